Source: an optimization exercise on an open RTL-to-GDS flow (aim: small area, a short achievable clock period and few clock cycles per item). Production flows keep margins and buffers that such runs may drop. Where RTL was checked, it was by simulation tests only, not by an equivalence proof against the original. Runs are listed by start time; runs that overlapped did not see each other's results, and the first one shown may already differ from the original design. The series may have gaps, and a smaller design here may also do less where the tests do not look. Function not checked in runs 2, 3, 8 to 11 and 13: the RTL went through the layout flow alone.

--- design/flow/design.v ---
module biriscv_divider
(
     input           clk_i
    ,input           rst_i
    ,input           opcode_valid_i
    ,input  [ 31:0]  opcode_opcode_i
    ,input  [ 31:0]  opcode_pc_i
    ,input           opcode_invalid_i
    ,input  [  4:0]  opcode_rd_idx_i
    ,input  [  4:0]  opcode_ra_idx_i
    ,input  [  4:0]  opcode_rb_idx_i
    ,input  [ 31:0]  opcode_ra_operand_i
    ,input  [ 31:0]  opcode_rb_operand_i
    ,output          writeback_valid_o
    ,output [ 31:0]  writeback_value_o
);
reg          valid_q;
reg  [31:0]  wb_result_q;
wire inst_div_w         = (opcode_opcode_i & 32'hfe00707f) == 32'h2004033;
wire inst_divu_w        = (opcode_opcode_i & 32'hfe00707f) == 32'h2005033;
wire inst_rem_w         = (opcode_opcode_i & 32'hfe00707f) == 32'h2006033;
wire inst_remu_w        = (opcode_opcode_i & 32'hfe00707f) == 32'h2007033;
wire div_rem_inst_w     = ((opcode_opcode_i & 32'hfe00707f) == 32'h2004033)  || 
                          ((opcode_opcode_i & 32'hfe00707f) == 32'h2005033) ||
                          ((opcode_opcode_i & 32'hfe00707f) == 32'h2006033)  ||
                          ((opcode_opcode_i & 32'hfe00707f) == 32'h2007033);
wire signed_operation_w = ((opcode_opcode_i & 32'hfe00707f) == 32'h2004033) || ((opcode_opcode_i & 32'hfe00707f) == 32'h2006033);
wire div_operation_w    = ((opcode_opcode_i & 32'hfe00707f) == 32'h2004033) || ((opcode_opcode_i & 32'hfe00707f) == 32'h2005033);
reg [31:0] dividend_q;
reg [62:0] divisor_q;
reg [31:0] quotient_q;
reg [31:0] q_mask_q;
reg        div_inst_q;
reg        div_busy_q;
reg        invert_res_q;
reg [31:0] last_a_q;
reg [31:0] last_b_q;
reg        last_div_q;
reg        last_divu_q;
reg        last_rem_q;
reg        last_remu_q;
wire div_start_w    = opcode_valid_i & div_rem_inst_w;
wire div_complete_w = !(|q_mask_q) & div_busy_q;
always @(posedge clk_i or posedge rst_i)
if (rst_i)
begin
    div_busy_q     <= 1'b0;
    dividend_q     <= 32'b0;
    divisor_q      <= 63'b0;
    invert_res_q   <= 1'b0;
    quotient_q     <= 32'b0;
    q_mask_q       <= 32'b0;
    div_inst_q     <= 1'b0;
    last_a_q       <= 32'b0;
    last_b_q       <= 32'b0;
    last_div_q     <= 1'b0;
    last_divu_q    <= 1'b0;
    last_rem_q     <= 1'b0;
    last_remu_q    <= 1'b0;
end
else if (div_start_w)
begin
    if (last_a_q    == opcode_ra_operand_i && 
        last_b_q    == opcode_rb_operand_i &&
        last_div_q  == inst_div_w &&
        last_divu_q == inst_divu_w &&
        last_rem_q  == inst_rem_w &&
        last_remu_q == inst_remu_w)
    begin
        div_busy_q     <= 1'b1;
    end
    else
    begin
        last_a_q       <= opcode_ra_operand_i;
        last_b_q       <= opcode_rb_operand_i;
        last_div_q     <= inst_div_w;
        last_divu_q    <= inst_divu_w;
        last_rem_q     <= inst_rem_w;
        last_remu_q    <= inst_remu_w;
        div_busy_q     <= 1'b1;
        div_inst_q     <= div_operation_w;
        if (signed_operation_w && opcode_ra_operand_i[31])
            dividend_q <= -opcode_ra_operand_i;
        else
            dividend_q <= opcode_ra_operand_i;
        if (signed_operation_w && opcode_rb_operand_i[31])
            divisor_q <= {-opcode_rb_operand_i, 31'b0};
        else
            divisor_q <= {opcode_rb_operand_i, 31'b0};
        invert_res_q  <= (((opcode_opcode_i & 32'hfe00707f) == 32'h2004033) && (opcode_ra_operand_i[31] != opcode_rb_operand_i[31]) && |opcode_rb_operand_i) || 
                         (((opcode_opcode_i & 32'hfe00707f) == 32'h2006033) && opcode_ra_operand_i[31]);
        quotient_q     <= 32'b0;
        q_mask_q       <= 32'h80000000;
    end
end
else if (div_complete_w)
begin
    div_busy_q <= 1'b0;
end
else if (div_busy_q)
begin
    if (divisor_q <= {31'b0, dividend_q})
    begin
        dividend_q <= dividend_q - divisor_q[31:0];
        quotient_q <= quotient_q | q_mask_q;
    end
    divisor_q <= {1'b0, divisor_q[62:1]};
    q_mask_q  <= {1'b0, q_mask_q[31:1]};
end
reg [31:0] div_result_r;
always @ *
begin
    div_result_r = 32'b0;
    if (div_inst_q)
        div_result_r = invert_res_q ? -quotient_q : quotient_q;
    else
        div_result_r = invert_res_q ? -dividend_q : dividend_q;
end
always @(posedge clk_i or posedge rst_i)
if (rst_i)
    valid_q <= 1'b0;
else
    valid_q <= div_complete_w;
always @(posedge clk_i or posedge rst_i)
if (rst_i)
    wb_result_q <= 32'b0;
else if (div_complete_w)
    wb_result_q <= div_result_r;
assign writeback_valid_o = valid_q;
assign writeback_value_o  = wb_result_q;
endmodule
--- design/flow/run.sh ---
#!/bin/bash
# synth_recipe.tcl (not shown) runs the flow's synth.tcl, then flattens the netlist and writes it again
# the make line also repeats each setting of config.mk as NAME=value (left out here)
make -C /OpenROAD-flow-scripts/flow DESIGN_CONFIG=/design/flow/config.mk WORK_HOME=/design/flow/orfs CLKGATE_MAP_FILE= SYNTH_SCRIPT=/design/flow/synth_recipe.tcl finish
--- design/flow/config.mk ---
export PLATFORM = sky130hd
export DESIGN_NAME = biriscv_divider
export DESIGN_NICKNAME = biriscv_divider
export VERILOG_FILES = /design/flow/design.v
export SDC_FILE = /design/flow/constraint.sdc
export NUM_CORES = 8
export LEC_CHECK = 0
export CAP_MARGIN = 20
export CORE_MARGIN = 2
export CORE_UTILIZATION = 40
export SLEW_MARGIN = 20
--- design/flow/constraint.sdc ---
create_clock -name core_clock -period 7.0 [get_ports {clk_i}]
set_input_delay 1.4000 -clock core_clock [delete_from_list [all_inputs] [get_ports {clk_i}]]
set_output_delay 1.4000 -clock core_clock [all_outputs]
set_load 0.01 [all_outputs]
==> impl_results.md, run 1 <==
* Outcome: timing/DRC/antenna clean
* Mapped cell area at roughly 17,000 um2
* CP required at between 7000 and 8000 ps
* Hold buffer count at CTS at 0
* Largest net degree at the start of global routing at ~190
* Worst-path clk slew at approximately 60 ps
* Crit path launch type: input pin
* Fin crit period at between 4000 and 5000 ps
* GPL Wtd Cong at a little under 0.9
* Yosys reg bits at ~260
* Slew headroom at about a third
* Ys async rst share at 100.0%
* Leading cell types in the layout, fill and taps excluded: 261 x dfrtp_1, 248 x nand2_1, 187 x o21ai_0, 155 x a21oi_1, 144 x nor2_1
* Final Cycle Share at approximately two thirds
* Worst Tran Pin Value at 1025 ps
* H-tree levels at 2
* Max cap viols at 0
* # IOs at between 150 and 200
* Drt via density at around 5.5
* Max stage delay cell, worst path: nor4_1
* Mux cell area share after synthesis at ~5.3%
* Setup_tns at 0 ps
* Post-synthesis compound-gate area fraction at a little under a fifth
* Max-slew violations at 0
* Initial antenna violation count at 3
* Worst hold-check path type: reg -> reg
* CP endpoint kind: register
* Fmax at approximately 210 MHz
* Synth Area in Adders at between 5 and 6%
* Nets at between 2,000 and 2,500
* Slowest cell delay on critical path at 650 ps
* CTS Buffer Depth at 3
* Netlist cell types at 70
* First-pass GRT wire length at roughly 75 mm
* Post-Synth XOR/XNOR Area at 10.42%
* Clock skew at ~26 ps
* Die H at approximately 210 um
* Die W at between 200 and 250 um
* # DRC at 0
* Worst EP arrival at 5130 ps
* Max FO, Critical Path at a little over 60
* Clock root cell: clkbuf_16
* Post-cts sizing count at 0
* Ys Warns at 1
* DR iter-0 viols at just over 1,000
* Port bufs at roughly 120
* EDFF count, synth at 0
* Final WL at 46.64 mm
* RSZ-0062 raised after global routing: no
* Initial Utilization at about two fifths
* Post-synthesis simple-gate area fraction at 16.37%
* CP Cell Sequence: clkdlybuf4s50_1 > xor2_1 > nor4_1 > nand4_1 > nor4_1 > a31oi_4 > o21bai_4 > buf_4 > o211ai_1 > o21ai_0
* Crit Path Category: in -> reg
* HPWL after DPL at about 33 mm
* WL/cell at between 15 and 20 um
* Via count at between 10,000 and 15,000
* Num CTS Buffers at 34
* Post-Syn Instances at between 1,500 and 2,000
* Detailed-router iteration count before antenna repair at 7
* Avg Synthesized Cell Area at about 8.7 um2
* Overflow after GRT at 0
* Syn nets at 2,140
* Final ANT Viol Nets at 0
* Largest family of logic cells by synthesized area: compound AO/OA/AOI/OAI gates
* CTS tree: done
* FP Rows at between 70 and 80
* Post-CTS setup buffer count at 0
* Seq/Total Area, Yosys at 39.16%
* Vias in the first global route at 13,630
* Most used flip-flop cell after synthesis: dfrtp_1
* CP dominant cell by count: nor4_1
* Area Growth Syn to Fin at 16.55%
* Die area at around 44,000 um2
* Clock Latency Late Sink at ~550 ps
* Final setup viols at 0
* Num Clock Sinks at 263
* Commonest non-fill, non-tap cell in the layout: dfrtp_1
* Core area at about 42,000 um2
* Final hold vios at 0
* Total GRT Usage at a little over a fifth
* Share of cells above drive strength 1 at just over 6%
[metal layers]
layer / global-route usage [%] / wire length (um)
met3: 3.727 / 2263
met1: 30.39 / 21760
met2: 33.83 / 21320
met4: 6.675 / 1264
met5: 0 / 30
[cell families after synthesis]
kind of cell / count (synthesis)
xor+xnor: 200
flops: 263
buf+inv: 205
compound gates: 521
fa+ha+maj: 68
simple gates: 588
mux: 80
[registers in the layout, summed over array words and instances, names as in the netlist, 32 cells and up]
signal / flops
last_b_q: 32
dividend_q: 32
divisor_q: 63
last_a_q: 32
wb_result_q: 32
quotient_q: 32
q_mask_q: 32
[cells in the mapped netlist, types with 17 or more instances]
cell type | n | area share, %
o21ai_0 | 187 | 5.6
o22ai_1 | 30 | 1.1
nand2_1 | 249 | 5.6
ha_1 | 67 | 5.0
a21oi_1 | 155 | 4.6
nor3_1 | 21 | 0.63
dfrtp_1 | 263 | 39
inv_1 | 89 | 2.0
xor2_1 | 125 | 6.5
nor4_1 | 44 | 1.6
xnor2_1 | 75 | 3.9
nand4_1 | 21 | 0.78
clkbuf_1 | 85 | 1.9
nand3_1 | 20 | 0.60
o31ai_1 | 29 | 1.3
a21o_1 | 28 | 1.3
or3_1 | 17 | 0.63
mux2_1 | 64 | 4.3
nor2_1 | 146 | 3.3
[area by class of cell]
| type | count | area (um2) |
|---|---|---|
| clock buffer | 47 | 991.0 |
| sequential | 263 | 6584 |
| inverter | 89 | 337.8 |
| clock inverter | 15 | 236.5 |
| tap | 539 | 674.4 |
| multi-input combinational | 1457 | 9389 |
| fill | 4023 | 22080 |
| antenna | 1 | 2.502 |
| timing repair buffer | 134 | 1374 |
[final timing paths]
kind                                        start         endpoint  slack, ps  cells after the start
setup / recovery           opcode_ra_operand_i[3]    dividend_q[7]       2240                     10
hold / removal                    wb_result_q[21]  wb_result_q[21]        470                      2
setup reg to reg                   dividend_q[11]    dividend_q[7]       2810                     11
hold reg to reg                   wb_result_q[21]  wb_result_q[21]        470                      2
max in group asynchronous                   rst_i    divisor_q[28]       4680                      4
min in group asynchronous                   rst_i      q_mask_q[4]       1310                      3
[worst max-delay path, delay by kind of cell]
family          cells  cell delay [ps]
compound gates      4              930
buf+inv             2              870
xor+xnor            1              260
simple gates        3             1630
[through the flow]
step                hold slack, ps  instances  setup slack (ps)  cell area, um2  utilization, %
global route                 517.0       2545              2181           19590           47.02
floorplan                    460.5       1925              2130           16810               -
CTS                          482.2       2541              1923           19510           46.83
detailed placement           469.6       2479              1367           18280           43.88
global placement             459.1       2479              1374           18280           43.88
finish                       474.3       2545              2243           19590           47.02
Testbench counts, summed over its fixed seeds: cycles 148,140, ops 4,800.
Power of run 1 is not shown: the default activity estimate is doubtful for this run.
==> run 2: changes to the inputs <==
==> design/flow/design.v (replaced) <==
module biriscv_divider
(
     input           clk_i
    ,input           rst_i
    ,input           opcode_valid_i
    ,input  [ 31:0]  opcode_opcode_i
    ,input  [ 31:0]  opcode_pc_i
    ,input           opcode_invalid_i
    ,input  [  4:0]  opcode_rd_idx_i
    ,input  [  4:0]  opcode_ra_idx_i
    ,input  [  4:0]  opcode_rb_idx_i
    ,input  [ 31:0]  opcode_ra_operand_i
    ,input  [ 31:0]  opcode_rb_operand_i
    ,output          writeback_valid_o
    ,output [ 31:0]  writeback_value_o
);
wire div_rem_inst_w = ((opcode_opcode_i & 32'hfe00707f)  == 32'h2004033)  ||
                      ((opcode_opcode_i & 32'hfe00707f) == 32'h2005033) ||
                      ((opcode_opcode_i & 32'hfe00707f)  == 32'h2006033)  ||
                      ((opcode_opcode_i & 32'hfe00707f) == 32'h2007033);
wire start_w  = opcode_valid_i & div_rem_inst_w;
wire signed_w = ~opcode_opcode_i[12];    
wire div_w    = ~opcode_opcode_i[13];    
wire a_neg_w  = signed_w & opcode_ra_operand_i[31];
wire b_neg_w  = signed_w & opcode_rb_operand_i[31];
wire [31:0] a_abs_w = a_neg_w ? -opcode_ra_operand_i : opcode_ra_operand_i;
wire [31:0] b_abs_w = b_neg_w ? -opcode_rb_operand_i : opcode_rb_operand_i;
function [5:0] clz32;
    input [31:0] x;
    integer i;
    reg found;
    begin
        clz32 = 6'd32;
        found = 1'b0;
        for (i = 31; i >= 0; i = i - 1)
            if (!found && x[i])
            begin
                clz32 = 31 - i;
                found = 1'b1;
            end
    end
endfunction
localparam STATE_IDLE  = 2'd0;
localparam STATE_ALIGN = 2'd1;
localparam STATE_ITER  = 2'd2;
reg [1:0]  state_q;
reg        valid_q;
reg [4:0]  cnt_q;
reg        div_q;       
reg        neg_q;       
reg [31:0] r_q;         
reg [31:0] d_q;         
reg [31:0] q_q;         
wire       idle_w   = (state_q == STATE_IDLE);
wire [5:0] za_w     = clz32(r_q);
wire [5:0] zb_w     = clz32(d_q);
wire       d_zero_w = zb_w[5];
wire [6:0] shift_w  = {1'b0, zb_w} - {1'b0, za_w};
wire       no_q_w   = shift_w[6];        
wire [32:0] sub_w   = {1'b0, r_q} - {1'b0, d_q};
wire        qbit_w  = ~sub_w[32];
always @(posedge clk_i or posedge rst_i)
if (rst_i)
begin
    state_q <= STATE_IDLE;
    valid_q <= 1'b0;
    cnt_q   <= 5'b0;
end
else
begin
    valid_q <= 1'b0;
    case (state_q)
    STATE_ALIGN:
    begin
        cnt_q <= shift_w[4:0];
        if (d_zero_w || no_q_w)
        begin
            valid_q <= 1'b1;
            state_q <= STATE_IDLE;
        end
        else
            state_q <= STATE_ITER;
    end
    STATE_ITER:
    begin
        cnt_q <= cnt_q - 5'd1;
        if (cnt_q == 5'd0)
        begin
            valid_q <= 1'b1;
            state_q <= STATE_IDLE;
        end
    end
    default:
    begin
        if (start_w)
            state_q <= STATE_ALIGN;
    end
    endcase
end
always @(posedge clk_i)
begin
    case (state_q)
    STATE_ALIGN:
    begin
        d_q <= d_q << shift_w[4:0];
        q_q <= {32{d_zero_w}};
        if (d_zero_w & div_q)
            neg_q <= 1'b0;
    end
    STATE_ITER:
    begin
        if (qbit_w)
            r_q <= sub_w[31:0];
        d_q <= {1'b0, d_q[31:1]};
        q_q <= {q_q[30:0], qbit_w};
    end
    default:
    begin
        r_q   <= a_abs_w;
        d_q   <= b_abs_w;
        div_q <= div_w;
        neg_q <= div_w ? (a_neg_w ^ b_neg_w) : a_neg_w;
    end
    endcase
end
wire [31:0] res_w = div_q ? q_q : r_q;
assign writeback_valid_o = valid_q;
assign writeback_value_o = neg_q ? -res_w : res_w;
endmodule
==> run 2 against run 1 <==
Critical path depth increased by 5. Clock skew shrank 16 ps. Core utilization down 0.20 points. Cell count shrank 28%. Maximum frequency decreased by 14%. Synthesized cell count decreased by 28%. Register-to-register slack lost 1300 ps. Highest routed layer is now met4. Via count down 24%. Wire length down 27%. Critical endpoint is now d_q[24]. Largest cell class unchanged. Critical path type is now reg -> reg. Worst setup slack lost 780 ps.
==> impl_results.md, run 2 <==
* Outcome: timing/DRC/antenna clean (unchanged)
* Max-slew violations at 0 (unchanged)
* Leading cell types in the layout, fill and taps excluded: 147 x a21oi_1, 133 x nor2_1, 116 x clkdlybuf4s50_1, 109 x nand2_1, 79 x o21ai_0 (was 261 x dfrtp_1, 248 x nand2_1, 187 x o21ai_0, 155 x a21oi_1, 144 x nor2_1)
* # IOs at 180 (unchanged)
* Seq/Total Area, Yosys at 25.31% (was 39.16%)
* Syn nets at 1,572 (was 2,140)
* Fin crit period at 5539 ps (was 4757 ps)
* Nets at 1,637 (was 2,194)
* Initial antenna violation count at 0 (was 3)
* Post-synthesis compound-gate area fraction at 23.56% (was 18.46%)
* Num CTS Buffers at 9 (was 34)
* Port bufs at 116 (unchanged)
* Clock Latency Late Sink at 370 ps (was 550 ps)
* Mapped cell area at 11,150 um2 (was 16,810 um2)
* Clock root cell: clkbuf_16 (unchanged)
* Vias in the first global route at 10,200 (was 13,630)
* RSZ-0062 raised after global routing: no (unchanged)
* H-tree levels at 3 (was 2)
* Final WL at 34.15 mm (was 46.64 mm)
* Total GRT Usage at 23.41% (was 21.55%)
* Crit path launch type: register (was input pin)
* Fmax at 180.5 MHz (was 210.2 MHz)
* Final core utilization at 46.82% (was 47.02%)
* Antenna diodes at 0 (was 1)
* Largest net degree at the start of global routing at 82 (was 189)
* Mux cell area share after synthesis at 11.21% (was 5.345%)
* # DRC at 0 (unchanged)
* Biggest regs: d_q x32, q_q x32, r_q x32
* Yosys reg bits at 106 (was 263)
* Final Cycle Share at 79.13% (was 67.96%)
* Final hold vios at 0 (unchanged)
* Max stage delay cell, worst path: fa_2 (was nor4_1)
* Overflow after GRT at 0 (unchanged)
* Worst Tran Pin Value at 1066 ps (was 1025 ps)
* Initial Utilization at 40.37% (was 40.34%)
* Commonest non-fill, non-tap cell in the layout: a21oi_1 (was dfrtp_1)
* CTS tree: done (unchanged)
* Yosys top cell area share at 17.77% (was 39.16%)
* Top post-synthesis cells by area: edfxtp_1 18%, a21oi_1 6.6%, dfxtp_1 5.7% (was dfrtp_1 39%, xor2_1 6.5%, o21ai_0 5.6%)
* Worst hold-check path type: reg -> reg (unchanged)
* Avg Synthesized Cell Area at 8.094 um2 (was 8.731 um2)
* Synth Area in Adders at 5.407% (was 5.107%)
* FP Rows at 61 (was 75)
* Clock skew at 10.38 ps (was 26.09 ps)
* Post-CTS setup buffer count at 0 (unchanged)
* Ys Warns at 1 (unchanged)
* Area Growth Syn to Fin at 15.97% (was 16.55%)
* Max FO, Critical Path at 27 (was 61)
* CP endpoint kind: register (unchanged)
* Crit Path Category: reg -> reg (was in -> reg)
* Via count at 10,720 (was 14,100)
* Pre-CTS setup slack at 1501 ps (was 1367 ps)
* Num Clock Sinks at 106 (was 263)
* Post-Synth XOR/XNOR Area at 9.502% (was 10.42%)
* Hold buffer count at CTS at 0 (unchanged)
* Max cap viols at 0 (unchanged)
* HPWL after DPL at 26.33 mm (was 33.43 mm)
* Detailed-router iteration count before antenna repair at 5 (was 7)
* GPL Wtd Cong at 0.9153 (was 0.8807)
* Final worst setup slack at 1461 ps (was 2243 ps)
* Drt via density at 5.869 (was 5.542)
* Synth top cells by count: 147 x a21oi_1, 134 x nor2_1, 109 x nand2_1 (was 263 x dfrtp_1, 249 x nand2_1, 187 x o21ai_0)
* DR iter-0 viols at 886 (was 1,024)
* EDFF count, synth at 66 (was 0)
* Worst-path clk slew at 80 ps (was 60 ps)
* Core area at 27,630 um2 (was 41,670 um2)
* Most used flip-flop cell after synthesis: edfxtp_1 (was dfrtp_1)
* First-pass GRT wire length at 54.20 mm (was 75.26 mm)
* CP Buf/Inv Count at 1 (was 2)
* CP dominant cell by count: nand2_1 (was nor4_1)
* Final setup viols at 0 (unchanged)
* Share of cells above drive strength 1 at 6.699% (was 6.185%)
* Post-cts sizing count at 0 (unchanged)
* Worst hold slack at 516.2 ps (was 474.3 ps)
* Ys async rst share at 7.547% (was 100.0%)
* Final ANT Viol Nets at 0 (unchanged)
* Netlist cell types at 74 (was 70)
* Largest family of logic cells by synthesized area: compound AO/OA/AOI/OAI gates (unchanged)
* Post-Syn Instances at 1,378 (was 1,925)
* Worst EP arrival at 5770 ps (was 5130 ps)
* Slew headroom at 28.80% (was 31.64%)
* CP Cell Sequence: nor2_1 > nand2_1 > nor3_1 > nand3_1 > or3_1 > nor4_1 > a31oi_1 > fa_2 > buf_4 > mux4_2 > nand2_1 > nand2_1 > mux4_2 > a221oi_1 > a21oi_1 (was clkdlybuf4s50_1 > xor2_1 > nor4_1 > nand4_1 > nor4_1 > a31oi_4 > o21bai_4 > buf_4 > o211ai_1 > o21ai_0)
* Die area at 29,230 um2 (was 43,670 um2)
* Cell with the most instances after synthesis: a21oi_1 (was dfrtp_1)
* Top cell type by total area after synthesis: edfxtp_1 (was dfrtp_1)
* WL/cell at 18.70 um (was 18.32 um)
* Die H at 171.0 um (was 209.0 um)
* CP required at 7230 ps (was 7370 ps)
* Die W at 171.0 um (was 209.0 um)
* Post-synthesis simple-gate area fraction at 19.78% (was 16.37%)
* CTS Buffer Depth at 2 (was 3)
* Setup_tns at 0 ps (unchanged)
* Slowest cell delay on critical path at 1170 ps (was 650 ps)
* Delay-heaviest family, CP: simple AND/OR/NAND/NOR gates (unchanged)
==> run 2: cell count changes after synthesis, moves of 29 or more <==
cell / before / now
nand2_1: 249 / 109
edfxtp_1: 0 / 66
xor2_1: 125 / 66
dfxtp_1: 0 / 32
nor3_1: 21 / 52
mux2i_1: 11 / 63
dfrtp_1: 263 / 8
clkbuf_1: 85 / 56
o21ai_0: 187 / 79
mux2_1: 64 / 0
==> run 2: final timing paths <==
check	to	depth (start not counted)	slack [ps]	startpoint
min in group asynchronous	cnt_q[1]	2	1270	rst_i
max in group asynchronous	state_q[0]	2	5490	rst_i
worst min-delay path	cnt_q[4]	2	520	cnt_q[4]
worst max register to register	d_q[24]	15	1460	r_q[28]
worst min register to register	cnt_q[4]	2	520	cnt_q[4]
worst max-delay path	d_q[24]	15	1460	r_q[28]
==> run 2: metrics by stage <==
step                      cells  instance area (um2)
final                      1826                12930
after global routing       1826                12930
after CTS                  1825                12910
after detailed placement   1809                12610
after global placement     1809                12610
after floorplan            1378                11150
==> run 2: per-layer routing <==
metal | GRT usage [%] | share of wire (%) | up-vias | wire [um]
met5 | 0 | 0 | - | 0
met4 | 6.485 | 1.9 | 0 | 647
met2 | 37.94 | 46 | 335 | 15850
met3 | 3.747 | 6.5 | 46 | 2231
li1 | - | - | 5208 | -
met1 | 32.30 | 45 | 5128 | 15430
==> run 2: cell type report <==
type | count | area (um2)
inverters | 70 | 262.8
well taps | 378 | 473.0
flip-flops and latches | 106 | 2823
fillers | 2778 | 14690
multi-input cells | 1125 | 7784
repair buffers | 131 | 1294
clock buffers | 11 | 252.7
clock inverters | 5 | 46.29
==> run 2: cells by family (layout without fill, tap and decap cells) <==
group / Yosys count / after routing
compound gates: 418 / 418
fa+ha+maj: 47 / 47
mux: 93 / 93
xor+xnor: 121 / 121
flops: 106 / 106
buf+inv: 147 / 217
simple gates: 446 / 446
==> run 2: worst reg2reg max path: cells and delay by family (launching register included) <==
kind | cells | cell delay [ps]
muxes | 2 | 1040
AOI/OAI and AO/OA | 3 | 580
adders and majority gates | 1 | 1170
and+or+nand+nor | 8 | 1680
buffers and inverters | 1 | 370
DFF | 1 | 550
Power of run 2 is left out: the tool's default activity adds up to more than one toggle a clock period on the data nets, which glitch-free logic cannot reach.
==> run 3: changes to the inputs <==
==> design/flow/design.v (replaced) <==
module biriscv_divider
(
     input           clk_i
    ,input           rst_i
    ,input           opcode_valid_i
    ,input  [ 31:0]  opcode_opcode_i
    ,input  [ 31:0]  opcode_pc_i
    ,input           opcode_invalid_i
    ,input  [  4:0]  opcode_rd_idx_i
    ,input  [  4:0]  opcode_ra_idx_i
    ,input  [  4:0]  opcode_rb_idx_i
    ,input  [ 31:0]  opcode_ra_operand_i
    ,input  [ 31:0]  opcode_rb_operand_i
    ,output          writeback_valid_o
    ,output [ 31:0]  writeback_value_o
);
function [5:0] clz32;
    input [31:0] x;
    integer i;
    reg found;
    begin
        clz32 = 6'd32;
        found = 1'b0;
        for (i = 31; i >= 0; i = i - 1)
            if (!found && x[i])
            begin
                clz32 = 31 - i;
                found = 1'b1;
            end
    end
endfunction
function low_mask32;
    input [31:0] x;
    begin
        low_mask32 = ~|(x[31:1] & ~x[30:0]);
    end
endfunction
wire div_rem_inst_w = ((opcode_opcode_i & 32'hfe00707f)  == 32'h2004033)  ||
                      ((opcode_opcode_i & 32'hfe00707f) == 32'h2005033) ||
                      ((opcode_opcode_i & 32'hfe00707f)  == 32'h2006033)  ||
                      ((opcode_opcode_i & 32'hfe00707f) == 32'h2007033);
wire start_w  = opcode_valid_i & div_rem_inst_w;
wire signed_w = ~opcode_opcode_i[12];    
wire div_w    = ~opcode_opcode_i[13];    
wire [31:0] a_w = opcode_ra_operand_i;
wire [31:0] b_w = opcode_rb_operand_i;
wire a_neg_w  = signed_w & a_w[31];
wire b_neg_w  = signed_w & b_w[31];
wire [31:0] a_abs_w = a_neg_w ? -a_w : a_w;
wire [31:0] b_abs_w = b_neg_w ? -b_w : b_w;
wire [31:0] a_inv_w = a_w ^ {32{a_neg_w}};
wire [31:0] b_inv_w = b_w ^ {32{b_neg_w}};
wire [5:0]  za_w    = clz32(a_inv_w);
wire [5:0]  zb_w    = clz32(b_inv_w);
wire        pa_w    = a_neg_w & low_mask32(a_inv_w);
wire        pb_w    = b_neg_w & low_mask32(b_inv_w);
wire        b_zero_w = zb_w[5] & ~b_neg_w;
wire [6:0]  shift_w  = {1'b0, zb_w} - {1'b0, za_w} + {6'b0, pa_w} - {6'b0, pb_w};
wire        no_q_w   = shift_w[6] | b_zero_w;
wire [4:0]  sh_w     = {shift_w[4:1], 1'b1};
wire [32:0] d_init_w = {1'b0, b_abs_w} << sh_w;
reg        busy_q;
reg        valid_q;
reg [3:0]  cnt_q;
reg        div_q;       
reg        neg_q;       
reg [31:0] r_q;         
reg [32:0] d_q;         
reg [31:0] q_q;         
wire [33:0] sub1_w  = {2'b0, r_q} - {1'b0, d_q};
wire        q1_w    = ~sub1_w[33];
wire [31:0] r1_w    = q1_w ? sub1_w[31:0] : r_q;
wire [32:0] d1_w    = {1'b0, d_q[32:1]};
wire [33:0] sub2_w  = {2'b0, r1_w} - {1'b0, d1_w};
wire        q2_w    = ~sub2_w[33];
wire [31:0] r2_w    = q2_w ? sub2_w[31:0] : r1_w;
always @(posedge clk_i or posedge rst_i)
if (rst_i)
begin
    busy_q  <= 1'b0;
    valid_q <= 1'b0;
    cnt_q   <= 4'b0;
end
else if (busy_q)
begin
    cnt_q   <= cnt_q - 4'd1;
    if (cnt_q == 4'd0)
    begin
        valid_q <= 1'b1;
        busy_q  <= 1'b0;
    end
    else
        valid_q <= 1'b0;
end
else
begin
    cnt_q   <= sh_w[4:1];
    valid_q <= start_w & no_q_w;
    busy_q  <= start_w & ~no_q_w;
end
always @(posedge clk_i)
if (busy_q)
begin
    r_q <= r2_w;
    d_q <= {2'b0, d_q[32:2]};
    q_q <= {q_q[29:0], q1_w, q2_w};
end
else
begin
    r_q   <= a_abs_w;
    d_q   <= d_init_w;
    q_q   <= {32{b_zero_w}};
    div_q <= div_w;
    neg_q <= div_w ? (a_neg_w ^ b_neg_w) & ~b_zero_w : a_neg_w;
end
wire [31:0] res_w = div_q ? q_q : r_q;
assign writeback_valid_o = valid_q;
assign writeback_value_o = neg_q ? -res_w : res_w;
endmodule
==> run 3 against run 2 <==
Still clean. Die area increased by 27%. Clock-buffer cell count decreased by 1. Synthesized area is 28% higher. Non-clock buffer count rose by 257. Core utilization rose by 4.6 points. Largest cell class unchanged. Highest routed layer is now met5.
==> impl_results.md, run 3 <==
* Yosys reg bits at 105 (was 106)
* Largest net degree at the start of global routing at 58 (was 82)
* Biggest register: d_q
* Max cap viols at 0 (unchanged)
* CTS Buffer Depth at 2 (unchanged)
* Fin crit period at 6862 ps (was 5539 ps)
* Most used flip-flop cell after synthesis: dfxtp_1 (was edfxtp_1)
* Initial Utilization at 40.38% (was 40.37%)
* Outcome: timing/DRC/antenna clean (unchanged)
* Vias in the first global route at 15,120 (was 10,200)
* Placed cell areas at 17,480 um2 (was 12,610 um2)
* Largest register FFs at 33
* Biggest regs: d_q x33, q_q x32, r_q x32 (was d_q x32, q_q x32, r_q x32)
* Mux cell area share after synthesis at 5.874% (was 11.21%)
* Setup_tns at 0 ps (unchanged)
* Final ANT Viol Nets at 0 (unchanged)
* Area Growth Syn to Fin at 27.38% (was 15.97%)
* CP required at 7290 ps (was 7230 ps)
* Post-synthesis compound-gate area fraction at 31.65% (was 23.56%)
* RSZ-0062 raised after global routing: yes (was no)
* Slew headroom at 24.38% (was 28.80%)
* Nets at 2,538 (was 1,637)
* Leading cell types in the layout, fill and taps excluded: 256 x buf_4, 186 x nor2_1, 184 x nand2_1, 169 x a21oi_1, 148 x o21ai_0 (was 147 x a21oi_1, 133 x nor2_1, 116 x clkdlybuf4s50_1, 109 x nand2_1, 79 x o21ai_0)
* Fmax at 145.7 MHz (was 180.5 MHz)
* Crit path launch type: input pin (was register)
* CTS tree: done (unchanged)
* Clock root cell: clkbuf_16 (unchanged)
* Design area at 18,210 um2 (was 12,930 um2)
* Syn nets at 2,291 (was 1,572)
* Final setup viols at 0 (unchanged)
* Top post-synthesis cells by area: dfxtp_1 14%, ha_1 7.0%, a21oi_1 6.0% (was edfxtp_1 18%, a21oi_1 6.6%, dfxtp_1 5.7%)
* Num Clock Sinks at 105 (was 106)
* Die H at 193.0 um (was 171.0 um)
* First-pass GRT wire length at 79.78 mm (was 54.20 mm)
* Die W at 193.0 um (was 171.0 um)
* HPWL after DPL at 41.14 mm (was 26.33 mm)
* H-tree levels at 3 (unchanged)
* # IOs at 180 (unchanged)
* Netlist cell types at 92 (was 74)
* Final worst setup slack at 138.4 ps (was 1461 ps)
* Commonest non-fill, non-tap cell in the layout: buf_4 (was a21oi_1)
* Core area at 35,400 um2 (was 27,630 um2)
* Worst Tran Pin Value at 1127 ps (was 1066 ps)
* Ys Warns at 1 (unchanged)
* # DRC at 0 (unchanged)
* Max-slew violations at 0 (unchanged)
* Port bufs at 116 (unchanged)
* Overflow after GRT at 0 (unchanged)
* Synth Area in Adders at 7.703% (was 5.407%)
* Num CTS Buffers at 9 (unchanged)
* Cell with the most instances after synthesis: nor2_1 (was a21oi_1)
* Mapped cell area at 14,290 um2 (was 11,150 um2)
* Final hold vios at 0 (unchanged)
* GPL Wtd Cong at 0.9558 (was 0.9153)
* Total GRT Usage at 26.81% (was 23.41%)
* Die area at 37,260 um2 (was 29,230 um2)
* Worst EP arrival at 7150 ps (was 5770 ps)
* Top cell type by total area after synthesis: dfxtp_1 (was edfxtp_1)
* Drt via density at 5.906 (was 5.869)
* Final core utilization at 51.44% (was 46.82%)
* Post-Synth XOR/XNOR Area at 8.640% (was 9.502%)
* Ys async rst share at 5.714% (was 7.547%)
* Share of cells above drive strength 1 at 17.14% (was 6.699%)
* Max FO, Critical Path at 4 (was 27)
* DR iter-0 viols at 1,462 (was 886)
* Final WL at 50.67 mm (was 34.15 mm)
* Via count at 16,390 (was 10,720)
* Clock skew at 8.471 ps (was 10.38 ps)
* WL/cell at 18.26 um (was 18.70 um)
* Clock Latency Late Sink at 360 ps (was 370 ps)
* EDFF count, synth at 2 (was 66)
* Synth top cells by count: 188 x nor2_1, 184 x nand2_1, 172 x a21oi_1 (was 147 x a21oi_1, 134 x nor2_1, 109 x nand2_1)
* Worst reg2reg setup slack at 610 ps (was 1460 ps)
* Post-Syn Instances at 2,059 (was 1,378)
* CP endpoint kind: register (unchanged)
* Avg Synthesized Cell Area at 6.942 um2 (was 8.094 um2)
* FP Rows at 69 (was 61)
* Detailed-router iteration count before antenna repair at 6 (was 5)
* Pre-CTS setup slack at -1093 ps (was 1501 ps)
* Initial antenna violation count at 4 (was 0)
* Seq/Total Area, Yosys at 15.06% (was 25.31%)
* Yosys top cell area share at 13.59% (was 17.77%)
* Crit Path Category: in -> reg (was reg -> reg)
* Final Cycle Share at 98.02% (was 79.13%)
* Hold buffer count at CTS at 0 (unchanged)
* Worst-path clk slew at 70 ps (was 80 ps)
* Post-synthesis simple-gate area fraction at 24.10% (was 19.78%)
* Largest family of logic cells by synthesized area: compound AO/OA/AOI/OAI gates (unchanged)
* Worst hold-check path type: reg -> reg (unchanged)
[run 3: through the flow]
stage          instances  hold slack, ps
5_1_grt             2772           480.5
3_3_place_gp        2744           439.4
2_1_floorplan       2059           428.3
4_1_cts             2763           460.3
3_5_place_dp        2744           444.9
6_report            2775           454.0
[run 3: area by class of cell]
class | instances | area, um2
clock buffer | 10 | 229.0
fill | 3525 | 17190
sequential | 105 | 2156
clock inverter | 6 | 66.31
inverter | 101 | 381.6
timing repair buffer | 388 | 3323
antenna | 3 | 7.507
multi-input combinational | 1701 | 11470
tap | 461 | 576.8
[run 3: kinds of logic after synthesis]
group	after synthesis
adders and majority gates	85
DFF	105
AOI/OAI and AO/OA	691
buffers and inverters	253
and+or+nand+nor	704
muxes	80
xor gates and xnor gates	141
[run 3: final timing paths]
check	endpoint	start	cells after the start
max in group asynchronous	busy_q	rst_i	2
min in group asynchronous	valid_q	rst_i	2
max reg2reg	q_q[0]	d_q[1]	20
max	d_q[29]	opcode_rb_operand_i[31]	26
min reg2reg	q_q[29]	q_q[27]	1
min	q_q[29]	q_q[27]	1
[run 3: layer usage]
layer  global-route usage [%]  wire (um)  vias up
met3                    3.910       3309       95
met4                    10.84       1825        2
met2                    42.71      22250      603
li1                         -          -     8073
met5                        0          9        -
met1                    36.35      23270     7616
[run 3: worst max-delay path, cell delays in order]
cell and delay (ps):
buf_8 100, or4_4 550, o22ai_4 210, nand4_4 140, nor4b_4 390, nand3_2 130, buf_6 150, or3_4 370
a31oi_4 240, a2111oi_4 70, fa_1 490, a2111oi_2 330, and4_1 240, o2111ai_2 140, nor4_2 160, buf_4 160
ha_4 120, inv_2 30, fa_2 600, inv_4 70, mux4_2 330, mux2i_2 210, nor2_1 60, a311oi_1 240
a21oi_1 80, a21oi_1 160
[run 3: repair_timing]
action	in CTS	in global routing
setup endpoints to repair	35	32
pin swaps	20	21
resized for setup	38	52
hold endpoints to repair	0	0
buffers inserted	4	9
Power of run 3 is not shown: the default activity estimate is doubtful for this run.
==> run 4: changes to the inputs <==
--- a/design/flow/design.v
+++ b/design/flow/design.v
@@ -16,17 +16,2 @@
 );
-function [5:0] clz32;
-    input [31:0] x;
-    integer i;
-    reg found;
-    begin
-        clz32 = 6'd32;
-        found = 1'b0;
-        for (i = 31; i >= 0; i = i - 1)
-            if (!found && x[i])
-            begin
-                clz32 = 31 - i;
-                found = 1'b1;
-            end
-    end
-endfunction
 function low_mask32;
@@ -49,7 +34,8 @@
 wire [31:0] a_abs_w = a_neg_w ? -a_w : a_w;
-wire [31:0] b_abs_w = b_neg_w ? -b_w : b_w;
 wire [31:0] a_inv_w = a_w ^ {32{a_neg_w}};
 wire [31:0] b_inv_w = b_w ^ {32{b_neg_w}};
-wire [5:0]  za_w    = clz32(a_inv_w);
-wire [5:0]  zb_w    = clz32(b_inv_w);
+wire [5:0]  za_w;
+wire [5:0]  zb_w;
+biriscv_divider_clz u_clz_a (.x_i(a_inv_w), .z_o(za_w));
+biriscv_divider_clz u_clz_b (.x_i(b_inv_w), .z_o(zb_w));
 wire        pa_w    = a_neg_w & low_mask32(a_inv_w);
@@ -60,3 +46,4 @@
 wire [4:0]  sh_w     = {shift_w[4:1], 1'b1};
-wire [32:0] d_init_w = {1'b0, b_abs_w} << sh_w;
+wire [64:0] e_sh_w   = {1'b1, ~b_inv_w, {32{~b_neg_w}}} << sh_w;
+wire [32:0] e_init_w = e_sh_w[64:32];
 reg        busy_q;
@@ -67,9 +54,10 @@
 reg [31:0] r_q;         
-reg [32:0] d_q;         
+reg [32:0] e_q;         
+reg        c_q;         
 reg [31:0] q_q;         
-wire [33:0] sub1_w  = {2'b0, r_q} - {1'b0, d_q};
+wire [33:0] sub1_w  = {2'b0, r_q} + {1'b1, e_q} + {33'b0, c_q};
 wire        q1_w    = ~sub1_w[33];
 wire [31:0] r1_w    = q1_w ? sub1_w[31:0] : r_q;
-wire [32:0] d1_w    = {1'b0, d_q[32:1]};
-wire [33:0] sub2_w  = {2'b0, r1_w} - {1'b0, d1_w};
+wire [32:0] e1_w    = {1'b1, e_q[32:1]};
+wire [33:0] sub2_w  = {2'b0, r1_w} + {1'b1, e1_w} + {33'b0, c_q};
 wire        q2_w    = ~sub2_w[33];
@@ -104,3 +92,3 @@
     r_q <= r2_w;
-    d_q <= {2'b0, d_q[32:2]};
+    e_q <= {2'b11, e_q[32:2]};
     q_q <= {q_q[29:0], q1_w, q2_w};
@@ -110,3 +98,4 @@
     r_q   <= a_abs_w;
-    d_q   <= d_init_w;
+    e_q   <= e_init_w;
+    c_q   <= ~b_neg_w;
     q_q   <= {32{b_zero_w}};
@@ -119 +108,37 @@
 endmodule
+module biriscv_divider_clz
+(
+     input  [31:0] x_i
+    ,output [5:0]  z_o
+);
+wire [15:0] v1; wire [15:0] c1;
+wire [7:0]  v2; wire [15:0] c2;
+wire [3:0]  v3; wire [11:0] c3;
+wire [1:0]  v4; wire [7:0]  c4;
+genvar i;
+generate
+for (i = 0; i < 16; i = i + 1)
+begin : l1
+    assign v1[i] = x_i[2*i+1] | x_i[2*i];
+    assign c1[i] = ~x_i[2*i+1];
+end
+for (i = 0; i < 8; i = i + 1)
+begin : l2
+    assign v2[i]         = v1[2*i+1] | v1[2*i];
+    assign c2[2*i+1:2*i] = v1[2*i+1] ? {1'b0, c1[2*i+1]} : {1'b1, c1[2*i]};
+end
+for (i = 0; i < 4; i = i + 1)
+begin : l3
+    assign v3[i]         = v2[2*i+1] | v2[2*i];
+    assign c3[3*i+2:3*i] = v2[2*i+1] ? {1'b0, c2[4*i+3:4*i+2]} : {1'b1, c2[4*i+1:4*i]};
+end
+for (i = 0; i < 2; i = i + 1)
+begin : l4
+    assign v4[i]         = v3[2*i+1] | v3[2*i];
+    assign c4[4*i+3:4*i] = v3[2*i+1] ? {1'b0, c3[6*i+5:6*i+3]} : {1'b1, c3[6*i+2:6*i]};
+end
+endgenerate
+wire       v5 = v4[1] | v4[0];
+wire [4:0] c5 = v4[1] ? {1'b0, c4[7:4]} : {1'b1, c4[3:0]};
+assign z_o = v5 ? {1'b0, c5} : 6'd32;
+endmodule
==> run 4 against run 3 <==
Core utilization is 4.0 points lower. Largest cell class unchanged. Critical path type unchanged. Sequential share of layout area is 2.3 points higher. Hold slack better by 14 ps. Sequential cell count is 1 higher. Wire length is 16% lower. First-iteration DRC count is 41% lower. Final area is 15% lower.
==> impl_results.md, run 4 <==
* Outcome: timing/DRC/antenna clean (unchanged)
* Antenna diodes at 0 (was 3)
* GPL Wtd Cong at 0.9321 (was 0.9558)
* Final WL at 42.65 mm (was 50.67 mm)
* Worst EP arrival at 6750 ps (was 7150 ps)
* Delay-heaviest family, CP: compound AO/OA/AOI/OAI gates (was simple AND/OR/NAND/NOR gates)
* Slew headroom at 51.14% (was 24.38%)
* Die area at 34,560 um2 (was 37,260 um2)
* Die W at 185.9 um (was 193.0 um)
* Setup_tns at 0 ps (unchanged)
* Die H at 185.9 um (was 193.0 um)
* Commonest non-fill, non-tap cell in the layout: nand2_1 (was buf_4)
* Worst-path clk slew at 80 ps (was 70 ps)
* Max-slew violations at 0 (unchanged)
* Top cell type by total area after synthesis: dfxtp_1 (unchanged)
* Initial antenna violation count at 0 (was 4)
* Total GRT Usage at 24.85% (was 26.81%)
* Port bufs at 116 (unchanged)
* Ys async rst share at 5.660% (was 5.714%)
* Post-Syn Instances at 1,927 (was 2,059)
* Worst hold-check path type: reg -> reg (unchanged)
* Final setup viols at 0 (unchanged)
* Crit Path Category: in -> reg (unchanged)
* Final hold vios at 0 (unchanged)
* RSZ-0062 raised after global routing: no (was yes)
* Avg Synthesized Cell Area at 6.869 um2 (was 6.942 um2)
* Yosys top cell area share at 14.67% (was 13.59%)
* CP Depth at 24 (was 26)
* DR iter-0 viols at 867 (was 1,462)
* Clock Latency Late Sink at 370 ps (was 360 ps)
* FF-to-FF path depth at 22 (was 20)
* # IOs at 180 (unchanged)
* Num CTS Buffers at 9 (unchanged)
* Worst reg2reg setup slack at 1020 ps (was 610 ps)
* Num Clock Sinks at 106 (was 105)
* Synth top cells by count: 298 x nand2_1, 185 x o21ai_0, 149 x a21oi_1 (was 188 x nor2_1, 184 x nand2_1, 172 x a21oi_1)
* Worst hold slack at 468.5 ps (was 454.0 ps)
* Final Cycle Share at 93.08% (was 98.02%)
* Fin crit period at 6516 ps (was 6862 ps)
* Initial Utilization at 40.68% (was 40.38%)
* Biggest register: e_q (was d_q)
* Hold buffer count at CTS at 0 (unchanged)
* Hold depth at 2 (was 1)
* EDFF count, synth at 3 (was 2)
* Yosys reg bits at 106 (was 105)
* Netlist cell types at 78 (was 92)
* Hold EP: q_q[20] (was q_q[29])
* Biggest regs: e_q x33, q_q x32, r_q x32 (was d_q x33, q_q x32, r_q x32)
* Area Growth Syn to Fin at 16.49% (was 27.38%)
* Top post-synthesis cells by area: dfxtp_1 15%, nand2_1 8.5%, xnor2_1 7.6% (was dfxtp_1 14%, ha_1 7.0%, a21oi_1 6.0%)
* CP Cell Sequence: clkdlybuf4s50_1 > nor2b_2 > nand2_1 > a2bb2oi_1 > o21ai_0 > a21boi_0 > o22ai_1 > o21ai_0 > a32oi_1 > o21ai_0 > fa_1 > inv_1 > fa_1 > ha_1 > inv_1 > fa_2 > buf_12 > nor2_1 > a22oi_1 > xnor2_1 > nand2_1 > o21ai_0 > o21ai_0 > o21ai_0
* Ys Warns at 1 (unchanged)
* Largest net degree at the start of global routing at 86 (was 58)
* Worst Tran Pin Value at 732.9 ps (was 1127 ps)
* Crit path launch type: input pin (unchanged)
* CTS tree: done (unchanged)
* Area used by multi-input combinational logic at 10,270 um2 (was 11,470 um2)
* Via count at 14,030 (was 16,390)
* CP Buf/Inv Count at 4 (was 5)
* Slowest cell delay on critical path at 640 ps (was 600 ps)
* Mapped cell area at 13,240 um2 (was 14,290 um2)
* Overflow after GRT at 0 (unchanged)
* Max stage delay cell, worst path: clkdlybuf4s50_1 (was fa_2)
* Seq/Total Area, Yosys at 16.49% (was 15.06%)
* CP endpoint kind: register (unchanged)
* Share of cells above drive strength 1 at 6.567% (was 17.14%)
* CTS Buffer Depth at 2 (unchanged)
* Post-cts sizing count at 0 (was 38)
* Min-delay src: q_q[18] (was q_q[27])
* Largest register FFs at 33 (unchanged)
* CP required at 7230 ps (was 7290 ps)
* First-pass GRT wire length at 68.38 mm (was 79.78 mm)
* Reg2reg end: r_q[23] (was q_q[0])
* Crit path launch: opcode_ra_operand_i[31] (was opcode_rb_operand_i[31])
* Final ANT Viol Nets at 0 (unchanged)
* CP dominant cell by count: o21ai_0 (was a21oi_1)
* # DRC at 0 (unchanged)
* FP Rows at 66 (was 69)
* Leading cell types in the layout, fill and taps excluded: 298 x nand2_1, 185 x o21ai_0, 149 x a21oi_1, 148 x nor2_1, 116 x clkdlybuf4s50_1 (was 256 x buf_4, 186 x nor2_1, 184 x nand2_1, 169 x a21oi_1, 148 x o21ai_0)
* Clock skew at 11.52 ps (was 8.471 ps)
* WL/cell at 17.40 um (was 18.26 um)
* Core area at 32,540 um2 (was 35,400 um2)
* H-tree levels at 3 (unchanged)
* Nets at 2,236 (was 2,538)
* HPWL after DPL at 34.86 mm (was 41.14 mm)
* Drt via density at 5.723 (was 5.906)
* Fill count at 3,414 (was 3,525)
* Clock root cell: clkbuf_16 (unchanged)
* Detailed-router iteration count before antenna repair at 5 (was 6)
* Reg2reg start: r_q[1] (was d_q[1])
* Max FO, Critical Path at 28 (was 4)
* Syn nets at 2,158 (was 2,291)
* Max cap viols at 0 (unchanged)
* Vias in the first global route at 12,910 (was 15,120)
* Post-CTS setup buffer count at 0 (was 4)
* Reg area at 2186 um2 (was 2156 um2)
* Cell with the most instances after synthesis: nand2_1 (was nor2_1)
* Fmax at 153.5 MHz (was 145.7 MHz)
* Most used flip-flop cell after synthesis: dfxtp_1 (unchanged)
[run 4: cell types whose count changed in the layout (fill, tap and decap cells not counted), sizes merged, moves of 14 or more]
cell    previous run  this run
nand3             51        37
a21oi            172       149
nand2b            28        13
xnor2             89       115
o21ai            157       186
nand2            184       298
nor2             188       148
a21o              54        30
buf              273        77
nor3              96        47
[run 4: cell families (layout without fill, tap and decap cells)]
logic type | count (synthesis) | count (layout) | synth area share (%)
XOR/XNOR | 161 | 161 | 10.65
adder cells (fa/ha/maj) | 84 | 84 | 8.337
AO/OA/AOI/OAI | 613 | 613 | 28.83
buffers and inverters | 208 | 291 | 6.258
multiplexers | 84 | 84 | 6.456
flip-flops | 106 | 106 | 16.49
AND/OR/NAND/NOR | 671 | 671 | 22.98
[run 4: per-layer routing]
layer  share of wire [%]  wire length, um  up-vias  GRT usage, %
li1                    -                -     7071             -
met1                  50            21220     6512         35.73
met2                  43            18310      399         38.91
met3                 4.5             1934       51         2.035
met4                 2.8             1191        0         8.346
met5                   0                0        -             0
[run 4: how the worst max path moves through the flow]
stage,endpoint,slack (ps)
6_report,e_q[30],480
5_1_grt,e_q[30],20
4_1_cts,e_q[30],500
3_5_place_dp,e_q[30],100
3_3_place_gp,e_q[26],140
2_1_floorplan,e_q[29],510
[run 4: stage by stage]
step	instances	instance area [um2]	setup WS [ps]	utilization (%)
after floorplan	1927	13240	507.0	-
after global placement	2436	15130	140.5	46.49
after detailed placement	2436	15130	99.38	46.49
after CTS	2452	15420	496.7	47.39
after global routing	2452	15420	23.28	47.39
final	2452	15420	484.3	47.39
[run 4: cell type report]
cell class | count | area share [%]
Inverter | 82 | 1.996
Multi-Input combinational cell | 1613 | 66.58
Tap cell | 442 | 3.587
Sequential cell | 106 | 14.18
Clock buffer | 9 | 1.461
Timing Repair Buffer | 193 | 11.77
Clock inverter | 7 | 0.4301
[run 4: tightest hold or removal path, delay by kind of cell, from the launching register on]
kind	cells	cell delay (ps)
flops	1	320
simple gates	2	100
Testbench counts for the RTL of run 4, summed over its fixed seeds: cycles 19,588, ops 4,800.
Power of run 4 is not shown: the default activity estimate is doubtful for this run.
==> run 5: changes to the inputs <==
--- a/design/flow/config.mk
+++ b/design/flow/config.mk
@@ -10,2 +10,3 @@
 export CORE_UTILIZATION = 40
+export GPL_TIMING_DRIVEN = 0
 export SLEW_MARGIN = 20
==> run 5 against run 4 <==
Clock-buffer cell count unchanged. Hold slack better by 1.6 ps. Via count up 3.8%. Maximum frequency down 3.7%. Worst setup slack worse by 250 ps. Cell count up 0.45%. Sequential share of layout area up 0.30 points. Critical path type unchanged. Critical endpoint is now e_q[29]. Highest routed layer unchanged.
==> impl_results.md, run 5 <==
* Outcome: timing/DRC/antenna clean (unchanged)
* Ys Warns at 1 (unchanged)
* Cell with the most instances after synthesis: nand2_1 (unchanged)
* Delay-heaviest family, CP: compound AO/OA/AOI/OAI gates (unchanged)
* Hold EP: q_q[30] (was q_q[20])
* Post-synthesis compound-gate area fraction at 28.83% (unchanged)
* Max stage delay cell, worst path: clkdlybuf4s50_1 (unchanged)
* Via count at 14,560 (was 14,030)
* Avg Synthesized Cell Area at 6.869 um2 (unchanged)
* Yosys reg bits at 106 (unchanged)
* Vias in the first global route at 13,740 (was 12,910)
* Ys async rst share at 5.660% (unchanged)
* DR iter-0 viols at 1,238 (was 867)
* Top post-synthesis cells by area: dfxtp_1 15%, nand2_1 8.5%, xnor2_1 7.6% (unchanged)
* H-tree levels at 3 (unchanged)
* Post-synthesis simple-gate area fraction at 22.98% (unchanged)
* Largest register FFs at 33 (unchanged)
* Share of cells above drive strength 1 at 4.899% (was 6.567%)
* Detailed-router iteration count before antenna repair at 5 (unchanged)
* Biggest regs: e_q x33, q_q x32, r_q x32 (unchanged)
* Post-route met1 wirelength at 22.58 mm (was 21.22 mm)
* Commonest non-fill, non-tap cell in the layout: nand2_1 (unchanged)
* Hold buffer count at CTS at 0 (unchanged)
* Yosys top cell area share at 14.67% (unchanged)
* Largest net degree at the start of global routing at 20 (was 86)
* Worst hold-check path type: reg -> reg (unchanged)
* Overflow after GRT at 0 (unchanged)
* Mapped cell area at 13,240 um2 (unchanged)
* CP Cell Sequence: clkdlybuf4s50_1 > nor2b_1 > buf_2 > nand2_1 > o21ai_0 > nand2_1 > nor3_2 > a211oi_1 > a211oi_1 > o21ai_1 > fa_1 > inv_1 > fa_1 > ha_2 > inv_1 > fa_1 > clkbuf_4 > nor2_1 > a22oi_1 > xnor2_2 > o21ai_0 > o21ai_0 > o21ai_0 (was clkdlybuf4s50_1 > nor2b_2 > nand2_1 > a2bb2oi_1 > o21ai_0 > a21boi_0 > o22ai_1 > o21ai_0 > a32oi_1 > o21ai_0 > fa_1 > inv_1 > fa_1 > ha_1 > inv_1 > fa_2 > buf_12 > nor2_1 > a22oi_1 > xnor2_1 > nand2_1 > o21ai_0 > o21ai_0 > o21ai_0)
* CP dominant cell by count: o21ai_0 (unchanged)
* Core area at 32,540 um2 (unchanged)
* GPL Wtd Cong at 0.9500 (was 0.9321)
* Synth Area in Adders at 8.337% (unchanged)
* Port bufs at 82 (was 116)
* Nets at 2,247 (was 2,236)
* Clock skew at 12.02 ps (was 11.52 ps)
* Drt via density at 5.912 (was 5.723)
* Final Cycle Share at 96.65% (was 93.08%)
* Num CTS Buffers at 9 (unchanged)
* Initial Utilization at 40.68% (unchanged)
* Min-delay src: q_q[28] (was q_q[18])
* Worst reg2reg setup slack at 440 ps (was 1020 ps)
* Netlist cell types at 78 (unchanged)
* Slew headroom at 28.50% (was 51.14%)
* Max cap viols at 0 (unchanged)
* Worst hold slack at 470.1 ps (was 468.5 ps)
* CTS Buffer Depth at 2 (unchanged)
* Initial antenna violation count at 0 (unchanged)
* Num Clock Sinks at 106 (unchanged)
* Clock Latency Late Sink at 370 ps (about the same)
* Fin crit period at 6765 ps (was 6516 ps)
* CTS tree: done (unchanged)
* Hold depth at 2 (unchanged)
* HPWL after DPL at 41.73 mm (was 34.86 mm)
* # DRC at 0 (unchanged)
* # IOs at 180 (unchanged)
* Placed cell areas at 14,620 um2 (was 15,130 um2)
* Clock root cell: clkbuf_16 (unchanged)
* Metal3 WL at 2.934 mm (was 1.934 mm)
* Die area at 34,560 um2 (unchanged)
* Mux cell area share after synthesis at 6.456% (unchanged)
* Synth top cells by count: 298 x nand2_1, 185 x o21ai_0, 149 x a21oi_1 (unchanged)
* Syn nets at 2,158 (unchanged)
* FF-to-FF path depth at 23 (was 22)
* Slowest cell delay on critical path at 620 ps (was 640 ps)
* Final setup viols at 0 (unchanged)
* Leading cell types in the layout, fill and taps excluded: 298 x nand2_1, 183 x o21ai_0, 148 x nor2_1, 146 x a21oi_1, 113 x xnor2_1 (was 298 x nand2_1, 185 x o21ai_0, 149 x a21oi_1, 148 x nor2_1, 116 x clkdlybuf4s50_1)
* Total GRT Usage at 29.03% (was 24.85%)
* CP required at 7290 ps (was 7230 ps)
* EDFF count, synth at 3 (unchanged)
* CP endpoint kind: register (unchanged)
* Crit Path Category: in -> reg (unchanged)
* Worst EP arrival at 7060 ps (was 6750 ps)
* Worst-path clk slew at 70 ps (was 80 ps)
* Post-Synth XOR/XNOR Area at 10.65% (unchanged)
* Crit path launch type: input pin (unchanged)
* Reg2reg end: r_q[1] (was r_q[23])
* Largest family of logic cells by synthesized area: compound AO/OA/AOI/OAI gates (unchanged)
* Top Metal Used: met4 (unchanged)
* WL/cell at 20.27 um (was 17.40 um)
* Max-slew violations at 0 (unchanged)
* CP Buf/Inv Count at 5 (was 4)
* First-pass GRT wire length at 77.98 mm (was 68.38 mm)
* Max FO, Critical Path at 10 (was 28)
* Most used flip-flop cell after synthesis: dfxtp_1 (unchanged)
* Final hold vios at 0 (unchanged)
* Reg2reg start: r_q[1] (unchanged)
* Final WL at 49.93 mm (was 42.65 mm)
* Design area at 15,070 um2 (was 15,420 um2)
* FP Rows at 66 (unchanged)
* Top cell type by total area after synthesis: dfxtp_1 (unchanged)
* Final ANT Viol Nets at 0 (unchanged)
* Final core utilization at 46.31% (was 47.39%)
* Biggest register: e_q (unchanged)
* Die W at 185.9 um (unchanged)
* Post-Syn Instances at 1,927 (unchanged)
* Die H at 185.9 um (unchanged)
* Met2 Routed Length at 22.72 mm (was 18.31 mm)
* Fmax at 147.8 MHz (was 153.5 MHz)
* Antenna diodes at 0 (unchanged)
* Area Growth Syn to Fin at 13.84% (was 16.49%)
* Worst Tran Pin Value at 1045 ps (was 732.9 ps)
* Seq/Total Area, Yosys at 16.49% (unchanged)
[run 5: cell counts after synthesis]
Identical to the previous run, type by type.
[run 5: timing repair]
item | CTS | global route
buffers inserted | 0 | 0
resized for setup | 32 | 49
setup endpoints to repair | 71 | 67
[run 5: cells by family after synthesis]
group | count (synthesis)
AO/OA/AOI/OAI | 613
buffers and inverters | 208
XOR/XNOR | 161
multiplexers | 84
AND/OR/NAND/NOR | 671
flip-flops | 106
adder cells (fa/ha/maj) | 84
[run 5: how the worst max path moves through the flow]
stage                                  from       to  slack [ps]  cells past startpoint
floorplan           opcode_rb_operand_i[31]  e_q[29]         510                     21
global placement        opcode_opcode_i[12]  e_q[17]       -1940                     22
detailed placement      opcode_opcode_i[12]  e_q[26]       -1950                     22
CTS                     opcode_opcode_i[12]  e_q[27]          10                     20
global route        opcode_ra_operand_i[31]  e_q[17]         -20                     23
finish              opcode_ra_operand_i[31]  e_q[29]         230                     23
[run 5: area by class of cell]
cell class,count,area (um2)
fill,3454,17470
inverter,82,310.3
timing repair buffer,83,833.3
sequential,106,2182
tap,442,553.0
clock buffer,9,225.2
clock inverter,7,52.55
buffer,121,565.5
multi-input combinational,1613,10350
[run 5: tightest hold or removal path, stage by stage (launching register included)]
cell     delay, ps
dfxtp_1        320
nand2_1         60
nand2_1         50
[run 5: metrics by stage]
step	setup WS [ps]	cells	TNS, ps
floorplan	507.0	1927	0
global placement	-1944	2451	-80300
detailed placement	-1955	2452	-62830
CTS	9.980	2465	0
global route	-24.85	2463	-33.81
finish	234.8	2463	0
[run 5: metal layers]
layer	track usage, %	vias up
met2	48.82	574
met5	0	-
li1	-	7096
met1	39.30	6809
met3	1.820	82
met4	10.05	0
Power of run 5 is not shown: the default activity estimate is doubtful for this run.
==> run 6: changes to the inputs <==
--- a/design/flow/design.v
+++ b/design/flow/design.v
@@ -43,3 +43,5 @@
 wire        b_zero_w = zb_w[5] & ~b_neg_w;
-wire [6:0]  shift_w  = {1'b0, zb_w} - {1'b0, za_w} + {6'b0, pa_w} - {6'b0, pb_w};
+wire [5:0]  za_x_w   = za_w - {5'b0, pa_w};
+wire [5:0]  zb_x_w   = zb_w - {5'b0, pb_w};
+wire [6:0]  shift_w  = {1'b0, zb_x_w} - {1'b0, za_x_w};
 wire        no_q_w   = shift_w[6] | b_zero_w;
--- a/design/flow/config.mk
+++ b/design/flow/config.mk
@@ -10,3 +10,3 @@
 export CORE_UTILIZATION = 40
-export GPL_TIMING_DRIVEN = 0
+export SETUP_SLACK_MARGIN = 1.75
 export SLEW_MARGIN = 20
==> run 6 against run 5 <==
Still clean. First-iteration DRC count down 4.9%. Critical path type unchanged. Hold slack worse by 13 ps. Cell count up 0.12%. Via count down 0.32%. Global-route usage down 4.1 points.
==> impl_results.md, run 6 <==
* Worst Tran Pin Value at 750.4 ps (was 1045 ps)
* Total GRT Usage at 24.90% (was 29.03%)
* CTS tree: done (unchanged)
* Area Growth Syn to Fin at 30.17% (was 13.84%)
* Vias in the first global route at 13,140 (was 13,740)
* Via count at 14,510 (was 14,560)
* Largest net degree at the start of global routing at 82 (was 20)
* Reg2reg end: r_q[29] (was r_q[1])
* Final ANT Viol Nets at 0 (unchanged)
* Max cap viols at 0 (unchanged)
* Initial antenna violation count at 2 (was 0)
* Post-Syn Instances at 1,881 (was 1,927)
* CTS Buffer Depth at 2 (unchanged)
* Hold buffer count at CTS at 0 (unchanged)
* CP endpoint kind: register (unchanged)
* Outcome: timing/DRC/antenna clean (unchanged)
* Min-delay src: q_q[23] (was q_q[28])
* Worst-path clk slew at 80 ps (was 70 ps)
* Final hold vios at 0 (unchanged)
* Nets at 2,237 (was 2,247)
* Worst hold-check path type: reg -> reg (unchanged)
* EDFF count, synth at 3 (unchanged)
* Overflow after GRT at 0 (unchanged)
* Detailed-router iteration count before antenna repair at 7 (was 5)
* Leading cell types in the layout, fill and taps excluded: 198 x nand2_1, 140 x a21oi_1, 136 x nor2_1, 111 x buf_4, 106 x o21ai_0 (was 298 x nand2_1, 183 x o21ai_0, 148 x nor2_1, 146 x a21oi_1, 113 x xnor2_1)
* Worst reg2reg setup slack at 1890 ps (was 440 ps)
* Die H at 187.4 um (was 185.9 um)
* Hold EP: q_q[25] (was q_q[30])
* Initial Utilization at 40.32% (was 40.68%)
* Avg Synthesized Cell Area at 7.152 um2 (was 6.869 um2)
* WL/cell at 18.88 um (was 20.27 um)
* FP Rows at 67 (was 66)
* Core area at 33,360 um2 (was 32,540 um2)
* Cell with the most instances after synthesis: nand2_1 (unchanged)
* Drt via density at 5.886 (was 5.912)
* RSZ-0062 raised after global routing: yes
* Final setup viols at 0 (unchanged)
* Crit path launch type: input pin (unchanged)
* Num Clock Sinks at 106 (unchanged)
* Die area at 35,120 um2 (was 34,560 um2)
* Top cell type by total area after synthesis: dfxtp_1 (unchanged)
* DR iter-0 viols at 1,177 (was 1,238)
* HPWL after DPL at 34.56 mm (was 41.73 mm)
* # IOs at 180 (unchanged)
* Clock skew at 10.05 ps (was 12.02 ps)
* Fmax at 183.7 MHz (was 147.8 MHz)
* Die W at 187.4 um (was 185.9 um)
* Final core utilization at 52.49% (was 46.31%)
* Biggest register: e_q (unchanged)
* Hold depth at 1 (was 2)
* Ys Warns at 1 (unchanged)
* Top post-synthesis cells by area: dfxtp_1 14%, xnor2_1 7.7%, ha_1 6.9% (was dfxtp_1 15%, nand2_1 8.5%, xnor2_1 7.6%)
* Most used flip-flop cell after synthesis: dfxtp_1 (unchanged)
* Final Cycle Share at 77.77% (was 96.65%)
* Synth top cells by count: 203 x nand2_1, 170 x a21oi_1, 155 x o21ai_0 (was 298 x nand2_1, 185 x o21ai_0, 149 x a21oi_1)
* Port bufs at 116 (was 82)
* GPL Wtd Cong at 0.9289 (was 0.9500)
* Crit Path Category: in -> reg (unchanged)
* Netlist cell types at 89 (was 78)
* Share of cells above drive strength 1 at 22.27% (was 4.899%)
* Biggest regs: e_q x33, q_q x32, r_q x32 (unchanged)
* Worst EP arrival at 5670 ps (was 7060 ps)
* Mapped cell area at 13,450 um2 (was 13,240 um2)
* Final worst setup slack at 1556 ps (was 234.8 ps)
* CP required at 7220 ps (was 7290 ps)
* Num CTS Buffers at 9 (unchanged)
* Slew headroom at 49.97% (was 28.50%)
* Max-slew violations at 0 (unchanged)
* Clock root cell: clkbuf_16 (unchanged)
* Final WL at 46.55 mm (was 49.93 mm)
* Clock Latency Late Sink at 360 ps (was 370 ps)
* Commonest non-fill, non-tap cell in the layout: nand2_1 (unchanged)
* Yosys reg bits at 106 (unchanged)
* Syn nets at 2,107 (was 2,158)
* Post-placement cell count at 2,342 (was 2,452)
* Largest register FFs at 33 (unchanged)
* Ys async rst share at 5.660% (unchanged)
* Fin cells at 2,466 (was 2,463)
* Reg2reg start: c_q (was r_q[1])
* Setup_tns at 0 ps (unchanged)
* H-tree levels at 3 (unchanged)
* # DRC at 0 (unchanged)
* Fin crit period at 5444 ps (was 6765 ps)
* First-pass GRT wire length at 71.05 mm (was 77.98 mm)
* Yosys top cell area share at 14.43% (was 14.67%)
* Seq/Total Area, Yosys at 16.22% (was 16.49%)
* Pre-CTS setup slack at 287.7 ps (was -1955 ps)
* FF-to-FF path depth at 23 (unchanged)
* Max FO, Critical Path at 9 (was 10)
run 6: cell types whose count changed in the layout (fill, tap and decap cells not counted), moves of 31 or more:
| cell | before | now |
|---|---|---|
| clkdlybuf4s50_1 | 80 | 49 |
| dlygate4sd2_1 | 0 | 40 |
| o21ai_1 | 2 | 34 |
| clkbuf_1 | 82 | 0 |
| o21ai_0 | 183 | 106 |
| buf_4 | 4 | 111 |
| nand2_1 | 298 | 198 |
run 6: layout make-up:
| cell class | count | area (um2) |
|---|---|---|
| fill | 3258 | 15850 |
| multi-input combinational | 1565 | 11670 |
| timing repair buffer | 263 | 2532 |
| sequential | 106 | 2190 |
| tap | 448 | 560.5 |
| inverter | 66 | 259.0 |
| clock buffer | 9 | 225.2 |
| clock inverter | 7 | 66.31 |
| antenna | 2 | 5.005 |
run 6: metal layers:
layer | wire length, um | GRT usage, % | up-vias
li1 | - | - | 7068
met1 | 21220 | 34.81 | 6790
met2 | 21110 | 40.28 | 540
met3 | 2614 | 2.364 | 116
met4 | 1616 | 8.116 | 0
met5 | 0 | 0 | -
run 6: what timing repair did:
item / 4_1_cts / 5_1_grt
cloned: 6 / 1
gates resized for setup: 252 / 172
pin swaps: 83 / 74
setup buffers: 52 / 47
endpoints found under the setup margin: 82 / 71
run 6: worst max-delay path by stage:
stage | from | to | slack, ps | cells past startpoint
after global routing | opcode_opcode_i[12] | e_q[17] | 1460 | 21
after floorplan | opcode_ra_operand_i[6] | e_q[29] | 1700 | 22
final | opcode_rb_operand_i[6] | e_q[17] | 1560 | 19
after global placement | opcode_opcode_i[12] | e_q[16] | 310 | 18
after CTS | opcode_ra_operand_i[7] | e_q[9] | 1660 | 20
after detailed placement | opcode_ra_operand_i[31] | e_q[16] | 290 | 18
run 6: worst max-delay path, cell delays in order:
cell	delay [ps]
clkdlybuf4s15_1	400
inv_1	160
a2111oi_1	390
nand2_1	90
nor3_1	170
o2111ai_1	150
a311oi_2	370
ha_2	270
ha_4	210
inv_4	50
fa_2	520
buf_6	180
buf_16	140
mux4_2	420
nand2_2	90
a221oi_2	280
a31oi_1	70
a21oi_1	220
o21ai_1	80
run 6: metrics by stage:
step	hold slack, ps	area (um2)
finish	456.9	17510
global route	477.3	17510
CTS	461.6	16530
detailed placement	441.4	15150
global placement	442.9	15150
floorplan	421.8	13740
run 6: cell families after synthesis:
| kind of cell | synth area share (%) |
|---|---|
| AND/OR/NAND/NOR | 21.18 |
| multiplexers | 8.845 |
| adder cells (fa/ha/maj) | 7.627 |
| AO/OA/AOI/OAI | 29.12 |
| flip-flops | 16.22 |
| XOR/XNOR | 10.81 |
| buffers and inverters | 6.203 |
Testbench counts for the RTL of run 6, summed over its fixed seeds: cycles 19,588, ops 4,800.
Power of run 6 is not shown: the default activity estimate is doubtful for this run.
==> run 7: changes to the inputs <==
--- a/design/flow/config.mk
+++ b/design/flow/config.mk
@@ -10,3 +10,3 @@
 export CORE_UTILIZATION = 40
-export SETUP_SLACK_MARGIN = 1.75
+export SETUP_SLACK_MARGIN = 1.5
 export SLEW_MARGIN = 20
==> run 7 against run 6 <==
Still clean on timing, DRC and antenna. Worst setup slack better by 110 ps. Synthesized cell count stayed put. Sequential cell count stayed put. Cell count is 1.7% lower. Synthesized area stayed put. Hold slack worse by 10 ps. First-iteration DRC count is 7.8% lower. Clock-buffer cell count is 1 higher. Clock skew is 0.71 ps higher. Via count is 2.6% lower. Sequential share of layout area is 0.50 points higher. Maximum frequency is 2.0% higher. Critical endpoint is now e_q[9].
==> impl_results.md, run 7 <==
* Final setup viols at 0 (unchanged)
* # IOs at 180 (unchanged)
* Clock Latency Late Sink at 360 ps (about the same)
* Avg Synthesized Cell Area at 7.152 um2 (unchanged)
* CP endpoint kind: register (unchanged)
* Seq/Total Area, Yosys at 16.22% (unchanged)
* Max FO, Critical Path at 9 (unchanged)
* First-pass GRT wire length at 70.81 mm (was 71.05 mm)
* Worst reg2reg setup slack at 1740 ps (was 1890 ps)
* Num Clock Sinks at 106 (unchanged)
* Slew headroom at 48.74% (was 49.97%)
* CP Cell Sequence: dlygate4sd2_1 > nand4_1 > o21ai_1 > nand2_2 > nor2_4 > and2_4 > a31oi_1 > o22ai_1 > nor2_2 > ha_2 > ha_4 > inv_4 > fa_2 > buf_12 > buf_16 > mux4_2 > a21oi_2 > xnor2_1 > o21ai_1 > o21ai_0 (was clkdlybuf4s15_1 > inv_1 > a2111oi_1 > nand2_1 > nor3_1 > o2111ai_1 > a311oi_2 > ha_2 > ha_4 > inv_4 > fa_2 > buf_6 > buf_16 > mux4_2 > nand2_2 > a221oi_2 > a31oi_1 > a21oi_1 > o21ai_1)
* Worst EP arrival at 5550 ps (was 5670 ps)
* Most used flip-flop cell after synthesis: dfxtp_1 (unchanged)
* Worst-path clk slew at 70 ps (was 80 ps)
* EDFF count, synth at 3 (unchanged)
* Netlist cell types at 89 (unchanged)
* Fill count at 3,351 (was 3,258)
* Final Cycle Share at 76.24% (was 77.77%)
* Synth top cells by count: 203 x nand2_1, 170 x a21oi_1, 155 x o21ai_0 (unchanged)
* DR iter-0 viols at 1,085 (was 1,177)
* Port bufs at 116 (unchanged)
* WL/cell at 18.55 um (was 18.88 um)
* Largest net degree at the start of global routing at 89 (was 82)
* Outcome: timing/DRC/antenna clean (unchanged)
* Reg2reg end: r_q[23] (was r_q[29])
* RSZ-0062 raised after global routing: yes (unchanged)
* FF-to-FF path depth at 21 (was 23)
* Drt via density at 5.837 (was 5.886)
* Num CTS Buffers at 9 (unchanged)
* Hold EP: q_q[9] (was q_q[25])
* Pre-CTS setup slack at 148.2 ps (was 287.7 ps)
* Ys async rst share at 5.660% (unchanged)
* CP dominant cell by count: o21ai_1
* GPL Wtd Cong at 0.9619 (was 0.9289)
* Crit Path Category: in -> reg (unchanged)
* Worst Tran Pin Value at 768.9 ps (was 750.4 ps)
* Mapped cell area at 13,450 um2 (unchanged)
* CP required at 7210 ps (was 7220 ps)
* Min-delay src: q_q[7] (was q_q[23])
* Crit path launch type: input pin (unchanged)
* Area Growth Syn to Fin at 24.99% (was 30.17%)
* Fmax at 187.4 MHz (was 183.7 MHz)
* HPWL after DPL at 34.61 mm (was 34.56 mm)
* Max cap viols at 0 (unchanged)
* Max-slew violations at 0 (unchanged)
* Leading cell types in the layout, fill and taps excluded: 199 x nand2_1, 146 x a21oi_1, 142 x nor2_1, 120 x o21ai_0, 108 x xnor2_1 (was 198 x nand2_1, 140 x a21oi_1, 136 x nor2_1, 111 x buf_4, 106 x o21ai_0)
* Die area at 35,120 um2 (unchanged)
* # DRC at 0 (unchanged)
* Vias in the first global route at 13,090 (was 13,140)
* Max stage delay cell, worst path: fa_2 (unchanged)
* Ys Warns at 1 (unchanged)
* Die W at 187.4 um (unchanged)
* Core area at 33,360 um2 (unchanged)
* Final hold vios at 0 (unchanged)
* Commonest non-fill, non-tap cell in the layout: nand2_1 (unchanged)
* Share of cells above drive strength 1 at 17.52% (was 22.27%)
* Clock root cell: clkbuf_16 (unchanged)
* H-tree levels at 3 (unchanged)
* Slowest cell delay on critical path at 670 ps (was 520 ps)
* Fin cells at 2,423 (was 2,466)
* Initial Utilization at 40.32% (unchanged)
* Hold depth at 1 (unchanged)
* Post-placement cell count at 2,352 (was 2,342)
* Detailed-router iteration count before antenna repair at 6 (was 7)
* Final WL at 44.94 mm (was 46.55 mm)
* Setup_tns at 0 ps (unchanged)
* FP Rows at 67 (unchanged)
* Post-Syn Instances at 1,881 (unchanged)
* Worst hold-check path type: reg -> reg (unchanged)
* Via count at 14,140 (was 14,510)
* Worst hold slack at 446.5 ps (was 456.9 ps)
* Top post-synthesis cells by area: dfxtp_1 14%, xnor2_1 7.7%, ha_1 6.9% (unchanged)
* Final ANT Viol Nets at 0 (unchanged)
* Largest register FFs at 33 (unchanged)
* CP Buf/Inv Count at 4 (was 5)
* CTS Buffer Depth at 2 (unchanged)
* Yosys reg bits at 106 (unchanged)
* Top cell type by total area after synthesis: dfxtp_1 (unchanged)
* Yosys top cell area share at 14.43% (unchanged)
* Biggest register: e_q (unchanged)
* Antenna diodes at 0 (was 2)
* Clock skew at 10.76 ps (was 10.05 ps)
* Nets at 2,196 (was 2,237)
* Fin crit period at 5337 ps (was 5444 ps)
* Syn nets at 2,107 (unchanged)
* Die H at 187.4 um (unchanged)
* Final worst setup slack at 1663 ps (was 1556 ps)
* Delay-heaviest family, CP: adder cells (was compound AO/OA/AOI/OAI gates)
* Reg2reg start: r_q[0] (was c_q)
* CTS tree: done (unchanged)
* Cell with the most instances after synthesis: nand2_1 (unchanged)
* Overflow after GRT at 0 (unchanged)
* Initial antenna violation count at 0 (was 2)
* Total GRT Usage at 24.71% (was 24.90%)
* Biggest regs: e_q x33, q_q x32, r_q x32 (unchanged)
## run 7: kinds of logic (layout without fill, tap and decap cells)
family / Yosys count / in the layout / share of synthesized area [%]
muxes: 107 / 107 / 8.845
adders and majority gates: 79 / 79 / 7.627
AOI/OAI and AO/OA: 612 / 612 / 29.12
and+or+nand+nor: 601 / 601 / 21.18
xor gates and xnor gates: 166 / 166 / 10.81
DFF: 106 / 106 / 16.22
buffers and inverters: 210 / 304 / 6.203
## run 7: through the flow
| step | utilization (%) | instance area (um2) |
|---|---|---|
| 2_1_floorplan | - | 13590 |
| 6_report | 50.40 | 16810 |
| 4_1_cts | 48.28 | 16110 |
| 5_1_grt | 50.40 | 16810 |
| 3_3_place_gp | 45.34 | 15130 |
| 3_5_place_dp | 45.34 | 15130 |
## run 7: cell type report
type	instances	area, um2	share of cell area (%)
multi-input cells	1565	11270	67.05
repair buffers	221	2258	13.43
flip-flops and latches	106	2186	13.00
well taps	448	560.5	3.334
inverters	66	256.5	1.525
clock buffers	10	229.0	1.362
clock inverters	6	42.54	0.2530
repair inverters	1	7.507	0.04465
## run 7: how the worst max path moves through the flow
stage                       endpoint                     from  cells after the start
6_report                      e_q[9]  opcode_rb_operand_i[24]                     20
5_1_grt                      e_q[20]  opcode_rb_operand_i[24]                     21
4_1_cts        writeback_value_o[30]                    div_q                     11
3_5_place_dp                 e_q[28]      opcode_opcode_i[12]                     23
3_3_place_gp                 e_q[28]      opcode_opcode_i[12]                     23
2_1_floorplan                e_q[23]  opcode_rb_operand_i[31]                     22
## run 7: repair_timing
action | in CTS | in global routing
gates resized for setup | 166 | 177
pin swaps | 51 | 63
setup endpoints to repair | 76 | 73
gates cloned | 5 | 1
setup buffers | 27 | 22
hold buffers | 0 | 0
## run 7: routing by layer
layer / vias up / share of wire [%] / GRT usage (%)
met4: 0 / 2.7 / 7.480
met3: 71 / 5.5 / 1.295
met5: - / 0 / 0
li1: 6997 / - / -
met1: 6574 / 47 / 35.24
met2: 500 / 45 / 40.18
## run 7: worst register-to-register path, cell delays in order (launching register included)
cell,delay [ps]
dfxtp_1,410
inv_1,90
fa_2,410
nor2b_2,160
o2111ai_2,190
a21oi_2,240
o21ai_2,140
o31ai_4,280
o21a_2,210
buf_12,160
mux2_2,380
ha_1,360
and3_1,230
and3_1,190
a211o_4,360
a211o_1,390
nand2_2,150
o21a_1,170
nor2_1,90
buf_4,210
a22oi_1,210
o31a_1,180
Power of run 7 is not shown: the default activity estimate is doubtful for this run.
==> run 8: changes to the inputs <==
--- a/design/flow/design.v
+++ b/design/flow/design.v
@@ -59,3 +59,4 @@
 reg [31:0] q_q;         
-wire [33:0] sub1_w  = {2'b0, r_q} + {1'b1, e_q} + {33'b0, c_q};
+wire [34:0] sum1_w  = {2'b0, r_q, 1'b1} + {1'b1, e_q, c_q};
+wire [33:0] sub1_w  = sum1_w[34:1];
 wire        q1_w    = ~sub1_w[33];
@@ -63,3 +64,4 @@
 wire [32:0] e1_w    = {1'b1, e_q[32:1]};
-wire [33:0] sub2_w  = {2'b0, r1_w} + {1'b1, e1_w} + {33'b0, c_q};
+wire [34:0] sum2_w  = {2'b0, r1_w, 1'b1} + {1'b1, e1_w, c_q};
+wire [33:0] sub2_w  = sum2_w[34:1];
 wire        q2_w    = ~sub2_w[33];
@@ -93,3 +95,6 @@
 begin
-    r_q <= r2_w;
+    if (div_q && cnt_q == 4'd0)
+        r_q <= {q_q[29:0], q1_w, q2_w};
+    else
+        r_q <= r2_w;
     e_q <= {2'b11, e_q[32:2]};
@@ -99,6 +104,6 @@
 begin
-    r_q   <= a_abs_w;
+    r_q   <= (div_w & no_q_w) ? {32{b_zero_w}} : a_abs_w;
     e_q   <= e_init_w;
     c_q   <= ~b_neg_w;
-    q_q   <= {32{b_zero_w}};
+    q_q   <= 32'b0;
     div_q <= div_w;
@@ -106,5 +111,4 @@
 end
-wire [31:0] res_w = div_q ? q_q : r_q;
 assign writeback_valid_o = valid_q;
-assign writeback_value_o = neg_q ? -res_w : res_w;
+assign writeback_value_o = neg_q ? -r_q : r_q;
 endmodule
--- a/design/flow/config.mk
+++ b/design/flow/config.mk
@@ -9,3 +9,3 @@
 export CORE_MARGIN = 2
-export CORE_UTILIZATION = 40
+export CORE_UTILIZATION = 60
 export SETUP_SLACK_MARGIN = 1.5
==> run 8 against run 7 <==
Via count increased by 6.5%. Critical path depth up 3. Clock-buffer cell count shrank 1. Global-route usage is 12 points higher. Hold slack got worse by 15 ps. Die area down 36%. Non-clock buffer count grew 26. Core utilization rose by 29 points. Register-to-register slack worse by 340 ps. First-iteration DRC count grew 32%. Synthesized area fell by 4.8%. Clock skew grew 5.6 ps.
==> impl_results.md, run 8 <==
* Worst hold slack at 431.8 ps (was 446.5 ps)
* FP Rows at 53 (was 67)
* Hold buffer count at CTS at 0 (unchanged)
* Outcome: timing/DRC/antenna clean (unchanged)
* Largest net degree at the start of global routing at 96 (was 89)
* Fmax at 178.5 MHz (was 187.4 MHz)
* Nets at 2,189 (was 2,196)
* Mapped cell area at 12,810 um2 (was 13,450 um2)
* Syn nets at 2,053 (was 2,107)
* Cell with the most instances after synthesis: o21ai_0 (was nand2_1)
* RSZ-0062 raised after global routing: yes (unchanged)
* Met3 GRT Util at 3.455% (was 1.295%)
* Num Clock Sinks at 104 (was 106)
* Top post-synthesis cells by area: dfxtp_1 15%, xnor2_1 9.5%, o21ai_0 7.7% (was dfxtp_1 14%, xnor2_1 7.7%, ha_1 6.9%)
* Slowest cell delay on critical path at 500 ps (was 670 ps)
* Crit path launch type: register (was input pin)
* Most used flip-flop cell after synthesis: dfxtp_1 (unchanged)
* Drt via density at 6.715 (was 5.837)
* Initial antenna violation count at 0 (unchanged)
* Worst Tran Pin Value at 1073 ps (was 768.9 ps)
* CTS tree: done (unchanged)
* Clock root cell: clkbuf_16 (unchanged)
* Detailed-router iteration count before antenna repair at 9 (was 6)
* Die W at 150.1 um (was 187.4 um)
* Biggest register: e_q (unchanged)
* Leading cell types in the layout, fill and taps excluded: 185 x nand2_1, 133 x nor2_1, 133 x xnor2_1, 131 x a21oi_1, 118 x o21ai_0 (was 199 x nand2_1, 146 x a21oi_1, 142 x nor2_1, 120 x o21ai_0, 108 x xnor2_1)
* Crit Path Category: reg -> reg (was in -> reg)
* Initial Utilization at 61.12% (was 40.32%)
* Largest register FFs at 33 (unchanged)
* Max-slew violations at 0 (unchanged)
* Seq/Total Area, Yosys at 16.72% (was 16.22%)
* Top cell type by total area after synthesis: dfxtp_1 (unchanged)
* Worst hold-check path type: reg -> reg (unchanged)
* Core area at 20,960 um2 (was 33,360 um2)
* Fin crit period at 5601 ps (was 5337 ps)
* Die H at 150.1 um (was 187.4 um)
* Final WL at 46.13 mm (was 44.94 mm)
* Avg Synthesized Cell Area at 7.011 um2 (was 7.152 um2)
* Met2 Resource Use GR at 61.71% (was 40.18%)
* Post-Syn Instances at 1,827 (was 1,881)
* Worst-path clk slew at 90 ps (was 70 ps)
* Overflow after GRT at 0 (unchanged)
* DR iter-0 viols at 1,432 (was 1,085)
* Share of cells above drive strength 1 at 20.73% (was 17.52%)
* Vias in the first global route at 13,100 (was 13,090)
* Delay-heaviest family, CP: compound AO/OA/AOI/OAI gates (was adder cells)
* Via count at 15,060 (was 14,140)
* Worst EP arrival at 5870 ps (was 5550 ps)
* Synth top cells by count: 196 x o21ai_0, 188 x nand2_1, 172 x a21oi_1 (was 203 x nand2_1, 170 x a21oi_1, 155 x o21ai_0)
* Final setup viols at 0 (unchanged)
* Gr busiest metal: met2 (unchanged)
* Yosys top cell area share at 14.85% (was 14.43%)
* Netlist cell types at 88 (was 89)
* Antenna diodes at 0 (unchanged)
* EDFF count, synth at 3 (unchanged)
* Clock Latency Late Sink at 370 ps (was 360 ps)
* Ys Warns at 1 (unchanged)
* # DRC at 0 (unchanged)
* CP endpoint kind: register (unchanged)
* Clock skew at 16.39 ps (was 10.76 ps)
* # IOs at 180 (unchanged)
* CTS Buffer Depth at 2 (unchanged)
* WL/cell at 20.57 um (was 18.55 um)
* Biggest regs: e_q x33, r_q x32, q_q x30 (was e_q x33, q_q x32, r_q x32)
* CP Buf/Inv Count at 4 (unchanged)
* CP Cell Sequence: inv_2 > fa_2 > nor2b_2 > o211ai_1 > a21boi_2 > a21oi_2 > o41a_1 > o21ai_4 > buf_12 > mux2_4 > ha_4 > a21o_4 > a22o_4 > o31ai_4 > o21ai_4 > buf_6 > a211o_1 > a21o_1 > buf_4 > xor2_1 > a31oi_1 > a21boi_2 > a41o_1 (was dlygate4sd2_1 > nand4_1 > o21ai_1 > nand2_2 > nor2_4 > and2_4 > a31oi_1 > o22ai_1 > nor2_2 > ha_2 > ha_4 > inv_4 > fa_2 > buf_12 > buf_16 > mux4_2 > a21oi_2 > xnor2_1 > o21ai_1 > o21ai_0)
* Ys async rst share at 5.769% (was 5.660%)
* Max stage delay cell, worst path: o41a_1 (was fa_2)
* Max FO, Critical Path at 5 (was 9)
* Num CTS Buffers at 9 (unchanged)
* First-pass GRT wire length at 67.57 mm (was 70.81 mm)
* Commonest non-fill, non-tap cell in the layout: nand2_1 (unchanged)
* Setup_tns at 0 ps (unchanged)
* Max cap viols at 0 (unchanged)
* Total GRT Usage at 37.14% (was 24.71%)
* Die area at 22,530 um2 (was 35,120 um2)
* Area Growth Syn to Fin at 29.15% (was 24.99%)
* Met1 Use GR at 49.90% (was 35.24%)
* Port bufs at 116 (unchanged)
* Final ANT Viol Nets at 0 (unchanged)
* GPL Wtd Cong at 1.006 (was 0.9619)
* CP required at 7270 ps (was 7210 ps)
* Final hold vios at 0 (unchanged)
* HPWL after DPL at 32.23 mm (was 34.61 mm)
* Yosys reg bits at 104 (was 106)
* Final Cycle Share at 80.02% (was 76.24%)
* Slew headroom at 28.41% (was 48.74%)
* H-tree levels at 3 (unchanged)
==> run 8: cell families (layout without fill, tap and decap cells) <==
| logic type | count (synthesis) | count (layout) | synth area share (%) |
|---|---|---|---|
| AO/OA/AOI/OAI | 646 | 646 | 31.52 |
| adder cells (fa/ha/maj) | 79 | 79 | 7.893 |
| multiplexers | 54 | 54 | 4.474 |
| AND/OR/NAND/NOR | 574 | 574 | 21.66 |
| flip-flops | 104 | 104 | 16.72 |
| XOR/XNOR | 170 | 170 | 11.62 |
| buffers and inverters | 200 | 341 | 6.105 |
==> run 8: worst paths after layout <==
check                       start  endpoint  slack (ps)  cells after the start
max reg2reg                   c_q   r_q[31]        1400                     23
max in group asynchronous   rst_i    busy_q        5510                      2
min                        q_q[1]    q_q[3]         430                      2
min in group asynchronous   rst_i   valid_q        1260                      2
min reg2reg                q_q[1]    q_q[3]         430                      2
max                           c_q   r_q[31]        1400                     23
==> run 8: final cells by class <==
type | instances | area [um2]
Sequential cell | 104 | 2151
Timing Repair Buffer | 247 | 2431
Clock buffer | 9 | 225.2
Clock inverter | 7 | 86.33
Tap cell | 275 | 344.1
Inverter | 78 | 300.3
Multi-Input combinational cell | 1523 | 11000
Fill cell | 1519 | 4413
==> run 8: per-stage QoR <==
stage                     utilization, %  setup slack, ps  std cells  area [um2]
after floorplan                        -             1510       1827       12850
after global placement             68.25            305.7       2147       14300
after detailed placement           68.25            218.8       2147       14300
after CTS                          73.63             1501       2202       15430
after global routing               78.94             1161       2243       16540
final                              78.94             1399       2243       16540
==> run 8: tightest hold or removal path, stage by stage, from the launching register on <==
cell and delay, ps:
dfxtp_1 300, inv_1 60, nor2_1 40
==> run 8: routing by layer <==
layer	share of wire [%]	up-vias	wire length [um]
li1	-	6936	-
met1	40	6986	18540
met2	46	955	21360
met3	8.7	185	3994
met4	4.8	0	2237
met5	0	-	0
==> run 8: what timing repair did <==
action | 4_1_cts | 5_1_grt
resized for setup | 202 | 251
gates cloned | 4 | 4
pin swaps | 41 | 86
setup endpoints to repair | 69 | 65
endpoints found under the hold margin | 0 | 0
setup buffers | 35 | 36
Power of run 8 is not shown: the default activity estimate is doubtful for this run.
==> run 9: changes to the inputs <==
--- a/design/flow/design.v
+++ b/design/flow/design.v
@@ -41,6 +41,5 @@
 wire        pa_w    = a_neg_w & low_mask32(a_inv_w);
-wire        pb_w    = b_neg_w & low_mask32(b_inv_w);
 wire        b_zero_w = zb_w[5] & ~b_neg_w;
 wire [5:0]  za_x_w   = za_w - {5'b0, pa_w};
-wire [5:0]  zb_x_w   = zb_w - {5'b0, pb_w};
+wire [5:0]  zb_x_w   = {zb_w[5] & ~b_neg_w, zb_w[4:0] | {5{zb_w[5]}}};
 wire [6:0]  shift_w  = {1'b0, zb_x_w} - {1'b0, za_x_w};
@@ -48,4 +47,4 @@
 wire [4:0]  sh_w     = {shift_w[4:1], 1'b1};
-wire [64:0] e_sh_w   = {1'b1, ~b_inv_w, {32{~b_neg_w}}} << sh_w;
-wire [32:0] e_init_w = e_sh_w[64:32];
+wire [65:0] e_sh_w   = {2'b11, ~b_inv_w, {32{~b_neg_w}}} << sh_w;
+wire [33:0] e_init_w = e_sh_w[65:32];
 reg        busy_q;
@@ -56,13 +55,13 @@
 reg [31:0] r_q;         
-reg [32:0] e_q;         
+reg [33:0] e_q;         
 reg        c_q;         
 reg [31:0] q_q;         
-wire [34:0] sum1_w  = {2'b0, r_q, 1'b1} + {1'b1, e_q, c_q};
-wire [33:0] sub1_w  = sum1_w[34:1];
-wire        q1_w    = ~sub1_w[33];
+wire [35:0] sum1_w  = {3'b0, r_q, 1'b1} + {1'b1, e_q, c_q};
+wire [34:0] sub1_w  = sum1_w[35:1];
+wire        q1_w    = ~sub1_w[34];
 wire [31:0] r1_w    = q1_w ? sub1_w[31:0] : r_q;
-wire [32:0] e1_w    = {1'b1, e_q[32:1]};
-wire [34:0] sum2_w  = {2'b0, r1_w, 1'b1} + {1'b1, e1_w, c_q};
-wire [33:0] sub2_w  = sum2_w[34:1];
-wire        q2_w    = ~sub2_w[33];
+wire [33:0] e1_w    = {1'b1, e_q[33:1]};
+wire [35:0] sum2_w  = {3'b0, r1_w, 1'b1} + {1'b1, e1_w, c_q};
+wire [34:0] sub2_w  = sum2_w[35:1];
+wire        q2_w    = ~sub2_w[34];
 wire [31:0] r2_w    = q2_w ? sub2_w[31:0] : r1_w;
@@ -99,3 +98,3 @@
         r_q <= r2_w;
-    e_q <= {2'b11, e_q[32:2]};
+    e_q <= {2'b11, e_q[33:2]};
     q_q <= {q_q[29:0], q1_w, q2_w};
==> run 9 against run 8 <==
Still clean. Sequential cell count grew 1. Via count shrank 2.1%. Synthesized area shrank 1.8%. Final area grew 0.54%. Maximum frequency shrank 5.9%. Clock-buffer cell count is the same. Die area shrank 1.8%. Global-route usage grew 0.57 points. Hold slack gained 38 ps. Critical path type is now in -> reg.
==> impl_results.md, run 9 <==
* Post-Syn Instances at 1,715 (was 1,827)
* Final hold vios at 0 (unchanged)
* WL/cell at 22.11 um (was 20.57 um)
* Total GRT Usage at 37.71% (was 37.14%)
* Gr busiest metal: met2 (unchanged)
* Commonest non-fill, non-tap cell in the layout: nand2_1 (unchanged)
* Most used flip-flop cell after synthesis: dfxtp_1 (unchanged)
* Overflow after GRT at 0 (unchanged)
* Clock skew at 13.34 ps (was 16.39 ps)
* Yosys reg bits at 105 (was 104)
* Worst-path clk slew at 80 ps (was 90 ps)
* Num Clock Sinks at 105 (was 104)
* Num CTS Buffers at 9 (unchanged)
* Share of cells above drive strength 1 at 22.74% (was 20.73%)
* Delay-heaviest family, CP: compound AO/OA/AOI/OAI gates (unchanged)
* Crit Path Category: in -> reg (was reg -> reg)
* Final Cycle Share at 85.07% (was 80.02%)
* Max-slew violations at 0 (unchanged)
* GPL Wtd Cong at 0.9788 (was 1.006)
* CP Cell Sequence: clkdlybuf4s50_1 > nor2b_4 > inv_2 > nand3b_1 > and2_1 > nor2_1 > o41ai_1 > o21ai_0 > a32oi_2 > fa_2 > buf_6 > buf_16 > buf_8 > mux2i_4 > xnor2_2 > nor2_2 > a211oi_2 > a21oi_1 > nor2_1 > o21ai_1 > o211ai_1 (was inv_2 > fa_2 > nor2b_2 > o211ai_1 > a21boi_2 > a21oi_2 > o41a_1 > o21ai_4 > buf_12 > mux2_4 > ha_4 > a21o_4 > a22o_4 > o31ai_4 > o21ai_4 > buf_6 > a211o_1 > a21o_1 > buf_4 > xor2_1 > a31oi_1 > a21boi_2 > a41o_1)
* Top post-synthesis cells by area: dfxtp_1 15%, xnor2_1 9.4%, ha_1 7.4% (was dfxtp_1 15%, xnor2_1 9.5%, o21ai_0 7.7%)
* Ys async rst share at 5.714% (was 5.769%)
* Cell with the most instances after synthesis: o21ai_0 (unchanged)
* Worst EP arrival at 6240 ps (was 5870 ps)
* Final ANT Viol Nets at 0 (unchanged)
* Via count at 14,750 (was 15,060)
* Port bufs at 116 (unchanged)
* Top cell type by total area after synthesis: dfxtp_1 (unchanged)
* Vias in the first global route at 12,850 (was 13,100)
* Largest net degree at the start of global routing at 94 (was 96)
* Clock root cell: clkbuf_16 (unchanged)
* Fmax at 167.9 MHz (was 178.5 MHz)
* # DRC at 0 (unchanged)
* Mapped cell area at 12,580 um2 (was 12,810 um2)
* CP endpoint kind: register (unchanged)
* FP Rows at 52 (was 53)
* CTS Buffer Depth at 2 (unchanged)
* Biggest register: e_q (unchanged)
* Max stage delay cell, worst path: clkdlybuf4s50_1 (was o41a_1)
* Yosys top cell area share at 15.28% (was 14.85%)
* RSZ-0062 raised after global routing: yes (unchanged)
* Leading cell types in the layout, fill and taps excluded: 150 x nand2_1, 122 x a21oi_1, 117 x xnor2_1, 106 x nor2_1, 101 x buf_4 (was 185 x nand2_1, 133 x nor2_1, 133 x xnor2_1, 131 x a21oi_1, 118 x o21ai_0)
* Final core utilization at 81.41% (was 78.94%)
* Pre-CTS setup slack at 120.3 ps (was 218.8 ps)
* Biggest regs: e_q x34, r_q x32, q_q x30 (was e_q x33, r_q x32, q_q x30)
* Detailed-router iteration count before antenna repair at 6 (was 9)
* Synth top cells by count: 180 x o21ai_0, 153 x nand2_1, 139 x a21oi_1 (was 196 x o21ai_0, 188 x nand2_1, 172 x a21oi_1)
* Syn nets at 1,939 (was 2,053)
* Final WL at 47.38 mm (was 46.13 mm)
* Largest register FFs at 34 (was 33)
* # IOs at 180 (unchanged)
* Die W at 148.8 um (was 150.1 um)
* Max cap viols at 0 (unchanged)
* H-tree levels at 3 (unchanged)
* Final worst setup slack at 1045 ps (was 1399 ps)
* Area Growth Syn to Fin at 32.23% (was 29.15%)
* Met1 Use GR at 50.89% (was 49.90%)
* Nets at 2,092 (was 2,189)
* Outcome: timing/DRC/antenna clean (unchanged)
* Worst Tran Pin Value at 1435 ps (was 1073 ps)
* Initial antenna violation count at 0 (unchanged)
* Ys Warns at 1 (unchanged)
* Crit path launch type: input pin (was register)
* Initial Utilization at 61.56% (was 61.12%)
* Met2 Resource Use GR at 63.47% (was 61.71%)
* Max FO, Critical Path at 10 (was 5)
* Setup_tns at 0 ps (unchanged)
* Seq/Total Area, Yosys at 17.19% (was 16.72%)
* Worst hold-check path type: reg -> reg (unchanged)
* CP required at 7280 ps (was 7270 ps)
* Met3 GRT Util at 3.700% (was 3.455%)
* Final setup viols at 0 (unchanged)
* First-pass GRT wire length at 67.30 mm (was 67.57 mm)
* Slowest cell delay on critical path at 630 ps (was 500 ps)
* Fin crit period at 5955 ps (was 5601 ps)
* Die area at 22,140 um2 (was 22,530 um2)
* CP Buf/Inv Count at 5 (was 4)
* Slew headroom at 4.121% (was 28.41%)
* Die H at 148.8 um (was 150.1 um)
* Avg Synthesized Cell Area at 7.334 um2 (was 7.011 um2)
* Drt via density at 6.883 (was 6.715)
* Antenna diodes at 0 (unchanged)
* HPWL after DPL at 32.23 mm (about the same)
* Clock Latency Late Sink at 360 ps (was 370 ps)
* CTS tree: done (unchanged)
* Fill count at 1,294 (was 1,519)
* DR iter-0 viols at 1,717 (was 1,432)
* CP dominant cell by count: nor2_1
* Netlist cell types at 90 (was 88)
* EDFF count, synth at 3 (unchanged)
* Core area at 20,430 um2 (was 20,960 um2)
-- run 9: changes by cell type in the layout (fill, tap and decap cells not counted), moves of 16 or more --
| cell | before | now |
|---|---|---|
| o21ai_1 | 53 | 36 |
| clkdlybuf4s50_1 | 63 | 84 |
| o21ai_0 | 118 | 99 |
| nor2_1 | 133 | 106 |
| nand2_1 | 185 | 150 |
| xnor2_1 | 133 | 117 |
| o211ai_1 | 36 | 9 |
| a21oi_2 | 37 | 15 |
-- run 9: area by class of cell --
cell class	count	area (um2)	share of cell area [%]
Clock inverter	7	93.84	0.5642
Tap cell	270	337.8	2.031
Inverter	64	240.2	1.444
Timing Repair Buffer	253	2546	15.31
Clock buffer	9	225.2	1.354
Sequential cell	105	2165	13.02
Multi-Input combinational cell	1435	11020	66.28
-- run 9: metal layers --
metal | share of wire (%) | vias up
met2 | 46 | 983
met4 | 5.7 | 0
li1 | - | 6652
met5 | 0 | -
met1 | 39 | 6877
met3 | 9.5 | 238
-- run 9: what timing repair did --
item,4_1_cts,5_1_grt
setup buffers,34,38
pin swaps,48,56
setup endpoints to repair,71,71
gates cloned,4,5
hold buffers,0,0
resized for setup,165,193
-- run 9: worst reg2reg max path, cell delays in order, from the launching register on --
cell      delay, ps
dfxtp_1         360
ha_1            390
and4_2          290
nand2_1         110
or4b_4          610
o22ai_4         210
nor3_4           90
nor2_4          200
buf_12          130
buf_12          140
mux2_2          360
ha_1            350
a21o_1          220
a21o_1          200
a211oi_1        270
o21ai_2         130
a31oi_4         250
o21ai_4         110
and2_2          270
buf_4           190
a211o_1         270
a31oi_1         150
-- run 9: stage by stage --
step	instances	hold slack, ps	area (um2)
floorplan	1715	435.3	12790
global route	2143	482.9	16630
finish	2143	469.5	16630
detailed placement	2046	447.3	14240
CTS	2100	466.1	15340
global placement	2046	441.0	14240
-- run 9: kinds of logic after synthesis --
| family | Yosys count | synth area share, % |
|---|---|---|
| AND/OR/NAND/NOR | 530 | 20.96 |
| flip-flops | 105 | 17.19 |
| adder cells (fa/ha/maj) | 77 | 7.839 |
| AO/OA/AOI/OAI | 592 | 30.13 |
| multiplexers | 77 | 7.581 |
| buffers and inverters | 178 | 5.432 |
| XOR/XNOR | 156 | 10.86 |
-- run 9: final timing paths --
path                                    startpoint       end  slack (ps)  depth (start not counted)
min in group asynchronous                    rst_i  cnt_q[2]        1260                          2
min                                        q_q[26]   q_q[28]         470                          1
min reg2reg                                q_q[26]   q_q[28]         470                          1
max reg2reg                                e_q[13]   r_q[29]        1640                         21
max                        opcode_rb_operand_i[31]   e_q[30]        1050                         21
max in group asynchronous                    rst_i    busy_q        5530                          2
Power of run 9 is not shown: the default activity estimate is doubtful for this run.
==> run 10: changes to the inputs <==
--- a/design/flow/design.v
+++ b/design/flow/design.v
@@ -41,5 +41,6 @@
 wire        pa_w    = a_neg_w & low_mask32(a_inv_w);
+wire        pb_w    = b_neg_w & low_mask32(b_inv_w);
 wire        b_zero_w = zb_w[5] & ~b_neg_w;
 wire [5:0]  za_x_w   = za_w - {5'b0, pa_w};
-wire [5:0]  zb_x_w   = {zb_w[5] & ~b_neg_w, zb_w[4:0] | {5{zb_w[5]}}};
+wire [5:0]  zb_x_w   = zb_w - {5'b0, pb_w};
 wire [6:0]  shift_w  = {1'b0, zb_x_w} - {1'b0, za_x_w};
@@ -47,4 +48,4 @@
 wire [4:0]  sh_w     = {shift_w[4:1], 1'b1};
-wire [65:0] e_sh_w   = {2'b11, ~b_inv_w, {32{~b_neg_w}}} << sh_w;
-wire [33:0] e_init_w = e_sh_w[65:32];
+wire [64:0] e_sh_w   = {1'b1, ~b_inv_w, {32{~b_neg_w}}} << sh_w;
+wire [32:0] e_init_w = e_sh_w[64:32];
 reg        busy_q;
@@ -55,13 +56,13 @@
 reg [31:0] r_q;         
-reg [33:0] e_q;         
+reg [32:0] e_q;         
 reg        c_q;         
 reg [31:0] q_q;         
-wire [35:0] sum1_w  = {3'b0, r_q, 1'b1} + {1'b1, e_q, c_q};
-wire [34:0] sub1_w  = sum1_w[35:1];
-wire        q1_w    = ~sub1_w[34];
+wire [34:0] sum1_w  = {2'b0, r_q, 1'b1} + {1'b1, e_q, c_q};
+wire [33:0] sub1_w  = sum1_w[34:1];
+wire        q1_w    = ~sub1_w[33];
 wire [31:0] r1_w    = q1_w ? sub1_w[31:0] : r_q;
-wire [33:0] e1_w    = {1'b1, e_q[33:1]};
-wire [35:0] sum2_w  = {3'b0, r1_w, 1'b1} + {1'b1, e1_w, c_q};
-wire [34:0] sub2_w  = sum2_w[35:1];
-wire        q2_w    = ~sub2_w[34];
+wire [32:0] e1_w    = {1'b1, e_q[32:1]};
+wire [34:0] sum2_w  = {2'b0, r1_w, 1'b1} + {1'b1, e1_w, c_q};
+wire [33:0] sub2_w  = sum2_w[34:1];
+wire        q2_w    = ~sub2_w[33];
 wire [31:0] r2_w    = q2_w ? sub2_w[31:0] : r1_w;
@@ -98,3 +99,3 @@
         r_q <= r2_w;
-    e_q <= {2'b11, e_q[33:2]};
+    e_q <= {2'b11, e_q[32:2]};
     q_q <= {q_q[29:0], q1_w, q2_w};
==> design/flow/flow/run.sh (new file) <==
#!/bin/bash
# Standard layout, with plain buffers (buf_1) on the ports instead of the
# default delay cells; repair resizes them where timing needs it.
set -euo pipefail
export BUFFER_PORTS_ARGS="-buffer_cell sky130_fd_sc_hd__buf_1"
bash standard.sh > standard.log 2>&1
==> design/flow/standard.sh (new file) <==
#!/bin/bash
# synth_recipe.tcl (not shown) runs the flow's synth.tcl, then flattens the netlist and writes it again
# the make line also repeats each setting of config.mk as NAME=value (left out here)
make -C /OpenROAD-flow-scripts/flow DESIGN_CONFIG=/design/flow/config.mk WORK_HOME=/design/flow/orfs CLKGATE_MAP_FILE= SYNTH_SCRIPT=/design/flow/synth_recipe.tcl "${@:-finish}"
--- a/design/flow/config.mk
+++ b/design/flow/config.mk
@@ -9,3 +9,3 @@
 export CORE_MARGIN = 2
-export CORE_UTILIZATION = 60
+export CORE_UTILIZATION = 50
 export SETUP_SLACK_MARGIN = 1.5
removed: design/flow/run.sh
==> run 10 against run 9 <==
Core utilization is 18 points lower. Worst setup slack better by 320 ps. Final area is 4.0% lower. Non-clock buffer count down 30.
==> impl_results.md, run 10 <==
* Slew headroom at 17.82% (was 4.121%)
* Post-Syn Instances at 1,827 (was 1,715)
* Area Growth Syn to Fin at 24.65% (was 32.23%)
* Max FO, Critical Path at 8 (was 10)
* Yosys reg bits at 104 (was 105)
* Synth top cells by count: 196 x o21ai_0, 188 x nand2_1, 172 x a21oi_1 (was 180 x o21ai_0, 153 x nand2_1, 139 x a21oi_1)
* Antenna diodes at 0 (unchanged)
* Total GRT Usage at 32.64% (was 37.71%)
* Reg area at 2150 um2 (was 2165 um2)
* Fin crit period at 5638 ps (was 5955 ps)
* Max cap viols at 0 (unchanged)
* # IOs at 180 (unchanged)
* Cell with the most instances after synthesis: o21ai_0 (unchanged)
* Biggest register: e_q (unchanged)
* Crit path launch: opcode_ra_operand_i[1] (was opcode_rb_operand_i[31])
* Crit Path Category: in -> reg (unchanged)
* Drt via density at 6.209 (was 6.883)
* Biggest regs: e_q x33, r_q x32, q_q x30 (was e_q x34, r_q x32, q_q x30)
* Leading cell types in the layout, fill and taps excluded: 184 x nand2_1, 132 x nor2_1, 130 x a21oi_1, 129 x xnor2_1, 114 x o21ai_0 (was 150 x nand2_1, 122 x a21oi_1, 117 x xnor2_1, 106 x nor2_1, 101 x buf_4)
* Reg2reg start: r_q[0] (was e_q[13])
* Ys async rst share at 5.769% (was 5.714%)
* Port bufs at 116 (unchanged)
* Core area at 25,180 um2 (was 20,430 um2)
* # DRC at 0 (unchanged)
* Final WL at 45.79 mm (was 47.38 mm)
* Final setup viols at 0 (unchanged)
* Worst hold-check path type: reg -> reg (unchanged)
* Top post-synthesis cells by area: dfxtp_1 15%, xnor2_1 9.5%, o21ai_0 7.7% (was dfxtp_1 15%, xnor2_1 9.4%, ha_1 7.4%)
* Die W at 164.1 um (was 148.8 um)
* Initial Utilization at 50.86% (was 61.56%)
* Crit path launch type: input pin (unchanged)
* CP endpoint kind: register (unchanged)
* H-tree levels at 3 (unchanged)
* Num CTS Buffers at 9 (unchanged)
* HPWL after DPL at 33.78 mm (was 32.23 mm)
* Worst Tran Pin Value at 1229 ps (was 1435 ps)
* Met3 GRT Util at 3.510% (was 3.700%)
* Share of cells above drive strength 1 at 20.01% (was 22.74%)
* EDFF count, synth at 3 (unchanged)
* Hold EP: q_q[3] (was q_q[28])
* Met2 Resource Use GR at 52.90% (was 63.47%)
* Outcome: timing/DRC/antenna clean (unchanged)
* Vias in the first global route at 12,890 (was 12,850)
* FP Rows at 58 (was 52)
* Final hold vios at 0 (unchanged)
* Yosys top cell area share at 14.85% (was 15.28%)
* Top cell type by total area after synthesis: dfxtp_1 (unchanged)
* Most used flip-flop cell after synthesis: dfxtp_1 (unchanged)
* Fill count at 2,295 (was 1,294)
* CTS Buffer Depth at 2 (unchanged)
* First-pass GRT wire length at 69.37 mm (was 67.30 mm)
* Clock skew at 13.68 ps (was 13.34 ps)
* Commonest non-fill, non-tap cell in the layout: nand2_1 (unchanged)
* Netlist cell types at 88 (was 90)
* Mapped cell area at 12,810 um2 (was 12,580 um2)
* Detailed-router iteration count before antenna repair at 8 (was 6)
* Largest net degree at the start of global routing at 94 (unchanged)
* Worst reg2reg setup slack at 1580 ps (was 1640 ps)
* DR iter-0 viols at 1,118 (was 1,717)
* GPL Wtd Cong at 0.9587 (was 0.9788)
* Final ANT Viol Nets at 0 (unchanged)
* Die H at 164.1 um (was 148.8 um)
* Reg2reg end: r_q[22] (was r_q[29])
* Initial antenna violation count at 0 (unchanged)
* Hold depth at 2 (was 1)
* WL/cell at 20.14 um (was 22.11 um)
* Min-delay src: q_q[1] (was q_q[26])
* Overflow after GRT at 0 (unchanged)
* Setup_tns at 0 ps (unchanged)
* Fmax at 177.4 MHz (was 167.9 MHz)
* CP required at 7240 ps (was 7280 ps)
* CTS tree: done (unchanged)
* Met1 Use GR at 44.03% (was 50.89%)
* Max-slew violations at 0 (unchanged)
* Die area at 26,910 um2 (was 22,140 um2)
* Num Clock Sinks at 104 (was 105)
* Largest register FFs at 33 (was 34)
* Worst-path clk slew at 70 ps (was 80 ps)
* Clock Latency Late Sink at 360 ps (about the same)
* Ys Warns at 1 (unchanged)
* Area used by multi-input combinational logic at 11,110 um2 (was 11,020 um2)
* Seq/Total Area, Yosys at 16.72% (was 17.19%)
* Via count at 14,120 (was 14,750)
* FF-to-FF path depth at 24 (was 21)
* Nets at 2,165 (was 2,092)
* Syn nets at 2,053 (was 1,939)
* Final Cycle Share at 80.54% (was 85.07%)
* Clock root cell: clkbuf_16 (unchanged)
* Gr busiest metal: met2 (unchanged)
* Avg Synthesized Cell Area at 7.011 um2 (was 7.334 um2)
* Hold buffer count at CTS at 0 (unchanged)
* Worst hold slack at 447.3 ps (was 469.5 ps)
* RSZ-0062 raised after global routing: yes (unchanged)
* Worst EP arrival at 5880 ps (was 6240 ps)
==> run 10: per-layer routing <==
metal / wire length [um] / vias up
met5: 0 / -
met4: 1891 / 0
met3: 2760 / 86
met2: 20880 / 562
met1: 20260 / 6597
li1: - / 6874
==> run 10: cell families after synthesis <==
family,synth area share [%]
multiplexers,4.474
adder cells (fa/ha/maj),7.893
flip-flops,16.72
XOR/XNOR,11.62
AO/OA/AOI/OAI,31.52
AND/OR/NAND/NOR,21.66
buffers and inverters,6.105
==> run 10: what timing repair did <==
item	CTS	global route
pin swaps	42	80
gates cloned	9	2
setup buffers	28	23
setup endpoints to repair	68	66
resized for setup	157	228
==> run 10: through the flow <==
stage | area, um2 | utilization (%) | setup WS [ps] | instances
after floorplan | 12850 | - | 1510 | 1827
after global placement | 13630 | 54.14 | 518.0 | 2196
after detailed placement | 13630 | 54.14 | 468.2 | 2196
after CTS | 14880 | 59.10 | 1393 | 2249
after global routing | 15970 | 63.40 | 1238 | 2274
final | 15970 | 63.40 | 1362 | 2274
==> run 10: worst max-delay path, cell delays in order <==
cell	delay, ps
buf_12	110
nand2b_4	140
a21oi_4	160
o221ai_2	100
a21oi_1	220
nor2_1	90
a221oi_2	350
nor3_2	90
o211ai_1	230
a21boi_1	120
o41ai_2	260
ha_2	270
ha_4	230
fa_2	400
buf_6	150
xor2_4	180
buf_6	140
buf_16	140
a21oi_4	160
mux2i_1	100
xnor2_1	200
nor2_1	90
a21oi_2	180
a21oi_2	100
mux2_2	270
==> run 10: area by class of cell <==
cell class | instances | share of cell area (%)
Clock buffer | 9 | 1.411
Clock inverter | 7 | 0.4859
Inverter | 78 | 1.881
Multi-Input combinational cell | 1523 | 69.58
Sequential cell | 104 | 13.46
Tap cell | 330 | 2.586
Timing Repair Buffer | 223 | 10.59
==> run 10: worst max-delay path by stage <==
stage | endpoint | slack, ps | cells past startpoint
after floorplan | r_q[31] | 1510 | 24
after global placement | r_q[5] | 520 | 24
after detailed placement | r_q[5] | 470 | 24
after CTS | e_q[18] | 1390 | 26
after global routing | e_q[17] | 1240 | 26
final | e_q[30] | 1360 | 25
Power of run 10 is not shown: the default activity estimate is doubtful for this run.
==> run 11: changes to the inputs <==
--- a/design/flow/config.mk
+++ b/design/flow/config.mk
@@ -9,3 +9,3 @@
 export CORE_MARGIN = 2
-export CORE_UTILIZATION = 50
+export CORE_UTILIZATION = 40
 export SETUP_SLACK_MARGIN = 1.5
==> run 11 against run 10 <==
Synthesized cell count is the same. Maximum frequency rose by 2.4%. Still clean. Sequential share of layout area is 0.34 points lower. Core utilization decreased by 11 points. Sequential cell count unchanged. Final area up 2.6%. Global-route usage decreased by 5.7 points. Cell count rose by 4.9%. Via count up 0.76%. Die area increased by 24%. Critical path type is now reg -> reg.
==> impl_results.md, run 11 <==
* Outcome: timing/DRC/antenna clean (unchanged)
* Clock Latency Late Sink at 360 ps (about the same)
* Syn nets at 2,053 (unchanged)
* CP required at 7230 ps (was 7240 ps)
* Vias in the first global route at 12,970 (was 12,890)
* WL/cell at 19.73 um (was 20.14 um)
* H-tree levels at 3 (unchanged)
* Post-Syn Instances at 1,827 (unchanged)
* Reg2reg end: r_q[22] (unchanged)
* Area Growth Syn to Fin at 27.95% (was 24.65%)
* Netlist cell types at 88 (unchanged)
* Num Clock Sinks at 104 (unchanged)
* Final setup viols at 0 (unchanged)
* EDFF count, synth at 3 (unchanged)
* CP Capture Point: r_q[22] (was e_q[30])
* Setup_tns at 0 ps (unchanged)
* Clock root cell: clkbuf_16 (unchanged)
* Crit path launch: r_q[0] (was opcode_ra_operand_i[1])
* Top post-synthesis cells by area: dfxtp_1 15%, xnor2_1 9.5%, o21ai_0 7.7% (unchanged)
* Num CTS Buffers at 9 (unchanged)
* Reg2reg start: r_q[0] (unchanged)
* Detailed-router iteration count before antenna repair at 7 (was 8)
* First-pass GRT wire length at 72.16 mm (was 69.37 mm)
* # DRC at 0 (unchanged)
* Crit path launch type: register (was input pin)
* Worst reg2reg setup slack at 1500 ps (was 1580 ps)
* Slew headroom at 36.22% (was 17.82%)
* Final WL at 47.08 mm (was 45.79 mm)
* Top cell type by total area after synthesis: dfxtp_1 (unchanged)
* # IOs at 180 (unchanged)
* Clock skew at 10.20 ps (was 13.68 ps)
* Avg Synthesized Cell Area at 7.011 um2 (unchanged)
* Die W at 182.9 um (was 164.1 um)
* DR iter-0 viols at 1,041 (was 1,118)
* Share of cells above drive strength 1 at 22.23% (was 20.01%)
* Crit Path Category: reg -> reg (was in -> reg)
* Max FO, Critical Path at 8 (unchanged)
* Largest register FFs at 33 (unchanged)
* Port bufs at 116 (unchanged)
* Most used flip-flop cell after synthesis: dfxtp_1 (unchanged)
* Yosys top cell area share at 14.85% (unchanged)
* Worst hold-check path type: reg -> reg (unchanged)
* Max-slew violations at 0 (unchanged)
* Seq/Total Area, Yosys at 16.72% (unchanged)
* Max cap viols at 0 (unchanged)
* GPL Wtd Cong at 0.9220 (was 0.9587)
* Initial antenna violation count at 0 (unchanged)
* HPWL after DPL at 35.51 mm (was 33.78 mm)
* Yosys reg bits at 104 (unchanged)
* Synth top cells by count: 196 x o21ai_0, 188 x nand2_1, 172 x a21oi_1 (unchanged)
* Drt via density at 5.962 (was 6.209)
* Worst EP arrival at 5730 ps (was 5880 ps)
* Final ANT Viol Nets at 0 (unchanged)
* Final hold vios at 0 (unchanged)
* Biggest register: e_q (unchanged)
* Ys Warns at 1 (unchanged)
* Commonest non-fill, non-tap cell in the layout: nand2_1 (unchanged)
* Initial Utilization at 40.59% (was 50.86%)
* Biggest regs: e_q x33, r_q x32, q_q x30 (unchanged)
* Die H at 182.9 um (was 164.1 um)
* FF-to-FF path depth at 23 (was 24)
* CTS tree: done (unchanged)
* Cell with the most instances after synthesis: o21ai_0 (unchanged)
* Via count at 14,230 (was 14,120)
* Fin crit period at 5504 ps (was 5638 ps)
* Fmax at 181.7 MHz (was 177.4 MHz)
* Antenna diodes at 0 (unchanged)
* Leading cell types in the layout, fill and taps excluded: 182 x nand2_1, 133 x nor2_1, 133 x o21ai_0, 131 x xnor2_1, 121 x a21oi_1 (was 184 x nand2_1, 132 x nor2_1, 130 x a21oi_1, 129 x xnor2_1, 114 x o21ai_0)
* RSZ-0062 raised after global routing: yes (unchanged)
* Worst Tran Pin Value at 955.6 ps (was 1229 ps)
* Ys async rst share at 5.769% (unchanged)
* FP Rows at 65 (was 58)
* Final Cycle Share at 78.63% (was 80.54%)
* Worst-path clk slew at 80 ps (was 70 ps)
* Total GRT Usage at 26.99% (was 32.64%)
* CTS Buffer Depth at 2 (unchanged)
* Overflow after GRT at 0 (unchanged)
* Core area at 31,560 um2 (was 25,180 um2)
* Die area at 33,470 um2 (was 26,910 um2)
* Largest net degree at the start of global routing at 97 (was 94)
* Mapped cell area at 12,810 um2 (unchanged)
* CP endpoint kind: register (unchanged)
* Nets at 2,205 (was 2,165)
## run 11: cell counts after synthesis
No cell type changed its count.
## run 11: area by class of cell
class / count / area [um2]
fill: 3143 / 15170
sequential: 104 / 2151
inverter: 78 / 297.8
timing repair buffer: 263 / 2068
clock inverter: 7 / 60.06
multi-input combinational: 1523 / 11080
tap: 402 / 503.0
clock buffer: 9 / 225.2
## run 11: layer usage
| metal | part of all wire, % | track usage [%] |
|---|---|---|
| met3 | 6.0 | 2.303 |
| met5 | 0 | 0 |
| met4 | 2.3 | 6.272 |
| met2 | 45 | 43.09 |
| met1 | 47 | 39.35 |
## run 11: how the worst min path moves through the flow
stage / start / endpoint / slack, ps / depth (start not counted)
after floorplan: q_q[1] / q_q[3] / 410 / 2
after global placement: q_q[1] / q_q[3] / 430 / 2
after detailed placement: q_q[1] / q_q[3] / 430 / 2
after CTS: q_q[1] / q_q[3] / 440 / 2
after global routing: q_q[1] / q_q[3] / 460 / 2
final: q_q[1] / q_q[3] / 450 / 2
## run 11: cells by family after synthesis
logic type / synth area share, %
AOI/OAI and AO/OA: 31.52
xor gates and xnor gates: 11.62
adders and majority gates: 7.893
buffers and inverters: 6.105
DFF: 16.72
muxes: 4.474
and+or+nand+nor: 21.66
## run 11: critical path: stages, from the launching register on
cell and delay [ps]:
dfxtp_4 390, inv_4 50, fa_2 420, nor2b_4 130, o211ai_1 160, a21boi_2 210
a21oi_1 80, buf_4 160, o41a_1 470, o21ai_4 260, buf_12 190, mux2_4 320
ha_4 230, a21o_1 230, a22o_4 270, o31ai_4 300, o21ai_4 110, a211o_1 260
a21o_1 210, a21oi_4 220, buf_12 160, nor3_1 50, a211o_1 270, o211a_1 190
## run 11: repair_timing
item / in CTS / in global routing
setup endpoints to repair: 66 / 65
setup buffers: 42 / 31
pin swaps: 53 / 97
endpoints found under the hold margin: 0 / 0
gates cloned: 8 / 2
hold buffers: 0 / 0
resized for setup: 151 / 224
## run 11: through the flow
stage | std cells | instance area [um2] | util [%] | setup slack [ps] | hold slack, ps
5_1_grt | 2386 | 16390 | 51.93 | 1340 | 462.6
4_1_cts | 2352 | 15290 | 48.45 | 1505 | 444.4
2_1_floorplan | 1827 | 12850 | - | 1510 | 408.7
3_5_place_dp | 2286 | 13860 | 43.92 | 556.0 | 433.8
3_3_place_gp | 2286 | 13860 | 43.92 | 630.6 | 427.2
6_report | 2386 | 16390 | 51.93 | 1496 | 447.9
Power of run 11 is not shown: the default activity estimate is doubtful for this run.
==> run 12: changes to the inputs <==
--- a/design/flow/design.v
+++ b/design/flow/design.v
@@ -59,4 +59,3 @@
 reg [31:0] q_q;         
-wire [34:0] sum1_w  = {2'b0, r_q, 1'b1} + {1'b1, e_q, c_q};
-wire [33:0] sub1_w  = sum1_w[34:1];
+wire [33:0] sub1_w  = {2'b0, r_q} + {1'b1, e_q} + {33'b0, c_q};
 wire        q1_w    = ~sub1_w[33];
@@ -64,4 +63,3 @@
 wire [32:0] e1_w    = {1'b1, e_q[32:1]};
-wire [34:0] sum2_w  = {2'b0, r1_w, 1'b1} + {1'b1, e1_w, c_q};
-wire [33:0] sub2_w  = sum2_w[34:1];
+wire [33:0] sub2_w  = {2'b0, r1_w} + {1'b1, e1_w} + {33'b0, c_q};
 wire        q2_w    = ~sub2_w[33];
@@ -95,6 +93,3 @@
 begin
-    if (div_q && cnt_q == 4'd0)
-        r_q <= {q_q[29:0], q1_w, q2_w};
-    else
-        r_q <= r2_w;
+    r_q <= r2_w;
     e_q <= {2'b11, e_q[32:2]};
@@ -104,6 +99,6 @@
 begin
-    r_q   <= (div_w & no_q_w) ? {32{b_zero_w}} : a_abs_w;
+    r_q   <= a_abs_w;
     e_q   <= e_init_w;
     c_q   <= ~b_neg_w;
-    q_q   <= 32'b0;
+    q_q   <= {32{b_zero_w}};
     div_q <= div_w;
@@ -111,4 +106,5 @@
 end
+wire [31:0] res_w = div_q ? q_q : r_q;
 assign writeback_valid_o = valid_q;
-assign writeback_value_o = neg_q ? -r_q : r_q;
+assign writeback_value_o = neg_q ? -res_w : res_w;
 endmodule
==> run 12 against run 11 <==
Maximum frequency barely moved. Via count fell by 1.9%. Synthesized cell count rose by 3.0%. First-iteration DRC count rose by 29%. Core utilization fell by 4.3 points. Largest cell class unchanged. Die area rose by 4.9%. Register-to-register slack improved by 180 ps. Global-route usage fell by 3.0 points. Clock-buffer cell count rose by 1. Sequential share of layout area rose by 0.64 points. Wire length fell by 5.8%.
==> impl_results.md, run 12 <==
* HPWL after DPL at 34.06 mm (was 35.51 mm)
* Vias in the first global route at 12,760 (was 12,970)
* Fin crit period at 5509 ps (was 5504 ps)
* Initial Utilization at 40.32% (was 40.59%)
* Min-delay src: q_q[29] (was q_q[1])
* Outcome: timing/DRC/antenna clean (unchanged)
* Most used flip-flop cell after synthesis: dfxtp_1 (unchanged)
* Share of cells above drive strength 1 at 15.15% (was 22.23%)
* Max cap viols at 0 (unchanged)
* Detailed-router iteration count before antenna repair at 7 (unchanged)
* WL/cell at 18.41 um (was 19.73 um)
* CTS Buffer Depth at 2 (unchanged)
* Worst-path clk slew at 70 ps (was 80 ps)
* Worst reg2reg setup slack at 1680 ps (was 1500 ps)
* Setup_tns at 0 ps (unchanged)
* Ys async rst share at 5.660% (was 5.769%)
* H-tree levels at 3 (unchanged)
* Yosys reg bits at 106 (was 104)
* Die area at 35,120 um2 (was 33,470 um2)
* Top cell type by total area after synthesis: dfxtp_1 (unchanged)
* Seq/Total Area, Yosys at 16.22% (was 16.72%)
* CP required at 7220 ps (was 7230 ps)
* Slowest cell delay on critical path at 500 ps (was 470 ps)
* Fill count at 3,403 (was 3,143)
* Biggest register: e_q (unchanged)
* Num CTS Buffers at 9 (unchanged)
* Total GRT Usage at 23.99% (was 26.99%)
* Pre-CTS setup slack at 420.9 ps (was 556.0 ps)
* Reg2reg end: r_q[29] (was r_q[22])
* FP Rows at 67 (was 65)
* Final setup viols at 0 (unchanged)
* Yosys top cell area share at 14.43% (was 14.85%)
* CP Buf/Inv Count at 6 (was 4)
* Fmax at 181.5 MHz (was 181.7 MHz)
* Via count at 13,950 (was 14,230)
* Num Clock Sinks at 106 (was 104)
* # DRC at 0 (unchanged)
* Worst EP arrival at 5730 ps (about the same)
* Final ANT Viol Nets at 0 (unchanged)
* Netlist cell types at 89 (was 88)
* Clock Latency Late Sink at 360 ps (about the same)
* Nets at 2,181 (was 2,205)
* Overflow after GRT at 0 (unchanged)
* Max FO, Critical Path at 14 (was 8)
* Crit path launch type: input pin (was register)
* Avg Synthesized Cell Area at 7.152 um2 (was 7.011 um2)
* Worst Tran Pin Value at 720.9 ps (was 955.6 ps)
* Worst hold slack at 455.6 ps (was 447.9 ps)
* GPL Wtd Cong at 0.9280 (was 0.9220)
* Leading cell types in the layout, fill and taps excluded: 201 x nand2_1, 151 x a21oi_1, 148 x nor2_1, 127 x o21ai_0, 108 x xnor2_1 (was 182 x nand2_1, 133 x nor2_1, 133 x o21ai_0, 131 x xnor2_1, 121 x a21oi_1)
* EDFF count, synth at 3 (unchanged)
* Final hold vios at 0 (unchanged)
* DR iter-0 viols at 1,340 (was 1,041)
* Post-Syn Instances at 1,881 (was 1,827)
* Core area at 33,360 um2 (was 31,560 um2)
* Max stage delay cell, worst path: fa_2 (was o41a_1)
* Final worst setup slack at 1491 ps (was 1496 ps)
* Synth top cells by count: 203 x nand2_1, 170 x a21oi_1, 155 x o21ai_0 (was 196 x o21ai_0, 188 x nand2_1, 172 x a21oi_1)
* Final WL at 44.37 mm (was 47.08 mm)
* Delay-heaviest family, CP: compound AO/OA/AOI/OAI gates (unchanged)
* First-pass GRT wire length at 68.53 mm (was 72.16 mm)
* Area Growth Syn to Fin at 18.18% (was 27.95%)
* Crit Path Category: in -> reg (was reg -> reg)
* Clock root cell: clkbuf_16 (unchanged)
* RSZ-0062 raised after global routing: yes (unchanged)
* Die H at 187.4 um (was 182.9 um)
* Initial antenna violation count at 4 (was 0)
* Clock skew at 7.262 ps (was 10.20 ps)
* # IOs at 180 (unchanged)
* Ys Warns at 1 (unchanged)
* Final Cycle Share at 78.71% (was 78.63%)
* Cell with the most instances after synthesis: nand2_1 (was o21ai_0)
* Drt via density at 5.789 (was 5.962)
* Commonest non-fill, non-tap cell in the layout: nand2_1 (unchanged)
* FF-to-FF path depth at 21 (was 23)
* Port bufs at 116 (unchanged)
* Hold EP: q_q[31] (was q_q[3])
* Largest net degree at the start of global routing at 77 (was 97)
* Worst hold-check path type: reg -> reg (unchanged)
* Biggest regs: e_q x33, q_q x32, r_q x32 (was e_q x33, r_q x32, q_q x30)
* Max-slew violations at 0 (unchanged)
* CP Cell Sequence: buf_4 > nor2b_4 > buf_4 > bufbuf_16 > nand3_2 > a2111oi_4 > o2111ai_2 > a311oi_2 > ha_2 > ha_1 > inv_2 > fa_2 > buf_6 > buf_16 > o211a_1 > a21oi_2 > xnor2_2 > nor2_1 > or3_1 > o21ai_0 > o21ai_0 (was inv_4 > fa_2 > nor2b_4 > o211ai_1 > a21boi_2 > a21oi_1 > buf_4 > o41a_1 > o21ai_4 > buf_12 > mux2_4 > ha_4 > a21o_1 > a22o_4 > o31ai_4 > o21ai_4 > a211o_1 > a21o_1 > a21oi_4 > buf_12 > nor3_1 > a211o_1 > o211a_1)
* Syn nets at 2,107 (was 2,053)
* Mapped cell area at 13,450 um2 (was 12,810 um2)
* Largest register FFs at 33 (unchanged)
* Slew headroom at 51.94% (was 36.22%)
* CP endpoint kind: register (unchanged)
* CTS tree: done (unchanged)
* Reg2reg start: r_q[0] (unchanged)
* Die W at 187.4 um (was 182.9 um)
* Hold depth at 1 (was 2)
* Top post-synthesis cells by area: dfxtp_1 14%, xnor2_1 7.7%, ha_1 6.9% (was dfxtp_1 15%, xnor2_1 9.5%, o21ai_0 7.7%)
## run 12: kinds of logic (layout without fill, tap and decap cells)
group	Yosys count	after routing	share of synthesized area, %
and+or+nand+nor	601	601	21.18
other	0	2	0
xor gates and xnor gates	166	166	10.81
DFF	106	106	16.22
muxes	107	107	8.845
buffers and inverters	210	289	6.203
AOI/OAI and AO/OA	612	612	29.12
adders and majority gates	79	79	7.627
## run 12: per-layer routing
layer	up-vias	global-route usage (%)	part of all wire, %	wire length (um)
met5	-	0	0.072	32
met2	443	36.89	43	19060
met3	77	2.927	5.7	2522
met4	4	8.631	3.2	1409
met1	6484	34.37	48	21350
li1	6943	-	-	-
## run 12: layout make-up
| cell class | count | area (um2) | area share (%) |
|---|---|---|---|
| Multi-Input combinational cell | 1565 | 11130 | 69.99 |
| Sequential cell | 106 | 2188 | 13.76 |
| Timing Repair Buffer | 207 | 1414 | 8.893 |
| Tap cell | 448 | 560.5 | 3.526 |
| Inverter | 66 | 252.7 | 1.590 |
| Clock buffer | 10 | 239.0 | 1.503 |
| Clock inverter | 6 | 111.4 | 0.7004 |
| Antenna cell | 2 | 5.005 | 0.03148 |
## run 12: worst max-delay path by stage
| stage | startpoint | to | slack [ps] | cells after the start |
|---|---|---|---|---|
| after global placement | opcode_rb_operand_i[31] | e_q[23] | 490 | 22 |
| after detailed placement | opcode_rb_operand_i[31] | e_q[23] | 420 | 22 |
| after floorplan | opcode_rb_operand_i[31] | e_q[23] | 1500 | 22 |
| final | opcode_rb_operand_i[31] | e_q[23] | 1490 | 21 |
| after CTS | c_q | r_q[20] | 1460 | 23 |
| after global routing | opcode_rb_operand_i[31] | e_q[23] | 1360 | 22 |
## run 12: through the flow
stage	util [%]	instance area, um2	instances
3_5_place_dp	42.81	14280	2337
2_1_floorplan	-	13590	1881
4_1_cts	44.95	15000	2365
5_1_grt	47.64	15890	2408
3_3_place_gp	42.81	14280	2337
6_report	47.65	15900	2410
## run 12: repair_timing
| item | in CTS | in global routing |
|---|---|---|
| buffers inserted | 7 | 39 |
| gates resized for setup | 48 | 151 |
| endpoints found under the setup margin | 68 | 72 |
| cloned | 5 | 4 |
| hold buffers | 0 | 0 |
| pin swaps | 11 | 50 |
## run 12: worst register-to-register path, cell delays in order, from the launching register on
cell and delay (ps):
dfxtp_2 370, inv_1 80, fa_2 420, nor2b_2 170
o2111ai_2 200, a21oi_2 230, o21ai_2 120, o31ai_4 300
o21a_2 200, buf_12 160, mux2_2 400, ha_2 320
and3_1 200, and3_1 180, a211o_1 350, a211o_1 380
a21oi_1 140, buf_4 150, o21ai_1 130, a21oi_1 210
mux2_2 350, o311a_1 130
Testbench counts for the RTL of run 12, summed over its fixed seeds: cycles 19,588, ops 4,800.
Power of run 12 is not shown: the default activity estimate is doubtful for this run.
==> run 13: changes to the inputs <==
--- a/design/flow/design.v
+++ b/design/flow/design.v
@@ -59,3 +59,4 @@
 reg [31:0] q_q;         
-wire [33:0] sub1_w  = {2'b0, r_q} + {1'b1, e_q} + {33'b0, c_q};
+wire [34:0] sum1_w  = {2'b0, r_q, 1'b1} + {1'b1, e_q, c_q};
+wire [33:0] sub1_w  = sum1_w[34:1];
 wire        q1_w    = ~sub1_w[33];
@@ -63,3 +64,4 @@
 wire [32:0] e1_w    = {1'b1, e_q[32:1]};
-wire [33:0] sub2_w  = {2'b0, r1_w} + {1'b1, e1_w} + {33'b0, c_q};
+wire [34:0] sum2_w  = {2'b0, r1_w, 1'b1} + {1'b1, e1_w, c_q};
+wire [33:0] sub2_w  = sum2_w[34:1];
 wire        q2_w    = ~sub2_w[33];
@@ -93,3 +95,6 @@
 begin
-    r_q <= r2_w;
+    if (div_q && cnt_q == 4'd0)
+        r_q <= {q_q[29:0], q1_w, q2_w};
+    else
+        r_q <= r2_w;
     e_q <= {2'b11, e_q[32:2]};
@@ -99,6 +104,6 @@
 begin
-    r_q   <= a_abs_w;
+    r_q   <= (div_w & no_q_w) ? {32{b_zero_w}} : a_abs_w;
     e_q   <= e_init_w;
     c_q   <= ~b_neg_w;
-    q_q   <= {32{b_zero_w}};
+    q_q   <= 32'b0;
     div_q <= div_w;
@@ -106,5 +111,4 @@
 end
-wire [31:0] res_w = div_q ? q_q : r_q;
 assign writeback_valid_o = valid_q;
-assign writeback_value_o = neg_q ? -res_w : res_w;
+assign writeback_value_o = neg_q ? -r_q : r_q;
 endmodule
==> design/flow/run.sh (new file) <==
#!/bin/bash
# synth_recipe.tcl (not shown) runs the flow's synth.tcl, then flattens the netlist and writes it again
# the make line also repeats each setting of config.mk as NAME=value (left out here)
make -C /OpenROAD-flow-scripts/flow DESIGN_CONFIG=/design/flow/config.mk WORK_HOME=/design/flow/orfs CLKGATE_MAP_FILE= SYNTH_SCRIPT=/design/flow/synth_recipe.tcl finish
removed: design/flow/flow/run.sh
removed: design/flow/standard.sh
==> run 13 against run 12 <==
Hold slack got worse by 12 ps. Cell count down 0.17%. Highest routed layer is now met4. Still clean. Sequential cell count is 2 lower. Non-clock buffer count rose by 75. Synthesized cell count decreased by 2.9%.
==> impl_results.md, run 13 <==
* Outcome: timing/DRC/antenna clean (unchanged)
* Final hold vios at 0 (unchanged)
* Leading cell types in the layout, fill and taps excluded: 184 x nand2_1, 135 x a21oi_1, 133 x o21ai_0, 131 x nor2_1, 130 x xnor2_1 (was 201 x nand2_1, 151 x a21oi_1, 148 x nor2_1, 127 x o21ai_0, 108 x xnor2_1)
* Biggest register: e_q (unchanged)
* Met2 Routed Length at 21.31 mm (was 19.06 mm)
* Nets at 2,225 (was 2,181)
* Hold buffer count at CTS at 0 (unchanged)
* Netlist cell types at 88 (was 89)
* Post-Synth XOR/XNOR Area at 11.62% (was 10.81%)
* # DRC at 0 (unchanged)
* Synth top cells by count: 196 x o21ai_0, 188 x nand2_1, 172 x a21oi_1 (was 203 x nand2_1, 170 x a21oi_1, 155 x o21ai_0)
* Commonest non-fill, non-tap cell in the layout: nand2_1 (unchanged)
* Top post-synthesis cells by area: dfxtp_1 15%, xnor2_1 9.5%, o21ai_0 7.7% (was dfxtp_1 14%, xnor2_1 7.7%, ha_1 6.9%)
* Slew headroom at 44.04% (was 51.94%)
* Port bufs at 116 (unchanged)
* Worst hold-check path type: reg -> reg (unchanged)
* Area used by multi-input combinational logic at 11,120 um2 (was 11,130 um2)
* Ys Warns at 1 (unchanged)
* Avg Synthesized Cell Area at 7.011 um2 (was 7.152 um2)
* Area Growth Syn to Fin at 34.32% (was 18.18%)
* Fin crit period at 5515 ps (was 5509 ps)
* Mapped cell area at 12,810 um2 (was 13,450 um2)
* Max cap viols at 0 (unchanged)
* Crit Path Category: in -> reg (unchanged)
* Antenna diodes at 0 (was 2)
* Fill count at 3,078 (was 3,403)
* Largest net degree at the start of global routing at 98 (was 77)
* Reg area at 2158 um2 (was 2188 um2)
* WL/cell at 20.29 um (was 18.41 um)
* Vias in the first global route at 13,360 (was 12,760)
* Final WL at 48.82 mm (was 44.37 mm)
* Ys async rst share at 5.769% (was 5.660%)
* Worst-path clk slew at 80 ps (was 70 ps)
* Top cell type by total area after synthesis: dfxtp_1 (unchanged)
* Top Metal Used: met4 (was met5)
* FP Rows at 65 (was 67)
* GPL Wtd Cong at 0.9522 (was 0.9280)
* Crit path launch type: input pin (unchanged)
* DR iter-0 viols at 1,121 (was 1,340)
* Die W at 182.9 um (was 187.4 um)
* Initial Utilization at 40.59% (was 40.32%)
* CTS tree: done (unchanged)
* CP required at 7220 ps (about the same)
* Post-route met1 wirelength at 22.50 mm (was 21.35 mm)
* Most used flip-flop cell after synthesis: dfxtp_1 (unchanged)
* Biggest regs: e_q x33, r_q x32, q_q x30 (was e_q x33, q_q x32, r_q x32)
* Die area at 33,470 um2 (was 35,120 um2)
* Yosys top cell area share at 14.85% (was 14.43%)
* Worst EP arrival at 5740 ps (was 5730 ps)
* Overflow after GRT at 0 (unchanged)
* Post-synthesis compound-gate area fraction at 31.52% (was 29.12%)
* # IOs at 180 (unchanged)
* First-pass GRT wire length at 73.86 mm (was 68.53 mm)
* Num CTS Buffers at 9 (unchanged)
* Post-Syn Instances at 1,827 (was 1,881)
* EDFF count, synth at 3 (unchanged)
* Max-slew violations at 0 (unchanged)
* RSZ-0062 raised after global routing: yes (unchanged)
* CP endpoint kind: register (unchanged)
* Largest family of logic cells by synthesized area: compound AO/OA/AOI/OAI gates (unchanged)
* Clock Latency Late Sink at 360 ps (about the same)
* Setup_tns at 0 ps (unchanged)
* Mux cell area share after synthesis at 4.474% (was 8.845%)
* HPWL after DPL at 36.28 mm (was 34.06 mm)
* Final ANT Viol Nets at 0 (unchanged)
* Detailed-router iteration count before antenna repair at 6 (was 7)
* Largest register FFs at 33 (unchanged)
* Num Clock Sinks at 104 (was 106)
* Fmax at 181.3 MHz (was 181.5 MHz)
* Clock skew at 13.38 ps (was 7.262 ps)
* Initial antenna violation count at 1 (was 4)
* Syn nets at 2,053 (was 2,107)
* Final setup viols at 0 (unchanged)
* H-tree levels at 3 (unchanged)
* Yosys reg bits at 104 (was 106)
* Total GRT Usage at 27.59% (was 23.99%)
* Via count at 14,620 (was 13,950)
* Worst Tran Pin Value at 839.3 ps (was 720.9 ps)
* Synth Area in Adders at 7.893% (was 7.626%)
* CTS Buffer Depth at 2 (unchanged)
* Drt via density at 6.076 (was 5.789)
* Core area at 31,560 um2 (was 33,360 um2)
* Max FO, Critical Path at 8 (was 14)
* Seq/Total Area, Yosys at 16.72% (was 16.22%)
* Die H at 182.9 um (was 187.4 um)
* Metal3 WL at 3.227 mm (was 2.522 mm)
* Clock root cell: clkbuf_16 (unchanged)
* Post-synthesis simple-gate area fraction at 21.66% (was 21.18%)
* Share of cells above drive strength 1 at 23.00% (was 15.15%)
* Cell with the most instances after synthesis: o21ai_0 (was nand2_1)
* Final Cycle Share at 78.78% (was 78.71%)
[run 13: cell count changes after synthesis, sizes merged, moves of 12 or more]
cell    change
nor2b      -15
inv        +12
and2       +30
a21o       -20
clkbuf     -20
mux2i      -32
xnor2      +21
o21ai      +38
nand2      -14
xor2       -17
mux2       -16
[run 13: logic make-up after synthesis]
family / after synthesis
flops: 104
compound gates: 646
xor+xnor: 170
simple gates: 574
fa+ha+maj: 79
buf+inv: 200
mux: 54
[run 13: routing by layer]
metal | vias to the layer above | GRT usage (%)
met5 | - | 0
met1 | 6895 | 39.61
met4 | 0 | 10.11
met3 | 90 | 2.145
li1 | 6994 | -
met2 | 641 | 43.20
[run 13: per-stage QoR]
step	instances	instance area [um2]	hold slack (ps)	utilization, %	worst slack (ps)
floorplan	1827	12850	408.7	-	1510
global placement	2296	14680	430.3	46.53	288.4
detailed placement	2296	14680	433.0	46.53	253.0
CTS	2358	16020	442.4	50.76	1474
global route	2406	17200	482.8	54.52	1330
finish	2406	17200	443.6	54.52	1485
[run 13: final timing paths]
path / start / cells past startpoint / slack [ps] / endpoint
min: q_q[1] / 2 / 440 / q_q[3]
min in group asynchronous: rst_i / 2 / 1280 / valid_q
max in group asynchronous: rst_i / 2 / 5470 / busy_q
max: opcode_ra_operand_i[24] / 20 / 1490 / e_q[19]
max reg2reg: e_q[26] / 23 / 1520 / r_q[22]
min reg2reg: q_q[1] / 2 / 440 / q_q[3]
[run 13: timing repair]
item | CTS | global route
pin swaps | 54 | 81
setup buffers | 40 | 42
endpoints found under the setup margin | 69 | 65
cloned | 6 | 5
gates resized for setup | 251 | 227
[run 13: worst max-delay path: stages]
cell and delay, ps:
clkdlybuf4s15_1 360, inv_1 190, a21oi_1 200, o211ai_1 130, or3_1 350, o311ai_1 130
nor4bb_1 300, buf_4 180, ha_2 200, ha_4 220, fa_2 590, buf_12 140
buf_8 140, mux2i_4 270, mux2i_2 110, xnor2_1 230, nor2_1 70, or3_1 380
o21ai_2 80, o21ai_1 70
[run 13: final cells by class]
class / count / share of cell area, %
Inverter: 78 / 1.767
Sequential cell: 104 / 12.55
Multi-Input combinational cell: 1524 / 64.62
Timing Repair Buffer: 282 / 16.41
Clock inverter: 7 / 0.4218
Clock buffer: 9 / 1.309
Tap cell: 402 / 2.924
Power of run 13 is not shown: the default activity estimate is doubtful for this run.
==> run 14: changes to the inputs <==
--- a/design/flow/design.v
+++ b/design/flow/design.v
@@ -59,4 +59,3 @@
 reg [31:0] q_q;         
-wire [34:0] sum1_w  = {2'b0, r_q, 1'b1} + {1'b1, e_q, c_q};
-wire [33:0] sub1_w  = sum1_w[34:1];
+wire [33:0] sub1_w  = {2'b0, r_q} + {1'b1, e_q} + {33'b0, c_q};
 wire        q1_w    = ~sub1_w[33];
@@ -64,4 +63,3 @@
 wire [32:0] e1_w    = {1'b1, e_q[32:1]};
-wire [34:0] sum2_w  = {2'b0, r1_w, 1'b1} + {1'b1, e1_w, c_q};
-wire [33:0] sub2_w  = sum2_w[34:1];
+wire [33:0] sub2_w  = {2'b0, r1_w} + {1'b1, e1_w} + {33'b0, c_q};
 wire        q2_w    = ~sub2_w[33];
@@ -95,6 +93,3 @@
 begin
-    if (div_q && cnt_q == 4'd0)
-        r_q <= {q_q[29:0], q1_w, q2_w};
-    else
-        r_q <= r2_w;
+    r_q <= r2_w;
     e_q <= {2'b11, e_q[32:2]};
@@ -104,6 +99,6 @@
 begin
-    r_q   <= (div_w & no_q_w) ? {32{b_zero_w}} : a_abs_w;
+    r_q   <= a_abs_w;
     e_q   <= e_init_w;
     c_q   <= ~b_neg_w;
-    q_q   <= 32'b0;
+    q_q   <= {32{b_zero_w}};
     div_q <= div_w;
@@ -111,4 +106,5 @@
 end
+wire [31:0] res_w = div_q ? q_q : r_q;
 assign writeback_valid_o = valid_q;
-assign writeback_value_o = neg_q ? -r_q : r_q;
+assign writeback_value_o = neg_q ? -res_w : res_w;
 endmodule
==> design/flow/flow/run.sh (new file) <==
#!/bin/bash
# Standard layout, with plain buffers (buf_1) on the ports instead of the
# default delay cells; repair resizes them where timing needs it.
set -euo pipefail
export BUFFER_PORTS_ARGS="-buffer_cell sky130_fd_sc_hd__buf_1"
bash standard.sh > standard.log 2>&1
==> design/flow/standard.sh (new file) <==
#!/bin/bash
# synth_recipe.tcl (not shown) runs the flow's synth.tcl, then flattens the netlist and writes it again
# the make line also repeats each setting of config.mk as NAME=value (left out here)
make -C /OpenROAD-flow-scripts/flow DESIGN_CONFIG=/design/flow/config.mk WORK_HOME=/design/flow/orfs CLKGATE_MAP_FILE= SYNTH_SCRIPT=/design/flow/synth_recipe.tcl "${@:-finish}"
--- a/design/flow/config.mk
+++ b/design/flow/config.mk
@@ -10,3 +10,3 @@
 export CORE_UTILIZATION = 40
-export SETUP_SLACK_MARGIN = 1.5
+export SETUP_SLACK_MARGIN = 1.25
 export SLEW_MARGIN = 20
removed: design/flow/run.sh
==> run 14 against run 13 <==
Worst setup slack improved by 33 ps. Clock skew decreased by 3.1 ps. Still clean. Sequential share of layout area increased by 1.9 points. Non-clock buffer count decreased by 101. Largest cell class unchanged. Highest routed layer is now met5. Hold slack improved by 12 ps. Core utilization decreased by 9.0 points. Via count decreased by 5.8%. Synthesized cell count increased by 3.0%. Die area increased by 4.9%. Clock-buffer cell count increased by 1. Critical path type unchanged.
==> impl_results.md, run 14 <==
* Final Cycle Share at 78.31% (was 78.78%)
* Detailed-router iteration count before antenna repair at 5 (was 6)
* Cell with the most instances after synthesis: nand2_1 (was o21ai_0)
* Yosys reg bits at 106 (was 104)
* CTS Buffer Depth at 2 (unchanged)
* Ys Warns at 1 (unchanged)
* Max FO, Critical Path at 8 (unchanged)
* Mux cell area share after synthesis at 8.845% (was 4.474%)
* Seq/Total Area, Yosys at 16.22% (was 16.72%)
* Final hold vios at 0 (unchanged)
* Max stage delay cell, worst path: or3_4 (was fa_2)
* Most used flip-flop cell after synthesis: dfxtp_1 (unchanged)
* Gr busiest metal: met2 (unchanged)
* Outcome: timing/DRC/antenna clean (unchanged)
* Core area at 33,360 um2 (was 31,560 um2)
* Ys async rst share at 5.660% (was 5.769%)
* Min-delay src: q_q[29] (was q_q[1])
* Final WL at 43.00 mm (was 48.82 mm)
* Fin cells at 2,384 (was 2,406)
* Die H at 187.4 um (was 182.9 um)
* Vias in the first global route at 12,620 (was 13,360)
* Mapped cell area at 13,450 um2 (was 12,810 um2)
* Delay-heaviest family, CP: simple AND/OR/NAND/NOR gates (unchanged)
* Drt via density at 5.779 (was 6.076)
* Num Clock Sinks at 106 (was 104)
* Top cell type by total area after synthesis: dfxtp_1 (unchanged)
* Overflow after GRT at 0 (unchanged)
* Worst hold slack at 455.3 ps (was 443.6 ps)
* Port bufs at 116 (unchanged)
* Crit Path Category: in -> reg (unchanged)
* Synth Area in Adders at 7.626% (was 7.893%)
* Post-synthesis compound-gate area fraction at 29.12% (was 31.52%)
* Fmax at 182.4 MHz (was 181.3 MHz)
* FF-to-FF path depth at 20 (was 23)
* Fin crit period at 5482 ps (was 5515 ps)
* Nets at 2,155 (was 2,225)
* Leading cell types in the layout, fill and taps excluded: 203 x nand2_1, 159 x a21oi_1, 148 x nor2_1, 139 x o21ai_0, 112 x xnor2_1 (was 184 x nand2_1, 135 x a21oi_1, 133 x o21ai_0, 131 x nor2_1, 130 x xnor2_1)
* H-tree levels at 3 (unchanged)
* Commonest non-fill, non-tap cell in the layout: nand2_1 (unchanged)
* Hold depth at 1 (was 2)
* Worst Tran Pin Value at 730.6 ps (was 839.3 ps)
* Total GRT Usage at 23.76% (was 27.59%)
* Slew headroom at 51.29% (was 44.04%)
* Clock root cell: clkbuf_16 (unchanged)
* Area used by multi-input combinational logic at 10,860 um2 (was 11,120 um2)
* CP Buf/Inv Count at 4 (was 5)
* Yosys top cell area share at 14.43% (was 14.85%)
* Worst hold-check path type: reg -> reg (unchanged)
* Final setup viols at 0 (unchanged)
* Worst EP arrival at 5760 ps (was 5740 ps)
* Post-Synth XOR/XNOR Area at 10.81% (was 11.62%)
* WL/cell at 18.04 um (was 20.29 um)
* DR iter-0 viols at 916 (was 1,121)
* Largest register FFs at 33 (unchanged)
* Hold EP: q_q[31] (was q_q[3])
* Setup_tns at 0 ps (unchanged)
* RSZ-0062 raised after global routing: no (was yes)
* GPL Wtd Cong at 0.9609 (was 0.9522)
* EDFF count, synth at 3 (unchanged)
* Max cap viols at 0 (unchanged)
* Synth top cells by count: 203 x nand2_1, 170 x a21oi_1, 155 x o21ai_0 (was 196 x o21ai_0, 188 x nand2_1, 172 x a21oi_1)
* Fill count at 3,485 (was 3,078)
* Reg area at 2187 um2 (was 2158 um2)
* Worst reg2reg setup slack at 1550 ps (was 1520 ps)
* Largest family of logic cells by synthesized area: compound AO/OA/AOI/OAI gates (unchanged)
* # IOs at 180 (unchanged)
* Post-Syn Instances at 1,881 (was 1,827)
* Final ANT Viol Nets at 0 (unchanged)
* Clock Latency Late Sink at 370 ps (was 360 ps)
* Syn nets at 2,107 (was 2,053)
* Clock skew at 10.29 ps (was 13.38 ps)
* Netlist cell types at 89 (was 88)
* Initial Utilization at 40.32% (was 40.59%)
* Biggest register: e_q (unchanged)
* Die area at 35,120 um2 (was 33,470 um2)
* Top post-synthesis cells by area: dfxtp_1 14%, xnor2_1 7.7%, ha_1 6.9% (was dfxtp_1 15%, xnor2_1 9.5%, o21ai_0 7.7%)
* Met3 GRT Util at 3.640% (was 2.145%)
* First-pass GRT wire length at 67.79 mm (was 73.86 mm)
* Avg Synthesized Cell Area at 7.152 um2 (was 7.011 um2)
* Met1 Use GR at 32.82% (was 39.61%)
* Max-slew violations at 0 (unchanged)
* Design area at 15,190 um2 (was 17,200 um2)
* Reg2reg end: r_q[29] (was r_q[22])
* Post-placement cell count at 2,337 (was 2,296)
* Placed cell areas at 14,180 um2 (was 14,680 um2)
* Reg2reg start: r_q[0] (was e_q[26])
* Area Growth Syn to Fin at 12.88% (was 34.32%)
* FP Rows at 67 (was 65)
* Via count at 13,780 (was 14,620)
* Slowest cell delay on critical path at 410 ps (was 590 ps)
* CP endpoint kind: register (unchanged)
* Worst-path clk slew at 70 ps (was 80 ps)
* Num CTS Buffers at 9 (unchanged)
* Initial antenna violation count at 4 (was 1)
* # DRC at 0 (unchanged)
* CP required at 7280 ps (was 7220 ps)
* Crit path launch type: input pin (unchanged)
* Post-synthesis simple-gate area fraction at 21.18% (was 21.66%)
* Met2 Resource Use GR at 36.87% (was 43.20%)
* Largest net degree at the start of global routing at 79 (was 98)
* CTS tree: done (unchanged)
* Die W at 187.4 um (was 182.9 um)
* HPWL after DPL at 33.98 mm (was 36.28 mm)
* Biggest regs: e_q x33, q_q x32, r_q x32 (was e_q x33, r_q x32, q_q x30)
* Share of cells above drive strength 1 at 11.27% (was 23.00%)
run 14: cell count changes after synthesis, sizes merged, moves of 17 or more:
cell    change
o21ai      -38
mux2i      +32
and2       -30
xnor2      -21
a21o       +20
clkbuf     +20
xor2       +17
run 14: per-layer routing:
layer | part of all wire [%] | up-vias
met3 | 6.1 | 87
met2 | 43 | 417
met1 | 47 | 6365
met4 | 3.6 | 4
met5 | 0.053 | -
li1 | - | 6904
run 14: cell families (layout without fill, tap and decap cells):
group | count (synthesis) | in the layout
other | 0 | 2
AOI/OAI and AO/OA | 612 | 612
and+or+nand+nor | 601 | 601
adders and majority gates | 79 | 79
buffers and inverters | 210 | 263
xor gates and xnor gates | 166 | 166
muxes | 107 | 107
DFF | 106 | 106
run 14: what timing repair did:
action                                  in CTS  in global routing
cloned                                       0                  3
setup buffers                                6                 20
gates resized for setup                     23                 97
pin swaps                                    4                 24
endpoints found under the setup margin      66                 67
hold buffers                                 0                  0
run 14: worst max-delay path by stage:
stage / startpoint / endpoint / slack (ps) / depth (start not counted)
floorplan: opcode_ra_operand_i[31] / e_q[29] / 1300 / 23
detailed placement: opcode_opcode_i[12] / e_q[23] / 300 / 22
CTS: e_q[6] / r_q[27] / 1210 / 18
global placement: opcode_opcode_i[12] / e_q[23] / 390 / 22
finish: opcode_opcode_i[12] / e_q[29] / 1520 / 25
global route: opcode_opcode_i[12] / e_q[15] / 1240 / 19
run 14: layout make-up:
class	instances	share of cell area, %
multi-input combinational	1565	71.53
timing repair buffer	181	6.699
antenna	2	0.03296
inverter	66	1.664
clock inverter	6	0.4779
tap	448	3.691
sequential	106	14.40
clock buffer	10	1.508
run 14: stage by stage:
step	worst slack [ps]	util, %
after floorplan	1295	-
after global placement	390.7	42.50
after detailed placement	302.5	42.50
after CTS	1208	43.91
after global routing	1237	45.50
final	1518	45.51
Testbench counts for the RTL of run 14, summed over its fixed seeds: cycles 19,588, ops 4,800.
Power of run 14 is not shown: the default activity estimate is doubtful for this run.
==> run 15: changes to the inputs <==
--- a/design/flow/config.mk
+++ b/design/flow/config.mk
@@ -10,3 +10,3 @@
 export CORE_UTILIZATION = 40
-export SETUP_SLACK_MARGIN = 1.25
+export SETUP_SLACK_MARGIN = 1.75
 export SLEW_MARGIN = 20
==> run 15 against run 14 <==
Via count is 6.6% higher. Clock skew is 1.7 ps higher. Critical path depth is 2 lower. Maximum frequency is 2.1% higher. Synthesized area stayed put. Final area is 13% higher. Non-clock buffer count is 77 higher. Hold slack worse by 3.4 ps. Register-to-register slack better by 280 ps. First-iteration DRC count is 31% higher. Cell count is 3.3% higher. Critical endpoint is now e_q[20].
==> impl_results.md, run 15 <==
* Share of cells above drive strength 1 at 23.04% (was 11.27%)
* Leading cell types in the layout, fill and taps excluded: 191 x nand2_1, 139 x nor2_1, 134 x a21oi_1, 99 x buf_1, 98 x buf_4 (was 203 x nand2_1, 159 x a21oi_1, 148 x nor2_1, 139 x o21ai_0, 112 x xnor2_1)
* Initial antenna violation count at 0 (was 4)
* Max FO, Critical Path at 8 (unchanged)
* Mapped cell area at 13,450 um2 (unchanged)
* Outcome: timing/DRC/antenna clean (unchanged)
* Worst Tran Pin Value at 850.4 ps (was 730.6 ps)
* Hold buffer count at CTS at 0 (unchanged)
* Die W at 187.4 um (unchanged)
* # DRC at 0 (unchanged)
* DR iter-0 viols at 1,199 (was 916)
* Setup_tns at 0 ps (unchanged)
* Netlist cell types at 89 (unchanged)
* Most used flip-flop cell after synthesis: dfxtp_1 (unchanged)
* Vias in the first global route at 13,090 (was 12,620)
* Detailed-router iteration count before antenna repair at 5 (unchanged)
* Placed cell areas at 14,360 um2 (was 14,180 um2)
* Commonest non-fill, non-tap cell in the layout: nand2_1 (unchanged)
* Gr busiest metal: met2 (unchanged)
* Slew headroom at 43.30% (was 51.29%)
* RSZ-0062 raised after global routing: yes (was no)
* Design area at 17,160 um2 (was 15,190 um2)
* Area Growth Syn to Fin at 27.57% (was 12.88%)
* Yosys top cell area share at 14.43% (unchanged)
* Final ANT Viol Nets at 0 (unchanged)
* Clock Latency Late Sink at 370 ps (about the same)
* Num CTS Buffers at 9 (unchanged)
* Nets at 2,235 (was 2,155)
* Fmax at 186.3 MHz (was 182.4 MHz)
* Max-slew violations at 0 (unchanged)
* Total GRT Usage at 24.78% (was 23.76%)
* H-tree levels at 3 (unchanged)
* Final WL at 46.92 mm (was 43.00 mm)
* Worst hold slack at 451.9 ps (was 455.3 ps)
* Final hold vios at 0 (unchanged)
* EDFF count, synth at 3 (unchanged)
* Antenna diodes at 0 (was 2)
* FP Rows at 67 (unchanged)
* Port bufs at 116 (unchanged)
* Max cap viols at 0 (unchanged)
* GPL Wtd Cong at 0.9424 (was 0.9609)
* Met2 Resource Use GR at 39.23% (was 36.87%)
* Die H at 187.4 um (unchanged)
* Via count at 14,690 (was 13,780)
* CP dominant cell by count: buf_12
* Yosys reg bits at 106 (unchanged)
* Clock root cell: clkbuf_16 (unchanged)
* CP endpoint kind: register (unchanged)
* CTS Buffer Depth at 2 (unchanged)
* Biggest register: e_q (unchanged)
* Fin crit period at 5367 ps (was 5482 ps)
* Worst EP arrival at 5600 ps (was 5760 ps)
* CTS tree: done (unchanged)
* Worst-path clk slew at 70 ps (about the same)
* First-pass GRT wire length at 70.59 mm (was 67.79 mm)
* Core area at 33,360 um2 (unchanged)
* Post-Syn Instances at 1,881 (unchanged)
* Synth top cells by count: 203 x nand2_1, 170 x a21oi_1, 155 x o21ai_0 (unchanged)
* Overflow after GRT at 0 (unchanged)
* Drt via density at 5.965 (was 5.779)
* CP Cell Sequence: buf_12 > nor2b_4 > buf_12 > inv_4 > o21ai_1 > nand2b_4 > nor2_4 > and2_4 > a31oi_1 > o22ai_1 > nor2_1 > ha_2 > ha_4 > inv_4 > fa_2 > buf_12 > buf_8 > mux2i_1 > a21oi_2 > xnor2_1 > mux2i_1 > a21oi_1 > o21ai_0
* Met3 GRT Util at 2.326% (was 3.640%)
* Cell with the most instances after synthesis: nand2_1 (unchanged)
* Final core utilization at 51.44% (was 45.51%)
* Die area at 35,120 um2 (unchanged)
* Top cell type by total area after synthesis: dfxtp_1 (unchanged)
* Slowest cell delay on critical path at 540 ps (was 410 ps)
* Top post-synthesis cells by area: dfxtp_1 14%, xnor2_1 7.7%, ha_1 6.9% (unchanged)
* Ys Warns at 1 (unchanged)
* Syn nets at 2,107 (unchanged)
* Crit Path Category: in -> reg (unchanged)
* Clock skew at 12.01 ps (was 10.29 ps)
* Ys async rst share at 5.660% (unchanged)
* Final setup viols at 0 (unchanged)
* Num Clock Sinks at 106 (unchanged)
* Delay-heaviest family, CP: adder cells (was simple AND/OR/NAND/NOR gates)
* Avg Synthesized Cell Area at 7.152 um2 (unchanged)
* Largest net degree at the start of global routing at 80 (was 79)
* # IOs at 180 (unchanged)
* Biggest regs: e_q x33, q_q x32, r_q x32 (unchanged)
* Seq/Total Area, Yosys at 16.22% (unchanged)
* Initial Utilization at 40.32% (unchanged)
* Met1 Use GR at 34.65% (was 32.82%)
* CP required at 7230 ps (was 7280 ps)
* WL/cell at 19.06 um (was 18.04 um)
* Worst hold-check path type: reg -> reg (unchanged)
* Crit path launch type: input pin (unchanged)
* Final Cycle Share at 76.67% (was 78.31%)
* Max stage delay cell, worst path: fa_2 (was or3_4)
* CP Buf/Inv Count at 6 (was 4)
* HPWL after DPL at 34.35 mm (was 33.98 mm)
* Largest register FFs at 33 (unchanged)
## run 15: cell counts after synthesis
No cell type changed its count.
## run 15: timing repair
item,CTS,global route
pin swaps,59,73
gates cloned,8,2
resized for setup,132,250
endpoints found under the setup margin,76,71
buffers inserted,56,42
## run 15: logic make-up after synthesis
group                      synth area share [%]
AOI/OAI and AO/OA                         29.12
and+or+nand+nor                           21.18
buffers and inverters                     6.203
xor gates and xnor gates                  10.81
muxes                                     8.845
DFF                                       16.22
adders and majority gates                 7.627
## run 15: final timing paths
path | startpoint | end | slack (ps) | cells past startpoint
max in group asynchronous | rst_i | busy_q | 5860 | 2
min in group asynchronous | rst_i | cnt_q[2] | 920 | 2
max reg2reg | e_q[6] | r_q[28] | 1830 | 22
max | opcode_opcode_i[12] | e_q[20] | 1630 | 23
min reg2reg | q_q[23] | q_q[25] | 450 | 1
min | q_q[23] | q_q[25] | 450 | 1
## run 15: cell type report
type,count,area [um2]
Fill cell,3275,16200
Multi-Input combinational cell,1566,11830
Sequential cell,106,2200
Timing Repair Buffer,258,2006
Tap cell,448,560.5
Inverter,66,257.7
Clock buffer,9,225.2
Clock inverter,7,67.56
Timing Repair inverter,2,12.51
## run 15: through the flow
stage | std cells | setup WS (ps)
after CTS | 2418 | 1728
after global placement | 2338 | 472.4
final | 2462 | 1633
after detailed placement | 2338 | 374.0
after global routing | 2462 | 1500
after floorplan | 1881 | 1696
## run 15: per-layer routing
| metal | wire (um) | share of wire (%) | vias to the layer above |
|---|---|---|---|
| li1 | - | - | 7071 |
| met1 | 21500 | 46 | 6940 |
| met5 | 0 | 0 | - |
| met3 | 2803 | 6.0 | 90 |
| met4 | 1754 | 3.7 | 0 |
| met2 | 20870 | 44 | 585 |
Power of run 15 is not shown: the default activity estimate is doubtful for this run.
==> run 16: changes to the inputs <==
--- a/design/flow/config.mk
+++ b/design/flow/config.mk
@@ -10,3 +10,3 @@
 export CORE_UTILIZATION = 40
-export SETUP_SLACK_MARGIN = 1.75
+export SETUP_SLACK_MARGIN = 1.0
 export SLEW_MARGIN = 20
==> run 16 against run 15 <==
Still clean. Die area unchanged. Synthesized cell count unchanged. Via count shrank 6.6%. Register-to-register slack lost 600 ps. Hold slack improved by 6.9 ps. Clock skew is 4.6 ps lower. Sequential share of layout area is 1.8 points higher. Clock-buffer cell count stayed put. Critical endpoint is now r_q[29]. Largest cell class unchanged. Highest routed layer unchanged.
==> impl_results.md, run 16 <==
* # IOs at 180 (unchanged)
* Leading cell types in the layout, fill and taps excluded: 203 x nand2_1, 162 x a21oi_1, 151 x nor2_1, 149 x o21ai_0, 112 x xnor2_1 (was 191 x nand2_1, 139 x nor2_1, 134 x a21oi_1, 99 x buf_1, 98 x buf_4)
* Final setup viols at 0 (unchanged)
* WL/cell at 18.14 um (was 19.06 um)
* Worst-path clk slew at 80 ps (was 70 ps)
* Final hold vios at 0 (unchanged)
* Commonest non-fill, non-tap cell in the layout: nand2_1 (unchanged)
* Yosys top cell area share at 14.43% (unchanged)
* DR iter-0 viols at 972 (was 1,199)
* Vias in the first global route at 12,620 (was 13,090)
* Avg Synthesized Cell Area at 7.152 um2 (unchanged)
* Total GRT Usage at 23.65% (was 24.78%)
* Worst Tran Pin Value at 735.5 ps (was 850.4 ps)
* Synth top cells by count: 203 x nand2_1, 170 x a21oi_1, 155 x o21ai_0 (unchanged)
* CTS tree: done (unchanged)
* Top post-synthesis cells by area: dfxtp_1 14%, xnor2_1 7.7%, ha_1 6.9% (unchanged)
* Area Growth Syn to Fin at 10.93% (was 27.57%)
* Worst hold slack at 458.8 ps (was 451.9 ps)
* Mapped cell area at 13,450 um2 (unchanged)
* Final Cycle Share at 82.50% (was 76.67%)
* Ys Warns at 1 (unchanged)
* Die H at 187.4 um (unchanged)
* Biggest register: e_q (unchanged)
* Core area at 33,360 um2 (unchanged)
* Syn nets at 2,107 (unchanged)
* Top cell type by total area after synthesis: dfxtp_1 (unchanged)
* Crit Path Category: reg -> reg (was in -> reg)
* EDFF count, synth at 3 (unchanged)
* Share of cells above drive strength 1 at 8.820% (was 23.04%)
* Largest net degree at the start of global routing at 80 (unchanged)
* HPWL after DPL at 34.15 mm (was 34.35 mm)
* Max-slew violations at 0 (unchanged)
* Fin crit period at 5775 ps (was 5367 ps)
* Initial Utilization at 40.32% (unchanged)
* Seq/Total Area, Yosys at 16.22% (unchanged)
* Port bufs at 116 (unchanged)
* Antenna diodes at 0 (unchanged)
* Post-synthesis compound-gate area fraction at 29.12% (unchanged)
* Max cap viols at 0 (unchanged)
* Drt via density at 5.803 (was 5.965)
* Initial antenna violation count at 0 (unchanged)
* Max stage delay cell, worst path: ha_1 (was fa_2)
* Max FO, Critical Path at 14 (was 8)
* CP required at 7250 ps (was 7230 ps)
* Cell with the most instances after synthesis: nand2_1 (unchanged)
* Placed cell areas at 14,200 um2 (was 14,360 um2)
* Worst EP arrival at 6030 ps (was 5600 ps)
* Largest register FFs at 33 (unchanged)
* H-tree levels at 3 (unchanged)
* Slowest cell delay on critical path at 490 ps (was 540 ps)
* Fin cells at 2,364 (was 2,462)
* Num Clock Sinks at 106 (unchanged)
* Post-Syn Instances at 1,881 (unchanged)
* Die W at 187.4 um (unchanged)
* Final ANT Viol Nets at 0 (unchanged)
* First-pass GRT wire length at 67.96 mm (was 70.59 mm)
* RSZ-0062 raised after global routing: no (was yes)
* Outcome: timing/DRC/antenna clean (unchanged)
* # DRC at 0 (unchanged)
* Design area at 14,920 um2 (was 17,160 um2)
* Hold buffer count at CTS at 0 (unchanged)
* Slew headroom at 50.51% (was 43.30%)
* Fmax at 173.2 MHz (was 186.3 MHz)
* Synth Area in Adders at 7.626% (unchanged)
* GPL Wtd Cong at 0.9644 (was 0.9424)
* Nets at 2,137 (was 2,235)
* Final WL at 42.87 mm (was 46.92 mm)
* CP Buf/Inv Count at 3 (was 6)
* Overflow after GRT at 0 (unchanged)
* Post-placement cell count at 2,336 (was 2,338)
* CP Cell Sequence: inv_1 > fa_1 > nor2b_1 > o2111ai_1 > a21oi_2 > o21ai_1 > o31ai_4 > o21a_4 > buf_4 > mux2_2 > ha_1 > a21o_1 > a31oi_1 > o32ai_1 > a211o_1 > nand2_1 > o21a_1 > buf_4 > or3_1 > mux2_2 > o311a_1 (was buf_12 > nor2b_4 > buf_12 > inv_4 > o21ai_1 > nand2b_4 > nor2_4 > and2_4 > a31oi_1 > o22ai_1 > nor2_1 > ha_2 > ha_4 > inv_4 > fa_2 > buf_12 > buf_8 > mux2i_1 > a21oi_2 > xnor2_1 > mux2i_1 > a21oi_1 > o21ai_0)
* Largest family of logic cells by synthesized area: compound AO/OA/AOI/OAI gates (unchanged)
* Clock skew at 7.361 ps (was 12.01 ps)
* Most used flip-flop cell after synthesis: dfxtp_1 (unchanged)
* FP Rows at 67 (unchanged)
* Setup_tns at 0 ps (unchanged)
* Post-synthesis simple-gate area fraction at 21.18% (unchanged)
* Delay-heaviest family, CP: compound AO/OA/AOI/OAI gates (was adder cells)
* Num CTS Buffers at 9 (unchanged)
* Worst hold-check path type: reg -> reg (unchanged)
* Clock root cell: clkbuf_16 (unchanged)
* Netlist cell types at 89 (unchanged)
* Crit path launch type: register (was input pin)
* Clock Latency Late Sink at 360 ps (was 370 ps)
* Yosys reg bits at 106 (unchanged)
* Ys async rst share at 5.660% (unchanged)
* Mux cell area share after synthesis at 8.845% (unchanged)
* Detailed-router iteration count before antenna repair at 8 (was 5)
* CTS Buffer Depth at 2 (unchanged)
* Post-Synth XOR/XNOR Area at 10.81% (unchanged)
* Biggest regs: e_q x33, q_q x32, r_q x32 (unchanged)
* Die area at 35,120 um2 (unchanged)
* Via count at 13,720 (was 14,690)
* CP endpoint kind: register (unchanged)
==> run 16: area by class of cell <==
cell class                      count  area, um2
Clock buffer                        9      225.2
Sequential cell                   106       2186
Timing Repair Buffer              163      922.1
Inverter                           66      250.2
Tap cell                          448      560.5
Multi-Input combinational cell   1565      10690
Fill cell                        3489      18440
Clock inverter                      7      86.33
==> run 16: metrics by stage <==
step | util [%] | setup slack, ps
after floorplan | - | 1012
after global placement | 42.57 | 605.2
after detailed placement | 42.57 | 515.6
after CTS | 43.56 | 991.9
after global routing | 44.73 | 953.2
final | 44.73 | 1225
==> run 16: metal layers <==
layer  track usage (%)  share of wire [%]
met5                 0                  0
met4             6.360                2.3
met3             2.026                4.8
met2             38.25                 45
met1             33.72                 48
==> run 16: logic make-up after synthesis <==
family | count (synthesis)
buffers and inverters | 210
AOI/OAI and AO/OA | 612
xor gates and xnor gates | 166
and+or+nand+nor | 601
adders and majority gates | 79
muxes | 107
DFF | 106
==> run 16: final timing paths <==
kind / startpoint / endpoint / slack [ps] / depth (start not counted)
worst max-delay path: r_q[0] / r_q[29] / 1230 / 21
worst min-delay path: q_q[23] / q_q[25] / 460 / 1
worst max register to register: r_q[0] / r_q[29] / 1230 / 21
worst min register to register: q_q[23] / q_q[25] / 460 / 1
max in group asynchronous: rst_i / busy_q / 5870 / 2
min in group asynchronous: rst_i / valid_q / 920 / 2
==> run 16: what timing repair did <==
action                     4_1_cts  5_1_grt
cloned                           0        4
setup endpoints to repair       45       68
pin swaps                        0        6
setup buffers                    0        8
resized for setup                6       53
Power of run 16 is not shown: the default activity estimate is doubtful for this run.
==> run 17: changes to the inputs <==
--- a/design/flow/config.mk
+++ b/design/flow/config.mk
@@ -10,3 +10,3 @@
 export CORE_UTILIZATION = 40
-export SETUP_SLACK_MARGIN = 1.0
+export SETUP_SLACK_MARGIN = 0.75
 export SLEW_MARGIN = 20
==> run 17 against run 16 <==
Global-route usage down 0.19 points. Register-to-register slack got worse by 50 ps. Sequential cell count unchanged. Sequential share of layout area up 0.21 points. Clock skew hardly changed. Critical path type is now in -> reg. Largest cell class unchanged.
==> impl_results.md, run 17 <==
* Fin crit period at 5901 ps (was 5775 ps)
* Final Cycle Share at 84.30% (was 82.50%)
* WL/cell at 17.73 um (was 18.14 um)
* Leading cell types in the layout, fill and taps excluded: 203 x nand2_1, 167 x a21oi_1, 154 x o21ai_0, 151 x nor2_1, 114 x xnor2_1 (was 203 x nand2_1, 162 x a21oi_1, 151 x nor2_1, 149 x o21ai_0, 112 x xnor2_1)
* Netlist cell types at 89 (unchanged)
* CP endpoint kind: register (unchanged)
* Largest net degree at the start of global routing at 76 (was 80)
* Fmax at 169.5 MHz (was 173.2 MHz)
* CP required at 7200 ps (was 7250 ps)
* Yosys reg bits at 106 (unchanged)
* EDFF count, synth at 3 (unchanged)
* Clock root cell: clkbuf_16 (unchanged)
* Post-Syn Instances at 1,881 (unchanged)
* Avg Synthesized Cell Area at 7.152 um2 (unchanged)
* Total GRT Usage at 23.46% (was 23.65%)
* Worst Tran Pin Value at 980.5 ps (was 735.5 ps)
* Final hold vios at 0 (unchanged)
* Top post-synthesis cells by area: dfxtp_1 14%, xnor2_1 7.7%, ha_1 6.9% (unchanged)
* Fin cells at 2,368 (was 2,364)
* Worst-path clk slew at 70 ps (was 80 ps)
* Syn nets at 2,107 (unchanged)
* Die H at 187.4 um (unchanged)
* Final setup viols at 0 (unchanged)
* Max-slew violations at 0 (unchanged)
* Worst hold-check path type: reg -> reg (unchanged)
* RSZ-0062 raised after global routing: no (unchanged)
* Antenna diodes at 0 (unchanged)
* First-pass GRT wire length at 67.61 mm (was 67.96 mm)
* Crit path launch type: input pin (was register)
* Synth top cells by count: 203 x nand2_1, 170 x a21oi_1, 155 x o21ai_0 (unchanged)
* H-tree levels at 3 (unchanged)
* Initial Utilization at 40.32% (unchanged)
* Slew headroom at 34.19% (was 50.51%)
* Biggest regs: e_q x33, q_q x32, r_q x32 (unchanged)
* Num CTS Buffers at 9 (unchanged)
* CTS tree: done (unchanged)
* Pre-CTS setup slack at 267.2 ps (was 515.6 ps)
* DR iter-0 viols at 778 (was 972)
* Core area at 33,360 um2 (unchanged)
* Worst EP arrival at 6100 ps (was 6030 ps)
* Commonest non-fill, non-tap cell in the layout: nand2_1 (unchanged)
* Most used flip-flop cell after synthesis: dfxtp_1 (unchanged)
* Crit Path Category: in -> reg (was reg -> reg)
* CTS Buffer Depth at 2 (unchanged)
* Largest register FFs at 33 (unchanged)
* Outcome: timing/DRC/antenna clean (unchanged)
* # DRC at 0 (unchanged)
* Max cap viols at 0 (unchanged)
* # IOs at 180 (unchanged)
* Share of cells above drive strength 1 at 8.073% (was 8.820%)
* Cell with the most instances after synthesis: nand2_1 (unchanged)
* Ys async rst share at 5.660% (unchanged)
* Drt via density at 5.746 (was 5.803)
* Die area at 35,120 um2 (unchanged)
* Clock Latency Late Sink at 350 ps (was 360 ps)
* FP Rows at 67 (unchanged)
* HPWL after DPL at 33.88 mm (was 34.15 mm)
* Via count at 13,610 (was 13,720)
* Area Growth Syn to Fin at 9.393% (was 10.93%)
* Nets at 2,141 (was 2,137)
* Final ANT Viol Nets at 0 (unchanged)
* Mapped cell area at 13,450 um2 (unchanged)
* Max FO, Critical Path at 21 (was 14)
* Top cell type by total area after synthesis: dfxtp_1 (unchanged)
* Final worst setup slack at 1099 ps (was 1225 ps)
* Port bufs at 116 (unchanged)
* Setup_tns at 0 ps (unchanged)
* Num Clock Sinks at 106 (unchanged)
* Yosys top cell area share at 14.43% (unchanged)
* Post-placement cell count at 2,347 (was 2,336)
* Vias in the first global route at 12,570 (was 12,620)
* Ys Warns at 1 (unchanged)
* Clock skew at 7.121 ps (was 7.361 ps)
* Final WL at 41.97 mm (was 42.87 mm)
* Detailed-router iteration count before antenna repair at 6 (was 8)
* Biggest register: e_q (unchanged)
* Overflow after GRT at 0 (unchanged)
* Initial antenna violation count at 0 (unchanged)
* Die W at 187.4 um (unchanged)
* Seq/Total Area, Yosys at 16.22% (unchanged)
* GPL Wtd Cong at 0.9419 (was 0.9644)
-- run 17: metrics by stage --
stage / util [%] / area, um2 / hold WS [ps]
6_report: 44.11 / 14720 / 449.9
5_1_grt: 44.11 / 14720 / 466.6
4_1_cts: 43.68 / 14580 / 454.3
3_5_place_dp: 42.78 / 14270 / 437.6
3_3_place_gp: 42.78 / 14270 / 439.8
2_1_floorplan: - / 13460 / 421.8
-- run 17: critical path, cell delays in order --
cell and delay (ps):
clkbuf_2 170, nor2b_4 280, inv_2 200, or3_1 430
a21oi_2 230, nand3_1 110, and2_1 260, a31oi_1 200
o22ai_1 100, nor2_1 150, ha_1 200, ha_1 150
inv_1 50, xnor2_1 200, ha_2 360, xor2_4 240
buf_4 220, mux2i_1 230, o21ai_0 150, xnor2_1 200
buf_4 170, o21ai_0 220, o311ai_0 170
-- run 17: layout make-up --
type	count	area, um2
flip-flops and latches	106	2186
repair buffers	167	863.3
fillers	3539	18650
clock buffers	9	225.2
inverters	66	247.7
well taps	448	560.5
multi-input cells	1565	10560
clock inverters	7	77.57
-- run 17: layer usage --
metal / share of wire (%) / track usage [%] / wire [um]
met2: 43 / 37.68 / 18230
met1: 50 / 33.56 / 20890
met5: 0 / 0 / 0
met4: 2.6 / 7.208 / 1088
met3: 4.2 / 1.595 / 1770
-- run 17: path summary, 6_finish.rpt --
check,from,to,slack [ps],depth (start not counted)
min in group asynchronous,rst_i,valid_q,930,2
worst max register to register,r_q[1],r_q[29],1180,19
max in group asynchronous,rst_i,busy_q,5860,2
worst min register to register,q_q[7],q_q[9],450,1
worst min-delay path,q_q[7],q_q[9],450,1
worst max-delay path,opcode_rb_operand_i[31],e_q[22],1100,23
-- run 17: cell families after synthesis --
family | after synthesis | synth area share, %
buf+inv | 210 | 6.203
fa+ha+maj | 79 | 7.627
simple gates | 601 | 21.18
mux | 107 | 8.845
flops | 106 | 16.22
xor+xnor | 166 | 10.81
compound gates | 612 | 29.12
-- run 17: what timing repair did --
item / CTS / global route
buffers inserted: 0 / 5
gates resized for setup: 1 / 18
hold buffers: 0 / 0
gates cloned: 0 / 0
pin swaps: 0 / 3
endpoints found under the setup margin: 8 / 61
Power of run 17 is not shown: the default activity estimate is doubtful for this run.
==> run 18: changes to the inputs <==
--- a/design/flow/design.v
+++ b/design/flow/design.v
@@ -16,8 +16,2 @@
 );
-function low_mask32;
-    input [31:0] x;
-    begin
-        low_mask32 = ~|(x[31:1] & ~x[30:0]);
-    end
-endfunction
 wire div_rem_inst_w = ((opcode_opcode_i & 32'hfe00707f)  == 32'h2004033)  ||
@@ -40,7 +34,5 @@
 biriscv_divider_clz u_clz_b (.x_i(b_inv_w), .z_o(zb_w));
-wire        pa_w    = a_neg_w & low_mask32(a_inv_w);
-wire        pb_w    = b_neg_w & low_mask32(b_inv_w);
 wire        b_zero_w = zb_w[5] & ~b_neg_w;
-wire [5:0]  za_x_w   = za_w - {5'b0, pa_w};
-wire [5:0]  zb_x_w   = zb_w - {5'b0, pb_w};
+wire [5:0]  za_x_w   = za_w - {5'b0, a_neg_w};
+wire [5:0]  zb_x_w   = {zb_w[5] & ~b_neg_w, zb_w[4:0] | {5{zb_w[5]}}};
 wire [6:0]  shift_w  = {1'b0, zb_x_w} - {1'b0, za_x_w};
@@ -48,4 +40,4 @@
 wire [4:0]  sh_w     = {shift_w[4:1], 1'b1};
-wire [64:0] e_sh_w   = {1'b1, ~b_inv_w, {32{~b_neg_w}}} << sh_w;
-wire [32:0] e_init_w = e_sh_w[64:32];
+wire [65:0] e_sh_w   = {2'b11, ~b_inv_w, {32{~b_neg_w}}} << sh_w;
+wire [33:0] e_init_w = e_sh_w[65:32];
 reg        busy_q;
@@ -56,11 +48,13 @@
 reg [31:0] r_q;         
-reg [32:0] e_q;         
+reg [33:0] e_q;         
 reg        c_q;         
 reg [31:0] q_q;         
-wire [33:0] sub1_w  = {2'b0, r_q} + {1'b1, e_q} + {33'b0, c_q};
-wire        q1_w    = ~sub1_w[33];
+wire [35:0] sum1_w  = {3'b0, r_q, 1'b1} + {1'b1, e_q, c_q};
+wire [34:0] sub1_w  = sum1_w[35:1];
+wire        q1_w    = ~sub1_w[34];
 wire [31:0] r1_w    = q1_w ? sub1_w[31:0] : r_q;
-wire [32:0] e1_w    = {1'b1, e_q[32:1]};
-wire [33:0] sub2_w  = {2'b0, r1_w} + {1'b1, e1_w} + {33'b0, c_q};
-wire        q2_w    = ~sub2_w[33];
+wire [33:0] e1_w    = {1'b1, e_q[33:1]};
+wire [35:0] sum2_w  = {3'b0, r1_w, 1'b1} + {1'b1, e1_w, c_q};
+wire [34:0] sub2_w  = sum2_w[35:1];
+wire        q2_w    = ~sub2_w[34];
 wire [31:0] r2_w    = q2_w ? sub2_w[31:0] : r1_w;
@@ -93,4 +87,7 @@
 begin
-    r_q <= r2_w;
-    e_q <= {2'b11, e_q[32:2]};
+    if (div_q && cnt_q == 4'd0)
+        r_q <= {q_q[29:0], q1_w, q2_w};
+    else
+        r_q <= r2_w;
+    e_q <= {2'b11, e_q[33:2]};
     q_q <= {q_q[29:0], q1_w, q2_w};
@@ -99,6 +96,6 @@
 begin
-    r_q   <= a_abs_w;
+    r_q   <= (div_w & no_q_w) ? {32{b_zero_w}} : a_abs_w;
     e_q   <= e_init_w;
     c_q   <= ~b_neg_w;
-    q_q   <= {32{b_zero_w}};
+    q_q   <= 32'b0;
     div_q <= div_w;
@@ -106,5 +103,4 @@
 end
-wire [31:0] res_w = div_q ? q_q : r_q;
 assign writeback_valid_o = valid_q;
-assign writeback_value_o = neg_q ? -res_w : res_w;
+assign writeback_value_o = neg_q ? -r_q : r_q;
 endmodule
--- a/design/flow/config.mk
+++ b/design/flow/config.mk
@@ -10,3 +10,3 @@
 export CORE_UTILIZATION = 40
-export SETUP_SLACK_MARGIN = 0.75
+export SETUP_SLACK_MARGIN = 1.5
 export SLEW_MARGIN = 20
==> run 18 against run 17 <==
Still clean on timing, DRC and antenna. Critical path depth down 1. Cell count fell by 8.7%. Non-clock buffer count grew 32. Sequential cell count down 1. Sequential share of layout area is 0.14 points higher. Maximum frequency grew 6.7%. Die area shrank 9.7%. Final area is 1.6% lower. Worst setup slack better by 370 ps. Critical path type unchanged. Highest routed layer unchanged.
==> impl_results.md, run 18 <==
* GPL Wtd Cong at 0.9569 (was 0.9419)
* CP required at 7280 ps (was 7200 ps)
* Ys async rst share at 5.714% (was 5.660%)
* WL/cell at 18.39 um (was 17.73 um)
* Max FO, Critical Path at 7 (was 21)
* Clock root cell: clkbuf_16 (unchanged)
* Worst Tran Pin Value at 897.9 ps (was 980.5 ps)
* Top post-synthesis cells by area: dfxtp_1 16%, xnor2_1 8.9%, o21ai_0 7.8% (was dfxtp_1 14%, xnor2_1 7.7%, ha_1 6.9%)
* CP endpoint kind: register (unchanged)
* Final worst setup slack at 1471 ps (was 1099 ps)
* Die H at 178.1 um (was 187.4 um)
* Synth top cells by count: 188 x o21ai_0, 168 x nand2_1, 143 x a21oi_1 (was 203 x nand2_1, 170 x a21oi_1, 155 x o21ai_0)
* Biggest regs: e_q x34, r_q x32, q_q x30 (was e_q x33, q_q x32, r_q x32)
* Post-placement cell count at 2,092 (was 2,347)
* Final Cycle Share at 78.98% (was 84.30%)
* Clock skew at 11.12 ps (was 7.121 ps)
* Met3 GRT Util at 2.110% (was 1.595%)
* Post-Syn Instances at 1,647 (was 1,881)
* RSZ-0062 raised after global routing: yes (was no)
* Nets at 1,989 (was 2,141)
* Cell with the most instances after synthesis: o21ai_0 (was nand2_1)
* Clock Latency Late Sink at 350 ps (about the same)
* Final hold vios at 0 (unchanged)
* Yosys reg bits at 105 (was 106)
* Die area at 31,710 um2 (was 35,120 um2)
* Max-slew violations at 0 (unchanged)
* Worst hold-check path type: reg -> reg (unchanged)
* FP Rows at 63 (was 67)
* Slew headroom at 40.14% (was 34.19%)
* CP Cell Sequence: buf_6 > nand2b_4 > buf_6 > clkinvlp_4 > buf_6 > nand2_4 > o22ai_4 > a32oi_2 > nor2_1 > o21ai_1 > o21ai_1 > a41oi_1 > ha_1 > a31oi_4 > nand2_2 > fa_2 > buf_6 > mux4_2 > xnor2_2 > inv_2 > mux4_2 > o21ai_1 (was clkbuf_2 > nor2b_4 > inv_2 > or3_1 > a21oi_2 > nand3_1 > and2_1 > a31oi_1 > o22ai_1 > nor2_1 > ha_1 > ha_1 > inv_1 > xnor2_1 > ha_2 > xor2_4 > buf_4 > mux2i_1 > o21ai_0 > xnor2_1 > buf_4 > o21ai_0 > o311ai_0)
* Area Growth Syn to Fin at 19.52% (was 9.393%)
* Via count at 12,530 (was 13,610)
* Commonest non-fill, non-tap cell in the layout: nand2_1 (unchanged)
* Fmax at 180.9 MHz (was 169.5 MHz)
* Mapped cell area at 12,120 um2 (was 13,450 um2)
* # IOs at 180 (unchanged)
* Pre-CTS setup slack at 348.8 ps (was 267.2 ps)
* Fin crit period at 5529 ps (was 5901 ps)
* Avg Synthesized Cell Area at 7.359 um2 (was 7.152 um2)
* Met2 Resource Use GR at 38.50% (was 37.68%)
* Seq/Total Area, Yosys at 17.84% (was 16.22%)
* Core area at 29,720 um2 (was 33,360 um2)
* Setup_tns at 0 ps (unchanged)
* CP dominant cell by count: buf_6
* Port bufs at 116 (unchanged)
* CTS tree: done (unchanged)
* Delay-heaviest family, CP: multiplexers (was simple AND/OR/NAND/NOR gates)
* Initial antenna violation count at 1 (was 0)
* # DRC at 0 (unchanged)
* Gr busiest metal: met2 (unchanged)
* Worst EP arrival at 5810 ps (was 6100 ps)
* Drt via density at 5.798 (was 5.746)
* Vias in the first global route at 11,450 (was 12,570)
* Netlist cell types at 79 (was 89)
* Crit Path Category: in -> reg (unchanged)
* Total GRT Usage at 24.52% (was 23.46%)
* Most used flip-flop cell after synthesis: dfxtp_1 (unchanged)
* Max stage delay cell, worst path: fa_2 (was or3_1)
* CTS Buffer Depth at 2 (unchanged)
* Fill count at 2,981 (was 3,539)
* Initial Utilization at 40.79% (was 40.32%)
* Worst hold slack at 459.6 ps (was 449.9 ps)
* Die W at 178.1 um (was 187.4 um)
* HPWL after DPL at 30.51 mm (was 33.88 mm)
* Largest register FFs at 34 (was 33)
* Overflow after GRT at 0 (unchanged)
* Num CTS Buffers at 9 (unchanged)
* Met1 Use GR at 36.16% (was 33.56%)
* Final ANT Viol Nets at 0 (unchanged)
* First-pass GRT wire length at 62.21 mm (was 67.61 mm)
* H-tree levels at 3 (unchanged)
* Final WL at 39.74 mm (was 41.97 mm)
* Biggest register: e_q (unchanged)
* Slowest cell delay on critical path at 650 ps (was 430 ps)
* Largest net degree at the start of global routing at 101 (was 76)
* Outcome: timing/DRC/antenna clean (unchanged)
* Max cap viols at 0 (unchanged)
* DR iter-0 viols at 716 (was 778)
* Syn nets at 1,871 (was 2,107)
* Num Clock Sinks at 105 (was 106)
* Share of cells above drive strength 1 at 17.29% (was 8.073%)
* Final setup viols at 0 (unchanged)
* CP Buf/Inv Count at 6 (was 5)
* Top cell type by total area after synthesis: dfxtp_1 (unchanged)
* Hold buffer count at CTS at 0 (unchanged)
* Ys Warns at 1 (unchanged)
* Fin cells at 2,161 (was 2,368)
* EDFF count, synth at 3 (unchanged)
* Detailed-router iteration count before antenna repair at 5 (was 6)
* Leading cell types in the layout, fill and taps excluded: 163 x nand2_1, 134 x o21ai_0, 133 x a21oi_1, 118 x nor2_1, 113 x xnor2_1 (was 203 x nand2_1, 167 x a21oi_1, 154 x o21ai_0, 151 x nor2_1, 114 x xnor2_1)
* Crit path launch type: input pin (unchanged)
* Yosys top cell area share at 15.86% (was 14.43%)
* Worst-path clk slew at 80 ps (was 70 ps)
==> run 18: timing repair <==
| action | CTS | global route |
|---|---|---|
| cloned | 1 | 4 |
| setup buffers | 27 | 19 |
| setup endpoints to repair | 67 | 64 |
| pin swaps | 16 | 44 |
| gates resized for setup | 62 | 161 |
==> run 18: kinds of logic (layout without fill, tap and decap cells) <==
| group | after synthesis | count (layout) | share of synthesized area [%] |
|---|---|---|---|
| XOR/XNOR | 156 | 157 | 11.33 |
| adder cells (fa/ha/maj) | 77 | 77 | 8.135 |
| flip-flops | 105 | 105 | 17.84 |
| AO/OA/AOI/OAI | 564 | 564 | 28.73 |
| other | 0 | 1 | 0 |
| multiplexers | 72 | 72 | 7.907 |
| AND/OR/NAND/NOR | 533 | 534 | 21.40 |
| buffers and inverters | 140 | 261 | 4.656 |
==> run 18: worst paths after layout <==
check / startpoint / to / slack, ps / cells after the start
max: opcode_opcode_i[12] / e_q[25] / 1470 / 22
min: q_q[18] / q_q[20] / 460 / 1
max reg2reg: e_q[5] / r_q[19] / 1680 / 23
min reg2reg: q_q[18] / q_q[20] / 460 / 1
max in group asynchronous: rst_i / busy_q / 5880 / 2
min in group asynchronous: rst_i / valid_q / 920 / 2
==> run 18: layout make-up <==
cell class / count / area (um2) / share of cell area, %
clock buffers: 10 / 239.0 / 1.650
inverters: 46 / 176.4 / 1.218
multi-input cells: 1404 / 10050 / 69.40
flip-flops and latches: 105 / 2172 / 14.99
repair buffers: 199 / 1299 / 8.965
diodes: 1 / 2.502 / 0.01727
clock inverters: 6 / 56.30 / 0.3887
well taps: 390 / 488.0 / 3.368
==> run 18: routing by layer <==
metal  part of all wire (%)  vias to the layer above
li1                       -                     6276
met1                     48                     5845
met2                     45                      356
met3                    5.0                       52
met4                    2.0                        0
met5                      0                        -
==> run 18: metrics by stage <==
step                      util [%]  area (um2)
after detailed placement     43.66       12970
after CTS                    46.15       13710
after global routing         48.74       14480
after floorplan                  -       12150
after global placement       43.66       12970
final                        48.75       14490
==> run 18: worst register-to-register path, cell delays in order (launching register included) <==
cell and delay [ps]:
dfxtp_4 390, ha_2 320, a2111oi_2 320, o21ai_1 170, a41o_1 310, a21oi_2 180, o21a_2 210, o21ai_2 120
a31oi_4 220, buf_12 160, buf_4 150, buf_4 120, mux2_2 360, ha_4 180, or3_1 410, o31ai_4 310
o22ai_2 190, buf_4 190, a211oi_2 260, o21ai_0 110, a21oi_1 190, xnor2_1 140, a21oi_1 80, a21oi_1 160
Testbench counts for the RTL of run 18, summed over its fixed seeds: cycles 19,868, ops 4,800.
Power of run 18 is not shown: the default activity estimate is doubtful for this run.
==> run 19: changes to the inputs <==
--- a/design/flow/config.mk
+++ b/design/flow/config.mk
@@ -10,3 +10,3 @@
 export CORE_UTILIZATION = 40
-export SETUP_SLACK_MARGIN = 1.5
+export SETUP_SLACK_MARGIN = 1.25
 export SLEW_MARGIN = 20
==> run 19 against run 18 <==
Still clean. Hold slack got worse by 0.92 ps. Cell count fell by 1.5%. Clock skew fell by 1.5 ps. Maximum frequency fell by 0.47%. Clock-buffer cell count did not move. Core utilization fell by 2.3 points. Non-clock buffer count fell by 29. Critical path type unchanged. Highest routed layer unchanged.
==> impl_results.md, run 19 <==
* Mux cell area share after synthesis at 7.908% (unchanged)
* Clock root cell: clkbuf_16 (unchanged)
* Share of cells above drive strength 1 at 12.77% (was 17.29%)
* Setup_tns at 0 ps (unchanged)
* Final Cycle Share at 79.36% (was 78.98%)
* Area Growth Syn to Fin at 13.94% (was 19.52%)
* Netlist cell types at 79 (unchanged)
* # DRC at 0 (unchanged)
* Fin crit period at 5555 ps (was 5529 ps)
* Post-Syn Instances at 1,647 (unchanged)
* Crit path launch type: input pin (unchanged)
* First-pass GRT wire length at 61.00 mm (was 62.21 mm)
* Final worst setup slack at 1445 ps (was 1471 ps)
* Biggest register: e_q (unchanged)
* H-tree levels at 3 (unchanged)
* Total GRT Usage at 23.81% (was 24.52%)
* Crit Path Category: in -> reg (unchanged)
* Seq/Total Area, Yosys at 17.84% (unchanged)
* Syn nets at 1,871 (unchanged)
* Post-Synth XOR/XNOR Area at 11.33% (unchanged)
* Max stage delay cell, worst path: fa_2 (unchanged)
* Clock skew at 9.641 ps (was 11.12 ps)
* Synth top cells by count: 188 x o21ai_0, 168 x nand2_1, 143 x a21oi_1 (unchanged)
* Mapped cell area at 12,120 um2 (unchanged)
* Yosys reg bits at 105 (unchanged)
* Initial Utilization at 40.79% (unchanged)
* Max-slew violations at 0 (unchanged)
* Post-placement cell count at 2,092 (unchanged)
* Reg2reg start: e_q[5] (unchanged)
* Final ANT Viol Nets at 0 (unchanged)
* Die W at 178.1 um (unchanged)
* Fmax at 180.0 MHz (was 180.9 MHz)
* Area used by multi-input combinational logic at 9753 um2 (was 10,050 um2)
* Hold buffer count at CTS at 0 (unchanged)
* Max cap viols at 0 (unchanged)
* CP Buf/Inv Count at 6 (unchanged)
* Pre-CTS setup slack at 397.2 ps (was 348.8 ps)
* Placed cell areas at 12,960 um2 (was 12,970 um2)
* # IOs at 180 (unchanged)
* Final WL at 38.29 mm (was 39.74 mm)
* Max FO, Critical Path at 19 (was 7)
* Most used flip-flop cell after synthesis: dfxtp_1 (unchanged)
* Antenna diodes at 0 (was 1)
* Ys Warns at 1 (unchanged)
* Fin cells at 2,129 (was 2,161)
* Post-synthesis compound-gate area fraction at 28.73% (unchanged)
* Top cell type by total area after synthesis: dfxtp_1 (unchanged)
* Final hold vios at 0 (unchanged)
* Num Clock Sinks at 105 (unchanged)
* Slowest cell delay on critical path at 690 ps (was 650 ps)
* Avg Synthesized Cell Area at 7.359 um2 (unchanged)
* CTS tree: done (unchanged)
* Core area at 29,720 um2 (unchanged)
* Top post-synthesis cells by area: dfxtp_1 16%, xnor2_1 8.9%, o21ai_0 7.8% (unchanged)
* Reg area at 2165 um2 (was 2172 um2)
* EDFF count, synth at 3 (unchanged)
* Worst-path clk slew at 80 ps (about the same)
* Nets at 1,958 (was 1,989)
* Drt via density at 5.821 (was 5.798)
* CP required at 7290 ps (was 7280 ps)
* Biggest regs: e_q x34, r_q x32, q_q x30 (unchanged)
* Num CTS Buffers at 9 (unchanged)
* Crit path launch: opcode_opcode_i[12] (unchanged)
* Design area at 13,810 um2 (was 14,490 um2)
* Min-delay src: q_q[12] (was q_q[18])
* Largest register FFs at 34 (unchanged)
* Initial antenna violation count at 0 (was 1)
* FP Rows at 63 (unchanged)
* Via count at 12,390 (was 12,530)
* Leading cell types in the layout, fill and taps excluded: 167 x nand2_1, 164 x o21ai_0, 137 x a21oi_1, 118 x nor2_1, 117 x xnor2_1 (was 163 x nand2_1, 134 x o21ai_0, 133 x a21oi_1, 118 x nor2_1, 113 x xnor2_1)
* Fill count at 3,002 (was 2,981)
* HPWL after DPL at 30.28 mm (was 30.51 mm)
* Worst hold-check path type: reg -> reg (unchanged)
* Die area at 31,710 um2 (unchanged)
* Commonest non-fill, non-tap cell in the layout: nand2_1 (unchanged)
* DR iter-0 viols at 895 (was 716)
* Vias in the first global route at 11,310 (was 11,450)
* Delay-heaviest family, CP: compound AO/OA/AOI/OAI gates (was multiplexers)
* Worst EP arrival at 5850 ps (was 5810 ps)
* WL/cell at 17.98 um (was 18.39 um)
* Clock Latency Late Sink at 350 ps (about the same)
* CP Cell Sequence: buf_1 > nand2b_4 > buf_6 > inv_1 > buf_6 > o41ai_1 > nor3_1 > a21oi_1 > o31ai_2 > a221oi_2 > ha_2 > fa_2 > buf_6 > mux4_2 > xnor2_2 > inv_1 > mux2_2 > o31ai_1 > a31o_2 (was buf_6 > nand2b_4 > buf_6 > clkinvlp_4 > buf_6 > nand2_4 > o22ai_4 > a32oi_2 > nor2_1 > o21ai_1 > o21ai_1 > a41oi_1 > ha_1 > a31oi_4 > nand2_2 > fa_2 > buf_6 > mux4_2 > xnor2_2 > inv_2 > mux4_2 > o21ai_1)
* Detailed-router iteration count before antenna repair at 5 (unchanged)
* Largest net degree at the start of global routing at 100 (was 101)
* CTS Buffer Depth at 2 (unchanged)
* Largest family of logic cells by synthesized area: compound AO/OA/AOI/OAI gates (unchanged)
* CP endpoint kind: register (unchanged)
* Final setup viols at 0 (unchanged)
* GPL Wtd Cong at 0.9457 (was 0.9569)
* Worst Tran Pin Value at 858.1 ps (was 897.9 ps)
* Outcome: timing/DRC/antenna clean (unchanged)
* RSZ-0062 raised after global routing: yes (unchanged)
* Synth Area in Adders at 8.135% (unchanged)
* Overflow after GRT at 0 (unchanged)
* Die H at 178.1 um (unchanged)
* Slew headroom at 42.79% (was 40.14%)
* Post-synthesis simple-gate area fraction at 21.40% (unchanged)
* Cell with the most instances after synthesis: o21ai_0 (unchanged)
* CP dominant cell by count: buf_6 (unchanged)
* Ys async rst share at 5.714% (unchanged)
* Yosys top cell area share at 15.86% (unchanged)
* Port bufs at 116 (unchanged)
run 19: cells by family (layout without fill, tap and decap cells):
| logic type | Yosys count | after routing |
|---|---|---|
| AND/OR/NAND/NOR | 533 | 533 |
| buffers and inverters | 140 | 232 |
| flip-flops | 105 | 105 |
| multiplexers | 72 | 72 |
| AO/OA/AOI/OAI | 564 | 564 |
| XOR/XNOR | 156 | 156 |
| adder cells (fa/ha/maj) | 77 | 77 |
run 19: final cells by class:
cell class                 count  share of cell area (%)
clock buffer                  10                   1.731
timing repair buffer         170                   6.786
clock inverter                 6                  0.3987
tap                          390                   3.534
sequential                   105                   15.67
multi-input combinational   1402                   70.63
inverter                      46                   1.250
run 19: worst reg2reg max path, cell delays in order (launching register included):
cell,delay [ps]
dfxtp_1,400
ha_1,330
a2111oi_2,300
o21ai_1,150
a41o_1,270
a21oi_2,190
o21a_2,210
o21ai_2,120
a31oi_4,210
buf_12,150
buf_4,200
mux2_2,380
ha_1,400
nand3_1,150
nor2_1,80
a2111oi_2,420
o22ai_2,230
a21boi_2,220
or3_1,140
nand2_1,80
a221oi_1,360
xnor2_1,110
o221a_2,250
run 19: layer usage:
metal	up-vias	routed length (um)	global-route usage, %
met5	-	0	0
li1	6206	-	-
met1	5754	18580	34.61
met3	46	2066	1.897
met2	387	16910	38.36
met4	0	728	4.986
run 19: per-stage QoR:
| stage | hold WS, ps | utilization, % |
|---|---|---|
| finish | 458.7 | 46.47 |
| detailed placement | 438.6 | 43.61 |
| floorplan | 429.6 | - |
| CTS | 459.6 | 45.28 |
| global route | 483.1 | 46.47 |
| global placement | 436.4 | 43.61 |
run 19: what timing repair did:
| action | CTS | global route |
|---|---|---|
| setup buffers | 10 | 10 |
| setup endpoints to repair | 61 | 66 |
| resized for setup | 39 | 71 |
| pin swaps | 6 | 17 |
run 19: final timing paths:
path                       cells after the start  slack [ps]  endpoint
min                                            1         460   q_q[14]
min reg2reg                                    1         460   q_q[14]
min in group asynchronous                      2         920   valid_q
max reg2reg                                   22        1560   r_q[29]
max in group asynchronous                      2        5880    busy_q
max                                           19        1450   e_q[17]
Power of run 19 is not shown: the default activity estimate is doubtful for this run.
==> run 20: changes to the inputs <==
--- a/design/flow/config.mk
+++ b/design/flow/config.mk
@@ -10,2 +10,3 @@
 export CORE_UTILIZATION = 40
+export GPL_TIMING_DRIVEN = 0
 export SETUP_SLACK_MARGIN = 1.25
==> run 20 against run 19 <==
First-iteration DRC count is 9.1% higher. Synthesized area stayed put. Hold slack hardly changed. Via count is 5.2% higher. Clock skew is 0.79 ps higher. Sequential share of layout area is 0.59 points lower. Critical path depth is 4 higher. Critical endpoint is now e_q[25]. Largest cell class unchanged.
==> impl_results.md, run 20 <==
* RSZ-0062 raised after global routing: no (was yes)
* Final Cycle Share at 79.61% (was 79.36%)
* Most used flip-flop cell after synthesis: dfxtp_1 (unchanged)
* Synth top cells by count: 188 x o21ai_0, 168 x nand2_1, 143 x a21oi_1 (unchanged)
* Detailed-router iteration count before antenna repair at 5 (unchanged)
* Slowest cell delay on critical path at 660 ps (was 690 ps)
* Num Clock Sinks at 105 (unchanged)
* Post-Syn Instances at 1,647 (unchanged)
* Yosys top cell area share at 15.86% (unchanged)
* Yosys reg bits at 105 (unchanged)
* Top post-synthesis cells by area: dfxtp_1 16%, xnor2_1 8.9%, o21ai_0 7.8% (unchanged)
* Worst-path clk slew at 80 ps (about the same)
* # DRC at 0 (unchanged)
* Post-placement cell count at 2,139 (was 2,092)
* Die area at 31,710 um2 (unchanged)
* Initial antenna violation count at 2 (was 0)
* Fin cells at 2,193 (was 2,129)
* Share of cells above drive strength 1 at 16.26% (was 12.77%)
* CP dominant cell by count: o21ai_1 (was buf_6)
* HPWL after DPL at 34.58 mm (was 30.28 mm)
* Final hold vios at 0 (unchanged)
* Delay-heaviest family, CP: compound AO/OA/AOI/OAI gates (unchanged)
* Largest net degree at the start of global routing at 20 (was 100)
* CP required at 7290 ps (about the same)
* Die W at 178.1 um (unchanged)
* Max FO, Critical Path at 10 (was 19)
* Outcome: timing/DRC/antenna clean (unchanged)
* Syn nets at 1,871 (unchanged)
* H-tree levels at 3 (unchanged)
* Total GRT Usage at 26.92% (was 23.81%)
* Hold buffer count at CTS at 0 (unchanged)
* Max-slew violations at 0 (unchanged)
* # IOs at 180 (unchanged)
* Worst hold-check path type: reg -> reg (unchanged)
* Via count at 13,040 (was 12,390)
* Final setup viols at 0 (unchanged)
* Mapped cell area at 12,120 um2 (unchanged)
* Setup_tns at 0 ps (unchanged)
* Area Growth Syn to Fin at 18.68% (was 13.94%)
* Die H at 178.1 um (unchanged)
* CP Cell Sequence: buf_12 > nand2b_4 > buf_8 > clkinvlp_4 > buf_8 > buf_6 > nor2_2 > o21ai_1 > a32oi_1 > nor2_1 > o21ai_1 > o21ai_2 > a41oi_2 > ha_4 > a31oi_4 > nand2_2 > fa_2 > buf_6 > mux4_2 > xnor2_2 > inv_2 > mux4_2 > o21ai_1 (was buf_1 > nand2b_4 > buf_6 > inv_1 > buf_6 > o41ai_1 > nor3_1 > a21oi_1 > o31ai_2 > a221oi_2 > ha_2 > fa_2 > buf_6 > mux4_2 > xnor2_2 > inv_1 > mux2_2 > o31ai_1 > a31o_2)
* Max cap viols at 0 (unchanged)
* DR iter-0 viols at 976 (was 895)
* WL/cell at 19.73 um (was 17.98 um)
* Port bufs at 102 (was 116)
* Num CTS Buffers at 9 (unchanged)
* Worst EP arrival at 5860 ps (was 5850 ps)
* Crit path launch type: input pin (unchanged)
* Avg Synthesized Cell Area at 7.359 um2 (unchanged)
* FP Rows at 63 (unchanged)
* Clock root cell: clkbuf_16 (unchanged)
* Final WL at 43.26 mm (was 38.29 mm)
* Core area at 29,720 um2 (unchanged)
* CTS Buffer Depth at 2 (unchanged)
* EDFF count, synth at 3 (unchanged)
* Max stage delay cell, worst path: fa_2 (unchanged)
* Worst Tran Pin Value at 988.7 ps (was 858.1 ps)
* GPL Wtd Cong at 0.9603 (was 0.9457)
* Ys async rst share at 5.714% (unchanged)
* Seq/Total Area, Yosys at 17.84% (unchanged)
* Initial Utilization at 40.79% (unchanged)
* Clock Latency Late Sink at 360 ps (was 350 ps)
* Largest register FFs at 34 (unchanged)
* Ys Warns at 1 (unchanged)
* Drt via density at 5.946 (was 5.821)
* CP Buf/Inv Count at 7 (was 6)
* Biggest register: e_q (unchanged)
* Commonest non-fill, non-tap cell in the layout: nand2_1 (unchanged)
* Overflow after GRT at 0 (unchanged)
* Netlist cell types at 79 (unchanged)
* Crit Path Category: in -> reg (unchanged)
* CP endpoint kind: register (unchanged)
* Slew headroom at 33.95% (was 42.79%)
* Fmax at 179.4 MHz (was 180.0 MHz)
* Vias in the first global route at 12,230 (was 11,310)
* Top cell type by total area after synthesis: dfxtp_1 (unchanged)
* Leading cell types in the layout, fill and taps excluded: 165 x nand2_1, 145 x o21ai_0, 133 x a21oi_1, 118 x nor2_1, 112 x xnor2_1 (was 167 x nand2_1, 164 x o21ai_0, 137 x a21oi_1, 118 x nor2_1, 117 x xnor2_1)
* Fin crit period at 5573 ps (was 5555 ps)
* CTS tree: done (unchanged)
* Cell with the most instances after synthesis: o21ai_0 (unchanged)
* First-pass GRT wire length at 67.72 mm (was 61.00 mm)
* Clock skew at 10.43 ps (was 9.641 ps)
* Biggest regs: e_q x34, r_q x32, q_q x30 (unchanged)
* Nets at 2,021 (was 1,958)
* Final ANT Viol Nets at 0 (unchanged)
run 20: path summary, 6_finish.rpt:
check	from	endpoint	slack, ps	depth (start not counted)
setup / recovery	opcode_opcode_i[12]	e_q[25]	1430	23
hold / removal	q_q[21]	q_q[23]	460	1
setup reg to reg	r_q[4]	r_q[1]	1450	22
hold reg to reg	q_q[21]	q_q[23]	460	1
max in group asynchronous	rst_i	cnt_q[3]	5900	2
min in group asynchronous	rst_i	valid_q	920	2
run 20: cell type report:
class	count	area, um2
fillers	3042	15330
multi-input cells	1402	9952
flip-flops and latches	105	2170
repair buffers	139	743.2
plain buffers	94	570.5
well taps	390	488.0
clock buffers	9	225.2
inverters	46	176.4
clock inverters	7	57.56
diodes	1	2.502
run 20: worst reg2reg max path: stages, from the launching register on:
cell	delay [ps]
dfxtp_1	380
ha_1	260
a2111oi_2	350
o21ai_1	160
a41o_1	270
a21oi_2	200
o21a_2	220
o21ai_2	110
a31oi_4	340
buf_12	160
mux2i_2	320
inv_1	80
ha_1	320
a211oi_2	280
o21ai_1	160
a211oi_2	360
o211ai_1	210
a22oi_2	250
nor2_2	110
o21ai_4	250
clkbuf_8	220
a21oi_1	120
o221a_2	290
run 20: cells by family (layout without fill, tap and decap cells):
logic type,after synthesis,in the layout,share of synthesized area (%)
buf+inv,140,295,4.656
fa+ha+maj,77,77,8.135
compound gates,564,564,28.73
mux,72,72,7.907
simple gates,533,533,21.40
other cells,0,1,0
flops,105,105,17.84
xor+xnor,156,156,11.33
run 20: through the flow:
step / cell area, um2 / worst slack (ps) / hold slack [ps] / util [%]
6_report: 14390 / 1427 / 458.6 / 48.41
5_1_grt: 14380 / 1180 / 479.3 / 48.40
4_1_cts: 13890 / 1243 / 459.4 / 46.76
3_5_place_dp: 13000 / -709.7 / 442.1 / 43.75
3_3_place_gp: 13000 / -697.0 / 434.8 / 43.75
2_1_floorplan: 12130 / 1255 / 429.6 / -
run 20: repair_timing:
item                       in CTS  in global routing
pin swaps                      19                 33
gates resized for setup       139                122
setup endpoints to repair      72                 68
buffers inserted               19                 17
gates cloned                    1                  0
run 20: layer usage:
| layer | vias to the layer above | GRT usage (%) | part of all wire [%] |
|---|---|---|---|
| met5 | - | 0 | 0.030 |
| met4 | 2 | 8.231 | 2.7 |
| met3 | 75 | 2.664 | 6.2 |
| met2 | 523 | 44.80 | 46 |
| met1 | 6086 | 36.69 | 45 |
| li1 | 6353 | - | - |
Power of run 20 is not shown: the default activity estimate is doubtful for this run.
==> run 21: changes to the inputs <==
--- a/design/flow/config.mk
+++ b/design/flow/config.mk
@@ -10,3 +10,4 @@
 export CORE_UTILIZATION = 40
-export GPL_TIMING_DRIVEN = 0
+export CTS_CLUSTER_DIAMETER = 100
+export CTS_CLUSTER_SIZE = 40
 export SETUP_SLACK_MARGIN = 1.25
==> run 21 against run 20 <==
Die area stayed put. Maximum frequency is 0.32% higher. Worst setup slack better by 18 ps. Clock-buffer cell count is 1 higher. Clock skew is 0.79 ps lower. Still clean. Critical endpoint is now e_q[17]. Final area is 4.0% lower. Core utilization is 1.9 points lower.
==> impl_results.md, run 21 <==
* Outcome: timing/DRC/antenna clean (unchanged)
* Yosys reg bits at 105 (unchanged)
* Commonest non-fill, non-tap cell in the layout: nand2_1 (unchanged)
* CP endpoint kind: register (unchanged)
* Syn nets at 1,871 (unchanged)
* Num CTS Buffers at 9 (unchanged)
* Final Cycle Share at 79.36% (was 79.61%)
* Mapped cell area at 12,120 um2 (unchanged)
* Fill count at 3,002 (was 3,042)
* Fmax at 180.0 MHz (was 179.4 MHz)
* Top post-synthesis cells by area: dfxtp_1 16%, xnor2_1 8.9%, o21ai_0 7.8% (unchanged)
* Nets at 1,958 (was 2,021)
* Share of cells above drive strength 1 at 12.77% (was 16.26%)
* Max cap viols at 0 (unchanged)
* Slew headroom at 42.79% (was 33.95%)
* RSZ-0062 raised after global routing: yes (was no)
* Port bufs at 116 (was 102)
* Most used flip-flop cell after synthesis: dfxtp_1 (unchanged)
* Worst hold slack at 458.7 ps (was 458.6 ps)
* First-pass GRT wire length at 61.00 mm (was 67.72 mm)
* Met2 Resource Use GR at 38.36% (was 44.80%)
* DR iter-0 viols at 895 (was 976)
* Biggest regs: e_q x34, r_q x32, q_q x30 (unchanged)
* Crit Path Category: in -> reg (unchanged)
* EDFF count, synth at 3 (unchanged)
* GPL Wtd Cong at 0.9457 (was 0.9603)
* Initial Utilization at 40.79% (unchanged)
* Leading cell types in the layout, fill and taps excluded: 167 x nand2_1, 164 x o21ai_0, 137 x a21oi_1, 118 x nor2_1, 117 x xnor2_1 (was 165 x nand2_1, 145 x o21ai_0, 133 x a21oi_1, 118 x nor2_1, 112 x xnor2_1)
* Seq/Total Area, Yosys at 17.84% (unchanged)
* Setup_tns at 0 ps (unchanged)
* Total GRT Usage at 23.81% (was 26.92%)
* Worst hold-check path type: reg -> reg (unchanged)
* Clock skew at 9.641 ps (was 10.43 ps)
* Largest register FFs at 34 (unchanged)
* Cell with the most instances after synthesis: o21ai_0 (unchanged)
* Final ANT Viol Nets at 0 (unchanged)
* Initial antenna violation count at 0 (was 2)
* WL/cell at 17.98 um (was 19.73 um)
* CP dominant cell by count: buf_6 (was o21ai_1)
* Slowest cell delay on critical path at 690 ps (was 660 ps)
* CTS tree: done (unchanged)
* Overflow after GRT at 0 (unchanged)
* Fin crit period at 5555 ps (was 5573 ps)
* CTS Buffer Depth at 2 (unchanged)
* Met3 GRT Util at 1.897% (was 2.664%)
* Max stage delay cell, worst path: fa_2 (unchanged)
* Final WL at 38.29 mm (was 43.26 mm)
* HPWL after DPL at 30.28 mm (was 34.58 mm)
* Largest net degree at the start of global routing at 100 (was 20)
* Netlist cell types at 79 (unchanged)
* CP Cell Sequence: buf_1 > nand2b_4 > buf_6 > inv_1 > buf_6 > o41ai_1 > nor3_1 > a21oi_1 > o31ai_2 > a221oi_2 > ha_2 > fa_2 > buf_6 > mux4_2 > xnor2_2 > inv_1 > mux2_2 > o31ai_1 > a31o_2 (was buf_12 > nand2b_4 > buf_8 > clkinvlp_4 > buf_8 > buf_6 > nor2_2 > o21ai_1 > a32oi_1 > nor2_1 > o21ai_1 > o21ai_2 > a41oi_2 > ha_4 > a31oi_4 > nand2_2 > fa_2 > buf_6 > mux4_2 > xnor2_2 > inv_2 > mux4_2 > o21ai_1)
* Yosys top cell area share at 15.86% (unchanged)
* Num Clock Sinks at 105 (unchanged)
* Final hold vios at 0 (unchanged)
* Die H at 178.1 um (unchanged)
* Delay-heaviest family, CP: compound AO/OA/AOI/OAI gates (unchanged)
* Met1 Use GR at 34.61% (was 36.69%)
* Synth top cells by count: 188 x o21ai_0, 168 x nand2_1, 143 x a21oi_1 (unchanged)
* CP required at 7290 ps (about the same)
* Worst-path clk slew at 80 ps (about the same)
* Clock Latency Late Sink at 350 ps (was 360 ps)
* Gr busiest metal: met2 (unchanged)
* Crit path launch type: input pin (unchanged)
* Post-Syn Instances at 1,647 (unchanged)
* Core area at 29,720 um2 (unchanged)
* H-tree levels at 3 (unchanged)
* Ys async rst share at 5.714% (unchanged)
* # DRC at 0 (unchanged)
* Max-slew violations at 0 (unchanged)
* Via count at 12,390 (was 13,040)
* Drt via density at 5.821 (was 5.946)
* Max FO, Critical Path at 19 (was 10)
* # IOs at 180 (unchanged)
* Biggest register: e_q (unchanged)
* Detailed-router iteration count before antenna repair at 5 (unchanged)
* Die area at 31,710 um2 (unchanged)
* Avg Synthesized Cell Area at 7.359 um2 (unchanged)
* Antenna diodes at 0 (was 1)
* Worst EP arrival at 5850 ps (was 5860 ps)
* Vias in the first global route at 11,310 (was 12,230)
* CP Buf/Inv Count at 6 (was 7)
* Top cell type by total area after synthesis: dfxtp_1 (unchanged)
* Die W at 178.1 um (unchanged)
* Worst Tran Pin Value at 858.1 ps (was 988.7 ps)
* Hold buffer count at CTS at 0 (unchanged)
* Clock root cell: clkbuf_16 (unchanged)
* Ys Warns at 1 (unchanged)
* Area Growth Syn to Fin at 13.94% (was 18.68%)
* FP Rows at 63 (unchanged)
* Final setup viols at 0 (unchanged)
-- run 21: cell counts after synthesis --
Identical to the previous run, type by type.
-- run 21: area by class of cell --
cell class / count / area, um2 / share of cell area [%]
Multi-Input combinational cell: 1402 / 9753 / 70.63
Inverter: 46 / 172.7 / 1.250
Tap cell: 390 / 488.0 / 3.534
Timing Repair Buffer: 170 / 937.1 / 6.786
Clock buffer: 10 / 239.0 / 1.731
Clock inverter: 6 / 55.05 / 0.3987
Sequential cell: 105 / 2165 / 15.67
-- run 21: path summary, 6_finish.rpt --
path	start	end	slack (ps)	depth (start not counted)
setup / recovery	opcode_opcode_i[12]	e_q[17]	1450	19
hold / removal	q_q[12]	q_q[14]	460	1
setup reg to reg	e_q[5]	r_q[29]	1560	22
hold reg to reg	q_q[12]	q_q[14]	460	1
max in group asynchronous	rst_i	busy_q	5880	2
min in group asynchronous	rst_i	valid_q	920	2
-- run 21: cell families (layout without fill, tap and decap cells) --
kind of cell / count (synthesis) / in the layout / synth area share, %
compound gates: 564 / 564 / 28.73
xor+xnor: 156 / 156 / 11.33
fa+ha+maj: 77 / 77 / 8.135
buf+inv: 140 / 232 / 4.656
flops: 105 / 105 / 17.84
mux: 72 / 72 / 7.907
simple gates: 533 / 533 / 21.40
-- run 21: through the flow --
stage / std cells / worst slack (ps) / area, um2 / utilization (%)
after floorplan: 1647 / 1255 / 12130 / -
after global placement: 2092 / 542.1 / 12960 / 43.61
after detailed placement: 2092 / 397.2 / 12960 / 43.61
after CTS: 2118 / 1240 / 13460 / 45.28
after global routing: 2129 / 1202 / 13810 / 46.47
final: 2129 / 1445 / 13810 / 46.47
-- run 21: timing repair --
| item | 4_1_cts | 5_1_grt |
|---|---|---|
| pin swaps | 6 | 17 |
| setup endpoints to repair | 61 | 66 |
| setup buffers | 10 | 10 |
| gates resized for setup | 39 | 71 |
-- run 21: layer usage --
metal  vias to the layer above  wire length, um  share of wire, %
met3                        46             2066               5.4
li1                       6206                -                 -
met4                         0              728               1.9
met5                         -                0                 0
met2                       387            16910                44
met1                      5754            18580                49
Power of run 21 is not shown: the default activity estimate is doubtful for this run.
==> run 22: changes to the inputs <==
--- a/design/flow/config.mk
+++ b/design/flow/config.mk
@@ -10,5 +10,4 @@
 export CORE_UTILIZATION = 40
-export CTS_CLUSTER_DIAMETER = 100
-export CTS_CLUSTER_SIZE = 40
 export SETUP_SLACK_MARGIN = 1.25
 export SLEW_MARGIN = 20
+export TNS_END_PERCENT = 5
==> run 22 against run 21 <==
Via count about the same. Core utilization up 0.19 points. Sequential share of layout area about the same. Final area up 0.42%. Cell count up 0.14%. Critical path depth up 1. Non-clock buffer count up 2. Synthesized area unchanged. First-iteration DRC count down 0.45%. Register-to-register slack worse by 110 ps. Still clean on timing, DRC and antenna. Critical path type unchanged.
==> impl_results.md, run 22 <==
* Num Clock Sinks at 105 (unchanged)
* HPWL after DPL at 30.18 mm (was 30.28 mm)
* Final setup viols at 0 (unchanged)
* Max-slew violations at 0 (unchanged)
* Worst hold slack at 460.2 ps (was 458.7 ps)
* Die W at 178.1 um (unchanged)
* Total GRT Usage at 23.74% (was 23.81%)
* Final WL at 38.20 mm (was 38.29 mm)
* Detailed-router iteration count before antenna repair at 6 (was 5)
* Area used by multi-input combinational logic at 9761 um2 (was 9753 um2)
* Mapped cell area at 12,120 um2 (unchanged)
* CP Cell Sequence: buf_1 > nand2b_4 > buf_12 > buf_4 > clkinvlp_4 > buf_4 > nand2_1 > o22ai_4 > nand2_2 > o211ai_1 > o31ai_2 > a221oi_2 > ha_2 > fa_2 > buf_12 > buf_4 > mux4_2 > xnor2_1 > mux4_2 > o21ai_2 (was buf_1 > nand2b_4 > buf_6 > inv_1 > buf_6 > o41ai_1 > nor3_1 > a21oi_1 > o31ai_2 > a221oi_2 > ha_2 > fa_2 > buf_6 > mux4_2 > xnor2_2 > inv_1 > mux2_2 > o31ai_1 > a31o_2)
* Hold buffer count at CTS at 0 (unchanged)
* CTS tree: done (unchanged)
* GPL Wtd Cong at 0.9708 (was 0.9457)
* Leading cell types in the layout, fill and taps excluded: 167 x nand2_1, 164 x o21ai_0, 141 x a21oi_1, 120 x nor2_1, 117 x xnor2_1 (was 167 x nand2_1, 164 x o21ai_0, 137 x a21oi_1, 118 x nor2_1, 117 x xnor2_1)
* Yosys reg bits at 105 (unchanged)
* Largest register FFs at 34 (unchanged)
* Worst hold-check path type: reg -> reg (unchanged)
* EDFF count, synth at 3 (unchanged)
* Core area at 29,720 um2 (unchanged)
* # IOs at 180 (unchanged)
* Drt via density at 5.816 (was 5.821)
* Clock skew at 14.12 ps (was 9.641 ps)
* Final worst setup slack at 1439 ps (was 1445 ps)
* Netlist cell types at 79 (unchanged)
* Crit Path Category: in -> reg (unchanged)
* Area Growth Syn to Fin at 14.41% (was 13.94%)
* FP Rows at 63 (unchanged)
* Worst-path clk slew at 70 ps (was 80 ps)
* Seq/Total Area, Yosys at 17.84% (unchanged)
* Via count at 12,400 (was 12,390)
* Yosys top cell area share at 15.86% (unchanged)
* CP required at 7280 ps (was 7290 ps)
* Num CTS Buffers at 9 (unchanged)
* Final hold vios at 0 (unchanged)
* Reg area at 2167 um2 (was 2165 um2)
* FF-to-FF path depth at 22 (unchanged)
* Slowest cell delay on critical path at 620 ps (was 690 ps)
* Vias in the first global route at 11,290 (was 11,310)
* Commonest non-fill, non-tap cell in the layout: nand2_1 (unchanged)
* DR iter-0 viols at 891 (was 895)
* RSZ-0062 raised after global routing: yes (unchanged)
* CP dominant cell by count: buf_4 (was buf_6)
* Design area at 13,870 um2 (was 13,810 um2)
* H-tree levels at 3 (unchanged)
* Biggest register: e_q (unchanged)
* Largest net degree at the start of global routing at 101 (was 100)
* Final Cycle Share at 79.44% (was 79.36%)
* Post-Syn Instances at 1,647 (unchanged)
* Fmax at 179.8 MHz (was 180.0 MHz)
* First-pass GRT wire length at 60.40 mm (was 61.00 mm)
* Crit path launch type: input pin (unchanged)
* Max stage delay cell, worst path: fa_2 (unchanged)
* Clock Latency Late Sink at 350 ps (about the same)
* Max FO, Critical Path at 9 (was 19)
* Initial Utilization at 40.79% (unchanged)
* Pre-CTS setup slack at 309.0 ps (was 397.2 ps)
* Most used flip-flop cell after synthesis: dfxtp_1 (unchanged)
* Syn nets at 1,871 (unchanged)
* Port bufs at 116 (unchanged)
* Die area at 31,710 um2 (unchanged)
* # DRC at 0 (unchanged)
* CTS Buffer Depth at 2 (unchanged)
* Top cell type by total area after synthesis: dfxtp_1 (unchanged)
* Biggest regs: e_q x34, r_q x32, q_q x30 (unchanged)
* Hold depth at 1 (unchanged)
* Placed cell areas at 12,970 um2 (was 12,960 um2)
* Die H at 178.1 um (unchanged)
* Top post-synthesis cells by area: dfxtp_1 16%, xnor2_1 8.9%, o21ai_0 7.8% (unchanged)
* Nets at 1,961 (was 1,958)
* Max cap viols at 0 (unchanged)
* Initial antenna violation count at 1 (was 0)
* Slew headroom at 41.02% (was 42.79%)
* Avg Synthesized Cell Area at 7.359 um2 (unchanged)
* Antenna diodes at 0 (unchanged)
* Ys Warns at 1 (unchanged)
* Outcome: timing/DRC/antenna clean (unchanged)
* Fill count at 2,999 (was 3,002)
* Fin crit period at 5561 ps (was 5555 ps)
* Overflow after GRT at 0 (unchanged)
* Clock root cell: clkbuf_16 (unchanged)
* Synth top cells by count: 188 x o21ai_0, 168 x nand2_1, 143 x a21oi_1 (unchanged)
* WL/cell at 17.92 um (was 17.98 um)
* Ys async rst share at 5.714% (unchanged)
* Final ANT Viol Nets at 0 (unchanged)
* Cell with the most instances after synthesis: o21ai_0 (unchanged)
* CP endpoint kind: register (unchanged)
* Setup_tns at 0 ps (unchanged)
* Worst EP arrival at 5840 ps (was 5850 ps)
* Worst Tran Pin Value at 884.7 ps (was 858.1 ps)
* Share of cells above drive strength 1 at 12.51% (was 12.77%)
-- run 22: timing repair --
| action | 4_1_cts | 5_1_grt |
|---|---|---|
| cloned | 1 | 1 |
| resized for setup | 35 | 71 |
| setup buffers | 10 | 10 |
| pin swaps | 3 | 14 |
| setup endpoints to repair | 63 | 66 |
-- run 22: final cells by class --
class	instances	area share (%)
clock inverters	5	0.4602
well taps	390	3.519
repair inverters	1	0.05414
repair buffers	172	7.002
clock buffers	11	1.678
multi-input cells	1402	70.39
inverters	46	1.272
flip-flops and latches	105	15.63
-- run 22: routing by layer --
metal  up-vias  global-route usage [%]  share of wire [%]
met1      5762                   34.26                 48
met4         0                   7.206                2.8
met3        53                   2.835                5.5
met5         -                       0                  0
li1       6214                       -                  -
met2       371                   36.82                 44
-- run 22: path summary, 6_finish.rpt --
kind	to	start	slack, ps
worst max-delay path	e_q[25]	opcode_opcode_i[12]	1440
worst min-delay path	q_q[15]	q_q[13]	460
worst max register to register	r_q[24]	r_q[5]	1450
worst min register to register	q_q[15]	q_q[13]	460
max in group asynchronous	busy_q	rst_i	5890
min in group asynchronous	valid_q	rst_i	910
-- run 22: cell families (layout without fill, tap and decap cells) --
| group | Yosys count | after routing | synth area share, % |
|---|---|---|---|
| compound gates | 564 | 564 | 28.73 |
| simple gates | 533 | 533 | 21.40 |
| xor+xnor | 156 | 156 | 11.33 |
| buf+inv | 140 | 235 | 4.656 |
| flops | 105 | 105 | 17.84 |
| fa+ha+maj | 77 | 77 | 8.135 |
| mux | 72 | 72 | 7.907 |
-- run 22: worst max-delay path, delay by kind of cell --
kind,cells,cell delay (ps)
and+or+nand+nor,3,420
adders and majority gates,2,990
xor gates and xnor gates,1,150
buffers and inverters,7,890
muxes,2,1080
AOI/OAI and AO/OA,5,910
-- run 22: stage by stage --
stage | util (%) | std cells
2_1_floorplan | - | 1647
3_3_place_gp | 43.64 | 2093
3_5_place_dp | 43.64 | 2093
4_1_cts | 45.36 | 2120
5_1_grt | 46.66 | 2132
6_report | 46.66 | 2132
Power of run 22 is not shown: the default activity estimate is doubtful for this run.
==> run 23: changes to the inputs <==
--- a/design/flow/flow/run.sh
+++ b/design/flow/flow/run.sh
@@ -5,2 +5,3 @@
 export BUFFER_PORTS_ARGS="-buffer_cell sky130_fd_sc_hd__buf_1"
+export RECOVER_POWER=100
 bash standard.sh > standard.log 2>&1
--- a/design/flow/config.mk
+++ b/design/flow/config.mk
@@ -12,2 +12 @@
 export SLEW_MARGIN = 20
-export TNS_END_PERCENT = 5
==> run 23 against run 22 <==
Now fails the layout checks on capacitance limit, slew limit. Register-to-register slack got worse by 70 ps. Via count decreased by 0.24%. Synthesized cell count unchanged. Critical endpoint is now e_q[23]. Core utilization decreased by 0.67 points. Highest routed layer unchanged. Non-clock buffer count decreased by 2.
==> impl_results.md, run 23 <==
* Leading cell types in the layout, fill and taps excluded: 175 x o21ai_0, 167 x nand2_1, 140 x a21oi_1, 120 x nor2_1, 119 x xnor2_1 (was 167 x nand2_1, 164 x o21ai_0, 141 x a21oi_1, 120 x nor2_1, 117 x xnor2_1)
* Avg Synthesized Cell Area at 7.359 um2 (unchanged)
* Setup_tns at 0 ps (unchanged)
* First-pass GRT wire length at 61.00 mm (was 60.40 mm)
* Fill count at 3,025 (was 2,999)
* Slowest cell delay on critical path at 730 ps (was 620 ps)
* Top post-synthesis cells by area: dfxtp_1 16%, xnor2_1 8.9%, o21ai_0 7.8% (unchanged)
* Initial Utilization at 40.79% (unchanged)
* Worst-path clk slew at 80 ps (was 70 ps)
* CP Buf/Inv Count at 8 (was 7)
* Seq/Total Area, Yosys at 17.84% (unchanged)
* Layout check failures: capacitance limit, slew limit
* Via count at 12,370 (was 12,400)
* WL/cell at 17.92 um (about the same)
* Antenna diodes at 0 (unchanged)
* Nets at 1,958 (was 1,961)
* Share of cells above drive strength 1 at 11.10% (was 12.51%)
* Largest register FFs at 34 (unchanged)
* Max stage delay cell, worst path: fa_1 (was fa_2)
* Worst hold-check path type: reg -> reg (unchanged)
* Gr busiest metal: met2 (unchanged)
* Post-placement cell count at 2,092 (was 2,093)
* Clock Latency Late Sink at 350 ps (about the same)
* Worst hold slack at 458.9 ps (was 460.2 ps)
* GPL Wtd Cong at 0.9457 (was 0.9708)
* Yosys top cell area share at 15.86% (unchanged)
* Core area at 29,720 um2 (unchanged)
* Biggest register: e_q (unchanged)
* Fin crit period at 6056 ps (was 5561 ps)
* Delay-heaviest family, CP: compound AO/OA/AOI/OAI gates (was multiplexers)
* CTS Buffer Depth at 2 (unchanged)
* Port bufs at 116 (unchanged)
* Ys Warns at 1 (unchanged)
* HPWL after DPL at 30.28 mm (was 30.18 mm)
* Fin cells at 2,129 (was 2,132)
* CTS tree: done (unchanged)
* Final ANT Viol Nets at 0 (unchanged)
* Clock root cell: clkbuf_16 (unchanged)
* DR iter-0 viols at 844 (was 891)
* Final setup viols at 0 (unchanged)
* Synth top cells by count: 188 x o21ai_0, 168 x nand2_1, 143 x a21oi_1 (unchanged)
* Top cell type by total area after synthesis: dfxtp_1 (unchanged)
* Area used by multi-input combinational logic at 9638 um2 (was 9761 um2)
* Drt via density at 5.810 (was 5.816)
* Netlist cell types at 79 (unchanged)
* H-tree levels at 3 (unchanged)
* Die area at 31,710 um2 (unchanged)
* Crit Path Category: in -> reg (unchanged)
* Met3 GRT Util at 1.897% (was 2.835%)
* Worst EP arrival at 6140 ps (was 5840 ps)
* Final WL at 38.16 mm (was 38.20 mm)
* Met1 Use GR at 34.61% (was 34.26%)
* Area Growth Syn to Fin at 12.77% (was 14.41%)
* # DRC at 0 (unchanged)
* Slew headroom at -139.0% (was 41.02%)
* RSZ-0062 raised after global routing: yes (unchanged)
* Syn nets at 1,871 (unchanged)
* Initial antenna violation count at 0 (was 1)
* Biggest regs: e_q x34, r_q x32, q_q x30 (unchanged)
* Max cap viols at 1 (was 0)
* CP required at 7080 ps (was 7280 ps)
* Ys async rst share at 5.714% (unchanged)
* # IOs at 180 (unchanged)
* Cell with the most instances after synthesis: o21ai_0 (unchanged)
* FP Rows at 63 (unchanged)
* Die H at 178.1 um (unchanged)
* Worst Tran Pin Value at 3585 ps (was 884.7 ps)
* Num CTS Buffers at 9 (unchanged)
* Final Cycle Share at 86.51% (was 79.44%)
* Yosys reg bits at 105 (unchanged)
* Met2 Resource Use GR at 38.36% (was 36.82%)
* Total GRT Usage at 23.81% (was 23.74%)
* Crit path launch type: input pin (unchanged)
* Most used flip-flop cell after synthesis: dfxtp_1 (unchanged)
* Mapped cell area at 12,120 um2 (unchanged)
* CP dominant cell by count: inv_1 (was buf_4)
* Final core utilization at 45.99% (was 46.66%)
* Detailed-router iteration count before antenna repair at 5 (was 6)
* Fmax at 165.1 MHz (was 179.8 MHz)
* CP endpoint kind: register (unchanged)
* Die W at 178.1 um (unchanged)
* Outcome: finished with violations (was timing/DRC/antenna clean)
* Overflow after GRT at 0 (unchanged)
* Clock skew at 8.978 ps (was 14.12 ps)
* Max FO, Critical Path at 21 (was 9)
* Hold buffer count at CTS at 0 (unchanged)
* Vias in the first global route at 11,310 (was 11,290)
* EDFF count, synth at 3 (unchanged)
* Max-slew violations at 100 (was 0)
* Num Clock Sinks at 105 (unchanged)
* Largest net degree at the start of global routing at 100 (was 101)
* Post-Syn Instances at 1,647 (unchanged)
* Reg area at 2165 um2 (was 2167 um2)
* Final hold vios at 0 (unchanged)
* Commonest non-fill, non-tap cell in the layout: o21ai_0 (was nand2_1)
==> run 23: cell counts after synthesis <==
Identical to the previous run, type by type.
==> run 23: per-layer routing <==
metal	vias to the layer above	share of wire (%)
met5	-	0
met4	0	2.0
met3	45	5.2
met2	375	44
met1	5742	49
li1	6208	-
==> run 23: cell type report <==
class                      instances  area share [%]
clock inverter                     6          0.4028
timing repair buffer             170           6.664
sequential                       105           15.84
tap                              390           3.570
inverter                          46           1.263
multi-input combinational       1402           70.51
clock buffer                      10           1.748
==> run 23: worst paths after layout <==
check                               startpoint       to  slack, ps  depth (start not counted)
min reg2reg                            q_q[12]  q_q[14]        460                          1
min                                    q_q[12]  q_q[14]        460                          1
max in group asynchronous                rst_i   busy_q       5880                          2
max reg2reg                             busy_q  r_q[22]       1380                          7
min in group asynchronous                rst_i  valid_q        920                          2
max                        opcode_opcode_i[12]  e_q[23]        940                         25
==> run 23: timing repair <==
item	CTS	global route
buffers inserted	10	10
cloned	0	0
gates resized for setup	39	71
setup endpoints to repair	61	66
pin swaps	6	17
==> run 23: cells by family (layout without fill, tap and decap cells) <==
logic type               after synthesis  after routing  synth area share, %
multiplexers                          72             72                7.907
buffers and inverters                140            232                4.656
AO/OA/AOI/OAI                        564            564                28.73
adder cells (fa/ha/maj)               77             77                8.135
flip-flops                           105            105                17.84
AND/OR/NAND/NOR                      533            533                21.40
XOR/XNOR                             156            156                11.33
==> run 23: per-stage QoR <==
step           setup slack (ps)  instance area (um2)
2_1_floorplan              1255                12130
3_3_place_gp              542.1                12960
3_5_place_dp              397.2                12960
4_1_cts                    1240                13460
5_1_grt                   611.2                13670
6_report                  944.4                13670
Power of run 23 is not shown: the default activity estimate is doubtful for this run.
==> run 24: changes to the inputs <==
--- a/design/flow/flow/run.sh
+++ b/design/flow/flow/run.sh
@@ -5,3 +5,3 @@
 export BUFFER_PORTS_ARGS="-buffer_cell sky130_fd_sc_hd__buf_1"
-export RECOVER_POWER=100
+export RECOVER_POWER=50
 bash standard.sh > standard.log 2>&1
==> run 24 against run 23 <==
Still fails the layout checks on capacitance limit, slew limit. Clock skew is essentially flat. Cell count did not move. Wire length is 0.36% higher. Synthesized cell count is the same. Die area did not move. Critical endpoint unchanged. Highest routed layer unchanged.
==> impl_results.md, run 24 <==
* Ys async rst share at 5.714% (unchanged)
* Via count at 12,420 (was 12,370)
* Num Clock Sinks at 105 (unchanged)
* Drt via density at 5.832 (was 5.810)
* Max cap viols at 1 (unchanged)
* Num CTS Buffers at 9 (unchanged)
* Worst-path clk slew at 80 ps (about the same)
* Placed cell areas at 12,960 um2 (unchanged)
* Detailed-router iteration count before antenna repair at 8 (was 5)
* Crit path launch type: input pin (unchanged)
* Vias in the first global route at 11,310 (unchanged)
* Netlist cell types at 79 (unchanged)
* Post-Syn Instances at 1,647 (unchanged)
* Clock Latency Late Sink at 350 ps (about the same)
* Avg Synthesized Cell Area at 7.359 um2 (unchanged)
* Commonest non-fill, non-tap cell in the layout: nand2_1 (was o21ai_0)
* CTS Buffer Depth at 2 (unchanged)
* Fin crit period at 5791 ps (was 6056 ps)
* Post-placement cell count at 2,092 (unchanged)
* Die H at 178.1 um (unchanged)
* Die area at 31,710 um2 (unchanged)
* CP required at 7080 ps (about the same)
* Final Cycle Share at 82.73% (was 86.51%)
* First-pass GRT wire length at 61.00 mm (unchanged)
* Yosys top cell area share at 15.86% (unchanged)
* Largest net degree at the start of global routing at 100 (unchanged)
* Worst hold slack at 458.8 ps (was 458.9 ps)
* Design area at 13,770 um2 (was 13,670 um2)
* Cell with the most instances after synthesis: o21ai_0 (unchanged)
* Yosys reg bits at 105 (unchanged)
* Fill count at 3,008 (was 3,025)
* CP endpoint kind: register (unchanged)
* Leading cell types in the layout, fill and taps excluded: 167 x nand2_1, 165 x o21ai_0, 137 x a21oi_1, 118 x nor2_1, 117 x xnor2_1 (was 175 x o21ai_0, 167 x nand2_1, 140 x a21oi_1, 120 x nor2_1, 119 x xnor2_1)
* Initial antenna violation count at 0 (unchanged)
* Top cell type by total area after synthesis: dfxtp_1 (unchanged)
* Overflow after GRT at 0 (unchanged)
* Ys Warns at 1 (unchanged)
* Worst EP arrival at 5870 ps (was 6140 ps)
* Biggest regs: e_q x34, r_q x32, q_q x30 (unchanged)
* Largest register FFs at 34 (unchanged)
* Area Growth Syn to Fin at 13.62% (was 12.77%)
* Worst Tran Pin Value at 3648 ps (was 3585 ps)
* CTS tree: done (unchanged)
* Clock skew at 9.454 ps (was 8.978 ps)
* Port bufs at 116 (unchanged)
* Die W at 178.1 um (unchanged)
* # IOs at 180 (unchanged)
* H-tree levels at 3 (unchanged)
* Fin cells at 2,129 (unchanged)
* WL/cell at 17.99 um (was 17.92 um)
* Final ANT Viol Nets at 0 (unchanged)
* Max FO, Critical Path at 19 (was 21)
* # DRC at 0 (unchanged)
* EDFF count, synth at 3 (unchanged)
* Clock root cell: clkbuf_16 (unchanged)
* Worst hold-check path type: reg -> reg (unchanged)
* Final setup viols at 0 (unchanged)
* HPWL after DPL at 30.28 mm (unchanged)
* Layout check failures: capacitance limit, slew limit (unchanged)
* Share of cells above drive strength 1 at 12.25% (was 11.10%)
* RSZ-0062 raised after global routing: yes (unchanged)
* GPL Wtd Cong at 0.9457 (unchanged)
* Setup_tns at 0 ps (unchanged)
* Seq/Total Area, Yosys at 17.84% (unchanged)
* Crit Path Category: in -> reg (unchanged)
* Fmax at 172.7 MHz (was 165.1 MHz)
* Syn nets at 1,871 (unchanged)
* Final hold vios at 0 (unchanged)
* Initial Utilization at 40.79% (unchanged)
* DR iter-0 viols at 855 (was 844)
* Mapped cell area at 12,120 um2 (unchanged)
* Slew headroom at -143.2% (was -139.0%)
* Biggest register: e_q (unchanged)
* Outcome: finished with violations (unchanged)
* Top post-synthesis cells by area: dfxtp_1 16%, xnor2_1 8.9%, o21ai_0 7.8% (unchanged)
* Antenna diodes at 0 (unchanged)
* Total GRT Usage at 23.81% (unchanged)
* FP Rows at 63 (unchanged)
* Core area at 29,720 um2 (unchanged)
* Synth top cells by count: 188 x o21ai_0, 168 x nand2_1, 143 x a21oi_1 (unchanged)
* Final WL at 38.29 mm (was 38.16 mm)
* Nets at 1,958 (unchanged)
* Most used flip-flop cell after synthesis: dfxtp_1 (unchanged)
* Max-slew violations at 100 (unchanged)
-- run 24: final cells by class --
type	count	area, um2	area share (%)
Inverter	46	172.7	1.254
Timing Repair Buffer	170	929.6	6.751
Clock buffer	10	239.0	1.735
Multi-Input combinational cell	1402	9722	70.60
Clock inverter	6	55.05	0.3998
Tap cell	390	488.0	3.544
Sequential cell	105	2165	15.72
-- run 24: timing repair --
action / CTS / global route
pin swaps: 6 / 17
setup buffers: 10 / 10
setup endpoints to repair: 61 / 66
hold buffers: 0 / 0
gates resized for setup: 39 / 71
hold endpoints to repair: 0 / 0
-- run 24: worst paths after layout --
kind                       depth (start not counted)  slack (ps)       to                start
hold / removal                                     1         460  q_q[15]              q_q[13]
setup reg to reg                                   7        1320  r_q[22]               busy_q
min in group asynchronous                          2         920  valid_q                rst_i
max in group asynchronous                          2        5880   busy_q                rst_i
hold reg to reg                                    1         460  q_q[15]              q_q[13]
setup / recovery                                  20        1210  e_q[23]  opcode_opcode_i[12]
-- run 24: worst max-delay path, stage by stage --
cell and delay, ps:
buf_1 90, nand2b_4 150, buf_6 140, inv_1 60, buf_6 160, o41ai_1 500, nor3_1 100, a21oi_1 220
o31ai_2 100, a221oi_2 280, ha_2 360, fa_1 780, buf_4 190, mux2_2 350, o21ai_0 200, xnor2_1 200
a21oi_2 240, inv_1 60, o21ai_1 160, o21ai_0 110
-- run 24: kinds of logic (layout without fill, tap and decap cells) --
kind of cell	Yosys count	after routing	synth area share, %
XOR/XNOR	156	156	11.33
AND/OR/NAND/NOR	533	533	21.40
AO/OA/AOI/OAI	564	564	28.73
flip-flops	105	105	17.84
buffers and inverters	140	232	4.656
adder cells (fa/ha/maj)	77	77	8.135
multiplexers	72	72	7.907
-- run 24: metrics by stage --
stage / worst slack [ps] / utilization [%]
CTS: 1240 / 45.28
global route: 746.6 / 46.34
floorplan: 1255 / -
global placement: 542.1 / 43.61
detailed placement: 397.2 / 43.61
finish: 1209 / 46.34
-- run 24: routing by layer --
layer / global-route usage, % / part of all wire [%] / up-vias / routed length (um)
met5: 0 / 0 / - / 0
met4: 4.986 / 1.9 / 0 / 739
met3: 1.897 / 5.0 / 47 / 1926
met2: 38.36 / 44 / 368 / 16950
met1: 34.61 / 49 / 5794 / 18680
li1: - / - / 6207 / -
Power of run 24 is not shown: the default activity estimate is doubtful for this run.
==> run 25: changes to the inputs <==
--- a/design/flow/flow/run.sh
+++ b/design/flow/flow/run.sh
@@ -5,3 +5,2 @@
 export BUFFER_PORTS_ARGS="-buffer_cell sky130_fd_sc_hd__buf_1"
-export RECOVER_POWER=50
 bash standard.sh > standard.log 2>&1
--- a/design/flow/config.mk
+++ b/design/flow/config.mk
@@ -10,3 +10,3 @@
 export CORE_UTILIZATION = 40
-export SETUP_SLACK_MARGIN = 1.25
+export SETUP_SLACK_MARGIN = 1.4
 export SLEW_MARGIN = 20
==> run 25 against run 24 <==
The run now finishes clean. Synthesized cell count is the same. Wire length grew 1.1%. Non-clock buffer count grew 4. Maximum frequency grew 5.0%. Hold slack lost 3.8 ps. Critical path depth shrank 3. Core utilization grew 1.2 points. Clock-buffer cell count is the same. Final area grew 2.6%. Sequential cell count is the same. Clock skew grew 4.4 ps. Register-to-register slack gained 310 ps. Highest routed layer unchanged.
==> impl_results.md, run 25 <==
* Cell with the most instances after synthesis: o21ai_0 (unchanged)
* Fmax at 181.4 MHz (was 172.7 MHz)
* Port bufs at 116 (unchanged)
* Crit Path Category: in -> reg (unchanged)
* Overflow after GRT at 0 (unchanged)
* Total GRT Usage at 23.90% (was 23.81%)
* Slew headroom at 40.75% (was -143.2%)
* Worst reg2reg setup slack at 1630 ps (was 1320 ps)
* Largest net degree at the start of global routing at 101 (was 100)
* CP Cell Sequence: buf_1 > or4_4 > o22ai_4 > nand2_4 > nor2b_4 > nor2_1 > a41oi_1 > ha_1 > a31oi_2 > nand2_1 > fa_2 > clkbuf_16 > mux4_2 > xnor2_2 > inv_1 > mux4_2 > o21ai_1 (was buf_1 > nand2b_4 > buf_6 > inv_1 > buf_6 > o41ai_1 > nor3_1 > a21oi_1 > o31ai_2 > a221oi_2 > ha_2 > fa_1 > buf_4 > mux2_2 > o21ai_0 > xnor2_1 > a21oi_2 > inv_1 > o21ai_1 > o21ai_0)
* # IOs at 180 (unchanged)
* WL/cell at 18.15 um (was 17.99 um)
* Max FO, Critical Path at 7 (was 19)
* Synth Area in Adders at 8.135% (unchanged)
* Final ANT Viol Nets at 0 (unchanged)
* Worst-path clk slew at 80 ps (about the same)
* Hold buffer count at CTS at 0 (unchanged)
* H-tree levels at 3 (unchanged)
* Clock root cell: clkbuf_16 (unchanged)
* Hold EP: q_q[20] (was q_q[15])
* Commonest non-fill, non-tap cell in the layout: nand2_1 (unchanged)
* Biggest regs: e_q x34, r_q x32, q_q x30 (unchanged)
* DR iter-0 viols at 917 (was 855)
* Met1 Use GR at 34.54% (was 34.61%)
* Largest family of logic cells by synthesized area: compound AO/OA/AOI/OAI gates (unchanged)
* Gr busiest metal: met2 (unchanged)
* CTS Buffer Depth at 2 (unchanged)
* Initial antenna violation count at 0 (unchanged)
* Yosys top cell area share at 15.86% (unchanged)
* Worst EP arrival at 5790 ps (was 5870 ps)
* CP required at 7270 ps (was 7080 ps)
* Fill count at 2,986 (was 3,008)
* Reg area at 2170 um2 (was 2165 um2)
* Hold depth at 1 (unchanged)
* Reg2reg end: r_q[15] (was r_q[22])
* Drt via density at 5.863 (was 5.832)
* Most used flip-flop cell after synthesis: dfxtp_1 (unchanged)
* Final Cycle Share at 78.75% (was 82.73%)
* Max-slew violations at 0 (was 100)
* Seq/Total Area, Yosys at 17.84% (unchanged)
* FP Rows at 63 (unchanged)
* Die H at 178.1 um (unchanged)
* CP dominant cell by count: mux4_2
* FF-to-FF path depth at 22 (was 7)
* Mapped cell area at 12,120 um2 (unchanged)
* Reg2reg start: e_q[5] (was busy_q)
* Met2 Resource Use GR at 37.98% (was 38.36%)
* Post-synthesis compound-gate area fraction at 28.73% (unchanged)
* Post-Synth XOR/XNOR Area at 11.33% (unchanged)
* Worst Tran Pin Value at 888.7 ps (was 3648 ps)
* EDFF count, synth at 3 (unchanged)
* Area Growth Syn to Fin at 16.59% (was 13.62%)
* Worst hold-check path type: reg -> reg (unchanged)
* RSZ-0062 raised after global routing: yes (unchanged)
* Die W at 178.1 um (unchanged)
* Detailed-router iteration count before antenna repair at 5 (was 8)
* Avg Synthesized Cell Area at 7.359 um2 (unchanged)
* Outcome: timing/DRC/antenna clean (was finished with violations)
* Clock Latency Late Sink at 350 ps (about the same)
* CTS tree: done (unchanged)
* Leading cell types in the layout, fill and taps excluded: 164 x nand2_1, 160 x o21ai_0, 136 x a21oi_1, 117 x nor2_1, 113 x xnor2_1 (was 167 x nand2_1, 165 x o21ai_0, 137 x a21oi_1, 118 x nor2_1, 117 x xnor2_1)
* Max cap viols at 0 (was 1)
* Vias in the first global route at 11,330 (was 11,310)
* Final setup viols at 0 (unchanged)
* Yosys reg bits at 105 (unchanged)
* Mux cell area share after synthesis at 7.908% (unchanged)
* Initial Utilization at 40.79% (unchanged)
* Final WL at 38.73 mm (was 38.29 mm)
* Area used by multi-input combinational logic at 9931 um2 (was 9722 um2)
* GPL Wtd Cong at 0.9593 (was 0.9457)
* Nets at 1,963 (was 1,958)
* Worst hold slack at 455.0 ps (was 458.8 ps)
* Antenna diodes at 0 (unchanged)
* Via count at 12,510 (was 12,420)
* # DRC at 0 (unchanged)
* Max stage delay cell, worst path: fa_2 (was fa_1)
* Synth top cells by count: 188 x o21ai_0, 168 x nand2_1, 143 x a21oi_1 (unchanged)
* Post-Syn Instances at 1,647 (unchanged)
* CP endpoint kind: register (unchanged)
* Num Clock Sinks at 105 (unchanged)
* Ys Warns at 1 (unchanged)
* Ys async rst share at 5.714% (unchanged)
* Netlist cell types at 79 (unchanged)
* Top cell type by total area after synthesis: dfxtp_1 (unchanged)
* Met3 GRT Util at 2.110% (was 1.897%)
* Slowest cell delay on critical path at 650 ps (was 780 ps)
* HPWL after DPL at 30.19 mm (was 30.28 mm)
* Largest register FFs at 34 (unchanged)
* Share of cells above drive strength 1 at 14.62% (was 12.25%)
* Num CTS Buffers at 9 (unchanged)
* Top post-synthesis cells by area: dfxtp_1 16%, xnor2_1 8.9%, o21ai_0 7.8% (unchanged)
* Syn nets at 1,871 (unchanged)
* Setup_tns at 0 ps (unchanged)
* First-pass GRT wire length at 60.93 mm (was 61.00 mm)
* Die area at 31,710 um2 (unchanged)
* Post-synthesis simple-gate area fraction at 21.40% (unchanged)
* Clock skew at 13.81 ps (was 9.454 ps)
* Min-delay src: q_q[18] (was q_q[13])
* Final hold vios at 0 (unchanged)
* Delay-heaviest family, CP: multiplexers (was compound AO/OA/AOI/OAI gates)
* Crit path launch type: input pin (unchanged)
* Core area at 29,720 um2 (unchanged)
* Fin crit period at 5513 ps (was 5791 ps)
* CP Buf/Inv Count at 3 (was 6)
* Biggest register: e_q (unchanged)
==> run 25: through the flow <==
| step | cells | instance area, um2 | worst slack (ps) | util [%] |
|---|---|---|---|---|
| final | 2134 | 14130 | 1487 | 47.55 |
| after global routing | 2134 | 14130 | 1296 | 47.55 |
| after CTS | 2117 | 13500 | 1413 | 45.41 |
| after detailed placement | 2091 | 12950 | 457.4 | 43.59 |
| after global placement | 2091 | 12950 | 492.4 | 43.59 |
| after floorplan | 1647 | 12130 | 1405 | - |
==> run 25: worst max path at each step <==
stage / from / end / slack [ps] / cells after the start
3_5_place_dp: r_q[0] / r_q[29] / 460 / 21
4_1_cts: opcode_ra_operand_i[31] / e_q[31] / 1410 / 23
3_3_place_gp: r_q[0] / r_q[29] / 490 / 21
5_1_grt: e_q[5] / r_q[15] / 1300 / 22
6_report: opcode_ra_operand_i[15] / e_q[25] / 1490 / 17
2_1_floorplan: opcode_opcode_i[12] / e_q[32] / 1410 / 22
==> run 25: logic make-up after synthesis <==
| kind of cell | Yosys count |
|---|---|
| AOI/OAI and AO/OA | 564 |
| DFF | 105 |
| adders and majority gates | 77 |
| and+or+nand+nor | 533 |
| xor gates and xnor gates | 156 |
| buffers and inverters | 140 |
| muxes | 72 |
==> run 25: timing repair <==
item | CTS | global route
endpoints found under the setup margin | 66 | 64
gates cloned | 0 | 5
endpoints found under the hold margin | 0 | 0
pin swaps | 9 | 32
setup buffers | 10 | 11
gates resized for setup | 51 | 122
==> run 25: cell type report <==
type / count / share of cell area (%)
clock inverters: 6 / 0.3453
inverters: 46 / 1.240
clock buffers: 10 / 1.620
repair buffers: 174 / 7.712
flip-flops and latches: 105 / 15.35
well taps: 390 / 3.453
multi-input cells: 1403 / 70.28
==> run 25: routing by layer <==
metal  vias to the layer above  share of wire [%]
li1                       6211                  -
met1                      5860                 48
met2                       396                 45
met3                        45                5.4
met4                         0                2.0
met5                         -                  0
Power of run 25 is not shown: the default activity estimate is doubtful for this run.
==> run 26: changes to the inputs <==
--- a/design/flow/config.mk
+++ b/design/flow/config.mk
@@ -10,3 +10,3 @@
 export CORE_UTILIZATION = 40
-export SETUP_SLACK_MARGIN = 1.4
+export SETUP_SLACK_MARGIN = 1.1
 export SLEW_MARGIN = 20
==> run 26 against run 25 <==
Global-route usage hardly changed. Synthesized area unchanged. Wire length about the same. Clock-buffer cell count unchanged. Maximum frequency shrank 3.4%. Hold slack improved by 2.2 ps.
==> impl_results.md, run 26 <==
* RSZ-0062 raised after global routing: yes (unchanged)
* Reg2reg start: r_q[5] (was e_q[5])
* Worst Tran Pin Value at 888.8 ps (was 888.7 ps)
* Final ANT Viol Nets at 0 (unchanged)
* Delay-heaviest family, CP: compound AO/OA/AOI/OAI gates (was multiplexers)
* Yosys reg bits at 105 (unchanged)
* Overflow after GRT at 0 (unchanged)
* H-tree levels at 3 (unchanged)
* Final WL at 38.72 mm (was 38.73 mm)
* Top cell type by total area after synthesis: dfxtp_1 (unchanged)
* CP endpoint kind: register (unchanged)
* Design area at 13,750 um2 (was 14,130 um2)
* Ys async rst share at 5.714% (unchanged)
* Most used flip-flop cell after synthesis: dfxtp_1 (unchanged)
* Crit path launch type: input pin (unchanged)
* Final worst setup slack at 1294 ps (was 1487 ps)
* Largest register FFs at 34 (unchanged)
* Commonest non-fill, non-tap cell in the layout: o21ai_0 (was nand2_1)
* Fin crit period at 5706 ps (was 5513 ps)
* GPL Wtd Cong at 0.9662 (was 0.9593)
* EDFF count, synth at 3 (unchanged)
* Ys Warns at 1 (unchanged)
* CP Buf/Inv Count at 6 (was 3)
* Hold EP: q_q[13] (was q_q[20])
* Seq/Total Area, Yosys at 17.84% (unchanged)
* Setup_tns at 0 ps (unchanged)
* Leading cell types in the layout, fill and taps excluded: 177 x o21ai_0, 166 x nand2_1, 139 x a21oi_1, 121 x nor2_1, 118 x xnor2_1 (was 164 x nand2_1, 160 x o21ai_0, 136 x a21oi_1, 117 x nor2_1, 113 x xnor2_1)
* Final setup viols at 0 (unchanged)
* Reg2reg end: r_q[29] (was r_q[15])
* FP Rows at 63 (unchanged)
* Yosys top cell area share at 15.86% (unchanged)
* Min-delay src: q_q[11] (was q_q[18])
* Pre-CTS setup slack at 338.8 ps (was 457.4 ps)
* Top post-synthesis cells by area: dfxtp_1 16%, xnor2_1 8.9%, o21ai_0 7.8% (unchanged)
* CP required at 7280 ps (was 7270 ps)
* Clock Latency Late Sink at 360 ps (was 350 ps)
* FF-to-FF path depth at 23 (was 22)
* Detailed-router iteration count before antenna repair at 5 (unchanged)
* Initial Utilization at 40.79% (unchanged)
* Outcome: timing/DRC/antenna clean (unchanged)
* Max FO, Critical Path at 18 (was 7)
* Fmax at 175.3 MHz (was 181.4 MHz)
* Die area at 31,710 um2 (unchanged)
* HPWL after DPL at 30.50 mm (was 30.19 mm)
* DR iter-0 viols at 1,000 (was 917)
* Initial antenna violation count at 0 (unchanged)
* Worst reg2reg setup slack at 1320 ps (was 1630 ps)
* Vias in the first global route at 11,250 (was 11,330)
* Antenna diodes at 0 (unchanged)
* Netlist cell types at 79 (unchanged)
* Die W at 178.1 um (unchanged)
* Final Cycle Share at 81.51% (was 78.75%)
* Biggest register: e_q (unchanged)
* Syn nets at 1,871 (unchanged)
* Via count at 12,430 (was 12,510)
* Slew headroom at 40.75% (about the same)
* Biggest regs: e_q x34, r_q x32, q_q x30 (unchanged)
* First-pass GRT wire length at 60.99 mm (was 60.93 mm)
* Worst EP arrival at 5990 ps (was 5790 ps)
* CP dominant cell by count: a21oi_1 (was mux4_2)
* Port bufs at 116 (unchanged)
* Placed cell areas at 12,970 um2 (was 12,950 um2)
* Nets at 1,959 (was 1,963)
* CTS Buffer Depth at 2 (unchanged)
* Final hold vios at 0 (unchanged)
* Worst-path clk slew at 80 ps (about the same)
* Core area at 29,720 um2 (unchanged)
* Cell with the most instances after synthesis: o21ai_0 (unchanged)
* Clock root cell: clkbuf_16 (unchanged)
* Avg Synthesized Cell Area at 7.359 um2 (unchanged)
* Num Clock Sinks at 105 (unchanged)
* # DRC at 0 (unchanged)
* Num CTS Buffers at 9 (unchanged)
* Max-slew violations at 0 (unchanged)
* Post-Syn Instances at 1,647 (unchanged)
* Mapped cell area at 12,120 um2 (unchanged)
* Synth top cells by count: 188 x o21ai_0, 168 x nand2_1, 143 x a21oi_1 (unchanged)
* WL/cell at 18.18 um (was 18.15 um)
* Die H at 178.1 um (unchanged)
* Clock skew at 13.40 ps (was 13.81 ps)
* Area Growth Syn to Fin at 13.47% (was 16.59%)
* # IOs at 180 (unchanged)
* Hold depth at 1 (unchanged)
* Max cap viols at 0 (unchanged)
* Hold buffer count at CTS at 0 (unchanged)
* Crit Path Category: in -> reg (unchanged)
* Largest net degree at the start of global routing at 101 (unchanged)
* Share of cells above drive strength 1 at 11.72% (was 14.62%)
* Slowest cell delay on critical path at 530 ps (was 650 ps)
* Final core utilization at 46.28% (was 47.55%)
* Drt via density at 5.835 (was 5.863)
* Total GRT Usage at 23.88% (was 23.90%)
* CTS tree: done (unchanged)
* Max stage delay cell, worst path: o21ai_0 (was fa_2)
* Worst hold-check path type: reg -> reg (unchanged)
==> run 26: cell types whose count changed in the layout (fill, tap and decap cells not counted), moves of 4 or more <==
cell,delta
o21ai_0,+17
xnor2_2,-5
xnor2_1,+5
ha_2,-8
buf_1,+5
ha_1,+8
o21ai_1,-14
nor2_2,-5
nor2_1,+4
==> run 26: kinds of logic (layout without fill, tap and decap cells) <==
family                     after synthesis  after routing  synth area share (%)
buffers and inverters                  140            233                 4.656
DFF                                    105            105                 17.84
and+or+nand+nor                        533            533                 21.40
xor gates and xnor gates               156            156                 11.33
muxes                                   72             72                 7.907
AOI/OAI and AO/OA                      564            564                 28.73
adders and majority gates               77             77                 8.135
==> run 26: worst max-delay path by stage <==
stage,cells after the start,end,startpoint
6_report,26,r_q[2],opcode_ra_operand_i[31]
5_1_grt,22,r_q[29],r_q[5]
4_1_cts,22,r_q[29],r_q[5]
3_5_place_dp,19,e_q[25],opcode_ra_operand_i[31]
3_3_place_gp,19,e_q[25],opcode_ra_operand_i[31]
2_1_floorplan,23,e_q[32],opcode_opcode_i[12]
==> run 26: through the flow <==
step,hold WS (ps),cells
final,457.2,2130
after global routing,472.2,2130
after CTS,458.8,2120
after detailed placement,440.5,2093
after global placement,439.2,2093
after floorplan,429.6,1647
==> run 26: layout make-up <==
| type | instances | area [um2] |
|---|---|---|
| flip-flops and latches | 105 | 2163 |
| fillers | 3070 | 15960 |
| inverters | 46 | 176.4 |
| repair inverters | 1 | 5.005 |
| clock inverters | 6 | 53.80 |
| multi-input cells | 1402 | 9679 |
| well taps | 390 | 488.0 |
| clock buffers | 10 | 250.2 |
| repair buffers | 170 | 937.1 |
==> run 26: repair_timing <==
| action | 4_1_cts | 5_1_grt |
|---|---|---|
| setup buffers | 11 | 8 |
| pin swaps | 3 | 8 |
| gates cloned | 0 | 1 |
| resized for setup | 16 | 55 |
| endpoints found under the setup margin | 60 | 64 |
==> run 26: metal layers <==
layer,vias to the layer above,share of wire [%],track usage (%)
li1,6207,-,-
met1,5797,49,34.63
met2,385,44,38.89
met3,40,5.0,1.535
met4,0,1.8,4.918
met5,-,0,0
Power of run 26 is not shown: the default activity estimate is doubtful for this run.
==> run 27: changes to the inputs <==
--- a/design/flow/config.mk
+++ b/design/flow/config.mk
@@ -10,3 +10,4 @@
 export CORE_UTILIZATION = 40
-export SETUP_SLACK_MARGIN = 1.1
+export PLACE_DENSITY = 0.45
+export SETUP_SLACK_MARGIN = 1.25
 export SLEW_MARGIN = 20
==> run 27 against run 26 <==
Largest cell class unchanged. Via count is 0.60% higher. Global-route usage rose by 1.9 points. Still clean on timing, DRC and antenna. Synthesized cell count unchanged. Highest routed layer is now met5. Cell count increased by 0.61%.
==> impl_results.md, run 27 <==
* Commonest non-fill, non-tap cell in the layout: o21ai_0 (unchanged)
* Avg Synthesized Cell Area at 7.359 um2 (unchanged)
* Die H at 178.1 um (unchanged)
* # IOs at 180 (unchanged)
* Fmax at 178.9 MHz (was 175.3 MHz)
* RSZ-0062 raised after global routing: no (was yes)
* Final core utilization at 47.22% (was 46.28%)
* Leading cell types in the layout, fill and taps excluded: 167 x o21ai_0, 166 x nand2_1, 135 x a21oi_1, 119 x nor2_1, 116 x xnor2_1 (was 177 x o21ai_0, 166 x nand2_1, 139 x a21oi_1, 121 x nor2_1, 118 x xnor2_1)
* Biggest register: e_q (unchanged)
* Fill count at 3,086 (was 3,070)
* Initial Utilization at 40.79% (unchanged)
* Fin crit period at 5591 ps (was 5706 ps)
* Worst Tran Pin Value at 903.7 ps (was 888.8 ps)
* Netlist cell types at 79 (unchanged)
* Max stage delay cell, worst path: or4_4 (was o21ai_0)
* Overflow after GRT at 0 (unchanged)
* Top cell type by total area after synthesis: dfxtp_1 (unchanged)
* Post-Synth XOR/XNOR Area at 11.33% (unchanged)
* Post-synthesis compound-gate area fraction at 28.73% (unchanged)
* CP required at 7280 ps (about the same)
* Most used flip-flop cell after synthesis: dfxtp_1 (unchanged)
* Detailed-router iteration count before antenna repair at 5 (unchanged)
* Vias in the first global route at 11,370 (was 11,250)
* Reg area at 2166 um2 (was 2163 um2)
* Max FO, Critical Path at 13 (was 18)
* Drt via density at 5.834 (was 5.835)
* First-pass GRT wire length at 64.07 mm (was 60.99 mm)
* Slowest cell delay on critical path at 600 ps (was 530 ps)
* CTS tree: done (unchanged)
* Syn nets at 1,871 (unchanged)
* HPWL after DPL at 32.72 mm (was 30.50 mm)
* Yosys top cell area share at 15.86% (unchanged)
* Final setup viols at 0 (unchanged)
* Max-slew violations at 0 (unchanged)
* Outcome: timing/DRC/antenna clean (unchanged)
* Synth Area in Adders at 8.135% (unchanged)
* Top post-synthesis cells by area: dfxtp_1 16%, xnor2_1 8.9%, o21ai_0 7.8% (unchanged)
* Final ANT Viol Nets at 0 (unchanged)
* Port bufs at 116 (unchanged)
* Initial antenna violation count at 1 (was 0)
* Synth top cells by count: 188 x o21ai_0, 168 x nand2_1, 143 x a21oi_1 (unchanged)
* Biggest regs: e_q x34, r_q x32, q_q x30 (unchanged)
* Clock root cell: clkbuf_16 (unchanged)
* Mapped cell area at 12,120 um2 (unchanged)
* GPL Wtd Cong at 0.9196 (was 0.9662)
* FP Rows at 63 (unchanged)
* Seq/Total Area, Yosys at 17.84% (unchanged)
* Total GRT Usage at 25.77% (was 23.88%)
* CP Cell Sequence: buf_1 > or4_4 > o22ai_2 > nand2_1 > nor2b_2 > nor2_1 > a41oi_2 > ha_4 > a31oi_4 > nand2_1 > fa_2 > buf_12 > buf_12 > mux4_2 > xnor2_1 > mux4_2 > o21ai_0
* Nets at 1,973 (was 1,959)
* Ys Warns at 1 (unchanged)
* Final WL at 41.65 mm (was 38.72 mm)
* Worst hold-check path type: reg -> reg (unchanged)
* DR iter-0 viols at 743 (was 1,000)
* Setup_tns at 0 ps (unchanged)
* Antenna diodes at 0 (unchanged)
* Cell with the most instances after synthesis: o21ai_0 (unchanged)
* Core area at 29,720 um2 (unchanged)
* Area Growth Syn to Fin at 15.78% (was 13.47%)
* CP endpoint kind: register (unchanged)
* Slew headroom at 39.76% (was 40.75%)
* Final Cycle Share at 79.86% (was 81.51%)
* WL/cell at 19.44 um (was 18.18 um)
* Yosys reg bits at 105 (unchanged)
* Worst EP arrival at 5870 ps (was 5990 ps)
* Via count at 12,500 (was 12,430)
* Num Clock Sinks at 105 (unchanged)
* Die area at 31,710 um2 (unchanged)
* Die W at 178.1 um (unchanged)
* EDFF count, synth at 3 (unchanged)
* Max cap viols at 0 (unchanged)
* Largest register FFs at 34 (unchanged)
* Crit Path Category: in -> reg (unchanged)
* Crit path launch type: input pin (unchanged)
* Num CTS Buffers at 9 (unchanged)
* Largest net degree at the start of global routing at 82 (was 101)
* CTS Buffer Depth at 2 (unchanged)
* Ys async rst share at 5.714% (unchanged)
* Clock Latency Late Sink at 350 ps (was 360 ps)
* Area used by multi-input combinational logic at 9833 um2 (was 9679 um2)
* CP Buf/Inv Count at 3 (was 6)
* Post-Syn Instances at 1,647 (unchanged)
* Worst-path clk slew at 70 ps (was 80 ps)
* Largest family of logic cells by synthesized area: compound AO/OA/AOI/OAI gates (unchanged)
* Final hold vios at 0 (unchanged)
* H-tree levels at 3 (unchanged)
* # DRC at 0 (unchanged)
* Share of cells above drive strength 1 at 13.86% (was 11.72%)
* Clock skew at 8.265 ps (was 13.40 ps)
* Mux cell area share after synthesis at 7.908% (unchanged)
* Post-synthesis simple-gate area fraction at 21.40% (unchanged)
* Delay-heaviest family, CP: simple AND/OR/NAND/NOR gates (was compound AO/OA/AOI/OAI gates)
run 27: cell counts after synthesis:
No cell type changed its count.
run 27: final timing paths:
check	from	end	slack, ps	depth (start not counted)
worst max-delay path	opcode_ra_operand_i[15]	e_q[25]	1410	17
worst min-delay path	q_q[10]	q_q[12]	460	1
worst max register to register	r_q[5]	r_q[12]	1530	25
worst min register to register	q_q[10]	q_q[12]	460	1
max in group asynchronous	rst_i	busy_q	5860	2
min in group asynchronous	rst_i	valid_q	920	2
run 27: kinds of logic (layout without fill, tap and decap cells):
group,after synthesis,in the layout
AND/OR/NAND/NOR,533,533
AO/OA/AOI/OAI,564,564
multiplexers,72,72
buffers and inverters,140,246
XOR/XNOR,156,156
adder cells (fa/ha/maj),77,77
flip-flops,105,105
run 27: worst register-to-register path, stage by stage, from the launching register on:
cell       delay [ps]
dfxtp_2           390
ha_2              330
a2111oi_2         290
o21ai_1           160
a41o_1            270
a21oi_2           180
o21a_1            230
o21ai_2           130
a31oi_4           210
buf_12            140
buf_4             130
buf_12            170
mux2_2            380
ha_2              330
a21oi_2           240
o22ai_1           120
o31ai_1           210
o211ai_1          190
a22oi_1           190
buf_4             170
nor2_2             60
o21ai_4           240
buf_2             280
o21ai_0           120
a21oi_1           130
nor2_1             60
run 27: metrics by stage:
stage	instance area [um2]	std cells	setup slack, ps	hold WS, ps
after floorplan	12130	1647	1255	429.6
after global placement	13000	2095	356.9	436.6
after detailed placement	13000	2095	304.6	441.8
after CTS	13610	2126	1257	459.8
after global routing	14030	2143	1214	479.2
final	14030	2143	1409	457.4
run 27: layout make-up:
cell class / instances / area share (%)
Multi-Input combinational cell: 1402 / 70.07
Sequential cell: 105 / 15.43
Timing Repair Buffer: 185 / 7.828
Tap cell: 390 / 3.477
Clock buffer: 11 / 1.730
Inverter: 46 / 1.257
Clock inverter: 4 / 0.2051
run 27: what timing repair did:
item | CTS | global route
gates resized for setup | 49 | 70
endpoints found under the setup margin | 66 | 62
pin swaps | 9 | 21
hold buffers | 0 | 0
setup buffers | 16 | 12
endpoints found under the hold margin | 0 | 0
cloned | 0 | 4
run 27: metal layers:
layer	part of all wire (%)	track usage, %	routed length, um	vias to the layer above
met5	0.038	0	16	-
met4	2.3	7.275	973	2
met3	3.8	2.344	1593	47
met2	44	40.02	18350	291
met1	50	37.77	20710	5914
li1	-	-	-	6249
Power of run 27 is not shown: the default activity estimate is doubtful for this run.
==> run 28: changes to the inputs <==
--- a/design/flow/config.mk
+++ b/design/flow/config.mk
@@ -10,3 +10,3 @@
 export CORE_UTILIZATION = 40
-export PLACE_DENSITY = 0.45
+export PLACE_DENSITY = 0.75
 export SETUP_SLACK_MARGIN = 1.25
==> run 28 against run 27 <==
Register-to-register slack lost 50 ps. Synthesized cell count is the same. Critical path depth grew 9. Via count grew 2.2%. Worst setup slack lost 7.7 ps. Core utilization shrank 0.48 points. Critical endpoint is now e_q[19].
==> impl_results.md, run 28 <==
* Outcome: timing/DRC/antenna clean (unchanged)
* Overflow after GRT at 0 (unchanged)
* Commonest non-fill, non-tap cell in the layout: o21ai_0 (unchanged)
* Mapped cell area at 12,120 um2 (unchanged)
* Cell with the most instances after synthesis: o21ai_0 (unchanged)
* Min-delay src: q_q[21] (was q_q[10])
* Final Cycle Share at 79.97% (was 79.86%)
* HPWL after DPL at 29.46 mm (was 32.72 mm)
* Share of cells above drive strength 1 at 13.07% (was 13.86%)
* Port bufs at 116 (unchanged)
* Post-Syn Instances at 1,647 (unchanged)
* Worst Tran Pin Value at 873.9 ps (was 903.7 ps)
* CP endpoint kind: register (unchanged)
* Synth top cells by count: 188 x o21ai_0, 168 x nand2_1, 143 x a21oi_1 (unchanged)
* CP Capture Point: e_q[19] (was e_q[25])
* Avg Synthesized Cell Area at 7.359 um2 (unchanged)
* Crit Path Category: in -> reg (unchanged)
* Num CTS Buffers at 9 (unchanged)
* First-pass GRT wire length at 60.98 mm (was 64.07 mm)
* Final WL at 38.32 mm (was 41.65 mm)
* Final hold vios at 0 (unchanged)
* Max-slew violations at 0 (unchanged)
* FP Rows at 63 (unchanged)
* Final worst setup slack at 1402 ps (was 1409 ps)
* Top cell type by total area after synthesis: dfxtp_1 (unchanged)
* Largest net degree at the start of global routing at 101 (was 82)
* Worst reg2reg setup slack at 1480 ps (was 1530 ps)
* # DRC at 0 (unchanged)
* Fin crit period at 5598 ps (was 5591 ps)
* Core area at 29,720 um2 (unchanged)
* WL/cell at 18.02 um (was 19.44 um)
* RSZ-0062 raised after global routing: no (unchanged)
* Fmax at 178.6 MHz (was 178.9 MHz)
* CTS Buffer Depth at 2 (unchanged)
* Final setup viols at 0 (unchanged)
* Yosys reg bits at 105 (unchanged)
* Biggest regs: e_q x34, r_q x32, q_q x30 (unchanged)
* Drt via density at 6.007 (was 5.834)
* Total GRT Usage at 23.63% (was 25.77%)
* Detailed-router iteration count before antenna repair at 7 (was 5)
* Max stage delay cell, worst path: fa_2 (was or4_4)
* Delay-heaviest family, CP: compound AO/OA/AOI/OAI gates (was simple AND/OR/NAND/NOR gates)
* GPL Wtd Cong at 0.9603 (was 0.9196)
* Seq/Total Area, Yosys at 17.84% (unchanged)
* Antenna diodes at 0 (unchanged)
* Ys Warns at 1 (unchanged)
* EDFF count, synth at 3 (unchanged)
* Vias in the first global route at 11,590 (was 11,370)
* H-tree levels at 3 (unchanged)
* Initial antenna violation count at 0 (was 1)
* CTS tree: done (unchanged)
* Die area at 31,710 um2 (unchanged)
* Ys async rst share at 5.714% (unchanged)
* Reg2reg start: r_q[5] (unchanged)
* Initial Utilization at 40.79% (unchanged)
* Fill count at 2,933 (was 3,086)
* Top post-synthesis cells by area: dfxtp_1 16%, xnor2_1 8.9%, o21ai_0 7.8% (unchanged)
* CP Buf/Inv Count at 5 (was 3)
* Biggest register: e_q (unchanged)
* Area Growth Syn to Fin at 14.60% (was 15.78%)
* DR iter-0 viols at 1,074 (was 743)
* Nets at 1,956 (was 1,973)
* Reg2reg end: r_q[29] (was r_q[12])
* Worst-path clk slew at 70 ps (about the same)
* Largest register FFs at 34 (unchanged)
* Clock root cell: clkbuf_16 (unchanged)
* Worst EP arrival at 5790 ps (was 5870 ps)
* Num Clock Sinks at 105 (unchanged)
* Max cap viols at 0 (unchanged)
* Final ANT Viol Nets at 0 (unchanged)
* Pre-CTS setup slack at 384.7 ps (was 304.6 ps)
* Slew headroom at 41.74% (was 39.76%)
* Via count at 12,780 (was 12,500)
* Die W at 178.1 um (unchanged)
* Yosys top cell area share at 15.86% (unchanged)
* CP required at 7190 ps (was 7280 ps)
* Leading cell types in the layout, fill and taps excluded: 167 x o21ai_0, 166 x nand2_1, 135 x a21oi_1, 119 x nor2_1, 117 x xnor2_1 (was 167 x o21ai_0, 166 x nand2_1, 135 x a21oi_1, 119 x nor2_1, 116 x xnor2_1)
* CP Depth at 26 (was 17)
* Die H at 178.1 um (unchanged)
* Crit path launch: opcode_opcode_i[12] (was opcode_ra_operand_i[15])
* Most used flip-flop cell after synthesis: dfxtp_1 (unchanged)
* Slowest cell delay on critical path at 410 ps (was 600 ps)
* Syn nets at 1,871 (unchanged)
* FF-to-FF path depth at 23 (was 25)
* Setup_tns at 0 ps (unchanged)
* Netlist cell types at 79 (unchanged)
* Clock Latency Late Sink at 350 ps (about the same)
* Max FO, Critical Path at 12 (was 13)
* Clock skew at 8.768 ps (was 8.265 ps)
* Crit path launch type: input pin (unchanged)
* # IOs at 180 (unchanged)
* Worst hold-check path type: reg -> reg (unchanged)
-- run 28: stage by stage --
stage / hold slack, ps / cell area (um2) / utilization (%) / cells
after global routing: 474.9 / 13890 / 46.74 / 2127
after CTS: 459.7 / 13460 / 45.29 / 2112
after detailed placement: 440.3 / 12900 / 43.43 / 2085
final: 457.0 / 13890 / 46.74 / 2127
after global placement: 441.8 / 12900 / 43.43 / 2085
after floorplan: 429.6 / 12130 / - / 1647
-- run 28: how the worst min path moves through the flow --
stage	slack [ps]	cells past startpoint	to
floorplan	430	1	q_q[10]
global placement	440	1	q_q[28]
detailed placement	440	1	q_q[8]
CTS	460	1	q_q[23]
global route	470	1	q_q[19]
finish	460	1	q_q[23]
-- run 28: layout make-up --
class / count / area (um2) / area share, %
multi-input cells: 1403 / 9812 / 70.64
flip-flops and latches: 105 / 2170 / 15.62
repair buffers: 167 / 950.9 / 6.846
well taps: 390 / 488.0 / 3.513
clock buffers: 10 / 250.2 / 1.802
inverters: 46 / 172.7 / 1.243
clock inverters: 6 / 46.29 / 0.3333
-- run 28: worst reg2reg max path, delay by kind of cell (launching register included) --
family	cells	cell delay (ps)
buffers and inverters	4	650
AND/OR/NAND/NOR	3	310
flip-flops	1	390
AO/OA/AOI/OAI	13	3060
adder cells (fa/ha/maj)	2	680
multiplexers	1	340
-- run 28: repair_timing --
action	in CTS	in global routing
cloned	1	1
hold buffers	0	0
pin swaps	6	18
buffers inserted	10	13
setup endpoints to repair	63	66
hold endpoints to repair	0	0
gates resized for setup	41	83
-- run 28: routing by layer --
metal | global-route usage, % | routed length, um | vias to the layer above
li1 | - | - | 6195
met1 | 33.20 | 17650 | 5975
met2 | 37.86 | 17150 | 535
met3 | 2.771 | 2559 | 72
met4 | 7.070 | 963 | 0
met5 | 0 | 0 | -
-- run 28: cells by family (layout without fill, tap and decap cells) --
family | Yosys count | in the layout | share of synthesized area, %
adders and majority gates | 77 | 77 | 8.135
DFF | 105 | 105 | 17.84
muxes | 72 | 72 | 7.907
AOI/OAI and AO/OA | 564 | 564 | 28.73
and+or+nand+nor | 533 | 533 | 21.40
xor gates and xnor gates | 156 | 157 | 11.33
buffers and inverters | 140 | 229 | 4.656
Power of run 28 is not shown: the default activity estimate is doubtful for this run.
==> run 29: changes to the inputs <==
--- a/design/flow/flow/run.sh
+++ b/design/flow/flow/run.sh
@@ -5,2 +5,3 @@
 export BUFFER_PORTS_ARGS="-buffer_cell sky130_fd_sc_hd__buf_1"
+export SKIP_GATE_CLONING=1
 bash standard.sh > standard.log 2>&1
--- a/design/flow/config.mk
+++ b/design/flow/config.mk
@@ -10,3 +10,2 @@
 export CORE_UTILIZATION = 40
-export PLACE_DENSITY = 0.75
 export SETUP_SLACK_MARGIN = 1.25
==> run 29 against run 28 <==
Maximum frequency up 0.78%. Global-route usage grew 0.18 points. Non-clock buffer count up 3.
==> impl_results.md, run 29 <==
* Outcome: timing/DRC/antenna clean (unchanged)
* Nets at 1,958 (was 1,956)
* Clock Latency Late Sink at 350 ps (about the same)
* DR iter-0 viols at 895 (was 1,074)
* Post-Syn Instances at 1,647 (unchanged)
* Drt via density at 5.821 (was 6.007)
* Biggest regs: e_q x34, r_q x32, q_q x30 (unchanged)
* Port bufs at 116 (unchanged)
* Num Clock Sinks at 105 (unchanged)
* CP endpoint kind: register (unchanged)
* CP required at 7290 ps (was 7190 ps)
* Yosys reg bits at 105 (unchanged)
* Die H at 178.1 um (unchanged)
* Mapped cell area at 12,120 um2 (unchanged)
* Max-slew violations at 0 (unchanged)
* Total GRT Usage at 23.81% (was 23.63%)
* Crit path launch: opcode_opcode_i[12] (unchanged)
* CP dominant cell by count: buf_6
* Final setup viols at 0 (unchanged)
* Die area at 31,710 um2 (unchanged)
* Setup_tns at 0 ps (unchanged)
* Ys async rst share at 5.714% (unchanged)
* Hold buffer count at CTS at 0 (unchanged)
* Largest register FFs at 34 (unchanged)
* CTS Buffer Depth at 2 (unchanged)
* Fmax at 180.0 MHz (was 178.6 MHz)
* Syn nets at 1,871 (unchanged)
* FP Rows at 63 (unchanged)
* GPL Wtd Cong at 0.9457 (was 0.9603)
* Worst hold-check path type: reg -> reg (unchanged)
* Clock skew at 9.641 ps (was 8.768 ps)
* First-pass GRT wire length at 61.00 mm (was 60.98 mm)
* Worst Tran Pin Value at 858.1 ps (was 873.9 ps)
* Max stage delay cell, worst path: fa_2 (unchanged)
* WL/cell at 17.98 um (was 18.02 um)
* Antenna diodes at 0 (unchanged)
* Worst reg2reg setup slack at 1560 ps (was 1480 ps)
* Overflow after GRT at 0 (unchanged)
* Slew headroom at 42.79% (was 41.74%)
* Die W at 178.1 um (unchanged)
* Max FO, Critical Path at 19 (was 12)
* Clock root cell: clkbuf_16 (unchanged)
* Top cell type by total area after synthesis: dfxtp_1 (unchanged)
* Area Growth Syn to Fin at 13.94% (was 14.60%)
* Top post-synthesis cells by area: dfxtp_1 16%, xnor2_1 8.9%, o21ai_0 7.8% (unchanged)
* Vias in the first global route at 11,310 (was 11,590)
* Num CTS Buffers at 9 (unchanged)
* Final WL at 38.29 mm (was 38.32 mm)
* Final Cycle Share at 79.36% (was 79.97%)
* Core area at 29,720 um2 (unchanged)
* Crit path launch type: input pin (unchanged)
* Synth top cells by count: 188 x o21ai_0, 168 x nand2_1, 143 x a21oi_1 (unchanged)
* Share of cells above drive strength 1 at 12.77% (was 13.07%)
* Via count at 12,390 (was 12,780)
* Largest net degree at the start of global routing at 100 (was 101)
* HPWL after DPL at 30.28 mm (was 29.46 mm)
* # DRC at 0 (unchanged)
* Avg Synthesized Cell Area at 7.359 um2 (unchanged)
* # IOs at 180 (unchanged)
* Cell with the most instances after synthesis: o21ai_0 (unchanged)
* Fin crit period at 5555 ps (was 5598 ps)
* Final hold vios at 0 (unchanged)
* Yosys top cell area share at 15.86% (unchanged)
* Slowest cell delay on critical path at 690 ps (was 410 ps)
* Most used flip-flop cell after synthesis: dfxtp_1 (unchanged)
* Seq/Total Area, Yosys at 17.84% (unchanged)
* CTS tree: done (unchanged)
* CP Cell Sequence: buf_1 > nand2b_4 > buf_6 > inv_1 > buf_6 > o41ai_1 > nor3_1 > a21oi_1 > o31ai_2 > a221oi_2 > ha_2 > fa_2 > buf_6 > mux4_2 > xnor2_2 > inv_1 > mux2_2 > o31ai_1 > a31o_2
* Ys Warns at 1 (unchanged)
* Netlist cell types at 79 (unchanged)
* Leading cell types in the layout, fill and taps excluded: 167 x nand2_1, 164 x o21ai_0, 137 x a21oi_1, 118 x nor2_1, 117 x xnor2_1 (was 167 x o21ai_0, 166 x nand2_1, 135 x a21oi_1, 119 x nor2_1, 117 x xnor2_1)
* H-tree levels at 3 (unchanged)
* EDFF count, synth at 3 (unchanged)
* Initial antenna violation count at 0 (unchanged)
* Crit Path Category: in -> reg (unchanged)
* Detailed-router iteration count before antenna repair at 5 (was 7)
* Initial Utilization at 40.79% (unchanged)
* Final ANT Viol Nets at 0 (unchanged)
* Biggest register: e_q (unchanged)
* Worst-path clk slew at 80 ps (was 70 ps)
* Commonest non-fill, non-tap cell in the layout: nand2_1 (was o21ai_0)
* RSZ-0062 raised after global routing: yes (was no)
* Reg2reg start: e_q[5] (was r_q[5])
* Worst EP arrival at 5850 ps (was 5790 ps)
* Min-delay src: q_q[12] (was q_q[21])
* Max cap viols at 0 (unchanged)
## run 29: cell counts after synthesis
Identical to the previous run, type by type.
## run 29: cell families (layout without fill, tap and decap cells)
kind of cell | after synthesis | in the layout | share of synthesized area (%)
fa+ha+maj | 77 | 77 | 8.135
xor+xnor | 156 | 156 | 11.33
flops | 105 | 105 | 17.84
mux | 72 | 72 | 7.907
compound gates | 564 | 564 | 28.73
simple gates | 533 | 533 | 21.40
buf+inv | 140 | 232 | 4.656
## run 29: metrics by stage
step	utilization (%)	hold slack (ps)	cell area (um2)	cells	setup slack, ps
after CTS	45.28	459.6	13460	2118	1240
final	46.47	458.7	13810	2129	1445
after global routing	46.47	483.1	13810	2129	1202
after floorplan	-	429.6	12130	1647	1255
after global placement	43.61	436.4	12960	2092	542.1
after detailed placement	43.61	438.6	12960	2092	397.2
## run 29: layer usage
metal	share of wire, %	vias up	GRT usage (%)
met3	5.4	46	1.897
met4	1.9	0	4.986
met1	49	5754	34.61
li1	-	6206	-
met5	0	-	0
met2	44	387	38.36
## run 29: worst max-delay path: cells and delay by family
family	cells	cell delay (ps)
buffers and inverters	6	690
multiplexers	2	840
AND/OR/NAND/NOR	2	250
adder cells (fa/ha/maj)	2	1050
XOR/XNOR	1	130
AO/OA/AOI/OAI	6	1460
## run 29: what timing repair did
item | in CTS | in global routing
gates resized for setup | 39 | 71
endpoints found under the setup margin | 61 | 66
pin swaps | 6 | 17
buffers inserted | 10 | 10
## run 29: final cells by class
cell class | count | area (um2)
clock inverter | 6 | 55.05
clock buffer | 10 | 239.0
timing repair buffer | 170 | 937.1
inverter | 46 | 172.7
sequential | 105 | 2165
tap | 390 | 488.0
multi-input combinational | 1402 | 9753
fill | 3002 | 15910
## run 29: path summary, 6_finish.rpt
check	endpoint	depth (start not counted)
hold reg to reg	q_q[14]	1
hold / removal	q_q[14]	1
setup reg to reg	r_q[29]	22
setup / recovery	e_q[17]	19
min in group asynchronous	valid_q	2
max in group asynchronous	busy_q	2
Power of run 29 is not shown: the default activity estimate is doubtful for this run.
==> run 30: changes to the inputs <==
--- a/design/flow/flow/run.sh
+++ b/design/flow/flow/run.sh
@@ -5,3 +5,2 @@
 export BUFFER_PORTS_ARGS="-buffer_cell sky130_fd_sc_hd__buf_1"
-export SKIP_GATE_CLONING=1
 bash standard.sh > standard.log 2>&1
--- a/design/flow/config.mk
+++ b/design/flow/config.mk
@@ -10,2 +10,3 @@
 export CORE_UTILIZATION = 40
+export CTS_BUF_LIST = sky130_fd_sc_hd__clkbuf_4 sky130_fd_sc_hd__clkbuf_8
 export SETUP_SLACK_MARGIN = 1.25
==> run 30 against run 29 <==
Still clean on timing, DRC and antenna. Maximum frequency is 0.18% higher. Die area stayed put. Synthesized area is the same. Clock skew is 7.4 ps higher. Synthesized cell count unchanged. Global-route usage down 0.063 points. Wire length shrank 0.22%. Critical path type unchanged.
==> impl_results.md, run 30 <==
* Outcome: timing/DRC/antenna clean (unchanged)
* DR iter-0 viols at 863 (was 895)
* Clock root cell: clkbuf_8 (was clkbuf_16)
* CP endpoint kind: register (unchanged)
* Num CTS Buffers at 9 (unchanged)
* Drt via density at 5.805 (was 5.821)
* Post-Syn Instances at 1,647 (unchanged)
* Top cell type by total area after synthesis: dfxtp_1 (unchanged)
* Crit Path Category: in -> reg (unchanged)
* Detailed-router iteration count before antenna repair at 9 (was 5)
* Biggest regs: e_q x34, r_q x32, q_q x30 (unchanged)
* Initial Utilization at 40.79% (unchanged)
* Crit path launch type: input pin (unchanged)
* # DRC at 0 (unchanged)
* Final setup viols at 0 (unchanged)
* FP Rows at 63 (unchanged)
* Die area at 31,710 um2 (unchanged)
* GPL Wtd Cong at 0.9457 (unchanged)
* Worst EP arrival at 5780 ps (was 5850 ps)
* Port bufs at 116 (unchanged)
* CTS Buffer Depth at 2 (unchanged)
* EDFF count, synth at 3 (unchanged)
* Biggest register: e_q (unchanged)
* Final ANT Viol Nets at 0 (unchanged)
* Seq/Total Area, Yosys at 17.84% (unchanged)
* Post-placement cell count at 2,092 (unchanged)
* Fill count at 3,008 (was 3,002)
* Netlist cell types at 79 (unchanged)
* Overflow after GRT at 0 (unchanged)
* Mapped cell area at 12,120 um2 (unchanged)
* Hold buffer count at CTS at 0 (unchanged)
* Max-slew violations at 0 (unchanged)
* Num Clock Sinks at 105 (unchanged)
* Commonest non-fill, non-tap cell in the layout: nand2_1 (unchanged)
* Top post-synthesis cells by area: dfxtp_1 16%, xnor2_1 8.9%, o21ai_0 7.8% (unchanged)
* Die H at 178.1 um (unchanged)
* WL/cell at 17.93 um (was 17.98 um)
* HPWL after DPL at 30.28 mm (unchanged)
* Syn nets at 1,871 (unchanged)
* Final WL at 38.20 mm (was 38.29 mm)
* Clock Latency Late Sink at 380 ps (was 350 ps)
* Nets at 1,959 (was 1,958)
* Slew headroom at 43.09% (was 42.79%)
* # IOs at 180 (unchanged)
* Min-delay src: q_q[12] (unchanged)
* Die W at 178.1 um (unchanged)
* Worst Tran Pin Value at 853.6 ps (was 858.1 ps)
* Synth top cells by count: 188 x o21ai_0, 168 x nand2_1, 143 x a21oi_1 (unchanged)
* Final hold vios at 0 (unchanged)
* Reg area at 2166 um2 (was 2165 um2)
* Ys Warns at 1 (unchanged)
* Largest net degree at the start of global routing at 100 (unchanged)
* Worst hold-check path type: reg -> reg (unchanged)
* RSZ-0062 raised after global routing: yes (unchanged)
* Cell with the most instances after synthesis: o21ai_0 (unchanged)
* Fmax at 180.4 MHz (was 180.0 MHz)
* Fin crit period at 5545 ps (was 5555 ps)
* Avg Synthesized Cell Area at 7.359 um2 (unchanged)
* Via count at 12,360 (was 12,390)
* Vias in the first global route at 11,320 (was 11,310)
* Area used by multi-input combinational logic at 9719 um2 (was 9753 um2)
* Yosys top cell area share at 15.86% (unchanged)
* CTS tree: done (unchanged)
* Placed cell areas at 12,960 um2 (unchanged)
* Most used flip-flop cell after synthesis: dfxtp_1 (unchanged)
* Max cap viols at 0 (unchanged)
* Area Growth Syn to Fin at 12.98% (was 13.94%)
* Fin cells at 2,130 (was 2,129)
* Final Cycle Share at 79.21% (was 79.36%)
* Crit path launch: opcode_opcode_i[12] (unchanged)
* Clock skew at 17.04 ps (was 9.641 ps)
* Setup_tns at 0 ps (unchanged)
* Yosys reg bits at 105 (unchanged)
* Leading cell types in the layout, fill and taps excluded: 168 x nand2_1, 162 x o21ai_0, 137 x a21oi_1, 119 x xnor2_1, 118 x nor2_1 (was 167 x nand2_1, 164 x o21ai_0, 137 x a21oi_1, 118 x nor2_1, 117 x xnor2_1)
* Antenna diodes at 0 (unchanged)
* Design area at 13,690 um2 (was 13,810 um2)
* Share of cells above drive strength 1 at 12.76% (was 12.77%)
* First-pass GRT wire length at 60.89 mm (was 61.00 mm)
* Total GRT Usage at 23.75% (was 23.81%)
* CP required at 7240 ps (was 7290 ps)
* Core area at 29,720 um2 (unchanged)
* Largest register FFs at 34 (unchanged)
* Worst-path clk slew at 110 ps (was 80 ps)
* Max FO, Critical Path at 24 (was 19)
* Worst hold slack at 465.1 ps (was 458.7 ps)
* Initial antenna violation count at 0 (unchanged)
* H-tree levels at 3 (unchanged)
* Reg2reg start: r_q[5] (was e_q[5])
* Ys async rst share at 5.714% (unchanged)
[run 30: final timing paths]
check                           endpoint  slack (ps)  cells after the start
worst max-delay path             e_q[24]        1460                     23
worst min-delay path             q_q[14]         470                      1
worst max register to register   r_q[29]        1540                     21
worst min register to register   q_q[14]         470                      1
max in group asynchronous         busy_q        5910                      2
min in group asynchronous        valid_q         890                      2
[run 30: cell type report]
type	instances	share of cell area, %
timing repair buffer	171	6.972
sequential	105	15.82
tap	390	3.564
clock buffer	10	1.005
multi-input combinational	1402	70.98
clock inverter	6	0.4020
inverter	46	1.261
[run 30: critical path, stage by stage]
cell      delay (ps)
buf_1             90
nand2b_4         160
buf_12           160
nand3_1          150
o41ai_4          100
o211ai_1         180
a32oi_1          260
nor2_1            60
o21ai_0          150
o21ai_1           90
a41oi_1          240
ha_1             310
a31oi_4          180
nand2_1          100
fa_2             660
buf_4            180
mux2_2           360
o21ai_0          220
xnor2_1          170
nand2_1          110
o21ai_0          140
o21ai_1          220
o21ai_0           90
[run 30: routing by layer]
metal  track usage, %  wire length, um  part of all wire (%)  up-vias
met4            5.123              752                   2.0        0
met5                0                0                     0        -
met1            34.57            18710                    49     5784
met3            1.705             1760                   4.6       40
met2            38.26            16980                    44      339
li1                 -                -                     -     6201
[run 30: cells by family after synthesis]
logic type / share of synthesized area [%]
AOI/OAI and AO/OA: 28.73
xor gates and xnor gates: 11.33
adders and majority gates: 8.135
buffers and inverters: 4.656
DFF: 17.84
muxes: 7.907
and+or+nand+nor: 21.40
[run 30: what timing repair did]
action / in CTS / in global routing
setup endpoints to repair: 58 / 66
gates resized for setup: 41 / 71
pin swaps: 5 / 16
setup buffers: 9 / 12
[run 30: metrics by stage]
stage	util, %	setup WS, ps
CTS	44.91	1233
floorplan	-	1255
global placement	43.61	542.1
finish	46.08	1455
detailed placement	43.61	397.2
global route	46.08	1196
Power of run 30 is not shown: the default activity estimate is doubtful for this run.
==> run 31: changes to the inputs <==
--- a/design/flow/config.mk
+++ b/design/flow/config.mk
@@ -10,3 +10,3 @@
 export CORE_UTILIZATION = 40
-export CTS_BUF_LIST = sky130_fd_sc_hd__clkbuf_4 sky130_fd_sc_hd__clkbuf_8
+export GPL_ROUTABILITY_DRIVEN = 0
 export SETUP_SLACK_MARGIN = 1.25
==> run 31 against run 30 <==
Wire length grew 0.16%. Synthesized cell count is the same. Die area is the same. Clock skew shrank 5.7 ps. Non-clock buffer count shrank 1. Still clean on timing, DRC and antenna. Final area grew 0.87%. Largest cell class unchanged. Register-to-register slack lost 50 ps. Worst setup slack lost 0.96 ps. Sequential share of layout area shrank 0.14 points. Hold slack lost 15 ps.
==> impl_results.md, run 31 <==
* CP required at 7270 ps (was 7240 ps)
* Fmax at 180.3 MHz (was 180.4 MHz)
* Detailed-router iteration count before antenna repair at 5 (was 9)
* Met1 Use GR at 33.85% (was 34.57%)
* Die H at 178.1 um (unchanged)
* Yosys top cell area share at 15.86% (unchanged)
* Crit Path Category: in -> reg (unchanged)
* Clock skew at 11.35 ps (was 17.04 ps)
* Ys async rst share at 5.714% (unchanged)
* Biggest register: e_q (unchanged)
* Initial antenna violation count at 0 (unchanged)
* # DRC at 0 (unchanged)
* Gr busiest metal: met2 (unchanged)
* Synth top cells by count: 188 x o21ai_0, 168 x nand2_1, 143 x a21oi_1 (unchanged)
* DR iter-0 viols at 905 (was 863)
* Num CTS Buffers at 9 (unchanged)
* RSZ-0062 raised after global routing: no (was yes)
* Hold buffer count at CTS at 0 (unchanged)
* Fill count at 2,990 (was 3,008)
* Worst Tran Pin Value at 859.9 ps (was 853.6 ps)
* CP endpoint kind: register (unchanged)
* Biggest regs: e_q x34, r_q x32, q_q x30 (unchanged)
* Syn nets at 1,871 (unchanged)
* Clock root cell: clkbuf_16 (was clkbuf_8)
* Yosys reg bits at 105 (unchanged)
* Seq/Total Area, Yosys at 17.84% (unchanged)
* Final ANT Viol Nets at 0 (unchanged)
* Worst EP arrival at 5820 ps (was 5780 ps)
* Overflow after GRT at 0 (unchanged)
* Met2 Resource Use GR at 37.48% (was 38.26%)
* CTS tree: done (unchanged)
* WL/cell at 17.96 um (was 17.93 um)
* Vias in the first global route at 11,570 (was 11,320)
* Post-Syn Instances at 1,647 (unchanged)
* Fin crit period at 5546 ps (was 5545 ps)
* Commonest non-fill, non-tap cell in the layout: o21ai_0 (was nand2_1)
* Max cap viols at 0 (unchanged)
* Die W at 178.1 um (unchanged)
* Clock Latency Late Sink at 350 ps (was 380 ps)
* # IOs at 180 (unchanged)
* Final WL at 38.26 mm (was 38.20 mm)
* Worst-path clk slew at 70 ps (was 110 ps)
* CTS Buffer Depth at 2 (unchanged)
* Antenna diodes at 0 (unchanged)
* Most used flip-flop cell after synthesis: dfxtp_1 (unchanged)
* H-tree levels at 3 (unchanged)
* First-pass GRT wire length at 61.24 mm (was 60.89 mm)
* Port bufs at 116 (unchanged)
* Initial Utilization at 40.79% (unchanged)
* Slew headroom at 42.68% (was 43.09%)
* HPWL after DPL at 29.98 mm (was 30.28 mm)
* Largest register FFs at 34 (unchanged)
* Crit path launch type: input pin (unchanged)
* Max FO, Critical Path at 21 (was 24)
* Max-slew violations at 0 (unchanged)
* Mapped cell area at 12,120 um2 (unchanged)
* Drt via density at 5.819 (was 5.805)
* Final Cycle Share at 79.22% (was 79.21%)
* Worst hold-check path type: reg -> reg (unchanged)
* Final hold vios at 0 (unchanged)
* Via count at 12,400 (was 12,360)
* Total GRT Usage at 23.83% (was 23.75%)
* Final setup viols at 0 (unchanged)
* Top cell type by total area after synthesis: dfxtp_1 (unchanged)
* Share of cells above drive strength 1 at 12.82% (was 12.76%)
* Outcome: timing/DRC/antenna clean (unchanged)
* Netlist cell types at 79 (unchanged)
* Met3 GRT Util at 2.536% (was 1.705%)
* Reg area at 2166 um2 (unchanged)
* Setup_tns at 0 ps (unchanged)
* FP Rows at 63 (unchanged)
* Avg Synthesized Cell Area at 7.359 um2 (unchanged)
* Leading cell types in the layout, fill and taps excluded: 166 x o21ai_0, 165 x nand2_1, 136 x a21oi_1, 121 x nor2_1, 116 x xnor2_1 (was 168 x nand2_1, 162 x o21ai_0, 137 x a21oi_1, 119 x xnor2_1, 118 x nor2_1)
* Worst reg2reg setup slack at 1490 ps (was 1540 ps)
* Num Clock Sinks at 105 (unchanged)
* Cell with the most instances after synthesis: o21ai_0 (unchanged)
* Die area at 31,710 um2 (unchanged)
* EDFF count, synth at 3 (unchanged)
* Area Growth Syn to Fin at 13.96% (was 12.98%)
* Largest net degree at the start of global routing at 101 (was 100)
* Top post-synthesis cells by area: dfxtp_1 16%, xnor2_1 8.9%, o21ai_0 7.8% (unchanged)
* Core area at 29,720 um2 (unchanged)
* Ys Warns at 1 (unchanged)
* Area used by multi-input combinational logic at 9766 um2 (was 9719 um2)
* Nets at 1,959 (unchanged)
==> run 31: changes by cell type in the layout (fill, tap and decap cells not counted), moves of 4 or more <==
cell | previous run | this run
clkbuf_16 | 0 | 9
clkbuf_8 | 10 | 0
nor2_2 | 8 | 4
o21ai_0 | 162 | 166
==> run 31: logic make-up (layout without fill, tap and decap cells) <==
group	Yosys count	in the layout	synth area share (%)
adders and majority gates	77	77	8.135
buffers and inverters	140	232	4.656
and+or+nand+nor	533	534	21.40
DFF	105	105	17.84
AOI/OAI and AO/OA	564	564	28.73
xor gates and xnor gates	156	156	11.33
muxes	72	72	7.907
==> run 31: critical path, cell delays in order <==
cell and delay [ps]:
buf_1 90, nand2b_4 150, buf_6 140, inv_2 60
buf_6 160, or3_1 340, nor3_2 140, o21ai_2 140
inv_1 130, a21oi_1 90, a41oi_2 210, ha_4 250
a31oi_2 180, nand2_1 100, fa_2 660, buf_12 170
mux4_2 500, xnor2_1 150, inv_1 80, mux4_2 510
o21ai_1 130
==> run 31: layout make-up <==
class / count / share of cell area (%)
timing repair buffer: 170 / 6.848
clock inverter: 5 / 0.2989
tap: 390 / 3.533
multi-input combinational: 1403 / 70.70
clock buffer: 11 / 1.685
sequential: 105 / 15.68
inverter: 46 / 1.250
==> run 31: timing repair <==
| item | CTS | global route |
|---|---|---|
| setup buffers | 21 | 2 |
| gates resized for setup | 41 | 70 |
| gates cloned | 0 | 1 |
| endpoints found under the setup margin | 66 | 62 |
| pin swaps | 10 | 12 |
==> run 31: worst paths after layout <==
kind	from	to	depth (start not counted)
worst min-delay path	q_q[1]	q_q[3]	1
worst min register to register	q_q[1]	q_q[3]	1
worst max register to register	r_q[5]	r_q[29]	23
worst max-delay path	opcode_opcode_i[12]	e_q[25]	21
max in group asynchronous	rst_i	busy_q	2
min in group asynchronous	rst_i	valid_q	2
==> run 31: through the flow <==
step	setup slack, ps	util, %	hold slack, ps	std cells	instance area (um2)
after floorplan	1255	-	429.6	1647	12130
after global placement	496.5	43.61	436.3	2090	12960
after detailed placement	390.5	43.61	441.5	2090	12960
after CTS	1220	45.60	453.6	2127	13550
after global routing	1215	46.48	473.3	2130	13810
final	1454	46.48	450.0	2130	13810
==> run 31: routing by layer <==
metal | routed length [um] | part of all wire [%]
met1 | 17930 | 47
met4 | 1094 | 2.9
met5 | 0 | 0
met2 | 16990 | 44
met3 | 2243 | 5.9
Power of run 31 is not shown: the default activity estimate is doubtful for this run.
==> run 32: changes to the inputs <==
--- a/design/flow/config.mk
+++ b/design/flow/config.mk
@@ -8,5 +8,5 @@
 export CAP_MARGIN = 20
+export CORE_ASPECT_RATIO = 0.6
 export CORE_MARGIN = 2
 export CORE_UTILIZATION = 40
-export GPL_ROUTABILITY_DRIVEN = 0
 export SETUP_SLACK_MARGIN = 1.25
==> run 32 against run 31 <==
Still clean on timing, DRC and antenna. Global-route usage increased by 2.5 points. First-iteration DRC count increased by 72%. Register-to-register slack got worse by 70 ps. Core utilization increased by 0.99 points. Via count increased by 5.1%. Critical path type is now reg -> reg. Critical endpoint is now r_q[22].
==> impl_results.md, run 32 <==
* # IOs at 180 (unchanged)
* Max-slew violations at 0 (unchanged)
* Placed cell areas at 13,060 um2 (was 12,960 um2)
* H-tree levels at 3 (unchanged)
* Worst-path clk slew at 90 ps (was 70 ps)
* Detailed-router iteration count before antenna repair at 6 (was 5)
* Hold EP: q_q[4] (was q_q[3])
* Final WL at 43.37 mm (was 38.26 mm)
* Post-placement cell count at 2,118 (was 2,090)
* Avg Synthesized Cell Area at 7.359 um2 (unchanged)
* Core area at 29,860 um2 (was 29,720 um2)
* First-pass GRT wire length at 66.54 mm (was 61.24 mm)
* Vias in the first global route at 11,480 (was 11,570)
* EDFF count, synth at 3 (unchanged)
* Crit path launch: r_q[5] (was opcode_opcode_i[12])
* Mapped cell area at 12,120 um2 (unchanged)
* Biggest regs: e_q x34, r_q x32, q_q x30 (unchanged)
* Largest net degree at the start of global routing at 99 (was 101)
* Final ANT Viol Nets at 0 (unchanged)
* Reg2reg start: r_q[5] (unchanged)
* Final Cycle Share at 79.74% (was 79.22%)
* WL/cell at 20.02 um (was 17.96 um)
* Ys Warns at 1 (unchanged)
* Setup_tns at 0 ps (unchanged)
* Synth top cells by count: 188 x o21ai_0, 168 x nand2_1, 143 x a21oi_1 (unchanged)
* Nets at 1,977 (was 1,959)
* Hold buffer count at CTS at 0 (unchanged)
* Worst Tran Pin Value at 884.8 ps (was 859.9 ps)
* Outcome: timing/DRC/antenna clean (unchanged)
* # DRC at 0 (unchanged)
* Clock root cell: clkbuf_16 (unchanged)
* Syn nets at 1,871 (unchanged)
* Fin cells at 2,166 (was 2,130)
* CTS Buffer Depth at 2 (unchanged)
* Fmax at 179.2 MHz (was 180.3 MHz)
* Top post-synthesis cells by area: dfxtp_1 16%, xnor2_1 8.9%, o21ai_0 7.8% (unchanged)
* Biggest register: e_q (unchanged)
* Clock Latency Late Sink at 360 ps (was 350 ps)
* Total GRT Usage at 26.36% (was 23.83%)
* Seq/Total Area, Yosys at 17.84% (unchanged)
* RSZ-0062 raised after global routing: no (unchanged)
* Final setup viols at 0 (unchanged)
* Initial antenna violation count at 1 (was 0)
* Max FO, Critical Path at 8 (was 21)
* Largest register FFs at 34 (unchanged)
* Yosys reg bits at 105 (unchanged)
* Most used flip-flop cell after synthesis: dfxtp_1 (unchanged)
* Slowest cell delay on critical path at 490 ps (was 660 ps)
* Post-Syn Instances at 1,647 (unchanged)
* Delay-heaviest family, CP: compound AO/OA/AOI/OAI gates (was multiplexers)
* CP required at 7300 ps (was 7270 ps)
* Top cell type by total area after synthesis: dfxtp_1 (unchanged)
* Worst reg2reg setup slack at 1420 ps (was 1490 ps)
* Area used by multi-input combinational logic at 9882 um2 (was 9766 um2)
* CP Buf/Inv Count at 3 (was 7)
* Leading cell types in the layout, fill and taps excluded: 166 x nand2_1, 160 x o21ai_0, 134 x a21oi_1, 120 x nor2_1, 115 x xnor2_1 (was 166 x o21ai_0, 165 x nand2_1, 136 x a21oi_1, 121 x nor2_1, 116 x xnor2_1)
* Antenna diodes at 0 (unchanged)
* FF-to-FF path depth at 22 (was 23)
* Hold depth at 1 (unchanged)
* Netlist cell types at 79 (unchanged)
* Yosys top cell area share at 15.86% (unchanged)
* Overflow after GRT at 0 (unchanged)
* Initial Utilization at 40.59% (was 40.79%)
* DR iter-0 viols at 1,553 (was 905)
* Num CTS Buffers at 9 (unchanged)
* Crit path launch type: register (was input pin)
* Die W at 228.7 um (was 178.1 um)
* Fill count at 3,041 (was 2,990)
* Worst EP arrival at 5880 ps (was 5820 ps)
* Reg area at 2168 um2 (was 2166 um2)
* CP endpoint kind: register (unchanged)
* Max stage delay cell, worst path: xor2_1 (was fa_2)
* Clock skew at 11.34 ps (was 11.35 ps)
* Reg2reg end: r_q[22] (was r_q[29])
* Area Growth Syn to Fin at 16.94% (was 13.96%)
* Ys async rst share at 5.714% (unchanged)
* Num Clock Sinks at 105 (unchanged)
* Cell with the most instances after synthesis: o21ai_0 (unchanged)
* CTS tree: done (unchanged)
* HPWL after DPL at 33.75 mm (was 29.98 mm)
* Drt via density at 6.016 (was 5.819)
* Commonest non-fill, non-tap cell in the layout: nand2_1 (was o21ai_0)
* Die area at 31,760 um2 (was 31,710 um2)
* Fin crit period at 5582 ps (was 5546 ps)
* Design area at 14,170 um2 (was 13,810 um2)
* Die H at 138.8 um (was 178.1 um)
* Worst hold-check path type: reg -> reg (unchanged)
* Min-delay src: q_q[2] (was q_q[1])
* Final hold vios at 0 (unchanged)
* GPL Wtd Cong at between 0.9 and 1
* Crit Path Category: reg -> reg (was in -> reg)
* Slew headroom at 41.01% (was 42.68%)
* Share of cells above drive strength 1 at 14.68% (was 12.82%)
* Port bufs at 116 (unchanged)
* Via count at 13,030 (was 12,400)
* CP Cell Sequence: ha_1 > a2111oi_2 > o21ai_1 > a41o_1 > a21oi_2 > o21a_2 > o21ai_2 > a31oi_4 > buf_12 > buf_4 > mux2_2 > ha_2 > nand4_1 > o21bai_1 > a211oi_1 > buf_4 > o211ai_1 > nand4_1 > o21ai_1 > xor2_1 > o221ai_4 > a21oi_1 (was buf_1 > nand2b_4 > buf_6 > inv_2 > buf_6 > or3_1 > nor3_2 > o21ai_2 > inv_1 > a21oi_1 > a41oi_2 > ha_4 > a31oi_2 > nand2_1 > fa_2 > buf_12 > mux4_2 > xnor2_1 > inv_1 > mux4_2 > o21ai_1)
* FP Rows at 49 (was 63)
* Max cap viols at 0 (unchanged)
==> run 32: final cells by class <==
class / count / area share, %
Multi-Input combinational cell: 1402 / 69.72
Sequential cell: 105 / 15.30
Timing Repair Buffer: 189 / 7.954
Tap cell: 408 / 3.602
Clock buffer: 9 / 1.589
Inverter: 46 / 1.245
Clock inverter: 7 / 0.5915
==> run 32: per-layer routing <==
| metal | share of wire, % | track usage [%] | up-vias |
|---|---|---|---|
| li1 | - | - | 6251 |
| met3 | 11 | 8.203 | 32 |
| met2 | 36 | 33.07 | 621 |
| met5 | 0 | 0 | - |
| met4 | 0.77 | 2.821 | 0 |
| met1 | 52 | 43.13 | 6126 |
==> run 32: worst max-delay path by stage <==
stage | endpoint | cells past startpoint | slack [ps]
CTS | e_q[18] | 22 | 1240
global route | r_q[22] | 22 | 1200
detailed placement | e_q[30] | 21 | 360
global placement | e_q[30] | 21 | 510
finish | r_q[22] | 22 | 1420
floorplan | e_q[32] | 23 | 1250
==> run 32: logic make-up (layout without fill, tap and decap cells) <==
logic type               after synthesis  count (layout)  share of synthesized area (%)
adder cells (fa/ha/maj)               77              77                          8.135
XOR/XNOR                             156             156                          11.33
AO/OA/AOI/OAI                        564             564                          28.73
flip-flops                           105             105                          17.84
AND/OR/NAND/NOR                      533             533                          21.40
buffers and inverters                140             251                          4.656
multiplexers                          72              72                          7.907
==> run 32: worst register-to-register path, cell delays in order (launching register included) <==
cell	delay, ps
dfxtp_2	360
ha_1	390
a2111oi_2	320
o21ai_1	170
a41o_1	320
a21oi_2	180
o21a_2	220
o21ai_2	110
a31oi_4	210
buf_12	150
buf_4	170
mux2_2	380
ha_2	410
nand4_1	130
o21bai_1	210
a211oi_1	70
buf_4	170
o211ai_1	300
nand4_1	180
o21ai_1	190
xor2_1	490
o221ai_4	220
a21oi_1	160
==> run 32: repair_timing <==
item	4_1_cts	5_1_grt
gates resized for setup	46	96
gates cloned	0	3
setup buffers	17	12
pin swaps	6	21
setup endpoints to repair	67	66
==> run 32: through the flow <==
step	hold slack, ps	utilization [%]	worst slack [ps]
after floorplan	429.6	-	1255
after global placement	436.9	43.73	505.1
after detailed placement	438.2	43.73	364.5
after CTS	457.1	45.86	1242
after global routing	478.6	47.47	1199
final	458.3	47.47	1418
Power of run 32 is not shown: the default activity estimate is doubtful for this run.

-- re-timing with driven ports --
The flow's constraints put no driver on any port. The routed layouts listed below were extracted and timed again, unchanged, in two steps.
Step 1: set_driving_cell puts a clkbuf_16 on clk_i and a buf_2 on each other input, an assumption about the parent block.
Step 2 times the ports against the registers' clock, not the clock port: input delays grow and output delays shrink by t, the midpoint of the rising clock arrivals with the driver on.
Slacks: no drivers / after step 1 / after step 2; pairs: no drivers / after step 1.
run | t, ns | setup WS [ns] | slew at the worst register clock pin (ns) | cell pins on the clock port's net
run 1 | 0.591 | 2.243 / 2.270 / 1.679 | 0.06 / 0.06 | 1
run 2 | 0.414 | 1.461 / 1.461 / 1.461 | 0.08 / 0.08 | 1
run 3 | 0.402 | 0.138 / 0.148 / -0.254 | 0.07 / 0.07 | 1
run 4 | 0.409 | 0.484 / 0.505 / 0.096 | 0.08 / 0.08 | 1
run 5 | 0.408 | 0.235 / 0.262 / -0.146 | 0.08 / 0.08 | 1
run 6 | 0.406 | 1.556 / 1.582 / 1.176 | 0.08 / 0.08 | 1
run 7 | 0.401 | 1.663 / 1.656 / 1.287 | 0.08 / 0.08 | 1
run 8 | 0.397 | 1.399 / 1.399 / 1.039 | 0.09 / 0.09 | 1
run 9 | 0.397 | 1.045 / 1.061 / 0.664 | 0.08 / 0.08 | 1
run 10 | 0.399 | 1.362 / 1.359 / 0.960 | 0.08 / 0.08 | 1
run 11 | 0.397 | 1.496 / 1.496 / 1.154 | 0.08 / 0.08 | 1
run 12 | 0.403 | 1.491 / 1.516 / 1.113 | 0.07 / 0.07 | 1
run 13 | 0.401 | 1.485 / 1.507 / 1.106 | 0.09 / 0.09 | 1
run 14 | 0.410 | 1.518 / 1.503 / 1.135 | 0.08 / 0.08 | 1
run 15 | 0.408 | 1.633 / 1.633 / 1.225 | 0.08 / 0.08 | 1
run 16 | 0.407 | 1.225 / 1.225 / 0.904 | 0.08 / 0.08 | 1
run 17 | 0.395 | 1.099 / 1.121 / 0.726 | 0.07 / 0.07 | 1
run 18 | 0.393 | 1.471 / 1.485 / 1.093 | 0.08 / 0.08 | 1
run 19 | 0.388 | 1.445 / 1.461 / 1.073 | 0.08 / 0.08 | 1
run 20 | 0.392 | 1.427 / 1.408 / 1.016 | 0.08 / 0.08 | 1
run 21 | 0.388 | 1.445 / 1.461 / 1.073 | 0.08 / 0.08 | 1
run 22 | 0.383 | 1.439 / 1.451 / 1.078 | 0.08 / 0.08 | 1
run 23 | 0.388 | 0.944 / 0.961 / 0.573 | 0.08 / 0.08 | 1
run 24 | 0.389 | 1.209 / 1.224 / 0.836 | 0.08 / 0.08 | 1
run 25 | 0.381 | 1.487 / 1.507 / 1.126 | 0.08 / 0.08 | 1
run 26 | 0.392 | 1.294 / 1.319 / 0.927 | 0.08 / 0.08 | 1
run 27 | 0.395 | 1.409 / 1.423 / 1.028 | 0.08 / 0.08 | 1
run 28 | 0.391 | 1.402 / 1.427 / 1.036 | 0.08 / 0.08 | 1
run 29 | 0.388 | 1.445 / 1.461 / 1.073 | 0.08 / 0.08 | 1
run 30 | 0.407 | 1.455 / 1.465 / 1.057 | 0.12 / 0.12 | 1
run 31 | 0.383 | 1.454 / 1.470 / 1.087 | 0.08 / 0.08 | 1
run 32 | 0.404 | 1.418 / 1.418 / 1.050 | 0.09 / 0.09 | 1
Met with ideal ports but missed after step 2: setup timing in run 3 and run 5. For run 1, which loses most, drivers alone change the setup slack by +0.027 ns; drivers and shift together by -0.564 ns.
